This is an optimization exercise on Yosys and OpenROAD, whose aim is small area and a short achievable clock period, not a production implementation. RTL that was checked went through simulation tests only; none was proved equivalent to the original. Order is by start time. A run may have started before the one above it ended, and the first run may already hold edits. The series may have gaps, and a smaller design here may also do less where the tests do not look. No functional check of the RTL was part of runs 2 to 6, 9, 10 and 27 to 31. Power is estimated from default activity; no workload was simulated. No driver is modelled on the clock port, so clocking that relies on it looks cheaper here than on a real chip.

--- design.v ---
module D_ff (d,rst,clk,q);
    input d,rst,clk;
    output reg q;
always @(posedge clk) begin
    if (rst) begin
        q <=1'b0;
    end
    else begin
        q <=d;
    end
end
endmodule
module reg_n(d,clk,rst,q);
    parameter N = 4;
    input [(2**N)-1:0] d;
    input clk,rst;
    output [(2**N)-1:0] q;
    D_ff dff0(d[0],rst,clk,q[0]);
    D_ff dff1(d[1],rst,clk,q[1]);
    D_ff dff2(d[2],rst,clk,q[2]);
    D_ff dff3(d[3],rst,clk,q[3]);
    D_ff dff4(d[4],rst,clk,q[4]);
    D_ff dff5(d[5],rst,clk,q[5]);
    D_ff dff6(d[6],rst,clk,q[6]);
    D_ff dff7(d[7],rst,clk,q[7]);
    D_ff dff8(d[8],rst,clk,q[8]);
    D_ff dff9(d[9],rst,clk,q[9]);
    D_ff dff10(d[10],rst,clk,q[10]);
    D_ff dff11(d[11],rst,clk,q[11]);
    D_ff dff12(d[12],rst,clk,q[12]);
    D_ff dff13(d[13],rst,clk,q[13]);
    D_ff dff14(d[14],rst,clk,q[14]);
    D_ff dff15(d[15],rst,clk,q[15]);
endmodule  
module delay(a,clk,rst,b);
	parameter N = 4;
	input [(2**N)-1:0] a;
	output [(2**N)-1:0] b;
	input clk,rst;
	wire [(2**N)-1:0] a1,a2,a3,a4;
	 reg_n f1(a,clk,rst,a1);
	 reg_n f2(a1,clk,rst,a2);
	 reg_n f3(a2,clk,rst,a3);
	 reg_n f4(a3,clk,rst,b);
endmodule
module add_sub(add,a,b,result);
    input [15:0] a,b;
    input add;
    output[15:0] result;
	 assign result = (add)?(a-b) :(a+b);
endmodule
module rsh_1(a,b);
    input [15:0] a;
    output [15:0] b;
assign {b[15],b[14:0]}= {a[15],a[15:1]};
endmodule
module rsh_3(a,b);
    input [15:0] a;
    output [15:0] b;
assign {b[15:12],b[11:0]}= {a[15],a[15],a[15],a[15:3]};
endmodule
module rsh_4(a,b);
    input [15:0] a;
    output [15:0] b;
assign {b[15:11],b[10:0]}= {a[15],a[15],a[15],a[15],a[15:4]};
endmodule
module rsh_6(a,b);
    input [15:0] a;
    output [15:0] b;
assign {b[15:9],b[8:0]}= {a[15],a[15],a[15],a[15],a[15],a[15],a[15:6]};
endmodule
module rsh_8(a,b);
    input [15:0] a;
    output [15:0] b;
assign {b[15:7],b[6:0]}= {a[15],a[15],a[15],a[15],a[15],a[15],a[15],a[15],a[15:8]};
endmodule
module c_multiplier(a,clk,rst,result);
    parameter N = 4;
    input  [(2**N)-1:0] a;
    input clk,rst;
    output [(2**N)-1:0] result;
    wire [(2**N)-1:0] r1,r3,r4,r6,r8,s1,s2,s3,s4,s5,s6,s7,s8;
    rsh_1 rsh1(a,r1);
    rsh_3 rsh3(a,r3);
    rsh_4 rsh4(a,r4);
    rsh_6 rsh6(a,r6);
    rsh_8 rsh8(a,r8);
    add_sub add1(1'b0, r1,r3, s1);  
    add_sub add2(1'b0, r4,r6, s2);  
    reg_n rr1(s1,clk,rst,s3);  
    reg_n rr2(s2,clk,rst,s4);  
    reg_n rr3(r8,clk,rst,s5);  
    add_sub add3(1'b0, s3,s4,s6);  
    reg_n rr4(s6,clk,rst,s7);  
    reg_n rr5(s5,clk,rst,s8);  
    add_sub add4(1'b0, s7,s8,result);  
endmodule
module complex_mul(ra,rb,clk,rst,real_op,image_op);
    parameter N = 4;
    input [(2**N)-1:0] ra,rb;
    input clk,rst;
    output [(2**N)-1:0] real_op, image_op;
    wire [(2**N)-1:0] s1,s2,s3,s4,s5,s6;
    add_sub a1(1'b0,ra,rb,s1);
    add_sub a2(1'b1,ra,rb,s2);
    reg_n rr1 (s1,clk,rst,s3); 
    reg_n rr2 (s2,clk,rst,s4); 
    c_multiplier cm1(s3,clk,rst,s5);  
    c_multiplier cm2(s4,clk,rst,s6);  
    reg_n rr3(s5,clk,rst,real_op);
    reg_n rr4(s6,clk,rst,image_op);
endmodule
module complex_mul_2(ra,rb,clk,rst,real_op,image_op);
    parameter N = 4;
    input [(2**N)-1:0] ra,rb;
    input clk,rst;
    output [(2**N)-1:0] real_op, image_op;
    wire [(2**N)-1:0] s1,s2,s3,s4,s5,s6;
    add_sub a1(1'b1,ra,rb,s1); 
    add_sub a2(1'b0,ra,rb,s2); 
    reg_n rr1 (s1,clk,rst,s3); 
    reg_n rr2 (s2,clk,rst,s4); 
    c_multiplier cm1(s3,clk,rst,s5);  
    c_multiplier cm2(s4,clk,rst,s6);  
    reg_n rr3(s5,clk,rst,real_op);
    reg_n rr4(s6,clk,rst,image_op);
endmodule
module butterfly_1(a,b,clk,rst,y1,y2);
    parameter N = 4;
    input  [(2**N)-1:0] a,b;
    input clk,rst;
    output [(2**N)-1:0] y1,y2;
    wire [(2**N)-1:0] s1,s2;
    add_sub add1(1'b0,a,b,s1);  
    add_sub sub1(1'b1,a,b,s2); 
    reg_n rr1 (s1,clk,rst,y1);
    reg_n rr2 (s2,clk,rst,y2);
endmodule
module butterfly_2(a,b,clk,rst,yr1,yr2,yi1,yi2);
    parameter N = 4;
    input  [(2**N)-1:0] a,b;
    input clk,rst;
    output [(2**N)-1:0] yr1,yr2,yi1,yi2;  
    wire [(2**N)-1:0] t;
    parameter zero_real = 16'b0000000000000000;
    reg_n rr1 (a,clk,rst,yr1);
    add_sub sub1(1'b1,zero_real,b,t);  
    reg_n rr2 (t,clk,rst,yi1);
	 reg_n rr3 (b,clk,rst,yi2);
    assign yr2 = yr1;
endmodule
module fft_stage1(a0,a1,a2,a3,a4,a5,a6,a7,clk,rst,s0,s1,s2,s3,s4,s5,s6,s7);
    parameter N = 4;
    input [(2**N)-1:0]a0,a1,a2,a3,a4,a5,a6,a7;
    input clk,rst;
    output [(2**N)-1:0] s0,s1,s2,s3,s4,s5,s6,s7;
    butterfly_1 bf1(a0,a4,clk,rst,s0,s1);
    butterfly_1 bf2(a2,a6,clk,rst,s2,s3);
    butterfly_1 bf3(a1,a5,clk,rst,s4,s5);
    butterfly_1 bf4(a3,a7,clk,rst,s6,s7);
endmodule
module fft_stage2(s0,s1,s2,s3,s4,s5,s6,s7,clk,rst,t0,tr1,ti1,t2,tr3,ti3,t4,tr5,ti5,t6,tr7,ti7);
    parameter N = 4;
    input [(2**N)-1:0]s0,s1,s2,s3,s4,s5,s6,s7;
    input clk,rst;
    output [(2**N)-1:0] t0,tr1,ti1,t2,tr3,ti3,t4,tr5,ti5,t6,tr7,ti7;   
    wire [(2**N)-1:0] y0,y1,y2,y3,y4,yr5,yi5,y6,yr7,yi7;
    butterfly_1 bf1_1(s0,s1,clk,rst,y0,y2);
    butterfly_2 bf2_1(y1,y3,clk,rst,tr1,tr3,ti1,ti3);
    butterfly_1 bf1_2(s4,s5,clk,rst,y4,y6);
    butterfly_2 bf2_2(s6,s7,clk,rst,yr5,yr7,yi5,yi7);
    delay d1(y0,clk,rst,t0);
    delay d2(y2,clk,rst,t2);
    delay d3(s2,clk,rst,y1);
    delay d4(s3,clk,rst,y3);
    delay d5(y4,clk,rst,t4);
    delay d6(y6,clk,rst,t6);
    complex_mul cm1(yr5,yi5,clk,rst,tr5,ti5);
    complex_mul_2 cm2(yr7,yi7,clk,rst,tr7,ti7);
endmodule
module fft_stage3(a0,a1,ar2,ai2,ar3,ai3,a4,a5,ar6,ai6,ar7,ai7,clk,rst,
                y0,yr1,yi1,yr2,yi2,yr3,yi3,y4,yr5,yi5,yr6,yi6,yr7,yi7);
    parameter N = 4;
    input [(2**N)-1:0]a0,a1,ar2,ai2,ar3,ai3,a4,a5,ar6,ai6,ar7,ai7; 
    input clk,rst;
    output [(2**N)-1:0]y0,yr1,yi1,yr2,yi2,yr3,yi3,y4,yr5,yi5,yr6,yi6,yr7,yi7;  
    butterfly_1 bf1_1(a0,a1,clk,rst,y0,y4);
    butterfly_1 bf1_real(ar2,ar3,clk,rst,yr5,yr1); 
    butterfly_1 bf1_imag(ai2,ai3,clk,rst,yi5,yi1); 
    butterfly_2 bf2_1(a4,a5,clk,rst,yr2,yr6,yi2,yi6);
    butterfly_1 bf2_real(ar6,ar7,clk,rst,yr7,yr3); 
    butterfly_1 bf2_imag(ai6,ai7,clk,rst,yi7,yi3); 
endmodule
module eight_pt_fft(a0,a1,a2,a3,a4,a5,a6,a7,clk,rst,
                    y0,yr1,yi1,yr2,yi2,yr3,yi3,y4,yr5,yi5,yr6,yi6,yr7,yi7);
    parameter N = 4;
    input [(2**N)-1:0]a0,a1,a2,a3,a4,a5,a6,a7;
    input clk,rst;
    output [(2**N)-1:0]y0,yr1,yi1,yr2,yi2,yr3,yi3,y4,yr5,yi5,yr6,yi6,yr7,yi7;     
    wire [(2**N)-1:0]s0,s1,s2,s3,s4,s5,s6,s7;  
    wire [(2**N)-1:0]t0,t4, tr1,ti1,tr5,ti5,t2,t6,tr3,ti3,tr7,ti7;
    fft_stage1 fs1 (a0,a1,a2,a3,a4,a5,a6,a7,clk,rst,s0,s1,s2,s3,s4,s5,s6,s7);
    fft_stage2 fs2 (s0,s2,s1,s3,s4,s6,s5,s7,clk,rst,t0,tr1,ti1,t2,tr3,ti3,t4,tr5,ti5,t6,tr7,ti7); 
    fft_stage3 fs3 (t0,t4,tr1,ti1,tr5,ti5,t2,t6,tr3,ti3,tr7,ti7,clk,rst, y0,yr1,yi1,yr2,yi2,yr3,yi3,y4,yr5,yi5,yr6,yi6,yr7,yi7);
endmodule
--- run.sh ---
#!/bin/bash
# synth_recipe.tcl (not shown) runs the flow's synth.tcl, then flattens the netlist and writes it again
# the make line also repeats each setting of config.mk as NAME=value (left out here)
make -C /OpenROAD-flow-scripts/flow DESIGN_CONFIG=/design/flow/config.mk WORK_HOME=/design/flow/orfs CLKGATE_MAP_FILE= SYNTH_SCRIPT=/design/flow/synth_recipe.tcl finish
--- config.mk ---
export PLATFORM = sky130hd
export DESIGN_NAME = eight_pt_fft
export DESIGN_NICKNAME = eight_pt_fft
export VERILOG_FILES = /design/flow/design.v
export SDC_FILE = /design/flow/constraint.sdc
export NUM_CORES = 4
export LEC_CHECK = 0
export CAP_MARGIN = 20
export CORE_MARGIN = 2
export CORE_UTILIZATION = 40
export SLEW_MARGIN = 20
--- constraint.sdc ---
create_clock -name core_clock -period 4.0 [get_ports {clk}]
set_input_delay 0.8000 -clock core_clock [delete_from_list [all_inputs] [get_ports {clk}]]
set_output_delay 0.8000 -clock core_clock [all_outputs]
set_load 0.01 [all_outputs]
==> impl_metrics.toml, run 1 <==
[timing]
slew_headroom_pct = 37.1
final.setup.tns_ns = 0
setup_viol = 0
worst_pin_slew_ns = 0.931
fmax_ghz = 0.330
hold_viol_final = 0
min_period_over_period_pct = 75.7
clock_skew_ns = 0.0571
rsz0062_at_grt = "no"
drv_slew = 0
period_needed_ns = 3.03

[floorplanning]
row_count = 142
die_area_sq_um = 154000
die_w_um = 392
dieHeight_um = 392
ioPinCount = 354
core_area_sq_um = 150000
start_util_pct = 40.3

[synth]
synth_ff_type = "dfxtp_1"
synth-simple-area-share_pct = 18.9
syn_nets = 7404
synth_top_family_by_area = "simple AND/OR/NAND/NOR gates"
synth_enable_flop_cells = 0
async_flop_share_pct = 0
synth_area_per_cell_sq_um = 9.03
synthAdderAreaFrac_pct = 13.1
synthMuxAreaShare_pct = 0.764
synth_warnings = 1
synth-compound-area-share_pct = 13.1
ys_seq_area_share_pct = 40.5
ys_seq_elements = 1218
synth_cell_types = 92
syn-instance-count = 6669
synthXorXnorAreaFrac_pct = 6.65
netlist_area_sq_um = 60200

[cts]
cts_sinks = 1218
post_cts_buffers = 0
numCtsBuffers = 121
clockRootBuffer = "clkbuf_16"
clkLatencyLatePin_ns = 0.76
postCtsResizedCells = 0
htree_levels = 3
cts_tree = "built"
cts_buffer_depth = 3
clk_pin_slew_ns = 0.06
cts_hold_buf = 0

[critical_path]
critPathSlowestCell = "fa_1"
r2r_start = "fs2.bf2_1.rr1.dff0.q"
cp_max_fo = 3
worstSetupStartpointType = "register"
cp_cell_sequence = "ha_1, fa_1, a21oi_1, o22ai_1, o41ai_2, o21ai_1, a311oi_1, mux2_1"
rrSetupSlack_ns = 0.97
required_ns = 4.58
worstSetupPathType = "reg -> reg"
cp.arrival_ns = 3.61
crit_path_end_kind = "register"
reg2regPathDepth = 8
cp.buffers_inverters = 0
cp_top_family = "compound AO/OA/AOI/OAI gates"
startpoint = "fs2.bf2_1.rr1.dff0.q"
rr_endpoint = "fs3.bf1_real.rr1.dff14.q"
slowest_delay_ns = 0.49

[cells_and_area]
fillerInstances = 14500
mostFrequentLayoutCell = "dfxtp_1"
final_nets = 7424
syn_to_final_growth_pct = 13.5
mostFrequentLayoutCells = "dfxtp_1 (1218), nor2_1 (804), nor2b_1 (680)"
layout-drive-gt1-share_pct = 4.39

[worst_hold_path]
hold_path_end = "fs2.d6.f2.dff9.q"
hold_class = "reg -> reg"
hold_depth = 1
min_from = "fs2.d6.f1.dff9.q"

[power_and_ir_drop]
ir_worst_vdd_mv = 0.405
p_total_w = 0.0375
p_leak_nw = 29.6
power_density_nw_per_um2 = 549

[detailed_routing]
dr.pass1.iters = 6
post_drt_wl_per_cell_um = 16.9
num_vias = 43100
drt_iter0_drc = 2660
routed_wl_um = 149000
drc = 0
ant_nets = 0
routed_via_density = 4.89

[global_routing]
track_usage_pct = 19.0
grt_pass1_vias = 41500
grt_max_degree = 154
grt_pass1_wl_um = 233000
antenna_found_initial = 21
overflow = 0

[place]
place_hpwl_um = 118000
numPortBuffers = 353
routabilityCongestion = 0.900

[flow_run]
cap_violations = 0

[run_status]
outcome = "complete, no violations"
## where the power goes
part	total (W)	internal [W]	leakage (nW)	switching, W
clock	0.0120	0.00699	2.09	0.00500
sequential	0.0148	0.0139	9.99	0.000893
combinational	0.0107	0.00473	17.6	0.00599
## metal layers
metal / vias up / track usage [%] / part of all wire, %
met1: 19900 / 27.6 / 50
met5: - / 0 / 0.056
met2: 924 / 29.1 / 43
met3: 157 / 2.91 / 4.8
met4: 14 / 5.15 / 2.1
li1: 22100 / - / -
## worst reg2reg max path, cell delays in order (launching register included)
cell and delay [ns]:
dfxtp_1 0.38, ha_1 0.26, fa_1 0.49, a21oi_1 0.21, o22ai_1 0.15, o41ai_2 0.45
o21ai_1 0.21, a311oi_1 0.33, mux2_1 0.39
## area by class of cell
class / count / area (sq um) / area share, %
Timing Repair Buffer: 394 / 3960 / 5.79
Tap cell: 2016 / 2520 / 3.69
Antenna cell: 2 / 5.00 / 0.00732
Multi-Input combinational cell: 4553 / 31600 / 46.3
Clock inverter: 57 / 817 / 1.20
Clock buffer: 169 / 3530 / 5.16
Sequential cell: 1218 / 24400 / 35.7
Inverter: 401 / 1510 / 2.20
## worst max-delay path by stage
stage	to	slack (ns)	depth (start not counted)
2_1_floorplan	fs1.bf1.rr2.dff13.q	1.05	10
3_3_place_gp	fs1.bf1.rr2.dff13.q	0.40	10
3_5_place_dp	fs1.bf1.rr2.dff13.q	0.36	10
4_1_cts	fs3.bf1_real.rr1.dff14.q	0.97	8
5_1_grt	fs3.bf1_real.rr2.dff15.q	0.83	9
6_report	fs3.bf1_real.rr1.dff14.q	0.97	8
## Yosys cell counts (all sizes together), types with 42 or more instances
library cell  number  area [sq um]
inv              400          1500
nor3             166           836
nor2b            680          4250
a21oi            354          1770
dfxtp           1218         24400
buf              242          1770
and3              42           263
o21bai            68           510
a21o             136          1020
xnor2            282          2470
nand3             71           355
a31oi             51           319
clkbuf           255           957
nand2b            67           419
ha               565          7070
o31ai             42           325
nor2             804          3020
nand2            189           709
a211oi            50           375
nor4              42           269
o21ai            200          1000
or3               46           288
xor2             175          1530
o21a              72           541
## cell families after synthesis
group,after synthesis
multiplexers,43
AO/OA/AOI/OAI,1206
XOR/XNOR,457
adder cells (fa/ha/maj),605
AND/OR/NAND/NOR,2242
buffers and inverters,898
flip-flops,1218
## per-stage QoR
step / hold slack (ns) / area, sq um / std cells / utilization, % / worst slack [ns]
6_report: 0.406 / 68300 / 8810 / 45.7 / 0.972
5_1_grt: 0.413 / 68300 / 8808 / 45.7 / 0.826
4_1_cts: 0.387 / 68300 / 8808 / 45.7 / 0.971
3_5_place_dp: 0.420 / 64000 / 8582 / 42.8 / 0.362
3_3_place_gp: 0.420 / 64000 / 8582 / 42.8 / 0.399
2_1_floorplan: 0.414 / 60200 / 6669 / - / 1.05
==> run 2: changes to the inputs <==
==> design.v (replaced) <==
module eight_pt_fft(a0,a1,a2,a3,a4,a5,a6,a7,clk,rst,
                    y0,yr1,yi1,yr2,yi2,yr3,yi3,y4,yr5,yi5,yr6,yi6,yr7,yi7);
    input  [15:0] a0,a1,a2,a3,a4,a5,a6,a7;
    input  clk,rst;
    output [15:0] y0,yr1,yi1,yr2,yi2,yr3,yi3,y4,yr5,yi5,yr6,yi6,yr7,yi7;
    reg [15:0] s0,s1,s2,s3,s4,s5,s6,s7;
    always @(posedge clk) begin
        s0 <= a0 + a4;  s1 <= a0 - a4;
        s2 <= a2 + a6;  s3 <= a2 - a6;
        s4 <= a1 + a5;  s5 <= a1 - a5;
        s6 <= a3 + a7;  s7 <= a3 - a7;
    end
    reg [15:0] t0,t2,t4,t6,b1,b3,u,v;
    always @(posedge clk) begin
        t0 <= s0 + s2;  t2 <= s0 - s2;
        t4 <= s4 + s6;  t6 <= s4 - s6;
        u  <= s5 - s7;  v  <= s5 + s7;
        b1 <= s1;       b3 <= s3;
    end
    wire [15:0] su = u, sv = v;
    reg [15:0] pa,pb,qa,qb,c0,c2,c4,c6,c1,c3;
    always @(posedge clk) begin
        pa <= ($signed(su) >>> 1) + ($signed(su) >>> 3);
        pb <= ($signed(su) >>> 4) + ($signed(su) >>> 6) + ($signed(su) >>> 8);
        qa <= ($signed(sv) >>> 1) + ($signed(sv) >>> 3);
        qb <= ($signed(sv) >>> 4) + ($signed(sv) >>> 6) + ($signed(sv) >>> 8);
        c0 <= t0; c2 <= t2; c4 <= t4; c6 <= t6; c1 <= b1; c3 <= b3;
    end
    reg [15:0] d0,d2,d4,d6,d1,d3,p,q;
    always @(posedge clk) begin
        p <= pa + pb;  q <= qa + qb;
        d0 <= c0; d2 <= c2; d4 <= c4; d6 <= c6; d1 <= c1; d3 <= c3;
    end
    reg [15:0] e0,e2,e4,e6,e1,e3,ep,eq;
    reg [15:0] f0,f2,f4,f6,f1,f3,fp,fq;
    always @(posedge clk) begin
        e0 <= d0; e2 <= d2; e4 <= d4; e6 <= d6; e1 <= d1; e3 <= d3; ep <= p; eq <= q;
        f0 <= e0; f2 <= e2; f4 <= e4; f6 <= e6; f1 <= e1; f3 <= e3; fp <= ep; fq <= eq;
    end
    reg [2:0] cnt;
    always @(posedge clk)
        if (rst) cnt <= 3'd0;
        else if (cnt != 3'd6) cnt <= cnt + 3'd1;
    wire ok = (cnt == 3'd6) & ~rst;
    reg [15:0] o0,o4,or1,or5,or2,oi2,oi6,oi1,oi3,oi5,oi7;
    always @(posedge clk) begin
        if (!ok) begin
            o0 <= 16'd0; o4 <= 16'd0; or1 <= 16'd0; or5 <= 16'd0; or2 <= 16'd0;
            oi2 <= 16'd0; oi6 <= 16'd0; oi1 <= 16'd0; oi3 <= 16'd0; oi5 <= 16'd0; oi7 <= 16'd0;
        end else begin
            o0  <= f0 + f4;   o4  <= f0 - f4;
            or1 <= f1 - fp;   or5 <= f1 + fp;
            or2 <= f2;        oi2 <= -f6;       oi6 <= f6;
            oi3 <= f3 - fq;   oi5 <= fq - f3;
            oi7 <= f3 + fq;   oi1 <= -f3 - fq;
        end
    end
    assign y0 = o0;   assign y4 = o4;
    assign yr1 = or1; assign yr3 = or1;
    assign yr5 = or5; assign yr7 = or5;
    assign yr2 = or2; assign yr6 = or2;
    assign yi2 = oi2; assign yi6 = oi6;
    assign yi1 = oi1; assign yi3 = oi3;
    assign yi5 = oi5; assign yi7 = oi7;
endmodule
==> run 2 against run 1 <==
  * Clock power is 23% lower
  * Non-clock buffer count is 34 lower
  * Still clean on timing, DRC and antenna
  * Sequential share of layout area is 4.2 points higher
  * First-iteration DRC count is 50% lower
  * Worst hold slack worse by 0.11 ns
  * Critical endpoint is now oi1[15]
  * Critical path type unchanged
  * Register-to-register slack worse by 0.33 ns
  * Via count is 37% lower
  * Wire length is 39% lower
  * Global-route usage is 1.4 points lower
==> impl_metrics.toml, run 2 <==
[power_and_ir_drop]
p_leak_nw = 20.7
power_density_nw_per_um2 = 882
ir_worst_vdd_mv = 0.536

[detailed_routing]
drt_iter0_drc = 1333
routed_wl_um = 91500
ant_nets = 0
routed_via_density = 4.80
dr.pass1.iters = 5
post_drt_wl_per_cell_um = 16.3
drc = 0
num_vias = 27000

[global_routing]
grt_most_used_layer = "met2"
track_usage_pct = 17.6
grt_pass1_vias = 26400
met1_usage_pct = 22.5
gr-usage-met3_pct = 3.28
use_met2_pct = 29.9
overflow = 0
grt_max_degree = 63
grt_pass1_wl_um = 143000
antenna_found_initial = 6

[synth]
synthAdderAreaFrac_pct = 15.5
netlist_area_sq_um = 40100
netlist.top_cell.by_area = "dfxtp_1"
synth_area_per_cell_sq_um = 10.1
synth_warnings = 1
yosysMostFrequentCell = "dfxtp_1"
synthTopCellsByCount = "dfxtp_1 (953), ha_1 (422), nor2_1 (353)"
syn_nets = 4550
synth_ff_type = "dfxtp_1"
ys_seq_elements = 953
synthXorXnorAreaFrac_pct = 7.32
synth_cell_types = 89
ys_seq_area_share_pct = 47.6
async_flop_share_pct = 0
syn-instance-count = 3951
synth-compound-area-share_pct = 13.1
synth_area_leaders = "dfxtp_1 (48%), ha_1 (13%), xnor2_1 (5.2%)"
synthMuxAreaShare_pct = 0.275
synth_enable_flop_cells = 0
synth_top_cell_area_share_pct = 47.6
synth-simple-area-share_pct = 10.8
synth_top_family_by_area = "adder cells"

[timing]
hold_viol_final = 0
min_period_over_period_pct = 84.0
setup_viol = 0
period_needed_ns = 3.36
fmax_ghz = 0.298
drv_slew = 0
rsz0062_at_grt = "no"
final.setup.tns_ns = 0
slew_headroom_pct = 34.3
worst_pin_slew_ns = 0.973
setup_ws_ns = 0.640
clock_skew_ns = 0.0295

[critical_path]
cp_max_fo = 12
required_ns = 4.53
worstSetupPathType = "reg -> reg"
worstSetupStartpointType = "register"
crit_path_end_kind = "register"
cp.arrival_ns = 3.89

[cells_and_area]
final_util_pct = 47.9
layout-drive-gt1-share_pct = 4.90
syn_to_final_growth_pct = 19.2
postLayoutCellArea_sq_um = 47800
diodes = 0
final_nets = 4848
mostFrequentLayoutCells = "dfxtp_1 (953), ha_1 (422), clkdlybuf4s50_1 (353)"
mostFrequentLayoutCell = "dfxtp_1"
multi_input_area_sq_um = 18900
register_area_sq_um = 19100
fillerInstances = 9164

[place]
routabilityCongestion = 0.870
numPortBuffers = 353
place_area_sq_um = 44500
place_ws_ns = 0.472
place_hpwl_um = 72500

[floorplanning]
row_count = 116
core_area_sq_um = 99700
ioPinCount = 354
die_area_sq_um = 103000
start_util_pct = 40.2
die_w_um = 321
dieHeight_um = 321

[cts]
cts_hold_buf = 0
postCtsResizedCells = 0
cts_tree = "built"
numCtsBuffers = 95
clkLatencyLatePin_ns = 0.68
post_cts_buffers = 0
cts_sinks = 953
htree_levels = 3
clk_pin_slew_ns = 0.06
cts_buffer_depth = 3
clockRootBuffer = "clkbuf_16"

[worst_hold_path]
hold_class = "reg -> reg"

[run_status]
outcome = "complete, no violations"

[flow_run]
cap_violations = 0
[run 2: cell count changes in the layout (fill, tap and decap cells not counted), sizes merged, moves of 71 or more]
cell	before	now
nor2	804	353
a21oi	354	237
a21o	136	43
ha	565	422
dfxtp	1218	953
nand2	189	109
nor3	166	93
xor2	175	96
nor2b	680	75
o21ai	200	129
[run 2: worst max-delay path, stage by stage, from the launching register on]
cell      delay [ns]
dfxtp_1         0.41
inv_1           0.09
ha_1            0.54
fa_1            0.34
a211o_1         0.17
a211oi_1        0.10
o41ai_1         0.86
o21ai_0         0.29
a21oi_1         0.23
xnor2_1         0.14
nor2_1          0.05
[run 2: per-layer routing]
layer / vias to the layer above / share of wire, % / wire, um
met5: - / 0.014 / 13
met4: 2 / 2.7 / 2510
met3: 135 / 4.6 / 4240
met2: 549 / 47 / 42700
met1: 12500 / 46 / 42100
li1: 13800 / - / -
[run 2: worst paths after layout]
check / slack [ns] / depth (start not counted) / start / end
min reg2reg: 0.30 / 0 / b1[0] / c1[0]
max reg2reg: 0.64 / 10 / f3[2] / oi1[15]
max: 0.64 / 10 / f3[2] / oi1[15]
min: 0.30 / 0 / b1[0] / c1[0]
[run 2: stage by stage]
step / hold WS (ns) / cells / total power (W)
floorplan: 0.310 / 3951 / 0.0282
global placement: 0.310 / 5450 / 0.0329
detailed placement: 0.312 / 5450 / 0.0330
CTS: 0.296 / 5626 / 0.0425
global route: 0.302 / 5626 / 0.0455
finish: 0.298 / 5626 / 0.0422
[run 2: report_power, final]
group          leakage [nW]  switching [W]  internal [W]  total [W]
combinational          11.1         0.0103       0.00790     0.0182
clock                  1.63        0.00374       0.00554    0.00928
sequential             7.98        0.00170        0.0130     0.0147
[run 2: final cells by class]
cell class | instances | area share, %
sequential | 953 | 39.9
tap | 1298 | 3.40
timing repair buffer | 360 | 7.53
inverter | 349 | 2.74
clock buffer | 123 | 5.51
clock inverter | 53 | 1.45
multi-input combinational | 2490 | 39.5
[run 2: cell families (layout without fill, tap and decap cells)]
group | Yosys count | in the layout
flip-flops | 953 | 953
AND/OR/NAND/NOR | 896 | 896
AO/OA/AOI/OAI | 779 | 779
buffers and inverters | 508 | 885
adder cells (fa/ha/maj) | 469 | 469
XOR/XNOR | 335 | 335
multiplexers | 11 | 11
==> run 3: changes to the inputs <==
--- a/config.mk
+++ b/config.mk
@@ -9,3 +9,4 @@
 export CORE_MARGIN = 2
 export CORE_UTILIZATION = 40
+export SETUP_SLACK_MARGIN = 2.0
 export SLEW_MARGIN = 20
==> run 3 against run 2 <==
  * Combinational power rose by 49%
  * Largest cell class is now multi-input combinational cells
  * Total power rose by 22%
  * Area after synthesis did not move
  * Sequential share of layout area fell by 4.9 points
  * Utilization rose by 7.5 points
  * Clock power fell by 1%
==> impl_metrics.toml, run 3 <==
[place]
routabilityCongestion = 0.895
dp.cells = 5449
numPortBuffers = 353
place_hpwl_um = 74400
place_ws_ns = 0.390

[synth]
synth_area_per_cell_sq_um = 10.1
ys_seq_area_share_pct = 47.6
synth_area_leaders = "dfxtp_1 (48%), ha_1 (13%), xnor2_1 (5.2%)"
synthTopCellsByCount = "dfxtp_1 (953), ha_1 (422), nor2_1 (353)"
yosysMostFrequentCell = "dfxtp_1"
syn_nets = 4550
netlist_area_sq_um = 40100
synth_ff_type = "dfxtp_1"
synth_enable_flop_cells = 0
ys_seq_elements = 953
syn-instance-count = 3951
synth_cell_types = 89
netlist.top_cell.by_area = "dfxtp_1"
async_flop_share_pct = 0
synth_warnings = 1
synth_top_cell_area_share_pct = 47.6

[detailed_routing]
post_drt_wl_per_cell_um = 17.4
drt_iter0_drc = 1367
ant_nets = 0
dr.pass1.iters = 6
routed_via_density = 4.88
routed_wl_um = 104000
drc = 0
num_vias = 29200

[critical_path]
cp.arrival_ns = 3.10
slowest_delay_ns = 0.44
rrSetupSlack_ns = 1.43
crit_path_end_kind = "register"
cp_max_fo = 2
r2r_start = "f6[0]"
critPathCapture = "o4[14]"
cp_top_family = "compound AO/OA/AOI/OAI gates"
cp.depth = 9
critPathSlowestCell = "mux2i_2"
worstSetupPathType = "reg -> reg"
reg2regPathDepth = 9
worstSetupStartpointType = "register"
required_ns = 4.53
cp_cell_sequence = "ha_4, fa_2, nor2b_4, o21ai_2, a21boi_2, o31a_1, a221oi_2, o21bai_1, mux2i_2"
startpoint = "f6[0]"
cp.buffers_inverters = 0
rr_endpoint = "o4[14]"

[power_and_ir_drop]
ir_worst_vdd_mv = 0.638
power_density_nw_per_um2 = 928
p_leak_nw = 23.9

[global_routing]
grt_pass1_vias = 28600
track_usage_pct = 19.5
grt_max_degree = 31
grt_pass1_wl_um = 159000
overflow = 0
antenna_found_initial = 9

[cells_and_area]
mostFrequentLayoutCells = "dfxtp_1 (805), nor2_1 (327), buf_4 (293)"
syn_to_final_growth_pct = 38.0
layout-drive-gt1-share_pct = 36.8
mostFrequentLayoutCell = "dfxtp_1"
fin_cells = 5974
final_util_pct = 55.5
fillerInstances = 8527
final_nets = 5192

[cts]
numCtsBuffers = 98
htree_levels = 3
cts_hold_buf = 0
clk_pin_slew_ns = 0.06
cts_buffer_depth = 3
cts_tree = "built"
clockRootBuffer = "clkbuf_16"
cts_sinks = 953
clkLatencyLatePin_ns = 0.68

[timing]
setup_ws_ns = 1.43
drv_slew = 0
final.setup.tns_ns = 0
min_period_over_period_pct = 64.3
period_needed_ns = 2.57
fmax_ghz = 0.389
clock_skew_ns = 0.0317
worst_pin_slew_ns = 0.609
setup_viol = 0
rsz0062_at_grt = "yes"
slew_headroom_pct = 58.4
hold_viol_final = 0

[floorplanning]
die_w_um = 321
row_count = 116
core_area_sq_um = 99700
start_util_pct = 40.2
ioPinCount = 354
die_area_sq_um = 103000
dieHeight_um = 321

[worst_hold_path]
hold_class = "reg -> reg"

[flow_run]
cap_violations = 0

[run_status]
outcome = "complete, no violations"
run 3: where the power goes:
group,total (W),internal [W],switching [W]
Clock,0.00917,0.00529,0.00388
Sequential,0.0150,0.0132,0.00188
Combinational,0.0271,0.0133,0.0138
run 3: what timing repair did:
item / 4_1_cts / 5_1_grt
cloned: 2 / 0
buffers inserted: 235 / 105
setup endpoints to repair: 560 / 245
resized for setup: 1786 / 351
pin swaps: 355 / 299
run 3: kinds of logic after synthesis:
| group | Yosys count | share of synthesized area, % |
|---|---|---|
| flops | 953 | 47.6 |
| simple gates | 896 | 10.8 |
| compound gates | 779 | 13.1 |
| buf+inv | 508 | 5.39 |
| fa+ha+maj | 469 | 15.5 |
| xor+xnor | 335 | 7.32 |
| mux | 11 | 0.275 |
run 3: how the worst min path moves through the flow:
| stage | from | to | slack (ns) | cells after the start |
|---|---|---|---|---|
| final | b3[13] | c3[13] | 0.31 | 0 |
| after global routing | e1[0] | f1[0] | 0.31 | 0 |
| after floorplan | e3[1] | f3[1] | 0.31 | 0 |
| after detailed placement | d6[3] | e6[3] | 0.31 | 0 |
| after CTS | e1[2] | f1[2] | 0.31 | 0 |
| after global placement | e6[0] | f6[0] | 0.31 | 0 |
run 3: layer usage:
layer	share of wire, %	GRT usage, %	vias up
li1	-	-	14500
met1	46	26.0	13900
met2	47	32.7	591
met3	4.2	3.10	153
met4	2.1	4.85	0
met5	0	0	-
run 3: cell type report:
cell class / instances / area (sq um) / share of cell area, %
clock inverter: 50 / 543 / 0.982
antenna: 4 / 10.0 / 0.0181
tap: 1298 / 1620 / 2.94
sequential: 953 / 19400 / 35.0
inverter: 349 / 1530 / 2.77
timing repair buffer: 699 / 5360 / 9.69
clock buffer: 129 / 2780 / 5.03
multi-input combinational: 2492 / 24100 / 43.6
run 3: per-stage QoR:
step	cell area [sq um]	power [W]	hold WS, ns
final	55300	0.0513	0.311
after global routing	55300	0.0547	0.308
after CTS	53100	0.0487	0.309
after detailed placement	46200	0.0344	0.312
after global placement	46200	0.0343	0.310
after floorplan	42000	0.0296	0.309
--- run 4: outline of the changes from run 3 ---
design.v: 65 -> 2029 lines; modules unchanged: 0
  eight_pt_fft: edited, 65 -> 2029 lines, shown in part
==> module eight_pt_fft as of run 4, first 47 of 2029 lines <==
module eight_pt_fft(a0,a1,a2,a3,a4,a5,a6,a7,clk,rst,
                    y0,yr1,yi1,yr2,yi2,yr3,yi3,y4,yr5,yi5,yr6,yi6,yr7,yi7);
    input  [15:0] a0,a1,a2,a3,a4,a5,a6,a7;
    input  clk,rst;
    output [15:0] y0,yr1,yi1,yr2,yi2,yr3,yi3,y4,yr5,yi5,yr6,yi6,yr7,yi7;
    reg [2:0] cnt;
    always @(posedge clk)
        if (rst) cnt <= 3'd0;
        else if (cnt != 3'd6) cnt <= cnt + 3'd1;
    wire ok = (cnt == 3'd6) & ~rst;
    wire w_s0_p1 = a0[0] ^ a4[0];
    wire w_s0_p2 = a0[1] ^ a4[1];
    wire w_s0_p3 = a0[2] ^ a4[2];
    wire w_s0_p4 = a0[3] ^ a4[3];
    wire w_s0_p5 = a0[4] ^ a4[4];
    wire w_s0_p6 = a0[5] ^ a4[5];
    wire w_s0_p7 = a0[6] ^ a4[6];
    wire w_s0_p8 = a0[7] ^ a4[7];
    wire w_s0_p9 = a0[8] ^ a4[8];
    wire w_s0_p10 = a0[9] ^ a4[9];
    wire w_s0_p11 = a0[10] ^ a4[10];
    wire w_s0_p12 = a0[11] ^ a4[11];
    wire w_s0_p13 = a0[12] ^ a4[12];
    wire w_s0_p14 = a0[13] ^ a4[13];
    wire w_s0_p15 = a0[14] ^ a4[14];
    wire w_s0_p16 = a0[15] ^ a4[15];
    wire w_s0_g17 = a0[0] & a4[0];
    wire w_s0_g18 = a0[1] & a4[1];
    wire w_s0_g19 = a0[2] & a4[2];
    wire w_s0_g20 = a0[3] & a4[3];
    wire w_s0_g21 = a0[4] & a4[4];
    wire w_s0_g22 = a0[5] & a4[5];
    wire w_s0_g23 = a0[6] & a4[6];
    wire w_s0_g24 = a0[7] & a4[7];
    wire w_s0_g25 = a0[8] & a4[8];
    wire w_s0_g26 = a0[9] & a4[9];
    wire w_s0_g27 = a0[10] & a4[10];
    wire w_s0_g28 = a0[11] & a4[11];
    wire w_s0_g29 = a0[12] & a4[12];
    wire w_s0_g30 = a0[13] & a4[13];
    wire w_s0_g31 = a0[14] & a4[14];
    wire w_s0_g32 = a0[15] & a4[15];
    wire w_s0_G33 = w_s0_g18 | (w_s0_p2 & w_s0_g17);
    wire w_s0_G34 = w_s0_g20 | (w_s0_p4 & w_s0_g19);
    wire w_s0_P35 = w_s0_p4 & w_s0_p3;
    wire w_s0_G36 = w_s0_g22 | (w_s0_p6 & w_s0_g21);
    wire w_s0_P37 = w_s0_p6 & w_s0_p5;
==> run 4 against run 3 <==
  * Sequential cell count down 5
  * Largest power group is now sequential cells
  * Still clean
  * Synthesized cell count fell by 28%
  * Clock power grew 2%
  * Combinational power fell by 48%
==> impl_metrics.toml, run 4 <==
[run_status]
outcome = "complete, no violations"

[synth]
synthTopCellsByCount = "dfxtp_1 (948), inv_1 (466), ha_1 (336)"
synthXorXnorAreaFrac_pct = 4.10
synthMuxAreaShare_pct = 0
synth_ff_type = "dfxtp_1"
synth_area_leaders = "dfxtp_1 (54%), fa_1 (13%), ha_1 (12%)"
synthAdderAreaFrac_pct = 25.0
syn-instance-count = 2864
synth-simple-area-share_pct = 5.02
netlist.top_cell.by_area = "dfxtp_1"
synth_enable_flop_cells = 0
async_flop_share_pct = 0
syn_nets = 3562
ys_seq_area_share_pct = 53.6
synth_cell_types = 61
synth_top_family_by_area = "adder cells"
synth_top_cell_area_share_pct = 53.6
synth_area_per_cell_sq_um = 12.4
netlist_area_sq_um = 35400
yosysMostFrequentCell = "dfxtp_1"
ys_seq_elements = 948
synth_warnings = 1
synth-compound-area-share_pct = 5.62

[cts]
clkLatencyLatePin_ns = 0.64
cts_hold_buf = 0
numCtsBuffers = 98
clk_pin_slew_ns = 0.06
cts_sinks = 948
cts_buffer_depth = 3
htree_levels = 3
cts_tree = "built"
clockRootBuffer = "clkbuf_16"

[detailed_routing]
routed_via_density = 4.39
routed_wl_um = 76700
drc = 0
drt_iter0_drc = 553
dr.pass1.iters = 4
num_vias = 20500
post_drt_wl_per_cell_um = 16.5
ant_nets = 0

[place]
dp.cells = 4287
place_hpwl_um = 58600
numPortBuffers = 353
routabilityCongestion = 0.818
place_area_sq_um = 41700
place_ws_ns = 0.142

[worst_hold_path]
hold_class = "reg -> reg"
min_from = "c2[12]"

[power_and_ir_drop]
p_leak_nw = 21.5
p_total_w = 0.0385
ir_worst_vdd_mv = 0.424
power_density_nw_per_um2 = 803

[global_routing]
grt_pass1_vias = 22200
antenna_found_initial = 23
grt_max_degree = 43
track_usage_pct = 16.9
grt_pass1_wl_um = 120000
overflow = 0

[critical_path]
cp_max_fo = 2
startpoint = "f6[0]"
worstSetupPathType = "reg -> reg"
crit_path_end_kind = "register"
r2r_start = "f6[0]"
cp.arrival_ns = 3.49
required_ns = 4.54
worstSetupStartpointType = "register"

[timing]
final.setup.tns_ns = 0
clock_skew_ns = 0.0322
fmax_ghz = 0.339
rsz0062_at_grt = "yes"
drv_slew = 0
setup_ws_ns = 1.05
min_period_over_period_pct = 73.7
setup_viol = 0
slew_headroom_pct = 47.8
period_needed_ns = 2.95
hold_viol_final = 0
worst_pin_slew_ns = 0.783

[cells_and_area]
mostFrequentLayoutCells = "dfxtp_1 (867), inv_1 (400), buf_2 (207)"
fillerInstances = 7505
layout-drive-gt1-share_pct = 36.5
final_nets = 4107
fin_cells = 4662
mostFrequentLayoutCell = "dfxtp_1"
multi_input_area_sq_um = 17700
postLayoutCellArea_sq_um = 47900
syn_to_final_growth_pct = 35.3
register_area_sq_um = 19100

[floorplanning]
ioPinCount = 354
die_w_um = 302
dieHeight_um = 302
start_util_pct = 40.2
die_area_sq_um = 91000
row_count = 109
core_area_sq_um = 88100

[flow_run]
cap_violations = 0
-- run 4: layer usage --
metal,vias to the layer above,share of wire [%],track usage [%],wire (um)
li1,9982,-,-,-
met1,9927,41,20.2,31700
met4,16,2.3,4.84,1750
met5,-,0.14,0,106
met2,395,51,30.2,38800
met3,132,5.7,3.74,4350
-- run 4: cells by family after synthesis --
group                      after synthesis
AOI/OAI and AO/OA                      281
xor gates and xnor gates               166
adders and majority gates              568
buffers and inverters                  571
DFF                                    948
and+or+nand+nor                        330
-- run 4: final cells by class --
class / instances / area share (%)
repair buffers: 549 / 9.19
inverters: 466 / 3.85
flip-flops and latches: 948 / 39.9
clock inverters: 53 / 1.30
well taps: 1165 / 3.04
multi-input cells: 1346 / 36.9
clock buffers: 127 / 5.73
diodes: 8 / 0.0418
-- run 4: repair_timing --
item,CTS,global route
cloned,0,1
gates resized for setup,1409,233
buffers inserted,122,64
endpoints found under the setup margin,545,383
pin swaps,229,163
-- run 4: final timing paths --
check            end  slack, ns  depth (start not counted)
max          oi2[15]       1.05                         17
min reg2reg   d2[12]       0.31                          0
min           d2[12]       0.31                          0
max reg2reg  oi2[15]       1.05                         17
-- run 4: power breakdown --
| part | total, W | switching (W) | internal (W) |
|---|---|---|---|
| sequential | 0.0151 | 0.00185 | 0.0132 |
| combinational | 0.0141 | 0.00717 | 0.00694 |
| clock | 0.00932 | 0.00369 | 0.00563 |
| total | 0.0385 | 0.0127 | 0.0258 |
-- run 4: metrics by stage --
stage               hold WS, ns  util, %
finish                    0.310     54.4
global route              0.317     54.4
CTS                       0.305     53.2
detailed placement        0.312     47.4
global placement          0.310     47.4
floorplan                 0.310        -
-- run 4: critical path, cell delays in order (launching register included) --
cell,delay [ns]
dfxtp_2,0.32
inv_2,0.04
ha_4,0.15
ha_4,0.15
ha_4,0.15
ha_4,0.18
ha_4,0.17
ha_4,0.15
ha_4,0.16
ha_4,0.16
ha_4,0.15
ha_4,0.16
ha_4,0.16
ha_4,0.15
ha_4,0.15
ha_4,0.15
xor2_2,0.14
nor2_2,0.12
==> run 5: changes to the inputs <==
==> design.v (replaced) <==
module eight_pt_fft(a0,a1,a2,a3,a4,a5,a6,a7,clk,rst,
                    y0,yr1,yi1,yr2,yi2,yr3,yi3,y4,yr5,yi5,yr6,yi6,yr7,yi7);
    input  [15:0] a0,a1,a2,a3,a4,a5,a6,a7;
    input  clk,rst;
    output [15:0] y0,yr1,yi1,yr2,yi2,yr3,yi3,y4,yr5,yi5,yr6,yi6,yr7,yi7;
    reg [2:0] cnt;
    always @(posedge clk)
        if (rst) cnt <= 3'd0;
        else if (cnt != 3'd6) cnt <= cnt + 3'd1;
    wire ok = (cnt == 3'd6) & ~rst;
    wire [15:0] w_s0 = a0 + a4;
    wire [15:0] w_s1 = a0 - a4;
    reg [15:0] s0;
    reg [15:0] s1;
    always @(posedge clk) begin s0 <= w_s0; s1 <= w_s1; end
    wire [15:0] w_s2 = a2 + a6;
    wire [15:0] w_s3 = a2 - a6;
    reg [15:0] s2;
    reg [15:0] s3;
    always @(posedge clk) begin s2 <= w_s2; s3 <= w_s3; end
    wire [15:0] w_s4 = a1 + a5;
    wire [15:0] w_s5 = a1 - a5;
    reg [15:0] s4;
    reg [15:0] s5;
    always @(posedge clk) begin s4 <= w_s4; s5 <= w_s5; end
    wire [15:0] w_s6 = a3 + a7;
    wire [15:0] w_s7 = a3 - a7;
    reg [15:0] s6;
    reg [15:0] s7;
    always @(posedge clk) begin s6 <= w_s6; s7 <= w_s7; end
    wire [15:0] w_t0 = s0 + s2;
    reg [15:0] t0;
    always @(posedge clk) t0 <= w_t0;
    wire [15:0] w_t2 = s0 - s2;
    reg [15:0] t2;
    always @(posedge clk) t2 <= w_t2;
    wire [15:0] w_t4 = s4 + s6;
    reg [15:0] t4;
    always @(posedge clk) t4 <= w_t4;
    wire [15:0] w_t6 = s4 - s6;
    reg [15:0] t6;
    always @(posedge clk) t6 <= w_t6;
    wire [15:0] w_u = s5 - s7;
    reg [15:0] u;
    always @(posedge clk) u <= w_u;
    wire [15:0] w_v = s5 + s7;
    reg [15:0] v;
    always @(posedge clk) v <= w_v;
    reg [15:0] b1;
    always @(posedge clk) b1 <= s1;
    reg [15:0] b3;
    always @(posedge clk) b3 <= s3;
    wire cp_hs1 = u[1] ^ u[3];
    wire cp_hc2 = u[1] & u[3];
    wire cp_fs3 = u[2] ^ u[4] ^ u[5];
    wire cp_fc4 = (u[2] & u[4]) | (u[2] & u[5]) | (u[4] & u[5]);
    wire cp_fs5 = u[3] ^ u[5] ^ u[6];
    wire cp_fc6 = (u[3] & u[5]) | (u[3] & u[6]) | (u[5] & u[6]);
    wire cp_fs7 = u[4] ^ u[6] ^ u[7];
    wire cp_fc8 = (u[4] & u[6]) | (u[4] & u[7]) | (u[6] & u[7]);
    wire cp_fs9 = u[5] ^ u[7] ^ u[8];
    wire cp_fc10 = (u[5] & u[7]) | (u[5] & u[8]) | (u[7] & u[8]);
    wire cp_fs11 = u[6] ^ u[8] ^ u[9];
    wire cp_fc12 = (u[6] & u[8]) | (u[6] & u[9]) | (u[8] & u[9]);
    wire cp_fs13 = u[7] ^ u[9] ^ u[10];
    wire cp_fc14 = (u[7] & u[9]) | (u[7] & u[10]) | (u[9] & u[10]);
    wire cp_fs15 = u[8] ^ u[10] ^ u[11];
    wire cp_fc16 = (u[8] & u[10]) | (u[8] & u[11]) | (u[10] & u[11]);
    wire cp_fs17 = u[9] ^ u[11] ^ u[12];
    wire cp_fc18 = (u[9] & u[11]) | (u[9] & u[12]) | (u[11] & u[12]);
    wire cp_hs19 = cp_hs1 ^ u[4];
    wire cp_hc20 = cp_hs1 & u[4];
    wire cp_fs21 = cp_hc2 ^ cp_fs3 ^ u[7];
    wire cp_fc22 = (cp_hc2 & cp_fs3) | (cp_hc2 & u[7]) | (cp_fs3 & u[7]);
    wire cp_fs23 = cp_fc4 ^ cp_fs5 ^ u[8];
    wire cp_fc24 = (cp_fc4 & cp_fs5) | (cp_fc4 & u[8]) | (cp_fs5 & u[8]);
    wire cp_fs25 = cp_fc6 ^ cp_fs7 ^ u[9];
    wire cp_fc26 = (cp_fc6 & cp_fs7) | (cp_fc6 & u[9]) | (cp_fs7 & u[9]);
    wire cp_fs27 = cp_fc8 ^ cp_fs9 ^ u[10];
    wire cp_fc28 = (cp_fc8 & cp_fs9) | (cp_fc8 & u[10]) | (cp_fs9 & u[10]);
    wire cp_fs29 = cp_fc10 ^ cp_fs11 ^ u[11];
    wire cp_fc30 = (cp_fc10 & cp_fs11) | (cp_fc10 & u[11]) | (cp_fs11 & u[11]);
    wire cp_fs31 = cp_fc12 ^ cp_fs13 ^ u[12];
    wire cp_fc32 = (cp_fc12 & cp_fs13) | (cp_fc12 & u[12]) | (cp_fs13 & u[12]);
    wire cp_fs33 = cp_fc14 ^ cp_fs15 ^ u[13];
    wire cp_fc34 = (cp_fc14 & cp_fs15) | (cp_fc14 & u[13]) | (cp_fs15 & u[13]);
    wire cp_fs35 = cp_fc16 ^ cp_fs17 ^ u[14];
    wire cp_fc36 = (cp_fc16 & cp_fs17) | (cp_fc16 & u[14]) | (cp_fs17 & u[14]);
    wire cp_fs37 = cp_fc18 ^ u[10] ^ u[12];
    wire cp_fc38 = (cp_fc18 & u[10]) | (cp_fc18 & u[12]) | (u[10] & u[12]);
    wire cp_fs39 = u[11] ^ u[13] ^ u[14];
    wire cp_fc40 = (u[11] & u[13]) | (u[11] & u[14]) | (u[13] & u[14]);
    wire cp_hs41 = cp_hs19 ^ u[6];
    wire cp_hc42 = cp_hs19 & u[6];
    wire cp_fs43 = cp_hc20 ^ cp_fs21 ^ u[9];
    wire cp_fc44 = (cp_hc20 & cp_fs21) | (cp_hc20 & u[9]) | (cp_fs21 & u[9]);
    wire cp_fs45 = cp_fc22 ^ cp_fs23 ^ u[10];
    wire cp_fc46 = (cp_fc22 & cp_fs23) | (cp_fc22 & u[10]) | (cp_fs23 & u[10]);
    wire cp_fs47 = cp_fc24 ^ cp_fs25 ^ u[11];
    wire cp_fc48 = (cp_fc24 & cp_fs25) | (cp_fc24 & u[11]) | (cp_fs25 & u[11]);
    wire cp_fs49 = cp_fc26 ^ cp_fs27 ^ u[12];
    wire cp_fc50 = (cp_fc26 & cp_fs27) | (cp_fc26 & u[12]) | (cp_fs27 & u[12]);
    wire cp_fs51 = cp_fc28 ^ cp_fs29 ^ u[13];
    wire cp_fc52 = (cp_fc28 & cp_fs29) | (cp_fc28 & u[13]) | (cp_fs29 & u[13]);
    wire cp_fs53 = cp_fc30 ^ cp_fs31 ^ u[14];
    wire cp_fc54 = (cp_fc30 & cp_fs31) | (cp_fc30 & u[14]) | (cp_fs31 & u[14]);
    wire cp_fs55 = cp_fc32 ^ cp_fs33 ^ u[15];
    wire cp_fc56 = (cp_fc32 & cp_fs33) | (cp_fc32 & u[15]) | (cp_fs33 & u[15]);
    wire cp_fs57 = cp_fc34 ^ cp_fs35 ^ u[15];
    wire cp_fc58 = (cp_fc34 & cp_fs35) | (cp_fc34 & u[15]) | (cp_fs35 & u[15]);
    wire cp_fs59 = cp_fc36 ^ cp_fs37 ^ u[13];
    wire cp_fc60 = (cp_fc36 & cp_fs37) | (cp_fc36 & u[13]) | (cp_fs37 & u[13]);
    wire cp_fs61 = cp_fc38 ^ cp_fs39 ^ u[15];
    wire cp_fc62 = (cp_fc38 & cp_fs39) | (cp_fc38 & u[15]) | (cp_fs39 & u[15]);
    wire cp_fs63 = cp_fc40 ^ u[12] ^ u[14];
    wire cp_fc64 = (cp_fc40 & u[12]) | (cp_fc40 & u[14]) | (u[12] & u[14]);
    wire [15:0] cp_s = {u[15], 1'b0, u[14], cp_fc64, cp_fc62, cp_fc60, cp_fc58, cp_fc56, cp_fc54, cp_fc52, cp_fc50, cp_fc48, cp_fc46, cp_fc44, cp_hc42, cp_hs41};
    wire [15:0] cp_c = {1'b0, 1'b0, u[15], u[13], cp_fs63, cp_fs61, cp_fs59, cp_fs57, cp_fs55, cp_fs53, cp_fs51, cp_fs49, cp_fs47, cp_fs45, cp_fs43, u[8]};
    wire cq_hs65 = v[1] ^ v[3];
    wire cq_hc66 = v[1] & v[3];
    wire cq_fs67 = v[2] ^ v[4] ^ v[5];
    wire cq_fc68 = (v[2] & v[4]) | (v[2] & v[5]) | (v[4] & v[5]);
    wire cq_fs69 = v[3] ^ v[5] ^ v[6];
    wire cq_fc70 = (v[3] & v[5]) | (v[3] & v[6]) | (v[5] & v[6]);
    wire cq_fs71 = v[4] ^ v[6] ^ v[7];
    wire cq_fc72 = (v[4] & v[6]) | (v[4] & v[7]) | (v[6] & v[7]);
    wire cq_fs73 = v[5] ^ v[7] ^ v[8];
    wire cq_fc74 = (v[5] & v[7]) | (v[5] & v[8]) | (v[7] & v[8]);
    wire cq_fs75 = v[6] ^ v[8] ^ v[9];
    wire cq_fc76 = (v[6] & v[8]) | (v[6] & v[9]) | (v[8] & v[9]);
    wire cq_fs77 = v[7] ^ v[9] ^ v[10];
    wire cq_fc78 = (v[7] & v[9]) | (v[7] & v[10]) | (v[9] & v[10]);
    wire cq_fs79 = v[8] ^ v[10] ^ v[11];
    wire cq_fc80 = (v[8] & v[10]) | (v[8] & v[11]) | (v[10] & v[11]);
    wire cq_fs81 = v[9] ^ v[11] ^ v[12];
    wire cq_fc82 = (v[9] & v[11]) | (v[9] & v[12]) | (v[11] & v[12]);
    wire cq_hs83 = cq_hs65 ^ v[4];
    wire cq_hc84 = cq_hs65 & v[4];
    wire cq_fs85 = cq_hc66 ^ cq_fs67 ^ v[7];
    wire cq_fc86 = (cq_hc66 & cq_fs67) | (cq_hc66 & v[7]) | (cq_fs67 & v[7]);
    wire cq_fs87 = cq_fc68 ^ cq_fs69 ^ v[8];
    wire cq_fc88 = (cq_fc68 & cq_fs69) | (cq_fc68 & v[8]) | (cq_fs69 & v[8]);
    wire cq_fs89 = cq_fc70 ^ cq_fs71 ^ v[9];
    wire cq_fc90 = (cq_fc70 & cq_fs71) | (cq_fc70 & v[9]) | (cq_fs71 & v[9]);
    wire cq_fs91 = cq_fc72 ^ cq_fs73 ^ v[10];
    wire cq_fc92 = (cq_fc72 & cq_fs73) | (cq_fc72 & v[10]) | (cq_fs73 & v[10]);
    wire cq_fs93 = cq_fc74 ^ cq_fs75 ^ v[11];
    wire cq_fc94 = (cq_fc74 & cq_fs75) | (cq_fc74 & v[11]) | (cq_fs75 & v[11]);
    wire cq_fs95 = cq_fc76 ^ cq_fs77 ^ v[12];
    wire cq_fc96 = (cq_fc76 & cq_fs77) | (cq_fc76 & v[12]) | (cq_fs77 & v[12]);
    wire cq_fs97 = cq_fc78 ^ cq_fs79 ^ v[13];
    wire cq_fc98 = (cq_fc78 & cq_fs79) | (cq_fc78 & v[13]) | (cq_fs79 & v[13]);
    wire cq_fs99 = cq_fc80 ^ cq_fs81 ^ v[14];
    wire cq_fc100 = (cq_fc80 & cq_fs81) | (cq_fc80 & v[14]) | (cq_fs81 & v[14]);
    wire cq_fs101 = cq_fc82 ^ v[10] ^ v[12];
    wire cq_fc102 = (cq_fc82 & v[10]) | (cq_fc82 & v[12]) | (v[10] & v[12]);
    wire cq_fs103 = v[11] ^ v[13] ^ v[14];
    wire cq_fc104 = (v[11] & v[13]) | (v[11] & v[14]) | (v[13] & v[14]);
    wire cq_hs105 = cq_hs83 ^ v[6];
    wire cq_hc106 = cq_hs83 & v[6];
    wire cq_fs107 = cq_hc84 ^ cq_fs85 ^ v[9];
    wire cq_fc108 = (cq_hc84 & cq_fs85) | (cq_hc84 & v[9]) | (cq_fs85 & v[9]);
    wire cq_fs109 = cq_fc86 ^ cq_fs87 ^ v[10];
    wire cq_fc110 = (cq_fc86 & cq_fs87) | (cq_fc86 & v[10]) | (cq_fs87 & v[10]);
    wire cq_fs111 = cq_fc88 ^ cq_fs89 ^ v[11];
    wire cq_fc112 = (cq_fc88 & cq_fs89) | (cq_fc88 & v[11]) | (cq_fs89 & v[11]);
    wire cq_fs113 = cq_fc90 ^ cq_fs91 ^ v[12];
    wire cq_fc114 = (cq_fc90 & cq_fs91) | (cq_fc90 & v[12]) | (cq_fs91 & v[12]);
    wire cq_fs115 = cq_fc92 ^ cq_fs93 ^ v[13];
    wire cq_fc116 = (cq_fc92 & cq_fs93) | (cq_fc92 & v[13]) | (cq_fs93 & v[13]);
    wire cq_fs117 = cq_fc94 ^ cq_fs95 ^ v[14];
    wire cq_fc118 = (cq_fc94 & cq_fs95) | (cq_fc94 & v[14]) | (cq_fs95 & v[14]);
    wire cq_fs119 = cq_fc96 ^ cq_fs97 ^ v[15];
    wire cq_fc120 = (cq_fc96 & cq_fs97) | (cq_fc96 & v[15]) | (cq_fs97 & v[15]);
    wire cq_fs121 = cq_fc98 ^ cq_fs99 ^ v[15];
    wire cq_fc122 = (cq_fc98 & cq_fs99) | (cq_fc98 & v[15]) | (cq_fs99 & v[15]);
    wire cq_fs123 = cq_fc100 ^ cq_fs101 ^ v[13];
    wire cq_fc124 = (cq_fc100 & cq_fs101) | (cq_fc100 & v[13]) | (cq_fs101 & v[13]);
    wire cq_fs125 = cq_fc102 ^ cq_fs103 ^ v[15];
    wire cq_fc126 = (cq_fc102 & cq_fs103) | (cq_fc102 & v[15]) | (cq_fs103 & v[15]);
    wire cq_fs127 = cq_fc104 ^ v[12] ^ v[14];
    wire cq_fc128 = (cq_fc104 & v[12]) | (cq_fc104 & v[14]) | (v[12] & v[14]);
    wire [15:0] cq_s = {v[15], 1'b0, v[14], cq_fc128, cq_fc126, cq_fc124, cq_fc122, cq_fc120, cq_fc118, cq_fc116, cq_fc114, cq_fc112, cq_fc110, cq_fc108, cq_hc106, cq_hs105};
    wire [15:0] cq_c = {1'b0, 1'b0, v[15], v[13], cq_fs127, cq_fs125, cq_fs123, cq_fs121, cq_fs119, cq_fs117, cq_fs115, cq_fs113, cq_fs111, cq_fs109, cq_fs107, v[8]};
    reg [15:0] ps;
    reg [15:0] pc;
    reg [15:0] qs;
    reg [15:0] qc;
    reg [15:0] c0;
    reg [15:0] c2;
    reg [15:0] c4;
    reg [15:0] c6;
    reg [15:0] c1;
    reg [15:0] c3;
    always @(posedge clk) begin ps <= cp_s; pc <= cp_c; qs <= cq_s; qc <= cq_c; c0 <= t0; c2 <= t2; c4 <= t4; c6 <= t6; c1 <= b1; c3 <= b3; end
    wire [15:0] w_p = ps + pc;
    wire [15:0] w_q = qs + qc;
    reg [15:0] p;
    reg [15:0] q;
    reg [15:0] d0;
    reg [15:0] d2;
    reg [15:0] d4;
    reg [15:0] d6;
    reg [15:0] d1;
    reg [15:0] d3;
    always @(posedge clk) begin p <= w_p; q <= w_q; d0 <= c0; d2 <= c2; d4 <= c4; d6 <= c6; d1 <= c1; d3 <= c3; end
    reg [15:0] ep;
    reg [15:0] eq;
    reg [15:0] e0;
    reg [15:0] e2;
    reg [15:0] e4;
    reg [15:0] e6;
    reg [15:0] e1;
    reg [15:0] e3;
    always @(posedge clk) begin ep <= p; eq <= q; e0 <= d0; e2 <= d2; e4 <= d4; e6 <= d6; e1 <= d1; e3 <= d3; end
    wire [15:0] w_f0 = e0 + e4;
    reg [15:0] f0;
    always @(posedge clk) f0 <= w_f0;
    wire [15:0] w_f4 = e0 - e4;
    reg [15:0] f4;
    always @(posedge clk) f4 <= w_f4;
    wire [15:0] w_fr1 = e1 - ep;
    reg [15:0] fr1;
    always @(posedge clk) fr1 <= w_fr1;
    wire [15:0] w_fr5 = e1 + ep;
    reg [15:0] fr5;
    always @(posedge clk) fr5 <= w_fr5;
    wire [15:0] w_fi3 = e3 - eq;
    reg [15:0] fi3;
    always @(posedge clk) fi3 <= w_fi3;
    wire [15:0] w_fi7 = e3 + eq;
    reg [15:0] fi7;
    always @(posedge clk) fi7 <= w_fi7;
    reg [15:0] f2;
    always @(posedge clk) f2 <= e2;
    reg [15:0] f6;
    always @(posedge clk) f6 <= e6;
    wire w_ni2_o129 = f6[0];
    wire w_ni2_o130 = w_ni2_o129 | f6[1];
    wire w_ni2_o131 = w_ni2_o130 | f6[2];
    wire w_ni2_o132 = w_ni2_o131 | f6[3];
    wire w_ni2_o133 = w_ni2_o132 | f6[4];
    wire w_ni2_o134 = w_ni2_o133 | f6[5];
    wire w_ni2_o135 = w_ni2_o134 | f6[6];
    wire w_ni2_o136 = w_ni2_o135 | f6[7];
    wire w_ni2_o137 = w_ni2_o136 | f6[8];
    wire w_ni2_o138 = w_ni2_o137 | f6[9];
    wire w_ni2_o139 = w_ni2_o138 | f6[10];
    wire w_ni2_o140 = w_ni2_o139 | f6[11];
    wire w_ni2_o141 = w_ni2_o140 | f6[12];
    wire w_ni2_o142 = w_ni2_o141 | f6[13];
    wire w_ni2_o143 = w_ni2_o142 | f6[14];
    wire [15:0] w_ni2 = {f6[15] ^ w_ni2_o143, f6[14] ^ w_ni2_o142, f6[13] ^ w_ni2_o141, f6[12] ^ w_ni2_o140, f6[11] ^ w_ni2_o139, f6[10] ^ w_ni2_o138, f6[9] ^ w_ni2_o137, f6[8] ^ w_ni2_o136, f6[7] ^ w_ni2_o135, f6[6] ^ w_ni2_o134, f6[5] ^ w_ni2_o133, f6[4] ^ w_ni2_o132, f6[3] ^ w_ni2_o131, f6[2] ^ w_ni2_o130, f6[1] ^ w_ni2_o129, f6[0]};
    wire w_ni5_o144 = fi3[0];
    wire w_ni5_o145 = w_ni5_o144 | fi3[1];
    wire w_ni5_o146 = w_ni5_o145 | fi3[2];
    wire w_ni5_o147 = w_ni5_o146 | fi3[3];
    wire w_ni5_o148 = w_ni5_o147 | fi3[4];
    wire w_ni5_o149 = w_ni5_o148 | fi3[5];
    wire w_ni5_o150 = w_ni5_o149 | fi3[6];
    wire w_ni5_o151 = w_ni5_o150 | fi3[7];
    wire w_ni5_o152 = w_ni5_o151 | fi3[8];
    wire w_ni5_o153 = w_ni5_o152 | fi3[9];
    wire w_ni5_o154 = w_ni5_o153 | fi3[10];
    wire w_ni5_o155 = w_ni5_o154 | fi3[11];
    wire w_ni5_o156 = w_ni5_o155 | fi3[12];
    wire w_ni5_o157 = w_ni5_o156 | fi3[13];
    wire w_ni5_o158 = w_ni5_o157 | fi3[14];
    wire [15:0] w_ni5 = {fi3[15] ^ w_ni5_o158, fi3[14] ^ w_ni5_o157, fi3[13] ^ w_ni5_o156, fi3[12] ^ w_ni5_o155, fi3[11] ^ w_ni5_o154, fi3[10] ^ w_ni5_o153, fi3[9] ^ w_ni5_o152, fi3[8] ^ w_ni5_o151, fi3[7] ^ w_ni5_o150, fi3[6] ^ w_ni5_o149, fi3[5] ^ w_ni5_o148, fi3[4] ^ w_ni5_o147, fi3[3] ^ w_ni5_o146, fi3[2] ^ w_ni5_o145, fi3[1] ^ w_ni5_o144, fi3[0]};
    wire w_ni1_o159 = fi7[0];
    wire w_ni1_o160 = w_ni1_o159 | fi7[1];
    wire w_ni1_o161 = w_ni1_o160 | fi7[2];
    wire w_ni1_o162 = w_ni1_o161 | fi7[3];
    wire w_ni1_o163 = w_ni1_o162 | fi7[4];
    wire w_ni1_o164 = w_ni1_o163 | fi7[5];
    wire w_ni1_o165 = w_ni1_o164 | fi7[6];
    wire w_ni1_o166 = w_ni1_o165 | fi7[7];
    wire w_ni1_o167 = w_ni1_o166 | fi7[8];
    wire w_ni1_o168 = w_ni1_o167 | fi7[9];
    wire w_ni1_o169 = w_ni1_o168 | fi7[10];
    wire w_ni1_o170 = w_ni1_o169 | fi7[11];
    wire w_ni1_o171 = w_ni1_o170 | fi7[12];
    wire w_ni1_o172 = w_ni1_o171 | fi7[13];
    wire w_ni1_o173 = w_ni1_o172 | fi7[14];
    wire [15:0] w_ni1 = {fi7[15] ^ w_ni1_o173, fi7[14] ^ w_ni1_o172, fi7[13] ^ w_ni1_o171, fi7[12] ^ w_ni1_o170, fi7[11] ^ w_ni1_o169, fi7[10] ^ w_ni1_o168, fi7[9] ^ w_ni1_o167, fi7[8] ^ w_ni1_o166, fi7[7] ^ w_ni1_o165, fi7[6] ^ w_ni1_o164, fi7[5] ^ w_ni1_o163, fi7[4] ^ w_ni1_o162, fi7[3] ^ w_ni1_o161, fi7[2] ^ w_ni1_o160, fi7[1] ^ w_ni1_o159, fi7[0]};
    reg [15:0] o0;
    always @(posedge clk) o0 <= f0 & {16{ok}};
    reg [15:0] o4;
    always @(posedge clk) o4 <= f4 & {16{ok}};
    reg [15:0] or1;
    always @(posedge clk) or1 <= fr1 & {16{ok}};
    reg [15:0] or5;
    always @(posedge clk) or5 <= fr5 & {16{ok}};
    reg [15:0] or2;
    always @(posedge clk) or2 <= f2 & {16{ok}};
    reg [15:0] oi6;
    always @(posedge clk) oi6 <= f6 & {16{ok}};
    reg [15:0] oi2;
    always @(posedge clk) oi2 <= w_ni2 & {16{ok}};
    reg [15:0] oi3;
    always @(posedge clk) oi3 <= fi3 & {16{ok}};
    reg [15:0] oi5;
    always @(posedge clk) oi5 <= w_ni5 & {16{ok}};
    reg [15:0] oi7;
    always @(posedge clk) oi7 <= fi7 & {16{ok}};
    reg [15:0] oi1;
    always @(posedge clk) oi1 <= w_ni1 & {16{ok}};
    assign y0 = o0;   assign y4 = o4;
    assign yr1 = or1; assign yr3 = or1;
    assign yr5 = or5; assign yr7 = or5;
    assign yr2 = or2; assign yr6 = or2;
    assign yi2 = oi2; assign yi6 = oi6;
    assign yi1 = oi1; assign yi3 = oi3;
    assign yi5 = oi5; assign yi7 = oi7;
endmodule
==> flow/run.sh (new file) <==
#!/bin/bash
# Standard layout, except that synthesis maps adders to plain gates instead of
# the platform's full/half-adder cells (ADDER_MAP_FILE left empty). Registers,
# their names and cell types are the same as the standard synthesis.
set -euo pipefail
bash standard.sh ADDER_MAP_FILE= finish > run_make.log 2>&1
==> standard.sh (new file) <==
#!/bin/bash
# synth_recipe.tcl (not shown) runs the flow's synth.tcl, then flattens the netlist and writes it again
# the make line also repeats each setting of config.mk as NAME=value (left out here)
make -C /OpenROAD-flow-scripts/flow DESIGN_CONFIG=/design/flow/config.mk WORK_HOME=/design/flow/orfs CLKGATE_MAP_FILE= SYNTH_SCRIPT=/design/flow/synth_recipe.tcl "${@:-finish}"
removed: run.sh
==> run 5 against run 4 <==
  * Still clean on timing, DRC and antenna
  * Maximum frequency fell by 14%
  * Utilization rose by 2.1 points
  * Register-to-register slack got worse by 0.49 ns
  * First-iteration DRC count rose by 25%
  * Die area fell by 3.1%
  * Sequential share of layout area fell by 0.092 points
  * Total power rose by 7.6%
  * Sequential power rose by 5%
  * Combinational power rose by 13%
  * Count of clock-buffer cells in the layout fell by 3
  * Clock power rose by 3.3%
  * Sequential cell count did not move
  * Critical path type unchanged
==> impl_metrics.toml, run 5 <==
[synth]
yosysMostFrequentCell = "dfxtp_1"
synth_area_per_cell_sq_um = 10.7
synth_top_cell_area_share_pct = 55.3
ys_seq_elements = 948
async_flop_share_pct = 0
netlist.top_cell.by_area = "dfxtp_1"
netlist_area_sq_um = 34300
syn-instance-count = 3219
ys_seq_area_share_pct = 55.3
synth_ff_type = "dfxtp_1"
synth_cell_types = 76
synth_enable_flop_cells = 0
synth_area_leaders = "dfxtp_1 (55%), xnor2_1 (10%), xor2_1 (5.0%)"
synth_warnings = 1
synthTopCellsByCount = "dfxtp_1 (948), xnor2_1 (407), nor2_1 (207)"
syn_nets = 3349

[critical_path]
cp.arrival_ns = 3.95
required_ns = 4.51
cp_cell_sequence = "o211ai_4, a31oi_4, maj3_2, maj3_2, maj3_2, maj3_2, maj3_2, o21a_1, maj3_2, maj3_2, xnor2_2"
worstSetupPathType = "reg -> reg"
cpMostUsedCell = "maj3_2"
crit_path_end_kind = "register"
critPathSlowestCell = "dfxtp_4"
cp_max_fo = 3
slowest_delay_ns = 0.36
worstSetupStartpointType = "register"

[floorplanning]
core_area_sq_um = 85100
dieHeight_um = 297
die_area_sq_um = 88200
die_w_um = 297
row_count = 107
start_util_pct = 40.3
ioPinCount = 354

[global_routing]
grt_pass1_wl_um = 121000
antenna_found_initial = 6
track_usage_pct = 17.0
overflow = 0
grt_max_degree = 77
grt_pass1_vias = 23000

[cts]
numCtsBuffers = 96
cts_sinks = 948
cts_tree = "built"
cts_hold_buf = 0
clkLatencyLatePin_ns = 0.64
clockRootBuffer = "clkbuf_16"
cts_buffer_depth = 3
htree_levels = 3
clk_pin_slew_ns = 0.06

[timing]
worst_pin_slew_ns = 0.919
slew_headroom_pct = 38.1
setup_viol = 0
period_needed_ns = 3.44
fmax_ghz = 0.291
hold_ws_ns = 0.310
min_period_over_period_pct = 86.0
hold_viol_final = 0
rsz0062_at_grt = "yes"
setup_ws_ns = 0.560
clock_skew_ns = 0.0243
drv_slew = 0

[power_and_ir_drop]
ir_worst_vdd_mv = 0.424
power_density_nw_per_um2 = 861
p_leak_nw = 20.3

[cells_and_area]
final_nets = 4086
mostFrequentLayoutCell = "dfxtp_1"
fillerInstances = 7225
syn_to_final_growth_pct = 40.2
mostFrequentLayoutCells = "dfxtp_1 (859), xnor2_1 (337), buf_4 (233)"
layout-drive-gt1-share_pct = 36.5

[place]
numPortBuffers = 353
place_hpwl_um = 54800
routabilityCongestion = 0.846
place_ws_ns = -0.255

[detailed_routing]
routed_wl_um = 78000
drt_iter0_drc = 693
routed_via_density = 4.51
dr.pass1.iters = 4
post_drt_wl_per_cell_um = 15.1
ant_nets = 0
drc = 0
num_vias = 23400

[run_status]
outcome = "complete, no violations"

[worst_hold_path]
hold_class = "reg -> reg"

[flow_run]
cap_violations = 0
[run 5: worst max-delay path, delay by kind of cell, from the launching register on]
kind | cells | cell delay (ns)
AOI/OAI and AO/OA | 3 | 0.55
DFF | 1 | 0.36
adders and majority gates | 7 | 2.26
xor gates and xnor gates | 1 | 0.15
[run 5: where the power goes]
part | internal [W] | total (W) | switching (W) | leakage (nW)
logic | 0.00883 | 0.0160 | 0.00716 | 10.6
registers | 0.0131 | 0.0158 | 0.00267 | 7.96
clock network | 0.00589 | 0.00963 | 0.00374 | 1.72
total | 0.0279 | 0.0414 | 0.0136 | 20.3
[run 5: layer usage]
| metal | wire [um] | GRT usage, % |
|---|---|---|
| met5 | 7 | 0 |
| met3 | 2550 | 2.76 |
| met1 | 33300 | 20.0 |
| met4 | 1990 | 5.74 |
| met2 | 40200 | 31.0 |
[run 5: area by class of cell]
type	instances	area (sq um)	area share [%]
repair buffers	771	6310	13.1
diodes	2	5.00	0.0104
clock buffers	124	2760	5.74
clock inverters	53	748	1.55
flip-flops and latches	948	19200	39.8
well taps	1144	1430	2.97
multi-input cells	2013	17200	35.8
inverters	126	474	0.985
[run 5: what timing repair did]
item,in CTS,in global routing
setup endpoints to repair,451,253
resized for setup,1414,273
pin swaps,248,226
buffers inserted,205,127
[run 5: final timing paths]
path,endpoint,slack (ns),startpoint,cells past startpoint
max,t4[15],0.56,s6[1],11
min,e1[5],0.31,d1[5],0
max reg2reg,t4[15],0.56,s6[1],11
min reg2reg,e1[5],0.31,d1[5],0
[run 5: cells by family (layout without fill, tap and decap cells)]
logic type      Yosys count  count (layout)  share of synthesized area [%]
xor+xnor                602             602                           15.4
other cells               0               2                              0
flops                   948             948                           55.3
fa+ha+maj               202             202                           6.03
buf+inv                 258            1074                           3.42
simple gates            769             769                           11.3
compound gates          439             439                           8.52
mux                       1               1                         0.0292
[run 5: through the flow]
stage	instance area [sq um]	setup TNS (ns)	total power (W)	util, %	instances
2_1_floorplan	35500	0	0.0251	-	3219
3_3_place_gp	40400	-1.11	0.0280	47.5	4670
3_5_place_dp	40400	-1.62	0.0282	47.5	4670
4_1_cts	45900	0	0.0401	53.9	5052
5_1_grt	48100	0	0.0441	56.5	5181
6_report	48100	0	0.0414	56.5	5181
==> run 6: changes to the inputs <==
--- a/design.v
+++ b/design.v
@@ -236,52 +236,103 @@
     reg [15:0] f6;
     always @(posedge clk) f6 <= e6;
-    wire w_ni2_o129 = f6[0];
-    wire w_ni2_o130 = w_ni2_o129 | f6[1];
-    wire w_ni2_o131 = w_ni2_o130 | f6[2];
-    wire w_ni2_o132 = w_ni2_o131 | f6[3];
-    wire w_ni2_o133 = w_ni2_o132 | f6[4];
-    wire w_ni2_o134 = w_ni2_o133 | f6[5];
-    wire w_ni2_o135 = w_ni2_o134 | f6[6];
-    wire w_ni2_o136 = w_ni2_o135 | f6[7];
-    wire w_ni2_o137 = w_ni2_o136 | f6[8];
-    wire w_ni2_o138 = w_ni2_o137 | f6[9];
-    wire w_ni2_o139 = w_ni2_o138 | f6[10];
-    wire w_ni2_o140 = w_ni2_o139 | f6[11];
-    wire w_ni2_o141 = w_ni2_o140 | f6[12];
-    wire w_ni2_o142 = w_ni2_o141 | f6[13];
-    wire w_ni2_o143 = w_ni2_o142 | f6[14];
-    wire [15:0] w_ni2 = {f6[15] ^ w_ni2_o143, f6[14] ^ w_ni2_o142, f6[13] ^ w_ni2_o141, f6[12] ^ w_ni2_o140, f6[11] ^ w_ni2_o139, f6[10] ^ w_ni2_o138, f6[9] ^ w_ni2_o137, f6[8] ^ w_ni2_o136, f6[7] ^ w_ni2_o135, f6[6] ^ w_ni2_o134, f6[5] ^ w_ni2_o133, f6[4] ^ w_ni2_o132, f6[3] ^ w_ni2_o131, f6[2] ^ w_ni2_o130, f6[1] ^ w_ni2_o129, f6[0]};
-    wire w_ni5_o144 = fi3[0];
-    wire w_ni5_o145 = w_ni5_o144 | fi3[1];
-    wire w_ni5_o146 = w_ni5_o145 | fi3[2];
-    wire w_ni5_o147 = w_ni5_o146 | fi3[3];
-    wire w_ni5_o148 = w_ni5_o147 | fi3[4];
-    wire w_ni5_o149 = w_ni5_o148 | fi3[5];
-    wire w_ni5_o150 = w_ni5_o149 | fi3[6];
-    wire w_ni5_o151 = w_ni5_o150 | fi3[7];
-    wire w_ni5_o152 = w_ni5_o151 | fi3[8];
-    wire w_ni5_o153 = w_ni5_o152 | fi3[9];
-    wire w_ni5_o154 = w_ni5_o153 | fi3[10];
-    wire w_ni5_o155 = w_ni5_o154 | fi3[11];
-    wire w_ni5_o156 = w_ni5_o155 | fi3[12];
-    wire w_ni5_o157 = w_ni5_o156 | fi3[13];
-    wire w_ni5_o158 = w_ni5_o157 | fi3[14];
-    wire [15:0] w_ni5 = {fi3[15] ^ w_ni5_o158, fi3[14] ^ w_ni5_o157, fi3[13] ^ w_ni5_o156, fi3[12] ^ w_ni5_o155, fi3[11] ^ w_ni5_o154, fi3[10] ^ w_ni5_o153, fi3[9] ^ w_ni5_o152, fi3[8] ^ w_ni5_o151, fi3[7] ^ w_ni5_o150, fi3[6] ^ w_ni5_o149, fi3[5] ^ w_ni5_o148, fi3[4] ^ w_ni5_o147, fi3[3] ^ w_ni5_o146, fi3[2] ^ w_ni5_o145, fi3[1] ^ w_ni5_o144, fi3[0]};
-    wire w_ni1_o159 = fi7[0];
-    wire w_ni1_o160 = w_ni1_o159 | fi7[1];
-    wire w_ni1_o161 = w_ni1_o160 | fi7[2];
-    wire w_ni1_o162 = w_ni1_o161 | fi7[3];
-    wire w_ni1_o163 = w_ni1_o162 | fi7[4];
-    wire w_ni1_o164 = w_ni1_o163 | fi7[5];
-    wire w_ni1_o165 = w_ni1_o164 | fi7[6];
-    wire w_ni1_o166 = w_ni1_o165 | fi7[7];
-    wire w_ni1_o167 = w_ni1_o166 | fi7[8];
-    wire w_ni1_o168 = w_ni1_o167 | fi7[9];
-    wire w_ni1_o169 = w_ni1_o168 | fi7[10];
-    wire w_ni1_o170 = w_ni1_o169 | fi7[11];
-    wire w_ni1_o171 = w_ni1_o170 | fi7[12];
-    wire w_ni1_o172 = w_ni1_o171 | fi7[13];
-    wire w_ni1_o173 = w_ni1_o172 | fi7[14];
-    wire [15:0] w_ni1 = {fi7[15] ^ w_ni1_o173, fi7[14] ^ w_ni1_o172, fi7[13] ^ w_ni1_o171, fi7[12] ^ w_ni1_o170, fi7[11] ^ w_ni1_o169, fi7[10] ^ w_ni1_o168, fi7[9] ^ w_ni1_o167, fi7[8] ^ w_ni1_o166, fi7[7] ^ w_ni1_o165, fi7[6] ^ w_ni1_o164, fi7[5] ^ w_ni1_o163, fi7[4] ^ w_ni1_o162, fi7[3] ^ w_ni1_o161, fi7[2] ^ w_ni1_o160, fi7[1] ^ w_ni1_o159, fi7[0]};
+    wire w_ni2_o129 = f6[1] | f6[0];
+    wire w_ni2_o130 = f6[3] | f6[2];
+    wire w_ni2_o131 = f6[5] | f6[4];
+    wire w_ni2_o132 = f6[7] | f6[6];
+    wire w_ni2_o133 = f6[9] | f6[8];
+    wire w_ni2_o134 = f6[11] | f6[10];
+    wire w_ni2_o135 = f6[13] | f6[12];
+    wire w_ni2_o136 = f6[15] | f6[14];
+    wire w_ni2_o137 = f6[2] | w_ni2_o129;
+    wire w_ni2_o138 = w_ni2_o130 | w_ni2_o129;
+    wire w_ni2_o139 = f6[6] | w_ni2_o131;
+    wire w_ni2_o140 = w_ni2_o132 | w_ni2_o131;
+    wire w_ni2_o141 = f6[10] | w_ni2_o133;
+    wire w_ni2_o142 = w_ni2_o134 | w_ni2_o133;
+    wire w_ni2_o143 = f6[14] | w_ni2_o135;
+    wire w_ni2_o144 = w_ni2_o136 | w_ni2_o135;
+    wire w_ni2_o145 = f6[4] | w_ni2_o138;
+    wire w_ni2_o146 = w_ni2_o131 | w_ni2_o138;
+    wire w_ni2_o147 = w_ni2_o139 | w_ni2_o138;
+    wire w_ni2_o148 = w_ni2_o140 | w_ni2_o138;
+    wire w_ni2_o149 = f6[12] | w_ni2_o142;
+    wire w_ni2_o150 = w_ni2_o135 | w_ni2_o142;
+    wire w_ni2_o151 = w_ni2_o143 | w_ni2_o142;
+    wire w_ni2_o152 = w_ni2_o144 | w_ni2_o142;
+    wire w_ni2_o153 = f6[8] | w_ni2_o148;
+    wire w_ni2_o154 = w_ni2_o133 | w_ni2_o148;
+    wire w_ni2_o155 = w_ni2_o141 | w_ni2_o148;
+    wire w_ni2_o156 = w_ni2_o142 | w_ni2_o148;
+    wire w_ni2_o157 = w_ni2_o149 | w_ni2_o148;
+    wire w_ni2_o158 = w_ni2_o150 | w_ni2_o148;
+    wire w_ni2_o159 = w_ni2_o151 | w_ni2_o148;
+    wire w_ni2_o160 = w_ni2_o152 | w_ni2_o148;
+    wire [15:0] w_ni2 = {f6[15] ^ w_ni2_o159, f6[14] ^ w_ni2_o158, f6[13] ^ w_ni2_o157, f6[12] ^ w_ni2_o156, f6[11] ^ w_ni2_o155, f6[10] ^ w_ni2_o154, f6[9] ^ w_ni2_o153, f6[8] ^ w_ni2_o148, f6[7] ^ w_ni2_o147, f6[6] ^ w_ni2_o146, f6[5] ^ w_ni2_o145, f6[4] ^ w_ni2_o138, f6[3] ^ w_ni2_o137, f6[2] ^ w_ni2_o129, f6[1] ^ f6[0], f6[0]};
+    wire w_ni5_o161 = fi3[1] | fi3[0];
+    wire w_ni5_o162 = fi3[3] | fi3[2];
+    wire w_ni5_o163 = fi3[5] | fi3[4];
+    wire w_ni5_o164 = fi3[7] | fi3[6];
+    wire w_ni5_o165 = fi3[9] | fi3[8];
+    wire w_ni5_o166 = fi3[11] | fi3[10];
+    wire w_ni5_o167 = fi3[13] | fi3[12];
+    wire w_ni5_o168 = fi3[15] | fi3[14];
+    wire w_ni5_o169 = fi3[2] | w_ni5_o161;
+    wire w_ni5_o170 = w_ni5_o162 | w_ni5_o161;
+    wire w_ni5_o171 = fi3[6] | w_ni5_o163;
+    wire w_ni5_o172 = w_ni5_o164 | w_ni5_o163;
+    wire w_ni5_o173 = fi3[10] | w_ni5_o165;
+    wire w_ni5_o174 = w_ni5_o166 | w_ni5_o165;
+    wire w_ni5_o175 = fi3[14] | w_ni5_o167;
+    wire w_ni5_o176 = w_ni5_o168 | w_ni5_o167;
+    wire w_ni5_o177 = fi3[4] | w_ni5_o170;
+    wire w_ni5_o178 = w_ni5_o163 | w_ni5_o170;
+    wire w_ni5_o179 = w_ni5_o171 | w_ni5_o170;
+    wire w_ni5_o180 = w_ni5_o172 | w_ni5_o170;
+    wire w_ni5_o181 = fi3[12] | w_ni5_o174;
+    wire w_ni5_o182 = w_ni5_o167 | w_ni5_o174;
+    wire w_ni5_o183 = w_ni5_o175 | w_ni5_o174;
+    wire w_ni5_o184 = w_ni5_o176 | w_ni5_o174;
+    wire w_ni5_o185 = fi3[8] | w_ni5_o180;
+    wire w_ni5_o186 = w_ni5_o165 | w_ni5_o180;
+    wire w_ni5_o187 = w_ni5_o173 | w_ni5_o180;
+    wire w_ni5_o188 = w_ni5_o174 | w_ni5_o180;
+    wire w_ni5_o189 = w_ni5_o181 | w_ni5_o180;
+    wire w_ni5_o190 = w_ni5_o182 | w_ni5_o180;
+    wire w_ni5_o191 = w_ni5_o183 | w_ni5_o180;
+    wire w_ni5_o192 = w_ni5_o184 | w_ni5_o180;
+    wire [15:0] w_ni5 = {fi3[15] ^ w_ni5_o191, fi3[14] ^ w_ni5_o190, fi3[13] ^ w_ni5_o189, fi3[12] ^ w_ni5_o188, fi3[11] ^ w_ni5_o187, fi3[10] ^ w_ni5_o186, fi3[9] ^ w_ni5_o185, fi3[8] ^ w_ni5_o180, fi3[7] ^ w_ni5_o179, fi3[6] ^ w_ni5_o178, fi3[5] ^ w_ni5_o177, fi3[4] ^ w_ni5_o170, fi3[3] ^ w_ni5_o169, fi3[2] ^ w_ni5_o161, fi3[1] ^ fi3[0], fi3[0]};
+    wire w_ni1_o193 = fi7[1] | fi7[0];
+    wire w_ni1_o194 = fi7[3] | fi7[2];
+    wire w_ni1_o195 = fi7[5] | fi7[4];
+    wire w_ni1_o196 = fi7[7] | fi7[6];
+    wire w_ni1_o197 = fi7[9] | fi7[8];
+    wire w_ni1_o198 = fi7[11] | fi7[10];
+    wire w_ni1_o199 = fi7[13] | fi7[12];
+    wire w_ni1_o200 = fi7[15] | fi7[14];
+    wire w_ni1_o201 = fi7[2] | w_ni1_o193;
+    wire w_ni1_o202 = w_ni1_o194 | w_ni1_o193;
+    wire w_ni1_o203 = fi7[6] | w_ni1_o195;
+    wire w_ni1_o204 = w_ni1_o196 | w_ni1_o195;
+    wire w_ni1_o205 = fi7[10] | w_ni1_o197;
+    wire w_ni1_o206 = w_ni1_o198 | w_ni1_o197;
+    wire w_ni1_o207 = fi7[14] | w_ni1_o199;
+    wire w_ni1_o208 = w_ni1_o200 | w_ni1_o199;
+    wire w_ni1_o209 = fi7[4] | w_ni1_o202;
+    wire w_ni1_o210 = w_ni1_o195 | w_ni1_o202;
+    wire w_ni1_o211 = w_ni1_o203 | w_ni1_o202;
+    wire w_ni1_o212 = w_ni1_o204 | w_ni1_o202;
+    wire w_ni1_o213 = fi7[12] | w_ni1_o206;
+    wire w_ni1_o214 = w_ni1_o199 | w_ni1_o206;
+    wire w_ni1_o215 = w_ni1_o207 | w_ni1_o206;
+    wire w_ni1_o216 = w_ni1_o208 | w_ni1_o206;
+    wire w_ni1_o217 = fi7[8] | w_ni1_o212;
+    wire w_ni1_o218 = w_ni1_o197 | w_ni1_o212;
+    wire w_ni1_o219 = w_ni1_o205 | w_ni1_o212;
+    wire w_ni1_o220 = w_ni1_o206 | w_ni1_o212;
+    wire w_ni1_o221 = w_ni1_o213 | w_ni1_o212;
+    wire w_ni1_o222 = w_ni1_o214 | w_ni1_o212;
+    wire w_ni1_o223 = w_ni1_o215 | w_ni1_o212;
+    wire w_ni1_o224 = w_ni1_o216 | w_ni1_o212;
+    wire [15:0] w_ni1 = {fi7[15] ^ w_ni1_o223, fi7[14] ^ w_ni1_o222, fi7[13] ^ w_ni1_o221, fi7[12] ^ w_ni1_o220, fi7[11] ^ w_ni1_o219, fi7[10] ^ w_ni1_o218, fi7[9] ^ w_ni1_o217, fi7[8] ^ w_ni1_o212, fi7[7] ^ w_ni1_o211, fi7[6] ^ w_ni1_o210, fi7[5] ^ w_ni1_o209, fi7[4] ^ w_ni1_o202, fi7[3] ^ w_ni1_o201, fi7[2] ^ w_ni1_o193, fi7[1] ^ fi7[0], fi7[0]};
     reg [15:0] o0;
     always @(posedge clk) o0 <= f0 & {16{ok}};
==> run 6 against run 5 <==
  * Sequential cell count unchanged
  * Critical path depth stayed put
  * Non-clock buffer count rose by 27
  * Setup slack gained 0.035 ns
  * First-iteration DRC count rose by 52%
  * Die area hardly changed
  * Count of clock-buffer cells in the layout rose by 12
  * Via count rose by 3.0%
  * Global-route usage up 0.56 points
  * Combinational power grew 4%
  * Final area grew 1.6%
  * Critical path type unchanged
  * Critical endpoint is now f0[14]
  * Highest routed layer unchanged
==> impl_metrics.toml, run 6 <==
[run_status]
outcome = "complete, no violations"

[worst_hold_path]
hold_class = "reg -> reg"
min_from = "p[10]"

[timing]
hold_viol_final = 0
drv_slew = 0
final.setup.tns_ns = 0
rsz0062_at_grt = "yes"
worst_pin_slew_ns = 0.819
clock_skew_ns = 0.0186
period_needed_ns = 3.40
setup_viol = 0
min_period_over_period_pct = 85.1
fmax_ghz = 0.294
slew_headroom_pct = 45.0

[cts]
clk_pin_slew_ns = 0.06
cts_hold_buf = 0
cts_tree = "built"
clkLatencyLatePin_ns = 0.63
cts_buffer_depth = 3
cts_sinks = 948
htree_levels = 3
clockRootBuffer = "clkbuf_16"
numCtsBuffers = 95

[detailed_routing]
routed_wl_um = 81300
num_vias = 24100
dr.pass1.iters = 5
ant_nets = 0
drt_iter0_drc = 1050
routed_via_density = 4.60
drc = 0
post_drt_wl_per_cell_um = 15.5

[cells_and_area]
mostFrequentLayoutCells = "dfxtp_1 (839), xnor2_1 (350), buf_4 (228)"
postLayoutCellArea_sq_um = 48900
final_nets = 4143
mostFrequentLayoutCell = "dfxtp_1"
layout-drive-gt1-share_pct = 36.7
final_util_pct = 57.5
syn_to_final_growth_pct = 42.4

[power_and_ir_drop]
p_total_w = 0.0420
p_leak_nw = 20.4
p_clk_share_pct = 22.2
power_frac_comb_pct = 39.7
switchingPower_w = 0.0137
p_sw_share_pct = 32.7
seqPwrFrac_pct = 38.1
ir_worst_vdd_mv = 0.448
power_density_nw_per_um2 = 858
p_int_w = 0.0282

[synth]
synthXorXnorAreaFrac_pct = 15.2
async_flop_share_pct = 0
synth_top_cell_area_share_pct = 55.3
synth_warnings = 1
syn_nets = 3385
synth_cell_types = 64
netlist_area_sq_um = 34300
ys_seq_elements = 948
synth-compound-area-share_pct = 8.89
netlist.top_cell.by_area = "dfxtp_1"
syn-instance-count = 3255
synth_area_per_cell_sq_um = 10.6
synth-simple-area-share_pct = 12.0
synth_area_leaders = "dfxtp_1 (55%), xnor2_1 (11%), xor2_1 (4.6%)"
synth_ff_type = "dfxtp_1"
synth_top_family_by_area = "XOR/XNOR gates"
yosysMostFrequentCell = "dfxtp_1"
synthAdderAreaFrac_pct = 5.23
ys_seq_area_share_pct = 55.3
synthTopCellsByCount = "dfxtp_1 (948), xnor2_1 (417), nor2_1 (205)"
synth_enable_flop_cells = 0
synthMuxAreaShare_pct = 0.0291

[global_routing]
track_usage_pct = 17.5
overflow = 0
grt_max_degree = 129
grt_pass1_vias = 23300
grt_pass1_wl_um = 124000
antenna_found_initial = 7

[floorplanning]
start_util_pct = 40.3
row_count = 107
ioPinCount = 354
core_area_sq_um = 85100
dieHeight_um = 297
die_w_um = 297
die_area_sq_um = 88200

[critical_path]
startpoint = "e0[1]"
required_ns = 4.52
worstSetupPathType = "reg -> reg"
worstSetupStartpointType = "register"
critPathSlowestCell = "maj3_2"
cp_cell_sequence = "a31oi_4, o31ai_4, maj3_2, maj3_2, maj3_2, maj3_2, o2bb2ai_4, maj3_2, maj3_2, maj3_2, xnor2_1"
cpMostUsedCell = "maj3_2"
slowest_delay_ns = 0.38
cp.buffers_inverters = 0
r2r_start = "e0[1]"
cp.arrival_ns = 3.93
cp_max_fo = 4
cp_top_family = "adder cells"
crit_path_end_kind = "register"

[place]
place_hpwl_um = 57000
place_area_sq_um = 40400
numPortBuffers = 353
routabilityCongestion = 0.838

[flow_run]
cap_violations = 0
## run 6: path summary, 6_finish.rpt
check	to	slack (ns)	cells after the start
worst min register to register	ep[10]	0.31	0
worst max register to register	f0[14]	0.60	11
worst max-delay path	f0[14]	0.60	11
worst min-delay path	ep[10]	0.31	0
## run 6: worst register-to-register path, delay by kind of cell (launching register included)
kind / cells / cell delay [ns]
adder cells (fa/ha/maj): 7 / 2.37
AO/OA/AOI/OAI: 3 / 0.45
flip-flops: 1 / 0.37
XOR/XNOR: 1 / 0.12
## run 6: layer usage
metal  vias to the layer above  share of wire (%)  global-route usage (%)
met3                       112                4.6                    3.18
met5                         -              0.028                       0
met2                       432                 47                    28.9
met4                         4                2.4                    5.65
met1                     11200                 46                    23.2
li1                      12300                  -                       -
## run 6: layout make-up
| type | instances | area (sq um) |
|---|---|---|
| Fill cell | 7136 | 36200 |
| Sequential cell | 948 | 19200 |
| Multi-Input combinational cell | 2051 | 17700 |
| Timing Repair Buffer | 798 | 6790 |
| Clock buffer | 136 | 2840 |
| Tap cell | 1144 | 1430 |
| Clock inverter | 35 | 536 |
| Inverter | 119 | 450 |
| Antenna cell | 4 | 10.0 |
## run 6: timing repair
| action | 4_1_cts | 5_1_grt |
|---|---|---|
| resized for setup | 1393 | 336 |
| endpoints found under the setup margin | 452 | 278 |
| cloned | 0 | 0 |
| pin swaps | 281 | 249 |
| buffers inserted | 247 | 124 |
## run 6: cell families (layout without fill, tap and decap cells)
group | Yosys count | in the layout
AO/OA/AOI/OAI | 460 | 460
XOR/XNOR | 597 | 597
adder cells (fa/ha/maj) | 176 | 176
buffers and inverters | 256 | 1088
multiplexers | 1 | 1
other | 0 | 4
AND/OR/NAND/NOR | 817 | 817
flip-flops | 948 | 948
## run 6: through the flow
step	hold WS, ns	std cells	setup WS [ns]
after CTS	0.314	5107	0.619
after floorplan	0.309	3255	0.321
after global placement	0.310	4689	-0.491
final	0.314	5235	0.595
after global routing	0.321	5231	0.522
after detailed placement	0.312	4689	-0.549
## run 6: power groups by stage
stage / clock, W / sequential, W / combinational, W
after CTS: 0.00957 / 0.0159 / 0.0148
after floorplan: 0 / 0.0146 / 0.0106
after global placement: 0 / 0.0160 / 0.0120
after global routing: 0.00995 / 0.0165 / 0.0181
final: 0.00931 / 0.0160 / 0.0166
after detailed placement: 0 / 0.0161 / 0.0121
## Run 7: large edit since run 6, in outline
design.v: 366 -> 2080 lines; modules unchanged: 0
  eight_pt_fft: edited, 366 -> 2080 lines, shown in part
==> module eight_pt_fft, changes in run 7, first 46 of 2277 lines <==
@@ -9,40 +9,1132 @@
         else if (cnt != 3'd6) cnt <= cnt + 3'd1;
     wire ok = (cnt == 3'd6) & ~rst;
-    wire [15:0] w_s0 = a0 + a4;
-    wire [15:0] w_s1 = a0 - a4;
+    wire w_s0_p1 = a0[0] ^ a4[0];
+    wire w_s0_p2 = a0[1] ^ a4[1];
+    wire w_s0_p3 = a0[2] ^ a4[2];
+    wire w_s0_p4 = a0[3] ^ a4[3];
+    wire w_s0_p5 = a0[4] ^ a4[4];
+    wire w_s0_p6 = a0[5] ^ a4[5];
+    wire w_s0_p7 = a0[6] ^ a4[6];
+    wire w_s0_p8 = a0[7] ^ a4[7];
+    wire w_s0_p9 = a0[8] ^ a4[8];
+    wire w_s0_p10 = a0[9] ^ a4[9];
+    wire w_s0_p11 = a0[10] ^ a4[10];
+    wire w_s0_p12 = a0[11] ^ a4[11];
+    wire w_s0_p13 = a0[12] ^ a4[12];
+    wire w_s0_p14 = a0[13] ^ a4[13];
+    wire w_s0_p15 = a0[14] ^ a4[14];
+    wire w_s0_p16 = a0[15] ^ a4[15];
+    wire w_s0_g17 = a0[0] & a4[0];
+    wire w_s0_g18 = a0[1] & a4[1];
+    wire w_s0_g19 = a0[2] & a4[2];
+    wire w_s0_g20 = a0[3] & a4[3];
+    wire w_s0_g21 = a0[4] & a4[4];
+    wire w_s0_g22 = a0[5] & a4[5];
+    wire w_s0_g23 = a0[6] & a4[6];
+    wire w_s0_g24 = a0[7] & a4[7];
+    wire w_s0_g25 = a0[8] & a4[8];
+    wire w_s0_g26 = a0[9] & a4[9];
+    wire w_s0_g27 = a0[10] & a4[10];
+    wire w_s0_g28 = a0[11] & a4[11];
+    wire w_s0_g29 = a0[12] & a4[12];
+    wire w_s0_g30 = a0[13] & a4[13];
+    wire w_s0_g31 = a0[14] & a4[14];
+    wire w_s0_g32 = a0[15] & a4[15];
+    wire w_s0_G33 = w_s0_g18 | (w_s0_p2 & w_s0_g17);
+    wire w_s0_G34 = w_s0_g20 | (w_s0_p4 & w_s0_g19);
+    wire w_s0_P35 = w_s0_p4 & w_s0_p3;
+    wire w_s0_G36 = w_s0_g22 | (w_s0_p6 & w_s0_g21);
+    wire w_s0_P37 = w_s0_p6 & w_s0_p5;
+    wire w_s0_G38 = w_s0_g24 | (w_s0_p8 & w_s0_g23);
+    wire w_s0_P39 = w_s0_p8 & w_s0_p7;
+    wire w_s0_G40 = w_s0_g26 | (w_s0_p10 & w_s0_g25);
+    wire w_s0_P41 = w_s0_p10 & w_s0_p9;
removed: flow/run.sh
removed: standard.sh
==> run.sh (new file) <==
#!/bin/bash
# synth_recipe.tcl (not shown) runs the flow's synth.tcl, then flattens the netlist and writes it again
# the make line also repeats each setting of config.mk as NAME=value (left out here)
make -C /OpenROAD-flow-scripts/flow DESIGN_CONFIG=/design/flow/config.mk WORK_HOME=/design/flow/orfs CLKGATE_MAP_FILE= SYNTH_SCRIPT=/design/flow/synth_recipe.tcl finish
==> run 7 against run 6 <==
  * Die area rose by 3.2%
  * First-iteration DRC count fell by 31%
  * Global-route usage fell by 0.81 points
  * Wire length fell by 5.1%
  * Via count fell by 15%
  * Setup slack improved by 0.81 ns
  * Non-clock buffer count fell by 262
  * Critical path depth fell by 2
==> impl_metrics.toml, run 7 <==
[run_status]
outcome = "complete, no violations"

[synth]
synth-simple-area-share_pct = 5.56
synth_top_cell_area_share_pct = 53.5
syn-instance-count = 2891
netlist.top_cell.by_area = "dfxtp_1"
synth_cell_types = 61
synthAdderAreaFrac_pct = 23.9
netlist_area_sq_um = 35500
synthXorXnorAreaFrac_pct = 4.52
yosysMostFrequentCell = "dfxtp_1"
synth_enable_flop_cells = 0
ys_seq_elements = 948
synth_warnings = 1
synth-compound-area-share_pct = 5.87
synth_ff_type = "dfxtp_1"
syn_nets = 3559
synth_area_per_cell_sq_um = 12.3
synth_top_family_by_area = "adder cells"
ys_seq_area_share_pct = 53.5
synthMuxAreaShare_pct = 0
synth_area_leaders = "dfxtp_1 (54%), fa_1 (13%), ha_1 (11%)"
async_flop_share_pct = 0
synthTopCellsByCount = "dfxtp_1 (948), inv_1 (455), ha_1 (306)"

[flow_run]
cap_violations = 0

[timing]
worst_pin_slew_ns = 0.707
drv_slew = 0
rsz0062_at_grt = "yes"
hold_viol_final = 0
period_needed_ns = 2.59
fmax_ghz = 0.386
slew_headroom_pct = 52.5
clock_skew_ns = 0.0201
setup_viol = 0
min_period_over_period_pct = 64.8
final.setup.tns_ns = 0

[floorplanning]
core_area_sq_um = 88100
ioPinCount = 354
start_util_pct = 40.2
die_w_um = 302
die_area_sq_um = 91000
dieHeight_um = 302
row_count = 109

[power_and_ir_drop]
ir_worst_vdd_mv = 0.384
p_clk_share_pct = 24.3
p_sw_share_pct = 33.2
seqPwrFrac_pct = 40.2
p_int_w = 0.0255
power_frac_comb_pct = 35.5
power_density_nw_per_um2 = 811
p_leak_nw = 21.3
switchingPower_w = 0.0127

[detailed_routing]
num_vias = 20400
drc = 0
drt_iter0_drc = 726
ant_nets = 0
post_drt_wl_per_cell_um = 16.5
routed_wl_um = 77100
dr.pass1.iters = 5
routed_via_density = 4.37

[worst_hold_path]
hold_path_end = "e3[12]"
hold_class = "reg -> reg"
hold_depth = 0
min_from = "d3[12]"

[cts]
cts_buffer_depth = 3
cts_tree = "built"
cts_hold_buf = 0
htree_levels = 3
numCtsBuffers = 93
clkLatencyLatePin_ns = 0.63
clk_pin_slew_ns = 0.06
clockRootBuffer = "clkbuf_16"
cts_sinks = 948

[global_routing]
grt_pass1_wl_um = 118000
overflow = 0
grt_pass1_vias = 21800
grt_max_degree = 68
antenna_found_initial = 21
track_usage_pct = 16.7

[critical_path]
worstSetupStartpointType = "register"
reg2regPathDepth = 9
rrSetupSlack_ns = 1.41
worstSetupPathType = "reg -> reg"
crit_path_end_kind = "register"
required_ns = 4.49
cp_max_fo = 9
rr_endpoint = "v[15]"
cp.arrival_ns = 3.08
r2r_start = "s7[9]"

[cells_and_area]
syn_to_final_growth_pct = 33.0
final_util_pct = 53.5
fillerInstances = 7469
final_nets = 4087
mostFrequentLayoutCell = "dfxtp_1"
mostFrequentLayoutCells = "dfxtp_1 (847), inv_1 (393), ha_1 (217)"
layout-drive-gt1-share_pct = 35.1

[place]
routabilityCongestion = 0.820
place_hpwl_um = 58800
numPortBuffers = 353
==> run 7: cell types whose count changed after synthesis, sizes merged, moves of 113 or more <==
| cell | previous run | this run |
|---|---|---|
| fa | 0 | 232 |
| ha | 0 | 306 |
| inv | 118 | 456 |
| maj3 | 176 | 0 |
| nand2 | 164 | 41 |
| nor2 | 205 | 92 |
| xnor2 | 417 | 108 |
==> run 7: power by group through the flow <==
stage	clock network (W)	registers (W)	logic (W)
after detailed placement	0	0.0155	0.0112
final	0.00930	0.0154	0.0136
after global placement	0	0.0155	0.0108
after floorplan	0	0.0146	0.00829
after CTS	0.00956	0.0154	0.0128
after global routing	0.00995	0.0158	0.0155
==> run 7: cell families after synthesis <==
family          Yosys count
simple gates            363
compound gates          298
buf+inv                 561
flops                   948
fa+ha+maj               538
xor+xnor                183
==> run 7: cell type report <==
cell class / instances / area, sq um / area share, %
Tap cell: 1165 / 1460 / 3.09
Antenna cell: 2 / 5.00 / 0.0106
Sequential cell: 948 / 19200 / 40.7
Inverter: 456 / 1770 / 3.75
Clock buffer: 114 / 2610 / 5.53
Timing Repair Buffer: 536 / 4200 / 8.90
Multi-Input combinational cell: 1384 / 17200 / 36.5
Clock inverter: 61 / 753 / 1.60
==> run 7: critical path, stage by stage (launching register included) <==
cell and delay, ns:
dfxtp_1 0.33, inv_1 0.05, ha_2 0.48, inv_1 0.11, a211o_1 0.28, a21oi_1 0.26
o21bai_1 0.09, a221o_1 0.37, fa_2 0.34, xnor2_1 0.14
==> run 7: worst max-delay path by stage <==
stage / to / cells past startpoint / from
after global placement: s2[15] / 11 / a2[0]
after detailed placement: s2[15] / 11 / a2[0]
final: v[15] / 9 / s7[9]
after global routing: v[15] / 11 / s5[0]
after CTS: s2[15] / 12 / a6[0]
after floorplan: s2[15] / 9 / a2[0]
==> run 7: routing by layer <==
| metal | track usage (%) | wire [um] | vias to the layer above |
|---|---|---|---|
| met4 | 5.99 | 2410 | 22 |
| met2 | 28.4 | 37300 | 349 |
| met3 | 3.26 | 3560 | 159 |
| li1 | - | - | 10100 |
| met1 | 21.2 | 33700 | 9819 |
| met5 | 0 | 127 | - |
==> run 7: what timing repair did <==
item | CTS | global route
setup buffers | 93 | 84
setup endpoints to repair | 494 | 308
endpoints found under the hold margin | 0 | 0
gates cloned | 0 | 2
pin swaps | 188 | 162
gates resized for setup | 1373 | 240
==> run 7: stage by stage <==
stage	hold slack, ns	total power [W]	cells	instance area [sq um]	setup WS [ns]
global route	0.319	0.0413	4664	47100	1.31
CTS	0.311	0.0378	4578	45800	1.36
finish	0.315	0.0382	4666	47100	1.41
global placement	0.310	0.0263	4310	41100	0.174
detailed placement	0.312	0.0267	4310	41100	0.0973
floorplan	0.309	0.0229	2891	36700	1.14
==> run 8: changes to the inputs <==
==> flow/run.sh (new file) <==
#!/bin/bash
# Standard layout, except that synthesis maps adders to plain gates instead of
# the platform's full/half-adder cells (ADDER_MAP_FILE left empty). Registers,
# their names and cell types are the same as the standard synthesis.
set -euo pipefail
bash standard.sh ADDER_MAP_FILE= finish > run_make.log 2>&1
==> standard.sh (new file) <==
#!/bin/bash
# synth_recipe.tcl (not shown) runs the flow's synth.tcl, then flattens the netlist and writes it again
# the make line also repeats each setting of config.mk as NAME=value (left out here)
make -C /OpenROAD-flow-scripts/flow DESIGN_CONFIG=/design/flow/config.mk WORK_HOME=/design/flow/orfs CLKGATE_MAP_FILE= SYNTH_SCRIPT=/design/flow/synth_recipe.tcl "${@:-finish}"
removed: run.sh
==> run 8 against run 7 <==
  * Worst hold slack got worse by 0.010 ns
  * Register-to-register slack got worse by 0.55 ns
  * Total power rose by 8.6%
  * Setup slack got worse by 0.55 ns
  * Clock power fell by 1%
  * Final cell count rose by 14%
==> impl_metrics.toml, run 8 <==
[run_status]
outcome = "complete, no violations"

[synth]
netlist_area_sq_um = 35100
synth_ff_type = "dfxtp_1"
yosysMostFrequentCell = "dfxtp_1"
ys_seq_elements = 948
syn-instance-count = 3384
synth_area_leaders = "dfxtp_1 (54%), xnor2_1 (10%), xor2_1 (4.6%)"
synthTopCellsByCount = "dfxtp_1 (948), xnor2_1 (402), nor2_1 (229)"
synth_area_per_cell_sq_um = 10.4
synth_enable_flop_cells = 0
netlist.top_cell.by_area = "dfxtp_1"
async_flop_share_pct = 0
synth_cell_types = 77
synth_warnings = 1
ys_seq_area_share_pct = 54.1
syn_nets = 3514
synth_top_cell_area_share_pct = 54.1

[timing]
worst_pin_slew_ns = 0.870
slew_headroom_pct = 41.4
hold_ws_ns = 0.304
setup_viol = 0
period_needed_ns = 3.14
drv_slew = 0
min_period_over_period_pct = 78.6
clock_skew_ns = 0.0226
rsz0062_at_grt = "yes"
hold_viol_final = 0
fmax_ghz = 0.318

[critical_path]
critPathSlowestCell = "a2111oi_4"
cp_cell_sequence = "a22oi_2, o31ai_2, maj3_2, a22o_4, a2111oi_4, o21ai_2, a221oi_4, o41ai_4, maj3_2, maj3_2, xnor2_1"
crit_path_end_kind = "register"
cpMostUsedCell = "maj3_2"
worstSetupStartpointType = "register"
worstSetupPathType = "reg -> reg"
slowest_delay_ns = 0.43
rrSetupSlack_ns = 0.86
cp.arrival_ns = 3.67
rr_endpoint = "fr5[15]"
critPathCapture = "fr5[15]"
startpoint = "ep[0]"
required_ns = 4.53
reg2regPathDepth = 11
r2r_start = "ep[0]"
cp_max_fo = 3

[floorplanning]
dieHeight_um = 300
ioPinCount = 354
die_area_sq_um = 90200
die_w_um = 300
row_count = 108
core_area_sq_um = 86900
start_util_pct = 40.4

[cts]
cts_hold_buf = 0
clockRootBuffer = "clkbuf_16"
htree_levels = 3
cts_buffer_depth = 3
numCtsBuffers = 95
clkLatencyLatePin_ns = 0.64
cts_tree = "built"
clk_pin_slew_ns = 0.06
cts_sinks = 948

[power_and_ir_drop]
p_leak_nw = 20.5
p_sw_share_pct = 33.6
seqPwrFrac_pct = 38.3
p_int_w = 0.0276
p_clk_share_pct = 22.1
switchingPower_w = 0.0140
power_frac_comb_pct = 39.6
ir_worst_vdd_mv = 0.447
power_density_nw_per_um2 = 851
p_total_w = 0.0415

[cells_and_area]
final_nets = 4218
mostFrequentLayoutCells = "dfxtp_1 (862), xnor2_1 (340), buf_4 (246)"
mostFrequentLayoutCell = "dfxtp_1"
layout-drive-gt1-share_pct = 35.3
syn_to_final_growth_pct = 39.1

[global_routing]
grt_pass1_wl_um = 130000
antenna_found_initial = 20
track_usage_pct = 18.0
grt_max_degree = 130
overflow = 0
grt_pass1_vias = 24200

[detailed_routing]
drt_iter0_drc = 1112
routed_via_density = 4.68
ant_nets = 0
post_drt_wl_per_cell_um = 15.8
routed_wl_um = 84100
dr.pass1.iters = 5
drc = 0
num_vias = 24900

[flow_run]
cap_violations = 0

[place]
numPortBuffers = 353
place_hpwl_um = 59800
routabilityCongestion = 0.814

[worst_hold_path]
hold_class = "reg -> reg"
run 8: changes by cell type in the layout (fill, tap and decap cells not counted), sizes merged, moves of 137 or more:
cell,before,now
xnor2,108,402
fa,232,0
ha,306,0
nand2,41,197
inv,461,130
buf,404,650
maj3,0,137
run 8: logic make-up after synthesis:
group / synth area share (%)
DFF: 54.1
and+or+nand+nor: 13.1
xor gates and xnor gates: 14.7
AOI/OAI and AO/OA: 10.7
buffers and inverters: 3.50
adders and majority gates: 3.99
run 8: worst max-delay path: cells and delay by family, from the launching register on:
kind                     cells  cell delay [ns]
flip-flops                   1             0.33
AO/OA/AOI/OAI                7             1.58
XOR/XNOR                     1             0.12
adder cells (fa/ha/maj)      3             0.98
run 8: layout make-up:
type / count / area (sq um)
fill: 7443 / 38100
sequential: 948 / 19100
multi-input combinational: 2167 / 18300
timing repair buffer: 755 / 6190
clock buffer: 130 / 2690
tap: 1155 / 1450
clock inverter: 47 / 621
inverter: 121 / 464
antenna: 5 / 12.5
run 8: timing repair:
action / 4_1_cts / 5_1_grt
pin swaps: 261 / 204
resized for setup: 1531 / 303
endpoints found under the setup margin: 444 / 263
setup buffers: 223 / 95
run 8: power by group through the flow:
stage	sequential (W)	clock (W)	combinational, W
after floorplan	0.0146	0	0.0108
after global placement	0.0160	0	0.0124
after detailed placement	0.0161	0	0.0125
after CTS	0.0159	0.00942	0.0150
after global routing	0.0164	0.00981	0.0180
final	0.0159	0.00917	0.0165
run 8: worst min path at each step:
stage	startpoint	endpoint	slack (ns)	cells past startpoint
after CTS	d3[6]	e3[6]	0.30	0
after global routing	d3[6]	e3[6]	0.32	0
after detailed placement	d3[5]	e3[5]	0.31	0
after floorplan	d3[5]	e3[5]	0.31	0
final	d3[6]	e3[6]	0.30	0
after global placement	d0[15]	e0[15]	0.31	0
run 8: through the flow:
stage | cells | instance area (sq um) | utilization [%] | TNS (ns) | worst slack, ns
floorplan | 3384 | 36000 | - | 0 | 0.624
global placement | 4828 | 40800 | 47.0 | -0.880 | -0.292
detailed placement | 4828 | 40800 | 47.0 | -1.10 | -0.310
CTS | 5228 | 47000 | 54.1 | 0 | 0.851
global route | 5326 | 48800 | 56.2 | 0 | 0.672
finish | 5328 | 48800 | 56.2 | 0 | 0.855
run 8: routing by layer:
| layer | global-route usage [%] | vias to the layer above | part of all wire, % |
|---|---|---|---|
| met5 | 0 | - | 0.031 |
| met4 | 4.50 | 4 | 1.6 |
| met3 | 3.32 | 112 | 4.9 |
| met2 | 30.5 | 445 | 48 |
| met1 | 23.7 | 11600 | 45 |
| li1 | - | 12700 | - |
## Run 9: large edit since run 8, in outline
design.v: 2080 -> 2344 lines; modules unchanged: 0
  eight_pt_fft: edited, 2080 -> 2344 lines, shown in part
==> module eight_pt_fft as of run 9, first 47 of 2344 lines <==
module eight_pt_fft(a0,a1,a2,a3,a4,a5,a6,a7,clk,rst,
                    y0,yr1,yi1,yr2,yi2,yr3,yi3,y4,yr5,yi5,yr6,yi6,yr7,yi7);
    input  [15:0] a0,a1,a2,a3,a4,a5,a6,a7;
    input  clk,rst;
    output [15:0] y0,yr1,yi1,yr2,yi2,yr3,yi3,y4,yr5,yi5,yr6,yi6,yr7,yi7;
    reg [2:0] cnt;
    always @(posedge clk)
        if (rst) cnt <= 3'd0;
        else if (cnt != 3'd6) cnt <= cnt + 3'd1;
    wire ok = (cnt == 3'd6) & ~rst;
    wire w_s0_p1 = a0[0] ^ a4[0];
    wire w_s0_p2 = a0[1] ^ a4[1];
    wire w_s0_p3 = a0[2] ^ a4[2];
    wire w_s0_p4 = a0[3] ^ a4[3];
    wire w_s0_p5 = a0[4] ^ a4[4];
    wire w_s0_p6 = a0[5] ^ a4[5];
    wire w_s0_p7 = a0[6] ^ a4[6];
    wire w_s0_p8 = a0[7] ^ a4[7];
    wire w_s0_p9 = a0[8] ^ a4[8];
    wire w_s0_p10 = a0[9] ^ a4[9];
    wire w_s0_p11 = a0[10] ^ a4[10];
    wire w_s0_p12 = a0[11] ^ a4[11];
    wire w_s0_p13 = a0[12] ^ a4[12];
    wire w_s0_p14 = a0[13] ^ a4[13];
    wire w_s0_p15 = a0[14] ^ a4[14];
    wire w_s0_p16 = a0[15] ^ a4[15];
    wire w_s0_g17 = a0[0] & a4[0];
    wire w_s0_g18 = a0[1] & a4[1];
    wire w_s0_g19 = a0[2] & a4[2];
    wire w_s0_g20 = a0[3] & a4[3];
    wire w_s0_g21 = a0[4] & a4[4];
    wire w_s0_g22 = a0[5] & a4[5];
    wire w_s0_g23 = a0[6] & a4[6];
    wire w_s0_g24 = a0[7] & a4[7];
    wire w_s0_g25 = a0[8] & a4[8];
    wire w_s0_g26 = a0[9] & a4[9];
    wire w_s0_g27 = a0[10] & a4[10];
    wire w_s0_g28 = a0[11] & a4[11];
    wire w_s0_g29 = a0[12] & a4[12];
    wire w_s0_g30 = a0[13] & a4[13];
    wire w_s0_g31 = a0[14] & a4[14];
    wire w_s0_g32 = a0[15] & a4[15];
    wire w_s0_G33 = w_s0_g18 | (w_s0_p2 & w_s0_g17);
    wire w_s0_G34 = w_s0_g20 | (w_s0_p4 & w_s0_g19);
    wire w_s0_P35 = w_s0_p4 & w_s0_p3;
    wire w_s0_G36 = w_s0_g22 | (w_s0_p6 & w_s0_g21);
    wire w_s0_P37 = w_s0_p6 & w_s0_p5;
removed: flow/run.sh
removed: standard.sh
==> run.sh (new file) <==
#!/bin/bash
# synth_recipe.tcl (not shown) runs the flow's synth.tcl, then flattens the netlist and writes it again
# the make line also repeats each setting of config.mk as NAME=value (left out here)
make -C /OpenROAD-flow-scripts/flow DESIGN_CONFIG=/design/flow/config.mk WORK_HOME=/design/flow/orfs CLKGATE_MAP_FILE= SYNTH_SCRIPT=/design/flow/synth_recipe.tcl finish
==> run 9 against run 8 <==
  * Sequential share of layout area rose by 0.63 points
  * Setup slack improved by 0.56 ns
  * First-iteration DRC count fell by 39%
  * Count of clock-buffer cells in the layout rose by 3
  * Register-to-register slack improved by 0.56 ns
  * Clock power is 6.0% higher
  * Non-clock buffer count decreased by 157
  * Synthesized cell count down 7.7%
  * Combinational power fell by 6%
  * Wire length decreased by 8.2%
  * Critical endpoint is now f4[15]
==> impl_metrics.toml, run 9 <==
[run_status]
outcome = "complete, no violations"

[cells_and_area]
final_util_pct = 54.5
mostFrequentLayoutCells = "dfxtp_1 (854), inv_1 (376), ha_1 (230)"
postLayoutCellArea_sq_um = 48100
layout-drive-gt1-share_pct = 34.9
fin_cells = 4955
mostFrequentLayoutCell = "dfxtp_1"
syn_to_final_growth_pct = 34.8
fillerInstances = 7580
final_nets = 4309

[cts]
cts_buffer_depth = 3
numCtsBuffers = 98
cts_tree = "built"
clk_pin_slew_ns = 0.06
cts_sinks = 948
clkLatencyLatePin_ns = 0.65
clockRootBuffer = "clkbuf_16"
htree_levels = 3

[timing]
drv_slew = 0
min_period_over_period_pct = 64.6
rsz0062_at_grt = "yes"
period_needed_ns = 2.58
setup_viol = 0
worst_pin_slew_ns = 0.700
slew_headroom_pct = 53.2
hold_viol_final = 0
clock_skew_ns = 0.0321
fmax_ghz = 0.387
final.setup.tns_ns = 0

[detailed_routing]
routed_wl_um = 77200
dr.pass1.iters = 6
drc = 0
post_drt_wl_per_cell_um = 15.6
routed_via_density = 4.36
ant_nets = 0
drt_iter0_drc = 673
num_vias = 21600

[synth]
netlist_area_sq_um = 35700
synth_ff_type = "dfxtp_1"
synth_enable_flop_cells = 0
synth_cell_types = 68
ys_seq_area_share_pct = 53.1
syn_nets = 3726
async_flop_share_pct = 0
ys_seq_elements = 948
synthTopCellsByCount = "dfxtp_1 (948), inv_1 (450), ha_1 (325)"
syn-instance-count = 3125
synth_top_cell_area_share_pct = 53.1
yosysMostFrequentCell = "dfxtp_1"
netlist.top_cell.by_area = "dfxtp_1"
synth_area_leaders = "dfxtp_1 (53%), ha_1 (11%), fa_1 (8.2%)"
synth_area_per_cell_sq_um = 11.4
synth_warnings = 1

[critical_path]
required_ns = 4.51
slowest_delay_ns = 0.42
cp.arrival_ns = 3.09
crit_path_end_kind = "register"
cp_cell_sequence = "ha_4, inv_2, fa_2, a211oi_4, o211ai_1, a221o_1, or3b_1, a31oi_2, xnor2_1"
worstSetupStartpointType = "register"
worstSetupPathType = "reg -> reg"
cp_max_fo = 4
critPathSlowestCell = "dfxtp_4"

[power_and_ir_drop]
ir_worst_vdd_mv = 0.420
power_density_nw_per_um2 = 834
p_leak_nw = 22.1

[global_routing]
track_usage_pct = 16.5
antenna_found_initial = 5
grt_pass1_vias = 21900
grt_pass1_wl_um = 118000
grt_max_degree = 129
overflow = 0

[worst_hold_path]
hold_class = "reg -> reg"

[floorplanning]
dieHeight_um = 303
ioPinCount = 354
start_util_pct = 40.4
die_w_um = 303
core_area_sq_um = 88400
row_count = 109
die_area_sq_um = 91700

[place]
place_area_sq_um = 41300
place_hpwl_um = 55900
dp.cells = 4532
numPortBuffers = 353
routabilityCongestion = 0.827

[flow_run]
cap_violations = 0
==> run 9: path summary, 6_finish.rpt <==
path | slack (ns) | endpoint | startpoint | cells past startpoint
worst max-delay path | 1.42 | f4[15] | e6[0] | 9
worst min-delay path | 0.31 | d2[0] | c2[0] | 0
worst max register to register | 1.42 | f4[15] | e6[0] | 9
worst min register to register | 0.31 | d2[0] | c2[0] | 0
==> run 9: what timing repair did <==
| item | in CTS | in global routing |
|---|---|---|
| endpoints found under the setup margin | 472 | 248 |
| cloned | 0 | 0 |
| pin swaps | 204 | 169 |
| gates resized for setup | 1462 | 271 |
| hold buffers | 0 | 0 |
| buffers inserted | 158 | 83 |
==> run 9: layout make-up <==
type	instances	area, sq um	area share (%)
repair buffers	598	4520	9.40
inverters	450	1810	3.76
diodes	3	7.51	0.0156
clock buffers	133	2840	5.90
clock inverters	46	728	1.51
multi-input cells	1612	17600	36.6
flip-flops and latches	948	19200	39.8
well taps	1165	1460	3.03
==> run 9: cells by family after synthesis <==
logic type      Yosys count  share of synthesized area (%)
flops                   948                           53.1
buf+inv                 565                           6.60
simple gates            550                           7.93
fa+ha+maj               471                           19.6
compound gates          356                           7.00
xor+xnor                235                           5.76
==> run 9: per-layer routing <==
metal  vias up  track usage (%)  wire [um]
li1      11000                -          -
met5         -                0          0
met2       348             29.1      38500
met1     10200             20.8      33800
met4         0             5.11       1970
met3       112             2.48       2970
==> run 9: worst max-delay path: cells and delay by family, from the launching register on <==
| family | cells | cell delay [ns] |
|---|---|---|
| AO/OA/AOI/OAI | 4 | 1.01 |
| AND/OR/NAND/NOR | 1 | 0.39 |
| flip-flops | 1 | 0.42 |
| XOR/XNOR | 1 | 0.09 |
| adder cells (fa/ha/maj) | 2 | 0.51 |
| buffers and inverters | 1 | 0.03 |
==> run 9: through the flow <==
step | total power, W | setup slack [ns] | hold WS (ns)
after floorplan | 0.0237 | 1.28 | 0.309
after global routing | 0.0433 | 1.34 | 0.317
after global placement | 0.0270 | 0.275 | 0.310
after detailed placement | 0.0272 | 0.259 | 0.312
after CTS | 0.0393 | 1.37 | 0.303
final | 0.0402 | 1.42 | 0.306
==> run 9: power breakdown <==
part	switching [W]	total [W]	internal, W
registers	0.00174	0.0149	0.0132
logic	0.00792	0.0155	0.00760
clock network	0.00375	0.00972	0.00598
total	0.0134	0.0402	0.0268
==> run 10: changes to the inputs <==
==> flow/run.sh (new file) <==
#!/bin/bash
# Standard layout, except that synthesis maps adders to plain gates instead of
# the platform's full/half-adder cells (ADDER_MAP_FILE left empty). Registers,
# their names and cell types are the same as the standard synthesis.
set -euo pipefail
bash standard.sh ADDER_MAP_FILE= finish > run_make.log 2>&1
==> standard.sh (new file) <==
#!/bin/bash
# synth_recipe.tcl (not shown) runs the flow's synth.tcl, then flattens the netlist and writes it again
# the make line also repeats each setting of config.mk as NAME=value (left out here)
make -C /OpenROAD-flow-scripts/flow DESIGN_CONFIG=/design/flow/config.mk WORK_HOME=/design/flow/orfs CLKGATE_MAP_FILE= SYNTH_SCRIPT=/design/flow/synth_recipe.tcl "${@:-finish}"
--- a/config.mk
+++ b/config.mk
@@ -6,4 +6,5 @@
 export NUM_CORES = 4
 export LEC_CHECK = 0
+export ABC_AREA = 1
 export CAP_MARGIN = 20
 export CORE_MARGIN = 2
removed: run.sh
==> run 10 against run 9 <==
  * Still clean
  * Clock skew fell by 0.0098 ns
  * Non-clock buffer count fell by 241
  * Global-route usage rose by 1.2 points
  * Sequential power fell by 3%
  * Area after synthesis rose by 4.8%
  * Largest power group is now sequential cells
==> impl_metrics.toml, run 10 <==
[synth]
synth_ff_type = "dfxtp_1"
synth_enable_flop_cells = 0
synthTopCellsByCount = "nand2_1 (1978), dfxtp_1 (948), inv_1 (788)"
ys_seq_area_share_pct = 50.7
syn_nets = 5345
syn-instance-count = 5215
async_flop_share_pct = 0
ys_seq_elements = 948
synth_warnings = 1
synth_area_per_cell_sq_um = 7.18
synth_area_leaders = "dfxtp_1 (51%), nand2_1 (20%), inv_1 (7.9%)"
synth_top_cell_area_share_pct = 50.7
netlist.top_cell.by_area = "dfxtp_1"
yosysMostFrequentCell = "nand2_1"
netlist_area_sq_um = 37400
synth_cell_types = 30

[detailed_routing]
routed_wl_um = 85900
post_drt_wl_per_cell_um = 12.4
drt_iter0_drc = 1533
dr.pass1.iters = 5
routed_via_density = 4.34
drc = 0
num_vias = 30000
ant_nets = 0

[cts]
cts_sinks = 948
htree_levels = 3
clkLatencyLatePin_ns = 0.67
cts_hold_buf = 0
numCtsBuffers = 98
cts_tree = "built"
clk_pin_slew_ns = 0.06
clockRootBuffer = "clkbuf_16"
cts_buffer_depth = 3

[place]
routabilityCongestion = 0.861
place_ws_ns = 1.30
numPortBuffers = 353
place_hpwl_um = 67700

[critical_path]
reg2regPathDepth = 11
cp_cell_sequence = "buf_6"
cp_max_fo = 1
cp.arrival_ns = 1.16
required_ns = 3.20
crit_path_end_kind = "primary output"
worstSetupStartpointType = "register"
cp.buffers_inverters = 1
r2r_start = "e1[3]"
slowest_delay_ns = 0.36
rrSetupSlack_ns = 2.16
cp_top_family = "flip-flops"
rr_endpoint = "fr1[15]"
critPathSlowestCell = "dfxtp_4"
worstSetupPathType = "reg -> out"

[cells_and_area]
syn_to_final_growth_pct = 19.3
layout-drive-gt1-share_pct = 9.31
fillerInstances = 9335
mostFrequentLayoutCell = "nand2_1"
final_nets = 5718
mostFrequentLayoutCells = "nand2_1 (1957), dfxtp_1 (905), inv_1 (786)"

[floorplanning]
row_count = 112
ioPinCount = 354
dieHeight_um = 310
die_area_sq_um = 96000
core_area_sq_um = 93000
die_w_um = 310
start_util_pct = 40.2

[timing]
rsz0062_at_grt = "yes"
setup_ws_ns = 2.04
setup_viol = 0
min_period_over_period_pct = 48.9
final.setup.tns_ns = 0
worst_pin_slew_ns = 0.621
fmax_ghz = 0.511
drv_slew = 0
period_needed_ns = 1.96
clock_skew_ns = 0.0223
slew_headroom_pct = 58.4
hold_viol_final = 0

[global_routing]
grt_pass1_vias = 27500
antenna_found_initial = 5
track_usage_pct = 17.7
overflow = 0
grt_pass1_wl_um = 137000
grt_max_degree = 72

[worst_hold_path]
hold_depth = 0
min_from = "t4[3]"
hold_path_end = "c4[3]"
hold_class = "reg -> reg"

[power_and_ir_drop]
power_density_nw_per_um2 = 784
p_leak_nw = 24.6
ir_worst_vdd_mv = 0.370

[flow_run]
cap_violations = 0

[run_status]
outcome = "complete, no violations"
## run 10: cell types whose count changed in the layout (fill, tap and decap cells not counted), moves of 74 or more
cell,delta
o21ai_0,+111
nor2_1,+272
nand2_1,+1936
buf_4,-160
a21oi_1,+105
and2_1,-114
clkdlybuf4s50_1,+80
ha_1,-230
fa_1,-79
ha_4,-82
buf_6,-74
inv_1,+410
nand3_1,+303
## run 10: kinds of logic after synthesis
| group | Yosys count | share of synthesized area, % |
|---|---|---|
| compound gates | 333 | 4.72 |
| xor+xnor | 203 | 4.75 |
| buf+inv | 875 | 9.38 |
| flops | 948 | 50.7 |
| simple gates | 2856 | 30.4 |
## run 10: worst max path at each step
stage          cells after the start   start     end
3_3_place_gp                      10   a3[0]  s6[15]
4_1_cts                            1  oi2[7]  yi2[7]
2_1_floorplan                     12   a6[1]  s3[12]
5_1_grt                           12   a1[1]   s5[9]
6_report                           1  oi2[7]  yi2[7]
3_5_place_dp                      10   a7[0]  s6[15]
## run 10: timing repair
item,CTS,global route
gates resized for setup,955,70
buffers inserted,0,1
setup endpoints to repair,224,155
pin swaps,0,4
endpoints found under the hold margin,0,0
## run 10: final cells by class
cell class                      instances  area (sq um)  area share (%)
Tap cell                             1254          1570            3.51
Timing Repair Buffer                  357          2570            5.76
Antenna cell                            2          5.00          0.0112
Sequential cell                       948         19100            42.7
Clock buffer                          130          2780            6.23
Inverter                              791          2970            6.66
Multi-Input combinational cell       3392         15100            33.8
Clock inverter                         52           601            1.35
## run 10: worst register-to-register path: cells and delay by family, from the launching register on
family / cells / cell delay (ns)
flops: 1 / 0.45
simple gates: 11 / 1.19
## run 10: per-layer routing
metal / up-vias / track usage (%) / part of all wire (%)
met1: 12900 / 23.9 / 49
met5: - / 0 / 0.036
met4: 6 / 5.74 / 2.6
met2: 565 / 28.8 / 43
li1: 16400 / - / -
met3: 141 / 2.99 / 5.3
## run 10: power breakdown
| part | total (W) | internal [W] | leakage, nW | switching (W) |
|---|---|---|---|---|
| clock network | 0.00926 | 0.00546 | 1.65 | 0.00380 |
| registers | 0.0144 | 0.0127 | 7.95 | 0.00171 |
| logic | 0.0114 | 0.00393 | 15.0 | 0.00743 |
## run 10: stage by stage
| step | instances | area [sq um] | hold slack (ns) | utilization, % | power, W |
|---|---|---|---|---|---|
| after floorplan | 5215 | 37400 | 0.310 | - | 0.0229 |
| after CTS | 6923 | 44400 | 0.305 | 47.8 | 0.0353 |
| after global placement | 6741 | 42000 | 0.310 | 45.2 | 0.0258 |
| after global routing | 6924 | 44600 | 0.323 | 48.0 | 0.0379 |
| final | 6926 | 44600 | 0.305 | 48.0 | 0.0350 |
| after detailed placement | 6741 | 42000 | 0.312 | 45.2 | 0.0260 |
==> run 11: changes to the inputs <==
==> design.v: back to that of run 7 <==
==> run 11 against run 10 <==
  * Clock power down 2%
  * Die area down 6.9%
  * Area after synthesis down 7.0%
  * Worst hold slack better by 0.0051 ns
  * Critical endpoint is now s0[15]
  * Highest routed layer is now met4
==> impl_metrics.toml, run 11 <==
[synth]
netlist.top_cell.by_area = "dfxtp_1"
netlist_area_sq_um = 34800
synth-simple-area-share_pct = 22.8
synth_top_cell_area_share_pct = 54.5
ys_seq_elements = 948
synthAdderAreaFrac_pct = 0
synthXorXnorAreaFrac_pct = 9.91
synthTopCellsByCount = "nand2_1 (1227), dfxtp_1 (948), inv_1 (589)"
synth_enable_flop_cells = 0
async_flop_share_pct = 0
synth_warnings = 1
synth_top_family_by_area = "simple AND/OR/NAND/NOR gates"
synth_area_per_cell_sq_um = 8.20
synth-compound-area-share_pct = 4.79
synthMuxAreaShare_pct = 0
syn-instance-count = 4244
ys_seq_area_share_pct = 54.5
synth_ff_type = "dfxtp_1"
syn_nets = 4374
synth_cell_types = 42
yosysMostFrequentCell = "nand2_1"
synth_area_leaders = "dfxtp_1 (55%), nand2_1 (13%), xor2_1 (8.9%)"

[place]
routabilityCongestion = 0.863
numPortBuffers = 353
place_ws_ns = 1.07
place_hpwl_um = 57000
dp.cells = 5675

[timing]
period_needed_ns = 1.99
worst_pin_slew_ns = 0.685
setup_viol = 0
slew_headroom_pct = 54.3
min_period_over_period_pct = 49.8
final.setup.tns_ns = 0
hold_viol_final = 0
drv_slew = 0
clock_skew_ns = 0.0261
setup_ws_ns = 2.01
fmax_ghz = 0.502
rsz0062_at_grt = "yes"

[cts]
cts_buffer_depth = 3
cts_sinks = 948
htree_levels = 3
clk_pin_slew_ns = 0.06
numCtsBuffers = 95
clkLatencyLatePin_ns = 0.64
clockRootBuffer = "clkbuf_16"
cts_tree = "built"

[detailed_routing]
routed_via_density = 4.27
ant_nets = 0
dr.pass1.iters = 5
drt_iter0_drc = 1116
num_vias = 25200
post_drt_wl_per_cell_um = 12.7
drc = 0
routed_wl_um = 74900

[critical_path]
slowest_delay_ns = 0.45
crit_path_end_kind = "register"
cp_top_family = "simple AND/OR/NAND/NOR gates"
cp_cell_sequence = "clkdlybuf4s50_1, inv_1, nand2_1, nand2_2, nand2_1, nor3_2, nand2_1, nand2_4, nand2_1, nand2_2, nand2_1, nand2_1, nand2_1, nand3_1, nand2_1"
critPathSlowestCell = "clkdlybuf4s50_1"
cpMostUsedCell = "nand2_1"
worstSetupPathType = "in -> reg"
required_ns = 4.53
cp.arrival_ns = 2.52
cp.buffers_inverters = 2
worstSetupStartpointType = "primary input"
cp_max_fo = 5

[floorplanning]
die_area_sq_um = 89400
start_util_pct = 40.3
core_area_sq_um = 86500
row_count = 108
ioPinCount = 354
die_w_um = 299
dieHeight_um = 299

[worst_hold_path]
hold_class = "reg -> reg"

[power_and_ir_drop]
power_density_nw_per_um2 = 812
ir_worst_vdd_mv = 0.410
p_leak_nw = 22.6
p_total_w = 0.0346

[cells_and_area]
final_util_pct = 49.2
mostFrequentLayoutCell = "nand2_1"
final_nets = 4794
syn_to_final_growth_pct = 22.3
mostFrequentLayoutCells = "nand2_1 (1147), dfxtp_1 (891), inv_1 (573)"
fin_cells = 5896
layout-drive-gt1-share_pct = 17.3

[flow_run]
cap_violations = 0

[global_routing]
grt_pass1_vias = 23700
track_usage_pct = 16.3
grt_pass1_wl_um = 117000
grt_max_degree = 71
antenna_found_initial = 5
overflow = 0

[run_status]
outcome = "complete, no violations"
==> run 11: changes by cell type after synthesis, moves of 20 or more <==
cell     previous run  this run
a21oi_1           157       131
a31o_2              0        20
inv_1             788       589
nand2_1          1978      1227
nand2_2            29        96
nand3_1           313        86
nor2_1            461       387
xor2_1            165       354
==> run 11: final cells by class <==
class	instances	area, sq um
fillers	8332	43900
inverters	601	2260
diodes	2	5.00
repair buffers	405	2950
clock buffers	134	2760
multi-input cells	2613	13600
flip-flops and latches	948	19100
well taps	1155	1450
clock inverters	38	515
==> run 11: cells by family after synthesis <==
family | count (synthesis)
and+or+nand+nor | 1922
buffers and inverters | 683
DFF | 948
AOI/OAI and AO/OA | 297
xor gates and xnor gates | 394
==> run 11: repair_timing <==
action                                  4_1_cts  5_1_grt
setup buffers                                10       37
hold buffers                                  0        0
gates resized for setup                     960      247
pin swaps                                    11       46
endpoints found under the setup margin      259      165
hold endpoints to repair                      0        0
==> run 11: per-stage QoR <==
| step | instance area [sq um] | hold slack [ns] |
|---|---|---|
| floorplan | 34800 | 0.310 |
| global placement | 39300 | 0.310 |
| detailed placement | 39300 | 0.312 |
| CTS | 42000 | 0.310 |
| global route | 42600 | 0.319 |
| finish | 42600 | 0.310 |
==> run 11: path summary, 6_finish.rpt <==
check	cells after the start	slack [ns]	from	end
worst max-delay path	15	2.01	a4[4]	s0[15]
worst min-delay path	0	0.31	t0[1]	c0[1]
worst max register to register	11	2.13	f6[0]	oi2[13]
worst min register to register	0	0.31	t0[1]	c0[1]
==> run 11: report_power, final <==
group          switching, W  internal (W)
Combinational       0.00685       0.00404
Clock               0.00360       0.00547
Sequential          0.00168        0.0129
==> run 11: routing by layer <==
metal | GRT usage, % | wire [um]
met5 | 0 | 0
met4 | 4.99 | 1920
met3 | 2.71 | 3030
met2 | 27.6 | 34400
met1 | 21.4 | 35500
==> run 12: changes to the inputs <==
--- a/design.v
+++ b/design.v
@@ -9,36 +9,52 @@
         else if (cnt != 3'd6) cnt <= cnt + 3'd1;
     wire ok = (cnt == 3'd6) & ~rst;
-    wire w_s0_p1 = a0[0] ^ a4[0];
-    wire w_s0_p2 = a0[1] ^ a4[1];
-    wire w_s0_p3 = a0[2] ^ a4[2];
-    wire w_s0_p4 = a0[3] ^ a4[3];
-    wire w_s0_p5 = a0[4] ^ a4[4];
-    wire w_s0_p6 = a0[5] ^ a4[5];
-    wire w_s0_p7 = a0[6] ^ a4[6];
-    wire w_s0_p8 = a0[7] ^ a4[7];
-    wire w_s0_p9 = a0[8] ^ a4[8];
-    wire w_s0_p10 = a0[9] ^ a4[9];
-    wire w_s0_p11 = a0[10] ^ a4[10];
-    wire w_s0_p12 = a0[11] ^ a4[11];
-    wire w_s0_p13 = a0[12] ^ a4[12];
-    wire w_s0_p14 = a0[13] ^ a4[13];
-    wire w_s0_p15 = a0[14] ^ a4[14];
-    wire w_s0_p16 = a0[15] ^ a4[15];
-    wire w_s0_g17 = a0[0] & a4[0];
-    wire w_s0_g18 = a0[1] & a4[1];
-    wire w_s0_g19 = a0[2] & a4[2];
-    wire w_s0_g20 = a0[3] & a4[3];
-    wire w_s0_g21 = a0[4] & a4[4];
-    wire w_s0_g22 = a0[5] & a4[5];
-    wire w_s0_g23 = a0[6] & a4[6];
-    wire w_s0_g24 = a0[7] & a4[7];
-    wire w_s0_g25 = a0[8] & a4[8];
-    wire w_s0_g26 = a0[9] & a4[9];
-    wire w_s0_g27 = a0[10] & a4[10];
-    wire w_s0_g28 = a0[11] & a4[11];
-    wire w_s0_g29 = a0[12] & a4[12];
-    wire w_s0_g30 = a0[13] & a4[13];
-    wire w_s0_g31 = a0[14] & a4[14];
-    wire w_s0_g32 = a0[15] & a4[15];
+    reg [15:0] x0;
+    always @(posedge clk) x0 <= a0;
+    reg [15:0] x1;
+    always @(posedge clk) x1 <= a1;
+    reg [15:0] x2;
+    always @(posedge clk) x2 <= a2;
+    reg [15:0] x3;
+    always @(posedge clk) x3 <= a3;
+    reg [15:0] x4;
+    always @(posedge clk) x4 <= a4;
+    reg [15:0] x5;
+    always @(posedge clk) x5 <= a5;
+    reg [15:0] x6;
+    always @(posedge clk) x6 <= a6;
+    reg [15:0] x7;
+    always @(posedge clk) x7 <= a7;
+    wire w_s0_p1 = x0[0] ^ x4[0];
+    wire w_s0_p2 = x0[1] ^ x4[1];
+    wire w_s0_p3 = x0[2] ^ x4[2];
+    wire w_s0_p4 = x0[3] ^ x4[3];
+    wire w_s0_p5 = x0[4] ^ x4[4];
+    wire w_s0_p6 = x0[5] ^ x4[5];
+    wire w_s0_p7 = x0[6] ^ x4[6];
+    wire w_s0_p8 = x0[7] ^ x4[7];
+    wire w_s0_p9 = x0[8] ^ x4[8];
+    wire w_s0_p10 = x0[9] ^ x4[9];
+    wire w_s0_p11 = x0[10] ^ x4[10];
+    wire w_s0_p12 = x0[11] ^ x4[11];
+    wire w_s0_p13 = x0[12] ^ x4[12];
+    wire w_s0_p14 = x0[13] ^ x4[13];
+    wire w_s0_p15 = x0[14] ^ x4[14];
+    wire w_s0_p16 = x0[15] ^ x4[15];
+    wire w_s0_g17 = x0[0] & x4[0];
+    wire w_s0_g18 = x0[1] & x4[1];
+    wire w_s0_g19 = x0[2] & x4[2];
+    wire w_s0_g20 = x0[3] & x4[3];
+    wire w_s0_g21 = x0[4] & x4[4];
+    wire w_s0_g22 = x0[5] & x4[5];
+    wire w_s0_g23 = x0[6] & x4[6];
+    wire w_s0_g24 = x0[7] & x4[7];
+    wire w_s0_g25 = x0[8] & x4[8];
+    wire w_s0_g26 = x0[9] & x4[9];
+    wire w_s0_g27 = x0[10] & x4[10];
+    wire w_s0_g28 = x0[11] & x4[11];
+    wire w_s0_g29 = x0[12] & x4[12];
+    wire w_s0_g30 = x0[13] & x4[13];
+    wire w_s0_g31 = x0[14] & x4[14];
+    wire w_s0_g32 = x0[15] & x4[15];
     wire w_s0_G33 = w_s0_g18 | (w_s0_p2 & w_s0_g17);
     wire w_s0_G34 = w_s0_g20 | (w_s0_p4 & w_s0_g19);
@@ -87,37 +103,37 @@
     wire w_s0_s77 = w_s0_p16 ^ w_s0_G62;
     wire [15:0] w_s0 = {w_s0_s77, w_s0_s76, w_s0_s75, w_s0_s74, w_s0_s73, w_s0_s72, w_s0_s71, w_s0_s70, w_s0_s69, w_s0_s68, w_s0_s67, w_s0_s66, w_s0_s65, w_s0_s64, w_s0_s63, w_s0_p1};
-    wire w_s1_p78 = a0[0] ^ ~a4[0];
-    wire w_s1_p79 = a0[1] ^ ~a4[1];
-    wire w_s1_p80 = a0[2] ^ ~a4[2];
-    wire w_s1_p81 = a0[3] ^ ~a4[3];
-    wire w_s1_p82 = a0[4] ^ ~a4[4];
-    wire w_s1_p83 = a0[5] ^ ~a4[5];
-    wire w_s1_p84 = a0[6] ^ ~a4[6];
-    wire w_s1_p85 = a0[7] ^ ~a4[7];
-    wire w_s1_p86 = a0[8] ^ ~a4[8];
-    wire w_s1_p87 = a0[9] ^ ~a4[9];
-    wire w_s1_p88 = a0[10] ^ ~a4[10];
-    wire w_s1_p89 = a0[11] ^ ~a4[11];
-    wire w_s1_p90 = a0[12] ^ ~a4[12];
-    wire w_s1_p91 = a0[13] ^ ~a4[13];
-    wire w_s1_p92 = a0[14] ^ ~a4[14];
-    wire w_s1_p93 = a0[15] ^ ~a4[15];
-    wire w_s1_g94 = a0[0] & ~a4[0];
-    wire w_s1_g95 = a0[1] & ~a4[1];
-    wire w_s1_g96 = a0[2] & ~a4[2];
-    wire w_s1_g97 = a0[3] & ~a4[3];
-    wire w_s1_g98 = a0[4] & ~a4[4];
-    wire w_s1_g99 = a0[5] & ~a4[5];
-    wire w_s1_g100 = a0[6] & ~a4[6];
-    wire w_s1_g101 = a0[7] & ~a4[7];
-    wire w_s1_g102 = a0[8] & ~a4[8];
-    wire w_s1_g103 = a0[9] & ~a4[9];
-    wire w_s1_g104 = a0[10] & ~a4[10];
-    wire w_s1_g105 = a0[11] & ~a4[11];
-    wire w_s1_g106 = a0[12] & ~a4[12];
-    wire w_s1_g107 = a0[13] & ~a4[13];
-    wire w_s1_g108 = a0[14] & ~a4[14];
-    wire w_s1_g109 = a0[15] & ~a4[15];
-    wire w_s1_g110 = a0[0] | ~a4[0];
+    wire w_s1_p78 = x0[0] ^ ~x4[0];
+    wire w_s1_p79 = x0[1] ^ ~x4[1];
+    wire w_s1_p80 = x0[2] ^ ~x4[2];
+    wire w_s1_p81 = x0[3] ^ ~x4[3];
+    wire w_s1_p82 = x0[4] ^ ~x4[4];
+    wire w_s1_p83 = x0[5] ^ ~x4[5];
+    wire w_s1_p84 = x0[6] ^ ~x4[6];
+    wire w_s1_p85 = x0[7] ^ ~x4[7];
+    wire w_s1_p86 = x0[8] ^ ~x4[8];
+    wire w_s1_p87 = x0[9] ^ ~x4[9];
+    wire w_s1_p88 = x0[10] ^ ~x4[10];
+    wire w_s1_p89 = x0[11] ^ ~x4[11];
+    wire w_s1_p90 = x0[12] ^ ~x4[12];
+    wire w_s1_p91 = x0[13] ^ ~x4[13];
+    wire w_s1_p92 = x0[14] ^ ~x4[14];
+    wire w_s1_p93 = x0[15] ^ ~x4[15];
+    wire w_s1_g94 = x0[0] & ~x4[0];
+    wire w_s1_g95 = x0[1] & ~x4[1];
+    wire w_s1_g96 = x0[2] & ~x4[2];
+    wire w_s1_g97 = x0[3] & ~x4[3];
+    wire w_s1_g98 = x0[4] & ~x4[4];
+    wire w_s1_g99 = x0[5] & ~x4[5];
+    wire w_s1_g100 = x0[6] & ~x4[6];
+    wire w_s1_g101 = x0[7] & ~x4[7];
+    wire w_s1_g102 = x0[8] & ~x4[8];
+    wire w_s1_g103 = x0[9] & ~x4[9];
+    wire w_s1_g104 = x0[10] & ~x4[10];
+    wire w_s1_g105 = x0[11] & ~x4[11];
+    wire w_s1_g106 = x0[12] & ~x4[12];
+    wire w_s1_g107 = x0[13] & ~x4[13];
+    wire w_s1_g108 = x0[14] & ~x4[14];
+    wire w_s1_g109 = x0[15] & ~x4[15];
+    wire w_s1_g110 = x0[0] | ~x4[0];
     wire w_s1_G111 = w_s1_g95 | (w_s1_p79 & w_s1_g110);
     wire w_s1_G112 = w_s1_g97 | (w_s1_p81 & w_s1_g96);
@@ -170,36 +186,36 @@
     reg [15:0] s1;
     always @(posedge clk) begin s0 <= w_s0; s1 <= w_s1; end
-    wire w_s2_p157 = a2[0] ^ a6[0];
-    wire w_s2_p158 = a2[1] ^ a6[1];
-    wire w_s2_p159 = a2[2] ^ a6[2];
-    wire w_s2_p160 = a2[3] ^ a6[3];
-    wire w_s2_p161 = a2[4] ^ a6[4];
-    wire w_s2_p162 = a2[5] ^ a6[5];
-    wire w_s2_p163 = a2[6] ^ a6[6];
-    wire w_s2_p164 = a2[7] ^ a6[7];
-    wire w_s2_p165 = a2[8] ^ a6[8];
-    wire w_s2_p166 = a2[9] ^ a6[9];
-    wire w_s2_p167 = a2[10] ^ a6[10];
-    wire w_s2_p168 = a2[11] ^ a6[11];
-    wire w_s2_p169 = a2[12] ^ a6[12];
-    wire w_s2_p170 = a2[13] ^ a6[13];
-    wire w_s2_p171 = a2[14] ^ a6[14];
-    wire w_s2_p172 = a2[15] ^ a6[15];
-    wire w_s2_g173 = a2[0] & a6[0];
-    wire w_s2_g174 = a2[1] & a6[1];
-    wire w_s2_g175 = a2[2] & a6[2];
-    wire w_s2_g176 = a2[3] & a6[3];
-    wire w_s2_g177 = a2[4] & a6[4];
-    wire w_s2_g178 = a2[5] & a6[5];
-    wire w_s2_g179 = a2[6] & a6[6];
-    wire w_s2_g180 = a2[7] & a6[7];
-    wire w_s2_g181 = a2[8] & a6[8];
-    wire w_s2_g182 = a2[9] & a6[9];
-    wire w_s2_g183 = a2[10] & a6[10];
-    wire w_s2_g184 = a2[11] & a6[11];
-    wire w_s2_g185 = a2[12] & a6[12];
-    wire w_s2_g186 = a2[13] & a6[13];
-    wire w_s2_g187 = a2[14] & a6[14];
-    wire w_s2_g188 = a2[15] & a6[15];
+    wire w_s2_p157 = x2[0] ^ x6[0];
+    wire w_s2_p158 = x2[1] ^ x6[1];
+    wire w_s2_p159 = x2[2] ^ x6[2];
+    wire w_s2_p160 = x2[3] ^ x6[3];
+    wire w_s2_p161 = x2[4] ^ x6[4];
+    wire w_s2_p162 = x2[5] ^ x6[5];
+    wire w_s2_p163 = x2[6] ^ x6[6];
+    wire w_s2_p164 = x2[7] ^ x6[7];
+    wire w_s2_p165 = x2[8] ^ x6[8];
+    wire w_s2_p166 = x2[9] ^ x6[9];
+    wire w_s2_p167 = x2[10] ^ x6[10];
+    wire w_s2_p168 = x2[11] ^ x6[11];
+    wire w_s2_p169 = x2[12] ^ x6[12];
+    wire w_s2_p170 = x2[13] ^ x6[13];
+    wire w_s2_p171 = x2[14] ^ x6[14];
+    wire w_s2_p172 = x2[15] ^ x6[15];
+    wire w_s2_g173 = x2[0] & x6[0];
+    wire w_s2_g174 = x2[1] & x6[1];
+    wire w_s2_g175 = x2[2] & x6[2];
+    wire w_s2_g176 = x2[3] & x6[3];
+    wire w_s2_g177 = x2[4] & x6[4];
+    wire w_s2_g178 = x2[5] & x6[5];
+    wire w_s2_g179 = x2[6] & x6[6];
+    wire w_s2_g180 = x2[7] & x6[7];
+    wire w_s2_g181 = x2[8] & x6[8];
+    wire w_s2_g182 = x2[9] & x6[9];
+    wire w_s2_g183 = x2[10] & x6[10];
+    wire w_s2_g184 = x2[11] & x6[11];
+    wire w_s2_g185 = x2[12] & x6[12];
+    wire w_s2_g186 = x2[13] & x6[13];
+    wire w_s2_g187 = x2[14] & x6[14];
+    wire w_s2_g188 = x2[15] & x6[15];
     wire w_s2_G189 = w_s2_g174 | (w_s2_p158 & w_s2_g173);
     wire w_s2_G190 = w_s2_g176 | (w_s2_p160 & w_s2_g175);
@@ -248,37 +264,37 @@
     wire w_s2_s233 = w_s2_p172 ^ w_s2_G218;
     wire [15:0] w_s2 = {w_s2_s233, w_s2_s232, w_s2_s231, w_s2_s230, w_s2_s229, w_s2_s228, w_s2_s227, w_s2_s226, w_s2_s225, w_s2_s224, w_s2_s223, w_s2_s222, w_s2_s221, w_s2_s220, w_s2_s219, w_s2_p157};
-    wire w_s3_p234 = a2[0] ^ ~a6[0];
-    wire w_s3_p235 = a2[1] ^ ~a6[1];
-    wire w_s3_p236 = a2[2] ^ ~a6[2];
-    wire w_s3_p237 = a2[3] ^ ~a6[3];
-    wire w_s3_p238 = a2[4] ^ ~a6[4];
-    wire w_s3_p239 = a2[5] ^ ~a6[5];
-    wire w_s3_p240 = a2[6] ^ ~a6[6];
-    wire w_s3_p241 = a2[7] ^ ~a6[7];
-    wire w_s3_p242 = a2[8] ^ ~a6[8];
-    wire w_s3_p243 = a2[9] ^ ~a6[9];
-    wire w_s3_p244 = a2[10] ^ ~a6[10];
-    wire w_s3_p245 = a2[11] ^ ~a6[11];
-    wire w_s3_p246 = a2[12] ^ ~a6[12];
-    wire w_s3_p247 = a2[13] ^ ~a6[13];
-    wire w_s3_p248 = a2[14] ^ ~a6[14];
-    wire w_s3_p249 = a2[15] ^ ~a6[15];
-    wire w_s3_g250 = a2[0] & ~a6[0];
-    wire w_s3_g251 = a2[1] & ~a6[1];
-    wire w_s3_g252 = a2[2] & ~a6[2];
-    wire w_s3_g253 = a2[3] & ~a6[3];
-    wire w_s3_g254 = a2[4] & ~a6[4];
-    wire w_s3_g255 = a2[5] & ~a6[5];
-    wire w_s3_g256 = a2[6] & ~a6[6];
-    wire w_s3_g257 = a2[7] & ~a6[7];
-    wire w_s3_g258 = a2[8] & ~a6[8];
-    wire w_s3_g259 = a2[9] & ~a6[9];
-    wire w_s3_g260 = a2[10] & ~a6[10];
-    wire w_s3_g261 = a2[11] & ~a6[11];
-    wire w_s3_g262 = a2[12] & ~a6[12];
-    wire w_s3_g263 = a2[13] & ~a6[13];
-    wire w_s3_g264 = a2[14] & ~a6[14];
-    wire w_s3_g265 = a2[15] & ~a6[15];
-    wire w_s3_g266 = a2[0] | ~a6[0];
+    wire w_s3_p234 = x2[0] ^ ~x6[0];
+    wire w_s3_p235 = x2[1] ^ ~x6[1];
+    wire w_s3_p236 = x2[2] ^ ~x6[2];
+    wire w_s3_p237 = x2[3] ^ ~x6[3];
+    wire w_s3_p238 = x2[4] ^ ~x6[4];
+    wire w_s3_p239 = x2[5] ^ ~x6[5];
+    wire w_s3_p240 = x2[6] ^ ~x6[6];
+    wire w_s3_p241 = x2[7] ^ ~x6[7];
+    wire w_s3_p242 = x2[8] ^ ~x6[8];
+    wire w_s3_p243 = x2[9] ^ ~x6[9];
+    wire w_s3_p244 = x2[10] ^ ~x6[10];
+    wire w_s3_p245 = x2[11] ^ ~x6[11];
+    wire w_s3_p246 = x2[12] ^ ~x6[12];
+    wire w_s3_p247 = x2[13] ^ ~x6[13];
+    wire w_s3_p248 = x2[14] ^ ~x6[14];
+    wire w_s3_p249 = x2[15] ^ ~x6[15];
+    wire w_s3_g250 = x2[0] & ~x6[0];
+    wire w_s3_g251 = x2[1] & ~x6[1];
+    wire w_s3_g252 = x2[2] & ~x6[2];
+    wire w_s3_g253 = x2[3] & ~x6[3];
+    wire w_s3_g254 = x2[4] & ~x6[4];
+    wire w_s3_g255 = x2[5] & ~x6[5];
+    wire w_s3_g256 = x2[6] & ~x6[6];
+    wire w_s3_g257 = x2[7] & ~x6[7];
+    wire w_s3_g258 = x2[8] & ~x6[8];
+    wire w_s3_g259 = x2[9] & ~x6[9];
+    wire w_s3_g260 = x2[10] & ~x6[10];
+    wire w_s3_g261 = x2[11] & ~x6[11];
+    wire w_s3_g262 = x2[12] & ~x6[12];
+    wire w_s3_g263 = x2[13] & ~x6[13];
+    wire w_s3_g264 = x2[14] & ~x6[14];
+    wire w_s3_g265 = x2[15] & ~x6[15];
+    wire w_s3_g266 = x2[0] | ~x6[0];
     wire w_s3_G267 = w_s3_g251 | (w_s3_p235 & w_s3_g266);
     wire w_s3_G268 = w_s3_g253 | (w_s3_p237 & w_s3_g252);
@@ -331,36 +347,36 @@
     reg [15:0] s3;
     always @(posedge clk) begin s2 <= w_s2; s3 <= w_s3; end
-    wire w_s4_p313 = a1[0] ^ a5[0];
-    wire w_s4_p314 = a1[1] ^ a5[1];
-    wire w_s4_p315 = a1[2] ^ a5[2];
-    wire w_s4_p316 = a1[3] ^ a5[3];
-    wire w_s4_p317 = a1[4] ^ a5[4];
-    wire w_s4_p318 = a1[5] ^ a5[5];
-    wire w_s4_p319 = a1[6] ^ a5[6];
-    wire w_s4_p320 = a1[7] ^ a5[7];
-    wire w_s4_p321 = a1[8] ^ a5[8];
-    wire w_s4_p322 = a1[9] ^ a5[9];
-    wire w_s4_p323 = a1[10] ^ a5[10];
-    wire w_s4_p324 = a1[11] ^ a5[11];
-    wire w_s4_p325 = a1[12] ^ a5[12];
-    wire w_s4_p326 = a1[13] ^ a5[13];
-    wire w_s4_p327 = a1[14] ^ a5[14];
-    wire w_s4_p328 = a1[15] ^ a5[15];
-    wire w_s4_g329 = a1[0] & a5[0];
-    wire w_s4_g330 = a1[1] & a5[1];
-    wire w_s4_g331 = a1[2] & a5[2];
-    wire w_s4_g332 = a1[3] & a5[3];
-    wire w_s4_g333 = a1[4] & a5[4];
-    wire w_s4_g334 = a1[5] & a5[5];
-    wire w_s4_g335 = a1[6] & a5[6];
-    wire w_s4_g336 = a1[7] & a5[7];
-    wire w_s4_g337 = a1[8] & a5[8];
-    wire w_s4_g338 = a1[9] & a5[9];
-    wire w_s4_g339 = a1[10] & a5[10];
-    wire w_s4_g340 = a1[11] & a5[11];
-    wire w_s4_g341 = a1[12] & a5[12];
-    wire w_s4_g342 = a1[13] & a5[13];
-    wire w_s4_g343 = a1[14] & a5[14];
-    wire w_s4_g344 = a1[15] & a5[15];
+    wire w_s4_p313 = x1[0] ^ x5[0];
+    wire w_s4_p314 = x1[1] ^ x5[1];
+    wire w_s4_p315 = x1[2] ^ x5[2];
+    wire w_s4_p316 = x1[3] ^ x5[3];
+    wire w_s4_p317 = x1[4] ^ x5[4];
+    wire w_s4_p318 = x1[5] ^ x5[5];
+    wire w_s4_p319 = x1[6] ^ x5[6];
+    wire w_s4_p320 = x1[7] ^ x5[7];
+    wire w_s4_p321 = x1[8] ^ x5[8];
+    wire w_s4_p322 = x1[9] ^ x5[9];
+    wire w_s4_p323 = x1[10] ^ x5[10];
+    wire w_s4_p324 = x1[11] ^ x5[11];
+    wire w_s4_p325 = x1[12] ^ x5[12];
+    wire w_s4_p326 = x1[13] ^ x5[13];
+    wire w_s4_p327 = x1[14] ^ x5[14];
+    wire w_s4_p328 = x1[15] ^ x5[15];
+    wire w_s4_g329 = x1[0] & x5[0];
+    wire w_s4_g330 = x1[1] & x5[1];
+    wire w_s4_g331 = x1[2] & x5[2];
+    wire w_s4_g332 = x1[3] & x5[3];
+    wire w_s4_g333 = x1[4] & x5[4];
+    wire w_s4_g334 = x1[5] & x5[5];
+    wire w_s4_g335 = x1[6] & x5[6];
+    wire w_s4_g336 = x1[7] & x5[7];
+    wire w_s4_g337 = x1[8] & x5[8];
+    wire w_s4_g338 = x1[9] & x5[9];
+    wire w_s4_g339 = x1[10] & x5[10];
+    wire w_s4_g340 = x1[11] & x5[11];
+    wire w_s4_g341 = x1[12] & x5[12];
+    wire w_s4_g342 = x1[13] & x5[13];
+    wire w_s4_g343 = x1[14] & x5[14];
+    wire w_s4_g344 = x1[15] & x5[15];
     wire w_s4_G345 = w_s4_g330 | (w_s4_p314 & w_s4_g329);
     wire w_s4_G346 = w_s4_g332 | (w_s4_p316 & w_s4_g331);
@@ -409,37 +425,37 @@
     wire w_s4_s389 = w_s4_p328 ^ w_s4_G374;
     wire [15:0] w_s4 = {w_s4_s389, w_s4_s388, w_s4_s387, w_s4_s386, w_s4_s385, w_s4_s384, w_s4_s383, w_s4_s382, w_s4_s381, w_s4_s380, w_s4_s379, w_s4_s378, w_s4_s377, w_s4_s376, w_s4_s375, w_s4_p313};
-    wire w_s5_p390 = a1[0] ^ ~a5[0];
-    wire w_s5_p391 = a1[1] ^ ~a5[1];
-    wire w_s5_p392 = a1[2] ^ ~a5[2];
-    wire w_s5_p393 = a1[3] ^ ~a5[3];
-    wire w_s5_p394 = a1[4] ^ ~a5[4];
-    wire w_s5_p395 = a1[5] ^ ~a5[5];
-    wire w_s5_p396 = a1[6] ^ ~a5[6];
-    wire w_s5_p397 = a1[7] ^ ~a5[7];
-    wire w_s5_p398 = a1[8] ^ ~a5[8];
-    wire w_s5_p399 = a1[9] ^ ~a5[9];
-    wire w_s5_p400 = a1[10] ^ ~a5[10];
-    wire w_s5_p401 = a1[11] ^ ~a5[11];
-    wire w_s5_p402 = a1[12] ^ ~a5[12];
-    wire w_s5_p403 = a1[13] ^ ~a5[13];
-    wire w_s5_p404 = a1[14] ^ ~a5[14];
-    wire w_s5_p405 = a1[15] ^ ~a5[15];
-    wire w_s5_g406 = a1[0] & ~a5[0];
-    wire w_s5_g407 = a1[1] & ~a5[1];
-    wire w_s5_g408 = a1[2] & ~a5[2];
-    wire w_s5_g409 = a1[3] & ~a5[3];
-    wire w_s5_g410 = a1[4] & ~a5[4];
-    wire w_s5_g411 = a1[5] & ~a5[5];
-    wire w_s5_g412 = a1[6] & ~a5[6];
-    wire w_s5_g413 = a1[7] & ~a5[7];
-    wire w_s5_g414 = a1[8] & ~a5[8];
-    wire w_s5_g415 = a1[9] & ~a5[9];
-    wire w_s5_g416 = a1[10] & ~a5[10];
-    wire w_s5_g417 = a1[11] & ~a5[11];
-    wire w_s5_g418 = a1[12] & ~a5[12];
-    wire w_s5_g419 = a1[13] & ~a5[13];
-    wire w_s5_g420 = a1[14] & ~a5[14];
-    wire w_s5_g421 = a1[15] & ~a5[15];
-    wire w_s5_g422 = a1[0] | ~a5[0];
+    wire w_s5_p390 = x1[0] ^ ~x5[0];
+    wire w_s5_p391 = x1[1] ^ ~x5[1];
+    wire w_s5_p392 = x1[2] ^ ~x5[2];
+    wire w_s5_p393 = x1[3] ^ ~x5[3];
+    wire w_s5_p394 = x1[4] ^ ~x5[4];
+    wire w_s5_p395 = x1[5] ^ ~x5[5];
+    wire w_s5_p396 = x1[6] ^ ~x5[6];
+    wire w_s5_p397 = x1[7] ^ ~x5[7];
+    wire w_s5_p398 = x1[8] ^ ~x5[8];
+    wire w_s5_p399 = x1[9] ^ ~x5[9];
+    wire w_s5_p400 = x1[10] ^ ~x5[10];
+    wire w_s5_p401 = x1[11] ^ ~x5[11];
+    wire w_s5_p402 = x1[12] ^ ~x5[12];
+    wire w_s5_p403 = x1[13] ^ ~x5[13];
+    wire w_s5_p404 = x1[14] ^ ~x5[14];
+    wire w_s5_p405 = x1[15] ^ ~x5[15];
+    wire w_s5_g406 = x1[0] & ~x5[0];
+    wire w_s5_g407 = x1[1] & ~x5[1];
+    wire w_s5_g408 = x1[2] & ~x5[2];
+    wire w_s5_g409 = x1[3] & ~x5[3];
+    wire w_s5_g410 = x1[4] & ~x5[4];
+    wire w_s5_g411 = x1[5] & ~x5[5];
+    wire w_s5_g412 = x1[6] & ~x5[6];
+    wire w_s5_g413 = x1[7] & ~x5[7];
+    wire w_s5_g414 = x1[8] & ~x5[8];
+    wire w_s5_g415 = x1[9] & ~x5[9];
+    wire w_s5_g416 = x1[10] & ~x5[10];
+    wire w_s5_g417 = x1[11] & ~x5[11];
+    wire w_s5_g418 = x1[12] & ~x5[12];
+    wire w_s5_g419 = x1[13] & ~x5[13];
+    wire w_s5_g420 = x1[14] & ~x5[14];
+    wire w_s5_g421 = x1[15] & ~x5[15];
+    wire w_s5_g422 = x1[0] | ~x5[0];
     wire w_s5_G423 = w_s5_g407 | (w_s5_p391 & w_s5_g422);
     wire w_s5_G424 = w_s5_g409 | (w_s5_p393 & w_s5_g408);
@@ -492,36 +508,36 @@
     reg [15:0] s5;
     always @(posedge clk) begin s4 <= w_s4; s5 <= w_s5; end
-    wire w_s6_p469 = a3[0] ^ a7[0];
-    wire w_s6_p470 = a3[1] ^ a7[1];
-    wire w_s6_p471 = a3[2] ^ a7[2];
-    wire w_s6_p472 = a3[3] ^ a7[3];
-    wire w_s6_p473 = a3[4] ^ a7[4];
-    wire w_s6_p474 = a3[5] ^ a7[5];
-    wire w_s6_p475 = a3[6] ^ a7[6];
-    wire w_s6_p476 = a3[7] ^ a7[7];
-    wire w_s6_p477 = a3[8] ^ a7[8];
-    wire w_s6_p478 = a3[9] ^ a7[9];
-    wire w_s6_p479 = a3[10] ^ a7[10];
-    wire w_s6_p480 = a3[11] ^ a7[11];
-    wire w_s6_p481 = a3[12] ^ a7[12];
-    wire w_s6_p482 = a3[13] ^ a7[13];
-    wire w_s6_p483 = a3[14] ^ a7[14];
-    wire w_s6_p484 = a3[15] ^ a7[15];
-    wire w_s6_g485 = a3[0] & a7[0];
-    wire w_s6_g486 = a3[1] & a7[1];
-    wire w_s6_g487 = a3[2] & a7[2];
-    wire w_s6_g488 = a3[3] & a7[3];
-    wire w_s6_g489 = a3[4] & a7[4];
-    wire w_s6_g490 = a3[5] & a7[5];
-    wire w_s6_g491 = a3[6] & a7[6];
-    wire w_s6_g492 = a3[7] & a7[7];
-    wire w_s6_g493 = a3[8] & a7[8];
-    wire w_s6_g494 = a3[9] & a7[9];
-    wire w_s6_g495 = a3[10] & a7[10];
-    wire w_s6_g496 = a3[11] & a7[11];
-    wire w_s6_g497 = a3[12] & a7[12];
-    wire w_s6_g498 = a3[13] & a7[13];
-    wire w_s6_g499 = a3[14] & a7[14];
-    wire w_s6_g500 = a3[15] & a7[15];
+    wire w_s6_p469 = x3[0] ^ x7[0];
+    wire w_s6_p470 = x3[1] ^ x7[1];
+    wire w_s6_p471 = x3[2] ^ x7[2];
+    wire w_s6_p472 = x3[3] ^ x7[3];
+    wire w_s6_p473 = x3[4] ^ x7[4];
+    wire w_s6_p474 = x3[5] ^ x7[5];
+    wire w_s6_p475 = x3[6] ^ x7[6];
+    wire w_s6_p476 = x3[7] ^ x7[7];
+    wire w_s6_p477 = x3[8] ^ x7[8];
+    wire w_s6_p478 = x3[9] ^ x7[9];
+    wire w_s6_p479 = x3[10] ^ x7[10];
+    wire w_s6_p480 = x3[11] ^ x7[11];
+    wire w_s6_p481 = x3[12] ^ x7[12];
+    wire w_s6_p482 = x3[13] ^ x7[13];
+    wire w_s6_p483 = x3[14] ^ x7[14];
+    wire w_s6_p484 = x3[15] ^ x7[15];
+    wire w_s6_g485 = x3[0] & x7[0];
+    wire w_s6_g486 = x3[1] & x7[1];
+    wire w_s6_g487 = x3[2] & x7[2];
+    wire w_s6_g488 = x3[3] & x7[3];
+    wire w_s6_g489 = x3[4] & x7[4];
+    wire w_s6_g490 = x3[5] & x7[5];
+    wire w_s6_g491 = x3[6] & x7[6];
+    wire w_s6_g492 = x3[7] & x7[7];
+    wire w_s6_g493 = x3[8] & x7[8];
+    wire w_s6_g494 = x3[9] & x7[9];
+    wire w_s6_g495 = x3[10] & x7[10];
+    wire w_s6_g496 = x3[11] & x7[11];
+    wire w_s6_g497 = x3[12] & x7[12];
+    wire w_s6_g498 = x3[13] & x7[13];
+    wire w_s6_g499 = x3[14] & x7[14];
+    wire w_s6_g500 = x3[15] & x7[15];
     wire w_s6_G501 = w_s6_g486 | (w_s6_p470 & w_s6_g485);
     wire w_s6_G502 = w_s6_g488 | (w_s6_p472 & w_s6_g487);
@@ -570,37 +586,37 @@
     wire w_s6_s545 = w_s6_p484 ^ w_s6_G530;
     wire [15:0] w_s6 = {w_s6_s545, w_s6_s544, w_s6_s543, w_s6_s542, w_s6_s541, w_s6_s540, w_s6_s539, w_s6_s538, w_s6_s537, w_s6_s536, w_s6_s535, w_s6_s534, w_s6_s533, w_s6_s532, w_s6_s531, w_s6_p469};
-    wire w_s7_p546 = a3[0] ^ ~a7[0];
-    wire w_s7_p547 = a3[1] ^ ~a7[1];
-    wire w_s7_p548 = a3[2] ^ ~a7[2];
-    wire w_s7_p549 = a3[3] ^ ~a7[3];
-    wire w_s7_p550 = a3[4] ^ ~a7[4];
-    wire w_s7_p551 = a3[5] ^ ~a7[5];
-    wire w_s7_p552 = a3[6] ^ ~a7[6];
-    wire w_s7_p553 = a3[7] ^ ~a7[7];
-    wire w_s7_p554 = a3[8] ^ ~a7[8];
-    wire w_s7_p555 = a3[9] ^ ~a7[9];
-    wire w_s7_p556 = a3[10] ^ ~a7[10];
-    wire w_s7_p557 = a3[11] ^ ~a7[11];
-    wire w_s7_p558 = a3[12] ^ ~a7[12];
-    wire w_s7_p559 = a3[13] ^ ~a7[13];
-    wire w_s7_p560 = a3[14] ^ ~a7[14];
-    wire w_s7_p561 = a3[15] ^ ~a7[15];
-    wire w_s7_g562 = a3[0] & ~a7[0];
-    wire w_s7_g563 = a3[1] & ~a7[1];
-    wire w_s7_g564 = a3[2] & ~a7[2];
-    wire w_s7_g565 = a3[3] & ~a7[3];
-    wire w_s7_g566 = a3[4] & ~a7[4];
-    wire w_s7_g567 = a3[5] & ~a7[5];
-    wire w_s7_g568 = a3[6] & ~a7[6];
-    wire w_s7_g569 = a3[7] & ~a7[7];
-    wire w_s7_g570 = a3[8] & ~a7[8];
-    wire w_s7_g571 = a3[9] & ~a7[9];
-    wire w_s7_g572 = a3[10] & ~a7[10];
-    wire w_s7_g573 = a3[11] & ~a7[11];
-    wire w_s7_g574 = a3[12] & ~a7[12];
-    wire w_s7_g575 = a3[13] & ~a7[13];
-    wire w_s7_g576 = a3[14] & ~a7[14];
-    wire w_s7_g577 = a3[15] & ~a7[15];
-    wire w_s7_g578 = a3[0] | ~a7[0];
+    wire w_s7_p546 = x3[0] ^ ~x7[0];
+    wire w_s7_p547 = x3[1] ^ ~x7[1];
+    wire w_s7_p548 = x3[2] ^ ~x7[2];
+    wire w_s7_p549 = x3[3] ^ ~x7[3];
+    wire w_s7_p550 = x3[4] ^ ~x7[4];
+    wire w_s7_p551 = x3[5] ^ ~x7[5];
+    wire w_s7_p552 = x3[6] ^ ~x7[6];
+    wire w_s7_p553 = x3[7] ^ ~x7[7];
+    wire w_s7_p554 = x3[8] ^ ~x7[8];
+    wire w_s7_p555 = x3[9] ^ ~x7[9];
+    wire w_s7_p556 = x3[10] ^ ~x7[10];
+    wire w_s7_p557 = x3[11] ^ ~x7[11];
+    wire w_s7_p558 = x3[12] ^ ~x7[12];
+    wire w_s7_p559 = x3[13] ^ ~x7[13];
+    wire w_s7_p560 = x3[14] ^ ~x7[14];
+    wire w_s7_p561 = x3[15] ^ ~x7[15];
+    wire w_s7_g562 = x3[0] & ~x7[0];
+    wire w_s7_g563 = x3[1] & ~x7[1];
+    wire w_s7_g564 = x3[2] & ~x7[2];
+    wire w_s7_g565 = x3[3] & ~x7[3];
+    wire w_s7_g566 = x3[4] & ~x7[4];
+    wire w_s7_g567 = x3[5] & ~x7[5];
+    wire w_s7_g568 = x3[6] & ~x7[6];
+    wire w_s7_g569 = x3[7] & ~x7[7];
+    wire w_s7_g570 = x3[8] & ~x7[8];
+    wire w_s7_g571 = x3[9] & ~x7[9];
+    wire w_s7_g572 = x3[10] & ~x7[10];
+    wire w_s7_g573 = x3[11] & ~x7[11];
+    wire w_s7_g574 = x3[12] & ~x7[12];
+    wire w_s7_g575 = x3[13] & ~x7[13];
+    wire w_s7_g576 = x3[14] & ~x7[14];
+    wire w_s7_g577 = x3[15] & ~x7[15];
+    wire w_s7_g578 = x3[0] | ~x7[0];
     wire w_s7_G579 = w_s7_g563 | (w_s7_p547 & w_s7_g578);
     wire w_s7_G580 = w_s7_g565 | (w_s7_p549 & w_s7_g564);
@@ -1451,45 +1467,36 @@
     reg [15:0] d3;
     always @(posedge clk) begin p <= w_p; q <= w_q; d0 <= c0; d2 <= c2; d4 <= c4; d6 <= c6; d1 <= c1; d3 <= c3; end
-    reg [15:0] ep;
-    reg [15:0] eq;
-    reg [15:0] e0;
-    reg [15:0] e2;
-    reg [15:0] e4;
-    reg [15:0] e6;
-    reg [15:0] e1;
-    reg [15:0] e3;
-    always @(posedge clk) begin ep <= p; eq <= q; e0 <= d0; e2 <= d2; e4 <= d4; e6 <= d6; e1 <= d1; e3 <= d3; end
-    wire w_f0_p1375 = e0[0] ^ e4[0];
-    wire w_f0_p1376 = e0[1] ^ e4[1];
-    wire w_f0_p1377 = e0[2] ^ e4[2];
-    wire w_f0_p1378 = e0[3] ^ e4[3];
-    wire w_f0_p1379 = e0[4] ^ e4[4];
-    wire w_f0_p1380 = e0[5] ^ e4[5];
-    wire w_f0_p1381 = e0[6] ^ e4[6];
-    wire w_f0_p1382 = e0[7] ^ e4[7];
-    wire w_f0_p1383 = e0[8] ^ e4[8];
-    wire w_f0_p1384 = e0[9] ^ e4[9];
-    wire w_f0_p1385 = e0[10] ^ e4[10];
-    wire w_f0_p1386 = e0[11] ^ e4[11];
-    wire w_f0_p1387 = e0[12] ^ e4[12];
-    wire w_f0_p1388 = e0[13] ^ e4[13];
-    wire w_f0_p1389 = e0[14] ^ e4[14];
-    wire w_f0_p1390 = e0[15] ^ e4[15];
-    wire w_f0_g1391 = e0[0] & e4[0];
-    wire w_f0_g1392 = e0[1] & e4[1];
-    wire w_f0_g1393 = e0[2] & e4[2];
-    wire w_f0_g1394 = e0[3] & e4[3];
-    wire w_f0_g1395 = e0[4] & e4[4];
-    wire w_f0_g1396 = e0[5] & e4[5];
-    wire w_f0_g1397 = e0[6] & e4[6];
-    wire w_f0_g1398 = e0[7] & e4[7];
-    wire w_f0_g1399 = e0[8] & e4[8];
-    wire w_f0_g1400 = e0[9] & e4[9];
-    wire w_f0_g1401 = e0[10] & e4[10];
-    wire w_f0_g1402 = e0[11] & e4[11];
-    wire w_f0_g1403 = e0[12] & e4[12];
-    wire w_f0_g1404 = e0[13] & e4[13];
-    wire w_f0_g1405 = e0[14] & e4[14];
-    wire w_f0_g1406 = e0[15] & e4[15];
+    wire w_f0_p1375 = d0[0] ^ d4[0];
+    wire w_f0_p1376 = d0[1] ^ d4[1];
+    wire w_f0_p1377 = d0[2] ^ d4[2];
+    wire w_f0_p1378 = d0[3] ^ d4[3];
+    wire w_f0_p1379 = d0[4] ^ d4[4];
+    wire w_f0_p1380 = d0[5] ^ d4[5];
+    wire w_f0_p1381 = d0[6] ^ d4[6];
+    wire w_f0_p1382 = d0[7] ^ d4[7];
+    wire w_f0_p1383 = d0[8] ^ d4[8];
+    wire w_f0_p1384 = d0[9] ^ d4[9];
+    wire w_f0_p1385 = d0[10] ^ d4[10];
+    wire w_f0_p1386 = d0[11] ^ d4[11];
+    wire w_f0_p1387 = d0[12] ^ d4[12];
+    wire w_f0_p1388 = d0[13] ^ d4[13];
+    wire w_f0_p1389 = d0[14] ^ d4[14];
+    wire w_f0_p1390 = d0[15] ^ d4[15];
+    wire w_f0_g1391 = d0[0] & d4[0];
+    wire w_f0_g1392 = d0[1] & d4[1];
+    wire w_f0_g1393 = d0[2] & d4[2];
+    wire w_f0_g1394 = d0[3] & d4[3];
+    wire w_f0_g1395 = d0[4] & d4[4];
+    wire w_f0_g1396 = d0[5] & d4[5];
+    wire w_f0_g1397 = d0[6] & d4[6];
+    wire w_f0_g1398 = d0[7] & d4[7];
+    wire w_f0_g1399 = d0[8] & d4[8];
+    wire w_f0_g1400 = d0[9] & d4[9];
+    wire w_f0_g1401 = d0[10] & d4[10];
+    wire w_f0_g1402 = d0[11] & d4[11];
+    wire w_f0_g1403 = d0[12] & d4[12];
+    wire w_f0_g1404 = d0[13] & d4[13];
+    wire w_f0_g1405 = d0[14] & d4[14];
+    wire w_f0_g1406 = d0[15] & d4[15];
     wire w_f0_G1407 = w_f0_g1392 | (w_f0_p1376 & w_f0_g1391);
     wire w_f0_G1408 = w_f0_g1394 | (w_f0_p1378 & w_f0_g1393);
@@ -1540,37 +1547,37 @@
     reg [15:0] f0;
     always @(posedge clk) f0 <= w_f0;
-    wire w_f4_p1452 = e0[0] ^ ~e4[0];
-    wire w_f4_p1453 = e0[1] ^ ~e4[1];
-    wire w_f4_p1454 = e0[2] ^ ~e4[2];
-    wire w_f4_p1455 = e0[3] ^ ~e4[3];
-    wire w_f4_p1456 = e0[4] ^ ~e4[4];
-    wire w_f4_p1457 = e0[5] ^ ~e4[5];
-    wire w_f4_p1458 = e0[6] ^ ~e4[6];
-    wire w_f4_p1459 = e0[7] ^ ~e4[7];
-    wire w_f4_p1460 = e0[8] ^ ~e4[8];
-    wire w_f4_p1461 = e0[9] ^ ~e4[9];
-    wire w_f4_p1462 = e0[10] ^ ~e4[10];
-    wire w_f4_p1463 = e0[11] ^ ~e4[11];
-    wire w_f4_p1464 = e0[12] ^ ~e4[12];
-    wire w_f4_p1465 = e0[13] ^ ~e4[13];
-    wire w_f4_p1466 = e0[14] ^ ~e4[14];
-    wire w_f4_p1467 = e0[15] ^ ~e4[15];
-    wire w_f4_g1468 = e0[0] & ~e4[0];
-    wire w_f4_g1469 = e0[1] & ~e4[1];
-    wire w_f4_g1470 = e0[2] & ~e4[2];
-    wire w_f4_g1471 = e0[3] & ~e4[3];
-    wire w_f4_g1472 = e0[4] & ~e4[4];
-    wire w_f4_g1473 = e0[5] & ~e4[5];
-    wire w_f4_g1474 = e0[6] & ~e4[6];
-    wire w_f4_g1475 = e0[7] & ~e4[7];
-    wire w_f4_g1476 = e0[8] & ~e4[8];
-    wire w_f4_g1477 = e0[9] & ~e4[9];
-    wire w_f4_g1478 = e0[10] & ~e4[10];
-    wire w_f4_g1479 = e0[11] & ~e4[11];
-    wire w_f4_g1480 = e0[12] & ~e4[12];
-    wire w_f4_g1481 = e0[13] & ~e4[13];
-    wire w_f4_g1482 = e0[14] & ~e4[14];
-    wire w_f4_g1483 = e0[15] & ~e4[15];
-    wire w_f4_g1484 = e0[0] | ~e4[0];
+    wire w_f4_p1452 = d0[0] ^ ~d4[0];
+    wire w_f4_p1453 = d0[1] ^ ~d4[1];
+    wire w_f4_p1454 = d0[2] ^ ~d4[2];
+    wire w_f4_p1455 = d0[3] ^ ~d4[3];
+    wire w_f4_p1456 = d0[4] ^ ~d4[4];
+    wire w_f4_p1457 = d0[5] ^ ~d4[5];
+    wire w_f4_p1458 = d0[6] ^ ~d4[6];
+    wire w_f4_p1459 = d0[7] ^ ~d4[7];
+    wire w_f4_p1460 = d0[8] ^ ~d4[8];
+    wire w_f4_p1461 = d0[9] ^ ~d4[9];
+    wire w_f4_p1462 = d0[10] ^ ~d4[10];
+    wire w_f4_p1463 = d0[11] ^ ~d4[11];
+    wire w_f4_p1464 = d0[12] ^ ~d4[12];
+    wire w_f4_p1465 = d0[13] ^ ~d4[13];
+    wire w_f4_p1466 = d0[14] ^ ~d4[14];
+    wire w_f4_p1467 = d0[15] ^ ~d4[15];
+    wire w_f4_g1468 = d0[0] & ~d4[0];
+    wire w_f4_g1469 = d0[1] & ~d4[1];
+    wire w_f4_g1470 = d0[2] & ~d4[2];
+    wire w_f4_g1471 = d0[3] & ~d4[3];
+    wire w_f4_g1472 = d0[4] & ~d4[4];
+    wire w_f4_g1473 = d0[5] & ~d4[5];
+    wire w_f4_g1474 = d0[6] & ~d4[6];
+    wire w_f4_g1475 = d0[7] & ~d4[7];
+    wire w_f4_g1476 = d0[8] & ~d4[8];
+    wire w_f4_g1477 = d0[9] & ~d4[9];
+    wire w_f4_g1478 = d0[10] & ~d4[10];
+    wire w_f4_g1479 = d0[11] & ~d4[11];
+    wire w_f4_g1480 = d0[12] & ~d4[12];
+    wire w_f4_g1481 = d0[13] & ~d4[13];
+    wire w_f4_g1482 = d0[14] & ~d4[14];
+    wire w_f4_g1483 = d0[15] & ~d4[15];
+    wire w_f4_g1484 = d0[0] | ~d4[0];
     wire w_f4_G1485 = w_f4_g1469 | (w_f4_p1453 & w_f4_g1484);
     wire w_f4_G1486 = w_f4_g1471 | (w_f4_p1455 & w_f4_g1470);
@@ -1622,37 +1629,37 @@
     reg [15:0] f4;
     always @(posedge clk) f4 <= w_f4;
-    wire w_fr1_p1531 = e1[0] ^ ~ep[0];
-    wire w_fr1_p1532 = e1[1] ^ ~ep[1];
-    wire w_fr1_p1533 = e1[2] ^ ~ep[2];
-    wire w_fr1_p1534 = e1[3] ^ ~ep[3];
-    wire w_fr1_p1535 = e1[4] ^ ~ep[4];
-    wire w_fr1_p1536 = e1[5] ^ ~ep[5];
-    wire w_fr1_p1537 = e1[6] ^ ~ep[6];
-    wire w_fr1_p1538 = e1[7] ^ ~ep[7];
-    wire w_fr1_p1539 = e1[8] ^ ~ep[8];
-    wire w_fr1_p1540 = e1[9] ^ ~ep[9];
-    wire w_fr1_p1541 = e1[10] ^ ~ep[10];
-    wire w_fr1_p1542 = e1[11] ^ ~ep[11];
-    wire w_fr1_p1543 = e1[12] ^ ~ep[12];
-    wire w_fr1_p1544 = e1[13] ^ ~ep[13];
-    wire w_fr1_p1545 = e1[14] ^ ~ep[14];
-    wire w_fr1_p1546 = e1[15] ^ ~ep[15];
-    wire w_fr1_g1547 = e1[0] & ~ep[0];
-    wire w_fr1_g1548 = e1[1] & ~ep[1];
-    wire w_fr1_g1549 = e1[2] & ~ep[2];
-    wire w_fr1_g1550 = e1[3] & ~ep[3];
-    wire w_fr1_g1551 = e1[4] & ~ep[4];
-    wire w_fr1_g1552 = e1[5] & ~ep[5];
-    wire w_fr1_g1553 = e1[6] & ~ep[6];
-    wire w_fr1_g1554 = e1[7] & ~ep[7];
-    wire w_fr1_g1555 = e1[8] & ~ep[8];
-    wire w_fr1_g1556 = e1[9] & ~ep[9];
-    wire w_fr1_g1557 = e1[10] & ~ep[10];
-    wire w_fr1_g1558 = e1[11] & ~ep[11];
-    wire w_fr1_g1559 = e1[12] & ~ep[12];
-    wire w_fr1_g1560 = e1[13] & ~ep[13];
-    wire w_fr1_g1561 = e1[14] & ~ep[14];
-    wire w_fr1_g1562 = e1[15] & ~ep[15];
-    wire w_fr1_g1563 = e1[0] | ~ep[0];
+    wire w_fr1_p1531 = d1[0] ^ ~p[0];
+    wire w_fr1_p1532 = d1[1] ^ ~p[1];
+    wire w_fr1_p1533 = d1[2] ^ ~p[2];
+    wire w_fr1_p1534 = d1[3] ^ ~p[3];
+    wire w_fr1_p1535 = d1[4] ^ ~p[4];
+    wire w_fr1_p1536 = d1[5] ^ ~p[5];
+    wire w_fr1_p1537 = d1[6] ^ ~p[6];
+    wire w_fr1_p1538 = d1[7] ^ ~p[7];
+    wire w_fr1_p1539 = d1[8] ^ ~p[8];
+    wire w_fr1_p1540 = d1[9] ^ ~p[9];
+    wire w_fr1_p1541 = d1[10] ^ ~p[10];
+    wire w_fr1_p1542 = d1[11] ^ ~p[11];
+    wire w_fr1_p1543 = d1[12] ^ ~p[12];
+    wire w_fr1_p1544 = d1[13] ^ ~p[13];
+    wire w_fr1_p1545 = d1[14] ^ ~p[14];
+    wire w_fr1_p1546 = d1[15] ^ ~p[15];
+    wire w_fr1_g1547 = d1[0] & ~p[0];
+    wire w_fr1_g1548 = d1[1] & ~p[1];
+    wire w_fr1_g1549 = d1[2] & ~p[2];
+    wire w_fr1_g1550 = d1[3] & ~p[3];
+    wire w_fr1_g1551 = d1[4] & ~p[4];
+    wire w_fr1_g1552 = d1[5] & ~p[5];
+    wire w_fr1_g1553 = d1[6] & ~p[6];
+    wire w_fr1_g1554 = d1[7] & ~p[7];
+    wire w_fr1_g1555 = d1[8] & ~p[8];
+    wire w_fr1_g1556 = d1[9] & ~p[9];
+    wire w_fr1_g1557 = d1[10] & ~p[10];
+    wire w_fr1_g1558 = d1[11] & ~p[11];
+    wire w_fr1_g1559 = d1[12] & ~p[12];
+    wire w_fr1_g1560 = d1[13] & ~p[13];
+    wire w_fr1_g1561 = d1[14] & ~p[14];
+    wire w_fr1_g1562 = d1[15] & ~p[15];
+    wire w_fr1_g1563 = d1[0] | ~p[0];
     wire w_fr1_G1564 = w_fr1_g1548 | (w_fr1_p1532 & w_fr1_g1563);
     wire w_fr1_G1565 = w_fr1_g1550 | (w_fr1_p1534 & w_fr1_g1549);
@@ -1704,36 +1711,36 @@
     reg [15:0] fr1;
     always @(posedge clk) fr1 <= w_fr1;
-    wire w_fr5_p1610 = e1[0] ^ ep[0];
-    wire w_fr5_p1611 = e1[1] ^ ep[1];
-    wire w_fr5_p1612 = e1[2] ^ ep[2];
-    wire w_fr5_p1613 = e1[3] ^ ep[3];
-    wire w_fr5_p1614 = e1[4] ^ ep[4];
-    wire w_fr5_p1615 = e1[5] ^ ep[5];
-    wire w_fr5_p1616 = e1[6] ^ ep[6];
-    wire w_fr5_p1617 = e1[7] ^ ep[7];
-    wire w_fr5_p1618 = e1[8] ^ ep[8];
-    wire w_fr5_p1619 = e1[9] ^ ep[9];
-    wire w_fr5_p1620 = e1[10] ^ ep[10];
-    wire w_fr5_p1621 = e1[11] ^ ep[11];
-    wire w_fr5_p1622 = e1[12] ^ ep[12];
-    wire w_fr5_p1623 = e1[13] ^ ep[13];
-    wire w_fr5_p1624 = e1[14] ^ ep[14];
-    wire w_fr5_p1625 = e1[15] ^ ep[15];
-    wire w_fr5_g1626 = e1[0] & ep[0];
-    wire w_fr5_g1627 = e1[1] & ep[1];
-    wire w_fr5_g1628 = e1[2] & ep[2];
-    wire w_fr5_g1629 = e1[3] & ep[3];
-    wire w_fr5_g1630 = e1[4] & ep[4];
-    wire w_fr5_g1631 = e1[5] & ep[5];
-    wire w_fr5_g1632 = e1[6] & ep[6];
-    wire w_fr5_g1633 = e1[7] & ep[7];
-    wire w_fr5_g1634 = e1[8] & ep[8];
-    wire w_fr5_g1635 = e1[9] & ep[9];
-    wire w_fr5_g1636 = e1[10] & ep[10];
-    wire w_fr5_g1637 = e1[11] & ep[11];
-    wire w_fr5_g1638 = e1[12] & ep[12];
-    wire w_fr5_g1639 = e1[13] & ep[13];
-    wire w_fr5_g1640 = e1[14] & ep[14];
-    wire w_fr5_g1641 = e1[15] & ep[15];
+    wire w_fr5_p1610 = d1[0] ^ p[0];
+    wire w_fr5_p1611 = d1[1] ^ p[1];
+    wire w_fr5_p1612 = d1[2] ^ p[2];
+    wire w_fr5_p1613 = d1[3] ^ p[3];
+    wire w_fr5_p1614 = d1[4] ^ p[4];
+    wire w_fr5_p1615 = d1[5] ^ p[5];
+    wire w_fr5_p1616 = d1[6] ^ p[6];
+    wire w_fr5_p1617 = d1[7] ^ p[7];
+    wire w_fr5_p1618 = d1[8] ^ p[8];
+    wire w_fr5_p1619 = d1[9] ^ p[9];
+    wire w_fr5_p1620 = d1[10] ^ p[10];
+    wire w_fr5_p1621 = d1[11] ^ p[11];
+    wire w_fr5_p1622 = d1[12] ^ p[12];
+    wire w_fr5_p1623 = d1[13] ^ p[13];
+    wire w_fr5_p1624 = d1[14] ^ p[14];
+    wire w_fr5_p1625 = d1[15] ^ p[15];
+    wire w_fr5_g1626 = d1[0] & p[0];
+    wire w_fr5_g1627 = d1[1] & p[1];
+    wire w_fr5_g1628 = d1[2] & p[2];
+    wire w_fr5_g1629 = d1[3] & p[3];
+    wire w_fr5_g1630 = d1[4] & p[4];
+    wire w_fr5_g1631 = d1[5] & p[5];
+    wire w_fr5_g1632 = d1[6] & p[6];
+    wire w_fr5_g1633 = d1[7] & p[7];
+    wire w_fr5_g1634 = d1[8] & p[8];
+    wire w_fr5_g1635 = d1[9] & p[9];
+    wire w_fr5_g1636 = d1[10] & p[10];
+    wire w_fr5_g1637 = d1[11] & p[11];
+    wire w_fr5_g1638 = d1[12] & p[12];
+    wire w_fr5_g1639 = d1[13] & p[13];
+    wire w_fr5_g1640 = d1[14] & p[14];
+    wire w_fr5_g1641 = d1[15] & p[15];
     wire w_fr5_G1642 = w_fr5_g1627 | (w_fr5_p1611 & w_fr5_g1626);
     wire w_fr5_G1643 = w_fr5_g1629 | (w_fr5_p1613 & w_fr5_g1628);
@@ -1784,37 +1791,37 @@
     reg [15:0] fr5;
     always @(posedge clk) fr5 <= w_fr5;
-    wire w_fi3_p1687 = e3[0] ^ ~eq[0];
-    wire w_fi3_p1688 = e3[1] ^ ~eq[1];
-    wire w_fi3_p1689 = e3[2] ^ ~eq[2];
-    wire w_fi3_p1690 = e3[3] ^ ~eq[3];
-    wire w_fi3_p1691 = e3[4] ^ ~eq[4];
-    wire w_fi3_p1692 = e3[5] ^ ~eq[5];
-    wire w_fi3_p1693 = e3[6] ^ ~eq[6];
-    wire w_fi3_p1694 = e3[7] ^ ~eq[7];
-    wire w_fi3_p1695 = e3[8] ^ ~eq[8];
-    wire w_fi3_p1696 = e3[9] ^ ~eq[9];
-    wire w_fi3_p1697 = e3[10] ^ ~eq[10];
-    wire w_fi3_p1698 = e3[11] ^ ~eq[11];
-    wire w_fi3_p1699 = e3[12] ^ ~eq[12];
-    wire w_fi3_p1700 = e3[13] ^ ~eq[13];
-    wire w_fi3_p1701 = e3[14] ^ ~eq[14];
-    wire w_fi3_p1702 = e3[15] ^ ~eq[15];
-    wire w_fi3_g1703 = e3[0] & ~eq[0];
-    wire w_fi3_g1704 = e3[1] & ~eq[1];
-    wire w_fi3_g1705 = e3[2] & ~eq[2];
-    wire w_fi3_g1706 = e3[3] & ~eq[3];
-    wire w_fi3_g1707 = e3[4] & ~eq[4];
-    wire w_fi3_g1708 = e3[5] & ~eq[5];
-    wire w_fi3_g1709 = e3[6] & ~eq[6];
-    wire w_fi3_g1710 = e3[7] & ~eq[7];
-    wire w_fi3_g1711 = e3[8] & ~eq[8];
-    wire w_fi3_g1712 = e3[9] & ~eq[9];
-    wire w_fi3_g1713 = e3[10] & ~eq[10];
-    wire w_fi3_g1714 = e3[11] & ~eq[11];
-    wire w_fi3_g1715 = e3[12] & ~eq[12];
-    wire w_fi3_g1716 = e3[13] & ~eq[13];
-    wire w_fi3_g1717 = e3[14] & ~eq[14];
-    wire w_fi3_g1718 = e3[15] & ~eq[15];
-    wire w_fi3_g1719 = e3[0] | ~eq[0];
+    wire w_fi3_p1687 = d3[0] ^ ~q[0];
+    wire w_fi3_p1688 = d3[1] ^ ~q[1];
+    wire w_fi3_p1689 = d3[2] ^ ~q[2];
+    wire w_fi3_p1690 = d3[3] ^ ~q[3];
+    wire w_fi3_p1691 = d3[4] ^ ~q[4];
+    wire w_fi3_p1692 = d3[5] ^ ~q[5];
+    wire w_fi3_p1693 = d3[6] ^ ~q[6];
+    wire w_fi3_p1694 = d3[7] ^ ~q[7];
+    wire w_fi3_p1695 = d3[8] ^ ~q[8];
+    wire w_fi3_p1696 = d3[9] ^ ~q[9];
+    wire w_fi3_p1697 = d3[10] ^ ~q[10];
+    wire w_fi3_p1698 = d3[11] ^ ~q[11];
+    wire w_fi3_p1699 = d3[12] ^ ~q[12];
+    wire w_fi3_p1700 = d3[13] ^ ~q[13];
+    wire w_fi3_p1701 = d3[14] ^ ~q[14];
+    wire w_fi3_p1702 = d3[15] ^ ~q[15];
+    wire w_fi3_g1703 = d3[0] & ~q[0];
+    wire w_fi3_g1704 = d3[1] & ~q[1];
+    wire w_fi3_g1705 = d3[2] & ~q[2];
+    wire w_fi3_g1706 = d3[3] & ~q[3];
+    wire w_fi3_g1707 = d3[4] & ~q[4];
+    wire w_fi3_g1708 = d3[5] & ~q[5];
+    wire w_fi3_g1709 = d3[6] & ~q[6];
+    wire w_fi3_g1710 = d3[7] & ~q[7];
+    wire w_fi3_g1711 = d3[8] & ~q[8];
+    wire w_fi3_g1712 = d3[9] & ~q[9];
+    wire w_fi3_g1713 = d3[10] & ~q[10];
+    wire w_fi3_g1714 = d3[11] & ~q[11];
+    wire w_fi3_g1715 = d3[12] & ~q[12];
+    wire w_fi3_g1716 = d3[13] & ~q[13];
+    wire w_fi3_g1717 = d3[14] & ~q[14];
+    wire w_fi3_g1718 = d3[15] & ~q[15];
+    wire w_fi3_g1719 = d3[0] | ~q[0];
     wire w_fi3_G1720 = w_fi3_g1704 | (w_fi3_p1688 & w_fi3_g1719);
     wire w_fi3_G1721 = w_fi3_g1706 | (w_fi3_p1690 & w_fi3_g1705);
@@ -1866,36 +1873,36 @@
     reg [15:0] fi3;
     always @(posedge clk) fi3 <= w_fi3;
-    wire w_fi7_p1766 = e3[0] ^ eq[0];
-    wire w_fi7_p1767 = e3[1] ^ eq[1];
-    wire w_fi7_p1768 = e3[2] ^ eq[2];
-    wire w_fi7_p1769 = e3[3] ^ eq[3];
-    wire w_fi7_p1770 = e3[4] ^ eq[4];
-    wire w_fi7_p1771 = e3[5] ^ eq[5];
-    wire w_fi7_p1772 = e3[6] ^ eq[6];
-    wire w_fi7_p1773 = e3[7] ^ eq[7];
-    wire w_fi7_p1774 = e3[8] ^ eq[8];
-    wire w_fi7_p1775 = e3[9] ^ eq[9];
-    wire w_fi7_p1776 = e3[10] ^ eq[10];
-    wire w_fi7_p1777 = e3[11] ^ eq[11];
-    wire w_fi7_p1778 = e3[12] ^ eq[12];
-    wire w_fi7_p1779 = e3[13] ^ eq[13];
-    wire w_fi7_p1780 = e3[14] ^ eq[14];
-    wire w_fi7_p1781 = e3[15] ^ eq[15];
-    wire w_fi7_g1782 = e3[0] & eq[0];
-    wire w_fi7_g1783 = e3[1] & eq[1];
-    wire w_fi7_g1784 = e3[2] & eq[2];
-    wire w_fi7_g1785 = e3[3] & eq[3];
-    wire w_fi7_g1786 = e3[4] & eq[4];
-    wire w_fi7_g1787 = e3[5] & eq[5];
-    wire w_fi7_g1788 = e3[6] & eq[6];
-    wire w_fi7_g1789 = e3[7] & eq[7];
-    wire w_fi7_g1790 = e3[8] & eq[8];
-    wire w_fi7_g1791 = e3[9] & eq[9];
-    wire w_fi7_g1792 = e3[10] & eq[10];
-    wire w_fi7_g1793 = e3[11] & eq[11];
-    wire w_fi7_g1794 = e3[12] & eq[12];
-    wire w_fi7_g1795 = e3[13] & eq[13];
-    wire w_fi7_g1796 = e3[14] & eq[14];
-    wire w_fi7_g1797 = e3[15] & eq[15];
+    wire w_fi7_p1766 = d3[0] ^ q[0];
+    wire w_fi7_p1767 = d3[1] ^ q[1];
+    wire w_fi7_p1768 = d3[2] ^ q[2];
+    wire w_fi7_p1769 = d3[3] ^ q[3];
+    wire w_fi7_p1770 = d3[4] ^ q[4];
+    wire w_fi7_p1771 = d3[5] ^ q[5];
+    wire w_fi7_p1772 = d3[6] ^ q[6];
+    wire w_fi7_p1773 = d3[7] ^ q[7];
+    wire w_fi7_p1774 = d3[8] ^ q[8];
+    wire w_fi7_p1775 = d3[9] ^ q[9];
+    wire w_fi7_p1776 = d3[10] ^ q[10];
+    wire w_fi7_p1777 = d3[11] ^ q[11];
+    wire w_fi7_p1778 = d3[12] ^ q[12];
+    wire w_fi7_p1779 = d3[13] ^ q[13];
+    wire w_fi7_p1780 = d3[14] ^ q[14];
+    wire w_fi7_p1781 = d3[15] ^ q[15];
+    wire w_fi7_g1782 = d3[0] & q[0];
+    wire w_fi7_g1783 = d3[1] & q[1];
+    wire w_fi7_g1784 = d3[2] & q[2];
+    wire w_fi7_g1785 = d3[3] & q[3];
+    wire w_fi7_g1786 = d3[4] & q[4];
+    wire w_fi7_g1787 = d3[5] & q[5];
+    wire w_fi7_g1788 = d3[6] & q[6];
+    wire w_fi7_g1789 = d3[7] & q[7];
+    wire w_fi7_g1790 = d3[8] & q[8];
+    wire w_fi7_g1791 = d3[9] & q[9];
+    wire w_fi7_g1792 = d3[10] & q[10];
+    wire w_fi7_g1793 = d3[11] & q[11];
+    wire w_fi7_g1794 = d3[12] & q[12];
+    wire w_fi7_g1795 = d3[13] & q[13];
+    wire w_fi7_g1796 = d3[14] & q[14];
+    wire w_fi7_g1797 = d3[15] & q[15];
     wire w_fi7_G1798 = w_fi7_g1783 | (w_fi7_p1767 & w_fi7_g1782);
     wire w_fi7_G1799 = w_fi7_g1785 | (w_fi7_p1769 & w_fi7_g1784);
@@ -1947,7 +1954,7 @@
     always @(posedge clk) fi7 <= w_fi7;
     reg [15:0] f2;
-    always @(posedge clk) f2 <= e2;
+    always @(posedge clk) f2 <= d2;
     reg [15:0] f6;
-    always @(posedge clk) f6 <= e6;
+    always @(posedge clk) f6 <= d6;
     wire w_ni2_o1843 = f6[1] | f6[0];
     wire w_ni2_o1844 = f6[3] | f6[2];
==> run 12 against run 11 <==
  * Synthesized cell count about the same
  * Critical path type is now reg -> out
  * Sequential power decreased by 3%
  * Final area shrank 1.3%
  * Area after synthesis barely moved
  * Die area is essentially flat
  * Critical endpoint is now yr6[6]
  * Combinational power about the same
  * Clock skew increased by 0.0013 ns
  * Total power increased by 0.37%
  * Still clean
==> impl_metrics.toml, run 12 <==
[run_status]
outcome = "complete, no violations"

[timing]
final.setup.tns_ns = 0
fmax_ghz = 0.516
setup_viol = 0
hold_viol_final = 0
rsz0062_at_grt = "no"
min_period_over_period_pct = 48.5
worst_pin_slew_ns = 0.456
clock_skew_ns = 0.0274
slew_headroom_pct = 69.5
drv_slew = 0
period_needed_ns = 1.94
setup_ws_ns = 2.06

[cts]
cts_tree = "built"
clkLatencyLatePin_ns = 0.65
htree_levels = 3
cts_buffer_depth = 3
numCtsBuffers = 98
clk_pin_slew_ns = 0.07
clockRootBuffer = "clkbuf_16"
cts_sinks = 950

[floorplanning]
core_area_sq_um = 86500
row_count = 108
start_util_pct = 40.3
dieHeight_um = 299
die_area_sq_um = 89400
die_w_um = 299
ioPinCount = 354

[synth]
syn-instance-count = 4248
synth_warnings = 1
netlist_area_sq_um = 34800
async_flop_share_pct = 0
netlist.top_cell.by_area = "dfxtp_1"
synthTopCellsByCount = "nand2_1 (1227), dfxtp_1 (950), inv_1 (601)"
synth_area_leaders = "dfxtp_1 (55%), nand2_1 (13%), xor2_1 (9.0%)"
ys_seq_elements = 950
ys_seq_area_share_pct = 54.6
synth_enable_flop_cells = 0
synth_cell_types = 40
syn_nets = 4378
synth_area_per_cell_sq_um = 8.20
synth_ff_type = "dfxtp_1"
synth_top_cell_area_share_pct = 54.6
yosysMostFrequentCell = "nand2_1"

[critical_path]
cp_max_fo = 2
cp.arrival_ns = 1.14
worstSetupPathType = "reg -> out"
rrSetupSlack_ns = 2.16
cp_cell_sequence = "buf_2"
slowest_delay_ns = 0.36
worstSetupStartpointType = "register"
crit_path_end_kind = "primary output"
cp_top_family = "flip-flops"
cp.buffers_inverters = 1
critPathSlowestCell = "dfxtp_2"
required_ns = 3.20

[place]
place_hpwl_um = 57300
routabilityCongestion = 0.850
place_ws_ns = 1.34
numPortBuffers = 353

[worst_hold_path]
hold_class = "reg -> reg"

[global_routing]
overflow = 0
antenna_found_initial = 7
track_usage_pct = 16.3
grt_pass1_vias = 23300
grt_pass1_wl_um = 117000
grt_max_degree = 57

[detailed_routing]
dr.pass1.iters = 7
post_drt_wl_per_cell_um = 12.7
drc = 0
drt_iter0_drc = 1019
num_vias = 25000
ant_nets = 0
routed_wl_um = 74300
routed_via_density = 4.26

[cells_and_area]
layout-drive-gt1-share_pct = 14.6
syn_to_final_growth_pct = 20.8
mostFrequentLayoutCells = "nand2_1 (1207), dfxtp_1 (875), inv_1 (597)"
mostFrequentLayoutCell = "nand2_1"
final_nets = 4758
fillerInstances = 8410
diodes = 0

[power_and_ir_drop]
power_density_nw_per_um2 = 825
p_leak_nw = 22.0
ir_worst_vdd_mv = 0.405
p_total_w = 0.0347

[flow_run]
cap_violations = 0
[run 12: cells by family (layout without fill, tap and decap cells)]
logic type | Yosys count | in the layout | share of synthesized area [%]
compound gates | 303 | 303 | 4.85
xor+xnor | 395 | 395 | 9.93
buf+inv | 694 | 1153 | 8.14
simple gates | 1906 | 1906 | 22.5
flops | 950 | 950 | 54.6
[run 12: repair_timing]
item,in CTS,in global routing
setup buffers,0,7
endpoints found under the setup margin,224,82
endpoints found under the hold margin,0,0
gates cloned,0,0
pin swaps,0,8
gates resized for setup,956,89
hold buffers,0,0
[run 12: worst paths after layout]
path	to	start	cells after the start
max	yr6[6]	or2[6]	1
min	c0[12]	t0[12]	0
max reg2reg	s6[14]	x3[0]	11
min reg2reg	c0[12]	t0[12]	0
[run 12: report_power, final]
group | total (W) | switching, W | internal [W]
Sequential | 0.0141 | 0.00161 | 0.0125
Clock | 0.00977 | 0.00371 | 0.00606
Combinational | 0.0109 | 0.00687 | 0.00398
Total | 0.0347 | 0.0122 | 0.0225
[run 12: layer usage]
metal	up-vias	track usage (%)	part of all wire [%]
met2	429	26.3	44
met5	-	0	0.015
met3	124	3.43	4.8
li1	13500	-	-
met4	2	5.13	2.7
met1	10900	21.9	48
[run 12: stage by stage]
step / instance area, sq um / std cells / util (%) / hold slack, ns
floorplan: 34800 / 4248 / - / 0.310
global placement: 39300 / 5676 / 45.4 / 0.310
detailed placement: 39300 / 5676 / 45.4 / 0.312
CTS: 41800 / 5855 / 48.3 / 0.313
global route: 42100 / 5862 / 48.6 / 0.325
finish: 42100 / 5862 / 48.6 / 0.321
[run 12: area by class of cell]
class                   instances  area (sq um)  area share [%]
clock buffers                 128          2740            6.51
clock inverters                51           808            1.92
inverters                     611          2300            5.47
multi-input cells            2604         13100            31.2
flip-flops and latches        950         19100            45.5
well taps                    1155          1450            3.44
repair buffers                363          2520            6.00
==> run 13: changes to the inputs <==
==> flow/run.sh (replaced) <==
#!/bin/bash
# Standard layout, except: synthesis maps adders to plain gates instead of the
# platform's full/half-adder cells (ADDER_MAP_FILE left empty).
# Registers, their names and cell types are the same as the standard synthesis.
set -euo pipefail
bash standard.sh ADDER_MAP_FILE=  finish > run_make.log 2>&1
--- a/config.mk
+++ b/config.mk
@@ -9,5 +9,6 @@
 export CAP_MARGIN = 20
 export CORE_MARGIN = 2
-export CORE_UTILIZATION = 40
+export CORE_UTILIZATION = 65
+export PLACE_DENSITY = 0.75
 export SETUP_SLACK_MARGIN = 2.0
 export SLEW_MARGIN = 20
==> run 13 against run 12 <==
  * Still clean on timing, DRC and antenna
  * Sequential share of layout area rose by 1.3 points
  * Sequential power about the same
  * Die area down 38%
  * Combinational power hardly changed
  * Clock power down 16%
  * Register-to-register slack got worse by 0.05 ns
  * Critical path depth stayed put
  * Critical path type unchanged
  * Critical endpoint is now yr3[10]
  * Largest cell class unchanged
==> impl_metrics.toml, run 13 <==
[synth]
async_flop_share_pct = 0
synth_ff_type = "dfxtp_1"
synth_area_per_cell_sq_um = 8.20
netlist_area_sq_um = 34800
synth_enable_flop_cells = 0
ys_seq_elements = 950
netlist.top_cell.by_area = "dfxtp_1"
synthTopCellsByCount = "nand2_1 (1227), dfxtp_1 (950), inv_1 (601)"
synth_cell_types = 40
synth_area_leaders = "dfxtp_1 (55%), nand2_1 (13%), xor2_1 (9.0%)"
yosysMostFrequentCell = "nand2_1"
synth-simple-area-share_pct = 22.5
synthAdderAreaFrac_pct = 0
synth-compound-area-share_pct = 4.85
synthMuxAreaShare_pct = 0
syn-instance-count = 4248
synth_warnings = 1
synthXorXnorAreaFrac_pct = 9.93
syn_nets = 4378
synth_top_family_by_area = "simple AND/OR/NAND/NOR gates"
ys_seq_area_share_pct = 54.6
synth_top_cell_area_share_pct = 54.6

[timing]
final.setup.tns_ns = 0
clock_skew_ns = 0.0197
period_needed_ns = 2.01
hold_viol_final = 0
hold_ws_ns = 0.313
slew_headroom_pct = 62.2
drv_slew = 0
worst_pin_slew_ns = 0.566
setup_viol = 0
rsz0062_at_grt = "yes"
min_period_over_period_pct = 50.1
fmax_ghz = 0.499

[power_and_ir_drop]
ir_worst_vdd_mv = 0.436
power_density_nw_per_um2 = 810
p_leak_nw = 21.6

[critical_path]
required_ns = 3.20
cp.buffers_inverters = 1
reg2regPathDepth = 13
rrSetupSlack_ns = 2.11
cp.arrival_ns = 1.21
crit_path_end_kind = "primary output"
cp_top_family = "flip-flops"
rr_endpoint = "s0[15]"
cp_max_fo = 2
slowest_delay_ns = 0.31
worstSetupStartpointType = "register"
worstSetupPathType = "reg -> out"
cp_cell_sequence = "dlygate4sd2_1"
critPathSlowestCell = "dfxtp_1"
r2r_start = "x0[0]"

[cells_and_area]
mostFrequentLayoutCell = "nand2_1"
final_nets = 4745
diodes = 0
layout-drive-gt1-share_pct = 12.9
mostFrequentLayoutCells = "nand2_1 (1218), dfxtp_1 (902), inv_1 (597)"
syn_to_final_growth_pct = 17.2

[place]
place_hpwl_um = 51100
routabilityCongestion = 0.878
numPortBuffers = 353

[flow_run]
cap_violations = 0

[cts]
cts_sinks = 950
numCtsBuffers = 88
cts_tree = "built"
cts_buffer_depth = 3
clk_pin_slew_ns = 0.06
cts_hold_buf = 0
clockRootBuffer = "clkbuf_16"
clkLatencyLatePin_ns = 0.63
htree_levels = 3

[global_routing]
grt_pass1_vias = 23700
track_usage_pct = 24.8
overflow = 0
antenna_found_initial = 2
grt_pass1_wl_um = 112000
grt_max_degree = 80

[detailed_routing]
drc = 0
dr.pass1.iters = 7
drt_iter0_drc = 1292
ant_nets = 0
post_drt_wl_per_cell_um = 12.9
num_vias = 25500
routed_via_density = 4.74
routed_wl_um = 69300

[floorplanning]
ioPinCount = 354
core_area_sq_um = 52800
die_area_sq_um = 55400
row_count = 84
die_w_um = 235
dieHeight_um = 235
start_util_pct = 66.0

[worst_hold_path]
hold_path_end = "c1[5]"
hold_depth = 0
min_from = "b1[5]"
hold_class = "reg -> reg"

[run_status]
outcome = "complete, no violations"
## run 13: cell counts after synthesis
Identical to the previous run, type by type.
## run 13: layout make-up
class | count | area (sq um)
Multi-Input combinational cell | 2604 | 13100
Sequential cell | 950 | 19100
Fill cell | 3842 | 11900
Inverter | 611 | 2300
Clock inverter | 34 | 339
Clock buffer | 124 | 2540
Timing Repair Buffer | 360 | 2640
Tap cell | 688 | 861
## run 13: timing repair
item | in CTS | in global routing
resized for setup | 786 | 122
cloned | 0 | 0
pin swaps | 0 | 3
setup buffers | 0 | 5
setup endpoints to repair | 224 | 121
## run 13: cells by family (layout without fill, tap and decap cells)
kind of cell,after synthesis,count (layout)
compound gates,303,303
buf+inv,694,1129
simple gates,1906,1906
xor+xnor,395,395
flops,950,950
## run 13: how the worst max path moves through the flow
stage | startpoint | end | depth (start not counted)
floorplan | rst | oi3[0] | 5
global placement | rst | or1[11] | 5
detailed placement | rst | or2[2] | 5
CTS | or1[10] | yr3[10] | 1
global route | x0[0] | s0[15] | 13
finish | or1[10] | yr3[10] | 1
## run 13: per-stage QoR
step | instances | cell area, sq um | util (%) | setup WS, ns | total power (W)
2_1_floorplan | 4248 | 34800 | - | 2.20 | 0.0223
3_3_place_gp | 5208 | 38700 | 73.4 | 1.46 | 0.0245
3_5_place_dp | 5208 | 38700 | 73.4 | 1.44 | 0.0248
4_1_cts | 5366 | 41000 | 77.8 | 1.96 | 0.0332
5_1_grt | 5371 | 40800 | 77.4 | 1.93 | 0.0355
6_report | 5371 | 40800 | 77.4 | 1.99 | 0.0331
## run 13: metal layers
| layer | vias up | GRT usage, % | share of wire [%] |
|---|---|---|---|
| li1 | 13500 | - | - |
| met1 | 11300 | 31.0 | 44 |
| met2 | 508 | 44.1 | 49 |
| met3 | 116 | 3.75 | 4.7 |
| met4 | 0 | 7.53 | 2.2 |
| met5 | - | 0 | 0 |
## run 13: power breakdown
part,total (W),switching (W),leakage (nW),internal [W]
clock,0.00819,0.00343,1.41,0.00477
sequential,0.0141,0.00162,7.97,0.0125
combinational,0.0108,0.00685,12.2,0.00396
total,0.0331,0.0119,21.6,0.0212
==> run 14: changes to the inputs <==
==> flow/run.sh (replaced) <==
#!/bin/bash
# Standard layout, except: synthesis maps adders to plain gates instead of the
# platform's full/half-adder cells (ADDER_MAP_FILE left empty); ports buffered with buf_2.
# Registers, their names and cell types are the same as the standard synthesis.
set -euo pipefail
bash standard.sh ADDER_MAP_FILE= 'BUFFER_PORTS_ARGS=-buffer_cell sky130_fd_sc_hd__buf_2' finish > run_make.log 2>&1
--- a/config.mk
+++ b/config.mk
@@ -10,4 +10,6 @@
 export CORE_MARGIN = 2
 export CORE_UTILIZATION = 65
+export CTS_CLUSTER_DIAMETER = 50
+export CTS_CLUSTER_SIZE = 24
 export PLACE_DENSITY = 0.75
 export SETUP_SLACK_MARGIN = 2.0
==> run 14 against run 13 <==
  * Total power down 3.4%
  * Utilization shrank 2.6 points
  * Setup slack better by 0.082 ns
  * Largest power group unchanged
  * Final cell count fell by 0.76%
  * First-iteration DRC count down 3.3%
  * Critical path depth unchanged
  * Non-clock buffer count decreased by 5
  * Via count fell by 2.6%
  * Highest routed layer unchanged
  * Critical endpoint is now yi3[0]
  * Global-route usage down 1.5 points
  * Clock skew is 0.0071 ns higher
  * Still clean on timing, DRC and antenna
==> impl_metrics.toml, run 14 <==
[critical_path]
cp_cell_sequence = "buf_2"
worstSetupStartpointType = "register"
cp_max_fo = 4
slowest_delay_ns = 0.37
required_ns = 3.20
crit_path_end_kind = "primary output"
worstSetupPathType = "reg -> out"
critPathSlowestCell = "dfxtp_2"
cp.buffers_inverters = 1
cp.arrival_ns = 1.12
cp_top_family = "flip-flops"

[cts]
cts_buffer_depth = 3
cts_hold_buf = 0
clk_pin_slew_ns = 0.09
clkLatencyLatePin_ns = 0.61
cts_tree = "built"
cts_sinks = 950
post_cts_buffers = 0
numCtsBuffers = 68
clockRootBuffer = "clkbuf_16"
htree_levels = 3

[cells_and_area]
diodes = 0
mostFrequentLayoutCell = "nand2_1"
final_nets = 4720
multi_input_area_sq_um = 13000
fillerInstances = 4076
mostFrequentLayoutCells = "nand2_1 (1221), dfxtp_1 (937), inv_1 (599)"
postLayoutCellArea_sq_um = 39500
layout-drive-gt1-share_pct = 14.6
syn_to_final_growth_pct = 13.4
register_area_sq_um = 19000

[power_and_ir_drop]
p_clk_share_pct = 22.9
power_frac_comb_pct = 33.3
p_total_w = 0.0320
seqPwrFrac_pct = 43.8
p_int_w = 0.0201
power_density_nw_per_um2 = 810
p_sw_share_pct = 37.0
p_leak_nw = 21.4
ir_worst_vdd_mv = 0.422
switchingPower_w = 0.0118

[synth]
netlist.top_cell.by_area = "dfxtp_1"
async_flop_share_pct = 0
synth_area_leaders = "dfxtp_1 (55%), nand2_1 (13%), xor2_1 (9.0%)"
synth_ff_type = "dfxtp_1"
ys_seq_elements = 950
netlist_area_sq_um = 34800
synthTopCellsByCount = "nand2_1 (1227), dfxtp_1 (950), inv_1 (601)"
ys_seq_area_share_pct = 54.6
synth_enable_flop_cells = 0
synth_top_cell_area_share_pct = 54.6
syn_nets = 4378
yosysMostFrequentCell = "nand2_1"
synth_area_per_cell_sq_um = 8.20
synth_cell_types = 40
synth_warnings = 1
syn-instance-count = 4248

[timing]
period_needed_ns = 1.92
clock_skew_ns = 0.0268
rsz0062_at_grt = "yes"
final.setup.tns_ns = 0
setup_viol = 0
fmax_ghz = 0.520
slew_headroom_pct = 64.3
worst_pin_slew_ns = 0.534
drv_slew = 0
min_period_over_period_pct = 48.1
hold_viol_final = 0

[detailed_routing]
num_vias = 24800
ant_nets = 0
post_drt_wl_per_cell_um = 12.2
dr.pass1.iters = 5
drt_iter0_drc = 1250
routed_wl_um = 65100
routed_via_density = 4.65
drc = 0

[floorplanning]
die_area_sq_um = 55400
core_area_sq_um = 52800
ioPinCount = 354
dieHeight_um = 235
row_count = 84
die_w_um = 235
start_util_pct = 66.0

[global_routing]
antenna_found_initial = 6
grt_max_degree = 69
grt_pass1_wl_um = 106000
grt_pass1_vias = 22700
track_usage_pct = 23.3
overflow = 0

[place]
place_hpwl_um = 49800
place_area_sq_um = 36900
routabilityCongestion = 0.896
numPortBuffers = 353

[worst_hold_path]
hold_class = "in -> reg"

[flow_run]
cap_violations = 0

[run_status]
outcome = "complete, no violations"
==> run 14: worst reg2reg max path: cells and delay by family, from the launching register on <==
kind,cells,cell delay (ns)
buffers and inverters,3,1.05
and+or+nand+nor,2,0.23
DFF,1,0.47
==> run 14: cells by family (layout without fill, tap and decap cells) <==
kind of cell / Yosys count / count (layout) / share of synthesized area (%)
buffers and inverters: 694 / 1088 / 8.14
XOR/XNOR: 395 / 395 / 9.93
AO/OA/AOI/OAI: 303 / 303 / 4.85
AND/OR/NAND/NOR: 1906 / 1906 / 22.5
flip-flops: 950 / 950 / 54.6
==> run 14: per-layer routing <==
metal | global-route usage (%) | part of all wire [%] | vias up
met4 | 5.52 | 1.8 | 0
met2 | 41.0 | 48 | 441
met1 | 30.3 | 46 | 10900
met5 | 0 | 0 | -
li1 | - | - | 13400
met3 | 3.41 | 4.1 | 84
==> run 14: power by group through the flow <==
stage	logic, W	clock network, W	registers, W
6_report	0.0106	0.00731	0.0140
5_1_grt	0.0122	0.00786	0.0143
4_1_cts	0.0106	0.00747	0.0140
3_5_place_dp	0.0105	0	0.0142
3_3_place_gp	0.0103	0	0.0142
2_1_floorplan	0.00876	0	0.0135
==> run 14: per-stage QoR <==
stage          hold WS (ns)  worst slack (ns)  utilization [%]  cells
2_1_floorplan         0.310              2.20                -   4248
3_3_place_gp          0.310              1.56             70.0   5208
3_5_place_dp          0.312              1.54             70.0   5208
4_1_cts               0.242              2.01             74.6   5330
5_1_grt               0.243              1.92             74.8   5330
6_report              0.276              2.08             74.8   5330
==> run 14: cell type report <==
class | count | share of cell area, %
well taps | 688 | 2.18
clock buffers | 80 | 4.80
flip-flops and latches | 950 | 48.2
clock inverters | 42 | 1.38
multi-input cells | 2604 | 33.1
inverters | 611 | 5.82
repair buffers | 355 | 4.55
==> run 14: timing repair <==
action	4_1_cts	5_1_grt
gates cloned	0	0
pin swaps	0	6
setup endpoints to repair	8	93
gates resized for setup	2	36
==> run 14: worst paths after layout <==
check / from / endpoint / slack (ns) / cells past startpoint
max: oi3[0] / yi3[0] / 2.08 / 1
min: a2[11] / x2[11] / 0.28 / 1
max reg2reg: cnt[0] / or1[11] / 2.13 / 5
min reg2reg: t6[7] / c6[7] / 0.30 / 0
==> run 15: changes to the inputs <==
--- a/config.mk
+++ b/config.mk
@@ -13,4 +13,4 @@
 export CTS_CLUSTER_SIZE = 24
 export PLACE_DENSITY = 0.75
-export SETUP_SLACK_MARGIN = 2.0
+export SETUP_SLACK_MARGIN = 2.3
 export SLEW_MARGIN = 20
==> run 15 against run 14 <==
  * Critical path type unchanged
  * Final cell count increased by 4.3%
  * Register-to-register slack better by 0.03 ns
  * Via count is 12% higher
==> impl_metrics.toml, run 15 <==
[synth]
async_flop_share_pct = 0
netlist_area_sq_um = 34800
synth_top_cell_area_share_pct = 54.6
synthTopCellsByCount = "nand2_1 (1227), dfxtp_1 (950), inv_1 (601)"
syn_nets = 4378
synth_cell_types = 40
synth_enable_flop_cells = 0
synth_warnings = 1
synth_area_per_cell_sq_um = 8.20
syn-instance-count = 4248
synth_ff_type = "dfxtp_1"
netlist.top_cell.by_area = "dfxtp_1"
ys_seq_elements = 950
synth_area_leaders = "dfxtp_1 (55%), nand2_1 (13%), xor2_1 (9.0%)"
ys_seq_area_share_pct = 54.6
yosysMostFrequentCell = "nand2_1"

[place]
place_hpwl_um = 49300
numPortBuffers = 353
routabilityCongestion = 0.894
place_ws_ns = 1.49

[critical_path]
cp_cell_sequence = "buf_6"
cp_max_fo = 2
crit_path_end_kind = "primary output"
worstSetupPathType = "reg -> out"
cp_top_family = "flip-flops"
cp.buffers_inverters = 1
slowest_delay_ns = 0.39
cp.arrival_ns = 1.12
critPathSlowestCell = "dfxtp_4"
worstSetupStartpointType = "register"
required_ns = 3.20

[timing]
fmax_ghz = 0.520
min_period_over_period_pct = 48.1
setup_viol = 0
final.setup.tns_ns = 0
clock_skew_ns = 0.0195
rsz0062_at_grt = "yes"
setup_ws_ns = 2.08
period_needed_ns = 1.92
hold_viol_final = 0
slew_headroom_pct = 61.4
drv_slew = 0
worst_pin_slew_ns = 0.575
hold_ws_ns = 0.276

[floorplanning]
ioPinCount = 354
core_area_sq_um = 52800
dieHeight_um = 235
start_util_pct = 66.0
die_area_sq_um = 55400
row_count = 84
die_w_um = 235

[cells_and_area]
diodes = 0
final_nets = 4953
mostFrequentLayoutCells = "nand2_1 (885), dfxtp_1 (641), inv_1 (513)"
final_util_pct = 86.2
layout-drive-gt1-share_pct = 37.4
mostFrequentLayoutCell = "nand2_1"
syn_to_final_growth_pct = 30.6

[global_routing]
grt_pass1_wl_um = 110000
grt_pass1_vias = 23700
antenna_found_initial = 6
overflow = 0
track_usage_pct = 24.4
grt_max_degree = 75

[detailed_routing]
dr.pass1.iters = 6
routed_wl_um = 83800
drc = 0
ant_nets = 0
drt_iter0_drc = 1631
post_drt_wl_per_cell_um = 15.1
num_vias = 27900
routed_via_density = 5.01

[power_and_ir_drop]
power_density_nw_per_um2 = 783
ir_worst_vdd_mv = 0.472
p_leak_nw = 23.2

[cts]
clkLatencyLatePin_ns = 0.62
cts_sinks = 950
cts_hold_buf = 0
clk_pin_slew_ns = 0.09
cts_tree = "built"
clockRootBuffer = "clkbuf_16"
cts_buffer_depth = 3
numCtsBuffers = 69
htree_levels = 3

[run_status]
outcome = "complete, no violations"

[worst_hold_path]
hold_class = "in -> reg"

[flow_run]
cap_violations = 0
-- run 15: cell families after synthesis --
| kind of cell | share of synthesized area (%) |
|---|---|
| flip-flops | 54.6 |
| AND/OR/NAND/NOR | 22.5 |
| AO/OA/AOI/OAI | 4.85 |
| buffers and inverters | 8.14 |
| XOR/XNOR | 9.93 |
-- run 15: timing repair --
action / 4_1_cts / 5_1_grt
gates cloned: 0 / 1
buffers inserted: 31 / 200
setup endpoints to repair: 384 / 454
resized for setup: 442 / 970
pin swaps: 32 / 279
-- run 15: path summary, 6_finish.rpt --
| kind | from | to | slack, ns | cells after the start |
|---|---|---|---|---|
| hold / removal | a2[7] | x2[7] | 0.28 | 1 |
| hold reg to reg | t4[11] | c4[11] | 0.32 | 0 |
| setup reg to reg | d1[12] | fr5[15] | 2.16 | 11 |
| setup / recovery | or2[0] | yr2[0] | 2.08 | 1 |
-- run 15: worst reg2reg max path, delay by kind of cell, from the launching register on --
family / cells / cell delay, ns
buf+inv: 2 / 0.23
flops: 1 / 0.43
simple gates: 9 / 1.14
-- run 15: metal layers --
layer  global-route usage [%]  routed length, um  up-vias  part of all wire (%)
met5                        0                  0        -                     0
met4                     7.80               3060        0                   3.7
met3                     4.00               4310      219                   5.1
met2                     42.4              42400      847                    51
met1                     31.0              34100    12900                    41
li1                         -                  -    13900                     -
-- run 15: through the flow --
step / power, W / std cells / area (sq um)
after CTS: 0.0323 / 5359 / 41100
after global placement: 0.0244 / 5208 / 36900
after floorplan: 0.0223 / 4248 / 34800
final: 0.0356 / 5560 / 45500
after global routing: 0.0379 / 5560 / 45500
after detailed placement: 0.0247 / 5208 / 36900
-- run 15: area by class of cell --
| type | count | area [sq um] |
|---|---|---|
| flip-flops and latches | 950 | 19500 |
| multi-input cells | 2604 | 15600 |
| fillers | 2797 | 7290 |
| repair buffers | 587 | 4690 |
| inverters | 611 | 2360 |
| clock buffers | 76 | 1850 |
| well taps | 688 | 861 |
| clock inverters | 44 | 583 |
-- run 15: report_power, final --
group	internal (W)	switching, W	total (W)	leakage [nW]
clock	0.00383	0.00352	0.00735	1.17
combinational	0.00545	0.00847	0.0139	14.0
sequential	0.0126	0.00177	0.0143	8.03
==> run 16: changes to the inputs <==
==> flow/run.sh (replaced) <==
#!/bin/bash
# Standard layout, except:
# - synthesis maps adders to plain gates instead of the platform's full/half-adder
#   cells (ADDER_MAP_FILE left empty);
# - ABC's area script gets a delay target (map -D 1700) so that it recovers area on
#   paths with slack;
# - ports are buffered with buf_2.
# Registers, their names and cell types are the same as the standard synthesis.
set -euo pipefail
rm -rf scripts_mod
cp -r "$FLOW_HOME/scripts" scripts_mod
printf 'strash\ndch\nmap -D 1700 -B 0.9\ntopo\nstime -c\nbuffer -c\nupsize -c\ndnsize -c\n' > scripts_mod/abc_area.script
bash standard.sh ADDER_MAP_FILE= SCRIPTS_DIR=$PWD/scripts_mod 'BUFFER_PORTS_ARGS=-buffer_cell sky130_fd_sc_hd__buf_2' finish > run_make.log 2>&1
--- a/config.mk
+++ b/config.mk
@@ -13,4 +13,4 @@
 export CTS_CLUSTER_SIZE = 24
 export PLACE_DENSITY = 0.75
-export SETUP_SLACK_MARGIN = 2.3
+export SETUP_SLACK_MARGIN = 2.0
 export SLEW_MARGIN = 20
==> run 16 against run 15 <==
  * Total power fell by 10%
  * Global-route usage fell by 1.1 points
  * Final cell count fell by 4.1%
  * Via count fell by 11%
  * Sequential cell count did not move
  * Maximum frequency barely moved
  * Final area fell by 13%
  * First-iteration DRC count fell by 23%
  * Count of clock-buffer cells in the layout rose by 4
  * Critical path type unchanged
  * Largest power group unchanged
  * Highest routed layer unchanged
==> impl_metrics.toml, run 16 <==
[place]
place_ws_ns = 1.54
place_hpwl_um = 49800
dp.cells = 5208
place_area_sq_um = 36900
numPortBuffers = 353
routabilityCongestion = 0.896

[cts]
cts_buffer_depth = 3
post_cts_buffers = 0
cts_tree = "built"
htree_levels = 3
numCtsBuffers = 68
clk_pin_slew_ns = 0.09
cts_sinks = 950
cts_hold_buf = 0
clockRootBuffer = "clkbuf_16"
clkLatencyLatePin_ns = 0.61

[synth]
async_flop_share_pct = 0
yosysMostFrequentCell = "nand2_1"
synth_cell_types = 40
synth_ff_type = "dfxtp_1"
ys_seq_area_share_pct = 54.6
netlist.top_cell.by_area = "dfxtp_1"
synth_enable_flop_cells = 0
synth_top_cell_area_share_pct = 54.6
ys_seq_elements = 950
synth_area_per_cell_sq_um = 8.20
synth_area_leaders = "dfxtp_1 (55%), nand2_1 (13%), xor2_1 (9.0%)"
synth_warnings = 1
synthTopCellsByCount = "nand2_1 (1227), dfxtp_1 (950), inv_1 (601)"
netlist_area_sq_um = 34800
syn-instance-count = 4248
syn_nets = 4378

[flow_run]
cap_violations = 0

[timing]
final.setup.tns_ns = 0
rsz0062_at_grt = "yes"
setup_ws_ns = 2.08
min_period_over_period_pct = 48.1
worst_pin_slew_ns = 0.534
hold_ws_ns = 0.276
slew_headroom_pct = 64.3
period_needed_ns = 1.92
hold_viol_final = 0
drv_slew = 0
clock_skew_ns = 0.0268
fmax_ghz = 0.520
setup_viol = 0

[cells_and_area]
layout-drive-gt1-share_pct = 14.6
fillerInstances = 4076
register_area_sq_um = 19000
multi_input_area_sq_um = 13000
fin_cells = 5330
final_nets = 4720
diodes = 0
syn_to_final_growth_pct = 13.4
mostFrequentLayoutCell = "nand2_1"
mostFrequentLayoutCells = "nand2_1 (1221), dfxtp_1 (937), inv_1 (599)"
postLayoutCellArea_sq_um = 39500

[critical_path]
startpoint = "oi3[0]"
slowest_delay_ns = 0.37
cp.arrival_ns = 1.12
required_ns = 3.20
cp.buffers_inverters = 1
crit_path_end_kind = "primary output"
cp_top_family = "flip-flops"
worstSetupStartpointType = "register"
r2r_start = "cnt[0]"
worstSetupPathType = "reg -> out"
critPathCapture = "yi3[0]"
rr_endpoint = "or1[11]"
rrSetupSlack_ns = 2.13
critPathSlowestCell = "dfxtp_2"
cp.depth = 1
reg2regPathDepth = 5
cp_max_fo = 4
cp_cell_sequence = "buf_2"

[global_routing]
antenna_found_initial = 6
grt_pass1_wl_um = 106000
overflow = 0
grt_pass1_vias = 22700
track_usage_pct = 23.3
grt_max_degree = 69

[floorplanning]
row_count = 84
core_area_sq_um = 52800
ioPinCount = 354
die_area_sq_um = 55400
die_w_um = 235
start_util_pct = 66.0
dieHeight_um = 235

[power_and_ir_drop]
p_leak_nw = 21.4
ir_worst_vdd_mv = 0.422
power_density_nw_per_um2 = 810

[detailed_routing]
routed_wl_um = 65100
post_drt_wl_per_cell_um = 12.2
dr.pass1.iters = 5
drt_iter0_drc = 1250
routed_via_density = 4.65
ant_nets = 0
drc = 0
num_vias = 24800

[worst_hold_path]
hold_depth = 1
hold_class = "in -> reg"

[run_status]
outcome = "complete, no violations"
run 16: cell counts after synthesis:
Identical to the previous run, type by type.
run 16: how the worst min path moves through the flow:
stage               startpoint  slack, ns     end
global placement        t2[15]       0.31  c2[15]
detailed placement      s1[13]       0.31  b1[13]
floorplan               s1[10]       0.31  b1[10]
global route            a4[13]       0.24  x4[13]
CTS                     a4[13]       0.24  x4[13]
finish                  a2[11]       0.28  x2[11]
run 16: layout make-up:
class	instances	share of cell area (%)
inverters	611	5.82
multi-input cells	2604	33.1
repair buffers	355	4.55
flip-flops and latches	950	48.2
clock buffers	80	4.80
well taps	688	2.18
clock inverters	42	1.38
run 16: what timing repair did:
item                                    in CTS  in global routing
pin swaps                                    0                  6
hold endpoints to repair                     0                  0
endpoints found under the setup margin       8                 93
gates resized for setup                      2                 36
run 16: kinds of logic after synthesis:
| kind of cell | Yosys count | synth area share, % |
|---|---|---|
| AND/OR/NAND/NOR | 1906 | 22.5 |
| AO/OA/AOI/OAI | 303 | 4.85 |
| flip-flops | 950 | 54.6 |
| XOR/XNOR | 395 | 9.93 |
| buffers and inverters | 694 | 8.14 |
run 16: power breakdown:
part | internal [W] | total (W) | switching, W
logic | 0.00387 | 0.0106 | 0.00677
registers | 0.0124 | 0.0140 | 0.00158
clock network | 0.00384 | 0.00731 | 0.00348
total | 0.0201 | 0.0320 | 0.0118
run 16: metrics by stage:
| step | total power (W) | utilization (%) |
|---|---|---|
| after floorplan | 0.0223 | - |
| after global placement | 0.0245 | 70.0 |
| after detailed placement | 0.0247 | 70.0 |
| after CTS | 0.0321 | 74.6 |
| after global routing | 0.0344 | 74.8 |
| final | 0.0320 | 74.8 |
run 16: layer usage:
layer	track usage (%)	share of wire, %
met1	30.3	46
met2	41.0	48
met3	3.41	4.1
met4	5.52	1.8
met5	0	0
==> run 17: changes to the inputs <==
==> flow/run.sh (replaced) <==
#!/bin/bash
# Standard layout, except:
# - synthesis maps adders to plain gates instead of the platform's full/half-adder
#   cells (ADDER_MAP_FILE left empty);
# - ABC's area script gets a delay target (map -D 1400) so that it recovers area on
#   paths with slack;
# - ports are buffered with buf_2.
# Registers, their names and cell types are the same as the standard synthesis.
set -euo pipefail
rm -rf scripts_mod
cp -r "$FLOW_HOME/scripts" scripts_mod
printf 'strash\ndch\nmap -D 1400 -B 0.9\ntopo\nstime -c\nbuffer -c\nupsize -c\ndnsize -c\n' > scripts_mod/abc_area.script
bash standard.sh ADDER_MAP_FILE= SCRIPTS_DIR=$PWD/scripts_mod 'BUFFER_PORTS_ARGS=-buffer_cell sky130_fd_sc_hd__buf_2' finish > run_make.log 2>&1
==> run 17 against run 16 <==
  * Global-route usage did not move
  * Sequential power barely moved
  * Still clean
  * Final area did not move
  * Synthesized cell count did not move
  * Die area did not move
  * Setup slack did not move
  * Via count did not move
  * Critical endpoint unchanged
  * Combinational power barely moved
  * Sequential cell count did not move
  * Total power did not move
  * Worst hold slack did not move
==> impl_metrics.toml, run 17 <==
[detailed_routing]
wl_met3_um = 2650
drc = 0
routed.top_layer = "met4"
dr.pass1.iters = 5
routed_wl_um = 65100
drt_iter0_drc = 1250
drt-met1-wl_um = 30100
post_drt_wl_per_cell_um = 12.2
met2_length_um = 31200
num_vias = 24800
ant_nets = 0
routed_via_density = 4.65

[synth]
synth_area_per_cell_sq_um = 8.20
syn_nets = 4378
yosysMostFrequentCell = "nand2_1"
synth-compound-area-share_pct = 4.85
synthAdderAreaFrac_pct = 0
netlist_area_sq_um = 34800
synth_warnings = 1
synth_ff_type = "dfxtp_1"
synth_top_cell_area_share_pct = 54.6
async_flop_share_pct = 0
synth_cell_types = 40
synth_top_family_by_area = "simple AND/OR/NAND/NOR gates"
synth_area_leaders = "dfxtp_1 (55%), nand2_1 (13%), xor2_1 (9.0%)"
syn-instance-count = 4248
synthTopCellsByCount = "nand2_1 (1227), dfxtp_1 (950), inv_1 (601)"
synth-simple-area-share_pct = 22.5
ys_seq_area_share_pct = 54.6
synth_enable_flop_cells = 0
synthMuxAreaShare_pct = 0
synthXorXnorAreaFrac_pct = 9.93
netlist.top_cell.by_area = "dfxtp_1"
ys_seq_elements = 950

[timing]
setup_viol = 0
clock_skew_ns = 0.0268
rsz0062_at_grt = "yes"
drv_slew = 0
setup_ws_ns = 2.08
worst_pin_slew_ns = 0.534
period_needed_ns = 1.92
final.setup.tns_ns = 0
hold_ws_ns = 0.276
min_period_over_period_pct = 48.1
slew_headroom_pct = 64.3
fmax_ghz = 0.520
hold_viol_final = 0

[cts]
cts_buffer_depth = 3
post_cts_buffers = 0
numCtsBuffers = 68
clockRootBuffer = "clkbuf_16"
htree_levels = 3
cts_sinks = 950
clk_pin_slew_ns = 0.09
clkLatencyLatePin_ns = 0.61
cts_tree = "built"

[power_and_ir_drop]
power_frac_comb_pct = 33.3
p_leak_nw = 21.4
seqPwrFrac_pct = 43.8
ir_worst_vdd_mv = 0.422
p_total_w = 0.0320
p_sw_share_pct = 37.0
p_int_w = 0.0201
switchingPower_w = 0.0118
power_density_nw_per_um2 = 810
p_clk_share_pct = 22.9

[cells_and_area]
mostFrequentLayoutCells = "nand2_1 (1221), dfxtp_1 (937), inv_1 (599)"
final_nets = 4720
diodes = 0
layout-drive-gt1-share_pct = 14.6
mostFrequentLayoutCell = "nand2_1"
final_util_pct = 74.8
fillerInstances = 4076
syn_to_final_growth_pct = 13.4

[critical_path]
cp.buffers_inverters = 1
cp_cell_sequence = "buf_2"
critPathSlowestCell = "dfxtp_2"
crit_path_end_kind = "primary output"
worstSetupStartpointType = "register"
slowest_delay_ns = 0.37
required_ns = 3.20
worstSetupPathType = "reg -> out"
cp.arrival_ns = 1.12
cp_max_fo = 4
cp_top_family = "flip-flops"

[floorplanning]
row_count = 84
dieHeight_um = 235
start_util_pct = 66.0
die_area_sq_um = 55400
die_w_um = 235
core_area_sq_um = 52800
ioPinCount = 354

[global_routing]
grt_max_degree = 69
grt_pass1_wl_um = 106000
grt_pass1_vias = 22700
track_usage_pct = 23.3
antenna_found_initial = 6
overflow = 0

[place]
routabilityCongestion = 0.896
place_ws_ns = 1.54
numPortBuffers = 353
place_hpwl_um = 49800

[run_status]
outcome = "complete, no violations"

[worst_hold_path]
hold_class = "in -> reg"

[flow_run]
cap_violations = 0
-- run 17: cell counts after synthesis --
No cell type changed its count.
-- run 17: timing repair --
action	4_1_cts	5_1_grt
hold buffers	0	0
pin swaps	0	6
gates cloned	0	0
setup endpoints to repair	8	93
gates resized for setup	2	36
-- run 17: path summary, 6_finish.rpt --
check	start	endpoint	slack, ns	cells after the start
min	a2[11]	x2[11]	0.28	1
max	oi3[0]	yi3[0]	2.08	1
min reg2reg	t6[7]	c6[7]	0.30	0
max reg2reg	cnt[0]	or1[11]	2.13	5
-- run 17: kinds of logic after synthesis --
group | Yosys count
xor+xnor | 395
flops | 950
buf+inv | 694
compound gates | 303
simple gates | 1906
-- run 17: cell type report --
| class | count | area, sq um | share of cell area, % |
|---|---|---|---|
| flip-flops and latches | 950 | 19000 | 48.2 |
| multi-input cells | 2604 | 13000 | 33.1 |
| clock inverters | 42 | 543 | 1.38 |
| well taps | 688 | 861 | 2.18 |
| clock buffers | 80 | 1890 | 4.80 |
| repair buffers | 355 | 1790 | 4.55 |
| inverters | 611 | 2300 | 5.82 |
-- run 17: power by group through the flow --
stage,sequential [W],combinational [W],clock [W]
after floorplan,0.0135,0.00876,0
after global placement,0.0142,0.0103,0
after detailed placement,0.0142,0.0105,0
after CTS,0.0140,0.0106,0.00747
after global routing,0.0143,0.0122,0.00786
final,0.0140,0.0106,0.00731
-- run 17: metal layers --
layer	GRT usage, %	vias up
met5	0	-
met4	5.52	0
met3	3.41	84
met2	41.0	441
met1	30.3	10900
li1	-	13400
-- run 17: metrics by stage --
| stage | std cells | area [sq um] |
|---|---|---|
| after floorplan | 4248 | 34800 |
| after global placement | 5208 | 36900 |
| after detailed placement | 5208 | 36900 |
| after CTS | 5330 | 39400 |
| after global routing | 5330 | 39500 |
| final | 5330 | 39500 |
==> run 18: changes to the inputs <==
==> flow/run.sh (replaced) <==
#!/bin/bash
# Standard layout, except: synthesis maps adders to plain gates instead of the
# platform's full/half-adder cells (ADDER_MAP_FILE left empty); ports buffered with buf_2.
# Registers, their names and cell types are the same as the standard synthesis.
set -euo pipefail
bash standard.sh ADDER_MAP_FILE= 'BUFFER_PORTS_ARGS=-buffer_cell sky130_fd_sc_hd__buf_2' finish > run_make.log 2>&1
--- a/config.mk
+++ b/config.mk
@@ -9,8 +9,8 @@
 export CAP_MARGIN = 20
 export CORE_MARGIN = 2
-export CORE_UTILIZATION = 65
+export CORE_UTILIZATION = 75
 export CTS_CLUSTER_DIAMETER = 50
 export CTS_CLUSTER_SIZE = 24
-export PLACE_DENSITY = 0.75
+export PLACE_DENSITY = 0.85
 export SETUP_SLACK_MARGIN = 2.0
 export SLEW_MARGIN = 20
==> run 18 against run 17 <==
  * Utilization rose by 11 points
  * Combinational power rose by 5%
  * Synthesized cell count did not move
  * Largest cell class unchanged
==> impl_metrics.toml, run 18 <==
[run_status]
outcome = "complete, no violations"

[timing]
hold_viol_final = 0
clock_skew_ns = 0.0238
setup_viol = 0
min_period_over_period_pct = 50.1
setup_ws_ns = 2.00
slew_headroom_pct = 62.5
period_needed_ns = 2.00
fmax_ghz = 0.499
drv_slew = 0
rsz0062_at_grt = "yes"
worst_pin_slew_ns = 0.560
final.setup.tns_ns = 0
hold_ws_ns = 0.249

[critical_path]
critPathSlowestCell = "dfxtp_1"
worstSetupStartpointType = "register"
crit_path_end_kind = "register"
cp_top_family = "simple AND/OR/NAND/NOR gates"
cp.arrival_ns = 2.59
cp.buffers_inverters = 1
worstSetupPathType = "reg -> reg"
required_ns = 4.58
cp_max_fo = 3
cpMostUsedCell = "nand2_1"
slowest_delay_ns = 0.43
cp_cell_sequence = "inv_1, nand2_1, nand2_1, o21ai_0, a21oi_2, nand2_2, nand2_1, nand2_2, nand2_1, nand2_1, nand2_2, nand2_1, nand2_1, nand2_1"

[power_and_ir_drop]
p_leak_nw = 21.3
power_frac_comb_pct = 34.6
p_int_w = 0.0198
seqPwrFrac_pct = 44.2
p_clk_share_pct = 21.2
switchingPower_w = 0.0122
p_sw_share_pct = 38.1
ir_worst_vdd_mv = 0.544
power_density_nw_per_um2 = 815

[place]
place_ws_ns = 1.34
numPortBuffers = 353
routabilityCongestion = 0.903
place_hpwl_um = 50800

[global_routing]
grt_pass1_vias = 24600
grt_max_degree = 72
track_usage_pct = 28.8
overflow = 0
grt_pass1_wl_um = 112000
antenna_found_initial = 9

[floorplanning]
die_w_um = 219
dieHeight_um = 219
row_count = 78
die_area_sq_um = 48200
start_util_pct = 76.4
core_area_sq_um = 45600
ioPinCount = 354

[cts]
cts_sinks = 950
cts_tree = "built"
cts_buffer_depth = 3
cts_hold_buf = 0
clkLatencyLatePin_ns = 0.65
clk_pin_slew_ns = 0.09
clockRootBuffer = "clkbuf_16"
htree_levels = 2
numCtsBuffers = 58

[cells_and_area]
layout-drive-gt1-share_pct = 15.0
mostFrequentLayoutCells = "nand2_1 (1212), dfxtp_1 (924), inv_1 (596)"
syn_to_final_growth_pct = 12.5
multi_input_area_sq_um = 13100
register_area_sq_um = 19100
final_util_pct = 85.9
mostFrequentLayoutCell = "nand2_1"
final_nets = 4713
fillerInstances = 2633

[synth]
netlist.top_cell.by_area = "dfxtp_1"
async_flop_share_pct = 0
synth_cell_types = 40
syn_nets = 4378
syn-instance-count = 4248
synthTopCellsByCount = "nand2_1 (1227), dfxtp_1 (950), inv_1 (601)"
synth_top_cell_area_share_pct = 54.6
synth_ff_type = "dfxtp_1"
synth_warnings = 1
yosysMostFrequentCell = "nand2_1"
netlist_area_sq_um = 34800
synth_enable_flop_cells = 0
ys_seq_area_share_pct = 54.6
synth_area_leaders = "dfxtp_1 (55%), nand2_1 (13%), xor2_1 (9.0%)"
synth_area_per_cell_sq_um = 8.20
ys_seq_elements = 950

[detailed_routing]
num_vias = 26000
ant_nets = 0
routed_wl_um = 71000
post_drt_wl_per_cell_um = 13.6
drt_iter0_drc = 1524
drc = 0
routed_via_density = 4.97
dr.pass1.iters = 6

[worst_hold_path]
hold_class = "in -> reg"

[flow_run]
cap_violations = 0
[run 18: power groups by stage]
stage          registers, W  clock network [W]  logic, W
2_1_floorplan        0.0135                  0   0.00876
4_1_cts              0.0141            0.00684    0.0108
3_3_place_gp         0.0141                  0    0.0102
6_report             0.0141            0.00676    0.0111
5_1_grt              0.0144            0.00721    0.0126
3_5_place_dp         0.0142                  0    0.0106
[run 18: what timing repair did]
| item | CTS | global route |
|---|---|---|
| resized for setup | 11 | 65 |
| setup endpoints to repair | 79 | 75 |
| pin swaps | 0 | 7 |
| buffers inserted | 0 | 2 |
[run 18: cell type report]
class	instances	share of cell area (%)
Antenna cell	4	0.0256
Inverter	611	5.88
Sequential cell	950	48.7
Timing Repair Buffer	358	4.69
Multi-Input combinational cell	2604	33.4
Clock inverter	40	1.46
Tap cell	600	1.92
Clock buffer	65	3.99
[run 18: layer usage]
layer  share of wire [%]  track usage (%)  routed length [um]  up-vias
li1                    -                -                   -    13400
met1                  41             33.8               29200    11800
met2                  50             52.9               35700      664
met3                 4.9             4.43                3470      164
met4                 3.5             10.9                2460        6
met5               0.048                0                  34        -
[run 18: worst paths after layout]
check | startpoint | to | slack (ns) | depth (start not counted)
max | s0[7] | t2[15] | 2.00 | 14
min | a6[0] | x6[0] | 0.25 | 1
max reg2reg | s0[7] | t2[15] | 2.00 | 14
min reg2reg | b1[7] | c1[7] | 0.32 | 0
[run 18: cells by family after synthesis]
logic type / count (synthesis) / share of synthesized area (%)
AOI/OAI and AO/OA: 303 / 4.85
xor gates and xnor gates: 395 / 9.93
buffers and inverters: 694 / 8.14
and+or+nand+nor: 1906 / 22.5
DFF: 950 / 54.6
[run 18: metrics by stage]
stage	cell area [sq um]	power (W)	instances
after floorplan	34800	0.0223	4248
after global placement	36800	0.0243	5121
after detailed placement	36800	0.0248	5121
after CTS	39000	0.0318	5226
after global routing	39200	0.0341	5230
final	39200	0.0319	5232
==> run 19: changes to the inputs <==
==> flow/run.sh (replaced) <==
#!/bin/bash
# Standard layout, except: synthesis maps adders to plain gates instead of the
# platform's full/half-adder cells (ADDER_MAP_FILE left empty); ports buffered with buf_2; clock tree without dummy loads.
# Registers, their names and cell types are the same as the standard synthesis.
set -euo pipefail
bash standard.sh ADDER_MAP_FILE= 'BUFFER_PORTS_ARGS=-buffer_cell sky130_fd_sc_hd__buf_2' 'CTS_ARGS=-sink_clustering_enable -repair_clock_nets -sink_clustering_size 24 -sink_clustering_max_diameter 50 -dont_use_dummy_load' finish > run_make.log 2>&1
--- a/config.mk
+++ b/config.mk
@@ -9,8 +9,6 @@
 export CAP_MARGIN = 20
 export CORE_MARGIN = 2
-export CORE_UTILIZATION = 75
-export CTS_CLUSTER_DIAMETER = 50
-export CTS_CLUSTER_SIZE = 24
-export PLACE_DENSITY = 0.85
+export CORE_UTILIZATION = 65
+export PLACE_DENSITY = 0.75
 export SETUP_SLACK_MARGIN = 2.0
 export SLEW_MARGIN = 20
==> run 19 against run 18 <==
  * Clock power down 13%
  * Area after synthesis unchanged
  * Via count down 5.3%
  * Sequential cell count unchanged
  * Final cell count up 0.88%
  * Register-to-register slack better by 0.13 ns
==> impl_metrics.toml, run 19 <==
[synth]
syn-instance-count = 4248
synth_top_cell_area_share_pct = 54.6
ys_seq_elements = 950
synth_area_leaders = "dfxtp_1 (55%), nand2_1 (13%), xor2_1 (9.0%)"
ys_seq_area_share_pct = 54.6
synthTopCellsByCount = "nand2_1 (1227), dfxtp_1 (950), inv_1 (601)"
synth_ff_type = "dfxtp_1"
synth_cell_types = 40
syn_nets = 4378
yosysMostFrequentCell = "nand2_1"
synth_warnings = 1
netlist_area_sq_um = 34800
synth_area_per_cell_sq_um = 8.20
synth_enable_flop_cells = 0
netlist.top_cell.by_area = "dfxtp_1"
async_flop_share_pct = 0

[detailed_routing]
routed_wl_um = 64400
post_drt_wl_per_cell_um = 12.2
routed_via_density = 4.67
drt_iter0_drc = 1212
drc = 0
ant_nets = 0
dr.pass1.iters = 5
num_vias = 24600

[timing]
period_needed_ns = 1.93
slew_headroom_pct = 64.4
hold_viol_final = 0
fmax_ghz = 0.517
min_period_over_period_pct = 48.3
clock_skew_ns = 0.0541
final.setup.tns_ns = 0
worst_pin_slew_ns = 0.532
setup_ws_ns = 2.07
hold_ws_ns = 0.281
rsz0062_at_grt = "yes"
setup_viol = 0
drv_slew = 0

[power_and_ir_drop]
power_density_nw_per_um2 = 788
p_sw_share_pct = 36.6
switchingPower_w = 0.0112
p_total_w = 0.0305
ir_worst_vdd_mv = 0.401
p_int_w = 0.0193
p_clk_share_pct = 19.3
seqPwrFrac_pct = 45.9
p_leak_nw = 21.1
power_frac_comb_pct = 34.8

[cells_and_area]
syn_to_final_growth_pct = 11.3
fillerInstances = 4214
fin_cells = 5278
layout-drive-gt1-share_pct = 13.9
mostFrequentLayoutCells = "nand2_1 (1219), dfxtp_1 (935), inv_1 (597)"
final_nets = 4722
mostFrequentLayoutCell = "nand2_1"
diodes = 0

[critical_path]
cp_max_fo = 4
critPathSlowestCell = "dfxtp_1"
worstSetupPathType = "reg -> out"
cp.depth = 1
slowest_delay_ns = 0.39
reg2regPathDepth = 10
required_ns = 3.20
crit_path_end_kind = "primary output"
cp_cell_sequence = "buf_2"
cp.buffers_inverters = 1
cp.arrival_ns = 1.13
cp_top_family = "flip-flops"
worstSetupStartpointType = "register"

[place]
numPortBuffers = 353
routabilityCongestion = 0.896
place_hpwl_um = 49800
place_ws_ns = 1.54
dp.cells = 5208

[worst_hold_path]
hold_class = "reg -> reg"
hold_depth = 0

[cts]
cts_tree = "built"
cts_hold_buf = 0
clkLatencyLatePin_ns = 0.61
cts_sinks = 950
clockRootBuffer = "clkbuf_16"
clk_pin_slew_ns = 0.08
cts_buffer_depth = 3
htree_levels = 3
numCtsBuffers = 68

[global_routing]
antenna_found_initial = 6
grt_pass1_vias = 22500
grt_max_degree = 69
overflow = 0
grt_pass1_wl_um = 105000
track_usage_pct = 23.1

[floorplanning]
start_util_pct = 66.0
die_area_sq_um = 55400
ioPinCount = 354
row_count = 84
die_w_um = 235
core_area_sq_um = 52800
dieHeight_um = 235

[flow_run]
cap_violations = 0

[run_status]
outcome = "complete, no violations"
## run 19: cell counts after synthesis
No cell type changed its count.
## run 19: logic make-up after synthesis
family	after synthesis	share of synthesized area [%]
xor gates and xnor gates	395	9.93
buffers and inverters	694	8.14
DFF	950	54.6
and+or+nand+nor	1906	22.5
AOI/OAI and AO/OA	303	4.85
## run 19: final timing paths
check	start	endpoint	slack [ns]
min reg2reg	t6[4]	c6[4]	0.28
min	t6[4]	c6[4]	0.28
max	or1[0]	yr7[0]	2.07
max reg2reg	u[11]	pc[8]	2.13
## run 19: layout make-up
cell class	count	area (sq um)	area share, %
flip-flops and latches	950	19000	49.1
multi-input cells	2604	13100	33.7
inverters	611	2300	5.93
repair buffers	357	1810	4.67
clock buffers	68	1700	4.39
well taps	688	861	2.22
## run 19: per-stage QoR
stage               util, %  area (sq um)
CTS                    73.3         38600
floorplan                 -         34800
finish                 73.5         38800
global placement       70.0         36900
global route           73.5         38800
detailed placement     70.0         36900
## run 19: repair_timing
item / CTS / global route
resized for setup: 1 / 45
pin swaps: 0 / 5
buffers inserted: 0 / 2
endpoints found under the setup margin: 4 / 92
## run 19: per-layer routing
layer | routed length (um) | vias to the layer above | GRT usage (%)
li1 | - | 13400 | -
met4 | 1360 | 0 | 5.81
met1 | 29800 | 10800 | 30.0
met2 | 30700 | 398 | 40.3
met3 | 2540 | 99 | 3.45
met5 | 0 | - | 0
## run 19: power by group through the flow
| stage | Combinational, W | Clock (W) | Sequential, W |
|---|---|---|---|
| 3_3_place_gp | 0.0103 | 0 | 0.0142 |
| 3_5_place_dp | 0.0105 | 0 | 0.0142 |
| 5_1_grt | 0.0122 | 0.00642 | 0.0143 |
| 6_report | 0.0106 | 0.00589 | 0.0140 |
| 4_1_cts | 0.0106 | 0.00604 | 0.0140 |
| 2_1_floorplan | 0.00876 | 0 | 0.0135 |
==> run 20: changes to the inputs <==
==> flow/run.sh (replaced) <==
#!/bin/bash
# Standard layout, except: synthesis maps adders to plain gates instead of the
# platform's full/half-adder cells (ADDER_MAP_FILE left empty); ports buffered with buf_2; clock tree without dummy loads.
# Registers, their names and cell types are the same as the standard synthesis.
set -euo pipefail
bash standard.sh ADDER_MAP_FILE= 'BUFFER_PORTS_ARGS=-buffer_cell sky130_fd_sc_hd__buf_2' 'CTS_ARGS=-sink_clustering_enable -repair_clock_nets -sink_clustering_size 16 -sink_clustering_max_diameter 40 -dont_use_dummy_load' finish > run_make.log 2>&1
==> run 20 against run 19 <==
  * Final cell count rose by 0.66%
  * Wire length rose by 2.4%
  * Critical path type unchanged
  * Still clean on timing, DRC and antenna
  * Combinational power barely moved
==> impl_metrics.toml, run 20 <==
[run_status]
outcome = "complete, no violations"

[critical_path]
cp.buffers_inverters = 1
cp.arrival_ns = 1.14
slowest_delay_ns = 0.36
startpoint = "or5[1]"
required_ns = 3.20
critPathSlowestCell = "dfxtp_1"
r2r_start = "u[11]"
crit_path_end_kind = "primary output"
worstSetupStartpointType = "register"
worstSetupPathType = "reg -> out"
cp_max_fo = 2
cp_cell_sequence = "buf_2"
cp_top_family = "flip-flops"

[detailed_routing]
post_drt_wl_per_cell_um = 12.4
routed_wl_um = 66000
routed_via_density = 4.69
ant_nets = 0
num_vias = 24900
drt_iter0_drc = 1143
dr.pass1.iters = 5
drc = 0

[synth]
synth_area_per_cell_sq_um = 8.20
synth_cell_types = 40
synth-compound-area-share_pct = 4.85
yosysMostFrequentCell = "nand2_1"
syn_nets = 4378
synthMuxAreaShare_pct = 0
netlist_area_sq_um = 34800
netlist.top_cell.by_area = "dfxtp_1"
synth_top_cell_area_share_pct = 54.6
synth_area_leaders = "dfxtp_1 (55%), nand2_1 (13%), xor2_1 (9.0%)"
ys_seq_elements = 950
synthXorXnorAreaFrac_pct = 9.93
synth_ff_type = "dfxtp_1"
synth_enable_flop_cells = 0
synthTopCellsByCount = "nand2_1 (1227), dfxtp_1 (950), inv_1 (601)"
syn-instance-count = 4248
synth_top_family_by_area = "simple AND/OR/NAND/NOR gates"
synth-simple-area-share_pct = 22.5
synth_warnings = 1
ys_seq_area_share_pct = 54.6
synthAdderAreaFrac_pct = 0
async_flop_share_pct = 0

[power_and_ir_drop]
p_leak_nw = 21.5
ir_worst_vdd_mv = 0.460
power_density_nw_per_um2 = 818

[place]
numPortBuffers = 353
place_hpwl_um = 49800
dp.cells = 5208
routabilityCongestion = 0.896

[floorplanning]
ioPinCount = 354
die_w_um = 235
start_util_pct = 66.0
dieHeight_um = 235
row_count = 84
die_area_sq_um = 55400
core_area_sq_um = 52800

[timing]
rsz0062_at_grt = "yes"
min_period_over_period_pct = 48.5
clock_skew_ns = 0.0527
final.setup.tns_ns = 0
period_needed_ns = 1.94
hold_viol_final = 0
setup_viol = 0
fmax_ghz = 0.515
drv_slew = 0
worst_pin_slew_ns = 0.519
slew_headroom_pct = 65.4

[cts]
clk_pin_slew_ns = 0.06
clockRootBuffer = "clkbuf_16"
htree_levels = 3
numCtsBuffers = 105
post_cts_buffers = 0
cts_tree = "built"
cts_sinks = 950
clkLatencyLatePin_ns = 0.66
cts_buffer_depth = 3

[cells_and_area]
fin_cells = 5313
final_nets = 4757
diodes = 0
mostFrequentLayoutCells = "nand2_1 (1220), dfxtp_1 (936), inv_1 (600)"
mostFrequentLayoutCell = "nand2_1"
fillerInstances = 4060
layout-drive-gt1-share_pct = 14.4
syn_to_final_growth_pct = 13.9

[global_routing]
grt_pass1_vias = 23400
gr-usage-met3_pct = 3.74
met1_usage_pct = 29.8
use_met2_pct = 41.7
grt_pass1_wl_um = 107000
antenna_found_initial = 5
grt_most_used_layer = "met2"
track_usage_pct = 23.6
overflow = 0
grt_max_degree = 69

[worst_hold_path]
hold_class = "in -> reg"
min_from = "a0[14]"

[flow_run]
cap_violations = 0
[run 20: final cells by class]
| type | instances | area, sq um | share of cell area [%] |
|---|---|---|---|
| Timing Repair Buffer | 355 | 1790 | 4.52 |
| Inverter | 611 | 2300 | 5.79 |
| Multi-Input combinational cell | 2604 | 13100 | 32.9 |
| Sequential cell | 950 | 19000 | 48.0 |
| Clock buffer | 105 | 2630 | 6.62 |
| Tap cell | 688 | 861 | 2.17 |
[run 20: power by group]
group	total, W	switching, W	internal, W
clock network	0.00776	0.00321	0.00454
logic	0.0107	0.00678	0.00388
registers	0.0141	0.00159	0.0125
total	0.0325	0.0116	0.0209
[run 20: cell families (layout without fill, tap and decap cells)]
| logic type | count (synthesis) | in the layout |
|---|---|---|
| xor gates and xnor gates | 395 | 395 |
| buffers and inverters | 694 | 1071 |
| AOI/OAI and AO/OA | 303 | 303 |
| DFF | 950 | 950 |
| and+or+nand+nor | 1906 | 1906 |
[run 20: what timing repair did]
| action | CTS | global route |
|---|---|---|
| pin swaps | 0 | 3 |
| resized for setup | 2 | 37 |
| hold buffers | 0 | 0 |
| setup endpoints to repair | 5 | 28 |
[run 20: per-stage QoR]
step / worst slack [ns] / total power [W] / util, % / hold slack, ns / cell area, sq um
finish: 2.06 / 0.0325 / 75.2 / 0.246 / 39700
global route: 1.96 / 0.0349 / 75.2 / 0.217 / 39700
CTS: 2.00 / 0.0326 / 75.0 / 0.209 / 39600
detailed placement: 1.54 / 0.0247 / 70.0 / 0.312 / 36900
global placement: 1.56 / 0.0245 / 70.0 / 0.310 / 36900
floorplan: 2.20 / 0.0223 / - / 0.310 / 34800
[run 20: final timing paths]
| kind | endpoint | slack (ns) | cells after the start |
|---|---|---|---|
| setup / recovery | yr7[1] | 2.06 | 1 |
| hold / removal | x0[14] | 0.25 | 1 |
| setup reg to reg | pc[8] | 2.13 | 10 |
| hold reg to reg | c6[7] | 0.29 | 0 |
[run 20: layer usage]
metal  routed length [um]  vias up  part of all wire [%]
met5                    0        -                     0
met4                 1580        0                   2.4
met3                 2470      122                   3.7
met2                31800      447                    48
met1                30100    10900                    46
li1                     -    13400                     -
==> run 21: changes to the inputs <==
==> flow/run.sh (replaced) <==
#!/bin/bash
# Standard layout, except: synthesis maps adders to plain gates instead of the
# platform's full/half-adder cells (ADDER_MAP_FILE left empty); ports buffered with buf_2; clock tree without dummy loads.
# Registers, their names and cell types are the same as the standard synthesis.
set -euo pipefail
bash standard.sh ADDER_MAP_FILE= 'BUFFER_PORTS_ARGS=-buffer_cell sky130_fd_sc_hd__buf_2' 'CTS_ARGS=-sink_clustering_enable -repair_clock_nets -sink_clustering_size 24 -sink_clustering_max_diameter 50 -dont_use_dummy_load' finish > run_make.log 2>&1
--- a/config.mk
+++ b/config.mk
@@ -11,4 +11,4 @@
 export CORE_UTILIZATION = 65
 export PLACE_DENSITY = 0.75
-export SETUP_SLACK_MARGIN = 2.0
+export SETUP_SLACK_MARGIN = 2.12
 export SLEW_MARGIN = 20
==> run 21 against run 20 <==
  * Global-route usage is essentially flat
  * Maximum frequency grew 1.3%
  * Sequential cell count is the same
  * Critical path type unchanged
  * Total power shrank 4.3%
  * First-iteration DRC count grew 3.8%
  * Sequential share of layout area shrank 0.34 points
  * Final area grew 1.8%
  * Register-to-register slack gained 0.03 ns
  * Combinational power grew 4%
  * Via count grew 1.1%
==> impl_metrics.toml, run 21 <==
[run_status]
outcome = "complete, no violations"

[critical_path]
cp_max_fo = 4
cp_top_family = "flip-flops"
cp.arrival_ns = 1.12
required_ns = 3.20
worstSetupStartpointType = "register"
worstSetupPathType = "reg -> out"
slowest_delay_ns = 0.40
cp_cell_sequence = "buf_6"
critPathSlowestCell = "dfxtp_4"
cp.buffers_inverters = 1
crit_path_end_kind = "primary output"

[worst_hold_path]
hold_class = "in -> reg"

[power_and_ir_drop]
power_density_nw_per_um2 = 770
p_total_w = 0.0311
ir_worst_vdd_mv = 0.404
p_leak_nw = 21.4

[synth]
ys_seq_area_share_pct = 54.6
netlist.top_cell.by_area = "dfxtp_1"
netlist_area_sq_um = 34800
synth_ff_type = "dfxtp_1"
synth_cell_types = 40
async_flop_share_pct = 0
syn_nets = 4378
ys_seq_elements = 950
synth_enable_flop_cells = 0
syn-instance-count = 4248
synth_area_leaders = "dfxtp_1 (55%), nand2_1 (13%), xor2_1 (9.0%)"
synth_top_cell_area_share_pct = 54.6
yosysMostFrequentCell = "nand2_1"
synth_warnings = 1
synthTopCellsByCount = "nand2_1 (1227), dfxtp_1 (950), inv_1 (601)"
synth_area_per_cell_sq_um = 8.20

[cells_and_area]
layout-drive-gt1-share_pct = 19.9
multi_input_area_sq_um = 13400
final_util_pct = 76.5
diodes = 0
final_nets = 4762
mostFrequentLayoutCell = "nand2_1"
mostFrequentLayoutCells = "nand2_1 (1170), dfxtp_1 (794), inv_1 (582)"
syn_to_final_growth_pct = 16.0
register_area_sq_um = 19200
fillerInstances = 3945

[timing]
drv_slew = 0
fmax_ghz = 0.522
clock_skew_ns = 0.0549
hold_ws_ns = 0.278
min_period_over_period_pct = 47.9
rsz0062_at_grt = "yes"
final.setup.tns_ns = 0
hold_viol_final = 0
worst_pin_slew_ns = 0.530
slew_headroom_pct = 64.6
setup_viol = 0
period_needed_ns = 1.92

[detailed_routing]
routed_via_density = 4.74
routed_wl_um = 68000
ant_nets = 0
num_vias = 25200
drt_iter0_drc = 1187
post_drt_wl_per_cell_um = 12.8
drc = 0
dr.pass1.iters = 5

[global_routing]
track_usage_pct = 23.6
grt_max_degree = 69
overflow = 0
grt_pass1_wl_um = 107000
grt_pass1_vias = 22900
antenna_found_initial = 6

[cts]
clockRootBuffer = "clkbuf_16"
cts_sinks = 950
numCtsBuffers = 68
clkLatencyLatePin_ns = 0.61
cts_buffer_depth = 3
cts_tree = "built"
htree_levels = 3
clk_pin_slew_ns = 0.09

[flow_run]
cap_violations = 0

[floorplanning]
die_area_sq_um = 55400
row_count = 84
ioPinCount = 354
die_w_um = 235
dieHeight_um = 235
start_util_pct = 66.0
core_area_sq_um = 52800

[place]
routabilityCongestion = 0.896
place_hpwl_um = 49800
numPortBuffers = 353
run 21: cell counts after synthesis:
Identical to the previous run, type by type.
run 21: through the flow:
stage | std cells | area (sq um) | setup slack (ns)
finish | 5318 | 40400 | 2.08
CTS | 5276 | 39300 | 2.05
detailed placement | 5208 | 36900 | 1.54
global placement | 5208 | 36900 | 1.56
global route | 5318 | 40400 | 2.01
floorplan | 4248 | 34800 | 2.20
run 21: path summary, 6_finish.rpt:
check                             from  endpoint  slack (ns)  cells after the start
worst max-delay path            oi3[0]    yi5[0]        2.08                      1
worst min-delay path            a2[11]    x2[11]        0.28                      1
worst max register to register  fi3[1]   oi5[12]        2.16                     12
worst min register to register   t6[4]     c6[4]        0.28                      0
run 21: final cells by class:
cell class	count	area share, %
timing repair buffer	397	7.08
multi-input combinational	2604	33.2
sequential	950	47.6
tap	688	2.13
clock buffer	68	4.21
inverter	611	5.70
run 21: power by group:
part	switching, W	internal, W	total [W]
Clock	0.00291	0.00301	0.00591
Combinational	0.00697	0.00410	0.0111
Sequential	0.00162	0.0125	0.0141
run 21: worst reg2reg max path, stage by stage, from the launching register on:
cell and delay (ns):
dfxtp_2 0.34, nor2_4 0.12, nand2_2 0.08, nor2_4 0.13
nand2_2 0.08, inv_2 0.10, nand2_4 0.07, nor3_4 0.29
nand2_4 0.09, nor3_4 0.22, nand2_2 0.10, nand2_1 0.06
nor2_1 0.04
run 21: per-layer routing:
layer	vias to the layer above	wire [um]	GRT usage (%)
met5	-	0	0
met2	436	33300	41.8
met4	0	1500	6.08
li1	13500	-	-
met3	112	2610	3.44
met1	11200	30500	30.2
run 21: cell families after synthesis:
| group | after synthesis | synth area share [%] |
|---|---|---|
| and+or+nand+nor | 1906 | 22.5 |
| DFF | 950 | 54.6 |
| buffers and inverters | 694 | 8.14 |
| xor gates and xnor gates | 395 | 9.93 |
| AOI/OAI and AO/OA | 303 | 4.85 |
run 21: timing repair:
action | in CTS | in global routing
resized for setup | 153 | 307
setup buffers | 0 | 42
pin swaps | 0 | 34
hold buffers | 0 | 0
setup endpoints to repair | 191 | 303
==> run 22: changes to the inputs <==
==> flow/run.sh (replaced) <==
#!/bin/bash
# Standard layout, except: synthesis maps adders to plain gates instead of the
# platform's full/half-adder cells (ADDER_MAP_FILE left empty); ports buffered with buf_2; clock tree without dummy loads.
# Registers, their names and cell types are the same as the standard synthesis.
set -euo pipefail
bash standard.sh ADDER_MAP_FILE= 'BUFFER_PORTS_ARGS=-buffer_cell sky130_fd_sc_hd__buf_2' 'CTS_ARGS=-sink_clustering_enable -repair_clock_nets -sink_clustering_size 32 -sink_clustering_max_diameter 60 -dont_use_dummy_load' finish > run_make.log 2>&1
--- a/config.mk
+++ b/config.mk
@@ -11,4 +11,4 @@
 export CORE_UTILIZATION = 65
 export PLACE_DENSITY = 0.75
-export SETUP_SLACK_MARGIN = 2.12
+export SETUP_SLACK_MARGIN = 2.0
 export SLEW_MARGIN = 20
==> run 22 against run 21 <==
  * Count of clock-buffer cells in the layout down 19
  * Maximum frequency down 1.1%
  * Critical path depth unchanged
  * Clock skew down 0.014 ns
  * Worst hold slack worse by 0.0087 ns
  * Largest cell class unchanged
  * Largest power group unchanged
  * Highest routed layer unchanged
==> impl_metrics.toml, run 22 <==
[floorplanning]
row_count = 84
ioPinCount = 354
die_w_um = 235
start_util_pct = 66.0
die_area_sq_um = 55400
dieHeight_um = 235
core_area_sq_um = 52800

[cells_and_area]
layout-drive-gt1-share_pct = 13.4
mostFrequentLayoutCells = "nand2_1 (1218), dfxtp_1 (933), inv_1 (599)"
mostFrequentLayoutCell = "nand2_1"
diodes = 0
fin_cells = 5257
fillerInstances = 4308
final_nets = 4701
postLayoutCellArea_sq_um = 38200
syn_to_final_growth_pct = 9.83

[power_and_ir_drop]
p_total_w = 0.0295
power_density_nw_per_um2 = 772
p_clk_share_pct = 16.6
seqPwrFrac_pct = 47.5
switchingPower_w = 0.0110
p_leak_nw = 20.8
p_sw_share_pct = 37.3
p_int_w = 0.0185
ir_worst_vdd_mv = 0.423
power_frac_comb_pct = 36.0

[detailed_routing]
drc = 0
dr.pass1.iters = 5
routed_wl_um = 63800
drt_iter0_drc = 1118
routed_via_density = 4.66
num_vias = 24500
post_drt_wl_per_cell_um = 12.1
ant_nets = 0

[run_status]
outcome = "complete, no violations"

[critical_path]
slowest_delay_ns = 0.37
r2r_start = "u[11]"
required_ns = 3.20
critPathSlowestCell = "dfxtp_1"
worstSetupPathType = "reg -> out"
rrSetupSlack_ns = 2.13
cp_cell_sequence = "buf_2"
crit_path_end_kind = "primary output"
cp.arrival_ns = 1.14
cp.buffers_inverters = 1
cp_max_fo = 2
cp_top_family = "flip-flops"
worstSetupStartpointType = "register"
startpoint = "or5[2]"

[timing]
fmax_ghz = 0.517
hold_viol_final = 0
worst_pin_slew_ns = 0.550
min_period_over_period_pct = 48.4
drv_slew = 0
final.setup.tns_ns = 0
slew_headroom_pct = 63.2
clock_skew_ns = 0.0405
setup_viol = 0
period_needed_ns = 1.94
rsz0062_at_grt = "yes"
hold_ws_ns = 0.269

[synth]
synth_top_cell_area_share_pct = 54.6
ys_seq_area_share_pct = 54.6
synth_warnings = 1
synth_enable_flop_cells = 0
synth_area_per_cell_sq_um = 8.20
synth_area_leaders = "dfxtp_1 (55%), nand2_1 (13%), xor2_1 (9.0%)"
netlist.top_cell.by_area = "dfxtp_1"
synthTopCellsByCount = "nand2_1 (1227), dfxtp_1 (950), inv_1 (601)"
netlist_area_sq_um = 34800
yosysMostFrequentCell = "nand2_1"
ys_seq_elements = 950
async_flop_share_pct = 0
synth_cell_types = 40
synth_ff_type = "dfxtp_1"
syn_nets = 4378
syn-instance-count = 4248

[place]
routabilityCongestion = 0.896
place_hpwl_um = 49800
numPortBuffers = 353
dp.cells = 5208
place_area_sq_um = 36900

[global_routing]
track_usage_pct = 22.8
antenna_found_initial = 6
overflow = 0
grt_max_degree = 69
grt_pass1_wl_um = 104000
grt_pass1_vias = 22400

[cts]
post_cts_buffers = 0
cts_sinks = 950
cts_tree = "built"
clockRootBuffer = "clkbuf_16"
cts_hold_buf = 0
cts_buffer_depth = 3
htree_levels = 2
clk_pin_slew_ns = 0.10
clkLatencyLatePin_ns = 0.62
numCtsBuffers = 49

[worst_hold_path]
hold_class = "in -> reg"
min_from = "a2[11]"

[flow_run]
cap_violations = 0
==> run 22: what timing repair did <==
item / in CTS / in global routing
setup endpoints to repair: 8 / 97
pin swaps: 0 / 4
gates resized for setup: 2 / 37
==> run 22: layer usage <==
| metal | global-route usage [%] | part of all wire [%] |
|---|---|---|
| met1 | 29.8 | 47 |
| met2 | 39.5 | 47 |
| met3 | 2.92 | 3.8 |
| met4 | 6.91 | 2.5 |
| met5 | 0 | 0 |
==> run 22: per-stage QoR <==
step                worst slack (ns)  utilization [%]
detailed placement              1.54             70.0
floorplan                       2.20                -
global route                    1.96             72.5
finish                          2.06             72.5
CTS                             2.02             72.4
global placement                1.56             70.0
==> run 22: cell families after synthesis <==
logic type                Yosys count  share of synthesized area [%]
AOI/OAI and AO/OA                 303                           4.85
buffers and inverters             694                           8.14
and+or+nand+nor                  1906                           22.5
xor gates and xnor gates          395                           9.93
DFF                               950                           54.6
==> run 22: layout make-up <==
cell class              count  area (sq um)  share of cell area [%]
flip-flops and latches    950         19000                    49.8
multi-input cells        2604         13000                    34.1
inverters                 611          2300                    6.01
repair buffers            355          1790                    4.69
clock buffers              49          1230                    3.21
well taps                 688           861                    2.25
==> run 22: power by group through the flow <==
stage                     Clock, W  Sequential [W]  Combinational [W]
after floorplan                  0          0.0135            0.00876
after global placement           0          0.0142             0.0103
after detailed placement         0          0.0142             0.0105
after CTS                  0.00504          0.0140             0.0106
after global routing       0.00540          0.0143             0.0122
final                      0.00490          0.0140             0.0106
==> run 22: final timing paths <==
| kind | to | cells past startpoint |
|---|---|---|
| max | yr5[2] | 1 |
| min | x2[11] | 1 |
| max reg2reg | pc[8] | 10 |
| min reg2reg | b3[9] | 0 |
==> run 23: changes to the inputs <==
==> flow/run.sh (replaced) <==
#!/bin/bash
# Standard layout, except: synthesis maps adders to plain gates instead of the
# platform's full/half-adder cells (ADDER_MAP_FILE left empty); ports buffered with buf_2; clock tree without dummy loads.
# Registers, their names and cell types are the same as the standard synthesis.
set -euo pipefail
bash standard.sh ADDER_MAP_FILE= 'BUFFER_PORTS_ARGS=-buffer_cell sky130_fd_sc_hd__buf_2' 'CTS_ARGS=-sink_clustering_enable -repair_clock_nets -sink_clustering_size 40 -sink_clustering_max_diameter 70 -dont_use_dummy_load' finish > run_make.log 2>&1
==> run 23 against run 22 <==
  * Still clean on timing, DRC and antenna
  * Die area unchanged
  * Worst hold slack improved by 0.016 ns
  * Largest power group unchanged
  * Maximum frequency is 0.30% higher
  * Sequential power about the same
  * Area after synthesis did not move
  * Critical endpoint is now yi3[0]
==> impl_metrics.toml, run 23 <==
[detailed_routing]
routed_wl_um = 63100
drc = 0
drt_iter0_drc = 1178
routed_via_density = 4.64
post_drt_wl_per_cell_um = 12.0
ant_nets = 0
dr.pass1.iters = 5
num_vias = 24300

[timing]
worst_pin_slew_ns = 0.538
hold_viol_final = 0
slew_headroom_pct = 64.0
rsz0062_at_grt = "yes"
setup_viol = 0
setup_ws_ns = 2.07
drv_slew = 0
period_needed_ns = 1.93
min_period_over_period_pct = 48.2
hold_ws_ns = 0.285
clock_skew_ns = 0.0437
fmax_ghz = 0.518
final.setup.tns_ns = 0

[power_and_ir_drop]
p_int_w = 0.0180
switchingPower_w = 0.0109
seqPwrFrac_pct = 48.4
power_frac_comb_pct = 36.6
p_clk_share_pct = 15.0
p_leak_nw = 20.7
power_density_nw_per_um2 = 761
p_sw_share_pct = 37.7
ir_worst_vdd_mv = 0.356

[synth]
synth_top_cell_area_share_pct = 54.6
synth_area_per_cell_sq_um = 8.20
synth_cell_types = 40
yosysMostFrequentCell = "nand2_1"
ys_seq_elements = 950
syn_nets = 4378
synth_warnings = 1
synth_ff_type = "dfxtp_1"
synth_area_leaders = "dfxtp_1 (55%), nand2_1 (13%), xor2_1 (9.0%)"
netlist.top_cell.by_area = "dfxtp_1"
synth_enable_flop_cells = 0
async_flop_share_pct = 0
synthTopCellsByCount = "nand2_1 (1227), dfxtp_1 (950), inv_1 (601)"
ys_seq_area_share_pct = 54.6
syn-instance-count = 4248
netlist_area_sq_um = 34800

[place]
place_hpwl_um = 49800
routabilityCongestion = 0.896
place_ws_ns = 1.54
numPortBuffers = 353
dp.cells = 5208

[global_routing]
overflow = 0
antenna_found_initial = 6
grt_pass1_vias = 22000
grt_most_used_layer = "met2"
gr-usage-met3_pct = 2.47
grt_max_degree = 69
use_met2_pct = 39.0
grt_pass1_wl_um = 102000
met1_usage_pct = 29.6
track_usage_pct = 22.4

[cts]
numCtsBuffers = 38
cts_hold_buf = 0
clkLatencyLatePin_ns = 0.61
cts_buffer_depth = 3
cts_sinks = 950
post_cts_buffers = 0
cts_tree = "built"
htree_levels = 2
clk_pin_slew_ns = 0.12
clockRootBuffer = "clkbuf_16"

[cells_and_area]
fin_cells = 5246
mostFrequentLayoutCell = "nand2_1"
layout-drive-gt1-share_pct = 13.1
diodes = 0
mostFrequentLayoutCells = "nand2_1 (1223), dfxtp_1 (935), inv_1 (600)"
final_nets = 4690
syn_to_final_growth_pct = 9.09

[floorplanning]
ioPinCount = 354
core_area_sq_um = 52800
die_area_sq_um = 55400
start_util_pct = 66.0
die_w_um = 235
row_count = 84
dieHeight_um = 235

[critical_path]
cp_top_family = "flip-flops"
worstSetupPathType = "reg -> out"
crit_path_end_kind = "primary output"
worstSetupStartpointType = "register"
critPathSlowestCell = "dfxtp_1"
cp_cell_sequence = "buf_2"
cp.arrival_ns = 1.13
slowest_delay_ns = 0.40
cp_max_fo = 4
required_ns = 3.20
cp.buffers_inverters = 1

[flow_run]
cap_violations = 0

[worst_hold_path]
hold_class = "in -> reg"

[run_status]
outcome = "complete, no violations"
==> run 23: through the flow <==
| step | power [W] | util, % | cell area [sq um] |
|---|---|---|---|
| after floorplan | 0.0223 | - | 34800 |
| after global placement | 0.0245 | 70.0 | 36900 |
| after detailed placement | 0.0247 | 70.0 | 36900 |
| after CTS | 0.0290 | 71.8 | 37900 |
| after global routing | 0.0313 | 72.0 | 38000 |
| final | 0.0289 | 72.0 | 38000 |
==> run 23: area by class of cell <==
cell class              count  area, sq um
clock buffers              38          951
fillers                  4325        14800
inverters                 611         2300
multi-input cells        2604        13000
flip-flops and latches    950        19000
well taps                 688          861
repair buffers            355         1790
==> run 23: cells by family (layout without fill, tap and decap cells) <==
kind of cell	Yosys count	after routing	synth area share [%]
AO/OA/AOI/OAI	303	303	4.85
XOR/XNOR	395	395	9.93
buffers and inverters	694	1004	8.14
flip-flops	950	950	54.6
AND/OR/NAND/NOR	1906	1906	22.5
==> run 23: path summary, 6_finish.rpt <==
kind,to,from,slack (ns),depth (start not counted)
setup / recovery,yi3[0],oi3[0],2.07,1
hold / removal,x6[6],a6[6],0.28,1
setup reg to reg,v[14],s7[0],2.11,11
hold reg to reg,d3[2],c3[2],0.29,0
==> run 23: power groups by stage <==
stage | clock, W | sequential [W] | combinational (W)
after floorplan | 0 | 0.0135 | 0.00876
after global placement | 0 | 0.0142 | 0.0103
after detailed placement | 0 | 0.0142 | 0.0105
after CTS | 0.00447 | 0.0140 | 0.0106
after global routing | 0.00479 | 0.0143 | 0.0122
final | 0.00433 | 0.0140 | 0.0106
==> run 23: routing by layer <==
metal | wire length, um | vias up
met5 | 0 | -
met1 | 29500 | 10600
li1 | - | 13300
met3 | 2300 | 84
met4 | 1490 | 0
met2 | 29800 | 380
==> run 23: repair_timing <==
item,4_1_cts,5_1_grt
setup endpoints to repair,6,30
pin swaps,0,5
resized for setup,2,38
==> run 24: changes to the inputs <==
==> flow/run.sh (replaced) <==
#!/bin/bash
# Standard layout, except: synthesis maps adders to plain gates instead of the
# platform's full/half-adder cells (ADDER_MAP_FILE left empty); ports buffered with buf_2; clock tree without dummy loads.
# Registers, their names and cell types are the same as the standard synthesis.
set -euo pipefail
bash standard.sh ADDER_MAP_FILE= 'BUFFER_PORTS_ARGS=-buffer_cell sky130_fd_sc_hd__buf_2' 'CTS_ARGS=-sink_clustering_enable -repair_clock_nets -sink_clustering_size 30 -sink_clustering_max_diameter 120 -dont_use_dummy_load' finish > run_make.log 2>&1
--- a/config.mk
+++ b/config.mk
@@ -9,6 +9,6 @@
 export CAP_MARGIN = 20
 export CORE_MARGIN = 2
-export CORE_UTILIZATION = 65
-export PLACE_DENSITY = 0.75
+export CORE_UTILIZATION = 58
+export PLACE_DENSITY = 0.68
 export SETUP_SLACK_MARGIN = 2.0
 export SLEW_MARGIN = 20
==> run 24 against run 23 <==
  * Still clean on timing, DRC and antenna
  * Clock power about the same
  * Sequential cell count unchanged
  * Final area increased by 0.15%
  * Clock skew decreased by 0.013 ns
  * Wire length increased by 1.8%
  * Critical endpoint is now yi6[14]
  * Setup slack improved by 0.0016 ns
  * Die area increased by 12%
  * Combinational power about the same
  * Worst hold slack improved by 0.013 ns
  * Highest routed layer is now met5
  * Via count about the same
  * Largest cell class unchanged
  * Area after synthesis unchanged
==> impl_metrics.toml, run 24 <==
[run_status]
outcome = "complete, no violations"

[detailed_routing]
drc = 0
num_vias = 24300
drt_iter0_drc = 1100
post_drt_wl_per_cell_um = 12.0
ant_nets = 0
dr.pass1.iters = 7
routed_wl_um = 64200
routed_via_density = 4.56

[flow_run]
cap_violations = 0

[global_routing]
track_usage_pct = 20.5
grt_max_degree = 79
overflow = 0
grt_pass1_vias = 21900
grt_pass1_wl_um = 104000
antenna_found_initial = 9

[floorplanning]
die_w_um = 249
dieHeight_um = 249
ioPinCount = 354
start_util_pct = 58.8
row_count = 89
core_area_sq_um = 59200
die_area_sq_um = 62000

[timing]
min_period_over_period_pct = 48.2
worst_pin_slew_ns = 0.555
final.setup.tns_ns = 0
period_needed_ns = 1.93
drv_slew = 0
slew_headroom_pct = 62.9
rsz0062_at_grt = "yes"
fmax_ghz = 0.519
hold_viol_final = 0
clock_skew_ns = 0.0308
setup_ws_ns = 2.07
setup_viol = 0

[worst_hold_path]
hold_class = "in -> reg"

[synth]
synthTopCellsByCount = "nand2_1 (1227), dfxtp_1 (950), inv_1 (601)"
syn_nets = 4378
synth_cell_types = 40
synth_warnings = 1
ys_seq_area_share_pct = 54.6
synth_area_per_cell_sq_um = 8.20
async_flop_share_pct = 0
synth_top_cell_area_share_pct = 54.6
synth_enable_flop_cells = 0
syn-instance-count = 4248
synth_area_leaders = "dfxtp_1 (55%), nand2_1 (13%), xor2_1 (9.0%)"
synth_ff_type = "dfxtp_1"
netlist.top_cell.by_area = "dfxtp_1"
netlist_area_sq_um = 34800
yosysMostFrequentCell = "nand2_1"
ys_seq_elements = 950

[critical_path]
cp_max_fo = 1
required_ns = 3.20
cp.buffers_inverters = 1
cp_cell_sequence = "buf_2"
slowest_delay_ns = 0.38
critPathSlowestCell = "dfxtp_1"
crit_path_end_kind = "primary output"
worstSetupStartpointType = "register"
cp.arrival_ns = 1.13
cp_top_family = "flip-flops"
worstSetupPathType = "reg -> out"

[cts]
clkLatencyLatePin_ns = 0.60
cts_hold_buf = 0
clk_pin_slew_ns = 0.11
cts_tree = "built"
cts_sinks = 950
htree_levels = 2
numCtsBuffers = 37
cts_buffer_depth = 3
clockRootBuffer = "clkbuf_16"

[power_and_ir_drop]
power_density_nw_per_um2 = 758
ir_worst_vdd_mv = 0.384
p_total_w = 0.0288
p_leak_nw = 20.7

[cells_and_area]
postLayoutCellArea_sq_um = 38000
syn_to_final_growth_pct = 9.26
mostFrequentLayoutCells = "nand2_1 (1225), dfxtp_1 (941), inv_1 (600)"
mostFrequentLayoutCell = "nand2_1"
fillerInstances = 5203
layout-drive-gt1-share_pct = 12.8
fin_cells = 5334
final_nets = 4690

[place]
dp.cells = 5293
place_ws_ns = 1.47
numPortBuffers = 353
place_hpwl_um = 50300
place_area_sq_um = 37100
routabilityCongestion = 0.868
==> run 24: path summary, 6_finish.rpt <==
path,slack (ns),cells after the start,to,start
min reg2reg,0.32,0,c0[2],t0[2]
min,0.30,1,x6[11],a6[11]
max reg2reg,2.15,15,s0[15],x0[3]
max,2.07,1,yi6[14],oi6[14]
==> run 24: area by class of cell <==
cell class | instances | area (sq um) | area share [%]
clock buffers | 37 | 926 | 2.43
multi-input cells | 2604 | 13000 | 34.2
well taps | 773 | 967 | 2.54
inverters | 611 | 2300 | 6.04
diodes | 3 | 7.51 | 0.0197
repair buffers | 356 | 1810 | 4.75
flip-flops and latches | 950 | 19000 | 50.0
==> run 24: power by group <==
part / total (W) / switching, W / leakage, nW / internal, W
Combinational: 0.0105 / 0.00663 / 12.3 / 0.00388
Clock: 0.00432 / 0.00264 / 0.456 / 0.00168
Sequential: 0.0140 / 0.00157 / 7.95 / 0.0124
Total: 0.0288 / 0.0108 / 20.7 / 0.0180
==> run 24: cells by family (layout without fill, tap and decap cells) <==
kind of cell	Yosys count	count (layout)	synth area share, %
buffers and inverters	694	1004	8.14
XOR/XNOR	395	395	9.93
flip-flops	950	950	54.6
AO/OA/AOI/OAI	303	303	4.85
other	0	3	0
AND/OR/NAND/NOR	1906	1906	22.5
==> run 24: routing by layer <==
metal / GRT usage [%] / wire length [um] / up-vias
li1: - / - / 13300
met1: 27.4 / 30900 / 10600
met2: 35.3 / 29700 / 344
met3: 2.42 / 2300 / 71
met4: 4.99 / 1290 / 2
met5: 0 / 8 / -
==> run 24: what timing repair did <==
item,4_1_cts,5_1_grt
pin swaps,0,5
gates resized for setup,1,26
endpoints found under the setup margin,40,74
setup buffers,0,1
==> run 24: stage by stage <==
stage	util [%]	hold WS [ns]
after CTS	64.1	0.258
final	64.2	0.298
after detailed placement	62.5	0.312
after floorplan	-	0.310
after global placement	62.5	0.310
after global routing	64.2	0.259
==> run 25: changes to the inputs <==
--- a/config.mk
+++ b/config.mk
@@ -9,6 +9,6 @@
 export CAP_MARGIN = 20
 export CORE_MARGIN = 2
-export CORE_UTILIZATION = 58
-export PLACE_DENSITY = 0.68
+export CORE_UTILIZATION = 65
+export PLACE_DENSITY = 0.75
 export SETUP_SLACK_MARGIN = 2.0
 export SLEW_MARGIN = 20
==> run 25 against run 24 <==
  * Die area is 11% lower
  * Sequential cell count stayed put
  * Still clean on timing, DRC and antenna
  * Setup slack improved by 0.0027 ns
  * First-iteration DRC count increased by 3.8%
  * Sequential share of layout area increased by 0.14 points
  * Maximum frequency rose by 0.14%
  * Largest power group unchanged
  * Wire length shrank 1.3%
  * Synthesized cell count unchanged
  * Area after synthesis unchanged
  * Clock skew increased by 0.016 ns
==> impl_metrics.toml, run 25 <==
[run_status]
outcome = "complete, no violations"

[synth]
synth_cell_types = 40
ys_seq_elements = 950
yosysMostFrequentCell = "nand2_1"
synth_top_cell_area_share_pct = 54.6
netlist_area_sq_um = 34800
netlist.top_cell.by_area = "dfxtp_1"
synth_warnings = 1
async_flop_share_pct = 0
synthAdderAreaFrac_pct = 0
synthMuxAreaShare_pct = 0
synth_enable_flop_cells = 0
synth_area_leaders = "dfxtp_1 (55%), nand2_1 (13%), xor2_1 (9.0%)"
synth-simple-area-share_pct = 22.5
syn-instance-count = 4248
synth_top_family_by_area = "simple AND/OR/NAND/NOR gates"
synth_area_per_cell_sq_um = 8.20
synthTopCellsByCount = "nand2_1 (1227), dfxtp_1 (950), inv_1 (601)"
synthXorXnorAreaFrac_pct = 9.93
ys_seq_area_share_pct = 54.6
syn_nets = 4378
synth_ff_type = "dfxtp_1"
synth-compound-area-share_pct = 4.85

[timing]
rsz0062_at_grt = "no"
worst_pin_slew_ns = 0.523
setup_viol = 0
slew_headroom_pct = 65.0
final.setup.tns_ns = 0
period_needed_ns = 1.93
min_period_over_period_pct = 48.1
fmax_ghz = 0.519
clock_skew_ns = 0.0463
hold_viol_final = 0
hold_ws_ns = 0.288
drv_slew = 0
setup_ws_ns = 2.07

[critical_path]
cp_max_fo = 2
slowest_delay_ns = 0.38
cp_cell_sequence = "buf_2"
worstSetupPathType = "reg -> out"
cp_top_family = "flip-flops"
cp.buffers_inverters = 1
worstSetupStartpointType = "register"
crit_path_end_kind = "primary output"
cp.arrival_ns = 1.13
critPathSlowestCell = "dfxtp_1"
required_ns = 3.20

[detailed_routing]
post_drt_wl_per_cell_um = 12.1
num_vias = 24400
routed_wl_um = 63300
dr.pass1.iters = 5
ant_nets = 0
drc = 0
routed_via_density = 4.65
drt_iter0_drc = 1142

[cells_and_area]
final_util_pct = 71.9
mostFrequentLayoutCell = "nand2_1"
diodes = 0
postLayoutCellArea_sq_um = 38000
mostFrequentLayoutCells = "nand2_1 (1219), dfxtp_1 (936), inv_1 (601)"
syn_to_final_growth_pct = 8.99
final_nets = 4689
layout-drive-gt1-share_pct = 13.1

[cts]
clkLatencyLatePin_ns = 0.60
post_cts_buffers = 0
cts_sinks = 950
cts_buffer_depth = 3
clockRootBuffer = "clkbuf_16"
numCtsBuffers = 37
cts_tree = "built"
clk_pin_slew_ns = 0.11
htree_levels = 2

[global_routing]
grt_max_degree = 69
overflow = 0
antenna_found_initial = 7
grt_pass1_vias = 22200
grt_pass1_wl_um = 103000
track_usage_pct = 22.7

[power_and_ir_drop]
power_density_nw_per_um2 = 761
switchingPower_w = 0.0109
ir_worst_vdd_mv = 0.461
p_clk_share_pct = 14.9
power_frac_comb_pct = 36.7
seqPwrFrac_pct = 48.4
p_leak_nw = 20.7
p_sw_share_pct = 37.8
p_int_w = 0.0180

[place]
place_area_sq_um = 36900
place_hpwl_um = 49800
numPortBuffers = 353
routabilityCongestion = 0.896
place_ws_ns = 1.54

[floorplanning]
core_area_sq_um = 52800
row_count = 84
die_area_sq_um = 55400
die_w_um = 235
ioPinCount = 354
start_util_pct = 66.0
dieHeight_um = 235

[worst_hold_path]
hold_class = "in -> reg"

[flow_run]
cap_violations = 0
==> run 25: cell counts after synthesis <==
Identical to the previous run, type by type.
==> run 25: worst paths after layout <==
kind | start | to | slack (ns) | cells past startpoint
hold reg to reg | c4[5] | d4[5] | 0.32 | 0
hold / removal | a2[11] | x2[11] | 0.29 | 1
setup reg to reg | cnt[0] | or1[11] | 2.15 | 5
setup / recovery | or2[2] | yr2[2] | 2.07 | 1
==> run 25: final cells by class <==
cell class	count	area (sq um)
Tap cell	688	861
Timing Repair Buffer	355	1790
Fill cell	4347	14800
Multi-Input combinational cell	2604	13000
Sequential cell	950	19000
Inverter	611	2300
Clock buffer	37	926
==> run 25: timing repair <==
item | in CTS | in global routing
hold buffers | 0 | 0
resized for setup | 1 | 36
pin swaps | 0 | 4
endpoints found under the setup margin | 1 | 96
==> run 25: metrics by stage <==
stage,cells,total power [W]
after floorplan,4248,0.0223
after global placement,5208,0.0245
after detailed placement,5208,0.0247
after CTS,5245,0.0290
after global routing,5245,0.0313
final,5245,0.0289
==> run 25: logic make-up (layout without fill, tap and decap cells) <==
group           after synthesis  count (layout)
flops                       950             950
buf+inv                     694            1003
compound gates              303             303
simple gates               1906            1906
xor+xnor                    395             395
==> run 25: power by group through the flow <==
| stage | combinational [W] | clock (W) | sequential (W) |
|---|---|---|---|
| after floorplan | 0.00876 | 0 | 0.0135 |
| after global placement | 0.0103 | 0 | 0.0142 |
| after detailed placement | 0.0105 | 0 | 0.0142 |
| after CTS | 0.0106 | 0.00444 | 0.0140 |
| after global routing | 0.0122 | 0.00478 | 0.0143 |
| final | 0.0106 | 0.00431 | 0.0140 |
==> run 25: per-layer routing <==
metal	track usage (%)	up-vias	part of all wire (%)
met5	0	-	0
met4	6.23	0	2.5
met3	3.06	90	4.0
met2	39.5	362	47
met1	29.6	10700	46
li1	-	13300	-
==> run 26: changes to the inputs <==
--- a/config.mk
+++ b/config.mk
@@ -10,4 +10,5 @@
 export CORE_MARGIN = 2
 export CORE_UTILIZATION = 65
+export GPL_TIMING_DRIVEN = 0
 export PLACE_DENSITY = 0.75
 export SETUP_SLACK_MARGIN = 2.0
==> run 26 against run 25 <==
  * Still clean
  * Sequential power barely moved
  * First-iteration DRC count rose by 13%
  * Critical path depth rose by 1
  * Final area rose by 2.5%
  * Maximum frequency fell by 3.3%
  * Register-to-register slack got worse by 0.12 ns
  * Die area did not move
  * Via count rose by 2.4%
  * Area after synthesis did not move
  * Wire length rose by 5.1%
  * Total power rose by 0.16%
  * Combinational power barely moved
  * Critical path type unchanged
  * Critical endpoint is now yr3[5]
==> impl_metrics.toml, run 26 <==
[timing]
drv_slew = 0
min_period_over_period_pct = 49.8
worst_pin_slew_ns = 0.716
period_needed_ns = 1.99
clock_skew_ns = 0.0478
final.setup.tns_ns = 0
hold_viol_final = 0
slew_headroom_pct = 52.3
fmax_ghz = 0.502
hold_ws_ns = 0.282
rsz0062_at_grt = "yes"
setup_viol = 0

[cells_and_area]
final_nets = 4771
fillerInstances = 4149
layout-drive-gt1-share_pct = 15.3
multi_input_area_sq_um = 13100
postLayoutCellArea_sq_um = 38900
mostFrequentLayoutCell = "nand2_1"
syn_to_final_growth_pct = 11.7
mostFrequentLayoutCells = "nand2_1 (1220), dfxtp_1 (905), inv_1 (599)"
register_area_sq_um = 19100

[critical_path]
cp.arrival_ns = 1.19
rrSetupSlack_ns = 2.03
worstSetupStartpointType = "register"
critPathSlowestCell = "dfxtp_1"
cp.buffers_inverters = 2
crit_path_end_kind = "primary output"
required_ns = 3.20
worstSetupPathType = "reg -> out"
slowest_delay_ns = 0.38
cp_cell_sequence = "buf_4, buf_2"
cp_max_fo = 2
cp_top_family = "flip-flops"

[synth]
synthTopCellsByCount = "nand2_1 (1227), dfxtp_1 (950), inv_1 (601)"
synth_enable_flop_cells = 0
syn-instance-count = 4248
ys_seq_elements = 950
synth_cell_types = 40
yosysMostFrequentCell = "nand2_1"
synth_warnings = 1
syn_nets = 4378
synth_area_leaders = "dfxtp_1 (55%), nand2_1 (13%), xor2_1 (9.0%)"
netlist.top_cell.by_area = "dfxtp_1"
synth_top_cell_area_share_pct = 54.6
synth_ff_type = "dfxtp_1"
netlist_area_sq_um = 34800
synth_area_per_cell_sq_um = 8.20
async_flop_share_pct = 0
ys_seq_area_share_pct = 54.6

[power_and_ir_drop]
p_total_w = 0.0289
ir_worst_vdd_mv = 0.407
power_density_nw_per_um2 = 744
p_leak_nw = 21.1

[worst_hold_path]
hold_class = "in -> reg"

[global_routing]
track_usage_pct = 23.5
grt_max_degree = 31
antenna_found_initial = 4
grt_pass1_wl_um = 106000
overflow = 0
grt_pass1_vias = 22600

[place]
place_area_sq_um = 37500
place_hpwl_um = 52200
numPortBuffers = 353
routabilityCongestion = 0.910

[floorplanning]
dieHeight_um = 235
die_w_um = 235
row_count = 84
core_area_sq_um = 52800
start_util_pct = 66.0
die_area_sq_um = 55400
ioPinCount = 354

[cts]
clk_pin_slew_ns = 0.10
numCtsBuffers = 37
cts_tree = "built"
cts_sinks = 950
clkLatencyLatePin_ns = 0.61
clockRootBuffer = "clkbuf_16"
cts_hold_buf = 0
htree_levels = 2
cts_buffer_depth = 3

[detailed_routing]
routed_wl_um = 66600
routed_via_density = 4.69
drt_iter0_drc = 1285
ant_nets = 0
dr.pass1.iters = 5
drc = 0
post_drt_wl_per_cell_um = 12.5
num_vias = 25000

[run_status]
outcome = "complete, no violations"

[flow_run]
cap_violations = 0
run 26: worst reg2reg max path, delay by kind of cell, from the launching register on:
kind | cells | cell delay [ns]
compound gates | 1 | 0.22
simple gates | 12 | 1.18
flops | 1 | 0.50
run 26: cell families after synthesis:
family / after synthesis / synth area share [%]
AO/OA/AOI/OAI: 303 / 4.85
buffers and inverters: 694 / 8.14
AND/OR/NAND/NOR: 1906 / 22.5
flip-flops: 950 / 54.6
XOR/XNOR: 395 / 9.93
run 26: layout make-up:
class | instances | share of cell area (%)
clock buffers | 37 | 2.38
inverters | 611 | 5.90
flip-flops and latches | 950 | 49.1
multi-input cells | 2604 | 33.6
well taps | 688 | 2.21
plain buffers | 83 | 1.71
diodes | 1 | 0.00643
repair buffers | 354 | 5.09
run 26: metrics by stage:
step,util (%),setup WS [ns],std cells
2_1_floorplan,-,2.20,4248
3_3_place_gp,71.0,0.822,5289
3_5_place_dp,71.0,0.814,5289
4_1_cts,73.2,1.98,5327
5_1_grt,73.7,1.91,5328
6_report,73.7,2.01,5328
run 26: routing by layer:
layer,track usage [%],share of wire [%],up-vias
li1,-,-,13500
met1,30.9,46,11000
met2,41.5,48,430
met3,2.85,4.0,83
met4,5.02,1.9,0
met5,0,0,-
run 26: timing repair:
| action | in CTS | in global routing |
|---|---|---|
| resized for setup | 72 | 87 |
| buffers inserted | 1 | 0 |
| pin swaps | 1 | 5 |
| endpoints found under the setup margin | 141 | 102 |
run 26: path summary, 6_finish.rpt:
| check | from | endpoint | cells after the start |
|---|---|---|---|
| min | a6[9] | x6[9] | 1 |
| min reg2reg | s3[2] | b3[2] | 0 |
| max | or1[5] | yr3[5] | 2 |
| max reg2reg | s3[0] | t0[15] | 13 |
run 26: power by group:
part | switching (W) | internal [W] | total (W)
registers | 0.00142 | 0.0124 | 0.0138
clock network | 0.00261 | 0.00168 | 0.00428
logic | 0.00687 | 0.00395 | 0.0108
total | 0.0109 | 0.0181 | 0.0289
==> run 27: changes to the inputs <==
--- a/design.v
+++ b/design.v
@@ -1162,65 +1162,65 @@
     wire cp_hc1094 = u[1] & u[3];
     wire cp_fs1095 = u[2] ^ u[4] ^ u[5];
-    wire cp_fc1096 = (u[2] & u[4]) | (u[2] & u[5]) | (u[4] & u[5]);
+    wire cp_fc1096 = (u[2] & u[4]) | (u[5] & (u[2] ^ u[4]));
     wire cp_fs1097 = u[3] ^ u[5] ^ u[6];
-    wire cp_fc1098 = (u[3] & u[5]) | (u[3] & u[6]) | (u[5] & u[6]);
+    wire cp_fc1098 = (u[3] & u[5]) | (u[6] & (u[3] ^ u[5]));
     wire cp_fs1099 = u[4] ^ u[6] ^ u[7];
-    wire cp_fc1100 = (u[4] & u[6]) | (u[4] & u[7]) | (u[6] & u[7]);
+    wire cp_fc1100 = (u[4] & u[6]) | (u[7] & (u[4] ^ u[6]));
     wire cp_fs1101 = u[5] ^ u[7] ^ u[8];
-    wire cp_fc1102 = (u[5] & u[7]) | (u[5] & u[8]) | (u[7] & u[8]);
+    wire cp_fc1102 = (u[5] & u[7]) | (u[8] & (u[5] ^ u[7]));
     wire cp_fs1103 = u[6] ^ u[8] ^ u[9];
-    wire cp_fc1104 = (u[6] & u[8]) | (u[6] & u[9]) | (u[8] & u[9]);
+    wire cp_fc1104 = (u[6] & u[8]) | (u[9] & (u[6] ^ u[8]));
     wire cp_fs1105 = u[7] ^ u[9] ^ u[10];
-    wire cp_fc1106 = (u[7] & u[9]) | (u[7] & u[10]) | (u[9] & u[10]);
+    wire cp_fc1106 = (u[7] & u[9]) | (u[10] & (u[7] ^ u[9]));
     wire cp_fs1107 = u[8] ^ u[10] ^ u[11];
-    wire cp_fc1108 = (u[8] & u[10]) | (u[8] & u[11]) | (u[10] & u[11]);
+    wire cp_fc1108 = (u[8] & u[10]) | (u[11] & (u[8] ^ u[10]));
     wire cp_fs1109 = u[9] ^ u[11] ^ u[12];
-    wire cp_fc1110 = (u[9] & u[11]) | (u[9] & u[12]) | (u[11] & u[12]);
+    wire cp_fc1110 = (u[9] & u[11]) | (u[12] & (u[9] ^ u[11]));
     wire cp_hs1111 = cp_hs1093 ^ u[4];
     wire cp_hc1112 = cp_hs1093 & u[4];
     wire cp_fs1113 = cp_hc1094 ^ cp_fs1095 ^ u[7];
-    wire cp_fc1114 = (cp_hc1094 & cp_fs1095) | (cp_hc1094 & u[7]) | (cp_fs1095 & u[7]);
+    wire cp_fc1114 = (cp_hc1094 & cp_fs1095) | (u[7] & (cp_hc1094 ^ cp_fs1095));
     wire cp_fs1115 = cp_fc1096 ^ cp_fs1097 ^ u[8];
-    wire cp_fc1116 = (cp_fc1096 & cp_fs1097) | (cp_fc1096 & u[8]) | (cp_fs1097 & u[8]);
+    wire cp_fc1116 = (cp_fc1096 & cp_fs1097) | (u[8] & (cp_fc1096 ^ cp_fs1097));
     wire cp_fs1117 = cp_fc1098 ^ cp_fs1099 ^ u[9];
-    wire cp_fc1118 = (cp_fc1098 & cp_fs1099) | (cp_fc1098 & u[9]) | (cp_fs1099 & u[9]);
+    wire cp_fc1118 = (cp_fc1098 & cp_fs1099) | (u[9] & (cp_fc1098 ^ cp_fs1099));
     wire cp_fs1119 = cp_fc1100 ^ cp_fs1101 ^ u[10];
-    wire cp_fc1120 = (cp_fc1100 & cp_fs1101) | (cp_fc1100 & u[10]) | (cp_fs1101 & u[10]);
+    wire cp_fc1120 = (cp_fc1100 & cp_fs1101) | (u[10] & (cp_fc1100 ^ cp_fs1101));
     wire cp_fs1121 = cp_fc1102 ^ cp_fs1103 ^ u[11];
-    wire cp_fc1122 = (cp_fc1102 & cp_fs1103) | (cp_fc1102 & u[11]) | (cp_fs1103 & u[11]);
+    wire cp_fc1122 = (cp_fc1102 & cp_fs1103) | (u[11] & (cp_fc1102 ^ cp_fs1103));
     wire cp_fs1123 = cp_fc1104 ^ cp_fs1105 ^ u[12];
-    wire cp_fc1124 = (cp_fc1104 & cp_fs1105) | (cp_fc1104 & u[12]) | (cp_fs1105 & u[12]);
+    wire cp_fc1124 = (cp_fc1104 & cp_fs1105) | (u[12] & (cp_fc1104 ^ cp_fs1105));
     wire cp_fs1125 = cp_fc1106 ^ cp_fs1107 ^ u[13];
-    wire cp_fc1126 = (cp_fc1106 & cp_fs1107) | (cp_fc1106 & u[13]) | (cp_fs1107 & u[13]);
+    wire cp_fc1126 = (cp_fc1106 & cp_fs1107) | (u[13] & (cp_fc1106 ^ cp_fs1107));
     wire cp_fs1127 = cp_fc1108 ^ cp_fs1109 ^ u[14];
-    wire cp_fc1128 = (cp_fc1108 & cp_fs1109) | (cp_fc1108 & u[14]) | (cp_fs1109 & u[14]);
+    wire cp_fc1128 = (cp_fc1108 & cp_fs1109) | (u[14] & (cp_fc1108 ^ cp_fs1109));
     wire cp_fs1129 = cp_fc1110 ^ u[10] ^ u[12];
-    wire cp_fc1130 = (cp_fc1110 & u[10]) | (cp_fc1110 & u[12]) | (u[10] & u[12]);
+    wire cp_fc1130 = (cp_fc1110 & u[10]) | (u[12] & (cp_fc1110 ^ u[10]));
     wire cp_fs1131 = u[11] ^ u[13] ^ u[14];
-    wire cp_fc1132 = (u[11] & u[13]) | (u[11] & u[14]) | (u[13] & u[14]);
+    wire cp_fc1132 = (u[11] & u[13]) | (u[14] & (u[11] ^ u[13]));
     wire cp_hs1133 = cp_hs1111 ^ u[6];
     wire cp_hc1134 = cp_hs1111 & u[6];
     wire cp_fs1135 = cp_hc1112 ^ cp_fs1113 ^ u[9];
-    wire cp_fc1136 = (cp_hc1112 & cp_fs1113) | (cp_hc1112 & u[9]) | (cp_fs1113 & u[9]);
+    wire cp_fc1136 = (cp_hc1112 & cp_fs1113) | (u[9] & (cp_hc1112 ^ cp_fs1113));
     wire cp_fs1137 = cp_fc1114 ^ cp_fs1115 ^ u[10];
-    wire cp_fc1138 = (cp_fc1114 & cp_fs1115) | (cp_fc1114 & u[10]) | (cp_fs1115 & u[10]);
+    wire cp_fc1138 = (cp_fc1114 & cp_fs1115) | (u[10] & (cp_fc1114 ^ cp_fs1115));
     wire cp_fs1139 = cp_fc1116 ^ cp_fs1117 ^ u[11];
-    wire cp_fc1140 = (cp_fc1116 & cp_fs1117) | (cp_fc1116 & u[11]) | (cp_fs1117 & u[11]);
+    wire cp_fc1140 = (cp_fc1116 & cp_fs1117) | (u[11] & (cp_fc1116 ^ cp_fs1117));
     wire cp_fs1141 = cp_fc1118 ^ cp_fs1119 ^ u[12];
-    wire cp_fc1142 = (cp_fc1118 & cp_fs1119) | (cp_fc1118 & u[12]) | (cp_fs1119 & u[12]);
+    wire cp_fc1142 = (cp_fc1118 & cp_fs1119) | (u[12] & (cp_fc1118 ^ cp_fs1119));
     wire cp_fs1143 = cp_fc1120 ^ cp_fs1121 ^ u[13];
-    wire cp_fc1144 = (cp_fc1120 & cp_fs1121) | (cp_fc1120 & u[13]) | (cp_fs1121 & u[13]);
+    wire cp_fc1144 = (cp_fc1120 & cp_fs1121) | (u[13] & (cp_fc1120 ^ cp_fs1121));
     wire cp_fs1145 = cp_fc1122 ^ cp_fs1123 ^ u[14];
-    wire cp_fc1146 = (cp_fc1122 & cp_fs1123) | (cp_fc1122 & u[14]) | (cp_fs1123 & u[14]);
+    wire cp_fc1146 = (cp_fc1122 & cp_fs1123) | (u[14] & (cp_fc1122 ^ cp_fs1123));
     wire cp_fs1147 = cp_fc1124 ^ cp_fs1125 ^ u[15];
-    wire cp_fc1148 = (cp_fc1124 & cp_fs1125) | (cp_fc1124 & u[15]) | (cp_fs1125 & u[15]);
+    wire cp_fc1148 = (cp_fc1124 & cp_fs1125) | (u[15] & (cp_fc1124 ^ cp_fs1125));
     wire cp_fs1149 = cp_fc1126 ^ cp_fs1127 ^ u[15];
-    wire cp_fc1150 = (cp_fc1126 & cp_fs1127) | (cp_fc1126 & u[15]) | (cp_fs1127 & u[15]);
+    wire cp_fc1150 = (cp_fc1126 & cp_fs1127) | (u[15] & (cp_fc1126 ^ cp_fs1127));
     wire cp_fs1151 = cp_fc1128 ^ cp_fs1129 ^ u[13];
-    wire cp_fc1152 = (cp_fc1128 & cp_fs1129) | (cp_fc1128 & u[13]) | (cp_fs1129 & u[13]);
+    wire cp_fc1152 = (cp_fc1128 & cp_fs1129) | (u[13] & (cp_fc1128 ^ cp_fs1129));
     wire cp_fs1153 = cp_fc1130 ^ cp_fs1131 ^ u[15];
-    wire cp_fc1154 = (cp_fc1130 & cp_fs1131) | (cp_fc1130 & u[15]) | (cp_fs1131 & u[15]);
+    wire cp_fc1154 = (cp_fc1130 & cp_fs1131) | (u[15] & (cp_fc1130 ^ cp_fs1131));
     wire cp_fs1155 = cp_fc1132 ^ u[12] ^ u[14];
-    wire cp_fc1156 = (cp_fc1132 & u[12]) | (cp_fc1132 & u[14]) | (u[12] & u[14]);
+    wire cp_fc1156 = (cp_fc1132 & u[12]) | (u[14] & (cp_fc1132 ^ u[12]));
     wire [15:0] cp_s = {u[15], 1'b0, u[14], cp_fc1156, cp_fc1154, cp_fc1152, cp_fc1150, cp_fc1148, cp_fc1146, cp_fc1144, cp_fc1142, cp_fc1140, cp_fc1138, cp_fc1136, cp_hc1134, cp_hs1133};
     wire [15:0] cp_c = {1'b0, 1'b0, u[15], u[13], cp_fs1155, cp_fs1153, cp_fs1151, cp_fs1149, cp_fs1147, cp_fs1145, cp_fs1143, cp_fs1141, cp_fs1139, cp_fs1137, cp_fs1135, u[8]};
@@ -1228,65 +1228,65 @@
     wire cq_hc1158 = v[1] & v[3];
     wire cq_fs1159 = v[2] ^ v[4] ^ v[5];
-    wire cq_fc1160 = (v[2] & v[4]) | (v[2] & v[5]) | (v[4] & v[5]);
+    wire cq_fc1160 = (v[2] & v[4]) | (v[5] & (v[2] ^ v[4]));
     wire cq_fs1161 = v[3] ^ v[5] ^ v[6];
-    wire cq_fc1162 = (v[3] & v[5]) | (v[3] & v[6]) | (v[5] & v[6]);
+    wire cq_fc1162 = (v[3] & v[5]) | (v[6] & (v[3] ^ v[5]));
     wire cq_fs1163 = v[4] ^ v[6] ^ v[7];
-    wire cq_fc1164 = (v[4] & v[6]) | (v[4] & v[7]) | (v[6] & v[7]);
+    wire cq_fc1164 = (v[4] & v[6]) | (v[7] & (v[4] ^ v[6]));
     wire cq_fs1165 = v[5] ^ v[7] ^ v[8];
-    wire cq_fc1166 = (v[5] & v[7]) | (v[5] & v[8]) | (v[7] & v[8]);
+    wire cq_fc1166 = (v[5] & v[7]) | (v[8] & (v[5] ^ v[7]));
     wire cq_fs1167 = v[6] ^ v[8] ^ v[9];
-    wire cq_fc1168 = (v[6] & v[8]) | (v[6] & v[9]) | (v[8] & v[9]);
+    wire cq_fc1168 = (v[6] & v[8]) | (v[9] & (v[6] ^ v[8]));
     wire cq_fs1169 = v[7] ^ v[9] ^ v[10];
-    wire cq_fc1170 = (v[7] & v[9]) | (v[7] & v[10]) | (v[9] & v[10]);
+    wire cq_fc1170 = (v[7] & v[9]) | (v[10] & (v[7] ^ v[9]));
     wire cq_fs1171 = v[8] ^ v[10] ^ v[11];
-    wire cq_fc1172 = (v[8] & v[10]) | (v[8] & v[11]) | (v[10] & v[11]);
+    wire cq_fc1172 = (v[8] & v[10]) | (v[11] & (v[8] ^ v[10]));
     wire cq_fs1173 = v[9] ^ v[11] ^ v[12];
-    wire cq_fc1174 = (v[9] & v[11]) | (v[9] & v[12]) | (v[11] & v[12]);
+    wire cq_fc1174 = (v[9] & v[11]) | (v[12] & (v[9] ^ v[11]));
     wire cq_hs1175 = cq_hs1157 ^ v[4];
     wire cq_hc1176 = cq_hs1157 & v[4];
     wire cq_fs1177 = cq_hc1158 ^ cq_fs1159 ^ v[7];
-    wire cq_fc1178 = (cq_hc1158 & cq_fs1159) | (cq_hc1158 & v[7]) | (cq_fs1159 & v[7]);
+    wire cq_fc1178 = (cq_hc1158 & cq_fs1159) | (v[7] & (cq_hc1158 ^ cq_fs1159));
     wire cq_fs1179 = cq_fc1160 ^ cq_fs1161 ^ v[8];
-    wire cq_fc1180 = (cq_fc1160 & cq_fs1161) | (cq_fc1160 & v[8]) | (cq_fs1161 & v[8]);
+    wire cq_fc1180 = (cq_fc1160 & cq_fs1161) | (v[8] & (cq_fc1160 ^ cq_fs1161));
     wire cq_fs1181 = cq_fc1162 ^ cq_fs1163 ^ v[9];
-    wire cq_fc1182 = (cq_fc1162 & cq_fs1163) | (cq_fc1162 & v[9]) | (cq_fs1163 & v[9]);
+    wire cq_fc1182 = (cq_fc1162 & cq_fs1163) | (v[9] & (cq_fc1162 ^ cq_fs1163));
     wire cq_fs1183 = cq_fc1164 ^ cq_fs1165 ^ v[10];
-    wire cq_fc1184 = (cq_fc1164 & cq_fs1165) | (cq_fc1164 & v[10]) | (cq_fs1165 & v[10]);
+    wire cq_fc1184 = (cq_fc1164 & cq_fs1165) | (v[10] & (cq_fc1164 ^ cq_fs1165));
     wire cq_fs1185 = cq_fc1166 ^ cq_fs1167 ^ v[11];
-    wire cq_fc1186 = (cq_fc1166 & cq_fs1167) | (cq_fc1166 & v[11]) | (cq_fs1167 & v[11]);
+    wire cq_fc1186 = (cq_fc1166 & cq_fs1167) | (v[11] & (cq_fc1166 ^ cq_fs1167));
     wire cq_fs1187 = cq_fc1168 ^ cq_fs1169 ^ v[12];
-    wire cq_fc1188 = (cq_fc1168 & cq_fs1169) | (cq_fc1168 & v[12]) | (cq_fs1169 & v[12]);
+    wire cq_fc1188 = (cq_fc1168 & cq_fs1169) | (v[12] & (cq_fc1168 ^ cq_fs1169));
     wire cq_fs1189 = cq_fc1170 ^ cq_fs1171 ^ v[13];
-    wire cq_fc1190 = (cq_fc1170 & cq_fs1171) | (cq_fc1170 & v[13]) | (cq_fs1171 & v[13]);
+    wire cq_fc1190 = (cq_fc1170 & cq_fs1171) | (v[13] & (cq_fc1170 ^ cq_fs1171));
     wire cq_fs1191 = cq_fc1172 ^ cq_fs1173 ^ v[14];
-    wire cq_fc1192 = (cq_fc1172 & cq_fs1173) | (cq_fc1172 & v[14]) | (cq_fs1173 & v[14]);
+    wire cq_fc1192 = (cq_fc1172 & cq_fs1173) | (v[14] & (cq_fc1172 ^ cq_fs1173));
     wire cq_fs1193 = cq_fc1174 ^ v[10] ^ v[12];
-    wire cq_fc1194 = (cq_fc1174 & v[10]) | (cq_fc1174 & v[12]) | (v[10] & v[12]);
+    wire cq_fc1194 = (cq_fc1174 & v[10]) | (v[12] & (cq_fc1174 ^ v[10]));
     wire cq_fs1195 = v[11] ^ v[13] ^ v[14];
-    wire cq_fc1196 = (v[11] & v[13]) | (v[11] & v[14]) | (v[13] & v[14]);
+    wire cq_fc1196 = (v[11] & v[13]) | (v[14] & (v[11] ^ v[13]));
     wire cq_hs1197 = cq_hs1175 ^ v[6];
     wire cq_hc1198 = cq_hs1175 & v[6];
     wire cq_fs1199 = cq_hc1176 ^ cq_fs1177 ^ v[9];
-    wire cq_fc1200 = (cq_hc1176 & cq_fs1177) | (cq_hc1176 & v[9]) | (cq_fs1177 & v[9]);
+    wire cq_fc1200 = (cq_hc1176 & cq_fs1177) | (v[9] & (cq_hc1176 ^ cq_fs1177));
     wire cq_fs1201 = cq_fc1178 ^ cq_fs1179 ^ v[10];
-    wire cq_fc1202 = (cq_fc1178 & cq_fs1179) | (cq_fc1178 & v[10]) | (cq_fs1179 & v[10]);
+    wire cq_fc1202 = (cq_fc1178 & cq_fs1179) | (v[10] & (cq_fc1178 ^ cq_fs1179));
     wire cq_fs1203 = cq_fc1180 ^ cq_fs1181 ^ v[11];
-    wire cq_fc1204 = (cq_fc1180 & cq_fs1181) | (cq_fc1180 & v[11]) | (cq_fs1181 & v[11]);
+    wire cq_fc1204 = (cq_fc1180 & cq_fs1181) | (v[11] & (cq_fc1180 ^ cq_fs1181));
     wire cq_fs1205 = cq_fc1182 ^ cq_fs1183 ^ v[12];
-    wire cq_fc1206 = (cq_fc1182 & cq_fs1183) | (cq_fc1182 & v[12]) | (cq_fs1183 & v[12]);
+    wire cq_fc1206 = (cq_fc1182 & cq_fs1183) | (v[12] & (cq_fc1182 ^ cq_fs1183));
     wire cq_fs1207 = cq_fc1184 ^ cq_fs1185 ^ v[13];
-    wire cq_fc1208 = (cq_fc1184 & cq_fs1185) | (cq_fc1184 & v[13]) | (cq_fs1185 & v[13]);
+    wire cq_fc1208 = (cq_fc1184 & cq_fs1185) | (v[13] & (cq_fc1184 ^ cq_fs1185));
     wire cq_fs1209 = cq_fc1186 ^ cq_fs1187 ^ v[14];
-    wire cq_fc1210 = (cq_fc1186 & cq_fs1187) | (cq_fc1186 & v[14]) | (cq_fs1187 & v[14]);
+    wire cq_fc1210 = (cq_fc1186 & cq_fs1187) | (v[14] & (cq_fc1186 ^ cq_fs1187));
     wire cq_fs1211 = cq_fc1188 ^ cq_fs1189 ^ v[15];
-    wire cq_fc1212 = (cq_fc1188 & cq_fs1189) | (cq_fc1188 & v[15]) | (cq_fs1189 & v[15]);
+    wire cq_fc1212 = (cq_fc1188 & cq_fs1189) | (v[15] & (cq_fc1188 ^ cq_fs1189));
     wire cq_fs1213 = cq_fc1190 ^ cq_fs1191 ^ v[15];
-    wire cq_fc1214 = (cq_fc1190 & cq_fs1191) | (cq_fc1190 & v[15]) | (cq_fs1191 & v[15]);
+    wire cq_fc1214 = (cq_fc1190 & cq_fs1191) | (v[15] & (cq_fc1190 ^ cq_fs1191));
     wire cq_fs1215 = cq_fc1192 ^ cq_fs1193 ^ v[13];
-    wire cq_fc1216 = (cq_fc1192 & cq_fs1193) | (cq_fc1192 & v[13]) | (cq_fs1193 & v[13]);
+    wire cq_fc1216 = (cq_fc1192 & cq_fs1193) | (v[13] & (cq_fc1192 ^ cq_fs1193));
     wire cq_fs1217 = cq_fc1194 ^ cq_fs1195 ^ v[15];
-    wire cq_fc1218 = (cq_fc1194 & cq_fs1195) | (cq_fc1194 & v[15]) | (cq_fs1195 & v[15]);
+    wire cq_fc1218 = (cq_fc1194 & cq_fs1195) | (v[15] & (cq_fc1194 ^ cq_fs1195));
     wire cq_fs1219 = cq_fc1196 ^ v[12] ^ v[14];
-    wire cq_fc1220 = (cq_fc1196 & v[12]) | (cq_fc1196 & v[14]) | (v[12] & v[14]);
+    wire cq_fc1220 = (cq_fc1196 & v[12]) | (v[14] & (cq_fc1196 ^ v[12]));
     wire [15:0] cq_s = {v[15], 1'b0, v[14], cq_fc1220, cq_fc1218, cq_fc1216, cq_fc1214, cq_fc1212, cq_fc1210, cq_fc1208, cq_fc1206, cq_fc1204, cq_fc1202, cq_fc1200, cq_hc1198, cq_hs1197};
     wire [15:0] cq_c = {1'b0, 1'b0, v[15], v[13], cq_fs1219, cq_fs1217, cq_fs1215, cq_fs1213, cq_fs1211, cq_fs1209, cq_fs1207, cq_fs1205, cq_fs1203, cq_fs1201, cq_fs1199, v[8]};
@@ -1965,95 +1965,77 @@
     wire w_ni2_o1849 = f6[13] | f6[12];
     wire w_ni2_o1850 = f6[15] | f6[14];
-    wire w_ni2_o1851 = f6[2] | w_ni2_o1843;
-    wire w_ni2_o1852 = w_ni2_o1844 | w_ni2_o1843;
-    wire w_ni2_o1853 = f6[6] | w_ni2_o1845;
-    wire w_ni2_o1854 = w_ni2_o1846 | w_ni2_o1845;
-    wire w_ni2_o1855 = f6[10] | w_ni2_o1847;
-    wire w_ni2_o1856 = w_ni2_o1848 | w_ni2_o1847;
-    wire w_ni2_o1857 = f6[14] | w_ni2_o1849;
-    wire w_ni2_o1858 = w_ni2_o1850 | w_ni2_o1849;
-    wire w_ni2_o1859 = f6[4] | w_ni2_o1852;
-    wire w_ni2_o1860 = w_ni2_o1845 | w_ni2_o1852;
-    wire w_ni2_o1861 = w_ni2_o1853 | w_ni2_o1852;
-    wire w_ni2_o1862 = w_ni2_o1854 | w_ni2_o1852;
-    wire w_ni2_o1863 = f6[12] | w_ni2_o1856;
-    wire w_ni2_o1864 = w_ni2_o1849 | w_ni2_o1856;
-    wire w_ni2_o1865 = w_ni2_o1857 | w_ni2_o1856;
-    wire w_ni2_o1866 = w_ni2_o1858 | w_ni2_o1856;
-    wire w_ni2_o1867 = f6[8] | w_ni2_o1862;
-    wire w_ni2_o1868 = w_ni2_o1847 | w_ni2_o1862;
-    wire w_ni2_o1869 = w_ni2_o1855 | w_ni2_o1862;
-    wire w_ni2_o1870 = w_ni2_o1856 | w_ni2_o1862;
-    wire w_ni2_o1871 = w_ni2_o1863 | w_ni2_o1862;
-    wire w_ni2_o1872 = w_ni2_o1864 | w_ni2_o1862;
-    wire w_ni2_o1873 = w_ni2_o1865 | w_ni2_o1862;
-    wire w_ni2_o1874 = w_ni2_o1866 | w_ni2_o1862;
-    wire [15:0] w_ni2 = {f6[15] ^ w_ni2_o1873, f6[14] ^ w_ni2_o1872, f6[13] ^ w_ni2_o1871, f6[12] ^ w_ni2_o1870, f6[11] ^ w_ni2_o1869, f6[10] ^ w_ni2_o1868, f6[9] ^ w_ni2_o1867, f6[8] ^ w_ni2_o1862, f6[7] ^ w_ni2_o1861, f6[6] ^ w_ni2_o1860, f6[5] ^ w_ni2_o1859, f6[4] ^ w_ni2_o1852, f6[3] ^ w_ni2_o1851, f6[2] ^ w_ni2_o1843, f6[1] ^ f6[0], f6[0]};
-    wire w_ni5_o1875 = fi3[1] | fi3[0];
-    wire w_ni5_o1876 = fi3[3] | fi3[2];
-    wire w_ni5_o1877 = fi3[5] | fi3[4];
-    wire w_ni5_o1878 = fi3[7] | fi3[6];
-    wire w_ni5_o1879 = fi3[9] | fi3[8];
-    wire w_ni5_o1880 = fi3[11] | fi3[10];
-    wire w_ni5_o1881 = fi3[13] | fi3[12];
-    wire w_ni5_o1882 = fi3[15] | fi3[14];
-    wire w_ni5_o1883 = fi3[2] | w_ni5_o1875;
-    wire w_ni5_o1884 = w_ni5_o1876 | w_ni5_o1875;
-    wire w_ni5_o1885 = fi3[6] | w_ni5_o1877;
-    wire w_ni5_o1886 = w_ni5_o1878 | w_ni5_o1877;
-    wire w_ni5_o1887 = fi3[10] | w_ni5_o1879;
-    wire w_ni5_o1888 = w_ni5_o1880 | w_ni5_o1879;
-    wire w_ni5_o1889 = fi3[14] | w_ni5_o1881;
-    wire w_ni5_o1890 = w_ni5_o1882 | w_ni5_o1881;
-    wire w_ni5_o1891 = fi3[4] | w_ni5_o1884;
-    wire w_ni5_o1892 = w_ni5_o1877 | w_ni5_o1884;
-    wire w_ni5_o1893 = w_ni5_o1885 | w_ni5_o1884;
-    wire w_ni5_o1894 = w_ni5_o1886 | w_ni5_o1884;
-    wire w_ni5_o1895 = fi3[12] | w_ni5_o1888;
-    wire w_ni5_o1896 = w_ni5_o1881 | w_ni5_o1888;
-    wire w_ni5_o1897 = w_ni5_o1889 | w_ni5_o1888;
-    wire w_ni5_o1898 = w_ni5_o1890 | w_ni5_o1888;
-    wire w_ni5_o1899 = fi3[8] | w_ni5_o1894;
-    wire w_ni5_o1900 = w_ni5_o1879 | w_ni5_o1894;
-    wire w_ni5_o1901 = w_ni5_o1887 | w_ni5_o1894;
-    wire w_ni5_o1902 = w_ni5_o1888 | w_ni5_o1894;
-    wire w_ni5_o1903 = w_ni5_o1895 | w_ni5_o1894;
-    wire w_ni5_o1904 = w_ni5_o1896 | w_ni5_o1894;
-    wire w_ni5_o1905 = w_ni5_o1897 | w_ni5_o1894;
-    wire w_ni5_o1906 = w_ni5_o1898 | w_ni5_o1894;
-    wire [15:0] w_ni5 = {fi3[15] ^ w_ni5_o1905, fi3[14] ^ w_ni5_o1904, fi3[13] ^ w_ni5_o1903, fi3[12] ^ w_ni5_o1902, fi3[11] ^ w_ni5_o1901, fi3[10] ^ w_ni5_o1900, fi3[9] ^ w_ni5_o1899, fi3[8] ^ w_ni5_o1894, fi3[7] ^ w_ni5_o1893, fi3[6] ^ w_ni5_o1892, fi3[5] ^ w_ni5_o1891, fi3[4] ^ w_ni5_o1884, fi3[3] ^ w_ni5_o1883, fi3[2] ^ w_ni5_o1875, fi3[1] ^ fi3[0], fi3[0]};
-    wire w_ni1_o1907 = fi7[1] | fi7[0];
-    wire w_ni1_o1908 = fi7[3] | fi7[2];
-    wire w_ni1_o1909 = fi7[5] | fi7[4];
-    wire w_ni1_o1910 = fi7[7] | fi7[6];
-    wire w_ni1_o1911 = fi7[9] | fi7[8];
-    wire w_ni1_o1912 = fi7[11] | fi7[10];
-    wire w_ni1_o1913 = fi7[13] | fi7[12];
-    wire w_ni1_o1914 = fi7[15] | fi7[14];
-    wire w_ni1_o1915 = fi7[2] | w_ni1_o1907;
-    wire w_ni1_o1916 = w_ni1_o1908 | w_ni1_o1907;
-    wire w_ni1_o1917 = fi7[6] | w_ni1_o1909;
-    wire w_ni1_o1918 = w_ni1_o1910 | w_ni1_o1909;
-    wire w_ni1_o1919 = fi7[10] | w_ni1_o1911;
-    wire w_ni1_o1920 = w_ni1_o1912 | w_ni1_o1911;
-    wire w_ni1_o1921 = fi7[14] | w_ni1_o1913;
-    wire w_ni1_o1922 = w_ni1_o1914 | w_ni1_o1913;
-    wire w_ni1_o1923 = fi7[4] | w_ni1_o1916;
-    wire w_ni1_o1924 = w_ni1_o1909 | w_ni1_o1916;
-    wire w_ni1_o1925 = w_ni1_o1917 | w_ni1_o1916;
-    wire w_ni1_o1926 = w_ni1_o1918 | w_ni1_o1916;
-    wire w_ni1_o1927 = fi7[12] | w_ni1_o1920;
-    wire w_ni1_o1928 = w_ni1_o1913 | w_ni1_o1920;
-    wire w_ni1_o1929 = w_ni1_o1921 | w_ni1_o1920;
-    wire w_ni1_o1930 = w_ni1_o1922 | w_ni1_o1920;
-    wire w_ni1_o1931 = fi7[8] | w_ni1_o1926;
-    wire w_ni1_o1932 = w_ni1_o1911 | w_ni1_o1926;
-    wire w_ni1_o1933 = w_ni1_o1919 | w_ni1_o1926;
-    wire w_ni1_o1934 = w_ni1_o1920 | w_ni1_o1926;
-    wire w_ni1_o1935 = w_ni1_o1927 | w_ni1_o1926;
-    wire w_ni1_o1936 = w_ni1_o1928 | w_ni1_o1926;
-    wire w_ni1_o1937 = w_ni1_o1929 | w_ni1_o1926;
-    wire w_ni1_o1938 = w_ni1_o1930 | w_ni1_o1926;
-    wire [15:0] w_ni1 = {fi7[15] ^ w_ni1_o1937, fi7[14] ^ w_ni1_o1936, fi7[13] ^ w_ni1_o1935, fi7[12] ^ w_ni1_o1934, fi7[11] ^ w_ni1_o1933, fi7[10] ^ w_ni1_o1932, fi7[9] ^ w_ni1_o1931, fi7[8] ^ w_ni1_o1926, fi7[7] ^ w_ni1_o1925, fi7[6] ^ w_ni1_o1924, fi7[5] ^ w_ni1_o1923, fi7[4] ^ w_ni1_o1916, fi7[3] ^ w_ni1_o1915, fi7[2] ^ w_ni1_o1907, fi7[1] ^ fi7[0], fi7[0]};
+    wire w_ni2_o1851 = w_ni2_o1844 | w_ni2_o1843;
+    wire w_ni2_o1852 = w_ni2_o1846 | w_ni2_o1845;
+    wire w_ni2_o1853 = w_ni2_o1848 | w_ni2_o1847;
+    wire w_ni2_o1854 = w_ni2_o1850 | w_ni2_o1849;
+    wire w_ni2_o1855 = w_ni2_o1852 | w_ni2_o1851;
+    wire w_ni2_o1856 = w_ni2_o1854 | w_ni2_o1853;
+    wire w_ni2_o1857 = w_ni2_o1856 | w_ni2_o1855;
+    wire w_ni2_o1858 = w_ni2_o1853 | w_ni2_o1855;
+    wire w_ni2_o1859 = w_ni2_o1845 | w_ni2_o1851;
+    wire w_ni2_o1860 = w_ni2_o1847 | w_ni2_o1855;
+    wire w_ni2_o1861 = w_ni2_o1849 | w_ni2_o1858;
+    wire w_ni2_o1862 = f6[2] | w_ni2_o1843;
+    wire w_ni2_o1863 = f6[4] | w_ni2_o1851;
+    wire w_ni2_o1864 = f6[6] | w_ni2_o1859;
+    wire w_ni2_o1865 = f6[8] | w_ni2_o1855;
+    wire w_ni2_o1866 = f6[10] | w_ni2_o1860;
+    wire w_ni2_o1867 = f6[12] | w_ni2_o1858;
+    wire w_ni2_o1868 = f6[14] | w_ni2_o1861;
+    wire [15:0] w_ni2 = {f6[15] ^ w_ni2_o1868, f6[14] ^ w_ni2_o1861, f6[13] ^ w_ni2_o1867, f6[12] ^ w_ni2_o1858, f6[11] ^ w_ni2_o1866, f6[10] ^ w_ni2_o1860, f6[9] ^ w_ni2_o1865, f6[8] ^ w_ni2_o1855, f6[7] ^ w_ni2_o1864, f6[6] ^ w_ni2_o1859, f6[5] ^ w_ni2_o1863, f6[4] ^ w_ni2_o1851, f6[3] ^ w_ni2_o1862, f6[2] ^ w_ni2_o1843, f6[1] ^ f6[0], f6[0]};
+    wire w_ni5_o1869 = fi3[1] | fi3[0];
+    wire w_ni5_o1870 = fi3[3] | fi3[2];
+    wire w_ni5_o1871 = fi3[5] | fi3[4];
+    wire w_ni5_o1872 = fi3[7] | fi3[6];
+    wire w_ni5_o1873 = fi3[9] | fi3[8];
+    wire w_ni5_o1874 = fi3[11] | fi3[10];
+    wire w_ni5_o1875 = fi3[13] | fi3[12];
+    wire w_ni5_o1876 = fi3[15] | fi3[14];
+    wire w_ni5_o1877 = w_ni5_o1870 | w_ni5_o1869;
+    wire w_ni5_o1878 = w_ni5_o1872 | w_ni5_o1871;
+    wire w_ni5_o1879 = w_ni5_o1874 | w_ni5_o1873;
+    wire w_ni5_o1880 = w_ni5_o1876 | w_ni5_o1875;
+    wire w_ni5_o1881 = w_ni5_o1878 | w_ni5_o1877;
+    wire w_ni5_o1882 = w_ni5_o1880 | w_ni5_o1879;
+    wire w_ni5_o1883 = w_ni5_o1882 | w_ni5_o1881;
+    wire w_ni5_o1884 = w_ni5_o1879 | w_ni5_o1881;
+    wire w_ni5_o1885 = w_ni5_o1871 | w_ni5_o1877;
+    wire w_ni5_o1886 = w_ni5_o1873 | w_ni5_o1881;
+    wire w_ni5_o1887 = w_ni5_o1875 | w_ni5_o1884;
+    wire w_ni5_o1888 = fi3[2] | w_ni5_o1869;
+    wire w_ni5_o1889 = fi3[4] | w_ni5_o1877;
+    wire w_ni5_o1890 = fi3[6] | w_ni5_o1885;
+    wire w_ni5_o1891 = fi3[8] | w_ni5_o1881;
+    wire w_ni5_o1892 = fi3[10] | w_ni5_o1886;
+    wire w_ni5_o1893 = fi3[12] | w_ni5_o1884;
+    wire w_ni5_o1894 = fi3[14] | w_ni5_o1887;
+    wire [15:0] w_ni5 = {fi3[15] ^ w_ni5_o1894, fi3[14] ^ w_ni5_o1887, fi3[13] ^ w_ni5_o1893, fi3[12] ^ w_ni5_o1884, fi3[11] ^ w_ni5_o1892, fi3[10] ^ w_ni5_o1886, fi3[9] ^ w_ni5_o1891, fi3[8] ^ w_ni5_o1881, fi3[7] ^ w_ni5_o1890, fi3[6] ^ w_ni5_o1885, fi3[5] ^ w_ni5_o1889, fi3[4] ^ w_ni5_o1877, fi3[3] ^ w_ni5_o1888, fi3[2] ^ w_ni5_o1869, fi3[1] ^ fi3[0], fi3[0]};
+    wire w_ni1_o1895 = fi7[1] | fi7[0];
+    wire w_ni1_o1896 = fi7[3] | fi7[2];
+    wire w_ni1_o1897 = fi7[5] | fi7[4];
+    wire w_ni1_o1898 = fi7[7] | fi7[6];
+    wire w_ni1_o1899 = fi7[9] | fi7[8];
+    wire w_ni1_o1900 = fi7[11] | fi7[10];
+    wire w_ni1_o1901 = fi7[13] | fi7[12];
+    wire w_ni1_o1902 = fi7[15] | fi7[14];
+    wire w_ni1_o1903 = w_ni1_o1896 | w_ni1_o1895;
+    wire w_ni1_o1904 = w_ni1_o1898 | w_ni1_o1897;
+    wire w_ni1_o1905 = w_ni1_o1900 | w_ni1_o1899;
+    wire w_ni1_o1906 = w_ni1_o1902 | w_ni1_o1901;
+    wire w_ni1_o1907 = w_ni1_o1904 | w_ni1_o1903;
+    wire w_ni1_o1908 = w_ni1_o1906 | w_ni1_o1905;
+    wire w_ni1_o1909 = w_ni1_o1908 | w_ni1_o1907;
+    wire w_ni1_o1910 = w_ni1_o1905 | w_ni1_o1907;
+    wire w_ni1_o1911 = w_ni1_o1897 | w_ni1_o1903;
+    wire w_ni1_o1912 = w_ni1_o1899 | w_ni1_o1907;
+    wire w_ni1_o1913 = w_ni1_o1901 | w_ni1_o1910;
+    wire w_ni1_o1914 = fi7[2] | w_ni1_o1895;
+    wire w_ni1_o1915 = fi7[4] | w_ni1_o1903;
+    wire w_ni1_o1916 = fi7[6] | w_ni1_o1911;
+    wire w_ni1_o1917 = fi7[8] | w_ni1_o1907;
+    wire w_ni1_o1918 = fi7[10] | w_ni1_o1912;
+    wire w_ni1_o1919 = fi7[12] | w_ni1_o1910;
+    wire w_ni1_o1920 = fi7[14] | w_ni1_o1913;
+    wire [15:0] w_ni1 = {fi7[15] ^ w_ni1_o1920, fi7[14] ^ w_ni1_o1913, fi7[13] ^ w_ni1_o1919, fi7[12] ^ w_ni1_o1910, fi7[11] ^ w_ni1_o1918, fi7[10] ^ w_ni1_o1912, fi7[9] ^ w_ni1_o1917, fi7[8] ^ w_ni1_o1907, fi7[7] ^ w_ni1_o1916, fi7[6] ^ w_ni1_o1911, fi7[5] ^ w_ni1_o1915, fi7[4] ^ w_ni1_o1903, fi7[3] ^ w_ni1_o1914, fi7[2] ^ w_ni1_o1895, fi7[1] ^ fi7[0], fi7[0]};
     reg [15:0] o0;
     always @(posedge clk) o0 <= f0 & {16{ok}};
--- a/config.mk
+++ b/config.mk
@@ -10,5 +10,4 @@
 export CORE_MARGIN = 2
 export CORE_UTILIZATION = 65
-export GPL_TIMING_DRIVEN = 0
 export PLACE_DENSITY = 0.75
 export SETUP_SLACK_MARGIN = 2.0
==> run 27 against run 26 <==
  * Sequential share of layout area increased by 1.3 points
  * Highest routed layer is now met5
  * Combinational power is 6% lower
  * Still clean
  * Count of clock-buffer cells in the layout is the same
  * Utilization fell by 1.7 points
  * Register-to-register slack better by 0.10 ns
  * Clock power is essentially flat
  * Worst hold slack improved by 0.014 ns
  * Sequential power is essentially flat
==> impl_metrics.toml, run 27 <==
[global_routing]
grt_pass1_vias = 21900
track_usage_pct = 23.0
grt_max_degree = 94
overflow = 0
antenna_found_initial = 5
grt_pass1_wl_um = 102000

[synth]
synth_ff_type = "dfxtp_1"
synthTopCellsByCount = "nand2_1 (1239), dfxtp_1 (950), inv_1 (584)"
synth_warnings = 1
synth_area_per_cell_sq_um = 8.18
synth_enable_flop_cells = 0
netlist.top_cell.by_area = "dfxtp_1"
synth_area_leaders = "dfxtp_1 (55%), nand2_1 (13%), xor2_1 (8.5%)"
synth_cell_types = 34
syn-instance-count = 4221
ys_seq_area_share_pct = 55.1
ys_seq_elements = 950
synth_top_cell_area_share_pct = 55.1
netlist_area_sq_um = 34500
async_flop_share_pct = 0
yosysMostFrequentCell = "nand2_1"
syn_nets = 4351

[timing]
worst_pin_slew_ns = 0.977
hold_viol_final = 0
period_needed_ns = 1.94
setup_viol = 0
rsz0062_at_grt = "yes"
min_period_over_period_pct = 48.6
drv_slew = 0
final.setup.tns_ns = 0
clock_skew_ns = 0.0311
slew_headroom_pct = 34.9
fmax_ghz = 0.515

[critical_path]
cp.buffers_inverters = 1
worstSetupStartpointType = "register"
cp.arrival_ns = 1.14
cp_cell_sequence = "buf_2"
cp_max_fo = 1
worstSetupPathType = "reg -> out"
crit_path_end_kind = "primary output"
required_ns = 3.20
cp_top_family = "flip-flops"
slowest_delay_ns = 0.34
critPathSlowestCell = "dfxtp_1"

[cts]
numCtsBuffers = 37
cts_hold_buf = 0
cts_sinks = 950
cts_tree = "built"
clockRootBuffer = "clkbuf_16"
clkLatencyLatePin_ns = 0.58
clk_pin_slew_ns = 0.11
cts_buffer_depth = 3
htree_levels = 2

[place]
place_area_sq_um = 36700
place_hpwl_um = 50000
dp.cells = 5192
routabilityCongestion = 0.902
numPortBuffers = 353

[run_status]
outcome = "complete, no violations"

[power_and_ir_drop]
ir_worst_vdd_mv = 0.388
power_density_nw_per_um2 = 753
p_leak_nw = 20.5

[cells_and_area]
fin_cells = 5234
mostFrequentLayoutCells = "nand2_1 (1220), dfxtp_1 (928), inv_1 (580)"
layout-drive-gt1-share_pct = 12.8
postLayoutCellArea_sq_um = 37800
syn_to_final_growth_pct = 9.56
fillerInstances = 4321
final_util_pct = 72.0
final_nets = 4677
mostFrequentLayoutCell = "nand2_1"

[floorplanning]
core_area_sq_um = 52600
die_w_um = 234
start_util_pct = 65.7
row_count = 84
dieHeight_um = 234
ioPinCount = 354
die_area_sq_um = 55000

[detailed_routing]
routed_wl_um = 63800
routed_via_density = 4.68
num_vias = 24500
dr.pass1.iters = 5
drt_iter0_drc = 1207
post_drt_wl_per_cell_um = 12.2
ant_nets = 0
drc = 0

[worst_hold_path]
hold_class = "in -> reg"

[flow_run]
cap_violations = 0
[run 27: what timing repair did]
item	4_1_cts	5_1_grt
pin swaps	0	5
resized for setup	4	70
setup endpoints to repair	4	46
buffers inserted	0	4
[run 27: final cells by class]
cell class / count / area (sq um) / share of cell area [%]
sequential: 950 / 19000 / 50.3
multi-input combinational: 2612 / 13000 / 34.3
inverter: 587 / 2210 / 5.83
timing repair buffer: 359 / 1820 / 4.82
clock buffer: 37 / 926 / 2.45
tap: 688 / 861 / 2.28
antenna: 1 / 2.50 / 0.00661
[run 27: kinds of logic (layout without fill, tap and decap cells)]
logic type / Yosys count / in the layout / synth area share, %
AOI/OAI and AO/OA: 302 / 302 / 4.83
xor gates and xnor gates: 371 / 371 / 9.41
buffers and inverters: 659 / 983 / 7.75
DFF: 950 / 950 / 55.1
other: 0 / 1 / 0
and+or+nand+nor: 1939 / 1939 / 22.9
[run 27: report_power, final]
part,internal (W),switching [W]
Sequential,0.0124,0.00154
Clock,0.00168,0.00262
Combinational,0.00373,0.00650
[run 27: final timing paths]
path | startpoint | to | slack, ns | cells after the start
hold reg to reg | b3[3] | c3[3] | 0.32 | 0
hold / removal | a4[12] | x4[12] | 0.30 | 1
setup reg to reg | fi3[0] | oi5[15] | 2.13 | 12
setup / recovery | oi6[12] | yi6[12] | 2.06 | 1
[run 27: layer usage]
layer / wire length [um] / up-vias / track usage (%)
li1: - / 13300 / -
met4: 1460 / 6 / 5.76
met2: 28900 / 406 / 38.3
met5: 34 / - / 0
met1: 30800 / 10700 / 31.9
met3: 2640 / 88 / 3.20
[run 27: stage by stage]
stage | setup slack [ns] | hold slack, ns | power (W)
6_report | 2.06 | 0.296 | 0.0285
5_1_grt | 1.97 | 0.267 | 0.0309
4_1_cts | 2.00 | 0.263 | 0.0286
3_5_place_dp | 1.73 | 0.312 | 0.0243
3_3_place_gp | 1.76 | 0.310 | 0.0240
2_1_floorplan | 2.20 | 0.310 | 0.0219
==> run 28: changes to the inputs <==
==> flow/run.sh (replaced) <==
#!/bin/bash
# Standard layout, except:
# - synthesis maps adders to plain gates instead of the platform's full/half-adder
#   cells (ADDER_MAP_FILE left empty);
# - ABC's area script is replaced by flow/abc_area.script (a copy of ORFS's
#   scripts folder is made with only that file changed);
# - ports are buffered with buf_2; the clock tree is built without dummy loads.
# Registers, their names and cell types are the same as the standard synthesis.
set -euo pipefail
rm -rf scripts_mod
cp -r "$FLOW_HOME/scripts" scripts_mod
cp flow/abc_area.script scripts_mod/abc_area.script
bash standard.sh ADDER_MAP_FILE= SCRIPTS_DIR=$PWD/scripts_mod \
  'BUFFER_PORTS_ARGS=-buffer_cell sky130_fd_sc_hd__buf_2' \
  'CTS_ARGS=-sink_clustering_enable -repair_clock_nets -sink_clustering_size 30 -sink_clustering_max_diameter 120 -dont_use_dummy_load' \
  finish > run_make.log 2>&1
==> flow/abc_area.script (new file) <==
strash
dch
map -B 0.9
topo
stime -c
==> run 28 against run 27 <==
  * Synthesized cell count decreased by 0.43%
  * Sequential cell count unchanged
  * Sequential share of layout area decreased by 0.44 points
  * Clock skew decreased by 0.0086 ns
  * Utilization increased by 1.3 points
  * Area after synthesis decreased by 1.1%
  * Critical endpoint is now yi2[14]
  * Clock power about the same
  * Combinational power increased by 5%
  * Worst hold slack about the same
  * Global-route usage decreased by 0.35 points
  * Total power increased by 1.7%
  * Setup slack improved by 0.00088 ns
==> impl_metrics.toml, run 28 <==
[run_status]
outcome = "complete, no violations"

[place]
place_hpwl_um = 47300
routabilityCongestion = 0.892
dp.cells = 5191
numPortBuffers = 353

[cells_and_area]
final_util_pct = 73.3
final_nets = 4695
syn_to_final_growth_pct = 12.1
fin_cells = 5252
mostFrequentLayoutCells = "nand2_1 (1193), dfxtp_1 (887), clkinv_1 (575)"
mostFrequentLayoutCell = "nand2_1"
layout-drive-gt1-share_pct = 15.5
fillerInstances = 4095

[synth]
ys_seq_elements = 950
syn-instance-count = 4203
synth_enable_flop_cells = 0
netlist.top_cell.by_area = "dfxtp_1"
synth_warnings = 1
synth_area_leaders = "dfxtp_1 (56%), nand2_1 (14%), xor2_1 (8.6%)"
syn_nets = 4333
synth_area_per_cell_sq_um = 8.13
ys_seq_area_share_pct = 55.7
netlist_area_sq_um = 34200
async_flop_share_pct = 0
yosysMostFrequentCell = "nand2_1"
synth_cell_types = 21
synthTopCellsByCount = "nand2_1 (1298), dfxtp_1 (950), clkinv_1 (587)"
synth_top_cell_area_share_pct = 55.7
synth_ff_type = "dfxtp_1"

[global_routing]
met1_usage_pct = 29.6
use_met2_pct = 39.2
track_usage_pct = 22.7
overflow = 0
grt_pass1_wl_um = 99800
antenna_found_initial = 0
grt_pass1_vias = 22100
grt_max_degree = 138
gr-usage-met3_pct = 3.15
grt_most_used_layer = "met2"

[detailed_routing]
drc = 0
ant_nets = 0
routed_via_density = 4.71
num_vias = 24700
drt_iter0_drc = 1018
dr.pass1.iters = 7
routed_wl_um = 62300
post_drt_wl_per_cell_um = 11.9

[power_and_ir_drop]
ir_worst_vdd_mv = 0.485
p_leak_nw = 18.4
power_density_nw_per_um2 = 757
p_total_w = 0.0290

[timing]
final.setup.tns_ns = 0
slew_headroom_pct = 68.4
clock_skew_ns = 0.0225
drv_slew = 0
period_needed_ns = 1.94
fmax_ghz = 0.515
hold_viol_final = 0
setup_viol = 0
min_period_over_period_pct = 48.5
worst_pin_slew_ns = 0.470
hold_ws_ns = 0.297
rsz0062_at_grt = "yes"

[critical_path]
rr_endpoint = "oi1[12]"
cp.depth = 1
cp.arrival_ns = 1.14
crit_path_end_kind = "primary output"
critPathSlowestCell = "dfxtp_1"
cp_top_family = "flip-flops"
critPathCapture = "yi2[14]"
r2r_start = "fi3[0]"
cp.buffers_inverters = 1
worstSetupPathType = "reg -> out"
slowest_delay_ns = 0.40
required_ns = 3.20
startpoint = "oi2[14]"
reg2regPathDepth = 12
cp_cell_sequence = "buf_2"
rrSetupSlack_ns = 2.08
worstSetupStartpointType = "register"
cp_max_fo = 1

[cts]
clockRootBuffer = "clkbuf_16"
numCtsBuffers = 37
cts_buffer_depth = 3
cts_sinks = 950
clkLatencyLatePin_ns = 0.59
cts_tree = "built"
htree_levels = 2
clk_pin_slew_ns = 0.10

[floorplanning]
row_count = 84
start_util_pct = 65.4
ioPinCount = 354
die_w_um = 233
dieHeight_um = 233
core_area_sq_um = 52200
die_area_sq_um = 54400

[flow_run]
cap_violations = 0

[worst_hold_path]
hold_class = "in -> reg"
run 28: cell count changes after synthesis, moves of 17 or more:
cell / change
nand2_2: -59
clkinv_1: +587
inv_1: -584
clkbuf_1: -17
o21ai_0: +17
nand2_1: +59
run 28: cell families (layout without fill, tap and decap cells):
| kind of cell | count (synthesis) | after routing | synth area share [%] |
|---|---|---|---|
| other cells | 0 | 1 | 0 |
| xor+xnor | 371 | 371 | 9.51 |
| compound gates | 302 | 302 | 4.76 |
| flops | 950 | 950 | 55.7 |
| simple gates | 1939 | 1939 | 22.4 |
| buf+inv | 641 | 1001 | 7.64 |
run 28: layer usage:
layer / vias up / part of all wire, %
met5: - / 0
met4: 0 / 2.4
met3: 79 / 4.2
met2: 413 / 47
met1: 10800 / 46
li1: 13500 / -
run 28: through the flow:
step	area, sq um	worst slack, ns
finish	38300	2.06
global route	38300	1.93
CTS	37500	1.99
detailed placement	36400	1.50
global placement	36400	1.52
floorplan	34200	1.62
run 28: worst min path at each step:
stage	from	to	slack (ns)	depth (start not counted)
2_1_floorplan	s1[10]	b1[10]	0.31	0
3_3_place_gp	s1[4]	b1[4]	0.31	0
3_5_place_dp	s1[2]	b1[2]	0.31	0
4_1_cts	a3[4]	x3[4]	0.26	1
5_1_grt	a3[4]	x3[4]	0.26	1
6_report	a7[0]	x7[0]	0.30	1
run 28: repair_timing:
action / 4_1_cts / 5_1_grt
gates resized for setup: 40 / 275
gates cloned: 0 / 0
setup buffers: 3 / 20
setup endpoints to repair: 75 / 170
hold buffers: 0 / 0
pin swaps: 3 / 27
run 28: area by class of cell:
| class | count | area (sq um) | share of cell area (%) |
|---|---|---|---|
| clock buffer | 37 | 926 | 2.42 |
| sequential | 950 | 19100 | 49.9 |
| tap | 688 | 861 | 2.25 |
| timing repair buffer | 377 | 1950 | 5.10 |
| inverter | 587 | 2230 | 5.83 |
| multi-input combinational | 2612 | 13200 | 34.5 |
| antenna | 1 | 2.50 | 0.00654 |
run 28: power by group:
part / internal (W) / switching (W) / leakage (nW)
Clock: 0.00168 / 0.00260 / 0.456
Combinational: 0.00392 / 0.00679 / 10.0
Sequential: 0.0125 / 0.00153 / 7.95
==> run 29: changes to the inputs <==
==> flow/abc_area.script (replaced) <==
strash
&get -n
&dch
&nf
&put
topo
stime -c
buffer -c
upsize -c
dnsize -c
==> run 29 against run 28 <==
  * First-iteration DRC count is 22% higher
  * Critical path type is now reg -> reg
  * Worst hold slack worse by 0.0094 ns
  * Total power is 27% higher
  * Register-to-register slack worse by 0.65 ns
  * Clock skew is 0.011 ns higher
  * Highest routed layer unchanged
  * Final area is 9.9% higher
  * Sequential cell count stayed put
  * Still clean on timing, DRC and antenna
  * Sequential power is 11% higher
  * Largest cell class unchanged
  * Area after synthesis is 3.3% lower
  * Sequential share of layout area is 3.9 points lower
  * Die area is 3.3% lower
  * Wire length is 25% higher
==> impl_metrics.toml, run 29 <==
[timing]
worst_pin_slew_ns = 0.793
min_period_over_period_pct = 64.2
final.setup.tns_ns = 0
setup_ws_ns = 1.43
fmax_ghz = 0.389
setup_viol = 0
period_needed_ns = 2.57
clock_skew_ns = 0.0337
drv_slew = 0
hold_viol_final = 0
rsz0062_at_grt = "yes"
slew_headroom_pct = 46.8

[power_and_ir_drop]
power_frac_comb_pct = 46.0
p_clk_share_pct = 11.8
power_density_nw_per_um2 = 873
p_int_w = 0.0233
p_leak_nw = 17.4
seqPwrFrac_pct = 42.2
p_total_w = 0.0367
switchingPower_w = 0.0134
p_sw_share_pct = 36.5
ir_worst_vdd_mv = 0.534

[synth]
synth-simple-area-share_pct = 11.3
syn-instance-count = 3046
synth_area_per_cell_sq_um = 10.8
ys_seq_elements = 950
synthMuxAreaShare_pct = 0
synth_warnings = 1
ys_seq_area_share_pct = 57.6
synth_top_family_by_area = "XOR/XNOR gates"
async_flop_share_pct = 0
netlist.top_cell.by_area = "dfxtp_1"
synthTopCellsByCount = "dfxtp_1 (950), xnor2_1 (500), nand2_1 (220)"
synthXorXnorAreaFrac_pct = 18.2
synth_cell_types = 48
synthAdderAreaFrac_pct = 3.55
synth_area_leaders = "dfxtp_1 (58%), xnor2_1 (13%), xor2_1 (5.0%)"
netlist_area_sq_um = 33000
synth_top_cell_area_share_pct = 57.6
synth_ff_type = "dfxtp_1"
syn_nets = 3176
synth_enable_flop_cells = 0
synth-compound-area-share_pct = 6.96
yosysMostFrequentCell = "dfxtp_1"

[critical_path]
crit_path_end_kind = "register"
critPathSlowestCell = "or4_4"
required_ns = 4.50
worstSetupPathType = "reg -> reg"
cpMostUsedCell = "or3_4"
cp_cell_sequence = "nor4_4, nand2_2, or3_4, or3_4, or3_4, or4_4, o21ai_1, a21oi_1"
cp_max_fo = 5
cp_top_family = "simple AND/OR/NAND/NOR gates"
slowest_delay_ns = 0.44
cp.buffers_inverters = 0
cp.arrival_ns = 3.06
worstSetupStartpointType = "register"

[place]
numPortBuffers = 353
place_ws_ns = 1.28
place_hpwl_um = 49700
place_area_sq_um = 36100
routabilityCongestion = 0.884

[cts]
cts_sinks = 950
clkLatencyLatePin_ns = 0.60
htree_levels = 2
numCtsBuffers = 37
cts_buffer_depth = 3
cts_tree = "built"
clk_pin_slew_ns = 0.12
cts_hold_buf = 0
clockRootBuffer = "clkbuf_16"

[floorplanning]
start_util_pct = 65.8
die_w_um = 229
ioPinCount = 354
dieHeight_um = 229
core_area_sq_um = 50200
die_area_sq_um = 52600
row_count = 82

[global_routing]
antenna_found_initial = 6
grt_pass1_vias = 21500
overflow = 0
grt_pass1_wl_um = 110000
grt_max_degree = 158
track_usage_pct = 26.1

[detailed_routing]
drt_iter0_drc = 1240
drc = 0
ant_nets = 0
dr.pass1.iters = 6
routed_via_density = 5.26
routed_wl_um = 77900
post_drt_wl_per_cell_um = 18.1
num_vias = 22600

[worst_hold_path]
hold_class = "in -> reg"

[cells_and_area]
final_nets = 3753
postLayoutCellArea_sq_um = 42100
layout-drive-gt1-share_pct = 34.9
final_util_pct = 83.8
diodes = 0
mostFrequentLayoutCell = "dfxtp_1"
syn_to_final_growth_pct = 27.4
mostFrequentLayoutCells = "dfxtp_1 (775), xnor2_1 (386), buf_2 (353)"

[run_status]
outcome = "complete, no violations"

[flow_run]
cap_violations = 0
run 29: cell count changes after synthesis, moves of 148 or more:
cell      previous run  this run
xnor2_1             36       500
xor2_1             335       187
nand3_1            161         5
nand2_1           1298       220
clkinv_1           587         0
and2_1               0       151
nor2_1             388       175
run 29: worst reg2reg max path, delay by kind of cell, from the launching register on:
kind	cells	cell delay (ns)
AOI/OAI and AO/OA	2	0.18
DFF	1	0.40
and+or+nand+nor	6	1.88
run 29: per-stage QoR:
| step | cells | hold WS [ns] |
|---|---|---|
| 2_1_floorplan | 3046 | 0.310 |
| 3_3_place_gp | 3976 | 0.310 |
| 3_5_place_dp | 3976 | 0.312 |
| 4_1_cts | 4196 | 0.260 |
| 5_1_grt | 4293 | 0.272 |
| 6_report | 4293 | 0.287 |
run 29: logic make-up (layout without fill, tap and decap cells):
| kind of cell | Yosys count | after routing |
|---|---|---|
| AOI/OAI and AO/OA | 398 | 398 |
| xor gates and xnor gates | 687 | 687 |
| adders and majority gates | 117 | 117 |
| buffers and inverters | 149 | 724 |
| DFF | 950 | 950 |
| and+or+nand+nor | 745 | 745 |
run 29: path summary, 6_finish.rpt:
check	end	cells past startpoint	slack, ns	from
setup / recovery	oi1[15]	8	1.43	fi7[1]
hold / removal	x3[0]	1	0.29	a3[0]
hold reg to reg	f2[12]	0	0.32	d2[12]
setup reg to reg	oi1[15]	8	1.43	fi7[1]
run 29: power by group through the flow:
stage | combinational (W) | sequential [W] | clock, W
after global placement | 0.0126 | 0.0151 | 0
after global routing | 0.0182 | 0.0158 | 0.00474
after detailed placement | 0.0129 | 0.0152 | 0
final | 0.0169 | 0.0155 | 0.00433
after floorplan | 0.0113 | 0.0141 | 0
after CTS | 0.0149 | 0.0152 | 0.00440
run 29: final cells by class:
| cell class | instances | area [sq um] |
|---|---|---|
| tap | 672 | 841 |
| clock buffer | 37 | 926 |
| inverter | 52 | 200 |
| fill | 2514 | 8110 |
| multi-input combinational | 1947 | 16700 |
| timing repair buffer | 635 | 4020 |
| sequential | 950 | 19300 |
run 29: layer usage:
metal / wire (um) / track usage [%] / up-vias
met5: 0 / 0 / -
met4: 3010 / 9.42 / 0
met3: 3610 / 3.01 / 183
met2: 38800 / 46.1 / 749
met1: 32500 / 33.2 / 10700
li1: - / - / 11000
run 29: repair_timing:
| item | 4_1_cts | 5_1_grt |
|---|---|---|
| setup endpoints to repair | 107 | 104 |
| hold endpoints to repair | 0 | 0 |
| buffers inserted | 183 | 97 |
| gates resized for setup | 347 | 297 |
| pin swaps | 195 | 172 |
==> run 30: changes to the inputs <==
==> flow/run.sh (replaced) <==
#!/bin/bash
# Standard layout, except: synthesis maps adders to plain gates instead of the
# platform's full/half-adder cells (ADDER_MAP_FILE left empty); ports buffered with buf_2; clock tree without dummy loads.
# Registers, their names and cell types are the same as the standard synthesis.
set -euo pipefail
bash standard.sh ADDER_MAP_FILE= 'BUFFER_PORTS_ARGS=-buffer_cell sky130_fd_sc_hd__buf_2' 'CTS_ARGS=-sink_clustering_enable -repair_clock_nets -sink_clustering_size 30 -sink_clustering_max_diameter 120 -dont_use_dummy_load' finish > run_make.log 2>&1
--- a/config.mk
+++ b/config.mk
@@ -10,5 +10,5 @@
 export CORE_MARGIN = 2
 export CORE_UTILIZATION = 65
-export PLACE_DENSITY = 0.75
+export PLACE_DENSITY = 0.65
 export SETUP_SLACK_MARGIN = 2.0
 export SLEW_MARGIN = 20
removed: flow/abc_area.script
==> run 30 against run 29 <==
  * Count of clock-buffer cells in the layout did not move
  * Sequential power fell by 9.7%
  * Register-to-register slack improved by 0.64 ns
  * Largest cell class unchanged
  * Critical path depth is 7 lower
  * Sequential share of layout area rose by 4.3 points
  * Worst hold slack better by 0.014 ns
  * Wire length shrank 19%
  * First-iteration DRC count is 1.6% higher
  * Still clean on timing, DRC and antenna
  * Maximum frequency up 31%
  * Global-route usage down 3.4 points
  * Combinational power shrank about 40%
  * Area after synthesis is 4.6% higher
==> impl_metrics.toml, run 30 <==
[power_and_ir_drop]
p_sw_share_pct = 37.4
p_clk_share_pct = 15.0
power_frac_comb_pct = 35.9
seqPwrFrac_pct = 49.0
p_int_w = 0.0178
switchingPower_w = 0.0107
ir_worst_vdd_mv = 0.454
power_density_nw_per_um2 = 753
p_leak_nw = 20.6

[flow_run]
cap_violations = 0

[timing]
period_needed_ns = 1.97
drv_slew = 0
fmax_ghz = 0.509
worst_pin_slew_ns = 0.796
hold_viol_final = 0
final.setup.tns_ns = 0
rsz0062_at_grt = "yes"
setup_viol = 0
min_period_over_period_pct = 49.1
slew_headroom_pct = 46.4
clock_skew_ns = 0.0475

[synth]
synth_ff_type = "dfxtp_1"
syn-instance-count = 4221
synth_top_cell_area_share_pct = 55.1
ys_seq_area_share_pct = 55.1
netlist_area_sq_um = 34500
ys_seq_elements = 950
synth_area_leaders = "dfxtp_1 (55%), nand2_1 (13%), xor2_1 (8.5%)"
async_flop_share_pct = 0
synth_cell_types = 34
syn_nets = 4351
netlist.top_cell.by_area = "dfxtp_1"
synth_enable_flop_cells = 0
synthTopCellsByCount = "nand2_1 (1239), dfxtp_1 (950), inv_1 (584)"
synth_area_per_cell_sq_um = 8.18
yosysMostFrequentCell = "nand2_1"
synth_warnings = 1

[critical_path]
critPathSlowestCell = "dfxtp_1"
cp.buffers_inverters = 1
required_ns = 3.20
cp.arrival_ns = 1.17
worstSetupStartpointType = "register"
worstSetupPathType = "reg -> out"
crit_path_end_kind = "primary output"
cp_cell_sequence = "buf_2"
slowest_delay_ns = 0.42
cp_top_family = "flip-flops"
cp_max_fo = 1

[place]
place_area_sq_um = 36700
numPortBuffers = 353
routabilityCongestion = 0.887
place_hpwl_um = 49700

[global_routing]
grt_pass1_vias = 21800
track_usage_pct = 22.7
grt_max_degree = 76
antenna_found_initial = 7
grt_pass1_wl_um = 100000
overflow = 0

[detailed_routing]
num_vias = 24500
routed_wl_um = 63200
drc = 0
post_drt_wl_per_cell_um = 12.1
drt_iter0_drc = 1260
routed_via_density = 4.67
dr.pass1.iters = 5
ant_nets = 0

[cells_and_area]
layout-drive-gt1-share_pct = 13.0
mostFrequentLayoutCell = "nand2_1"
postLayoutCellArea_sq_um = 37900
mostFrequentLayoutCells = "nand2_1 (1219), dfxtp_1 (926), inv_1 (580)"
syn_to_final_growth_pct = 9.71
diodes = 0
final_nets = 4682

[cts]
numCtsBuffers = 37
clockRootBuffer = "clkbuf_16"
cts_buffer_depth = 3
clk_pin_slew_ns = 0.10
cts_sinks = 950
clkLatencyLatePin_ns = 0.59
htree_levels = 2
cts_tree = "built"
cts_hold_buf = 0

[floorplanning]
die_area_sq_um = 55000
row_count = 84
die_w_um = 234
dieHeight_um = 234
ioPinCount = 354
start_util_pct = 65.7
core_area_sq_um = 52600

[run_status]
outcome = "complete, no violations"

[worst_hold_path]
hold_class = "in -> reg"
run 30: cell types whose count changed after synthesis, sizes merged, moves of 53 or more:
cell,change
nand2,+1075
inv,+535
xnor2,-464
nor2,+213
nand3,+156
and2,-151
xor2,+148
maj3,-117
nor2b,-94
o21ai,-53
run 30: through the flow:
| step | std cells | total power (W) | utilization [%] | hold slack (ns) | setup slack, ns |
|---|---|---|---|---|---|
| global route | 5238 | 0.0309 | 72.1 | 0.266 | 1.92 |
| CTS | 5230 | 0.0286 | 71.7 | 0.265 | 2.01 |
| finish | 5238 | 0.0285 | 72.1 | 0.301 | 2.03 |
| detailed placement | 5193 | 0.0243 | 69.9 | 0.312 | 1.51 |
| floorplan | 4221 | 0.0219 | - | 0.310 | 2.20 |
| global placement | 5193 | 0.0241 | 69.9 | 0.310 | 1.54 |
run 30: timing repair:
action                                  in CTS  in global routing
endpoints found under the setup margin      20                 48
gates resized for setup                      1                 75
setup buffers                                0                  8
endpoints found under the hold margin        0                  0
pin swaps                                    0                 19
run 30: final timing paths:
check           from  endpoint  slack (ns)  depth (start not counted)
max          oi2[14]   yi2[14]        2.03                          1
min           a6[12]    x6[12]        0.30                          1
max reg2reg    f6[0]   oi2[12]        2.07                         12
min reg2reg    c4[6]     d4[6]        0.32                          0
run 30: cells by family after synthesis:
kind of cell,Yosys count,share of synthesized area (%)
and+or+nand+nor,1939,22.9
DFF,950,55.1
buffers and inverters,659,7.75
xor gates and xnor gates,371,9.41
AOI/OAI and AO/OA,302,4.83
run 30: final cells by class:
type                    instances  area [sq um]
repair buffers                364          1870
multi-input cells            2612         13000
well taps                     688           861
flip-flops and latches        950         19000
inverters                     587          2210
clock buffers                  37           926
fillers                      4241         14700
run 30: power groups by stage:
stage	clock (W)	sequential [W]	combinational [W]
floorplan	0	0.0136	0.00830
global placement	0	0.0141	0.00995
detailed placement	0	0.0142	0.0101
CTS	0.00443	0.0140	0.0102
global route	0.00476	0.0143	0.0119
finish	0.00428	0.0140	0.0102
run 30: per-layer routing:
layer / GRT usage (%) / routed length, um / part of all wire, % / up-vias
met4: 5.80 / 1500 / 2.4 / 0
met3: 3.15 / 2810 / 4.4 / 83
met1: 31.2 / 30300 / 48 / 10700
met5: 0 / 0 / 0 / -
li1: - / - / - / 13300
met2: 38.0 / 28500 / 45 / 392
==> run 31: changes to the inputs <==
--- a/config.mk
+++ b/config.mk
@@ -9,6 +9,6 @@
 export CAP_MARGIN = 20
 export CORE_MARGIN = 2
-export CORE_UTILIZATION = 65
-export PLACE_DENSITY = 0.65
+export CORE_UTILIZATION = 60
+export PLACE_DENSITY = 0.85
 export SETUP_SLACK_MARGIN = 2.0
 export SLEW_MARGIN = 20
==> run 31 against run 30 <==
  * Still clean on timing, DRC and antenna
  * Total power up 0.46%
  * Clock power about the same
  * Combinational power about the same
  * Area after synthesis unchanged
  * Sequential share of layout area down 0.082 points
  * Setup slack better by 0.020 ns
  * Highest routed layer is now met5
==> impl_metrics.toml, run 31 <==
[run_status]
outcome = "complete, no violations"

[cells_and_area]
fillerInstances = 4509
mostFrequentLayoutCell = "nand2_1"
register_area_sq_um = 19100
multi_input_area_sq_um = 13000
layout-drive-gt1-share_pct = 13.4
mostFrequentLayoutCells = "nand2_1 (1208), dfxtp_1 (917), inv_1 (580)"
final_nets = 4675
syn_to_final_growth_pct = 9.98

[power_and_ir_drop]
ir_worst_vdd_mv = 0.439
power_density_nw_per_um2 = 754
p_leak_nw = 20.5

[global_routing]
overflow = 0
grt_max_degree = 82
track_usage_pct = 22.2
antenna_found_initial = 8
grt_pass1_vias = 23200
grt_pass1_wl_um = 107000

[synth]
synth_warnings = 1
synth_top_cell_area_share_pct = 55.1
synth_ff_type = "dfxtp_1"
ys_seq_elements = 950
yosysMostFrequentCell = "nand2_1"
synth_area_per_cell_sq_um = 8.18
async_flop_share_pct = 0
synthTopCellsByCount = "nand2_1 (1239), dfxtp_1 (950), inv_1 (584)"
synth_area_leaders = "dfxtp_1 (55%), nand2_1 (13%), xor2_1 (8.5%)"
synth_cell_types = 34
netlist.top_cell.by_area = "dfxtp_1"
netlist_area_sq_um = 34500
ys_seq_area_share_pct = 55.1
syn-instance-count = 4221
synth_enable_flop_cells = 0
syn_nets = 4351

[timing]
final.setup.tns_ns = 0
drv_slew = 0
fmax_ghz = 0.514
min_period_over_period_pct = 48.6
period_needed_ns = 1.95
clock_skew_ns = 0.0313
setup_ws_ns = 2.05
hold_viol_final = 0
setup_viol = 0
rsz0062_at_grt = "yes"
worst_pin_slew_ns = 0.493
slew_headroom_pct = 67.0

[critical_path]
cp_cell_sequence = "buf_4"
rrSetupSlack_ns = 2.12
cp_top_family = "flip-flops"
worstSetupStartpointType = "register"
crit_path_end_kind = "primary output"
worstSetupPathType = "reg -> out"
cp.buffers_inverters = 1
cp_max_fo = 1
required_ns = 3.20
slowest_delay_ns = 0.37
critPathSlowestCell = "dfxtp_1"
cp.arrival_ns = 1.15

[detailed_routing]
wl_met3_um = 3440
met2_length_um = 31400
drt_iter0_drc = 1301
post_drt_wl_per_cell_um = 12.6
routed.top_layer = "met5"
dr.pass1.iters = 5
drc = 0
routed_via_density = 4.74
drt-met1-wl_um = 30000
num_vias = 25100
routed_wl_um = 66800
ant_nets = 0

[flow_run]
cap_violations = 0

[floorplanning]
ioPinCount = 354
dieHeight_um = 244
die_w_um = 244
die_area_sq_um = 59500
core_area_sq_um = 56600
start_util_pct = 61.0
row_count = 87

[worst_hold_path]
hold_class = "in -> reg"

[cts]
cts_sinks = 950
cts_tree = "built"
clockRootBuffer = "clkbuf_16"
clkLatencyLatePin_ns = 0.60
clk_pin_slew_ns = 0.11
numCtsBuffers = 37
htree_levels = 2
cts_buffer_depth = 3
cts_hold_buf = 0

[place]
place_ws_ns = 1.49
numPortBuffers = 353
place_hpwl_um = 52400
routabilityCongestion = 0.913
## run 31: kinds of logic after synthesis
kind of cell,share of synthesized area (%)
AO/OA/AOI/OAI,4.83
buffers and inverters,7.75
XOR/XNOR,9.41
flip-flops,55.1
AND/OR/NAND/NOR,22.9
## run 31: stage by stage
step / util (%) / cell area [sq um] / std cells / hold WS, ns / power [W]
after floorplan: - / 34500 / 4221 / 0.310 / 0.0219
after global placement: 65.0 / 36800 / 5260 / 0.310 / 0.0240
after detailed placement: 65.0 / 36800 / 5260 / 0.312 / 0.0244
after CTS: 66.7 / 37800 / 5297 / 0.255 / 0.0287
after global routing: 67.1 / 38000 / 5302 / 0.256 / 0.0310
final: 67.1 / 38000 / 5304 / 0.294 / 0.0286
## run 31: final cells by class
type	count	share of cell area (%)
diodes	5	0.0329
clock buffers	37	2.44
inverters	587	5.82
multi-input cells	2612	34.2
flip-flops and latches	950	50.2
well taps	756	2.49
repair buffers	357	4.80
## run 31: routing by layer
metal | GRT usage [%] | up-vias
li1 | - | 13300
met1 | 28.5 | 11200
met2 | 38.2 | 494
met3 | 3.75 | 119
met4 | 7.10 | 2
met5 | 0 | -
## run 31: final timing paths
kind	startpoint	endpoint	cells after the start
setup / recovery	oi6[15]	yi6[15]	1
hold / removal	a3[1]	x3[1]	1
setup reg to reg	x6[8]	s3[15]	11
hold reg to reg	s3[2]	b3[2]	0
## run 31: timing repair
action	in CTS	in global routing
endpoints found under the setup margin	62	95
gates resized for setup	8	101
setup buffers	0	2
pin swaps	0	6
## run 31: power by group
group	total [W]	internal, W	switching, W
combinational	0.0103	0.00373	0.00661
sequential	0.0140	0.0124	0.00158
clock	0.00429	0.00168	0.00261
total	0.0286	0.0178	0.0108

re-timing with driven ports:
Ports are ideal in the flow. The routed layouts listed here were re-timed in OpenROAD.
Step 1: set_driving_cell puts a clkbuf_16 on clk and a buf_2 on each other input, an assumption about the parent block.
Step 2 moves the port delays by t, midway between the first and last clock arrival at a register: inputs arrive t later, outputs are due t later. That takes back most of the time a late clock gives input paths.
a / b / c = ideal ports / drivers / drivers and shift; a / b = the first two.
run	shift t [ns]	setup slack, ns	latest minus earliest clock arrival (ns)
run 1	0.805	0.972 / 0.972 / 0.323	0.060 / 0.059
run 2	0.730	0.640 / 0.640 / 0.370	0.030 / 0.030
run 3	0.730	1.428 / 1.428 / 0.991	0.036 / 0.035
run 4	0.681	1.052 / 1.052 / 0.527	0.032 / 0.033
run 5	0.698	0.560 / 0.560 / 0.086	0.027 / 0.026
run 6	0.686	0.595 / 0.551 / -0.136	0.021 / 0.021
run 7	0.690	1.408 / 1.408 / 0.791	0.024 / 0.025
run 8	0.691	0.855 / 0.855 / 0.172	0.028 / 0.028
run 9	0.696	1.417 / 1.417 / 0.978	0.043 / 0.042
run 10	0.720	2.044 / 1.978 / 1.387	0.029 / 0.030
run 11	0.692	2.008 / 1.983 / 1.334	0.027 / 0.028
run 12	0.705	2.061 / 1.994 / 1.473	0.028 / 0.028
run 13	0.682	1.994 / 1.933 / 1.537	0.024 / 0.024
run 14	0.660	2.076 / 2.018 / 1.645	0.028 / 0.028
run 15	0.670	2.078 / 2.013 / 2.016	0.025 / 0.026
run 16	0.660	2.076 / 2.018 / 1.645	0.028 / 0.028
run 17	0.660	2.076 / 2.018 / 1.645	0.028 / 0.028
run 18	0.695	1.996 / 1.959 / 1.732	0.027 / 0.026
run 19	0.646	2.067 / 2.006 / 1.666	0.055 / 0.056
run 20	0.689	2.060 / 1.999 / 1.651	0.062 / 0.063
run 21	0.649	2.085 / 2.024 / 1.793	0.061 / 0.060
run 22	0.665	2.064 / 2.005 / 1.665	0.042 / 0.043
run 23	0.645	2.070 / 2.013 / 1.718	0.047 / 0.047
run 24	0.645	2.072 / 2.010 / 1.691	0.041 / 0.042
run 25	0.641	2.075 / 2.012 / 1.669	0.051 / 0.051
run 26	0.643	2.010 / 1.949 / 1.733	0.053 / 0.053
run 27	0.639	2.057 / 1.994 / 1.748	0.047 / 0.047
run 28	0.641	2.058 / 1.998 / 1.782	0.024 / 0.024
run 29	0.647	1.432 / 1.432 / 1.432	0.034 / 0.033
run 30	0.625	2.035 / 1.975 / 1.759	0.049 / 0.050
run 31	0.647	2.055 / 1.994 / 1.703	0.038 / 0.039
Met with ideal ports but missed after step 2: setup timing in run 6. For run 6, which loses most, drivers alone change the setup slack by -0.044 ns; drivers and shift together by -0.731 ns.
